From an optimization exercise on the open Yosys and OpenROAD flow, aimed at small area and a short achievable clock period; shortcuts taken in it are not production practice. At most, simulation tests tie the RTL to the original design; equivalence was not proved. Runs are listed by start time; runs that overlapped did not see each other's results, and the first one shown may already differ from the original design. The series may have gaps, and a smaller design here may also do less where the tests do not look. Only the layout flow was run in runs 2 to 13, 16, 17, 22 to 25, 28, 31, 32, 35 to 39, 43 to 45, 48 and 50; the RTL was not checked for function there. The clock port is modelled as an ideal driver; clocking choices that lean on that would not hold on a real chip.

## flow/config.mk

```make
export PLATFORM = sky130hd
export DESIGN_NAME = fifo
export DESIGN_NICKNAME = fifo
export VERILOG_FILES = /design/flow/design.v
export SDC_FILE = /design/flow/constraint.sdc
export NUM_CORES = 4
export LEC_CHECK = 0
export CAP_MARGIN = 20
export CORE_MARGIN = 2
export CORE_UTILIZATION = 40
export SLEW_MARGIN = 20
```

## flow/run.sh

```bash
#!/bin/bash
# synth_recipe.tcl (not shown) runs the flow's synth.tcl, then flattens the netlist and writes it again
# the make line also repeats each setting of config.mk as NAME=value (left out here)
make -C /OpenROAD-flow-scripts/flow DESIGN_CONFIG=/design/flow/config.mk WORK_HOME=/design/flow/orfs CLKGATE_MAP_FILE= SYNTH_SCRIPT=/design/flow/synth_recipe.tcl finish
```

## flow/design.v

```verilog
`timescale 1ns / 1ps
module fifo
#
(
	parameter		depth = 60,
	parameter		width = 8
)
(
	input				clk,
	input				rst_n,
	input				wr_en,
	input	[width-1:0]	data_in,
	input				rd_en,
	output	[width-1:0]	data_out,
	output				full,
	output				empty
);
localparam		aw = $clog2(depth);
reg	[width-1:0]	mem	[depth-1:0];
reg	[aw:0]		waddr;			 
reg	[aw:0]		raddr;			 
reg	[width-1:0]	temp_rdata;
function [aw:0] next_addr;
	input [aw:0] a;
	begin
		if(a[aw-1:0] == depth-1)
			next_addr = { ~a[aw], { aw{ 1'b0}}};
		else
			next_addr = a + 1'b1;
	end
endfunction
always@(posedge clk or negedge rst_n)
begin
	if(!rst_n)
		waddr <= 0;
	else if(wr_en == 1'b1 && !full)
		waddr <= next_addr(waddr);
	else
		waddr <= waddr;
end
always@(posedge clk or negedge rst_n)
begin
	if(!rst_n)
		raddr <= 0;
	else if(rd_en == 1'b1 && !empty)
		raddr <= next_addr(raddr);
	else
		raddr <= raddr;
end
always@(posedge clk)
begin
	if(!full )
		mem[waddr[aw-1:0]] <= data_in;
	else
		mem[waddr[aw-1:0]] <= mem[waddr[aw-1:0]];
end
assign	data_out = temp_rdata;
always@(posedge clk or negedge rst_n)
begin
	if(!rst_n)
		temp_rdata <= { width{ 1'b0}};
	else if(!empty)
		temp_rdata <= mem[raddr[aw-1:0]];
	else
		temp_rdata <= temp_rdata ;
end
assign	empty = (waddr == raddr)?1'b1:1'b0;
assign	full = ({ ~waddr[aw],waddr[aw-1:0]} == raddr)?1'b1:1'b0;
endmodule
```

## flow/constraint.sdc

```tcl
create_clock -name core_clock -period 3.2 [get_ports {clk}]
set_input_delay 0.6400 -clock core_clock [delete_from_list [all_inputs] [get_ports {clk}]]
set_output_delay 0.6400 -clock core_clock [all_outputs]
set_load 0.01 [all_outputs]
```

==> flow_summary.json, run 1 <==
{
  "outcome": "no timing/DRC/antenna violations",
  "drive_gt1_frac": 0.267,
  "setup_viol": 0,
  "end_kind": "output pin",
  "place_area_mm2": 0.0213,
  "ys.flop_type": "edfxtp_1",
  "syn_inst": 1004,
  "placed_cells": 1714,
  "cts_tree": "built",
  "async_reset_ff_frac": 0.0438,
  "drtIter0Drc": 1000,
  "ant_nets": 0,
  "rsz0062_at_grt": "false",
  "layout_min_cycle_time_ns": 3.08,
  "yosysWarningCount": 1,
  "min_path_type": "primary input to flip-flop",
  "die_w_um": 227,
  "io_buffers": 21,
  "grt_max_degree": 71,
  "start_util": 0.406,
  "ioPinCount": 22,
  "first_pass_iters": 7,
  "routed_via_density": 5.52,
  "synth_edf_count": 480,
  "crit_type": "flip-flop to output pin",
  "vias": 9972,
  "place_congestion": 0.785,
  "holdBufCountCts": 0,
  "clk_path_buf_depth": 3,
  "slew_violations": 0,
  "fin_area_mm2": 0.0229,
  "wirelength_mm": 45.6,
  "max_freq_mhz": 324,
  "diodes": 0,
  "synth_area_mm2": 0.0199,
  "fin_cells": 1807,
  "slew_headroom": 0.391,
  "cp.required_ns": 2.56,
  "fin_skew_ns": 0.0226,
  "yosys_register_bits": 502,
  "syn_area_per_cell_um2": 19.8,
  "fin_crit_sh": 0.963,
  "dp_hpwl_mm": 27.9,
  "area_delta_synth_final_pct": 15.2,
  "max_cap_viol_count": 0,
  "arrival_ns": 2.44,
  "hold_violations": 0,
  "wire_per_inst_um": 25.3,
  "num_rows": 81,
  "cts_buffers": 51,
  "grt_pass1_wl_mm": 67.8,
  "fin_tns_setup_ns": 0,
  "cp_max_fo": 11,
  "yosysSeqAreaShare": 0.752,
  "core-area_mm2": 0.0491,
  "ys_types": 52,
  "dieHeight_um": 227,
  "gr-usage-all-layers": 0.183,
  "worst_pin_slew_ns": 0.911,
  "gr-total-overflow": 0,
  "grt_pass1_vias": 10100,
  "antenna_found_initial": 0,
  "clock_latency_ns": 0.59,
  "die_area_mm2": 0.0515,
  "numClockSinks": 502,
  "clk_pin_slew_ns": 0.06,
  "syn_nets": 1018,
  "final_nets": 1119,
  "cts_root_buf": "clkbuf_16",
  "htreeDepth": 2,
  "drc": 0,
  "start_kind": "flip-flop"
}
[worst max-delay path: stages (launching register included)]
cell and delay, ns:
dfrtp_1 0.49, xnor2_1 0.24, nand4_1 0.26, nor3_4 0.24, clkdlybuf4s50_1 0.62
[layer usage]
| metal | global-route usage | vias up | wire [um] |
|---|---|---|---|
| li1 | - | 4318 | - |
| met1 | 0.260 | 5293 | 20000 |
| met2 | 0.289 | 293 | 21900 |
| met3 | 0.0312 | 68 | 2630 |
| met4 | 0.0597 | 0 | 1150 |
| met5 | 0 | - | 0 |
[flip-flops by register name (all words and copies together), names as in the netlist]
register	flops
waddr	7
raddr	7
temp_rdata	8
mem	480
[cell usage in the layout, fill, tap and decap left out, drive strengths merged, types with 3 or more instances in the layout]
cell and n:
a22oi 9, and2 3, a31oi 5, clkdlybuf4s50 13, nor2 81, nand2b 6, xnor2 8, a211oi 14
o41ai 3, mux2i 32, and3 4, buf 91, o31ai 6, inv 4, nand3b 4, nand3 13
mux4 108, nor3 4, a41oi 4, o21ai 11, clkinv 19, nor2b 12, nor4 10, nand4 5
o22ai 11, edfxtp 480, dfrtp 22, mux2 27, nand2 30, clkbuf 72, a21oi 5
[cells in the mapped netlist, drive strengths merged, types with 3 or more instances]
cell type / number / area, um2
and2: 3 / 18.8
nand3b: 4 / 30.0
mux2i: 32 / 320
a31oi: 5 / 31.3
and3: 4 / 25.0
o41ai: 3 / 26.3
a21oi: 5 / 25.0
o22ai: 11 / 68.8
nand2b: 6 / 37.5
dfrtp: 22 / 551
o31ai: 6 / 50.1
nand4: 5 / 31.3
a211oi: 14 / 105
nor3: 4 / 25.0
nand2: 30 / 113
clkbuf: 19 / 71.3
o21ai: 11 / 55.1
a22oi: 9 / 67.6
mux4: 108 / 2430
nand3: 13 / 65.1
edfxtp: 480 / 14400
inv: 4 / 15.0
a41oi: 4 / 35.0
nor4: 10 / 62.6
buf: 37 / 234
mux2: 27 / 304
nor2: 81 / 304
xnor2: 8 / 70.1
nor2b: 12 / 75.1
[area by class of cell]
class | count | area [um2]
timing repair buffer | 104 | 906
fill | 4187 | 26100
clock inverter | 19 | 135
clock buffer | 72 | 1430
multi-input combinational | 440 | 4630
tap | 664 | 831
sequential | 502 | 15000
inverter | 6 | 22.5
[stage by stage]
stage / util / hold slack (ns) / worst slack, ns
final: 0.467 / 0.308 / 0.118
after global routing: 0.467 / 0.290 / 0.0219
after CTS: 0.467 / 0.275 / 0.0226
after detailed placement: 0.435 / 0.516 / 0.364
after global placement: 0.435 / 0.498 / 0.353
after floorplan: - / 0.344 / 0.873
[worst paths after layout]
| path | start | to | slack, ns | cells past startpoint |
|---|---|---|---|---|
| max reg2reg | raddr[0] | temp_rdata[0] | 0.54 | 6 |
| max | waddr[3] | full | 0.12 | 4 |
| min in group asynchronous | rst_n | temp_rdata[7] | 0.57 | 1 |
| min | data_in[5] | mem[6][5] | 0.31 | 1 |
| max in group asynchronous | rst_n | raddr[0] | 1.96 | 1 |
| min reg2reg | temp_rdata[2] | temp_rdata[2] | 0.53 | 2 |
[kinds of logic (layout without fill, tap and decap cells)]
logic type	count (synthesis)	in the layout	share of synthesized area
AOI/OAI and AO/OA	80	80	0.0291
xor gates and xnor gates	10	10	0.00440
adders and majority gates	2	2	0.00126
buffers and inverters	62	201	0.0165
DFF	502	502	0.752
muxes	167	167	0.154
and+or+nand+nor	181	181	0.0432
[timing repair]
action | in CTS | in global routing
hold endpoints to repair | 0 | 0
buffers inserted | 1 | 1
setup endpoints to repair | 2 | 2
pin swaps | 1 | 1
resized for setup | 2 | 2
Power of run 1 is not shown: the default activity estimate is doubtful for this run.
==> run 2, diff against run 1 <==
==> flow/design.v (replaced) <==
`timescale 1ns / 1ps
module fifo
#
(
	parameter		depth = 60,
	parameter		width = 8
)
(
	input				clk,
	input				rst_n,
	input				wr_en,
	input	[width-1:0]	data_in,
	input				rd_en,
	output	[width-1:0]	data_out,
	output				full,
	output				empty
);
localparam		aw = $clog2(depth);
reg	[width-1:0]	mem	[depth-1:0];
reg	[aw-1:0]	waddr;
reg	[aw-1:0]	raddr;
reg	[width-1:0]	rdata;
reg				full_r;
reg				empty_r;
wire	push = wr_en & ~full_r;
wire	pop  = rd_en & ~empty_r;
wire	[aw-1:0]	waddr_n = (waddr == depth-1) ? { aw{ 1'b0}} : waddr + 1'b1;
wire	[aw-1:0]	raddr_n = (raddr == depth-1) ? { aw{ 1'b0}} : raddr + 1'b1;
always@(posedge clk or negedge rst_n)
begin
	if(!rst_n) begin
		waddr   <= { aw{ 1'b0}};
		raddr   <= { aw{ 1'b0}};
		full_r  <= 1'b0;
		empty_r <= 1'b1;
	end else begin
		if(push)
			waddr <= waddr_n;
		if(pop)
			raddr <= raddr_n;
		empty_r <= push ? 1'b0 : (pop ? (raddr_n == waddr) : empty_r);
		full_r  <= pop  ? 1'b0 : (push ? (waddr_n == raddr) : full_r);
	end
end
always@(posedge clk)
begin
	if(!full_r)
		mem[waddr] <= data_in;
end
always@(posedge clk)
	rdata <= mem[raddr];
assign	data_out = rdata;
assign	empty    = empty_r;
assign	full     = full_r;
endmodule
==> flow_summary.json, run 2 <==
{
  "syn_inst": 1018,
  "startpoint": "raddr[1]",
  "cpPeakStageDelay_ns": 0.82,
  "setup_viol": 0,
  "synth.area.top_cells": "edfxtp_1 72%, mux4_2 10%, dfrtp_1 1.6%",
  "ys_types": 64,
  "drtIter0Drc": 1060,
  "ant_nets": 0,
  "largest_reg_flops": 480,
  "dieHeight_um": 228,
  "setup.worst_path.end": "rdata[6]",
  "timing.rr.start": "raddr[1]",
  "end_kind": "flip-flop",
  "clk_pin_slew_ns": 0.06,
  "core-area_mm2": 0.0492,
  "grt_pass1_vias": 10000,
  "r2r_cells": 5,
  "start_util": 0.407,
  "die_w_um": 228,
  "post-route-util": 0.467,
  "vias": 9935,
  "layout_common_cells": "480 x edfxtp_1, 93 x mux4_2, 79 x buf_4",
  "max_freq_mhz": 362,
  "fin_tns_setup_ns": 0,
  "arrival_ns": 3.21,
  "gr-usage-all-layers": 0.180,
  "crit_type": "flip-flop to flip-flop",
  "drc": 0,
  "first_pass_iters": 5,
  "antenna_found_initial": 0,
  "yosysSeqAreaShare": 0.746,
  "syn_nets": 1032,
  "wire_per_inst_um": 24.8,
  "regToRegEndpoint": "rdata[6]",
  "crit_chain": "mux4_2, o22ai_1, o21ai_1, a221oi_1, a211oi_1",
  "grt_max_degree": 61,
  "rsz0062_at_grt": "false",
  "crit_slowest_cell": "dfrtp_4",
  "post-cts-setup-buffers": 0,
  "reg2reg_slack_ns": 0.44,
  "async_reset_ff_frac": 0.0279,
  "yosysWarningCount": 1,
  "slew_headroom": 0.451,
  "fin_cells": 1821,
  "cts_root_buf": "clkbuf_16",
  "die_area_mm2": 0.0518,
  "io_buffers": 21,
  "gr-total-overflow": 0,
  "clk_path_buf_depth": 3,
  "slew_violations": 0,
  "yosys_register_bits": 502,
  "cts_buffers": 50,
  "min_path_type": "primary input to flip-flop",
  "synth_edf_count": 480,
  "max_cap_viol_count": 0,
  "synth_area_mm2": 0.0200,
  "synth.most_common_cell": "edfxtp_1",
  "worst_pin_slew_ns": 0.821,
  "cp_max_fo": 36,
  "syn_area_per_cell_um2": 19.7,
  "start_kind": "flip-flop",
  "yosys-top-cells-count": "480 x edfxtp_1, 93 x mux4_2, 66 x nor2_1",
  "diodes": 0,
  "routed_via_density": 5.46,
  "area_delta_synth_final_pct": 14.7,
  "yosysTopAreaCellShare": 0.720,
  "cts_resized": 0,
  "dp_hpwl_mm": 28.3,
  "yosysTopAreaCell": "edfxtp_1",
  "fin_skew_ns": 0.0209,
  "grt_pass1_wl_mm": 66.6,
  "ioPinCount": 22,
  "cp.required_ns": 3.64,
  "placed_cells": 1730,
  "ys.flop_type": "edfxtp_1",
  "numClockSinks": 502,
  "outcome": "no timing/DRC/antenna violations",
  "wirelength_mm": 45.2,
  "fin_crit_sh": 0.863,
  "holdBufCountCts": 0,
  "hold_violations": 0,
  "cts_tree": "built",
  "drive_gt1_frac": 0.255,
  "layout_min_cycle_time_ns": 2.76,
  "final_common_cell": "edfxtp_1",
  "clock_latency_ns": 0.59,
  "place_congestion": 0.782,
  "num_rows": 81,
  "htreeDepth": 2,
  "final_nets": 1132
}
-- run 2: cell types whose count changed after synthesis, moves of 8 or more --
cell,previous run,this run
dfrtp_1,22,13
buf_6,3,19
buf_4,14,4
dfxtp_1,0,8
a22o_1,0,16
mux2_2,27,14
nor4_1,10,1
o21ai_0,11,23
mux4_2,108,93
nor2_1,81,66
-- run 2: how the worst min path moves through the flow --
stage	from	end	slack (ns)	cells past startpoint
finish	data_in[0]	mem[28][0]	0.45	1
CTS	data_in[0]	mem[28][0]	0.42	1
global route	data_in[0]	mem[53][0]	0.42	1
global placement	empty_r	empty_r	0.57	1
floorplan	rst_n	full_r	0.34	0
detailed placement	empty_r	empty_r	0.57	1
-- run 2: final cells by class --
type	count	area [um2]
clock buffers	61	1310
clock inverters	30	334
fillers	4092	26200
inverters	2	7.51
multi-input cells	456	4620
flip-flops and latches	502	14900
well taps	664	831
repair buffers	106	913
-- run 2: cells by family (layout without fill, tap and decap cells) --
kind of cell | after synthesis | in the layout | synth area share
xor+xnor | 10 | 10 | 0.00438
buf+inv | 60 | 199 | 0.0231
mux | 145 | 145 | 0.134
fa+ha+maj | 2 | 2 | 0.00125
flops | 502 | 502 | 0.746
simple gates | 167 | 167 | 0.0437
compound gates | 132 | 132 | 0.0474
-- run 2: worst max-delay path, delay by kind of cell (launching register included) --
family	cells	cell delay, ns
AO/OA/AOI/OAI	4	1.17
flip-flops	1	0.82
multiplexers	1	0.60
-- run 2: per-stage QoR --
stage	instance area, um2	hold WS (ns)	setup WS [ns]
2_1_floorplan	20000	0.344	1.08
3_3_place_gp	21300	0.569	0.398
3_5_place_dp	21300	0.570	0.428
4_1_cts	22900	0.418	0.413
5_1_grt	23000	0.424	0.324
6_report	23000	0.451	0.439
-- run 2: metal layers --
metal | up-vias | track usage | wire length [um]
met4 | 0 | 0.0510 | 1100
met1 | 5202 | 0.247 | 19500
li1 | 4391 | - | -
met2 | 277 | 0.289 | 21600
met3 | 65 | 0.0413 | 3020
met5 | - | 0 | 0
Power of run 2 is not shown: the default activity estimate is doubtful for this run.
==> run 3, diff against run 2 <==
--- a/flow/config.mk
+++ b/flow/config.mk
@@ -9,3 +9,4 @@
 export CORE_MARGIN = 2
 export CORE_UTILIZATION = 40
+export SETUP_SLACK_MARGIN = 1.4
 export SLEW_MARGIN = 20
==> flow_summary.json, run 3 <==
{
  "die_w_um": 228,
  "yosysTopAreaCellShare": 0.720,
  "hold_violations": 0,
  "die_area_mm2": 0.0518,
  "clk_path_buf_depth": 3,
  "yosys-top-cells-count": "480 x edfxtp_1, 93 x mux4_2, 66 x nor2_1",
  "yosys_register_bits": 502,
  "worst_pin_slew_ns": 0.715,
  "drtIter0Drc": 985,
  "fin_crit_sh": 0.674,
  "io_buffers": 21,
  "final_common_cell": "edfxtp_1",
  "drc": 0,
  "synth_area_mm2": 0.0200,
  "fin_tns_setup_ns": 0,
  "place_congestion": 0.785,
  "post-route-util": 0.497,
  "holdBufCountCts": 0,
  "wirelength_mm": 48.2,
  "diodes": 0,
  "yosysSeqAreaShare": 0.746,
  "cp_max_fo": 7,
  "start_kind": "flip-flop",
  "syn_area_per_cell_um2": 19.7,
  "cts_buffers": 51,
  "ant_nets": 0,
  "start_util": 0.407,
  "end_kind": "flip-flop",
  "gr-total-overflow": 0,
  "dp_hpwl_mm": 28.5,
  "core-area_mm2": 0.0492,
  "max_cap_viol_count": 0,
  "grt_max_degree": 61,
  "slew_headroom": 0.522,
  "first_pass_iters": 5,
  "rsz0062_at_grt": "true",
  "routed_via_density": 5.55,
  "ys.flop_type": "edfxtp_1",
  "num_rows": 81,
  "ys_types": 64,
  "outcome": "no timing/DRC/antenna violations",
  "layout_common_cells": "480 x edfxtp_1, 95 x mux4_2, 87 x buf_4",
  "drive_gt1_frac": 0.392,
  "dieHeight_um": 228,
  "max_freq_mhz": 464,
  "antenna_found_initial": 0,
  "syn_inst": 1018,
  "slew_violations": 0,
  "cp.required_ns": 3.66,
  "ioPinCount": 22,
  "wire_per_inst_um": 25.8,
  "grt_pass1_vias": 10600,
  "yosysTopAreaCell": "edfxtp_1",
  "numClockSinks": 502,
  "gr-usage-all-layers": 0.191,
  "clock_latency_ns": 0.59,
  "setup_viol": 0,
  "fin_skew_ns": 0.0164,
  "synth_edf_count": 480,
  "vias": 10400,
  "worst_hold_slack_ns": 0.311,
  "synth.area.top_cells": "edfxtp_1 72%, mux4_2 10%, dfrtp_1 1.6%",
  "clk_pin_slew_ns": 0.06,
  "crit_type": "flip-flop to flip-flop",
  "async_reset_ff_frac": 0.0279,
  "cts_root_buf": "clkbuf_16",
  "grt_pass1_wl_mm": 70.9,
  "final_nets": 1188,
  "cts_tree": "built",
  "largest_reg_flops": 480,
  "syn_nets": 1032,
  "min_path_type": "primary input to flip-flop",
  "layout_min_cycle_time_ns": 2.16,
  "arrival_ns": 2.62,
  "synth.most_common_cell": "edfxtp_1",
  "yosysWarningCount": 1,
  "area_delta_synth_final_pct": 22.0,
  "htreeDepth": 2
}
## run 3: cell counts after synthesis
No cell type changed its count.
## run 3: kinds of logic (layout without fill, tap and decap cells)
group                      Yosys count  in the layout  share of synthesized area
AOI/OAI and AO/OA                  132            132                     0.0474
DFF                                502            502                      0.746
adders and majority gates            2              2                    0.00125
muxes                              145            145                      0.134
buffers and inverters               60            251                     0.0231
xor gates and xnor gates            10             10                    0.00438
and+or+nand+nor                    167            167                     0.0437
## run 3: through the flow
step	area [um2]	cells	worst slack [ns]
2_1_floorplan	20100	1018	1.31
3_3_place_gp	21200	1713	0.601
3_5_place_dp	21200	1713	0.604
4_1_cts	24000	1858	1.05
5_1_grt	24400	1873	1.00
6_report	24400	1873	1.04
## run 3: path summary, 6_finish.rpt
kind	from	end	slack, ns	depth (start not counted)
max	raddr[0]	rdata[6]	1.04	8
min	data_in[3]	mem[54][3]	0.31	1
max reg2reg	raddr[0]	rdata[6]	1.04	8
min reg2reg	waddr[0]	waddr[0]	0.67	2
max in group asynchronous	rst_n	raddr[1]	2.25	1
min in group asynchronous	rst_n	waddr[2]	0.45	1
## run 3: cell type report
| cell class | count | area [um2] |
|---|---|---|
| fillers | 3943 | 24700 |
| flip-flops and latches | 502 | 15000 |
| multi-input cells | 456 | 5400 |
| repair buffers | 161 | 1710 |
| clock buffers | 65 | 1360 |
| well taps | 664 | 831 |
| clock inverters | 23 | 148 |
| inverters | 2 | 7.51 |
## run 3: critical path: stages, from the launching register on
cell and delay, ns:
dfrtp_4 0.52, buf_12 0.16, buf_12 0.12, buf_16 0.14, mux4_2 0.45, a21oi_2 0.15
o21ai_2 0.11, a221oi_4 0.26, a211oi_2 0.11
## run 3: what timing repair did
action                                  in CTS  in global routing
setup buffers                               55                 14
gates resized for setup                    188                 43
pin swaps                                   32                 18
gates cloned                                 2                  1
endpoints found under the setup margin     507                298
## run 3: metal layers
layer / track usage / wire [um]
met2: 0.310 / 23600
met1: 0.262 / 20500
met4: 0.0519 / 1180
met3: 0.0404 / 2950
met5: 0 / 0
Power of run 3 is not shown: the default activity estimate is doubtful for this run.
==> run 4, diff against run 3 <==
==> flow/design.v (replaced) <==
`timescale 1ns / 1ps
module fifo
#
(
	parameter		depth = 60,
	parameter		width = 8
)
(
	input				clk,
	input				rst_n,
	input				wr_en,
	input	[width-1:0]	data_in,
	input				rd_en,
	output	[width-1:0]	data_out,
	output				full,
	output				empty
);
localparam		rows = depth / 4;		 
reg	[width-1:0]	bank0	[rows-1:0];
reg	[width-1:0]	bank1	[rows-1:0];
reg	[width-1:0]	bank2	[rows-1:0];
reg	[width-1:0]	bank3	[rows-1:0];
reg	[3:0]		wrow;			 
reg	[1:0]		wbank;			 
reg	[3:0]		rrow0, rrow1, rrow2, rrow3;	 
reg	[1:0]		rbank;			 
reg	[5:0]		count;
reg				full_r;
reg				empty_r;
reg	[width-1:0]	bq0, bq1, bq2, bq3;	 
reg	[width-1:0]	last_in;		 
reg				fresh;			 
reg	[width-1:0]	rdata;
wire	push = wr_en & ~full_r;
wire	pop  = rd_en & ~empty_r;
function [3:0] next_row;
	input [3:0] r;
	begin
		next_row = (r == rows-1) ? 4'd0 : r + 4'd1;
	end
endfunction
always@(posedge clk or negedge rst_n)
begin
	if(!rst_n) begin
		wrow    <= 4'd0;
		wbank   <= 2'd0;
		rrow0   <= 4'd0;
		rrow1   <= 4'd0;
		rrow2   <= 4'd0;
		rrow3   <= 4'd0;
		rbank   <= 2'd0;
		count   <= 6'd0;
		full_r  <= 1'b0;
		empty_r <= 1'b1;
	end else begin
		if(push) begin
			wbank <= wbank + 2'd1;
			if(wbank == 2'd3)
				wrow <= next_row(wrow);
		end
		if(pop) begin
			rbank <= rbank + 2'd1;
			case(rbank)
			2'd0: rrow0 <= next_row(rrow0);
			2'd1: rrow1 <= next_row(rrow1);
			2'd2: rrow2 <= next_row(rrow2);
			2'd3: rrow3 <= next_row(rrow3);
			endcase
		end
		if(push & ~pop)
			count <= count + 6'd1;
		else if(pop & ~push)
			count <= count - 6'd1;
		empty_r <= push ? 1'b0 : (pop ? (count == 6'd1) : empty_r);
		full_r  <= pop ? 1'b0 : (push ? (count == depth-1) : full_r);
	end
end
always@(posedge clk)
begin
	if(!full_r) begin
		case(wbank)
		2'd0: bank0[wrow] <= data_in;
		2'd1: bank1[wrow] <= data_in;
		2'd2: bank2[wrow] <= data_in;
		2'd3: bank3[wrow] <= data_in;
		endcase
	end
end
always@(posedge clk)
begin
	bq0     <= bank0[rrow0];
	bq1     <= bank1[rrow1];
	bq2     <= bank2[rrow2];
	bq3     <= bank3[rrow3];
	last_in <= data_in;
	fresh   <= push & (empty_r | (pop & (count == 6'd1)));
end
always@(posedge clk)
begin
	if(fresh)
		rdata <= last_in;
	else
		case(rbank)
		2'd0: rdata <= bq0;
		2'd1: rdata <= bq1;
		2'd2: rdata <= bq2;
		2'd3: rdata <= bq3;
		endcase
end
assign	data_out = rdata;
assign	empty    = empty_r;
assign	full     = full_r;
endmodule
--- a/flow/config.mk
+++ b/flow/config.mk
@@ -9,4 +9,4 @@
 export CORE_MARGIN = 2
 export CORE_UTILIZATION = 40
-export SETUP_SLACK_MARGIN = 1.4
+export SETUP_SLACK_MARGIN = 1.6
 export SLEW_MARGIN = 20
==> flow_summary.json, run 4 <==
{
  "outcome": "no timing/DRC/antenna violations",
  "htreeDepth": 2,
  "crit_slowest_cell": "dfstp_2",
  "reg2reg_slack_ns": 1.30,
  "max_freq_mhz": 514,
  "gr-total-overflow": 0,
  "async_reset_ff_frac": 0.0570,
  "slew_headroom": 0.429,
  "layout_common_cells": "480 x edfxtp_1, 96 x mux4_2, 74 x buf_4",
  "cp_max_fo": 2,
  "grt_pass1_vias": 11400,
  "synth.area.top_cells": "edfxtp_1 67%, mux4_2 10%, dfxtp_1 4.6%",
  "clk_path_buf_depth": 3,
  "worst_pin_slew_ns": 0.857,
  "hold_violations": 0,
  "rsz0062_at_grt": "true",
  "end_kind": "output pin",
  "wirelength_mm": 51.6,
  "arrival_ns": 1.31,
  "regToRegEndpoint": "bq1[3]",
  "yosysSeqAreaShare": 0.754,
  "crit_type": "flip-flop to output pin",
  "fin_cells": 2096,
  "layout_min_cycle_time_ns": 1.95,
  "dp_hpwl_mm": 29.2,
  "die_area_mm2": 0.0556,
  "yosys-top-cells-count": "480 x edfxtp_1, 96 x mux4_2, 68 x nor2_1",
  "grt_pass1_wl_mm": 75.1,
  "antenna_found_initial": 1,
  "start_util": 0.407,
  "yosysTopAreaCellShare": 0.671,
  "holdBufCountCts": 0,
  "diodes": 0,
  "routed_via_density": 5.49,
  "cp.required_ns": 2.56,
  "io_buffers": 21,
  "fin_tns_setup_ns": 0,
  "slew_violations": 0,
  "num_rows": 84,
  "cts_buffers": 56,
  "grt_max_degree": 62,
  "yosysTopAreaCell": "edfxtp_1",
  "clock_latency_ns": 0.60,
  "yosysWarningCount": 1,
  "wire_per_inst_um": 24.6,
  "ys_types": 46,
  "syn_inst": 1147,
  "max_cap_viol_count": 0,
  "min_path_type": "primary input to async pin",
  "numClockSinks": 561,
  "ys.flop_type": "edfxtp_1",
  "place_congestion": 0.813,
  "timing.rr.start": "rrow1[0]",
  "vias": 11500,
  "synth_edf_count": 480,
  "synth.most_common_cell": "edfxtp_1",
  "die_w_um": 236,
  "yosys_register_bits": 561,
  "final_nets": 1389,
  "area_delta_synth_final_pct": 27.4,
  "setup_viol": 0,
  "first_pass_iters": 6,
  "syn_area_per_cell_um2": 18.7,
  "clk_pin_slew_ns": 0.07,
  "cts_tree": "built",
  "crit_chain": "buf_6",
  "syn_nets": 1173,
  "cts_root_buf": "clkbuf_16",
  "synth_area_mm2": 0.0215,
  "placed_cells": 1849,
  "r2r_cells": 5,
  "final.fill_count": 4115,
  "final-seq-area_mm2": 0.0162,
  "fin_crit_sh": 0.608,
  "drc": 0,
  "final_common_cell": "edfxtp_1",
  "dieHeight_um": 236,
  "fin_skew_ns": 0.0172,
  "multiInputGateArea_mm2": 0.00578,
  "cp.buffers_inverters": 1,
  "gr-usage-all-layers": 0.182,
  "drive_gt1_frac": 0.386,
  "start_kind": "flip-flop",
  "core-area_mm2": 0.0529,
  "ant_nets": 0,
  "ioPinCount": 22,
  "cp_top_family": "flip-flops",
  "cpPeakStageDelay_ns": 0.58,
  "drtIter0Drc": 1122
}
## run 4: changes by cell type in the layout (fill, tap and decap cells not counted), sizes merged, moves of 20 or more
cell / previous run / this run
dfxtp: 8 / 49
o21ai: 30 / 60
buf: 156 / 218
nand2: 35 / 56
a221o: 0 / 32
a22o: 16 / 36
## run 4: how the worst max path moves through the flow
stage,start,to,cells after the start
after floorplan,rd_en,count[5],8
after CTS,empty_r,empty,1
after global routing,empty_r,empty,1
after detailed placement,rd_en,count[5],6
final,empty_r,empty,1
after global placement,rd_en,count[5],6
## run 4: timing repair
item                       4_1_cts  5_1_grt
resized for setup              257      105
cloned                           7        1
setup endpoints to repair      553      483
buffers inserted               103       33
pin swaps                       45       37
## run 4: layer usage
layer | part of all wire | routed length [um] | vias to the layer above | GRT usage
li1 | - | - | 5044 | -
met1 | 0.43 | 22300 | 5996 | 0.254
met2 | 0.48 | 25000 | 381 | 0.295
met3 | 0.057 | 2920 | 90 | 0.0316
met4 | 0.026 | 1360 | 2 | 0.0542
met5 | 0.00016 | 8 | - | 0
## run 4: per-stage QoR
stage | util | hold WS, ns | instance area [um2] | worst slack, ns
after floorplan | - | 0.344 | 21700 | 1.41
after global placement | 0.431 | 0.418 | 22800 | 0.775
after detailed placement | 0.431 | 0.421 | 22800 | 0.780
after CTS | 0.504 | 0.135 | 26700 | 1.22
after global routing | 0.518 | 0.175 | 27400 | 1.21
final | 0.518 | 0.140 | 27400 | 1.25
## run 4: cells by family (layout without fill, tap and decap cells)
group                      after synthesis  count (layout)  share of synthesized area
muxes                                  139             139                      0.121
AOI/OAI and AO/OA                      162             162                     0.0555
and+or+nand+nor                        181             182                     0.0388
buffers and inverters                   82             342                     0.0195
DFF                                    561             561                      0.754
xor gates and xnor gates                 8               8                    0.00326
adders and majority gates               14              14                    0.00815
## run 4: area by class of cell
| type | instances | area share |
|---|---|---|
| clock inverters | 31 | 0.00617 |
| clock buffers | 72 | 0.0545 |
| multi-input cells | 505 | 0.211 |
| repair buffers | 221 | 0.102 |
| inverters | 18 | 0.00256 |
| well taps | 688 | 0.0314 |
| flip-flops and latches | 561 | 0.593 |
## run 4: worst register-to-register path, cell delays in order (launching register included)
cell and delay, ns:
dfrtp_4 0.49, buf_12 0.14, buf_12 0.13, mux4_2 0.54, a22o_1 0.23, a221o_1 0.26
Power of run 4 is not shown: the default activity estimate is doubtful for this run.
==> run 5, diff against run 4 <==
--- a/flow/config.mk
+++ b/flow/config.mk
@@ -9,4 +9,4 @@
 export CORE_MARGIN = 2
 export CORE_UTILIZATION = 40
-export SETUP_SLACK_MARGIN = 1.6
+export SETUP_SLACK_MARGIN = 1.4
 export SLEW_MARGIN = 20
==> flow_summary.json, run 5 <==
{
  "cp_max_fo": 8,
  "cts_root_buf": "clkbuf_16",
  "fin_tns_setup_ns": 0,
  "ys.flop_type": "edfxtp_1",
  "end_kind": "flip-flop",
  "ant_nets": 0,
  "rsz0062_at_grt": "true",
  "synth.area.top_cells": "edfxtp_1 67%, mux4_2 10%, dfxtp_1 4.6%",
  "cp.required_ns": 3.68,
  "yosys_register_bits": 561,
  "wire_per_inst_um": 24.1,
  "grt_max_degree": 62,
  "cts_buffers": 56,
  "cpPeakStageDelay_ns": 0.52,
  "routed_via_density": 5.46,
  "core-area_mm2": 0.0529,
  "yosys-top-cells-count": "480 x edfxtp_1, 96 x mux4_2, 68 x nor2_1",
  "grt_pass1_wl_mm": 72.1,
  "drtIter0Drc": 1076,
  "yosysTopAreaCellShare": 0.671,
  "drive_gt1_frac": 0.305,
  "max_freq_mhz": 519,
  "worst_slack_ns": 1.27,
  "diodes": 0,
  "numClockSinks": 561,
  "grt_pass1_vias": 11100,
  "clock_latency_ns": 0.60,
  "post-route-util": 0.483,
  "clk_path_buf_depth": 3,
  "die_area_mm2": 0.0556,
  "yosysSeqAreaShare": 0.754,
  "dieHeight_um": 236,
  "yosysTopAreaCell": "edfxtp_1",
  "synth.most_common_cell": "edfxtp_1",
  "min_path_type": "primary input to async pin",
  "syn_area_per_cell_um2": 18.7,
  "place_worst_setup_slack_ns": 0.830,
  "startpoint": "rrow0[0]",
  "slew_headroom": 0.399,
  "wirelength_mm": 48.5,
  "final_nets": 1306,
  "fin_crit_sh": 0.603,
  "final_common_cell": "edfxtp_1",
  "antenna_found_initial": 0,
  "num_rows": 84,
  "vias": 11000,
  "clk_pin_slew_ns": 0.06,
  "syn_inst": 1147,
  "timing.rr.start": "rrow0[0]",
  "ys_types": 46,
  "worst_pin_slew_ns": 0.901,
  "async_reset_ff_frac": 0.0570,
  "layout_common_cells": "480 x edfxtp_1, 96 x mux4_2, 90 x buf_4",
  "first_pass_iters": 7,
  "dp_hpwl_mm": 28.3,
  "worst_hold_slack_ns": 0.157,
  "layout_min_cycle_time_ns": 1.93,
  "drc": 0,
  "cts_tree": "built",
  "htreeDepth": 2,
  "syn_nets": 1173,
  "slew_violations": 0,
  "fin_skew_ns": 0.0210,
  "crit_slowest_cell": "dfrtp_4",
  "gr-total-overflow": 0,
  "crit_chain": "buf_12, mux4_2, a22o_1, a221o_1",
  "start_kind": "flip-flop",
  "start_util": 0.407,
  "arrival_ns": 2.40,
  "crit_type": "flip-flop to flip-flop",
  "setup_viol": 0,
  "io_buffers": 21,
  "die_w_um": 236,
  "ioPinCount": 22,
  "max_cap_viol_count": 0,
  "holdBufCountCts": 0,
  "yosysWarningCount": 1,
  "place_congestion": 0.793,
  "hold_violations": 0,
  "outcome": "no timing/DRC/antenna violations",
  "gr-usage-all-layers": 0.175,
  "area_delta_synth_final_pct": 18.9,
  "cp_top_family": "compound AO/OA/AOI/OAI gates",
  "synth_area_mm2": 0.0215,
  "cp.buffers_inverters": 1,
  "synth_edf_count": 480
}
## run 5: cell type report
type	instances	area, um2
fillers	4320	27300
repair buffers	139	1340
clock inverters	23	210
flip-flops and latches	561	16200
multi-input cells	504	5290
well taps	688	861
clock buffers	82	1550
inverters	18	70.1
## run 5: worst paths after layout
path                                to  slack [ns]  cells past startpoint
max in group asynchronous     rrow2[0]        2.37                      1
hold / removal                rrow0[3]        0.16                      1
hold reg to reg               rdata[3]        0.44                      2
setup reg to reg                bq0[5]        1.27                      4
setup / recovery                bq0[5]        1.27                      4
min in group core_clock    bank2[2][2]        0.42                      1
## run 5: cell families after synthesis
logic type      synth area share
flops                      0.754
simple gates              0.0388
compound gates            0.0555
mux                        0.121
buf+inv                   0.0195
fa+ha+maj                0.00815
xor+xnor                 0.00326
## run 5: per-layer routing
layer  vias up  part of all wire  wire (um)  global-route usage
met1      5759              0.45      21900               0.248
met4         0             0.023       1130              0.0490
met2       304              0.47      23000               0.276
met5         -                 0          0                   0
li1       4863                 -          -                   -
met3        78             0.050       2420              0.0355
## run 5: worst reg2reg max path, delay by kind of cell (launching register included)
family / cells / cell delay (ns)
AO/OA/AOI/OAI: 2 / 0.59
flip-flops: 1 / 0.52
multiplexers: 1 / 0.51
buffers and inverters: 1 / 0.18
## run 5: through the flow
| stage | instances | instance area, um2 |
|---|---|---|
| global route | 2015 | 25500 |
| finish | 2015 | 25500 |
| global placement | 1851 | 22700 |
| floorplan | 1147 | 21600 |
| CTS | 1988 | 25200 |
| detailed placement | 1851 | 22700 |
## run 5: what timing repair did
action / CTS / global route
setup buffers: 29 / 26
gates resized for setup: 138 / 26
setup endpoints to repair: 510 / 412
pin swaps: 13 / 2
cloned: 3 / 1
Power of run 5 is not shown: the default activity estimate is doubtful for this run.
==> run 6, diff against run 5 <==
==> flow/design.v (replaced) <==
`timescale 1ns / 1ps
module fifo
#
(
	parameter		depth = 60,
	parameter		width = 8
)
(
	input				clk,
	input				rst_n,
	input				wr_en,
	input	[width-1:0]	data_in,
	input				rd_en,
	output	[width-1:0]	data_out,
	output				full,
	output				empty
);
localparam		rows = depth / 4;		 
reg	[width-1:0]	bank0	[rows-1:0];
reg	[width-1:0]	bank1	[rows-1:0];
reg	[width-1:0]	bank2	[rows-1:0];
reg	[width-1:0]	bank3	[rows-1:0];
reg	[3:0]		wrow;			 
reg	[1:0]		wbank;			 
reg	[3:0]		rrow0, rrow1, rrow2, rrow3;	 
reg	[1:0]		rbank;			 
reg	[5:0]		count;
reg				full_r;			 
reg				empty_r;		 
reg				nfull;			 
reg				nempty;			 
reg	[3:0]		wen;			 
reg	[3:0]		rsel0, rsel1, rsel2, rsel3;	 
reg	[width-1:0]	bq0, bq1, bq2, bq3;	 
reg	[width-1:0]	last_in;		 
reg				fresh;			 
reg	[width-1:0]	rdata;
function [3:0] next_row;
	input [3:0] r;
	begin
		next_row = (r == rows-1) ? 4'd0 : r + 4'd1;
	end
endfunction
wire	push = wr_en & nfull;
wire	pop  = rd_en & nempty;
wire	[1:0]	wbank_n = push ? wbank + 2'd1 : wbank;
wire	[3:0]	rrow0_n = (pop && rbank == 2'd0) ? next_row(rrow0) : rrow0;
wire	[3:0]	rrow1_n = (pop && rbank == 2'd1) ? next_row(rrow1) : rrow1;
wire	[3:0]	rrow2_n = (pop && rbank == 2'd2) ? next_row(rrow2) : rrow2;
wire	[3:0]	rrow3_n = (pop && rbank == 2'd3) ? next_row(rrow3) : rrow3;
wire			empty_n = push ? 1'b0 : (pop ? (count == 6'd1) : ~nempty);
wire			full_n  = pop  ? 1'b0 : (push ? (count == depth-1) : ~nfull);
always@(posedge clk or negedge rst_n)
begin
	if(!rst_n) begin
		wrow    <= 4'd0;
		wbank   <= 2'd0;
		wen     <= 4'b0001;
		rrow0   <= 4'd0;
		rrow1   <= 4'd0;
		rrow2   <= 4'd0;
		rrow3   <= 4'd0;
		rbank   <= 2'd0;
		count   <= 6'd0;
		full_r  <= 1'b0;
		empty_r <= 1'b1;
		nfull   <= 1'b1;
		nempty  <= 1'b0;
	end else begin
		wbank <= wbank_n;
		if(push && wbank == 2'd3)
			wrow <= next_row(wrow);
		wen   <= full_n ? 4'b0000 : (4'b0001 << wbank_n);
		if(pop)
			rbank <= rbank + 2'd1;
		rrow0 <= rrow0_n;
		rrow1 <= rrow1_n;
		rrow2 <= rrow2_n;
		rrow3 <= rrow3_n;
		if(push & ~pop)
			count <= count + 6'd1;
		else if(pop & ~push)
			count <= count - 6'd1;
		empty_r <= empty_n;
		nempty  <= ~empty_n;
		full_r  <= full_n;
		nfull   <= ~full_n;
	end
end
always@(posedge clk)
begin
	rsel0 <= rrow0_n;
	rsel1 <= rrow1_n;
	rsel2 <= rrow2_n;
	rsel3 <= rrow3_n;
end
always@(posedge clk)
begin
	if(wen[0]) bank0[wrow] <= data_in;
	if(wen[1]) bank1[wrow] <= data_in;
	if(wen[2]) bank2[wrow] <= data_in;
	if(wen[3]) bank3[wrow] <= data_in;
end
always@(posedge clk)
begin
	bq0     <= bank0[rsel0];
	bq1     <= bank1[rsel1];
	bq2     <= bank2[rsel2];
	bq3     <= bank3[rsel3];
	last_in <= data_in;
	fresh   <= push & (~nempty | (pop & (count == 6'd1)));
end
always@(posedge clk)
begin
	if(fresh)
		rdata <= last_in;
	else
		case(rbank)
		2'd0: rdata <= bq0;
		2'd1: rdata <= bq1;
		2'd2: rdata <= bq2;
		2'd3: rdata <= bq3;
		endcase
end
assign	data_out = rdata;
assign	empty    = empty_r;
assign	full     = full_r;
endmodule
--- a/flow/config.mk
+++ b/flow/config.mk
@@ -9,4 +9,6 @@
 export CORE_MARGIN = 2
 export CORE_UTILIZATION = 40
-export SETUP_SLACK_MARGIN = 1.4
+export CTS_CLUSTER_DIAMETER = 80
+export CTS_CLUSTER_SIZE = 24
+export SETUP_SLACK_MARGIN = 1.45
 export SLEW_MARGIN = 20
==> flow_summary.json, run 6 <==
{
  "dp_hpwl_mm": 29.4,
  "syn_inst": 1202,
  "worst_pin_slew_ns": 0.941,
  "rsz0062_at_grt": "true",
  "gr-total-overflow": 0,
  "first_pass_iters": 5,
  "holdBufCountCts": 0,
  "drc": 0,
  "routed_via_density": 5.42,
  "synth_edf_count": 480,
  "setup_viol": 0,
  "grt_pass1_wl_mm": 71.0,
  "outcome": "no timing/DRC/antenna violations",
  "min_path_type": "primary input to async pin",
  "fin_crit_sh": 0.594,
  "antenna_found_initial": 1,
  "placed_cells": 1940,
  "yosysWarningCount": 1,
  "wire_per_inst_um": 23.9,
  "vias": 11000,
  "syn_nets": 1223,
  "yosysTopAreaCellShare": 0.647,
  "slew_headroom": 0.373,
  "gr-usage-all-layers": 0.167,
  "synth_area_mm2": 0.0223,
  "grt_max_degree": 62,
  "cp.required_ns": 3.70,
  "drtIter0Drc": 1023,
  "htreeDepth": 1,
  "clock_latency_ns": 0.61,
  "cts_root_buf": "clkbuf_16",
  "max_cap_viol_count": 0,
  "max_freq_mhz": 526,
  "final_nets": 1274,
  "num_rows": 86,
  "drive_gt1_frac": 0.229,
  "clk_path_buf_depth": 3,
  "ant_nets": 0,
  "fin_cells": 2024,
  "hold_violations": 0,
  "clk_pin_slew_ns": 0.09,
  "synth.area.top_cells": "edfxtp_1 65%, mux4_2 6.1%, dfxtp_1 5.8%",
  "final_common_cell": "edfxtp_1",
  "place_congestion": 0.842,
  "arrival_ns": 2.40,
  "numClockSinks": 583,
  "start_kind": "flip-flop",
  "layout_min_cycle_time_ns": 1.90,
  "die_w_um": 240,
  "cts_tree": "built",
  "ys_types": 44,
  "yosys_register_bits": 583,
  "crit_type": "flip-flop to flip-flop",
  "dieHeight_um": 240,
  "layout_common_cells": "480 x edfxtp_1, 63 x nand2_1, 63 x mux4_2",
  "wirelength_mm": 48.3,
  "start_util": 0.405,
  "diodes": 0,
  "multiInputGateArea_mm2": 0.00545,
  "cp_max_fo": 9,
  "yosysSeqAreaShare": 0.748,
  "yosysTopAreaCell": "edfxtp_1",
  "synth.most_common_cell": "edfxtp_1",
  "die_area_mm2": 0.0576,
  "fin_skew_ns": 0.0224,
  "ys.flop_type": "edfxtp_1",
  "area_delta_synth_final_pct": 11.0,
  "io_buffers": 21,
  "syn_area_per_cell_um2": 18.5,
  "ioPinCount": 22,
  "end_kind": "flip-flop",
  "grt_pass1_vias": 10700,
  "final.fill_count": 4738,
  "slew_violations": 0,
  "final-seq-area_mm2": 0.0167,
  "core-area_mm2": 0.0551,
  "yosys-top-cells-count": "480 x edfxtp_1, 65 x dfxtp_1, 64 x nand2_1",
  "worst_hold_slack_ns": 0.170,
  "fin_tns_setup_ns": 0,
  "cts_buffers": 29,
  "async_reset_ff_frac": 0.0652
}
==> run 6: per-stage QoR <==
step	instance area (um2)	worst slack, ns	utilization
2_1_floorplan	22300	1.26	-
3_3_place_gp	23200	0.585	0.421
3_5_place_dp	23200	0.550	0.421
4_1_cts	24600	1.28	0.446
5_1_grt	24800	1.26	0.449
6_report	24800	1.30	0.449
==> run 6: cell type report <==
| cell class | instances | area share |
|---|---|---|
| repair buffers | 78 | 0.0291 |
| flip-flops and latches | 583 | 0.674 |
| well taps | 748 | 0.0378 |
| multi-input cells | 551 | 0.220 |
| inverters | 10 | 0.00177 |
| clock inverters | 7 | 0.00445 |
| clock buffers | 47 | 0.0325 |
==> run 6: cells by family (layout without fill, tap and decap cells) <==
logic type      Yosys count  count (layout)  synth area share
flops                   583             583             0.748
simple gates            234             234            0.0515
compound gates          168             168            0.0508
mux                     132             132             0.119
buf+inv                  68             142            0.0225
fa+ha+maj                 9               9           0.00505
xor+xnor                  8               8           0.00314
==> run 6: timing repair <==
action                     4_1_cts  5_1_grt
resized for setup              179       26
gates cloned                     1        1
setup buffers                   17       11
pin swaps                       10        3
setup endpoints to repair      528      385
==> run 6: worst paths after layout <==
check	slack (ns)	endpoint	cells past startpoint	start
hold reg to reg	0.44	rdata[6]	1	last_in[6]
hold / removal	0.17	rrow2[1]	1	rst_n
max in group asynchronous	2.37	wrow[3]	1	rst_n
setup / recovery	1.30	rdata[3]	5	rbank[0]
min in group core_clock	0.39	bank3[1][6]	1	data_in[6]
setup reg to reg	1.30	rdata[3]	5	rbank[0]
==> run 6: critical path: stages, from the launching register on <==
cell and delay (ns):
dfrtp_2 0.46, inv_4 0.07, ha_4 0.19, a222oi_1 0.65, a211oi_1 0.23, a21o_1 0.21
==> run 6: layer usage <==
metal | wire, um | track usage
met2 | 22700 | 0.266
met3 | 2390 | 0.0203
met4 | 1070 | 0.0359
met1 | 22100 | 0.248
met5 | 0 | 0
Power of run 6 is not shown: the default activity estimate is doubtful for this run.
==> run 7, diff against run 6 <==
--- a/flow/config.mk
+++ b/flow/config.mk
@@ -9,6 +9,4 @@
 export CORE_MARGIN = 2
 export CORE_UTILIZATION = 40
-export CTS_CLUSTER_DIAMETER = 80
-export CTS_CLUSTER_SIZE = 24
 export SETUP_SLACK_MARGIN = 1.45
 export SLEW_MARGIN = 20
==> flow_summary.json, run 7 <==
{
  "area_delta_synth_final_pct": 15.6,
  "drc": 0,
  "cpPeakStageDelay_ns": 0.70,
  "cp_max_fo": 9,
  "slew_headroom": 0.380,
  "antenna_found_initial": 1,
  "cts_root_buf": "clkbuf_16",
  "synthMuxAreaShare": 0.119,
  "synth_edf_count": 480,
  "yosysTopAreaCell": "edfxtp_1",
  "outcome": "no timing/DRC/antenna violations",
  "wirelength_mm": 49.4,
  "path_depth": 5,
  "clk_pin_slew_ns": 0.06,
  "synth-compound-area-share": 0.0508,
  "cp_top_family": "compound AO/OA/AOI/OAI gates",
  "fin_tns_setup_ns": 0,
  "yosys_register_bits": 583,
  "final_common_cell": "edfxtp_1",
  "num_rows": 86,
  "rsz0062_at_grt": "true",
  "ys_types": 44,
  "synth_xor_area_frac": 0.00314,
  "met1_length_mm": 22.1,
  "arrival_ns": 2.44,
  "ioPinCount": 22,
  "clock_latency_ns": 0.63,
  "ant_nets": 0,
  "fin_skew_ns": 0.0315,
  "holdBufCountCts": 0,
  "synthAdderAreaFrac": 0.00505,
  "hold_violations": 0,
  "yosysSeqAreaShare": 0.748,
  "yosys-top-cells-count": "480 x edfxtp_1, 65 x dfxtp_1, 64 x nand2_1",
  "cts_tree": "built",
  "reg2reg_slack_ns": 1.28,
  "syn_inst": 1202,
  "crit_slowest_cell": "a222oi_1",
  "layout_min_cycle_time_ns": 1.92,
  "synth_area_mm2": 0.0223,
  "gr-total-overflow": 0,
  "gr-usage-all-layers": 0.174,
  "diodes": 0,
  "cts_buffers": 57,
  "max_freq_mhz": 522,
  "drtIter0Drc": 1087,
  "met2WireLength_mm": 23.1,
  "cp.required_ns": 3.72,
  "top_layer": "met4",
  "htreeDepth": 2,
  "routed_via_density": 5.40,
  "start_kind": "flip-flop",
  "start_util": 0.405,
  "fin_crit_sh": 0.599,
  "syn_nets": 1223,
  "max_cap_viol_count": 0,
  "first_pass_iters": 6,
  "synthSimpleGateAreaFrac": 0.0515,
  "wire_per_inst_um": 23.8,
  "ys.flop_type": "edfxtp_1",
  "worst_pin_slew_ns": 0.930,
  "place_congestion": 0.842,
  "vias": 11200,
  "dieHeight_um": 240,
  "layout_common_cells": "480 x edfxtp_1, 63 x nand2_1, 62 x mux4_2",
  "yosysTopAreaCellShare": 0.647,
  "cp.buffers_inverters": 1,
  "synth.most_common_cell": "edfxtp_1",
  "grt_pass1_vias": 11100,
  "grt_max_degree": 62,
  "async_reset_ff_frac": 0.0652,
  "final_nets": 1299,
  "dp_hpwl_mm": 29.4,
  "synth_top_family_by_area": "multiplexers",
  "setup_viol": 0,
  "die_w_um": 240,
  "yosysWarningCount": 1,
  "slew_violations": 0,
  "syn_area_per_cell_um2": 18.5,
  "end_kind": "flip-flop",
  "core-area_mm2": 0.0551,
  "grt_pass1_wl_mm": 73.0,
  "die_area_mm2": 0.0576,
  "io_buffers": 21,
  "wl_met3_mm": 3.11,
  "clk_path_buf_depth": 3,
  "min_path_type": "primary input to async pin",
  "r2r_cells": 5,
  "drive_gt1_frac": 0.254,
  "numClockSinks": 583,
  "synth.area.top_cells": "edfxtp_1 65%, mux4_2 6.1%, dfxtp_1 5.8%",
  "final.fill_count": 4636,
  "crit_chain": "inv_4, ha_4, a222oi_1, a211oi_1, a21o_1",
  "crit_type": "flip-flop to flip-flop"
}
[run 7: cell counts after synthesis]
Identical to the previous run, type by type.
[run 7: through the flow]
step	hold WS, ns	cells	instance area, um2	utilization	worst slack [ns]
final	0.149	2075	25800	0.468	1.28
after global routing	0.190	2075	25800	0.468	1.24
after CTS	0.149	2066	25600	0.465	1.28
after detailed placement	0.415	1940	23200	0.421	0.550
after global placement	0.423	1940	23200	0.421	0.585
after floorplan	0.344	1202	22300	-	1.26
[run 7: path summary, 6_finish.rpt]
| check | from | endpoint |
|---|---|---|
| setup / recovery | rbank[0] | rdata[6] |
| hold / removal | rst_n | rrow2[1] |
| setup reg to reg | rbank[0] | rdata[6] |
| hold reg to reg | last_in[6] | rdata[6] |
| max in group asynchronous | rst_n | wrow[1] |
| min in group core_clock | data_in[6] | bank3[1][6] |
[run 7: final cells by class]
class	count	area (um2)	share of cell area
inverters	10	43.8	0.00170
multi-input cells	551	5450	0.211
flip-flops and latches	583	16700	0.648
clock inverters	27	277	0.0107
well taps	748	936	0.0363
repair buffers	75	692	0.0268
clock buffers	81	1680	0.0652
[run 7: kinds of logic after synthesis]
logic type | count (synthesis)
flip-flops | 583
AND/OR/NAND/NOR | 234
AO/OA/AOI/OAI | 168
multiplexers | 132
buffers and inverters | 68
adder cells (fa/ha/maj) | 9
XOR/XNOR | 8
[run 7: timing repair]
action | in CTS | in global routing
endpoints found under the setup margin | 525 | 410
gates cloned | 2 | 0
setup buffers | 16 | 9
gates resized for setup | 177 | 27
pin swaps | 10 | 10
[run 7: metal layers]
metal,up-vias,GRT usage
met3,74,0.0330
li1,4952,-
met5,-,0
met2,342,0.269
met1,5839,0.252
met4,0,0.0480
[run 7: worst reg2reg max path: stages (launching register included)]
cell and delay (ns):
dfrtp_2 0.45, inv_4 0.07, ha_4 0.19, a222oi_1 0.70, a211oi_1 0.21, a21o_1 0.19
Power of run 7 is not shown: the default activity estimate is doubtful for this run.
==> run 8, diff against run 7 <==
--- a/flow/design.v
+++ b/flow/design.v
@@ -26,7 +26,7 @@
 reg	[1:0]		rbank;			 
 reg	[5:0]		count;
-reg				full_r;			 
-reg				empty_r;		 
-reg				nfull;			 
+reg				full_o;			 
+reg				nempty_o;		 
+reg				full_i;			 
 reg				nempty;			 
 reg	[3:0]		wen;			 
@@ -35,4 +35,5 @@
 reg	[width-1:0]	last_in;		 
 reg				fresh;			 
+reg	[3:0]		osel;			 
 reg	[width-1:0]	rdata;
 function [3:0] next_row;
@@ -42,5 +43,5 @@
 	end
 endfunction
-wire	push = wr_en & nfull;
+wire	push = wr_en & ~full_i;
 wire	pop  = rd_en & nempty;
 wire	[1:0]	wbank_n = push ? wbank + 2'd1 : wbank;
@@ -50,5 +51,9 @@
 wire	[3:0]	rrow3_n = (pop && rbank == 2'd3) ? next_row(rrow3) : rrow3;
 wire			empty_n = push ? 1'b0 : (pop ? (count == 6'd1) : ~nempty);
-wire			full_n  = pop  ? 1'b0 : (push ? (count == depth-1) : ~nfull);
+wire			full_n  = pop  ? 1'b0 : (push ? (count == depth-1) : full_i);
+wire			fresh_n = push & (~nempty | (pop & (count == 6'd1)));
+wire	[1:0]	rbank_n = pop ? rbank + 2'd1 : rbank;
+wire	[5:0]	count_n = (push & ~pop) ? count + 6'd1 :
+			  (pop & ~push) ? count - 6'd1 : count;
 always@(posedge clk or negedge rst_n)
 begin
@@ -63,7 +68,7 @@
 		rbank   <= 2'd0;
 		count   <= 6'd0;
-		full_r  <= 1'b0;
-		empty_r <= 1'b1;
-		nfull   <= 1'b1;
+		full_o  <= 1'b0;
+		nempty_o <= 1'b0;
+		full_i  <= 1'b0;
 		nempty  <= 1'b0;
 	end else begin
@@ -72,18 +77,14 @@
 			wrow <= next_row(wrow);
 		wen   <= full_n ? 4'b0000 : (4'b0001 << wbank_n);
-		if(pop)
-			rbank <= rbank + 2'd1;
+		rbank <= rbank_n;
 		rrow0 <= rrow0_n;
 		rrow1 <= rrow1_n;
 		rrow2 <= rrow2_n;
 		rrow3 <= rrow3_n;
-		if(push & ~pop)
-			count <= count + 6'd1;
-		else if(pop & ~push)
-			count <= count - 6'd1;
-		empty_r <= empty_n;
+		count <= count_n;
+		nempty_o <= (count_n != 6'd0);
 		nempty  <= ~empty_n;
-		full_r  <= full_n;
-		nfull   <= ~full_n;
+		full_o  <= (count_n == depth);
+		full_i  <= full_n;
 	end
 end
@@ -109,20 +110,15 @@
 	bq3     <= bank3[rsel3];
 	last_in <= data_in;
-	fresh   <= push & (~nempty | (pop & (count == 6'd1)));
+	fresh   <= fresh_n;
+	osel    <= fresh_n ? 4'b0000 : (4'b0001 << rbank_n);
 end
 always@(posedge clk)
 begin
-	if(fresh)
-		rdata <= last_in;
-	else
-		case(rbank)
-		2'd0: rdata <= bq0;
-		2'd1: rdata <= bq1;
-		2'd2: rdata <= bq2;
-		2'd3: rdata <= bq3;
-		endcase
+	rdata <= ({ width{ fresh}} & last_in)
+	       | ({ width{ osel[0]}} & bq0) | ({ width{ osel[1]}} & bq1)
+	       | ({ width{ osel[2]}} & bq2) | ({ width{ osel[3]}} & bq3);
 end
 assign	data_out = rdata;
-assign	empty    = empty_r;
-assign	full     = full_r;
+assign	empty    = ~nempty_o;
+assign	full     = full_o;
 endmodule
--- a/flow/config.mk
+++ b/flow/config.mk
@@ -8,5 +8,7 @@
 export CAP_MARGIN = 20
 export CORE_MARGIN = 2
-export CORE_UTILIZATION = 40
+export CORE_UTILIZATION = 65
+export CTS_CLUSTER_DIAMETER = 80
+export CTS_CLUSTER_SIZE = 24
 export SETUP_SLACK_MARGIN = 1.45
 export SLEW_MARGIN = 20
==> flow_summary.json, run 8 <==
{
  "outcome": "no timing/DRC/antenna violations",
  "crit_type": "flip-flop to flip-flop",
  "place_congestion": 0.845,
  "ys_types": 48,
  "wirelength_mm": 46.2,
  "ioPinCount": 22,
  "synth_area_mm2": 0.0225,
  "place_area_mm2": 0.0232,
  "clock_latency_ns": 0.58,
  "cts_tree": "built",
  "htreeDepth": 1,
  "drive_gt1_frac": 0.281,
  "die_area_mm2": 0.0361,
  "synth_edf_count": 480,
  "area_delta_synth_final_pct": 9.67,
  "cp_max_fo": 5,
  "yosysWarningCount": 1,
  "synth.most_common_cell": "edfxtp_1",
  "slew_violations": 0,
  "yosysSeqAreaShare": 0.744,
  "max_freq_mhz": 546,
  "antenna_found_initial": 2,
  "fin_skew_ns": 0.0162,
  "min_path_type": "primary input to async pin",
  "fin_tns_setup_ns": 0,
  "setup_viol": 0,
  "worst_pin_slew_ns": 0.942,
  "fin_crit_sh": 0.572,
  "gr-total-overflow": 0,
  "start_kind": "flip-flop",
  "syn_nets": 1150,
  "final_common_cell": "edfxtp_1",
  "ys.flop_type": "edfxtp_1",
  "slew_headroom": 0.372,
  "final_nets": 1214,
  "diodes": 0,
  "layout_min_cycle_time_ns": 1.83,
  "vias": 10800,
  "dieHeight_um": 190,
  "rsz0062_at_grt": "true",
  "first_pass_iters": 5,
  "dp_hpwl_mm": 27.7,
  "cts_root_buf": "clkbuf_16",
  "end_kind": "flip-flop",
  "fin_area_mm2": 0.0247,
  "grt_pass1_vias": 10300,
  "holdBufCountCts": 0,
  "hold_violations": 0,
  "yosys-top-cells-count": "480 x edfxtp_1, 92 x mux4_1, 69 x dfxtp_1",
  "num_rows": 68,
  "io_buffers": 21,
  "yosysTopAreaCellShare": 0.640,
  "drtIter0Drc": 1251,
  "yosys_register_bits": 587,
  "layout_common_cells": "480 x edfxtp_1, 104 x mux4_2, 67 x nand2_1",
  "arrival_ns": 2.27,
  "syn_inst": 1130,
  "start_util": 0.656,
  "yosysTopAreaCell": "edfxtp_1",
  "synth.area.top_cells": "edfxtp_1 64%, mux4_1 11%, dfxtp_1 6.1%",
  "ant_nets": 0,
  "grt_max_degree": 62,
  "gr-usage-all-layers": 0.257,
  "drc": 0,
  "cp.required_ns": 3.64,
  "clk_pin_slew_ns": 0.09,
  "numClockSinks": 587,
  "grt_pass1_wl_mm": 67.1,
  "syn_area_per_cell_um2": 19.9,
  "core-area_mm2": 0.0343,
  "routed_via_density": 6.44,
  "clk_path_buf_depth": 3,
  "async_reset_ff_frac": 0.0647,
  "die_w_um": 190,
  "max_cap_viol_count": 0,
  "wire_per_inst_um": 27.6,
  "cts_buffers": 28,
  "final.fill_count": 2079
}
[run 8: changes by cell type after synthesis, sizes merged, moves of 6 or more]
cell    change
mux4       +32
a21oi      -35
o211ai     -33
a211oi      -7
o21ai      +30
clkbuf      +6
a22oi      -24
nor2       -41
a21o        -7
[run 8: worst paths after layout]
check / slack, ns / endpoint / cells past startpoint / start
max: 1.37 / bq3[7] / 3 / rsel3[0]
min: 0.19 / count[1] / 1 / rst_n
max reg2reg: 1.37 / bq3[7] / 3 / rsel3[0]
min reg2reg: 0.50 / rdata[7] / 2 / bq1[7]
max in group asynchronous: 2.34 / wrow[1] / 1 / rst_n
min in group core_clock: 0.35 / bank0[9][5] / 1 / data_in[5]
[run 8: cell families (layout without fill, tap and decap cells)]
kind of cell / after synthesis / count (layout) / share of synthesized area
xor gates and xnor gates: 7 / 7 / 0.00272
buffers and inverters: 69 / 155 / 0.0177
and+or+nand+nor: 198 / 198 / 0.0448
muxes: 162 / 162 / 0.159
adders and majority gates: 8 / 8 / 0.00445
DFF: 587 / 587 / 0.744
AOI/OAI and AO/OA: 99 / 99 / 0.0277
[run 8: repair_timing]
action | in CTS | in global routing
endpoints found under the hold margin | 0 | 0
cloned | 3 | 5
setup endpoints to repair | 526 | 342
buffers inserted | 14 | 24
pin swaps | 2 | 7
resized for setup | 241 | 58
[run 8: critical path, stage by stage (launching register included)]
cell and delay, ns:
dfxtp_4 0.47, clkbuf_16 0.19, mux4_2 0.51, mux4_2 0.51
[run 8: through the flow]
stage | std cells | hold slack [ns] | setup slack [ns] | utilization
2_1_floorplan | 1130 | 0.344 | 1.39 | -
3_3_place_gp | 1573 | 0.441 | 0.783 | 0.675
3_5_place_dp | 1573 | 0.448 | 0.744 | 0.675
4_1_cts | 1642 | 0.208 | 1.36 | 0.709
5_1_grt | 1671 | 0.251 | 1.36 | 0.720
6_report | 1671 | 0.193 | 1.37 | 0.720
[run 8: area by class of cell]
| type | count | area (um2) | share of cell area |
|---|---|---|---|
| inverters | 12 | 45.0 | 0.00182 |
| clock buffers | 51 | 851 | 0.0345 |
| well taps | 455 | 569 | 0.0231 |
| multi-input cells | 474 | 5490 | 0.222 |
| clock inverters | 1 | 6.26 | 0.000253 |
| repair buffers | 91 | 948 | 0.0384 |
| flip-flops and latches | 587 | 16800 | 0.680 |
[run 8: layer usage]
metal,wire [um],track usage,part of all wire
met1,20200,0.399,0.44
met2,22200,0.403,0.48
met3,2750,0.0356,0.060
met4,979,0.0543,0.021
met5,9,0,0.00019
Power of run 8 is not shown: the default activity estimate is doubtful for this run.
==> run 9, diff against run 8 <==
--- a/flow/config.mk
+++ b/flow/config.mk
@@ -8,5 +8,5 @@
 export CAP_MARGIN = 20
 export CORE_MARGIN = 2
-export CORE_UTILIZATION = 65
+export CORE_UTILIZATION = 40
 export CTS_CLUSTER_DIAMETER = 80
 export CTS_CLUSTER_SIZE = 24
==> flow_summary.json, run 9 <==
{
  "max_cap_viol_count": 0,
  "syn_nets": 1150,
  "clock_latency_ns": 0.59,
  "final_common_cell": "edfxtp_1",
  "async_reset_ff_frac": 0.0647,
  "yosysTopAreaCellShare": 0.640,
  "numClockSinks": 587,
  "end_kind": "flip-flop",
  "fin_skew_ns": 0.0153,
  "min_path_type": "primary input to async pin",
  "cts_buffers": 29,
  "cp.required_ns": 3.67,
  "setup_viol": 0,
  "crit_slowest_cell": "mux4_1",
  "ys.flop_type": "edfxtp_1",
  "worst_hold_slack_ns": 0.173,
  "drtIter0Drc": 1302,
  "rsz0062_at_grt": "true",
  "dp_hpwl_mm": 28.9,
  "synthAdderAreaFrac": 0.00445,
  "synth_area_mm2": 0.0225,
  "yosys_register_bits": 587,
  "startpoint": "rsel2[0]",
  "timing.rr.start": "rsel2[0]",
  "grt_max_degree": 62,
  "fin_crit_sh": 0.573,
  "diodes": 0,
  "grt_pass1_wl_mm": 71.6,
  "ioPinCount": 22,
  "num_rows": 86,
  "setup.worst_path.end": "bq2[2]",
  "io_buffers": 21,
  "slew_violations": 0,
  "drc": 0,
  "die_w_um": 241,
  "gr-total-overflow": 0,
  "cts_root_buf": "clkbuf_16",
  "synth_xor_area_frac": 0.00272,
  "syn_inst": 1130,
  "synth_edf_count": 480,
  "fin_tns_setup_ns": 0,
  "core-area_mm2": 0.0554,
  "grt_pass1_vias": 10600,
  "wire_per_inst_um": 24.9,
  "synth-compound-area-share": 0.0277,
  "yosysWarningCount": 1,
  "ant_nets": 0,
  "layout_common_cells": "480 x edfxtp_1, 109 x mux4_2, 67 x nand2_1",
  "layout_min_cycle_time_ns": 1.83,
  "drive_gt1_frac": 0.281,
  "clk_pin_slew_ns": 0.09,
  "holdBufCountCts": 0,
  "synth.area.top_cells": "edfxtp_1 64%, mux4_1 11%, dfxtp_1 6.1%",
  "worst_pin_slew_ns": 0.913,
  "synthMuxAreaShare": 0.159,
  "antenna_found_initial": 1,
  "arrival_ns": 2.31,
  "ys_types": 48,
  "final_nets": 1209,
  "crit_type": "flip-flop to flip-flop",
  "routed_via_density": 5.38,
  "vias": 10500,
  "start_kind": "flip-flop",
  "place_congestion": 0.825,
  "yosysTopAreaCell": "edfxtp_1",
  "start_util": 0.406,
  "slew_headroom": 0.391,
  "area_delta_synth_final_pct": 11.1,
  "outcome": "no timing/DRC/antenna violations",
  "cpPeakStageDelay_ns": 0.57,
  "cp_max_fo": 6,
  "htreeDepth": 1,
  "final.fill_count": 4692,
  "hold_violations": 0,
  "die_area_mm2": 0.0582,
  "reg2reg_slack_ns": 1.37,
  "gr-usage-all-layers": 0.169,
  "wirelength_mm": 48.8,
  "yosysSeqAreaShare": 0.744,
  "cts_tree": "built",
  "yosys-top-cells-count": "480 x edfxtp_1, 92 x mux4_1, 69 x dfxtp_1",
  "clk_path_buf_depth": 3,
  "first_pass_iters": 6,
  "dieHeight_um": 241,
  "syn_area_per_cell_um2": 19.9,
  "synth_top_family_by_area": "multiplexers",
  "r2r_cells": 4,
  "synthSimpleGateAreaFrac": 0.0448,
  "crit_chain": "buf_6, buf_16, mux4_1, mux4_2",
  "max_freq_mhz": 545,
  "regToRegEndpoint": "bq2[2]",
  "synth.most_common_cell": "edfxtp_1"
}
==> run 9: cell count changes in the layout (fill, tap and decap cells not counted), sizes merged <==
cell	before	now
buf	85	81
bufinv	0	2
clkbuf	55	50
clkinv	0	1
inv	13	14
==> run 9: logic make-up after synthesis <==
kind of cell,after synthesis
mux,162
xor+xnor,7
compound gates,99
buf+inv,69
simple gates,198
flops,587
fa+ha+maj,8
==> run 9: how the worst min path moves through the flow <==
stage | start | endpoint | slack [ns]
finish | rst_n | rrow3[1] | 0.17
global route | rst_n | rrow3[1] | 0.22
CTS | rst_n | rrow3[1] | 0.17
detailed placement | bq1[4] | rdata[4] | 0.45
global placement | bq1[6] | rdata[6] | 0.45
floorplan | rst_n | count[0] | 0.34
==> run 9: cell type report <==
cell class,count,area (um2),area share
clock buffers,48,827,0.0331
clock inverters,5,67.6,0.00270
inverters,12,45.0,0.00180
multi-input cells,474,5420,0.217
flip-flops and latches,587,16800,0.671
well taps,748,936,0.0374
repair buffers,85,946,0.0378
==> run 9: worst max-delay path, delay by kind of cell, from the launching register on <==
family / cells / cell delay [ns]
buffers and inverters: 2 / 0.27
flip-flops: 1 / 0.41
multiplexers: 2 / 1.03
==> run 9: repair_timing <==
| item | in CTS | in global routing |
|---|---|---|
| pin swaps | 2 | 3 |
| buffers inserted | 26 | 6 |
| cloned | 7 | 2 |
| endpoints found under the setup margin | 526 | 215 |
| gates resized for setup | 247 | 38 |
==> run 9: routing by layer <==
layer  GRT usage  routed length [um]  vias up
met4      0.0453                1110        2
met2       0.259               22600      280
met3      0.0313                2680       56
li1            -                   -     4614
met5           0                   8        -
met1       0.249               22300     5586
==> run 9: stage by stage <==
stage	std cells	worst slack (ns)	area [um2]	util
2_1_floorplan	1130	1.39	22500	-
3_3_place_gp	1865	0.729	23500	0.424
3_5_place_dp	1865	0.753	23500	0.424
4_1_cts	1951	1.36	24900	0.448
5_1_grt	1959	1.33	25000	0.451
6_report	1959	1.37	25000	0.451
Power of run 9 is not shown: the default activity estimate is doubtful for this run.
==> run 10, diff against run 9 <==
==> flow/design.v (replaced) <==
`timescale 1ns / 1ps
module fifo
#
(
	parameter		depth = 60,
	parameter		width = 8
)
(
	input				clk,
	input				rst_n,
	input				wr_en,
	input	[width-1:0]	data_in,
	input				rd_en,
	output	[width-1:0]	data_out,
	output				full,
	output				empty
);
localparam		rows = depth / 4;		 
reg	[width-1:0]	bank0	[rows-1:0];
reg	[width-1:0]	bank1	[rows-1:0];
reg	[width-1:0]	bank2	[rows-1:0];
reg	[width-1:0]	bank3	[rows-1:0];
reg	[3:0]		wrow;			 
reg	[1:0]		wbank;			 
reg	[3:0]		wen;			 
reg	[3:0]		rrow;			 
reg	[1:0]		rbank;			 
reg	[5:0]		count;
reg				full_o;			 
reg				nempty_o;		 
reg				full_i;			 
reg				nempty;			 
reg	[3:0]		rsel0, rsel1, rsel2, rsel3;	 
reg	[1:0]		rseln0, rseln1, rseln2, rseln3;	 
reg	[width-1:0]	bq0, bq1, bq2, bq3;	 
reg	[width-1:0]	last_in;		 
reg				fresh;			 
reg	[3:0]		osel;			 
reg	[width-1:0]	rdata;
function [3:0] next_row;
	input [3:0] r;
	begin
		next_row = (r == rows-1) ? 4'd0 : r + 4'd1;
	end
endfunction
wire			push = wr_en & ~full_i;
wire			pop  = rd_en & nempty;
wire	[1:0]	wbank_n = push ? wbank + 2'd1 : wbank;
wire	[1:0]	rbank_n = pop ? rbank + 2'd1 : rbank;
wire	[3:0]	rrow_n  = (pop && rbank == 2'd3) ? next_row(rrow) : rrow;
wire	[3:0]	rrow_n1 = next_row(rrow_n);
wire	[5:0]	count_n = (push & ~pop) ? count + 6'd1 :
			  (pop & ~push) ? count - 6'd1 : count;
wire			empty_n = push ? 1'b0 : (pop ? (count == 6'd1) : ~nempty);
wire			full_n  = pop  ? 1'b0 : (push ? (count == depth-1) : full_i);
wire			fresh_n = push & (~nempty | (pop & (count == 6'd1)));
wire	[3:0]	rsel0_n = (rbank_n == 2'd0) ? rrow_n : rrow_n1;
wire	[3:0]	rsel1_n = (rbank_n <= 2'd1) ? rrow_n : rrow_n1;
wire	[3:0]	rsel2_n = (rbank_n <= 2'd2) ? rrow_n : rrow_n1;
wire	[3:0]	rsel3_n = rrow_n;
always@(posedge clk or negedge rst_n)
begin
	if(!rst_n) begin
		wrow     <= 4'd0;
		wbank    <= 2'd0;
		wen      <= 4'b0001;
		rrow     <= 4'd0;
		rbank    <= 2'd0;
		count    <= 6'd0;
		full_o   <= 1'b0;
		nempty_o <= 1'b0;
		full_i   <= 1'b0;
		nempty   <= 1'b0;
	end else begin
		wbank    <= wbank_n;
		if(push && wbank == 2'd3)
			wrow <= next_row(wrow);
		wen      <= full_n ? 4'b0000 : (4'b0001 << wbank_n);
		rbank    <= rbank_n;
		rrow     <= rrow_n;
		count    <= count_n;
		full_o   <= (count_n == depth);
		nempty_o <= (count_n != 6'd0);
		full_i   <= full_n;
		nempty   <= ~empty_n;
	end
end
always@(posedge clk)
begin
	if(wen[0]) bank0[wrow] <= data_in;
	if(wen[1]) bank1[wrow] <= data_in;
	if(wen[2]) bank2[wrow] <= data_in;
	if(wen[3]) bank3[wrow] <= data_in;
end
always@(posedge clk)
begin
	rsel0   <= rsel0_n;
	rsel1   <= rsel1_n;
	rsel2   <= rsel2_n;
	rsel3   <= rsel3_n;
	rseln0  <= ~rsel0_n[1:0];
	rseln1  <= ~rsel1_n[1:0];
	rseln2  <= ~rsel2_n[1:0];
	rseln3  <= ~rsel3_n[1:0];
	bq0     <= { bank0[{ rsel0[3:2], ~rseln0}][7:4], bank0[rsel0][3:0]};
	bq1     <= { bank1[{ rsel1[3:2], ~rseln1}][7:4], bank1[rsel1][3:0]};
	bq2     <= { bank2[{ rsel2[3:2], ~rseln2}][7:4], bank2[rsel2][3:0]};
	bq3     <= { bank3[{ rsel3[3:2], ~rseln3}][7:4], bank3[rsel3][3:0]};
	last_in <= data_in;
	fresh   <= fresh_n;
	osel    <= fresh_n ? 4'b0000 : (4'b0001 << rbank_n);
end
always@(posedge clk)
begin
	rdata <= ({ width{ fresh}} & last_in)
	       | ({ width{ osel[0]}} & bq0) | ({ width{ osel[1]}} & bq1)
	       | ({ width{ osel[2]}} & bq2) | ({ width{ osel[3]}} & bq3);
end
assign	data_out = rdata;
assign	empty    = ~nempty_o;
assign	full     = full_o;
endmodule
--- a/flow/config.mk
+++ b/flow/config.mk
@@ -8,5 +8,5 @@
 export CAP_MARGIN = 20
 export CORE_MARGIN = 2
-export CORE_UTILIZATION = 40
+export CORE_UTILIZATION = 65
 export CTS_CLUSTER_DIAMETER = 80
 export CTS_CLUSTER_SIZE = 24
==> flow_summary.json, run 10 <==
{
  "outcome": "no timing/DRC/antenna violations",
  "synth.most_common_cell": "edfxtp_1",
  "clk_pin_slew_ns": 0.09,
  "start_util": 0.660,
  "clk_path_buf_depth": 3,
  "clock_latency_ns": 0.58,
  "place_congestion": 0.902,
  "synth_area_mm2": 0.0221,
  "layout_common_cells": "480 x edfxtp_1, 128 x mux4_2, 67 x buf_4",
  "ys_types": 55,
  "rsz0062_at_grt": "true",
  "arrival_ns": 2.61,
  "drive_gt1_frac": 0.341,
  "cts_buffers": 28,
  "r2r_cells": 11,
  "routed_via_density": 6.45,
  "htreeDepth": 1,
  "synth_edf_count": 480,
  "syn_inst": 1153,
  "wirelength_mm": 46.6,
  "crit_slowest_cell": "dfrtp_2",
  "ys.flop_type": "edfxtp_1",
  "final_nets": 1239,
  "die_area_mm2": 0.0356,
  "regToRegEndpoint": "rsel0[2]",
  "grt_max_degree": 62,
  "cpPeakStageDelay_ns": 0.40,
  "die_w_um": 189,
  "ant_nets": 0,
  "cts_root_buf": "clkbuf_16",
  "cp_max_fo": 6,
  "end_kind": "flip-flop",
  "grt_pass1_wl_mm": 69.1,
  "final.fill_count": 1948,
  "drtIter0Drc": 1234,
  "diodes": 0,
  "vias": 10900,
  "yosysSeqAreaShare": 0.750,
  "yosys-top-cells-count": "480 x edfxtp_1, 128 x mux4_2, 77 x dfxtp_1",
  "async_reset_ff_frac": 0.0446,
  "reg2reg_slack_ns": 1.06,
  "yosysTopAreaCell": "edfxtp_1",
  "num_rows": 67,
  "wire_per_inst_um": 27.6,
  "max_freq_mhz": 467,
  "holdBufCountCts": 0,
  "drc": 0,
  "yosysTopAreaCellShare": 0.651,
  "fin_crit_sh": 0.669,
  "antenna_found_initial": 0,
  "crit_type": "flip-flop to flip-flop",
  "core-area_mm2": 0.0335,
  "dp_hpwl_mm": 28.2,
  "crit_chain": "ha_4, and3_4, nand2_2, o21a_4, inv_4, ha_4, xor2_1, a21oi_1, nor2_1, nor3_2, mux2_4",
  "synth.area.top_cells": "edfxtp_1 65%, mux4_2 13%, dfxtp_1 7.0%",
  "hold_violations": 0,
  "start_kind": "flip-flop",
  "yosys_register_bits": 583,
  "cp.required_ns": 3.67,
  "slew_violations": 0,
  "timing.rr.start": "rbank[0]",
  "first_pass_iters": 6,
  "syn_area_per_cell_um2": 19.2,
  "gr-total-overflow": 0,
  "ioPinCount": 22,
  "slew_headroom": 0.480,
  "final_common_cell": "edfxtp_1",
  "cp_common_cell": "ha_4",
  "fin_tns_setup_ns": 0,
  "gr-usage-all-layers": 0.267,
  "area_delta_synth_final_pct": 12.1,
  "path_depth": 11,
  "worst_pin_slew_ns": 0.780,
  "setup_viol": 0,
  "worst_hold_slack_ns": 0.426,
  "numClockSinks": 583,
  "syn_nets": 1172,
  "io_buffers": 21,
  "cp_top_family": "simple AND/OR/NAND/NOR gates",
  "min_path_type": "primary input to async pin",
  "dieHeight_um": 189,
  "cp.buffers_inverters": 1,
  "grt_pass1_vias": 10700,
  "yosysWarningCount": 1,
  "max_cap_viol_count": 0,
  "cts_tree": "built",
  "fin_skew_ns": 0.00981,
  "layout_min_cycle_time_ns": 2.14
}
run 10: cell types whose count changed in the layout (fill, tap and decap cells not counted), moves of 19 or more:
cell	change
nor2_1	+23
buf_4	+30
mux4_2	+19
nand2_1	-21
o21ai_0	-25
mux4_1	-19
dfrtp_1	-22
run 10: through the flow:
stage / cell area [um2] / std cells / worst slack, ns / util
final: 24800 / 1690 / 1.06 / 0.740
after global routing: 24800 / 1690 / 0.993 / 0.740
after CTS: 24600 / 1671 / 1.14 / 0.732
after detailed placement: 22900 / 1580 / 0.146 / 0.682
after global placement: 22900 / 1580 / 0.233 / 0.682
after floorplan: 22300 / 1153 / 0.897 / -
run 10: per-layer routing:
| layer | part of all wire | GRT usage |
|---|---|---|
| met1 | 0.43 | 0.418 |
| met2 | 0.48 | 0.418 |
| met3 | 0.061 | 0.0251 |
| met4 | 0.026 | 0.0673 |
| met5 | 0 | 0 |
run 10: cells by family after synthesis:
family | Yosys count | synth area share
AO/OA/AOI/OAI | 99 | 0.0285
buffers and inverters | 75 | 0.0144
XOR/XNOR | 11 | 0.00435
flip-flops | 583 | 0.750
AND/OR/NAND/NOR | 205 | 0.0478
multiplexers | 173 | 0.151
adder cells (fa/ha/maj) | 7 | 0.00396
run 10: repair_timing:
item,4_1_cts,5_1_grt
pin swaps,12,8
setup buffers,32,18
gates resized for setup,230,47
endpoints found under the hold margin,0,0
endpoints found under the setup margin,559,451
cloned,7,1
run 10: area by class of cell:
| cell class | count | area (um2) | area share |
|---|---|---|---|
| inverters | 9 | 37.5 | 0.00151 |
| flip-flops and latches | 583 | 16700 | 0.672 |
| clock inverters | 3 | 46.3 | 0.00186 |
| repair buffers | 103 | 1010 | 0.0406 |
| well taps | 448 | 561 | 0.0226 |
| clock buffers | 49 | 811 | 0.0327 |
| multi-input cells | 495 | 5690 | 0.229 |
run 10: worst max-delay path by stage:
stage,startpoint,end
after floorplan,rd_en,rsel0[2]
after global routing,rbank[0],rsel1[2]
after global placement,rd_en,rsel0[2]
final,rbank[0],rsel0[2]
after CTS,rbank[0],rsel0[2]
after detailed placement,rd_en,rsel0[2]
Power of run 10 is not shown: the default activity estimate is doubtful for this run.
==> run 11, diff against run 10 <==
--- a/flow/config.mk
+++ b/flow/config.mk
@@ -11,4 +11,4 @@
 export CTS_CLUSTER_DIAMETER = 80
 export CTS_CLUSTER_SIZE = 24
-export SETUP_SLACK_MARGIN = 1.45
+export SETUP_SLACK_MARGIN = 1.55
 export SLEW_MARGIN = 20
==> flow_summary.json, run 11 <==
{
  "outcome": "no timing/DRC/antenna violations",
  "end_kind": "flip-flop",
  "syn_inst": 1153,
  "clk_pin_slew_ns": 0.09,
  "grt_max_degree": 62,
  "slew_headroom": 0.390,
  "syn_area_per_cell_um2": 19.2,
  "multiInputGateArea_mm2": 0.00584,
  "yosys-top-cells-count": "480 x edfxtp_1, 128 x mux4_2, 77 x dfxtp_1",
  "dieHeight_um": 189,
  "syn_nets": 1172,
  "diodes": 0,
  "regToRegEndpoint": "nempty_o",
  "clock_latency_ns": 0.58,
  "worst_pin_slew_ns": 0.914,
  "slew_violations": 0,
  "setup_viol": 0,
  "crit_slowest_cell": "or4_1",
  "rsz0062_at_grt": "true",
  "ys_types": 55,
  "routed_via_density": 6.38,
  "fin_tns_setup_ns": 0,
  "numClockSinks": 583,
  "final-seq-area_mm2": 0.0167,
  "layout_common_cells": "480 x edfxtp_1, 128 x mux4_2, 75 x buf_4",
  "ioPinCount": 22,
  "gr-total-overflow": 0,
  "cp_max_fo": 7,
  "area_delta_synth_final_pct": 13.9,
  "fin_skew_ns": 0.0213,
  "async_reset_ff_frac": 0.0446,
  "final_nets": 1267,
  "cts_buffers": 28,
  "start_util": 0.660,
  "layout_min_cycle_time_ns": 2.13,
  "yosysTopAreaCellShare": 0.651,
  "synth.most_common_cell": "edfxtp_1",
  "synth_area_mm2": 0.0221,
  "cts_root_buf": "clkbuf_16",
  "clk_path_buf_depth": 3,
  "antenna_found_initial": 1,
  "yosysWarningCount": 1,
  "first_pass_iters": 5,
  "crit_chain": "nand2b_2, or4_4, o211ai_2, a21bo_1, or4_1",
  "timing.rr.start": "full_i",
  "cts_tree": "built",
  "max_cap_viol_count": 0,
  "gr-usage-all-layers": 0.270,
  "synth.area.top_cells": "edfxtp_1 65%, mux4_2 13%, dfxtp_1 7.0%",
  "crit_type": "flip-flop to flip-flop",
  "wire_per_inst_um": 27.4,
  "ant_nets": 0,
  "arrival_ns": 2.59,
  "max_freq_mhz": 470,
  "reg2reg_slack_ns": 1.07,
  "drtIter0Drc": 1273,
  "synth_edf_count": 480,
  "place_congestion": 0.841,
  "holdBufCountCts": 0,
  "cpPeakStageDelay_ns": 0.49,
  "drive_gt1_frac": 0.369,
  "grt_pass1_wl_mm": 70.0,
  "ys.flop_type": "edfxtp_1",
  "yosys_register_bits": 583,
  "r2r_cells": 5,
  "post-route-util": 0.752,
  "cp.required_ns": 3.66,
  "wirelength_mm": 47.1,
  "die_w_um": 189,
  "final.fill_count": 1902,
  "die_area_mm2": 0.0356,
  "yosysTopAreaCell": "edfxtp_1",
  "io_buffers": 21,
  "vias": 11000,
  "dp_hpwl_mm": 29.2,
  "final_common_cell": "edfxtp_1",
  "htreeDepth": 1,
  "yosysSeqAreaShare": 0.750,
  "drc": 0,
  "core-area_mm2": 0.0335,
  "grt_pass1_vias": 10900,
  "min_path_type": "primary input to async pin",
  "fin_crit_sh": 0.665,
  "start_kind": "flip-flop",
  "hold_violations": 0,
  "num_rows": 67
}
-- run 11: cells by family (layout without fill, tap and decap cells) --
| family | after synthesis | after routing | share of synthesized area |
|---|---|---|---|
| flops | 583 | 583 | 0.750 |
| mux | 173 | 173 | 0.151 |
| fa+ha+maj | 7 | 7 | 0.00396 |
| compound gates | 99 | 99 | 0.0285 |
| xor+xnor | 11 | 11 | 0.00435 |
| buf+inv | 75 | 192 | 0.0144 |
| simple gates | 205 | 205 | 0.0478 |
-- run 11: final cells by class --
class,instances,share of cell area
clock buffers,50,0.0319
clock inverters,2,0.000844
inverters,9,0.00159
multi-input cells,495,0.232
flip-flops and latches,583,0.662
well taps,448,0.0222
repair buffers,131,0.0501
-- run 11: critical path, delay by kind of cell, from the launching register on --
family             cells  cell delay [ns]
DFF                    1             0.47
and+or+nand+nor        3             1.22
AOI/OAI and AO/OA      2             0.30
-- run 11: what timing repair did --
action,CTS,global route
gates resized for setup,255,65
buffers inserted,57,29
setup endpoints to repair,563,463
pin swaps,18,19
gates cloned,2,0
-- run 11: stage by stage --
stage          instances  setup WS [ns]  hold slack (ns)  cell area (um2)
2_1_floorplan       1153          0.897            0.344            22400
3_3_place_gp        1578          0.265            0.458            22900
3_5_place_dp        1578          0.191            0.479            22900
4_1_cts             1689           1.10            0.419            24800
5_1_grt             1718           1.01            0.458            25200
6_report            1718           1.07            0.439            25200
-- run 11: worst max-delay path by stage --
| stage | from | to | slack, ns | cells past startpoint |
|---|---|---|---|---|
| 2_1_floorplan | rd_en | rsel0[2] | 0.90 | 12 |
| 3_3_place_gp | rd_en | rsel2[2] | 0.26 | 9 |
| 3_5_place_dp | rd_en | rsel2[2] | 0.19 | 9 |
| 4_1_cts | rbank[1] | rsel2[2] | 1.10 | 11 |
| 5_1_grt | rbank[1] | rsel2[2] | 1.01 | 11 |
| 6_report | full_i | nempty_o | 1.07 | 5 |
-- run 11: layer usage --
layer	up-vias	part of all wire	GRT usage
met4	2	0.026	0.0628
li1	4762	-	-
met5	-	0.00028	0
met2	403	0.48	0.431
met1	5742	0.43	0.412
met3	60	0.066	0.0320
Power of run 11 is not shown: the default activity estimate is doubtful for this run.
==> run 12, diff against run 11 <==
--- a/flow/design.v
+++ b/flow/design.v
@@ -26,5 +26,4 @@
 reg	[3:0]		rrow;			 
 reg	[1:0]		rbank;			 
-reg	[5:0]		count;
 reg				full_o;			 
 reg				nempty_o;		 
@@ -48,15 +47,18 @@
 wire	[1:0]	wbank_n = push ? wbank + 2'd1 : wbank;
 wire	[1:0]	rbank_n = pop ? rbank + 2'd1 : rbank;
-wire	[3:0]	rrow_n  = (pop && rbank == 2'd3) ? next_row(rrow) : rrow;
-wire	[3:0]	rrow_n1 = next_row(rrow_n);
-wire	[5:0]	count_n = (push & ~pop) ? count + 6'd1 :
-			  (pop & ~push) ? count - 6'd1 : count;
-wire			empty_n = push ? 1'b0 : (pop ? (count == 6'd1) : ~nempty);
-wire			full_n  = pop  ? 1'b0 : (push ? (count == depth-1) : full_i);
-wire			fresh_n = push & (~nempty | (pop & (count == 6'd1)));
-wire	[3:0]	rsel0_n = (rbank_n == 2'd0) ? rrow_n : rrow_n1;
-wire	[3:0]	rsel1_n = (rbank_n <= 2'd1) ? rrow_n : rrow_n1;
-wire	[3:0]	rsel2_n = (rbank_n <= 2'd2) ? rrow_n : rrow_n1;
-wire	[3:0]	rsel3_n = rrow_n;
+wire	[3:0]	rrow_1  = next_row(rrow);
+wire	[3:0]	rrow_n  = (pop && rbank == 2'd3) ? rrow_1 : rrow;
+wire	[3:0]	wrow_1  = next_row(wrow);
+wire			one     = (rbank == 2'd3) ? (wbank == 2'd0 && wrow == rrow_1)
+				                  : (wbank == rbank + 2'd1 && wrow == rrow);
+wire			most    = (wbank == 2'd3) ? (rbank == 2'd0 && rrow == wrow_1)
+				                  : (rbank == wbank + 2'd1 && rrow == wrow);
+wire			empty_n = push ? 1'b0 : (pop ? one : ~nempty);
+wire			full_n  = pop  ? 1'b0 : (push ? most : full_i);
+wire			fresh_n = push & (~nempty | (pop & one));
+wire	[3:0]	rsel0_n = (rbank != 2'd0 || pop) ? rrow_1 : rrow;
+wire	[3:0]	rsel1_n = (rbank >= 2'd2 || (pop && rbank == 2'd1)) ? rrow_1 : rrow;
+wire	[3:0]	rsel2_n = (rbank == 2'd3 || (pop && rbank == 2'd2)) ? rrow_1 : rrow;
+wire	[3:0]	rsel3_n = (pop && rbank == 2'd3) ? rrow_1 : rrow;
 always@(posedge clk or negedge rst_n)
 begin
@@ -67,5 +69,4 @@
 		rrow     <= 4'd0;
 		rbank    <= 2'd0;
-		count    <= 6'd0;
 		full_o   <= 1'b0;
 		nempty_o <= 1'b0;
@@ -79,7 +80,6 @@
 		rbank    <= rbank_n;
 		rrow     <= rrow_n;
-		count    <= count_n;
-		full_o   <= (count_n == depth);
-		nempty_o <= (count_n != 6'd0);
+		full_o   <= ~pop & (push ? most : full_o);
+		nempty_o <= push | (pop ? ~one : nempty_o);
 		full_i   <= full_n;
 		nempty   <= ~empty_n;
--- a/flow/config.mk
+++ b/flow/config.mk
@@ -11,4 +11,4 @@
 export CTS_CLUSTER_DIAMETER = 80
 export CTS_CLUSTER_SIZE = 24
-export SETUP_SLACK_MARGIN = 1.55
+export SETUP_SLACK_MARGIN = 1.5
 export SLEW_MARGIN = 20
==> flow_summary.json, run 12 <==
{
  "yosys_register_bits": 577,
  "worst_pin_slew_ns": 0.971,
  "cp_max_fo": 7,
  "gr-total-overflow": 0,
  "r2r_cells": 7,
  "synth.area.top_cells": "edfxtp_1 66%, mux4_2 13%, dfxtp_1 7.1%",
  "start_util": 0.656,
  "max_freq_mhz": 503,
  "wire_per_inst_um": 27.1,
  "async_reset_ff_frac": 0.0347,
  "end_kind": "flip-flop",
  "slew_headroom": 0.350,
  "clock_latency_ns": 0.59,
  "gr-usage-all-layers": 0.261,
  "crit_type": "flip-flop to flip-flop",
  "final_nets": 1216,
  "fin_skew_ns": 0.0270,
  "holdPathStages": 2,
  "arrival_ns": 2.44,
  "yosysTopAreaCellShare": 0.660,
  "grt_pass1_vias": 10500,
  "start_kind": "flip-flop",
  "fin_tns_setup_ns": 0,
  "timing.rr.start": "rrow[1]",
  "clk_path_buf_depth": 3,
  "cp.required_ns": 3.65,
  "num_rows": 67,
  "vias": 10600,
  "syn_nets": 1145,
  "synth_area_mm2": 0.0218,
  "clk_pin_slew_ns": 0.09,
  "drive_gt1_frac": 0.333,
  "first_pass_iters": 6,
  "cts_tree": "built",
  "drc": 0,
  "reg2reg_slack_ns": 1.21,
  "area_delta_synth_final_pct": 12.7,
  "ys.flop_type": "edfxtp_1",
  "syn_area_per_cell_um2": 19.4,
  "ioPinCount": 22,
  "numClockSinks": 577,
  "setup_viol": 0,
  "htreeDepth": 1,
  "synth_edf_count": 480,
  "yosysWarningCount": 1,
  "layout_min_cycle_time_ns": 1.99,
  "dieHeight_um": 187,
  "final_common_cell": "edfxtp_1",
  "ant_nets": 0,
  "die_area_mm2": 0.0351,
  "die_w_um": 187,
  "place_congestion": 0.968,
  "yosysSeqAreaShare": 0.754,
  "wirelength_mm": 45.1,
  "grt_pass1_wl_mm": 67.2,
  "diodes": 0,
  "slew_violations": 0,
  "startpoint": "rrow[1]",
  "outcome": "no timing/DRC/antenna violations",
  "yosys-top-cells-count": "480 x edfxtp_1, 128 x mux4_2, 77 x dfxtp_1",
  "io_buffers": 21,
  "routed_via_density": 6.36,
  "rsz0062_at_grt": "true",
  "ys_types": 52,
  "min_path_type": "flip-flop to flip-flop",
  "max_cap_viol_count": 0,
  "dp_hpwl_mm": 27.5,
  "worst_hold_slack_ns": 0.462,
  "hold_violations": 0,
  "fin_crit_sh": 0.621,
  "cts_root_buf": "clkbuf_16",
  "grt_max_degree": 62,
  "layout_common_cells": "480 x edfxtp_1, 128 x mux4_2, 60 x buf_4",
  "cts_buffers": 28,
  "yosysTopAreaCell": "edfxtp_1",
  "antenna_found_initial": 0,
  "drtIter0Drc": 1215,
  "worstHoldStart": "bq3[4]",
  "synth.most_common_cell": "edfxtp_1",
  "core-area_mm2": 0.0333,
  "syn_inst": 1127
}
[run 12: cell types whose count changed after synthesis, sizes merged, moves of 9 or more]
cell / change
and2: -21
and3: +24
clkbuf: +9
inv: +11
nor2: -10
o21ai: +11
[run 12: layer usage]
metal | global-route usage | share of wire | up-vias
li1 | - | - | 4623
met1 | 0.399 | 0.44 | 5527
met2 | 0.402 | 0.47 | 385
met3 | 0.0432 | 0.068 | 74
met4 | 0.0742 | 0.029 | 0
met5 | 0 | 0 | -
[run 12: final timing paths]
check | end
hold / removal | rdata[4]
max in group asynchronous | wrow[0]
hold reg to reg | rdata[4]
setup / recovery | nempty_o
min in group asynchronous | rrow[0]
setup reg to reg | nempty_o
[run 12: cell type report]
class / count / area, um2
clock inverters: 5 / 45.0
clock buffers: 47 / 776
repair buffers: 108 / 1160
well taps: 448 / 561
multi-input cells: 464 / 5450
inverters: 19 / 71.3
flip-flops and latches: 577 / 16500
fillers: 2006 / 8690
[run 12: timing repair]
item	4_1_cts	5_1_grt
pin swaps	8	9
endpoints found under the hold margin	0	0
setup endpoints to repair	543	515
resized for setup	210	75
cloned	6	1
hold buffers	0	0
setup buffers	36	21
[run 12: cells by family (layout without fill, tap and decap cells)]
logic type | after synthesis | count (layout) | share of synthesized area
flops | 577 | 577 | 0.754
simple gates | 165 | 165 | 0.0392
mux | 163 | 163 | 0.148
compound gates | 117 | 117 | 0.0342
buf+inv | 86 | 179 | 0.0158
xor+xnor | 13 | 13 | 0.00522
fa+ha+maj | 6 | 6 | 0.00344
[run 12: metrics by stage]
step,setup WS [ns],cell area (um2),utilization,cells
floorplan,1.30,22000,-,1127
global placement,0.788,22500,0.676,1552
detailed placement,0.709,22500,0.676,1552
CTS,1.14,24100,0.725,1646
global route,1.16,24600,0.739,1668
finish,1.21,24600,0.739,1668
[run 12: worst max-delay path, cell delays in order, from the launching register on]
cell and delay [ns]:
dfrtp_2 0.39, buf_6 0.13, or3b_4 0.38, a311oi_2 0.31
o22ai_2 0.16, o41ai_4 0.21, buf_4 0.19, o221ai_2 0.09
Power of run 12 is not shown: the default activity estimate is doubtful for this run.
==> run 13, diff against run 12 <==
--- a/flow/config.mk
+++ b/flow/config.mk
@@ -9,6 +9,6 @@
 export CORE_MARGIN = 2
 export CORE_UTILIZATION = 65
-export CTS_CLUSTER_DIAMETER = 80
-export CTS_CLUSTER_SIZE = 24
+export CTS_CLUSTER_DIAMETER = 100
+export CTS_CLUSTER_SIZE = 32
 export SETUP_SLACK_MARGIN = 1.5
 export SLEW_MARGIN = 20
==> flow_summary.json, run 13 <==
{
  "outcome": "no timing/DRC/antenna violations",
  "yosysTopAreaCellShare": 0.660,
  "r2r_cells": 7,
  "grt_pass1_vias": 10400,
  "numClockSinks": 577,
  "place_congestion": 0.968,
  "arrival_ns": 2.43,
  "num_rows": 67,
  "first_pass_iters": 5,
  "layout_min_cycle_time_ns": 1.98,
  "start_kind": "flip-flop",
  "syn_nets": 1145,
  "holdBufCountCts": 0,
  "gr-usage-all-layers": 0.262,
  "grt_max_degree": 62,
  "fin_tns_setup_ns": 0,
  "end_kind": "flip-flop",
  "ys.flop_type": "edfxtp_1",
  "fin_crit_sh": 0.618,
  "cts_buffers": 22,
  "yosysTopAreaCell": "edfxtp_1",
  "ant_nets": 0,
  "yosys_register_bits": 577,
  "synth_edf_count": 480,
  "synth.area.top_cells": "edfxtp_1 66%, mux4_2 13%, dfxtp_1 7.1%",
  "crit_type": "flip-flop to flip-flop",
  "diodes": 0,
  "regToRegEndpoint": "nempty_o",
  "dieHeight_um": 187,
  "ys_types": 52,
  "dp_hpwl_mm": 27.5,
  "max_cap_viol_count": 0,
  "syn_area_per_cell_um2": 19.4,
  "htreeDepth": 1,
  "wirelength_mm": 45.1,
  "drc": 0,
  "routed_via_density": 6.41,
  "holdPathStages": 2,
  "drive_gt1_frac": 0.325,
  "clock_latency_ns": 0.57,
  "grt_pass1_wl_mm": 67.5,
  "yosysWarningCount": 1,
  "final_common_cell": "edfxtp_1",
  "clk_pin_slew_ns": 0.12,
  "layout_common_cells": "480 x edfxtp_1, 128 x mux4_2, 57 x buf_4",
  "gr-total-overflow": 0,
  "max_freq_mhz": 506,
  "worst_pin_slew_ns": 0.958,
  "cts_tree": "built",
  "ioPinCount": 22,
  "final.fill_count": 2028,
  "die_w_um": 187,
  "drtIter0Drc": 1244,
  "setup_viol": 0,
  "syn_inst": 1127,
  "synth_area_mm2": 0.0218,
  "min_path_type": "flip-flop to flip-flop",
  "vias": 10600,
  "wire_per_inst_um": 27.3,
  "fin_skew_ns": 0.0492,
  "io_buffers": 21,
  "core-area_mm2": 0.0333,
  "yosysSeqAreaShare": 0.754,
  "async_reset_ff_frac": 0.0347,
  "whs_endpoint": "rdata[2]",
  "hold_violations": 0,
  "start_util": 0.656,
  "slew_headroom": 0.359,
  "slew_violations": 0,
  "cts_root_buf": "clkbuf_16",
  "reg2reg_slack_ns": 1.22,
  "timing.rr.start": "rrow[1]",
  "cp_max_fo": 7,
  "synth.most_common_cell": "edfxtp_1",
  "worstHoldStart": "bq3[2]",
  "die_area_mm2": 0.0351,
  "yosys-top-cells-count": "480 x edfxtp_1, 128 x mux4_2, 77 x dfxtp_1",
  "rsz0062_at_grt": "true",
  "final_nets": 1205,
  "clk_path_buf_depth": 3,
  "area_delta_synth_final_pct": 11.9,
  "cp.required_ns": 3.65,
  "antenna_found_initial": 0
}
[run 13: cell counts after synthesis]
Identical to the previous run, type by type.
[run 13: cell families (layout without fill, tap and decap cells)]
| group | after synthesis | after routing | share of synthesized area |
|---|---|---|---|
| multiplexers | 163 | 163 | 0.148 |
| AND/OR/NAND/NOR | 165 | 165 | 0.0392 |
| flip-flops | 577 | 577 | 0.754 |
| AO/OA/AOI/OAI | 117 | 117 | 0.0342 |
| XOR/XNOR | 13 | 13 | 0.00522 |
| buffers and inverters | 86 | 162 | 0.0158 |
| adder cells (fa/ha/maj) | 6 | 6 | 0.00344 |
[run 13: how the worst max path moves through the flow]
stage	startpoint	to
5_1_grt	rrow[1]	nempty_o
6_report	rrow[1]	nempty_o
3_3_place_gp	wrow[1]	bank0[8][0]
4_1_cts	rrow[1]	nempty_o
3_5_place_dp	wr_en	wen[0]
2_1_floorplan	rrow[0]	nempty_o
[run 13: cell type report]
cell class              count  area (um2)  share of cell area
repair buffers            103        1130              0.0463
multi-input cells         464        5450               0.223
well taps                 448         561              0.0230
inverters                  19        73.8             0.00302
clock buffers              38         632              0.0259
flip-flops and latches    577       16500               0.677
clock inverters             2        47.5             0.00195
[run 13: per-layer routing]
| layer | global-route usage | vias to the layer above | share of wire |
|---|---|---|---|
| met5 | 0 | - | 0 |
| met4 | 0.0516 | 0 | 0.017 |
| met3 | 0.0300 | 53 | 0.066 |
| met2 | 0.412 | 371 | 0.48 |
| met1 | 0.409 | 5567 | 0.44 |
| li1 | - | 4594 | - |
[run 13: critical path, cell delays in order (launching register included)]
cell      delay, ns
dfrtp_2        0.40
buf_6          0.13
or3b_1         0.36
a311oi_2       0.31
o22ai_2        0.17
o41ai_4        0.21
buf_4          0.19
o221ai_2       0.09
[run 13: repair_timing]
| action | 4_1_cts | 5_1_grt |
|---|---|---|
| endpoints found under the setup margin | 547 | 506 |
| resized for setup | 201 | 80 |
| pin swaps | 5 | 12 |
| setup buffers | 38 | 14 |
| gates cloned | 6 | 1 |
[run 13: metrics by stage]
step                utilization  cells  setup slack, ns  hold slack (ns)  cell area, um2
floorplan                     -   1127             1.30            0.344           22000
global placement          0.676   1552            0.788            0.446           22500
detailed placement        0.676   1552            0.709            0.443           22500
CTS                       0.721   1636             1.15            0.472           24000
global route              0.734   1651             1.18            0.503           24400
finish                    0.734   1651             1.22            0.468           24400
Power of run 13 is not shown: the default activity estimate is doubtful for this run.
==> run 14, diff against run 13 <==
--- a/flow/design.v
+++ b/flow/design.v
@@ -26,4 +26,8 @@
 reg	[3:0]		rrow;			 
 reg	[1:0]		rbank;			 
+reg	[3:0]		p1row;			 
+reg	[1:0]		p1bank;
+reg	[3:0]		w1row;			 
+reg	[1:0]		w1bank;
 reg				full_o;			 
 reg				nempty_o;		 
@@ -49,9 +53,6 @@
 wire	[3:0]	rrow_1  = next_row(rrow);
 wire	[3:0]	rrow_n  = (pop && rbank == 2'd3) ? rrow_1 : rrow;
-wire	[3:0]	wrow_1  = next_row(wrow);
-wire			one     = (rbank == 2'd3) ? (wbank == 2'd0 && wrow == rrow_1)
-				                  : (wbank == rbank + 2'd1 && wrow == rrow);
-wire			most    = (wbank == 2'd3) ? (rbank == 2'd0 && rrow == wrow_1)
-				                  : (rbank == wbank + 2'd1 && rrow == wrow);
+wire			one     = (wrow == p1row) && (wbank == p1bank);
+wire			most    = (w1row == rrow) && (w1bank == rbank);
 wire			empty_n = push ? 1'b0 : (pop ? one : ~nempty);
 wire			full_n  = pop  ? 1'b0 : (push ? most : full_i);
@@ -69,4 +70,8 @@
 		rrow     <= 4'd0;
 		rbank    <= 2'd0;
+		p1row    <= 4'd0;
+		p1bank   <= 2'd1;
+		w1row    <= 4'd0;
+		w1bank   <= 2'd1;
 		full_o   <= 1'b0;
 		nempty_o <= 1'b0;
@@ -79,4 +84,14 @@
 		wen      <= full_n ? 4'b0000 : (4'b0001 << wbank_n);
 		rbank    <= rbank_n;
+		if(pop) begin
+			p1bank <= p1bank + 2'd1;
+			if(p1bank == 2'd3)
+				p1row <= next_row(p1row);
+		end
+		if(push) begin
+			w1bank <= w1bank + 2'd1;
+			if(w1bank == 2'd3)
+				w1row <= next_row(w1row);
+		end
 		rrow     <= rrow_n;
 		full_o   <= ~pop & (push ? most : full_o);
--- a/flow/config.mk
+++ b/flow/config.mk
@@ -9,6 +9,6 @@
 export CORE_MARGIN = 2
 export CORE_UTILIZATION = 65
-export CTS_CLUSTER_DIAMETER = 100
-export CTS_CLUSTER_SIZE = 32
-export SETUP_SLACK_MARGIN = 1.5
+export CTS_CLUSTER_DIAMETER = 80
+export CTS_CLUSTER_SIZE = 24
+export SETUP_SLACK_MARGIN = 1.6
 export SLEW_MARGIN = 20
==> flow_summary.json, run 14 <==
{
  "grt_pass1_wl_mm": 73.0,
  "yosysTopAreaCell": "edfxtp_1",
  "async_reset_ff_frac": 0.0543,
  "synth_area_mm2": 0.0224,
  "crit_chain": "buf_2",
  "rsz0062_at_grt": "true",
  "place_congestion": 0.882,
  "cts_root_buf": "clkbuf_16",
  "ioPinCount": 22,
  "max_freq_mhz": 570,
  "drive_gt1_frac": 0.310,
  "fin_crit_sh": 0.548,
  "ys.flop_type": "edfxtp_1",
  "num_rows": 67,
  "synth.area.top_cells": "edfxtp_1 64%, mux4_2 9.0%, dfxtp_1 6.9%",
  "grt_max_degree": 62,
  "worstHoldStart": "data_in[0]",
  "ant_nets": 0,
  "syn_inst": 1234,
  "final_nets": 1343,
  "synth_edf_count": 480,
  "setup_viol": 0,
  "die_area_mm2": 0.0359,
  "start_kind": "flip-flop",
  "hold_violations": 0,
  "yosysWarningCount": 1,
  "wirelength_mm": 49.2,
  "cts_buffers": 28,
  "slew_headroom": 0.519,
  "cp.buffers_inverters": 1,
  "slew_violations": 0,
  "dieHeight_um": 190,
  "core-area_mm2": 0.0337,
  "gr-usage-all-layers": 0.281,
  "numClockSinks": 589,
  "ys_types": 53,
  "layout_common_cells": "480 x edfxtp_1, 92 x mux4_2, 67 x nand2_1",
  "io_buffers": 21,
  "htreeDepth": 1,
  "syn_nets": 1253,
  "final_common_cell": "edfxtp_1",
  "fin_skew_ns": 0.0246,
  "cpPeakStageDelay_ns": 0.39,
  "grt_pass1_vias": 11200,
  "area_delta_synth_final_pct": 12.7,
  "fin_tns_setup_ns": 0,
  "clk_pin_slew_ns": 0.10,
  "regToRegEndpoint": "bank1[11][3]",
  "setup.worst_path.end": "full",
  "max_cap_viol_count": 0,
  "reg2reg_slack_ns": 1.56,
  "drtIter0Drc": 1349,
  "routed_via_density": 6.45,
  "diodes": 0,
  "syn_area_per_cell_um2": 18.1,
  "cp_top_family": "flip-flops",
  "start_util": 0.664,
  "path_depth": 1,
  "synth.most_common_cell": "edfxtp_1",
  "first_pass_iters": 6,
  "antenna_found_initial": 0,
  "drc": 0,
  "r2r_cells": 5,
  "post-route-util": 0.749,
  "yosys_register_bits": 589,
  "holdBufCountCts": 0,
  "wire_per_inst_um": 27.4,
  "fin_cells": 1794,
  "crit_type": "flip-flop to output pin",
  "clk_path_buf_depth": 3,
  "placed_cells": 1673,
  "min_path_type": "primary input to flip-flop",
  "startpoint": "full_o",
  "yosys-top-cells-count": "480 x edfxtp_1, 89 x mux4_2, 77 x dfxtp_1",
  "clock_latency_ns": 0.60,
  "cts_tree": "built",
  "timing.rr.start": "wrow[0]",
  "layout_min_cycle_time_ns": 1.75,
  "end_kind": "output pin",
  "gr-total-overflow": 0,
  "cp.required_ns": 2.56,
  "outcome": "no timing/DRC/antenna violations",
  "worst_pin_slew_ns": 0.722,
  "dp_hpwl_mm": 30.1,
  "arrival_ns": 1.11,
  "final.fill_count": 1931,
  "cp_max_fo": 2,
  "yosysSeqAreaShare": 0.749,
  "yosysTopAreaCellShare": 0.644,
  "crit_slowest_cell": "dfrtp_1",
  "die_w_um": 190,
  "vias": 11600
}
## run 14: cell type report
type,count,area [um2],share of cell area
flip-flops and latches,589,16800,0.666
clock inverters,2,10.0,0.000397
well taps,448,561,0.0222
inverters,7,26.3,0.00104
multi-input cells,573,5740,0.227
clock buffers,50,826,0.0327
repair buffers,125,1260,0.0499
## run 14: how the worst min path moves through the flow
| stage | endpoint | slack [ns] | depth (start not counted) |
|---|---|---|---|
| after global placement | rdata[5] | 0.48 | 2 |
| final | bank3[0][0] | 0.42 | 1 |
| after global routing | bank3[0][0] | 0.41 | 1 |
| after detailed placement | rdata[5] | 0.49 | 2 |
| after CTS | bank3[0][0] | 0.42 | 1 |
| after floorplan | full_i | 0.34 | 0 |
## run 14: metal layers
metal  wire length [um]  share of wire  global-route usage
met3               3500          0.071              0.0422
met1              20900           0.42               0.429
met2              23800           0.48               0.444
met4                988          0.020              0.0549
met5                  0              0                   0
## run 14: timing repair
item	CTS	global route
endpoints found under the setup margin	560	361
resized for setup	226	92
pin swaps	12	31
hold endpoints to repair	0	0
setup buffers	49	20
## run 14: cell families (layout without fill, tap and decap cells)
kind of cell	Yosys count	after routing	share of synthesized area
buf+inv	72	184	0.0203
fa+ha+maj	7	7	0.00391
flops	589	589	0.749
mux	133	133	0.114
simple gates	233	233	0.0519
xor+xnor	16	16	0.00626
compound gates	184	184	0.0548
## run 14: metrics by stage
stage / setup WS, ns / hold WS [ns] / area (um2)
2_1_floorplan: 1.60 / 0.344 / 22400
3_3_place_gp: 0.813 / 0.482 / 23000
3_5_place_dp: 0.782 / 0.494 / 23000
4_1_cts: 1.40 / 0.419 / 24800
5_1_grt: 1.40 / 0.408 / 25200
6_report: 1.45 / 0.425 / 25200
Power of run 14 is not shown: the default activity estimate is doubtful for this run.
==> run 15, diff against run 14 <==
--- a/flow/config.mk
+++ b/flow/config.mk
@@ -11,4 +11,4 @@
 export CTS_CLUSTER_DIAMETER = 80
 export CTS_CLUSTER_SIZE = 24
-export SETUP_SLACK_MARGIN = 1.6
+export SETUP_SLACK_MARGIN = 1.5
 export SLEW_MARGIN = 20
==> flow_summary.json, run 15 <==
{
  "start_kind": "flip-flop",
  "die_w_um": 190,
  "timing.rr.start": "rseln1[0]",
  "min_path_type": "primary input to async pin",
  "place_worst_setup_slack_ns": 0.773,
  "gr-usage-all-layers": 0.266,
  "place_area_mm2": 0.0231,
  "cts_buffers": 28,
  "end_kind": "output pin",
  "setup_viol": 0,
  "vias": 11300,
  "clk_pin_slew_ns": 0.10,
  "path_depth": 2,
  "crit_chain": "inv_1, buf_2",
  "core-area_mm2": 0.0337,
  "clock_latency_ns": 0.58,
  "cp_max_fo": 2,
  "layout_common_cells": "480 x edfxtp_1, 89 x mux4_2, 71 x nand2_1",
  "fin_area_mm2": 0.0245,
  "ant_nets": 0,
  "diodes": 0,
  "final_nets": 1314,
  "dieHeight_um": 190,
  "arrival_ns": 1.14,
  "async_reset_ff_frac": 0.0543,
  "dp_hpwl_mm": 30.2,
  "rsz0062_at_grt": "true",
  "cp.buffers_inverters": 2,
  "crit_type": "flip-flop to output pin",
  "die_area_mm2": 0.0359,
  "place_congestion": 0.858,
  "layout_min_cycle_time_ns": 1.78,
  "cts_root_buf": "clkbuf_16",
  "wire_per_inst_um": 26.8,
  "worst_slack_ns": 1.42,
  "htreeDepth": 1,
  "synth.area.top_cells": "edfxtp_1 64%, mux4_2 9.0%, dfxtp_1 6.9%",
  "max_freq_mhz": 562,
  "grt_pass1_vias": 10900,
  "slew_headroom": 0.544,
  "yosysTopAreaCellShare": 0.644,
  "cts_tree": "built",
  "grt_max_degree": 62,
  "crit_slowest_cell": "dfrtp_1",
  "numClockSinks": 589,
  "io_buffers": 21,
  "yosysWarningCount": 1,
  "outcome": "no timing/DRC/antenna violations",
  "post-route-util": 0.727,
  "ys.flop_type": "edfxtp_1",
  "routed_via_density": 6.41,
  "clk_path_buf_depth": 3,
  "regToRegEndpoint": "bq1[5]",
  "yosysTopAreaCell": "edfxtp_1",
  "ioPinCount": 22,
  "drive_gt1_frac": 0.253,
  "worst_pin_slew_ns": 0.684,
  "yosys_register_bits": 589,
  "synth_area_mm2": 0.0224,
  "drtIter0Drc": 1134,
  "fin_tns_setup_ns": 0,
  "yosysSeqAreaShare": 0.749,
  "gr-total-overflow": 0,
  "drc": 0,
  "yosys-top-cells-count": "480 x edfxtp_1, 89 x mux4_2, 77 x dfxtp_1",
  "num_rows": 67,
  "syn_inst": 1234,
  "fin_skew_ns": 0.0122,
  "cp.required_ns": 2.56,
  "final_common_cell": "edfxtp_1",
  "fin_crit_sh": 0.556,
  "holdBufCountCts": 0,
  "cpPeakStageDelay_ns": 0.37,
  "cp_top_family": "flip-flops",
  "first_pass_iters": 7,
  "ys_types": 53,
  "slew_violations": 0,
  "synth_edf_count": 480,
  "antenna_found_initial": 0,
  "syn_area_per_cell_um2": 18.1,
  "grt_pass1_wl_mm": 69.4,
  "final.fill_count": 2071,
  "start_util": 0.664,
  "syn_nets": 1253,
  "hold_violations": 0,
  "reg2reg_slack_ns": 1.44,
  "area_delta_synth_final_pct": 9.46,
  "r2r_cells": 5,
  "synth.most_common_cell": "edfxtp_1",
  "max_cap_viol_count": 0,
  "wirelength_mm": 47.3
}
==> run 15: cell counts after synthesis <==
No cell type changed its count.
==> run 15: through the flow <==
step	hold WS, ns	instances
after floorplan	0.344	1234
after global placement	0.501	1679
after detailed placement	0.501	1679
after CTS	0.451	1735
after global routing	0.471	1765
final	0.462	1765
==> run 15: cell type report <==
cell class / instances / area [um2] / area share
tap: 448 / 561 / 0.0229
clock buffer: 51 / 808 / 0.0330
sequential: 589 / 16800 / 0.686
inverter: 7 / 26.3 / 0.00107
timing repair buffer: 96 / 823 / 0.0336
multi-input combinational: 573 / 5460 / 0.223
clock inverter: 1 / 16.3 / 0.000664
==> run 15: timing repair <==
action                                  4_1_cts  5_1_grt
resized for setup                           182       44
hold endpoints to repair                      0        0
buffers inserted                              4       30
endpoints found under the setup margin      540      445
pin swaps                                     0        5
==> run 15: worst max-delay path by stage <==
stage          startpoint           to  slack (ns)
2_1_floorplan     wrow[1]  bank1[1][0]        1.56
3_3_place_gp        rd_en    rseln3[0]        0.82
3_5_place_dp        rd_en      rrow[0]        0.77
4_1_cts           wrow[1]  bank2[9][5]        1.39
5_1_grt          nempty_o        empty        1.37
6_report         nempty_o        empty        1.42
==> run 15: per-layer routing <==
| layer | GRT usage | up-vias | share of wire |
|---|---|---|---|
| li1 | - | 4970 | - |
| met2 | 0.415 | 406 | 0.48 |
| met1 | 0.413 | 5879 | 0.43 |
| met5 | 0 | - | 0 |
| met4 | 0.0558 | 0 | 0.016 |
| met3 | 0.0408 | 50 | 0.072 |
==> run 15: logic make-up (layout without fill, tap and decap cells) <==
| logic type | after synthesis | count (layout) | share of synthesized area |
|---|---|---|---|
| fa+ha+maj | 7 | 7 | 0.00391 |
| buf+inv | 72 | 155 | 0.0203 |
| mux | 133 | 133 | 0.114 |
| xor+xnor | 16 | 16 | 0.00626 |
| compound gates | 184 | 184 | 0.0548 |
| flops | 589 | 589 | 0.749 |
| simple gates | 233 | 233 | 0.0519 |
Power of run 15 is not shown: the default activity estimate is doubtful for this run.
==> run 16, diff against run 15 <==
==> flow/design.v (replaced) <==
`timescale 1ns / 1ps
module fifo
#
(
	parameter		depth = 60,
	parameter		width = 8
)
(
	input				clk,
	input				rst_n,
	input				wr_en,
	input	[width-1:0]	data_in,
	input				rd_en,
	output	[width-1:0]	data_out,
	output				full,
	output				empty
);
localparam		rows = depth / 4;		 
reg	[width-1:0]	bank0	[rows-1:0];
reg	[width-1:0]	bank1	[rows-1:0];
reg	[width-1:0]	bank2	[rows-1:0];
reg	[width-1:0]	bank3	[rows-1:0];
reg	[1:0]		wbank;			 
reg	[1:0]		rbank;			 
reg	[3:0]		n0, n1, n2, n3;	 
reg				full_o;			 
reg				nempty_o;		 
reg				full_i;			 
reg				nempty;			 
reg	[width-1:0]	bq0, bq1, bq2, bq3;	 
reg	[width-1:0]	last_in;		 
reg				fresh;			 
reg	[3:0]		osel;			 
reg	[width-1:0]	rdata;
wire			push = wr_en & ~full_i;
wire			pop  = rd_en & nempty;
wire	[3:0]	wr_k = { 4{ push}} & (4'b0001 << wbank);	 
wire	[3:0]	rd_k = { 4{ pop}}  & (4'b0001 << rbank);	 
wire	[1:0]	wbank_n = push ? wbank + 2'd1 : wbank;
wire	[1:0]	rbank_n = pop  ? rbank + 2'd1 : rbank;
wire	[3:0]	n_r = (rbank == 2'd0) ? n0 : (rbank == 2'd1) ? n1 : (rbank == 2'd2) ? n2 : n3;
wire	[3:0]	n_w = (wbank == 2'd0) ? n0 : (wbank == 2'd1) ? n1 : (wbank == 2'd2) ? n2 : n3;
wire			one  = (wbank == rbank + 2'd1) && (n_r == 4'd1);
wire			most = (rbank == wbank + 2'd1) && (n_w == rows-1);
wire			empty_n = push ? 1'b0 : (pop ? one : ~nempty);
wire			full_n  = pop  ? 1'b0 : (push ? most : full_i);
wire			fresh_n = push & (~nempty | (pop & one));
function [3:0] count_k;
	input [3:0] n;
	input       up;
	input       dn;
	begin
		count_k = (up & ~dn) ? n + 4'd1 : (dn & ~up) ? n - 4'd1 : n;
	end
endfunction
always@(posedge clk or negedge rst_n)
begin
	if(!rst_n) begin
		wbank    <= 2'd0;
		rbank    <= 2'd0;
		n0       <= 4'd0;
		n1       <= 4'd0;
		n2       <= 4'd0;
		n3       <= 4'd0;
		full_o   <= 1'b0;
		nempty_o <= 1'b0;
		full_i   <= 1'b0;
		nempty   <= 1'b0;
	end else begin
		wbank    <= wbank_n;
		rbank    <= rbank_n;
		n0       <= count_k(n0, wr_k[0], rd_k[0]);
		n1       <= count_k(n1, wr_k[1], rd_k[1]);
		n2       <= count_k(n2, wr_k[2], rd_k[2]);
		n3       <= count_k(n3, wr_k[3], rd_k[3]);
		full_o   <= ~pop & (push ? most : full_o);
		nempty_o <= push | (pop ? ~one : nempty_o);
		full_i   <= full_n;
		nempty   <= ~empty_n;
	end
end
integer i;
always@(posedge clk)
begin
	if(wr_k[0]) begin
		for(i = rows-1; i > 0; i = i - 1)
			bank0[i] <= bank0[i-1];
		bank0[0] <= data_in;
	end
	if(wr_k[1]) begin
		for(i = rows-1; i > 0; i = i - 1)
			bank1[i] <= bank1[i-1];
		bank1[0] <= data_in;
	end
	if(wr_k[2]) begin
		for(i = rows-1; i > 0; i = i - 1)
			bank2[i] <= bank2[i-1];
		bank2[0] <= data_in;
	end
	if(wr_k[3]) begin
		for(i = rows-1; i > 0; i = i - 1)
			bank3[i] <= bank3[i-1];
		bank3[0] <= data_in;
	end
end
wire	[16*width-1:0]	flat0, flat1, flat2, flat3;
genvar g;
generate
	for(g = 0; g < 16; g = g + 1) begin : flat
		assign flat0[g*width +: width] = bank0[(g == 0) ? 0 : g-1];
		assign flat1[g*width +: width] = bank1[(g == 0) ? 0 : g-1];
		assign flat2[g*width +: width] = bank2[(g == 0) ? 0 : g-1];
		assign flat3[g*width +: width] = bank3[(g == 0) ? 0 : g-1];
	end
endgenerate
wire	[width-1:0]	rd0 = flat0[n0*width +: width];
wire	[width-1:0]	rd1 = flat1[n1*width +: width];
wire	[width-1:0]	rd2 = flat2[n2*width +: width];
wire	[width-1:0]	rd3 = flat3[n3*width +: width];
always@(posedge clk)
begin
	bq0     <= rd0;
	bq1     <= rd1;
	bq2     <= rd2;
	bq3     <= rd3;
	last_in <= data_in;
	fresh   <= fresh_n;
	osel    <= fresh_n ? 4'b0000 : (4'b0001 << rbank_n);
end
always@(posedge clk)
begin
	rdata <= ({ width{ fresh}} & last_in)
	       | ({ width{ osel[0]}} & bq0) | ({ width{ osel[1]}} & bq1)
	       | ({ width{ osel[2]}} & bq2) | ({ width{ osel[3]}} & bq3);
end
assign	data_out = rdata;
assign	empty    = ~nempty_o;
assign	full     = full_o;
endmodule
==> flow_summary.json, run 16 <==
{
  "outcome": "no timing/DRC/antenna violations",
  "syn_inst": 992,
  "r2r_cells": 10,
  "die_w_um": 185,
  "yosysWarningCount": 5,
  "cts_buffers": 27,
  "arrival_ns": 2.55,
  "cts_tree": "built",
  "async_reset_ff_frac": 0.0431,
  "fin_crit_sh": 0.665,
  "diodes": 0,
  "fin_tns_setup_ns": 0,
  "worst_hold_slack_ns": 0.441,
  "syn_nets": 1028,
  "numClockSinks": 557,
  "end_kind": "flip-flop",
  "grt_pass1_wl_mm": 61.3,
  "yosys_register_bits": 557,
  "yosysTopAreaCell": "edfxtp_1",
  "ioPinCount": 22,
  "io_buffers": 21,
  "max_freq_mhz": 470,
  "ys_types": 45,
  "cts_root_buf": "clkbuf_16",
  "yosys-top-cells-count": "480 x edfxtp_1, 112 x mux4_2, 53 x dfxtp_1",
  "dieHeight_um": 185,
  "area_delta_synth_final_pct": 15.4,
  "crit_type": "flip-flop to flip-flop",
  "antenna_found_initial": 0,
  "fin_skew_ns": 0.0131,
  "ant_nets": 0,
  "clock_latency_ns": 0.56,
  "wire_per_inst_um": 26.2,
  "drive_gt1_frac": 0.326,
  "synth.area.top_cells": "edfxtp_1 68%, mux4_2 12%, dfxtp_1 5.0%",
  "first_pass_iters": 8,
  "ys.flop_type": "edfxtp_1",
  "drc": 0,
  "layout_common_cells": "480 x edfxtp_1, 126 x mux4_2, 61 x buf_4",
  "rsz0062_at_grt": "true",
  "final.fill_count": 1743,
  "place_congestion": 0.770,
  "cp.required_ns": 3.62,
  "routed_via_density": 6.29,
  "clk_pin_slew_ns": 0.10,
  "synth_area_mm2": 0.0212,
  "min_path_type": "flip-flop to flip-flop",
  "holdPathStages": 0,
  "worst_slack_ns": 1.07,
  "hold_violations": 0,
  "start_util": 0.656,
  "wirelength_mm": 41.4,
  "slew_violations": 0,
  "synth_edf_count": 480,
  "clk_path_buf_depth": 3,
  "setup_viol": 0,
  "yosysTopAreaCellShare": 0.680,
  "yosysSeqAreaShare": 0.759,
  "layout_min_cycle_time_ns": 2.13,
  "multiInputGateArea_mm2": 0.00500,
  "grt_pass1_vias": 10200,
  "core-area_mm2": 0.0323,
  "final-seq-area_mm2": 0.0161,
  "place_worst_setup_slack_ns": 0.176,
  "worst_pin_slew_ns": 0.931,
  "synth.most_common_cell": "edfxtp_1",
  "drtIter0Drc": 1130,
  "gr-total-overflow": 0,
  "vias": 9951,
  "slew_headroom": 0.379,
  "dp_hpwl_mm": 22.1,
  "final_common_cell": "edfxtp_1",
  "gr-usage-all-layers": 0.242,
  "start_kind": "flip-flop",
  "cp_max_fo": 3,
  "final_nets": 1156,
  "grt_max_degree": 121,
  "die_area_mm2": 0.0341,
  "htreeDepth": 1,
  "num_rows": 66,
  "holdBufCountCts": 0,
  "syn_area_per_cell_um2": 21.4,
  "max_cap_viol_count": 0
}
-- run 16: cell count changes after synthesis, sizes merged, moves of 12 or more --
cell,delta
a211oi,-16
a22oi,-27
and2,-56
buf,-14
dfxtp,-24
ha,+13
mux4,+32
nand2,-48
nor2b,-12
nor3,-17
o211ai,-18
o21ai,-36
-- run 16: logic make-up after synthesis --
| group | synth area share |
|---|---|
| flops | 0.759 |
| mux | 0.159 |
| simple gates | 0.0188 |
| compound gates | 0.0236 |
| buf+inv | 0.0176 |
| fa+ha+maj | 0.0156 |
| xor+xnor | 0.00703 |
-- run 16: layout make-up --
cell class	instances	share of cell area
Clock buffer	47	0.0311
Tap cell	442	0.0226
Clock inverter	2	0.000870
Timing Repair Buffer	149	0.0792
Sequential cell	557	0.659
Inverter	12	0.00235
Multi-Input combinational cell	373	0.205
-- run 16: path summary, 6_finish.rpt --
kind | slack (ns) | to | startpoint
min in group asynchronous | 0.47 | n0[0] | rst_n
worst max register to register | 1.07 | n1[3] | wbank[0]
worst min register to register | 0.44 | bank3[8][6] | bank3[7][6]
worst max-delay path | 1.07 | n1[3] | wbank[0]
worst min-delay path | 0.44 | bank3[8][6] | bank3[7][6]
max in group asynchronous | 2.44 | n3[1] | rst_n
-- run 16: worst max-delay path: stages (launching register included) --
cell,delay [ns]
dfrtp_1,0.42
buf_6,0.15
ha_4,0.15
and2_4,0.16
ha_4,0.16
inv_4,0.07
ha_4,0.19
a21o_1,0.19
a21oi_2,0.16
mux2i_1,0.24
xnor2_1,0.09
-- run 16: repair_timing --
| item | in CTS | in global routing |
|---|---|---|
| pin swaps | 19 | 21 |
| buffers inserted | 70 | 16 |
| gates cloned | 13 | 10 |
| setup endpoints to repair | 543 | 536 |
| hold endpoints to repair | 0 | 0 |
| resized for setup | 134 | 31 |
-- run 16: metrics by stage --
stage	instance area, um2	std cells	util
2_1_floorplan	21400	992	-
3_3_place_gp	22000	1424	0.682
3_5_place_dp	22000	1424	0.682
4_1_cts	24000	1556	0.742
5_1_grt	24400	1582	0.757
6_report	24400	1582	0.757
-- run 16: metal layers --
metal / track usage / vias up / wire length, um
met1: 0.365 / 5272 / 17300
met3: 0.0316 / 59 / 2460
met5: 0 / - / 0
met2: 0.386 / 325 / 20700
li1: - / 4295 / -
met4: 0.0634 / 0 / 982
Power of run 16 is not shown: the default activity estimate is doubtful for this run.
==> run 17, diff against run 16 <==
--- a/flow/design.v
+++ b/flow/design.v
@@ -28,4 +28,6 @@
 reg				full_i;			 
 reg				nempty;			 
+reg	[3:0]		s0, s1, s2, s3;	 
+reg	[1:0]		sn0, sn1, sn2, sn3;	 
 reg	[width-1:0]	bq0, bq1, bq2, bq3;	 
 reg	[width-1:0]	last_in;		 
@@ -39,8 +41,10 @@
 wire	[1:0]	wbank_n = push ? wbank + 2'd1 : wbank;
 wire	[1:0]	rbank_n = pop  ? rbank + 2'd1 : rbank;
-wire	[3:0]	n_r = (rbank == 2'd0) ? n0 : (rbank == 2'd1) ? n1 : (rbank == 2'd2) ? n2 : n3;
-wire	[3:0]	n_w = (wbank == 2'd0) ? n0 : (wbank == 2'd1) ? n1 : (wbank == 2'd2) ? n2 : n3;
-wire			one  = (wbank == rbank + 2'd1) && (n_r == 4'd1);
-wire			most = (rbank == wbank + 2'd1) && (n_w == rows-1);
+wire	[3:0]	one_k  = { (n3 == 4'd1) && (n0 == 4'd0), (n2 == 4'd1) && (n3 == 4'd0),
+			   (n1 == 4'd1) && (n2 == 4'd0), (n0 == 4'd1) && (n1 == 4'd0)};
+wire	[3:0]	most_k = { (n3 == rows-1) && (n0 == rows), (n2 == rows-1) && (n3 == rows),
+			   (n1 == rows-1) && (n2 == rows), (n0 == rows-1) && (n1 == rows)};
+wire			one  = one_k[rbank];
+wire			most = most_k[wbank];
 wire			empty_n = push ? 1'b0 : (pop ? one : ~nempty);
 wire			full_n  = pop  ? 1'b0 : (push ? most : full_i);
@@ -54,4 +58,8 @@
 	end
 endfunction
+wire	[3:0]	n0_n = count_k(n0, wr_k[0], rd_k[0]);
+wire	[3:0]	n1_n = count_k(n1, wr_k[1], rd_k[1]);
+wire	[3:0]	n2_n = count_k(n2, wr_k[2], rd_k[2]);
+wire	[3:0]	n3_n = count_k(n3, wr_k[3], rd_k[3]);
 always@(posedge clk or negedge rst_n)
 begin
@@ -70,8 +78,8 @@
 		wbank    <= wbank_n;
 		rbank    <= rbank_n;
-		n0       <= count_k(n0, wr_k[0], rd_k[0]);
-		n1       <= count_k(n1, wr_k[1], rd_k[1]);
-		n2       <= count_k(n2, wr_k[2], rd_k[2]);
-		n3       <= count_k(n3, wr_k[3], rd_k[3]);
+		n0       <= n0_n;
+		n1       <= n1_n;
+		n2       <= n2_n;
+		n3       <= n3_n;
 		full_o   <= ~pop & (push ? most : full_o);
 		nempty_o <= push | (pop ? ~one : nempty_o);
@@ -114,10 +122,22 @@
 	end
 endgenerate
-wire	[width-1:0]	rd0 = flat0[n0*width +: width];
-wire	[width-1:0]	rd1 = flat1[n1*width +: width];
-wire	[width-1:0]	rd2 = flat2[n2*width +: width];
-wire	[width-1:0]	rd3 = flat3[n3*width +: width];
+wire	[3:0]	t0 = { s0[3:2], ~sn0};
+wire	[3:0]	t1 = { s1[3:2], ~sn1};
+wire	[3:0]	t2 = { s2[3:2], ~sn2};
+wire	[3:0]	t3 = { s3[3:2], ~sn3};
+wire	[width-1:0]	rd0 = { flat0[t0*width+4 +: 4], flat0[s0*width +: 4]};
+wire	[width-1:0]	rd1 = { flat1[t1*width+4 +: 4], flat1[s1*width +: 4]};
+wire	[width-1:0]	rd2 = { flat2[t2*width+4 +: 4], flat2[s2*width +: 4]};
+wire	[width-1:0]	rd3 = { flat3[t3*width+4 +: 4], flat3[s3*width +: 4]};
 always@(posedge clk)
 begin
+	s0      <= n0_n;
+	s1      <= n1_n;
+	s2      <= n2_n;
+	s3      <= n3_n;
+	sn0     <= ~n0_n[1:0];
+	sn1     <= ~n1_n[1:0];
+	sn2     <= ~n2_n[1:0];
+	sn3     <= ~n3_n[1:0];
 	bq0     <= rd0;
 	bq1     <= rd1;
==> flow_summary.json, run 17 <==
{
  "cts_tree": "built",
  "clk_path_buf_depth": 3,
  "yosysWarningCount": 5,
  "clock_latency_ns": 0.58,
  "routed_via_density": 6.27,
  "layout_common_cells": "480 x edfxtp_1, 99 x mux4_2, 66 x dfxtp_1",
  "layout_min_cycle_time_ns": 1.79,
  "syn_area_per_cell_um2": 19.0,
  "yosys-top-cells-count": "480 x edfxtp_1, 97 x mux4_2, 77 x dfxtp_1",
  "outcome": "no timing/DRC/antenna violations",
  "io_buffers": 21,
  "place_congestion": 0.887,
  "synth_area_mm2": 0.0217,
  "rsz0062_at_grt": "true",
  "cp.required_ns": 2.56,
  "fin_skew_ns": 0.0152,
  "ant_nets": 0,
  "yosysSeqAreaShare": 0.762,
  "dieHeight_um": 187,
  "grt_pass1_vias": 10400,
  "cpPeakStageDelay_ns": 0.42,
  "max_freq_mhz": 557,
  "fin_crit_sh": 0.561,
  "syn_nets": 1181,
  "crit_type": "flip-flop to output pin",
  "holdBufCountCts": 0,
  "synth.area.top_cells": "edfxtp_1 66%, mux4_2 10%, dfxtp_1 7.1%",
  "cp_top_family": "flip-flops",
  "ys.flop_type": "edfxtp_1",
  "slew_headroom": 0.355,
  "htreeDepth": 1,
  "die_area_mm2": 0.0349,
  "die_w_um": 187,
  "clk_pin_slew_ns": 0.09,
  "fin_area_mm2": 0.0242,
  "wirelength_mm": 38.9,
  "synth_edf_count": 480,
  "cts_buffers": 28,
  "antenna_found_initial": 2,
  "gr-usage-all-layers": 0.224,
  "end_kind": "output pin",
  "start_kind": "flip-flop",
  "grt_pass1_wl_mm": 60.6,
  "grt_max_degree": 41,
  "vias": 10500,
  "gr-total-overflow": 0,
  "syn_inst": 1141,
  "crit_chain": "inv_2, buf_6",
  "wire_per_inst_um": 23.1,
  "slew_violations": 0,
  "final_nets": 1255,
  "core-area_mm2": 0.0327,
  "synth.most_common_cell": "edfxtp_1",
  "drtIter0Drc": 1102,
  "dp_hpwl_mm": 23.7,
  "place_area_mm2": 0.0226,
  "drive_gt1_frac": 0.226,
  "area_delta_synth_final_pct": 11.4,
  "ioPinCount": 22,
  "fin_tns_setup_ns": 0,
  "cts_root_buf": "clkbuf_16",
  "yosysTopAreaCellShare": 0.663,
  "max_cap_viol_count": 0,
  "cp_max_fo": 2,
  "start_util": 0.665,
  "setup_viol": 0,
  "ys_types": 46,
  "numClockSinks": 581,
  "async_reset_ff_frac": 0.0413,
  "worst_pin_slew_ns": 0.967,
  "diodes": 0,
  "yosysTopAreaCell": "edfxtp_1",
  "cp.buffers_inverters": 2,
  "crit_slowest_cell": "dfrtp_1",
  "drc": 0,
  "yosys_register_bits": 581,
  "final_common_cell": "edfxtp_1",
  "arrival_ns": 1.15,
  "hold_violations": 0,
  "num_rows": 66,
  "min_path_type": "flip-flop to flip-flop",
  "first_pass_iters": 6
}
==> run 17: kinds of logic (layout without fill, tap and decap cells) <==
family,after synthesis,after routing,share of synthesized area
XOR/XNOR,18,18,0.00725
flip-flops,581,581,0.762
AO/OA/AOI/OAI,170,170,0.0518
multiplexers,135,135,0.120
adder cells (fa/ha/maj),28,28,0.0161
AND/OR/NAND/NOR,139,141,0.0290
buffers and inverters,70,164,0.0145
==> run 17: what timing repair did <==
action	4_1_cts	5_1_grt
pin swaps	13	14
setup endpoints to repair	527	286
gates cloned	7	1
resized for setup	101	42
buffers inserted	24	13
==> run 17: routing by layer <==
metal / GRT usage / up-vias / routed length, um
met3: 0.0214 / 64 / 1820
met4: 0.0513 / 0 / 938
met2: 0.347 / 315 / 18500
met5: 0 / - / 0
met1: 0.357 / 5422 / 17600
li1: - / 4726 / -
==> run 17: worst paths after layout <==
path / start / to / slack (ns) / cells past startpoint
min: bank1[5][2] / bank1[6][2] / 0.44 / 0
min reg2reg: bank1[5][2] / bank1[6][2] / 0.44 / 0
min in group asynchronous: rst_n / n0[0] / 0.47 / 2
max: nempty_o / empty / 1.41 / 2
max reg2reg: n0[0] / nempty / 1.44 / 6
max in group asynchronous: rst_n / wbank[0] / 2.43 / 2
==> run 17: area by class of cell <==
cell class / instances / area, um2
Clock inverter: 3 / 18.8
Multi-Input combinational cell: 492 / 5070
Fill cell: 1919 / 8500
Inverter: 19 / 71.3
Sequential cell: 581 / 16600
Timing Repair Buffer: 93 / 1060
Tap cell: 442 / 553
Clock buffer: 49 / 832
==> run 17: metrics by stage <==
stage | hold WS [ns] | worst slack (ns) | cells | util
global route | 0.456 | 1.36 | 1679 | 0.740
detailed placement | 0.427 | 0.476 | 1582 | 0.690
floorplan | 0.344 | 0.830 | 1141 | -
global placement | 0.423 | 0.472 | 1582 | 0.690
finish | 0.444 | 1.41 | 1679 | 0.740
CTS | 0.449 | 1.38 | 1665 | 0.731
Power of run 17 is not shown: the default activity estimate is doubtful for this run.
==> run 18, diff against run 17 <==
--- a/flow/design.v
+++ b/flow/design.v
@@ -50,4 +50,50 @@
 wire			full_n  = pop  ? 1'b0 : (push ? most : full_i);
 wire			fresh_n = push & (~nempty | (pop & one));
+function [3:0] inc4;
+	input [3:0] n;
+	begin
+		case(n)
+		4'd0: inc4 = 4'd1;
+		4'd1: inc4 = 4'd2;
+		4'd2: inc4 = 4'd3;
+		4'd3: inc4 = 4'd4;
+		4'd4: inc4 = 4'd5;
+		4'd5: inc4 = 4'd6;
+		4'd6: inc4 = 4'd7;
+		4'd7: inc4 = 4'd8;
+		4'd8: inc4 = 4'd9;
+		4'd9: inc4 = 4'd10;
+		4'd10: inc4 = 4'd11;
+		4'd11: inc4 = 4'd12;
+		4'd12: inc4 = 4'd13;
+		4'd13: inc4 = 4'd14;
+		4'd14: inc4 = 4'd15;
+		4'd15: inc4 = 4'd0;
+		endcase
+	end
+endfunction
+function [3:0] dec4;
+	input [3:0] n;
+	begin
+		case(n)
+		4'd0: dec4 = 4'd15;
+		4'd1: dec4 = 4'd0;
+		4'd2: dec4 = 4'd1;
+		4'd3: dec4 = 4'd2;
+		4'd4: dec4 = 4'd3;
+		4'd5: dec4 = 4'd4;
+		4'd6: dec4 = 4'd5;
+		4'd7: dec4 = 4'd6;
+		4'd8: dec4 = 4'd7;
+		4'd9: dec4 = 4'd8;
+		4'd10: dec4 = 4'd9;
+		4'd11: dec4 = 4'd10;
+		4'd12: dec4 = 4'd11;
+		4'd13: dec4 = 4'd12;
+		4'd14: dec4 = 4'd13;
+		4'd15: dec4 = 4'd14;
+		endcase
+	end
+endfunction
 function [3:0] count_k;
 	input [3:0] n;
@@ -55,5 +101,5 @@
 	input       dn;
 	begin
-		count_k = (up & ~dn) ? n + 4'd1 : (dn & ~up) ? n - 4'd1 : n;
+		count_k = (up & ~dn) ? inc4(n) : (dn & ~up) ? dec4(n) : n;
 	end
 endfunction
==> flow_summary.json, run 18 <==
{
  "outcome": "no timing/DRC/antenna violations",
  "vias": 10300,
  "dp_hpwl_mm": 23.1,
  "yosysSeqAreaShare": 0.762,
  "crit_type": "flip-flop to output pin",
  "yosysTopAreaCellShare": 0.663,
  "hold_violations": 0,
  "grt_pass1_wl_mm": 61.2,
  "fin_skew_ns": 0.0147,
  "num_rows": 66,
  "synth.area.top_cells": "edfxtp_1 66%, mux4_2 11%, dfxtp_1 7.1%",
  "grt_max_degree": 44,
  "layout_min_cycle_time_ns": 1.80,
  "synth_edf_count": 480,
  "core-area_mm2": 0.0327,
  "final.fill_count": 1935,
  "min_path_type": "flip-flop to flip-flop",
  "yosysTopAreaCell": "edfxtp_1",
  "yosysWarningCount": 5,
  "first_pass_iters": 6,
  "diodes": 0,
  "final_common_cell": "edfxtp_1",
  "worst_pin_slew_ns": 0.908,
  "die_area_mm2": 0.0349,
  "worst_hold_slack_ns": 0.436,
  "synth.most_common_cell": "edfxtp_1",
  "gr-total-overflow": 0,
  "ant_nets": 0,
  "place_congestion": 0.808,
  "slew_headroom": 0.395,
  "die_w_um": 187,
  "routed_via_density": 6.16,
  "start_util": 0.664,
  "layout_common_cells": "480 x edfxtp_1, 107 x mux4_2, 61 x dfxtp_1",
  "setup_viol": 0,
  "cts_tree": "built",
  "cp.required_ns": 2.56,
  "numClockSinks": 581,
  "drive_gt1_frac": 0.255,
  "ioPinCount": 22,
  "post-route-util": 0.744,
  "ys.flop_type": "edfxtp_1",
  "rsz0062_at_grt": "true",
  "dieHeight_um": 187,
  "antenna_found_initial": 3,
  "clk_pin_slew_ns": 0.09,
  "syn_area_per_cell_um2": 19.5,
  "final_nets": 1237,
  "max_freq_mhz": 555,
  "syn_inst": 1115,
  "slew_violations": 0,
  "fin_crit_sh": 0.563,
  "arrival_ns": 1.16,
  "gr-usage-all-layers": 0.228,
  "final-seq-area_mm2": 0.0166,
  "max_cap_viol_count": 0,
  "drtIter0Drc": 1008,
  "wirelength_mm": 39.2,
  "clk_path_buf_depth": 3,
  "io_buffers": 21,
  "end_kind": "output pin",
  "syn_nets": 1151,
  "cts_root_buf": "clkbuf_16",
  "synth_area_mm2": 0.0217,
  "drc": 0,
  "wire_per_inst_um": 23.5,
  "htreeDepth": 1,
  "area_delta_synth_final_pct": 12.0,
  "cp_max_fo": 2,
  "multiInputGateArea_mm2": 0.00501,
  "ys_types": 42,
  "start_kind": "flip-flop",
  "async_reset_ff_frac": 0.0413,
  "yosys_register_bits": 581,
  "cts_buffers": 28,
  "yosys-top-cells-count": "480 x edfxtp_1, 107 x mux4_2, 77 x dfxtp_1",
  "clock_latency_ns": 0.58,
  "grt_pass1_vias": 10300
}
==> run 18: kinds of logic after synthesis <==
family | count (synthesis) | synth area share
buf+inv | 78 | 0.0176
xor+xnor | 18 | 0.00726
fa+ha+maj | 24 | 0.0138
flops | 581 | 0.762
compound gates | 148 | 0.0445
mux | 147 | 0.129
simple gates | 119 | 0.0254
==> run 18: worst max-delay path, stage by stage, from the launching register on <==
cell     delay (ns)
dfrtp_1        0.40
inv_2          0.08
buf_6          0.10
==> run 18: final timing paths <==
path                             start           to  slack [ns]  cells past startpoint
max                           nempty_o        empty        1.40                      2
min                        bank2[8][6]  bank2[9][6]        0.44                      0
max reg2reg                      s0[0]       bq0[1]        1.46                      3
min reg2reg                bank2[8][6]  bank2[9][6]        0.44                      0
max in group asynchronous        rst_n     wbank[0]        2.43                      2
min in group asynchronous        rst_n        n1[2]        0.45                      2
==> run 18: metal layers <==
metal / vias to the layer above / wire (um) / part of all wire / GRT usage
met3: 50 / 1740 / 0.044 / 0.0240
met5: - / 0 / 0 / 0
li1: 4647 / - / - / -
met1: 5324 / 17800 / 0.45 / 0.354
met2: 242 / 18800 / 0.48 / 0.357
met4: 0 / 877 / 0.022 / 0.0534
==> run 18: stage by stage <==
stage                     area [um2]  std cells  setup TNS [ns]  worst slack, ns
after floorplan                21800       1115          -0.192          -0.0758
after CTS                      23900       1639               0             1.36
after detailed placement       22600       1555               0            0.467
final                          24300       1665               0             1.40
after global routing           24300       1665               0             1.36
after global placement         22600       1555               0            0.489
==> run 18: repair_timing <==
action / CTS / global route
buffers inserted: 23 / 23
hold buffers: 0 / 0
resized for setup: 113 / 39
gates cloned: 9 / 3
endpoints found under the setup margin: 543 / 387
pin swaps: 6 / 12
==> run 18: final cells by class <==
| class | instances | area share |
|---|---|---|
| timing repair inverter | 1 | 0.000309 |
| clock inverter | 3 | 0.00103 |
| inverter | 22 | 0.00365 |
| timing repair buffer | 108 | 0.0506 |
| clock buffer | 49 | 0.0330 |
| sequential | 581 | 0.683 |
| tap | 442 | 0.0227 |
| multi-input combinational | 459 | 0.206 |
Power of run 18 is not shown: the default activity estimate is doubtful for this run.
==> run 19, diff against run 18 <==
--- a/flow/config.mk
+++ b/flow/config.mk
@@ -11,4 +11,4 @@
 export CTS_CLUSTER_DIAMETER = 80
 export CTS_CLUSTER_SIZE = 24
-export SETUP_SLACK_MARGIN = 1.5
+export SETUP_SLACK_MARGIN = 1.4
 export SLEW_MARGIN = 20
==> flow_summary.json, run 19 <==
{
  "outcome": "no timing/DRC/antenna violations",
  "wirelength_mm": 37.2,
  "first_pass_iters": 5,
  "synth_edf_count": 480,
  "worst_slack_ns": 1.36,
  "rsz0062_at_grt": "true",
  "grt_pass1_wl_mm": 58.2,
  "gr-usage-all-layers": 0.217,
  "layout_common_cells": "480 x edfxtp_1, 107 x mux4_2, 66 x dfxtp_1",
  "setup_viol": 0,
  "place_area_mm2": 0.0225,
  "worst_pin_slew_ns": 0.853,
  "final_common_cell": "edfxtp_1",
  "syn_nets": 1151,
  "clk_pin_slew_ns": 0.10,
  "synth_area_mm2": 0.0217,
  "yosysSeqAreaShare": 0.762,
  "max_freq_mhz": 543,
  "numClockSinks": 581,
  "fin_area_mm2": 0.0237,
  "drc": 0,
  "final_nets": 1197,
  "ys_types": 42,
  "io_buffers": 21,
  "yosys_register_bits": 581,
  "async_reset_ff_frac": 0.0413,
  "syn_area_per_cell_um2": 19.5,
  "end_kind": "output pin",
  "fin_crit_sh": 0.575,
  "crit_type": "flip-flop to output pin",
  "wire_per_inst_um": 22.9,
  "syn_inst": 1115,
  "fin_skew_ns": 0.0258,
  "start_kind": "flip-flop",
  "grt_max_degree": 81,
  "area_delta_synth_final_pct": 9.24,
  "yosysTopAreaCell": "edfxtp_1",
  "worst_hold_slack_ns": 0.424,
  "synth.area.top_cells": "edfxtp_1 66%, mux4_2 11%, dfxtp_1 7.1%",
  "clock_latency_ns": 0.60,
  "min_path_type": "primary input to async pin",
  "cts_root_buf": "clkbuf_16",
  "cp_max_fo": 2,
  "die_area_mm2": 0.0349,
  "slew_headroom": 0.431,
  "slew_violations": 0,
  "synth.most_common_cell": "edfxtp_1",
  "antenna_found_initial": 1,
  "gr-total-overflow": 0,
  "dieHeight_um": 187,
  "place_congestion": 0.821,
  "dp_hpwl_mm": 22.9,
  "clk_path_buf_depth": 3,
  "num_rows": 66,
  "ioPinCount": 22,
  "ant_nets": 0,
  "grt_pass1_vias": 9907,
  "post-route-util": 0.726,
  "hold_violations": 0,
  "yosysTopAreaCellShare": 0.663,
  "htreeDepth": 1,
  "drtIter0Drc": 996,
  "cp.required_ns": 2.56,
  "yosys-top-cells-count": "480 x edfxtp_1, 107 x mux4_2, 77 x dfxtp_1",
  "ys.flop_type": "edfxtp_1",
  "cts_buffers": 28,
  "vias": 9997,
  "routed_via_density": 6.15,
  "yosysWarningCount": 5,
  "die_w_um": 187,
  "cts_tree": "built",
  "arrival_ns": 1.20,
  "start_util": 0.664,
  "layout_min_cycle_time_ns": 1.84,
  "core-area_mm2": 0.0327,
  "place_worst_setup_slack_ns": 0.533,
  "drive_gt1_frac": 0.204,
  "max_cap_viol_count": 0
}
[run 19: cell counts after synthesis]
Identical to the previous run, type by type.
[run 19: worst paths after layout]
kind                               from  slack (ns)            to  cells after the start
max                            nempty_o        1.36         empty                      2
min                               rst_n        0.42        full_o                      2
max reg2reg                    wbank[0]        1.42   bank0[3][0]                      4
min reg2reg                bank2[13][1]        0.44  bank2[14][1]                      0
max in group asynchronous         rst_n        2.48      wbank[1]                      2
min in group core_clock    bank2[13][1]        0.44  bank2[14][1]                      0
[run 19: area by class of cell]
| cell class | count | area (um2) |
|---|---|---|
| Fill cell | 1989 | 8970 |
| Multi-Input combinational cell | 457 | 4900 |
| Tap cell | 442 | 553 |
| Timing Repair Buffer | 71 | 786 |
| Clock inverter | 2 | 36.3 |
| Clock buffer | 50 | 783 |
| Inverter | 22 | 86.3 |
| Sequential cell | 581 | 16600 |
| Antenna cell | 1 | 2.50 |
[run 19: critical path, cell delays in order, from the launching register on]
cell and delay (ns):
dfrtp_1 0.41, inv_2 0.07, clkbuf_2 0.13
[run 19: metrics by stage]
step                instances  TNS (ns)
finish                   1626         0
global route             1625         0
CTS                      1608         0
detailed placement       1548         0
global placement         1548         0
floorplan                1115    -0.192
[run 19: cell families after synthesis]
logic type,after synthesis,share of synthesized area
flip-flops,581,0.762
multiplexers,147,0.129
AO/OA/AOI/OAI,148,0.0445
XOR/XNOR,18,0.00726
adder cells (fa/ha/maj),24,0.0138
buffers and inverters,78,0.0176
AND/OR/NAND/NOR,119,0.0254
[run 19: timing repair]
item / 4_1_cts / 5_1_grt
setup buffers: 3 / 16
pin swaps: 2 / 5
gates resized for setup: 62 / 37
gates cloned: 5 / 1
endpoints found under the setup margin: 485 / 424
hold buffers: 0 / 0
[run 19: routing by layer]
| metal | track usage | wire, um | vias to the layer above |
|---|---|---|---|
| li1 | - | - | 4567 |
| met1 | 0.346 | 17200 | 5176 |
| met2 | 0.330 | 17500 | 205 |
| met3 | 0.0317 | 1720 | 49 |
| met4 | 0.0418 | 740 | 0 |
| met5 | 0 | 0 | - |
Power of run 19 is not shown: the default activity estimate is doubtful for this run.
==> run 20, diff against run 19 <==
==> flow/flow/run.sh (new file) <==
#!/bin/bash
# The standard layout, with power recovery after global routing: cells on
# paths with positive slack are downsized, which also gives back area.
set -euo pipefail
export RECOVER_POWER=100
bash standard.sh > standard.log 2>&1
==> flow/standard.sh (new file) <==
#!/bin/bash
# synth_recipe.tcl (not shown) runs the flow's synth.tcl, then flattens the netlist and writes it again
# the make line also repeats each setting of config.mk as NAME=value (left out here)
make -C /OpenROAD-flow-scripts/flow DESIGN_CONFIG=/design/flow/config.mk WORK_HOME=/design/flow/orfs CLKGATE_MAP_FILE= SYNTH_SCRIPT=/design/flow/synth_recipe.tcl "${@:-finish}"
--- a/flow/config.mk
+++ b/flow/config.mk
@@ -9,6 +9,6 @@
 export CORE_MARGIN = 2
 export CORE_UTILIZATION = 65
-export CTS_CLUSTER_DIAMETER = 80
-export CTS_CLUSTER_SIZE = 24
-export SETUP_SLACK_MARGIN = 1.4
+export CTS_CLUSTER_DIAMETER = 60
+export CTS_CLUSTER_SIZE = 30
+export SETUP_SLACK_MARGIN = 1.45
 export SLEW_MARGIN = 20
removed: flow/run.sh
==> flow_summary.json, run 20 <==
{
  "wire_per_inst_um": 23.2,
  "cts_buffers": 37,
  "max_cap_viol_count": 1,
  "place_area_mm2": 0.0226,
  "numClockSinks": 581,
  "gr-total-overflow": 0,
  "final_nets": 1231,
  "gr-usage-all-layers": 0.223,
  "syn_area_per_cell_um2": 19.5,
  "grt_max_degree": 86,
  "crit_type": "primary input to flip-flop",
  "synth_area_mm2": 0.0217,
  "max_freq_mhz": 416,
  "holdBufCountCts": 0,
  "post-route-util": 0.738,
  "grt_pass1_vias": 10300,
  "start_util": 0.664,
  "ys.flop_type": "edfxtp_1",
  "final_common_cell": "edfxtp_1",
  "ioPinCount": 22,
  "layout_min_cycle_time_ns": 2.41,
  "area_delta_synth_final_pct": 11.2,
  "arrival_ns": 2.66,
  "syn_nets": 1151,
  "layout_common_cells": "480 x edfxtp_1, 107 x mux4_2, 71 x dfxtp_1",
  "worst_slack_ns": 0.794,
  "crit_chain": "dlygate4sd2_1, nor2b_1, buf_6, and2_0, clkbuf_16",
  "async_reset_ff_frac": 0.0413,
  "yosysTopAreaCellShare": 0.663,
  "start_kind": "primary input",
  "synth_edf_count": 480,
  "ant_nets": 0,
  "num_rows": 66,
  "vias": 10300,
  "clk_pin_slew_ns": 0.09,
  "violations": "max-capacitance violations, max-slew violations",
  "die_w_um": 187,
  "grt_pass1_wl_mm": 60.1,
  "htreeDepth": 2,
  "slew_violations": 25,
  "yosysSeqAreaShare": 0.762,
  "cpPeakStageDelay_ns": 0.88,
  "cts_root_buf": "clkbuf_16",
  "synth.area.top_cells": "edfxtp_1 66%, mux4_2 11%, dfxtp_1 7.1%",
  "drtIter0Drc": 974,
  "wirelength_mm": 38.5,
  "worst_pin_slew_ns": 1.61,
  "setup_viol": 0,
  "dp_hpwl_mm": 23.1,
  "final.fill_count": 1964,
  "slew_headroom": -0.0743,
  "drive_gt1_frac": 0.208,
  "cp_max_fo": 18,
  "yosys-top-cells-count": "480 x edfxtp_1, 107 x mux4_2, 77 x dfxtp_1",
  "routed_via_density": 6.22,
  "end_kind": "flip-flop",
  "crit_slowest_cell": "and2_0",
  "fin_skew_ns": 0.0296,
  "place_worst_setup_slack_ns": 0.467,
  "yosys_register_bits": 581,
  "clock_latency_ns": 0.54,
  "min_path_type": "flip-flop to flip-flop",
  "drc": 0,
  "syn_inst": 1115,
  "outcome": "finished with violations",
  "cp.required_ns": 3.46,
  "antenna_found_initial": 3,
  "io_buffers": 21,
  "synth.most_common_cell": "edfxtp_1",
  "place_congestion": 0.808,
  "die_area_mm2": 0.0349,
  "rsz0062_at_grt": "true",
  "diodes": 0,
  "fin_crit_sh": 0.752,
  "worst_hold_slack_ns": 0.437,
  "cts_tree": "built",
  "yosysWarningCount": 5,
  "core-area_mm2": 0.0327,
  "dieHeight_um": 187,
  "hold_violations": 0,
  "yosysTopAreaCell": "edfxtp_1",
  "clk_path_buf_depth": 3,
  "ys_types": 42,
  "first_pass_iters": 5,
  "fin_area_mm2": 0.0241
}
-- run 20: cell counts after synthesis --
No cell type changed its count.
-- run 20: critical path, delay by kind of cell --
family	cells	cell delay (ns)
and+or+nand+nor	2	1.15
buffers and inverters	3	0.85
-- run 20: metal layers --
| layer | up-vias | routed length [um] | GRT usage |
|---|---|---|---|
| met3 | 57 | 1510 | 0.0257 |
| met4 | 0 | 808 | 0.0534 |
| li1 | 4643 | - | - |
| met5 | - | 0 | 0 |
| met1 | 5404 | 17800 | 0.349 |
| met2 | 241 | 18400 | 0.345 |
-- run 20: worst paths after layout --
| kind | start | to | slack, ns | cells past startpoint |
|---|---|---|---|---|
| worst min register to register | bank2[4][5] | bank2[5][5] | 0.44 | 0 |
| max in group asynchronous | rst_n | wbank[0] | 1.07 | 2 |
| worst max register to register | full_i | bank2[0][5] | 0.82 | 4 |
| worst min-delay path | bank2[4][5] | bank2[5][5] | 0.44 | 0 |
| min in group asynchronous | rst_n | n2[2] | 1.04 | 2 |
| worst max-delay path | wr_en | bank2[0][5] | 0.79 | 5 |
-- run 20: cell type report --
| cell class | instances | area [um2] | area share |
|---|---|---|---|
| clock buffers | 41 | 951 | 0.0394 |
| repair buffers | 94 | 870 | 0.0360 |
| multi-input cells | 458 | 4870 | 0.202 |
| inverters | 22 | 83.8 | 0.00347 |
| repair inverters | 1 | 5.00 | 0.000207 |
| flip-flops and latches | 581 | 16600 | 0.686 |
| well taps | 442 | 553 | 0.0229 |
| clock inverters | 24 | 238 | 0.00985 |
-- run 20: through the flow --
step | TNS (ns) | instances
4_1_cts | 0 | 1640
6_report | 0 | 1663
5_1_grt | 0 | 1663
2_1_floorplan | -0.192 | 1115
3_3_place_gp | 0 | 1555
3_5_place_dp | 0 | 1555
-- run 20: kinds of logic after synthesis --
| logic type | share of synthesized area |
|---|---|
| buffers and inverters | 0.0176 |
| AOI/OAI and AO/OA | 0.0445 |
| DFF | 0.762 |
| muxes | 0.129 |
| and+or+nand+nor | 0.0254 |
| xor gates and xnor gates | 0.00726 |
| adders and majority gates | 0.0138 |
-- run 20: timing repair --
item                                    4_1_cts  5_1_grt
endpoints found under the setup margin      542      415
buffers inserted                             16       19
pin swaps                                     5        5
cloned                                        4        4
resized for setup                            75       33
Power of run 20 is not shown: the default activity estimate is doubtful for this run.
==> run 21, diff against run 20 <==
==> flow/run.sh (new file) <==
#!/bin/bash
# synth_recipe.tcl (not shown) runs the flow's synth.tcl, then flattens the netlist and writes it again
# the make line also repeats each setting of config.mk as NAME=value (left out here)
make -C /OpenROAD-flow-scripts/flow DESIGN_CONFIG=/design/flow/config.mk WORK_HOME=/design/flow/orfs CLKGATE_MAP_FILE= SYNTH_SCRIPT=/design/flow/synth_recipe.tcl finish
removed: flow/flow/run.sh
removed: flow/standard.sh
==> flow_summary.json, run 21 <==
{
  "fin_crit_sh": 0.542,
  "slew_headroom": 0.363,
  "setup_viol": 0,
  "io_buffers": 21,
  "max_freq_mhz": 577,
  "final_nets": 1231,
  "timing.rr.start": "wbank[1]",
  "worstHoldStart": "bank2[4][5]",
  "numClockSinks": 581,
  "cp_max_fo": 2,
  "num_rows": 66,
  "syn_nets": 1151,
  "wirelength_mm": 38.4,
  "top_usage_layer": "met1",
  "arrival_ns": 1.09,
  "cts_root_buf": "clkbuf_16",
  "dp_hpwl_mm": 23.1,
  "htreeDepth": 2,
  "hold_violations": 0,
  "cp.required_ns": 2.56,
  "place_congestion": 0.808,
  "outcome": "no timing/DRC/antenna violations",
  "first_pass_iters": 6,
  "clk_pin_slew_ns": 0.09,
  "final_common_cell": "edfxtp_1",
  "yosys_register_bits": 581,
  "diodes": 0,
  "reg2reg_slack_ns": 1.48,
  "fin_skew_ns": 0.0326,
  "yosysTopAreaCellShare": 0.663,
  "r2r_cells": 4,
  "routed_via_density": 6.21,
  "ys.flop_type": "edfxtp_1",
  "start_kind": "flip-flop",
  "startpoint": "nempty_o",
  "clock_latency_ns": 0.54,
  "clk_path_buf_depth": 3,
  "core-area_mm2": 0.0327,
  "crit_chain": "inv_2, buf_6",
  "synth.area.top_cells": "edfxtp_1 66%, mux4_2 11%, dfxtp_1 7.1%",
  "cpPeakStageDelay_ns": 0.40,
  "post-route-util": 0.745,
  "fin_tns_setup_ns": 0,
  "die_w_um": 187,
  "start_util": 0.664,
  "ys_types": 42,
  "slew_violations": 0,
  "worst_hold_slack_ns": 0.437,
  "whs_endpoint": "bank2[5][5]",
  "crit_type": "flip-flop to output pin",
  "grt_max_degree": 86,
  "area_delta_synth_final_pct": 12.1,
  "vias": 10300,
  "use_met3": 0.0257,
  "regToRegEndpoint": "bank1[3][1]",
  "grt_pass1_vias": 10300,
  "yosys-top-cells-count": "480 x edfxtp_1, 107 x mux4_2, 77 x dfxtp_1",
  "holdPathStages": 0,
  "final.fill_count": 1921,
  "wire_per_inst_um": 23.1,
  "grtUsageMet1": 0.349,
  "cts_tree": "built",
  "drive_gt1_frac": 0.245,
  "crit_slowest_cell": "dfrtp_1",
  "use_met2": 0.345,
  "rsz0062_at_grt": "true",
  "synth.most_common_cell": "edfxtp_1",
  "syn_inst": 1115,
  "yosysTopAreaCell": "edfxtp_1",
  "synth_area_mm2": 0.0217,
  "ioPinCount": 22,
  "async_reset_ff_frac": 0.0413,
  "worst_slack_ns": 1.47,
  "ant_nets": 0,
  "layout_min_cycle_time_ns": 1.73,
  "gr-total-overflow": 0,
  "layout_common_cells": "480 x edfxtp_1, 107 x mux4_2, 64 x dfxtp_1",
  "end_kind": "output pin",
  "max_cap_viol_count": 0,
  "place_worst_setup_slack_ns": 0.467,
  "dieHeight_um": 187,
  "syn_area_per_cell_um2": 19.5,
  "drc": 0,
  "yosysWarningCount": 5,
  "grt_pass1_wl_mm": 60.1,
  "antenna_found_initial": 3,
  "yosysSeqAreaShare": 0.762,
  "cts_buffers": 37,
  "worst_pin_slew_ns": 0.956,
  "drtIter0Drc": 926,
  "min_path_type": "flip-flop to flip-flop",
  "gr-usage-all-layers": 0.223,
  "die_area_mm2": 0.0349,
  "synth_edf_count": 480
}
[run 21: cell counts after synthesis]
No cell type changed its count.
[run 21: routing by layer]
| layer | share of wire | routed length (um) |
|---|---|---|
| met4 | 0.021 | 790 |
| met2 | 0.48 | 18400 |
| met1 | 0.46 | 17500 |
| met5 | 0 | 0 |
| met3 | 0.046 | 1750 |
[run 21: final cells by class]
type / count / area, um2 / area share
tap: 442 / 553 / 0.0227
timing repair inverter: 1 / 7.51 / 0.000308
inverter: 22 / 86.3 / 0.00355
timing repair buffer: 94 / 996 / 0.0409
multi-input combinational: 458 / 4920 / 0.202
clock buffer: 41 / 951 / 0.0391
clock inverter: 24 / 238 / 0.00976
sequential: 581 / 16600 / 0.682
[run 21: how the worst max path moves through the flow]
stage	to	slack [ns]	depth (start not counted)
finish	empty	1.47	2
global route	bank0[1][2]	1.40	4
CTS	n3[1]	1.43	6
detailed placement	n3[1]	0.47	6
global placement	n3[1]	0.49	6
floorplan	n3[1]	-0.08	5
[run 21: critical path, delay by kind of cell, from the launching register on]
kind / cells / cell delay, ns
buffers and inverters: 2 / 0.18
flip-flops: 1 / 0.40
[run 21: what timing repair did]
item | 4_1_cts | 5_1_grt
endpoints found under the setup margin | 542 | 415
setup buffers | 16 | 19
resized for setup | 75 | 33
hold endpoints to repair | 0 | 0
hold buffers | 0 | 0
gates cloned | 4 | 4
pin swaps | 5 | 5
[run 21: cell families after synthesis]
logic type               after synthesis  share of synthesized area
buffers and inverters                 78                     0.0176
XOR/XNOR                              18                    0.00726
adder cells (fa/ha/maj)               24                     0.0138
flip-flops                           581                      0.762
multiplexers                         147                      0.129
AND/OR/NAND/NOR                      119                     0.0254
AO/OA/AOI/OAI                        148                     0.0445
[run 21: metrics by stage]
stage                     std cells  area, um2
after floorplan                1115      21800
after global placement         1555      22600
after detailed placement       1555      22600
after CTS                      1640      24100
after global routing           1663      24400
final                          1663      24400
Power of run 21 is not shown: the default activity estimate is doubtful for this run.
==> run 22, diff against run 21 <==
--- a/flow/design.v
+++ b/flow/design.v
@@ -23,4 +23,5 @@
 reg	[1:0]		wbank;			 
 reg	[1:0]		rbank;			 
+reg	[3:0]		wen;			 
 reg	[3:0]		n0, n1, n2, n3;	 
 reg				full_o;			 
@@ -35,10 +36,32 @@
 reg	[3:0]		osel;			 
 reg	[width-1:0]	rdata;
+function [1:0] inc2;
+	input [1:0] b;
+	begin
+		case(b)
+		2'd0: inc2 = 2'd1;
+		2'd1: inc2 = 2'd2;
+		2'd2: inc2 = 2'd3;
+		2'd3: inc2 = 2'd0;
+		endcase
+	end
+endfunction
+function [3:0] onehot;
+	input [1:0] b;
+	begin
+		case(b)
+		2'd0: onehot = 4'b0001;
+		2'd1: onehot = 4'b0010;
+		2'd2: onehot = 4'b0100;
+		2'd3: onehot = 4'b1000;
+		endcase
+	end
+endfunction
 wire			push = wr_en & ~full_i;
 wire			pop  = rd_en & nempty;
-wire	[3:0]	wr_k = { 4{ push}} & (4'b0001 << wbank);	 
-wire	[3:0]	rd_k = { 4{ pop}}  & (4'b0001 << rbank);	 
-wire	[1:0]	wbank_n = push ? wbank + 2'd1 : wbank;
-wire	[1:0]	rbank_n = pop  ? rbank + 2'd1 : rbank;
+wire	[3:0]	wr_k = { 4{ wr_en}} & wen;			 
+wire	[3:0]	rd_k = { 4{ pop}}  & onehot(rbank);	 
+wire	[1:0]	wbank_n = push ? inc2(wbank) : wbank;
+wire	[1:0]	rbank_n = pop  ? inc2(rbank) : rbank;
 wire	[3:0]	one_k  = { (n3 == 4'd1) && (n0 == 4'd0), (n2 == 4'd1) && (n3 == 4'd0),
 			   (n1 == 4'd1) && (n2 == 4'd0), (n0 == 4'd1) && (n1 == 4'd0)};
@@ -113,4 +136,5 @@
 		wbank    <= 2'd0;
 		rbank    <= 2'd0;
+		wen      <= 4'b0001;
 		n0       <= 4'd0;
 		n1       <= 4'd0;
@@ -124,4 +148,5 @@
 		wbank    <= wbank_n;
 		rbank    <= rbank_n;
+		wen      <= full_n ? 4'b0000 : onehot(wbank_n);
 		n0       <= n0_n;
 		n1       <= n1_n;
@@ -192,5 +217,5 @@
 	last_in <= data_in;
 	fresh   <= fresh_n;
-	osel    <= fresh_n ? 4'b0000 : (4'b0001 << rbank_n);
+	osel    <= fresh_n ? 4'b0000 : onehot(rbank_n);
 end
 always@(posedge clk)
==> flow_summary.json, run 22 <==
{
  "yosysSeqAreaShare": 0.747,
  "antenna_found_initial": 3,
  "start_kind": "flip-flop",
  "dp_hpwl_mm": 25.2,
  "max_freq_mhz": 557,
  "drive_gt1_frac": 0.247,
  "clock_latency_ns": 0.55,
  "yosys-top-cells-count": "480 x edfxtp_1, 104 x mux4_2, 77 x dfxtp_1",
  "syn_area_per_cell_um2": 18.4,
  "multiInputGateArea_mm2": 0.00558,
  "hold_violations": 0,
  "clk_pin_slew_ns": 0.08,
  "area_delta_synth_final_pct": 11.8,
  "arrival_ns": 2.22,
  "min_path_type": "flip-flop to flip-flop",
  "vias": 11100,
  "drc": 0,
  "wirelength_mm": 40.6,
  "ys.flop_type": "edfxtp_1",
  "whs_endpoint": "bank0[6][6]",
  "slew_violations": 0,
  "grt_pass1_wl_mm": 62.8,
  "setup_viol": 0,
  "layout_min_cycle_time_ns": 1.79,
  "cp_max_fo": 4,
  "grt_max_degree": 77,
  "end_kind": "flip-flop",
  "die_w_um": 189,
  "routed_via_density": 6.34,
  "first_pass_iters": 6,
  "drtIter0Drc": 1038,
  "final_common_cell": "edfxtp_1",
  "synth_area_mm2": 0.0223,
  "numClockSinks": 585,
  "final-seq-area_mm2": 0.0167,
  "fin_crit_sh": 0.561,
  "gr-total-overflow": 0,
  "synth.area.top_cells": "edfxtp_1 65%, mux4_2 11%, dfxtp_1 6.9%",
  "cts_tree": "built",
  "timing.rr.start": "n2[0]",
  "final_nets": 1313,
  "worst_pin_slew_ns": 0.812,
  "ioPinCount": 22,
  "crit_type": "flip-flop to flip-flop",
  "core-area_mm2": 0.0337,
  "synth_edf_count": 480,
  "cts_root_buf": "clkbuf_16",
  "holdBufCountCts": 0,
  "wire_per_inst_um": 23.3,
  "gr-usage-all-layers": 0.231,
  "layout_common_cells": "480 x edfxtp_1, 104 x mux4_2, 68 x dfxtp_1",
  "fin_skew_ns": 0.0229,
  "ys_types": 59,
  "htreeDepth": 2,
  "ant_nets": 0,
  "rsz0062_at_grt": "true",
  "yosysTopAreaCellShare": 0.646,
  "worstHoldStart": "bank0[5][6]",
  "final.fill_count": 2011,
  "syn_inst": 1215,
  "io_buffers": 21,
  "place_congestion": 0.872,
  "cts_buffers": 37,
  "max_cap_viol_count": 0,
  "clk_path_buf_depth": 3,
  "die_area_mm2": 0.0358,
  "regToRegEndpoint": "full_o",
  "cp.required_ns": 3.62,
  "start_util": 0.662,
  "yosysWarningCount": 5,
  "synth.most_common_cell": "edfxtp_1",
  "r2r_cells": 6,
  "holdPathStages": 0,
  "yosys_register_bits": 585,
  "reg2reg_slack_ns": 1.41,
  "outcome": "no timing/DRC/antenna violations",
  "num_rows": 67,
  "slew_headroom": 0.458,
  "syn_nets": 1257,
  "fin_tns_setup_ns": 0,
  "async_reset_ff_frac": 0.0479,
  "grt_pass1_vias": 10900,
  "dieHeight_um": 189,
  "yosysTopAreaCell": "edfxtp_1"
}
-- run 22: cell count changes in the layout (fill, tap and decap cells not counted), moves of 5 or more --
cell     before  now
nor2_1       37   48
dfxtp_4       8    3
a21oi_1      45   53
ha_4          0    6
dfrtp_1      20   13
nand2_1      38   57
nor4_1        0    8
xnor2_1      14    0
buf_4        50   41
o21ai_0      10   18
dfrtp_2       4   14
a31oi_1       0    8
-- run 22: worst max-delay path: stages (launching register included) --
cell and delay (ns):
dfrtp_2 0.44, buf_6 0.14, ha_4 0.16, nand4_1 0.11
nor3_2 0.06, or4_4 0.56, o21ba_4 0.21
-- run 22: worst max-delay path by stage --
stage                    to  cells past startpoint      from  slack, ns
2_1_floorplan         n0[0]                      6     wr_en      -0.32
3_3_place_gp   bank3[11][0]                      4     wr_en       0.53
3_5_place_dp          n1[0]                      6     wr_en       0.45
4_1_cts               empty                      2  nempty_o       1.25
5_1_grt              sn1[0]                      6  rbank[1]       1.36
6_report             full_o                      6     n2[0]       1.41
-- run 22: per-layer routing --
layer,up-vias,track usage,part of all wire,routed length [um]
li1,5002,-,-,-
met1,5715,0.358,0.44,18100
met2,301,0.355,0.48,19500
met3,54,0.0304,0.055,2220
met4,0,0.0635,0.022,888
met5,-,0,0,0
-- run 22: logic make-up after synthesis --
kind of cell             share of synthesized area
AO/OA/AOI/OAI                               0.0566
adder cells (fa/ha/maj)                     0.0168
buffers and inverters                       0.0180
flip-flops                                   0.747
multiplexers                                 0.123
AND/OR/NAND/NOR                             0.0382
-- run 22: per-stage QoR --
stage	cell area [um2]	cells	hold slack, ns	utilization	setup WS [ns]
2_1_floorplan	22400	1215	0.344	-	-0.319
3_3_place_gp	23100	1651	0.422	0.686	0.528
3_5_place_dp	23100	1651	0.427	0.686	0.452
4_1_cts	24600	1727	0.437	0.730	1.25
5_1_grt	24900	1745	0.442	0.740	1.36
6_report	24900	1746	0.434	0.740	1.41
-- run 22: layout make-up --
class / instances / share of cell area
multi-input combinational: 543 / 0.224
clock inverter: 24 / 0.0109
inverter: 27 / 0.00477
antenna: 1 / 0.000100
tap: 448 / 0.0225
timing repair buffer: 77 / 0.0294
sequential: 585 / 0.670
clock buffer: 41 / 0.0390
-- run 22: repair_timing --
action                     in CTS  in global routing
gates resized for setup        85                 66
buffers inserted               11                 16
cloned                          0                  2
setup endpoints to repair     563                 61
pin swaps                       4                 10
Power of run 22 is not shown: the default activity estimate is doubtful for this run.
==> run 23, diff against run 22 <==
--- a/flow/config.mk
+++ b/flow/config.mk
@@ -11,4 +11,4 @@
 export CTS_CLUSTER_DIAMETER = 60
 export CTS_CLUSTER_SIZE = 30
-export SETUP_SLACK_MARGIN = 1.45
+export SETUP_SLACK_MARGIN = 1.52
 export SLEW_MARGIN = 20
==> flow_summary.json, run 23 <==
{
  "outcome": "no timing/DRC/antenna violations",
  "numClockSinks": 585,
  "area_delta_synth_final_pct": 13.4,
  "start_util": 0.662,
  "place_congestion": 0.872,
  "setup_viol": 0,
  "htreeDepth": 2,
  "dieHeight_um": 189,
  "crit_chain": "inv_1, buf_2",
  "drive_gt1_frac": 0.273,
  "routed_via_density": 6.34,
  "yosysSeqAreaShare": 0.747,
  "clk_path_buf_depth": 3,
  "startpoint": "nempty_o",
  "arrival_ns": 1.15,
  "clock_latency_ns": 0.55,
  "vias": 11200,
  "grt_max_degree": 77,
  "clk_pin_slew_ns": 0.10,
  "cp_max_fo": 2,
  "yosysWarningCount": 5,
  "cp.required_ns": 2.56,
  "async_reset_ff_frac": 0.0479,
  "layout_common_cells": "480 x edfxtp_1, 104 x mux4_2, 66 x dfxtp_1",
  "rsz0062_at_grt": "true",
  "r2r_cells": 5,
  "synthAdderAreaFrac": 0.0168,
  "slew_headroom": 0.456,
  "min_path_type": "flip-flop to flip-flop",
  "yosysTopAreaCell": "edfxtp_1",
  "cpPeakStageDelay_ns": 0.43,
  "cts_root_buf": "clkbuf_16",
  "placed_cells": 1651,
  "yosysTopAreaCellShare": 0.646,
  "worst_pin_slew_ns": 0.815,
  "path_depth": 2,
  "cp.buffers_inverters": 2,
  "cp_top_family": "flip-flops",
  "crit_slowest_cell": "dfrtp_1",
  "yosys-top-cells-count": "480 x edfxtp_1, 104 x mux4_2, 77 x dfxtp_1",
  "final_common_cell": "edfxtp_1",
  "synth.most_common_cell": "edfxtp_1",
  "holdBufCountCts": 0,
  "grt_pass1_wl_mm": 63.8,
  "die_w_um": 189,
  "end_kind": "output pin",
  "dp_hpwl_mm": 25.2,
  "worst_hold_slack_ns": 0.436,
  "synth_xor_area_frac": 0,
  "cts_buffers": 37,
  "synthMuxAreaShare": 0.123,
  "gr-usage-all-layers": 0.235,
  "max_cap_viol_count": 0,
  "regToRegEndpoint": "full_o",
  "grt_pass1_vias": 11000,
  "synth-compound-area-share": 0.0566,
  "holdPathStages": 0,
  "die_area_mm2": 0.0358,
  "num_rows": 67,
  "yosys_register_bits": 585,
  "io_buffers": 21,
  "hold_violations": 0,
  "fin_cells": 1762,
  "synthSimpleGateAreaFrac": 0.0382,
  "wirelength_mm": 41.2,
  "ioPinCount": 22,
  "reg2reg_slack_ns": 1.43,
  "synth_edf_count": 480,
  "start_kind": "flip-flop",
  "fin_crit_sh": 0.558,
  "fin_skew_ns": 0.0234,
  "worstHoldStart": "bank1[9][0]",
  "max_freq_mhz": 560,
  "cts_tree": "built",
  "syn_nets": 1257,
  "synth_area_mm2": 0.0223,
  "core-area_mm2": 0.0337,
  "final_nets": 1329,
  "first_pass_iters": 7,
  "ant_nets": 0,
  "synth.area.top_cells": "edfxtp_1 65%, mux4_2 11%, dfxtp_1 6.9%",
  "syn_area_per_cell_um2": 18.4,
  "layout_min_cycle_time_ns": 1.79,
  "drc": 0,
  "setup.worst_path.end": "empty",
  "syn_inst": 1215,
  "ys_types": 59,
  "drtIter0Drc": 1119,
  "ys.flop_type": "edfxtp_1",
  "synth_top_family_by_area": "multiplexers",
  "antenna_found_initial": 3,
  "crit_type": "flip-flop to output pin",
  "wire_per_inst_um": 23.4,
  "gr-total-overflow": 0,
  "slew_violations": 0,
  "timing.rr.start": "n2[1]"
}
-- run 23: cell counts after synthesis --
No cell type changed its count.
-- run 23: area by class of cell --
class	instances	area [um2]
Clock inverter	24	273
Antenna cell	1	2.50
Multi-Input combinational cell	543	5720
Clock buffer	41	972
Fill cell	1959	8420
Inverter	27	121
Tap cell	448	561
Timing Repair Buffer	93	932
Sequential cell	585	16700
-- run 23: cell families (layout without fill, tap and decap cells) --
group                      count (synthesis)  in the layout
DFF                                      585            585
adders and majority gates                 30             30
buffers and inverters                     87            185
muxes                                    145            145
other                                      0              1
AOI/OAI and AO/OA                        188            188
and+or+nand+nor                          180            180
-- run 23: repair_timing --
item                                    in CTS  in global routing
hold endpoints to repair                     0                  0
buffers inserted                            21                 21
resized for setup                          137                 68
pin swaps                                    7                 15
endpoints found under the setup margin     570                146
cloned                                       3                  0
-- run 23: worst min-delay path by stage --
| stage | endpoint | slack [ns] |
|---|---|---|
| floorplan | full_i | 0.34 |
| global placement | bank3[14][0] | 0.42 |
| detailed placement | bank2[6][0] | 0.43 |
| CTS | bank0[6][6] | 0.44 |
| global route | bank1[10][0] | 0.44 |
| finish | bank1[10][0] | 0.44 |
-- run 23: metrics by stage --
step | TNS [ns] | setup WS (ns) | area, um2 | util
floorplan | -4.14 | -0.319 | 22400 | -
finish | 0 | 1.41 | 25300 | 0.750
detailed placement | 0 | 0.452 | 23100 | 0.686
global placement | 0 | 0.528 | 23100 | 0.686
CTS | 0 | 1.39 | 24800 | 0.737
global route | 0 | 1.37 | 25300 | 0.750
-- run 23: layer usage --
layer / up-vias / global-route usage / share of wire / routed length (um)
li1: 5053 / - / - / -
met4: 0 / 0.0704 / 0.027 / 1110
met3: 68 / 0.0313 / 0.050 / 2050
met5: - / 0 / 0 / 0
met2: 281 / 0.360 / 0.47 / 19500
met1: 5772 / 0.364 / 0.45 / 18500
Power of run 23 is not shown: the default activity estimate is doubtful for this run.
==> run 24, diff against run 23 <==
--- a/flow/design.v
+++ b/flow/design.v
@@ -21,7 +21,6 @@
 reg	[width-1:0]	bank2	[rows-1:0];
 reg	[width-1:0]	bank3	[rows-1:0];
-reg	[1:0]		wbank;			 
-reg	[1:0]		rbank;			 
-reg	[3:0]		wen;			 
+reg	[3:0]		wb;				 
+reg	[3:0]		rb;				 
 reg	[3:0]		n0, n1, n2, n3;	 
 reg				full_o;			 
@@ -36,38 +35,16 @@
 reg	[3:0]		osel;			 
 reg	[width-1:0]	rdata;
-function [1:0] inc2;
-	input [1:0] b;
-	begin
-		case(b)
-		2'd0: inc2 = 2'd1;
-		2'd1: inc2 = 2'd2;
-		2'd2: inc2 = 2'd3;
-		2'd3: inc2 = 2'd0;
-		endcase
-	end
-endfunction
-function [3:0] onehot;
-	input [1:0] b;
-	begin
-		case(b)
-		2'd0: onehot = 4'b0001;
-		2'd1: onehot = 4'b0010;
-		2'd2: onehot = 4'b0100;
-		2'd3: onehot = 4'b1000;
-		endcase
-	end
-endfunction
 wire			push = wr_en & ~full_i;
 wire			pop  = rd_en & nempty;
-wire	[3:0]	wr_k = { 4{ wr_en}} & wen;			 
-wire	[3:0]	rd_k = { 4{ pop}}  & onehot(rbank);	 
-wire	[1:0]	wbank_n = push ? inc2(wbank) : wbank;
-wire	[1:0]	rbank_n = pop  ? inc2(rbank) : rbank;
+wire	[3:0]	wr_k = { 4{ push}} & wb;		 
+wire	[3:0]	rd_k = { 4{ pop}}  & rb;		 
+wire	[3:0]	wb_n = push ? { wb[2:0], wb[3]} : wb;
+wire	[3:0]	rb_n = pop  ? { rb[2:0], rb[3]} : rb;
 wire	[3:0]	one_k  = { (n3 == 4'd1) && (n0 == 4'd0), (n2 == 4'd1) && (n3 == 4'd0),
 			   (n1 == 4'd1) && (n2 == 4'd0), (n0 == 4'd1) && (n1 == 4'd0)};
 wire	[3:0]	most_k = { (n3 == rows-1) && (n0 == rows), (n2 == rows-1) && (n3 == rows),
 			   (n1 == rows-1) && (n2 == rows), (n0 == rows-1) && (n1 == rows)};
-wire			one  = one_k[rbank];
-wire			most = most_k[wbank];
+wire			one  = |(one_k & rb);
+wire			most = |(most_k & wb);
 wire			empty_n = push ? 1'b0 : (pop ? one : ~nempty);
 wire			full_n  = pop  ? 1'b0 : (push ? most : full_i);
@@ -134,7 +111,6 @@
 begin
 	if(!rst_n) begin
-		wbank    <= 2'd0;
-		rbank    <= 2'd0;
-		wen      <= 4'b0001;
+		wb       <= 4'b0001;
+		rb       <= 4'b0001;
 		n0       <= 4'd0;
 		n1       <= 4'd0;
@@ -146,7 +122,6 @@
 		nempty   <= 1'b0;
 	end else begin
-		wbank    <= wbank_n;
-		rbank    <= rbank_n;
-		wen      <= full_n ? 4'b0000 : onehot(wbank_n);
+		wb       <= wb_n;
+		rb       <= rb_n;
 		n0       <= n0_n;
 		n1       <= n1_n;
@@ -217,5 +192,5 @@
 	last_in <= data_in;
 	fresh   <= fresh_n;
-	osel    <= fresh_n ? 4'b0000 : onehot(rbank_n);
+	osel    <= fresh_n ? 4'b0000 : rb_n;
 end
 always@(posedge clk)
--- a/flow/config.mk
+++ b/flow/config.mk
@@ -11,4 +11,4 @@
 export CTS_CLUSTER_DIAMETER = 60
 export CTS_CLUSTER_SIZE = 30
-export SETUP_SLACK_MARGIN = 1.52
+export SETUP_SLACK_MARGIN = 1.45
 export SLEW_MARGIN = 20
==> flow_summary.json, run 24 <==
{
  "outcome": "no timing/DRC/antenna violations",
  "r2r_cells": 4,
  "layout_min_cycle_time_ns": 1.76,
  "yosysTopAreaCellShare": 0.648,
  "crit_type": "flip-flop to output pin",
  "setup_viol": 0,
  "hold_violations": 0,
  "clock_latency_ns": 0.53,
  "final_common_cell": "edfxtp_1",
  "start_kind": "flip-flop",
  "num_rows": 67,
  "core-area_mm2": 0.0336,
  "synth.area.top_cells": "edfxtp_1 65%, mux4_2 11%, dfxtp_1 6.9%",
  "clk_path_buf_depth": 3,
  "grt_pass1_vias": 10600,
  "timing.rr.start": "nempty",
  "wirelength_mm": 39.9,
  "yosysTopAreaCell": "edfxtp_1",
  "yosys_register_bits": 585,
  "syn_nets": 1237,
  "final_nets": 1291,
  "arrival_ns": 1.12,
  "ys_types": 62,
  "wire_per_inst_um": 23.1,
  "slew_headroom": 0.425,
  "start_util": 0.661,
  "grt_max_degree": 121,
  "whs_endpoint": "bank3[12][6]",
  "slew_violations": 0,
  "holdBufCountCts": 0,
  "die_w_um": 189,
  "holdPathStages": 0,
  "cts_root_buf": "clkbuf_16",
  "cp.required_ns": 2.56,
  "die_area_mm2": 0.0357,
  "drtIter0Drc": 1067,
  "drive_gt1_frac": 0.227,
  "htreeDepth": 2,
  "cts_tree": "built",
  "yosysWarningCount": 5,
  "fin_skew_ns": 0.0183,
  "grt_pass1_wl_mm": 61.8,
  "synth.most_common_cell": "edfxtp_1",
  "regToRegEndpoint": "sn1[0]",
  "yosysSeqAreaShare": 0.749,
  "gr-usage-all-layers": 0.227,
  "rsz0062_at_grt": "true",
  "place_congestion": 0.862,
  "worstHoldStart": "bank3[11][6]",
  "clk_pin_slew_ns": 0.09,
  "numClockSinks": 585,
  "syn_area_per_cell_um2": 18.5,
  "dp_hpwl_mm": 24.5,
  "layout_common_cells": "480 x edfxtp_1, 104 x mux4_2, 64 x nand2_1, 64 x dfxtp_1, 54 x a21oi_1",
  "routed_via_density": 6.33,
  "antenna_found_initial": 2,
  "final.fill_count": 1958,
  "end_kind": "output pin",
  "synth_edf_count": 480,
  "ant_nets": 0,
  "async_reset_ff_frac": 0.0479,
  "min_path_type": "flip-flop to flip-flop",
  "ioPinCount": 22,
  "cp_max_fo": 2,
  "ys.flop_type": "edfxtp_1",
  "cts_buffers": 37,
  "area_delta_synth_final_pct": 11.4,
  "first_pass_iters": 7,
  "worst_pin_slew_ns": 0.862,
  "fin_tns_setup_ns": 0,
  "gr-total-overflow": 0,
  "vias": 10900,
  "max_freq_mhz": 568,
  "max_cap_viol_count": 0,
  "diodes": 0,
  "io_buffers": 21,
  "reg2reg_slack_ns": 1.44,
  "yosys-top-cells-count": "480 x edfxtp_1, 104 x mux4_2, 77 x dfxtp_1",
  "synth_area_mm2": 0.0222,
  "drc": 0,
  "fin_crit_sh": 0.551,
  "syn_inst": 1201,
  "dieHeight_um": 189
}
==> run 24: changes by cell type after synthesis, moves of 4 or more <==
cell and change:
and4_1 +4, ha_1 -6, nor4bb_1 -6, nor2_1 -7, nor4_1 -11, and2_1 -4
inv_1 -10, o21ai_0 +11, mux2i_1 -4
==> run 24: cell type report <==
cell class	count	area (um2)	area share
clock buffer	41	1000	0.0406
clock inverter	23	262	0.0106
inverter	18	97.6	0.00394
multi-input combinational	535	5340	0.215
sequential	585	16700	0.674
tap	448	561	0.0226
timing repair buffer	76	801	0.0323
timing repair inverter	2	13.8	0.000556
==> run 24: cell families (layout without fill, tap and decap cells) <==
group / Yosys count / after routing / share of synthesized area
adder cells (fa/ha/maj): 24 / 24 / 0.0135
flip-flops: 585 / 585 / 0.749
multiplexers: 143 / 143 / 0.123
XOR/XNOR: 1 / 1 / 0.000394
AO/OA/AOI/OAI: 195 / 195 / 0.0584
buffers and inverters: 81 / 160 / 0.0171
AND/OR/NAND/NOR: 172 / 172 / 0.0381
==> run 24: repair_timing <==
| action | CTS | global route |
|---|---|---|
| resized for setup | 76 | 35 |
| setup buffers | 8 | 17 |
| cloned | 2 | 2 |
| setup endpoints to repair | 534 | 300 |
==> run 24: worst max-delay path by stage <==
stage	from	endpoint	depth (start not counted)
after detailed placement	wr_en	bank2[10][2]	4
after global routing	nempty	sn1[0]	4
after CTS	nempty_o	empty	2
final	nempty_o	empty	2
after global placement	wr_en	sn2[0]	6
after floorplan	wr_en	sn1[0]	6
==> run 24: worst max-delay path, stage by stage (launching register included) <==
cell and delay (ns):
dfrtp_1 0.40, inv_2 0.09, buf_6 0.10
==> run 24: through the flow <==
stage                     std cells  area, um2  hold slack (ns)  setup WS [ns]   util
final                          1728      24800            0.438           1.44  0.737
after global routing           1728      24800            0.442           1.40  0.737
after CTS                      1709      24500            0.435           1.41  0.728
after detailed placement       1635      23000            0.427          0.355  0.684
after global placement         1635      23000            0.423          0.363  0.684
after floorplan                1201      22300            0.344         -0.367      -
==> run 24: metal layers <==
layer,part of all wire,global-route usage
met5,0.00025,0
met3,0.057,0.0300
met2,0.46,0.335
met4,0.022,0.0541
met1,0.46,0.368
Power of run 24 is not shown: the default activity estimate is doubtful for this run.
==> run 25, diff against run 24 <==
--- a/flow/config.mk
+++ b/flow/config.mk
@@ -11,4 +11,4 @@
 export CTS_CLUSTER_DIAMETER = 60
 export CTS_CLUSTER_SIZE = 30
-export SETUP_SLACK_MARGIN = 1.45
+export SETUP_SLACK_MARGIN = 1.5
 export SLEW_MARGIN = 20
==> flow_summary.json, run 25 <==
{
  "outcome": "no timing/DRC/antenna violations",
  "end_kind": "output pin",
  "crit_slowest_cell": "dfrtp_1",
  "fin_crit_sh": 0.551,
  "numClockSinks": 585,
  "yosysTopAreaCell": "edfxtp_1",
  "place_area_mm2": 0.0230,
  "setup_viol": 0,
  "place_congestion": 0.862,
  "cts_tree": "built",
  "cpPeakStageDelay_ns": 0.40,
  "grt_max_degree": 121,
  "fin_skew_ns": 0.0167,
  "layout_min_cycle_time_ns": 1.76,
  "arrival_ns": 1.12,
  "dieHeight_um": 189,
  "syn_nets": 1237,
  "grt_pass1_wl_mm": 62.7,
  "slew_violations": 0,
  "max_cap_viol_count": 0,
  "syn_area_per_cell_um2": 18.5,
  "ioPinCount": 22,
  "num_rows": 67,
  "clock_latency_ns": 0.53,
  "ant_nets": 0,
  "antenna_found_initial": 2,
  "synth_area_mm2": 0.0222,
  "dp_hpwl_mm": 24.5,
  "rsz0062_at_grt": "true",
  "vias": 11100,
  "async_reset_ff_frac": 0.0479,
  "gr-usage-all-layers": 0.230,
  "core-area_mm2": 0.0336,
  "placed_cells": 1635,
  "synth.most_common_cell": "edfxtp_1",
  "first_pass_iters": 7,
  "yosysSeqAreaShare": 0.749,
  "holdBufCountCts": 0,
  "cp.required_ns": 2.56,
  "yosysWarningCount": 5,
  "fin_cells": 1760,
  "ys_types": 62,
  "syn_inst": 1201,
  "hold_violations": 0,
  "layout_common_cells": "480 x edfxtp_1, 104 x mux4_2, 66 x buf_4",
  "start_util": 0.661,
  "max_freq_mhz": 567,
  "drtIter0Drc": 1037,
  "drc": 0,
  "clk_path_buf_depth": 3,
  "final_common_cell": "edfxtp_1",
  "grt_pass1_vias": 10700,
  "slew_headroom": 0.447,
  "wirelength_mm": 40.8,
  "synth.area.top_cells": "edfxtp_1 65%, mux4_2 11%, dfxtp_1 6.9%",
  "routed_via_density": 6.31,
  "die_w_um": 189,
  "worst_pin_slew_ns": 0.830,
  "wire_per_inst_um": 23.2,
  "yosys_register_bits": 585,
  "clk_pin_slew_ns": 0.09,
  "cts_root_buf": "clkbuf_16",
  "yosys-top-cells-count": "480 x edfxtp_1, 104 x mux4_2, 77 x dfxtp_1",
  "drive_gt1_frac": 0.259,
  "ys.flop_type": "edfxtp_1",
  "multiInputGateArea_mm2": 0.00538,
  "diodes": 0,
  "final_nets": 1323,
  "crit_type": "flip-flop to output pin",
  "worst_hold_slack_ns": 0.438,
  "synth_edf_count": 480,
  "io_buffers": 21,
  "fin_tns_setup_ns": 0,
  "cts_buffers": 37,
  "gr-total-overflow": 0,
  "htreeDepth": 2,
  "crit_chain": "inv_2, buf_6",
  "start_kind": "flip-flop",
  "fin_area_mm2": 0.0251,
  "final.fill_count": 1927,
  "yosysTopAreaCellShare": 0.648,
  "final-seq-area_mm2": 0.0167,
  "cp_max_fo": 2,
  "min_path_type": "flip-flop to flip-flop",
  "area_delta_synth_final_pct": 12.9,
  "die_area_mm2": 0.0357
}
## run 25: what timing repair did
action,4_1_cts,5_1_grt
setup buffers,13,42
setup endpoints to repair,544,211
pin swaps,0,5
resized for setup,104,47
gates cloned,5,1
## run 25: metal layers
layer | part of all wire | global-route usage | wire [um] | vias up
met4 | 0.024 | 0.0577 | 968 | 2
met3 | 0.052 | 0.0300 | 2130 | 61
met2 | 0.46 | 0.342 | 18700 | 321
met5 | 0.00025 | 0 | 10 | -
li1 | - | - | - | 5000
met1 | 0.46 | 0.370 | 19000 | 5713
## run 25: kinds of logic after synthesis
logic type                 count (synthesis)  share of synthesized area
AOI/OAI and AO/OA                        195                     0.0584
xor gates and xnor gates                   1                   0.000394
adders and majority gates                 24                     0.0135
buffers and inverters                     81                     0.0171
DFF                                      585                      0.749
muxes                                    143                      0.123
and+or+nand+nor                          172                     0.0381
## run 25: area by class of cell
cell class	count	area share
sequential	585	0.666
multi-input combinational	535	0.214
timing repair buffer	108	0.0426
clock buffer	41	0.0400
tap	448	0.0223
clock inverter	23	0.0104
inverter	18	0.00389
timing repair inverter	2	0.000548
## run 25: worst max-delay path, delay by kind of cell (launching register included)
family | cells | cell delay, ns
buffers and inverters | 2 | 0.19
DFF | 1 | 0.40
## run 25: worst paths after layout
path                               from           end  slack, ns  cells past startpoint
min                        bank3[11][6]  bank3[12][6]       0.44                      0
max                            nempty_o         empty       1.44                      2
max reg2reg                       s1[0]        bq1[1]       1.49                      3
min in group asynchronous         rst_n        full_i       0.53                      2
max in group asynchronous         rst_n         wb[0]       2.33                      2
min reg2reg                bank3[11][6]  bank3[12][6]       0.44                      0
## run 25: per-stage QoR
stage	setup slack, ns	utilization
3_5_place_dp	0.355	0.684
5_1_grt	1.41	0.747
6_report	1.44	0.747
2_1_floorplan	-0.367	-
4_1_cts	1.41	0.731
3_3_place_gp	0.363	0.684
Power of run 25 is not shown: the default activity estimate is doubtful for this run.
==> run 26, diff against run 25 <==
--- a/flow/design.v
+++ b/flow/design.v
@@ -21,6 +21,6 @@
 reg	[width-1:0]	bank2	[rows-1:0];
 reg	[width-1:0]	bank3	[rows-1:0];
-reg	[3:0]		wb;				 
-reg	[3:0]		rb;				 
+reg	[1:0]		wbank;			 
+reg	[1:0]		rbank;			 
 reg	[3:0]		n0, n1, n2, n3;	 
 reg				full_o;			 
@@ -37,14 +37,14 @@
 wire			push = wr_en & ~full_i;
 wire			pop  = rd_en & nempty;
-wire	[3:0]	wr_k = { 4{ push}} & wb;		 
-wire	[3:0]	rd_k = { 4{ pop}}  & rb;		 
-wire	[3:0]	wb_n = push ? { wb[2:0], wb[3]} : wb;
-wire	[3:0]	rb_n = pop  ? { rb[2:0], rb[3]} : rb;
+wire	[3:0]	wr_k = { 4{ push}} & (4'b0001 << wbank);	 
+wire	[3:0]	rd_k = { 4{ pop}}  & (4'b0001 << rbank);	 
+wire	[1:0]	wbank_n = push ? wbank + 2'd1 : wbank;
+wire	[1:0]	rbank_n = pop  ? rbank + 2'd1 : rbank;
 wire	[3:0]	one_k  = { (n3 == 4'd1) && (n0 == 4'd0), (n2 == 4'd1) && (n3 == 4'd0),
 			   (n1 == 4'd1) && (n2 == 4'd0), (n0 == 4'd1) && (n1 == 4'd0)};
 wire	[3:0]	most_k = { (n3 == rows-1) && (n0 == rows), (n2 == rows-1) && (n3 == rows),
 			   (n1 == rows-1) && (n2 == rows), (n0 == rows-1) && (n1 == rows)};
-wire			one  = |(one_k & rb);
-wire			most = |(most_k & wb);
+wire			one  = one_k[rbank];
+wire			most = most_k[wbank];
 wire			empty_n = push ? 1'b0 : (pop ? one : ~nempty);
 wire			full_n  = pop  ? 1'b0 : (push ? most : full_i);
@@ -111,6 +111,6 @@
 begin
 	if(!rst_n) begin
-		wb       <= 4'b0001;
-		rb       <= 4'b0001;
+		wbank    <= 2'd0;
+		rbank    <= 2'd0;
 		n0       <= 4'd0;
 		n1       <= 4'd0;
@@ -122,6 +122,6 @@
 		nempty   <= 1'b0;
 	end else begin
-		wb       <= wb_n;
-		rb       <= rb_n;
+		wbank    <= wbank_n;
+		rbank    <= rbank_n;
 		n0       <= n0_n;
 		n1       <= n1_n;
@@ -192,5 +192,5 @@
 	last_in <= data_in;
 	fresh   <= fresh_n;
-	osel    <= fresh_n ? 4'b0000 : rb_n;
+	osel    <= fresh_n ? 4'b0000 : (4'b0001 << rbank_n);
 end
 always@(posedge clk)
--- a/flow/config.mk
+++ b/flow/config.mk
@@ -11,4 +11,5 @@
 export CTS_CLUSTER_DIAMETER = 60
 export CTS_CLUSTER_SIZE = 30
-export SETUP_SLACK_MARGIN = 1.5
+export PLACE_DENSITY = 0.78
+export SETUP_SLACK_MARGIN = 1.45
 export SLEW_MARGIN = 20
==> flow_summary.json, run 26 <==
{
  "use_met2": 0.358,
  "final_nets": 1218,
  "synth_edf_count": 480,
  "crit_type": "flip-flop to output pin",
  "min_path_type": "flip-flop to flip-flop",
  "hold_violations": 0,
  "ioPinCount": 22,
  "yosysTopAreaCell": "edfxtp_1",
  "ant_nets": 0,
  "layout_common_cells": "480 x edfxtp_1, 107 x mux4_2, 70 x dfxtp_1",
  "setup_viol": 0,
  "dp_hpwl_mm": 23.8,
  "num_rows": 66,
  "final_common_cell": "edfxtp_1",
  "synth_area_mm2": 0.0217,
  "gr-total-overflow": 0,
  "async_reset_ff_frac": 0.0413,
  "die_w_um": 187,
  "htreeDepth": 2,
  "arrival_ns": 1.12,
  "outcome": "no timing/DRC/antenna violations",
  "wirelength_mm": 39.1,
  "clk_path_buf_depth": 3,
  "start_kind": "flip-flop",
  "drtIter0Drc": 1101,
  "antenna_found_initial": 1,
  "slew_headroom": 0.427,
  "gr-usage-all-layers": 0.227,
  "ys_types": 42,
  "routed_via_density": 6.30,
  "place_congestion": 0.853,
  "slew_violations": 0,
  "fin_cells": 1652,
  "dieHeight_um": 187,
  "io_buffers": 21,
  "layout_min_cycle_time_ns": 1.76,
  "cts_root_buf": "clkbuf_16",
  "clk_pin_slew_ns": 0.09,
  "vias": 10400,
  "grt_max_degree": 39,
  "max_cap_viol_count": 0,
  "syn_inst": 1115,
  "syn_nets": 1151,
  "yosysTopAreaCellShare": 0.663,
  "placed_cells": 1554,
  "top_usage_layer": "met2",
  "yosys-top-cells-count": "480 x edfxtp_1, 107 x mux4_2, 77 x dfxtp_1",
  "wire_per_inst_um": 23.6,
  "syn_area_per_cell_um2": 19.5,
  "yosys_register_bits": 581,
  "worst_pin_slew_ns": 0.859,
  "drc": 0,
  "cp_max_fo": 2,
  "core-area_mm2": 0.0327,
  "grt_pass1_vias": 10600,
  "timing.rr.start": "s0[0]",
  "cts_tree": "built",
  "synth.area.top_cells": "edfxtp_1 66%, mux4_2 11%, dfxtp_1 7.1%",
  "first_pass_iters": 7,
  "yosysSeqAreaShare": 0.762,
  "fin_skew_ns": 0.0162,
  "worstHoldStart": "bank3[7][3]",
  "use_met3": 0.0370,
  "numClockSinks": 581,
  "start_util": 0.664,
  "cts_buffers": 35,
  "synth.most_common_cell": "edfxtp_1",
  "clock_latency_ns": 0.54,
  "rsz0062_at_grt": "true",
  "startpoint": "nempty_o",
  "ys.flop_type": "edfxtp_1",
  "area_delta_synth_final_pct": 12.1,
  "die_area_mm2": 0.0349,
  "grt_pass1_wl_mm": 61.1,
  "cp.required_ns": 2.56,
  "end_kind": "output pin",
  "max_freq_mhz": 568,
  "yosysWarningCount": 5,
  "fin_crit_sh": 0.550,
  "grtUsageMet1": 0.341,
  "drive_gt1_frac": 0.238,
  "final.fill_count": 1874
}
==> run 26: changes by cell type in the layout (fill, tap and decap cells not counted), sizes merged, moves of 8 or more <==
cell	before	now
buf	95	64
nand2	64	38
o21ai	30	15
xnor2	1	16
nor2	47	37
a21oi	55	47
==> run 26: area by class of cell <==
type	count	area, um2	share of cell area
Sequential cell	581	16600	0.681
Multi-Input combinational cell	457	4920	0.202
Timing Repair Buffer	84	976	0.0401
Clock buffer	39	933	0.0383
Tap cell	442	553	0.0227
Clock inverter	24	288	0.0118
Inverter	22	86.3	0.00355
Timing Repair inverter	1	7.51	0.000308
Antenna cell	2	5.00	0.000206
==> run 26: path summary, 6_finish.rpt <==
check	endpoint	slack (ns)	cells after the start
worst max-delay path	empty	1.44	2
worst min-delay path	bank3[8][3]	0.44	0
worst max register to register	bq0[0]	1.45	3
worst min register to register	bank3[8][3]	0.44	0
max in group asynchronous	rbank[1]	2.41	2
min in group asynchronous	n0[3]	0.49	2
==> run 26: cells by family (layout without fill, tap and decap cells) <==
family | Yosys count | count (layout) | synth area share
adder cells (fa/ha/maj) | 24 | 24 | 0.0138
other | 0 | 2 | 0
flip-flops | 581 | 581 | 0.762
multiplexers | 147 | 147 | 0.129
buffers and inverters | 78 | 170 | 0.0176
XOR/XNOR | 18 | 18 | 0.00726
AO/OA/AOI/OAI | 148 | 148 | 0.0445
AND/OR/NAND/NOR | 119 | 120 | 0.0254
==> run 26: metrics by stage <==
step	hold WS (ns)	utilization	area [um2]	setup slack [ns]	setup TNS [ns]
after floorplan	0.344	-	21800	-0.0758	-0.192
after global placement	0.423	0.690	22600	0.521	0
after detailed placement	0.428	0.690	22600	0.473	0
after CTS	0.439	0.740	24200	1.39	0
after global routing	0.452	0.744	24300	1.39	0
final	0.436	0.744	24300	1.44	0
==> run 26: repair_timing <==
item	CTS	global route
gates cloned	7	0
hold buffers	0	0
resized for setup	64	40
setup endpoints to repair	522	375
buffers inserted	17	9
pin swaps	3	6
==> run 26: per-layer routing <==
layer / vias to the layer above / routed length (um)
met5: - / 0
met4: 0 / 842
met3: 55 / 2350
met2: 353 / 19200
met1: 5373 / 16600
li1: 4620 / -
==> run 26: critical path, stage by stage, from the launching register on <==
cell     delay [ns]
dfrtp_1        0.42
inv_2          0.08
buf_6          0.10
Power of run 26 is not shown: the default activity estimate is doubtful for this run.
==> run 27, diff against run 26 <==
--- a/flow/config.mk
+++ b/flow/config.mk
@@ -8,8 +8,7 @@
 export CAP_MARGIN = 20
 export CORE_MARGIN = 2
-export CORE_UTILIZATION = 65
+export CORE_UTILIZATION = 72
 export CTS_CLUSTER_DIAMETER = 60
 export CTS_CLUSTER_SIZE = 30
-export PLACE_DENSITY = 0.78
 export SETUP_SLACK_MARGIN = 1.45
 export SLEW_MARGIN = 20
==> flow_summary.json, run 27 <==
{
  "setup_viol": 0,
  "place_worst_setup_slack_ns": 0.526,
  "gr-total-overflow": 0,
  "synth_area_mm2": 0.0217,
  "die_area_mm2": 0.0316,
  "fin_area_mm2": 0.0243,
  "slew_violations": 0,
  "syn_nets": 1151,
  "antenna_found_initial": 2,
  "top_layer": "met4",
  "wirelength_mm": 39.8,
  "max_cap_viol_count": 0,
  "dieHeight_um": 178,
  "final_common_cell": "edfxtp_1",
  "cts_root_buf": "clkbuf_16",
  "clk_pin_slew_ns": 0.09,
  "cp.required_ns": 2.56,
  "grt_pass1_vias": 10500,
  "dp_hpwl_mm": 23.4,
  "crit_slowest_cell": "dfrtp_1",
  "start_util": 0.733,
  "routed_via_density": 6.56,
  "place_area_mm2": 0.0224,
  "yosysWarningCount": 5,
  "synth.most_common_cell": "edfxtp_1",
  "outcome": "no timing/DRC/antenna violations",
  "final.fill_count": 1435,
  "async_reset_ff_frac": 0.0413,
  "arrival_ns": 1.13,
  "max_freq_mhz": 565,
  "yosysTopAreaCellShare": 0.663,
  "fin_skew_ns": 0.0195,
  "worst_pin_slew_ns": 0.839,
  "crit_type": "flip-flop to output pin",
  "clk_path_buf_depth": 3,
  "ys_types": 42,
  "yosysTopAreaCell": "edfxtp_1",
  "layout_min_cycle_time_ns": 1.77,
  "clock_latency_ns": 0.55,
  "area_delta_synth_final_pct": 11.7,
  "met1_length_mm": 16.7,
  "synth_edf_count": 480,
  "drtIter0Drc": 1183,
  "numClockSinks": 581,
  "htreeDepth": 2,
  "cp.buffers_inverters": 2,
  "syn_area_per_cell_um2": 19.5,
  "hold_violations": 0,
  "syn_inst": 1115,
  "die_w_um": 178,
  "ant_nets": 0,
  "cts_tree": "built",
  "slew_headroom": 0.440,
  "drive_gt1_frac": 0.248,
  "gr-usage-all-layers": 0.263,
  "cp_top_family": "flip-flops",
  "yosys_register_bits": 581,
  "met2WireLength_mm": 19.8,
  "layout_common_cells": "480 x edfxtp_1, 107 x mux4_2, 65 x dfxtp_1",
  "synth.area.top_cells": "edfxtp_1 66%, mux4_2 11%, dfxtp_1 7.1%",
  "rsz0062_at_grt": "true",
  "drc": 0,
  "diodes": 0,
  "start_kind": "flip-flop",
  "fin_tns_setup_ns": 0,
  "min_path_type": "flip-flop to flip-flop",
  "grt_max_degree": 61,
  "grt_pass1_wl_mm": 61.5,
  "yosysSeqAreaShare": 0.762,
  "wire_per_inst_um": 25.0,
  "num_rows": 63,
  "yosys-top-cells-count": "480 x edfxtp_1, 107 x mux4_2, 77 x dfxtp_1",
  "place_congestion": 0.894,
  "cpPeakStageDelay_ns": 0.40,
  "worst_hold_slack_ns": 0.435,
  "ys.flop_type": "edfxtp_1",
  "final_nets": 1217,
  "end_kind": "output pin",
  "io_buffers": 21,
  "cp_max_fo": 2,
  "first_pass_iters": 8,
  "wl_met3_mm": 2.52,
  "fin_crit_sh": 0.553,
  "worst_slack_ns": 1.43,
  "ioPinCount": 22,
  "cts_buffers": 36,
  "vias": 10500,
  "crit_chain": "inv_2, buf_6",
  "core-area_mm2": 0.0296
}
-- run 27: cell counts after synthesis --
Identical to the previous run, type by type.
-- run 27: through the flow --
stage / util / std cells
after floorplan: - / 1115
after global placement: 0.757 / 1497
after detailed placement: 0.757 / 1497
after CTS: 0.812 / 1586
after global routing: 0.819 / 1597
final: 0.819 / 1597
-- run 27: kinds of logic after synthesis --
kind of cell	count (synthesis)	share of synthesized area
adders and majority gates	24	0.0138
muxes	147	0.129
AOI/OAI and AO/OA	148	0.0445
buffers and inverters	78	0.0176
and+or+nand+nor	119	0.0254
xor gates and xnor gates	18	0.00726
DFF	581	0.762
-- run 27: routing by layer --
layer,vias to the layer above,track usage
met2,362,0.410
met1,5433,0.403
met3,60,0.0409
met5,-,0
li1,4616,-
met4,0,0.0690
-- run 27: worst paths after layout --
| path | start | endpoint | slack [ns] | cells after the start |
|---|---|---|---|---|
| max | nempty_o | empty | 1.43 | 2 |
| min | bank2[8][6] | bank2[9][6] | 0.44 | 0 |
| max reg2reg | s2[0] | bq2[3] | 1.48 | 3 |
| min reg2reg | bank2[8][6] | bank2[9][6] | 0.44 | 0 |
| max in group asynchronous | rst_n | wbank[0] | 2.41 | 2 |
| min in group asynchronous | rst_n | n2[3] | 0.48 | 2 |
-- run 27: area by class of cell --
class | count | area (um2) | area share
Clock buffer | 41 | 951 | 0.0392
Sequential cell | 581 | 16600 | 0.684
Inverter | 22 | 88.8 | 0.00366
Clock inverter | 23 | 285 | 0.0118
Multi-Input combinational cell | 459 | 4960 | 0.204
Tap cell | 390 | 488 | 0.0201
Timing Repair Buffer | 81 | 901 | 0.0371
-- run 27: worst register-to-register path, stage by stage, from the launching register on --
cell,delay (ns)
dfxtp_4,0.41
buf_12,0.16
mux4_2,0.51
mux4_2,0.52
-- run 27: timing repair --
item	4_1_cts	5_1_grt
setup buffers	17	9
pin swaps	4	8
resized for setup	78	46
hold buffers	0	0
cloned	8	2
endpoints found under the setup margin	543	469
Power of run 27 is not shown: the default activity estimate is doubtful for this run.
==> run 28, diff against run 27 <==
--- a/flow/design.v
+++ b/flow/design.v
@@ -23,4 +23,5 @@
 reg	[1:0]		wbank;			 
 reg	[1:0]		rbank;			 
+reg	[3:0]		wen;			 
 reg	[3:0]		n0, n1, n2, n3;	 
 reg				full_o;			 
@@ -35,10 +36,32 @@
 reg	[3:0]		osel;			 
 reg	[width-1:0]	rdata;
+function [1:0] inc2;
+	input [1:0] b;
+	begin
+		case(b)
+		2'd0: inc2 = 2'd1;
+		2'd1: inc2 = 2'd2;
+		2'd2: inc2 = 2'd3;
+		2'd3: inc2 = 2'd0;
+		endcase
+	end
+endfunction
+function [3:0] onehot;
+	input [1:0] b;
+	begin
+		case(b)
+		2'd0: onehot = 4'b0001;
+		2'd1: onehot = 4'b0010;
+		2'd2: onehot = 4'b0100;
+		2'd3: onehot = 4'b1000;
+		endcase
+	end
+endfunction
 wire			push = wr_en & ~full_i;
 wire			pop  = rd_en & nempty;
-wire	[3:0]	wr_k = { 4{ push}} & (4'b0001 << wbank);	 
-wire	[3:0]	rd_k = { 4{ pop}}  & (4'b0001 << rbank);	 
-wire	[1:0]	wbank_n = push ? wbank + 2'd1 : wbank;
-wire	[1:0]	rbank_n = pop  ? rbank + 2'd1 : rbank;
+wire	[3:0]	wr_k = { 4{ wr_en}} & wen;			 
+wire	[3:0]	rd_k = { 4{ pop}}  & onehot(rbank);	 
+wire	[1:0]	wbank_n = push ? inc2(wbank) : wbank;
+wire	[1:0]	rbank_n = pop  ? inc2(rbank) : rbank;
 wire	[3:0]	one_k  = { (n3 == 4'd1) && (n0 == 4'd0), (n2 == 4'd1) && (n3 == 4'd0),
 			   (n1 == 4'd1) && (n2 == 4'd0), (n0 == 4'd1) && (n1 == 4'd0)};
@@ -113,4 +136,5 @@
 		wbank    <= 2'd0;
 		rbank    <= 2'd0;
+		wen      <= 4'b0001;
 		n0       <= 4'd0;
 		n1       <= 4'd0;
@@ -124,4 +148,5 @@
 		wbank    <= wbank_n;
 		rbank    <= rbank_n;
+		wen      <= full_n ? 4'b0000 : onehot(wbank_n);
 		n0       <= n0_n;
 		n1       <= n1_n;
@@ -192,5 +217,5 @@
 	last_in <= data_in;
 	fresh   <= fresh_n;
-	osel    <= fresh_n ? 4'b0000 : (4'b0001 << rbank_n);
+	osel    <= fresh_n ? 4'b0000 : onehot(rbank_n);
 end
 always@(posedge clk)
--- a/flow/config.mk
+++ b/flow/config.mk
@@ -8,7 +8,7 @@
 export CAP_MARGIN = 20
 export CORE_MARGIN = 2
-export CORE_UTILIZATION = 72
+export CORE_UTILIZATION = 65
 export CTS_CLUSTER_DIAMETER = 60
 export CTS_CLUSTER_SIZE = 30
-export SETUP_SLACK_MARGIN = 1.45
+export SETUP_SLACK_MARGIN = 1.47
 export SLEW_MARGIN = 20
==> flow_summary.json, run 28 <==
{
  "layout_common_cells": "480 x edfxtp_1, 104 x mux4_2, 68 x dfxtp_1",
  "crit_type": "flip-flop to output pin",
  "end_kind": "output pin",
  "r2r_cells": 5,
  "fin_skew_ns": 0.0245,
  "wirelength_mm": 40.8,
  "slew_violations": 0,
  "numClockSinks": 585,
  "worst_pin_slew_ns": 0.822,
  "cpPeakStageDelay_ns": 0.43,
  "cts_root_buf": "clkbuf_16",
  "cp_top_family": "flip-flops",
  "ys.flop_type": "edfxtp_1",
  "place_congestion": 0.872,
  "placed_cells": 1651,
  "setup_viol": 0,
  "slew_headroom": 0.451,
  "crit_chain": "inv_1, buf_2",
  "crit_slowest_cell": "dfrtp_1",
  "timing.rr.start": "n2[1]",
  "min_path_type": "flip-flop to flip-flop",
  "grt_pass1_vias": 10900,
  "outcome": "no timing/DRC/antenna violations",
  "clk_pin_slew_ns": 0.08,
  "routed_via_density": 6.33,
  "syn_nets": 1257,
  "grt_max_degree": 77,
  "die_area_mm2": 0.0358,
  "max_cap_viol_count": 0,
  "yosysTopAreaCell": "edfxtp_1",
  "start_kind": "flip-flop",
  "cp.required_ns": 2.56,
  "ant_nets": 0,
  "vias": 11100,
  "yosys_register_bits": 585,
  "num_rows": 67,
  "wire_per_inst_um": 23.3,
  "core-area_mm2": 0.0337,
  "yosysTopAreaCellShare": 0.646,
  "start_util": 0.662,
  "io_buffers": 21,
  "final_common_cell": "edfxtp_1",
  "htreeDepth": 2,
  "async_reset_ff_frac": 0.0479,
  "antenna_found_initial": 3,
  "synth_area_mm2": 0.0223,
  "grt_pass1_wl_mm": 63.0,
  "startpoint": "nempty_o",
  "synth_edf_count": 480,
  "holdBufCountCts": 0,
  "clock_latency_ns": 0.55,
  "gr-total-overflow": 0,
  "final_nets": 1317,
  "fin_crit_sh": 0.556,
  "setup.worst_path.end": "empty",
  "gr-usage-all-layers": 0.231,
  "syn_inst": 1215,
  "arrival_ns": 1.14,
  "hold_violations": 0,
  "cts_buffers": 37,
  "dp_hpwl_mm": 25.2,
  "syn_area_per_cell_um2": 18.4,
  "layout_min_cycle_time_ns": 1.78,
  "final.fill_count": 1983,
  "drive_gt1_frac": 0.258,
  "synth.area.top_cells": "edfxtp_1 65%, mux4_2 11%, dfxtp_1 6.9%",
  "path_depth": 2,
  "drtIter0Drc": 1141,
  "yosysWarningCount": 5,
  "synth.most_common_cell": "edfxtp_1",
  "cp.buffers_inverters": 2,
  "dieHeight_um": 189,
  "regToRegEndpoint": "full_o",
  "max_freq_mhz": 562,
  "multiInputGateArea_mm2": 0.00564,
  "ys_types": 59,
  "die_w_um": 189,
  "cp_max_fo": 2,
  "yosysSeqAreaShare": 0.747,
  "area_delta_synth_final_pct": 12.4,
  "yosys-top-cells-count": "480 x edfxtp_1, 104 x mux4_2, 77 x dfxtp_1",
  "reg2reg_slack_ns": 1.45,
  "cts_tree": "built",
  "drc": 0,
  "clk_path_buf_depth": 3,
  "final-seq-area_mm2": 0.0167,
  "rsz0062_at_grt": "true",
  "fin_cells": 1750,
  "ioPinCount": 22,
  "first_pass_iters": 6
}
-- run 28: cell types whose count changed in the layout (fill, tap and decap cells not counted), sizes merged, moves of 6 or more --
cell,previous run,this run
nor4,0,11
a31oi,0,8
a21oi,47,53
xnor2,16,0
ha,24,30
nor2,37,54
nand2,38,61
-- run 28: logic make-up after synthesis --
| family | share of synthesized area |
|---|---|
| DFF | 0.747 |
| buffers and inverters | 0.0180 |
| adders and majority gates | 0.0168 |
| muxes | 0.123 |
| AOI/OAI and AO/OA | 0.0566 |
| and+or+nand+nor | 0.0382 |
-- run 28: final cells by class --
cell class | instances | share of cell area
antenna | 1 | 0.0000999
clock buffer | 41 | 0.0388
clock inverter | 24 | 0.0109
inverter | 27 | 0.00484
multi-input combinational | 543 | 0.225
sequential | 585 | 0.666
tap | 448 | 0.0224
timing repair buffer | 81 | 0.0315
-- run 28: worst min path at each step --
stage                      start           end  slack [ns]  cells past startpoint
floorplan                  rst_n        full_i        0.34                      0
global placement    bank3[13][0]  bank3[14][0]        0.42                      0
detailed placement   bank2[5][0]   bank2[6][0]        0.43                      0
CTS                  bank0[5][6]   bank0[6][6]        0.44                      0
global route         bank1[9][0]  bank1[10][0]        0.44                      0
finish               bank0[5][6]   bank0[6][6]        0.43                      0
-- run 28: through the flow --
stage | hold slack [ns] | utilization | cell area, um2 | setup TNS [ns] | setup slack (ns)
floorplan | 0.344 | - | 22400 | -4.14 | -0.319
global placement | 0.422 | 0.686 | 23100 | 0 | 0.528
detailed placement | 0.427 | 0.686 | 23100 | 0 | 0.452
CTS | 0.437 | 0.730 | 24600 | 0 | 1.39
global route | 0.443 | 0.743 | 25100 | 0 | 1.37
finish | 0.434 | 0.744 | 25100 | 0 | 1.42
-- run 28: worst reg2reg max path, stage by stage, from the launching register on --
cell and delay (ns):
dfrtp_2 0.48, ha_4 0.19, nand4_1 0.12, nor3_1 0.08, or4_4 0.54, o21ba_2 0.22
-- run 28: timing repair --
item	4_1_cts	5_1_grt
setup endpoints to repair	564	55
pin swaps	4	17
cloned	0	2
setup buffers	13	18
gates resized for setup	106	69
-- run 28: metal layers --
metal,global-route usage,share of wire,vias to the layer above
met2,0.354,0.48,325
met4,0.0662,0.023,0
met5,0,0,-
li1,-,-,5014
met3,0.0311,0.054,54
met1,0.359,0.45,5683
Power of run 28 is not shown: the default activity estimate is doubtful for this run.
==> run 29, diff against run 28 <==
--- a/flow/design.v
+++ b/flow/design.v
@@ -23,5 +23,4 @@
 reg	[1:0]		wbank;			 
 reg	[1:0]		rbank;			 
-reg	[3:0]		wen;			 
 reg	[3:0]		n0, n1, n2, n3;	 
 reg				full_o;			 
@@ -36,32 +35,10 @@
 reg	[3:0]		osel;			 
 reg	[width-1:0]	rdata;
-function [1:0] inc2;
-	input [1:0] b;
-	begin
-		case(b)
-		2'd0: inc2 = 2'd1;
-		2'd1: inc2 = 2'd2;
-		2'd2: inc2 = 2'd3;
-		2'd3: inc2 = 2'd0;
-		endcase
-	end
-endfunction
-function [3:0] onehot;
-	input [1:0] b;
-	begin
-		case(b)
-		2'd0: onehot = 4'b0001;
-		2'd1: onehot = 4'b0010;
-		2'd2: onehot = 4'b0100;
-		2'd3: onehot = 4'b1000;
-		endcase
-	end
-endfunction
 wire			push = wr_en & ~full_i;
 wire			pop  = rd_en & nempty;
-wire	[3:0]	wr_k = { 4{ wr_en}} & wen;			 
-wire	[3:0]	rd_k = { 4{ pop}}  & onehot(rbank);	 
-wire	[1:0]	wbank_n = push ? inc2(wbank) : wbank;
-wire	[1:0]	rbank_n = pop  ? inc2(rbank) : rbank;
+wire	[3:0]	wr_k = { 4{ push}} & (4'b0001 << wbank);	 
+wire	[3:0]	rd_k = { 4{ pop}}  & (4'b0001 << rbank);	 
+wire	[1:0]	wbank_n = push ? wbank + 2'd1 : wbank;
+wire	[1:0]	rbank_n = pop  ? rbank + 2'd1 : rbank;
 wire	[3:0]	one_k  = { (n3 == 4'd1) && (n0 == 4'd0), (n2 == 4'd1) && (n3 == 4'd0),
 			   (n1 == 4'd1) && (n2 == 4'd0), (n0 == 4'd1) && (n1 == 4'd0)};
@@ -136,5 +113,4 @@
 		wbank    <= 2'd0;
 		rbank    <= 2'd0;
-		wen      <= 4'b0001;
 		n0       <= 4'd0;
 		n1       <= 4'd0;
@@ -148,5 +124,4 @@
 		wbank    <= wbank_n;
 		rbank    <= rbank_n;
-		wen      <= full_n ? 4'b0000 : onehot(wbank_n);
 		n0       <= n0_n;
 		n1       <= n1_n;
@@ -217,5 +192,5 @@
 	last_in <= data_in;
 	fresh   <= fresh_n;
-	osel    <= fresh_n ? 4'b0000 : onehot(rbank_n);
+	osel    <= fresh_n ? 4'b0000 : (4'b0001 << rbank_n);
 end
 always@(posedge clk)
--- a/flow/config.mk
+++ b/flow/config.mk
@@ -9,6 +9,6 @@
 export CORE_MARGIN = 2
 export CORE_UTILIZATION = 65
-export CTS_CLUSTER_DIAMETER = 60
-export CTS_CLUSTER_SIZE = 30
+export CTS_CLUSTER_DIAMETER = 55
+export CTS_CLUSTER_SIZE = 28
 export SETUP_SLACK_MARGIN = 1.47
 export SLEW_MARGIN = 20
==> flow_summary.json, run 29 <==
{
  "outcome": "no timing/DRC/antenna violations",
  "holdBufCountCts": 0,
  "synth_edf_count": 480,
  "gr-usage-all-layers": 0.225,
  "synth_area_mm2": 0.0217,
  "async_reset_ff_frac": 0.0413,
  "syn_inst": 1115,
  "cts_buffers": 37,
  "clk_pin_slew_ns": 0.09,
  "ant_nets": 0,
  "max_freq_mhz": 563,
  "fin_area_mm2": 0.0247,
  "drive_gt1_frac": 0.262,
  "dieHeight_um": 187,
  "synth_xor_area_frac": 0.00726,
  "reg2reg_slack_ns": 1.45,
  "core-area_mm2": 0.0327,
  "numClockSinks": 581,
  "crit_chain": "inv_2, buf_6",
  "final_common_cell": "edfxtp_1",
  "clock_latency_ns": 0.54,
  "place_congestion": 0.808,
  "diodes": 0,
  "yosysWarningCount": 5,
  "synthAdderAreaFrac": 0.0138,
  "place_area_mm2": 0.0226,
  "timing.rr.start": "wbank[1]",
  "cp_max_fo": 2,
  "arrival_ns": 1.14,
  "wirelength_mm": 38.9,
  "worstHoldStart": "bank2[13][3]",
  "layout_min_cycle_time_ns": 1.78,
  "antenna_found_initial": 3,
  "holdPathStages": 0,
  "final_nets": 1241,
  "slew_violations": 0,
  "synth_top_family_by_area": "multiplexers",
  "cp.buffers_inverters": 2,
  "synth-compound-area-share": 0.0445,
  "start_kind": "flip-flop",
  "layout_common_cells": "480 x edfxtp_1, 107 x mux4_2, 65 x dfxtp_1",
  "ys.flop_type": "edfxtp_1",
  "grt_max_degree": 44,
  "r2r_cells": 4,
  "synthSimpleGateAreaFrac": 0.0254,
  "post-route-util": 0.754,
  "final.fill_count": 1884,
  "vias": 10400,
  "cts_root_buf": "clkbuf_16",
  "clk_path_buf_depth": 3,
  "yosysTopAreaCell": "edfxtp_1",
  "yosysTopAreaCellShare": 0.663,
  "drtIter0Drc": 960,
  "crit_type": "flip-flop to output pin",
  "first_pass_iters": 8,
  "routed_via_density": 6.22,
  "fin_crit_sh": 0.555,
  "end_kind": "output pin",
  "yosys_register_bits": 581,
  "rsz0062_at_grt": "true",
  "worst_pin_slew_ns": 0.926,
  "whs_endpoint": "bank2[14][3]",
  "wire_per_inst_um": 23.2,
  "min_path_type": "flip-flop to flip-flop",
  "grt_pass1_wl_mm": 60.5,
  "max_cap_viol_count": 0,
  "placed_cells": 1555,
  "start_util": 0.664,
  "io_buffers": 21,
  "hold_violations": 0,
  "syn_area_per_cell_um2": 19.5,
  "num_rows": 66,
  "cpPeakStageDelay_ns": 0.40,
  "fin_skew_ns": 0.0193,
  "crit_slowest_cell": "dfrtp_1",
  "gr-total-overflow": 0,
  "regToRegEndpoint": "bank1[5][7]",
  "slew_headroom": 0.383,
  "setup_viol": 0,
  "cp.required_ns": 2.56,
  "synthMuxAreaShare": 0.129,
  "synth.most_common_cell": "edfxtp_1",
  "cts_tree": "built",
  "drc": 0,
  "grt_pass1_vias": 10400,
  "cp_top_family": "flip-flops",
  "ioPinCount": 22,
  "synth.area.top_cells": "edfxtp_1 66%, mux4_2 11%, dfxtp_1 7.1%",
  "die_w_um": 187,
  "ys_types": 42,
  "syn_nets": 1151,
  "yosysSeqAreaShare": 0.762,
  "area_delta_synth_final_pct": 13.5,
  "die_area_mm2": 0.0349,
  "yosys-top-cells-count": "480 x edfxtp_1, 107 x mux4_2, 77 x dfxtp_1",
  "htreeDepth": 2,
  "dp_hpwl_mm": 23.1,
  "fin_cells": 1676
}
-- run 29: kinds of logic after synthesis --
| kind of cell | after synthesis |
|---|---|
| DFF | 581 |
| AOI/OAI and AO/OA | 148 |
| muxes | 147 |
| and+or+nand+nor | 119 |
| buffers and inverters | 78 |
| adders and majority gates | 24 |
| xor gates and xnor gates | 18 |
-- run 29: layout make-up --
type | instances | area (um2) | area share
timing repair inverter | 1 | 7.51 | 0.000304
clock buffer | 46 | 1060 | 0.0432
tap | 442 | 553 | 0.0224
clock inverter | 22 | 251 | 0.0102
sequential | 581 | 16600 | 0.673
inverter | 22 | 86.3 | 0.00350
multi-input combinational | 458 | 4960 | 0.201
timing repair buffer | 104 | 1130 | 0.0460
-- run 29: worst max path at each step --
stage	slack, ns	cells past startpoint	endpoint	from
floorplan	-0.08	5	n3[1]	wr_en
global placement	0.49	6	n3[1]	wr_en
detailed placement	0.47	6	n3[1]	wr_en
CTS	1.42	2	empty	nempty_o
global route	1.38	6	n1[2]	rbank[1]
finish	1.42	2	empty	nempty_o
-- run 29: repair_timing --
item	CTS	global route
setup endpoints to repair	547	416
setup buffers	24	20
resized for setup	90	30
pin swaps	3	6
cloned	7	2
-- run 29: metrics by stage --
stage / TNS (ns) / worst slack (ns) / hold WS, ns
floorplan: -0.192 / -0.0758 / 0.344
CTS: 0 / 1.42 / 0.439
finish: 0 / 1.42 / 0.433
detailed placement: 0 / 0.467 / 0.428
global route: 0 / 1.38 / 0.448
global placement: 0 / 0.489 / 0.422
-- run 29: routing by layer --
metal,vias up,global-route usage,part of all wire
met5,-,0,0
met4,0,0.0507,0.021
met3,57,0.0295,0.046
met2,273,0.348,0.47
met1,5442,0.351,0.46
li1,4659,-,-
Power of run 29 is not shown: the default activity estimate is doubtful for this run.
==> run 30, diff against run 29 <==
==> flow/flow/run.sh (new file) <==
#!/bin/bash
set -euo pipefail
export POST_CTS_TCL="$PWD/flow/post_cts.tcl"
bash standard.sh > standard.log 2>&1
==> flow/flow/post_cts.tcl (new file) <==
set block [ord::get_db_block]
set removed 0
foreach inst [$block getInsts] {
  if {![string match "clkbuf_0_*" [$inst getName]]} { continue }
  set in_net ""
  set out_net ""
  foreach it [$inst getITerms] {
    if {[$it isInputSignal]} { set in_net [$it getNet] }
    if {[$it isOutputSignal]} { set out_net [$it getNet] }
  }
  if {$in_net eq "" || $out_net eq "" || [$in_net getName] ne "clk"} { continue }
  set loads {}
  foreach it [$out_net getITerms] {
    if {[$it getInst] ne $inst} { lappend loads $it }
  }
  set port_loads 0
  foreach it [$in_net getITerms] { incr port_loads }
  set after [expr {$port_loads - 1 + [llength $loads]}]
  if {$after > 4} {
    puts "post_cts: keeping [$inst getName]: the clock port would drive $after pins"
    continue
  }
  puts "post_cts: removing [$inst getName] ([[$inst getMaster] getName]); the clock port now drives $after pins"
  foreach it $loads {
    $it disconnect
    $it connect $in_net
  }
  foreach it [$inst getITerms] { $it disconnect }
  odb::dbInst_destroy $inst
  odb::dbNet_destroy $out_net
  incr removed
}
if {$removed} {
  estimate_parasitics -placement
  repair_timing_helper
  detailed_placement
  check_placement -verbose
  report_clock_latency
}
==> flow/standard.sh (new file) <==
#!/bin/bash
# synth_recipe.tcl (not shown) runs the flow's synth.tcl, then flattens the netlist and writes it again
# the make line also repeats each setting of config.mk as NAME=value (left out here)
make -C /OpenROAD-flow-scripts/flow DESIGN_CONFIG=/design/flow/config.mk WORK_HOME=/design/flow/orfs CLKGATE_MAP_FILE= SYNTH_SCRIPT=/design/flow/synth_recipe.tcl "${@:-finish}"
--- a/flow/config.mk
+++ b/flow/config.mk
@@ -9,6 +9,6 @@
 export CORE_MARGIN = 2
 export CORE_UTILIZATION = 65
-export CTS_CLUSTER_DIAMETER = 55
-export CTS_CLUSTER_SIZE = 28
-export SETUP_SLACK_MARGIN = 1.47
+export CTS_CLUSTER_DIAMETER = 60
+export CTS_CLUSTER_SIZE = 30
+export SETUP_SLACK_MARGIN = 1.6
 export SLEW_MARGIN = 20
removed: flow/run.sh
==> flow_summary.json, run 30 <==
{
  "grt_max_degree": 35,
  "syn_inst": 1115,
  "clock_latency_ns": 0.38,
  "synth_area_mm2": 0.0217,
  "fin_crit_sh": 0.560,
  "top_layer": "met4",
  "ys_types": 42,
  "die_area_mm2": 0.0349,
  "cpPeakStageDelay_ns": 0.46,
  "fin_skew_ns": 0.0201,
  "max_cap_viol_count": 0,
  "fin_area_mm2": 0.0274,
  "io_buffers": 21,
  "start_kind": "flip-flop",
  "num_rows": 66,
  "area_delta_synth_final_pct": 26.1,
  "async_reset_ff_frac": 0.0413,
  "gr-total-overflow": 0,
  "yosysWarningCount": 5,
  "hold_violations": 0,
  "synth.area.top_cells": "edfxtp_1 66%, mux4_2 11%, dfxtp_1 7.1%",
  "dp_hpwl_mm": 23.2,
  "cp_max_fo": 5,
  "first_pass_iters": 5,
  "final_nets": 1368,
  "met2WireLength_mm": 22.9,
  "ant_nets": 0,
  "start_util": 0.664,
  "place_area_mm2": 0.0225,
  "fin_tns_setup_ns": 0,
  "max_freq_mhz": 558,
  "layout_common_cells": "480 x edfxtp_1, 107 x mux4_2, 69 x clkbuf_16",
  "outcome": "no timing/DRC/antenna violations",
  "worst_hold_slack_ns": 0.443,
  "slew_headroom": 0.436,
  "synth.most_common_cell": "edfxtp_1",
  "drc": 0,
  "yosysSeqAreaShare": 0.762,
  "layout_min_cycle_time_ns": 1.79,
  "syn_nets": 1151,
  "wire_per_inst_um": 26.2,
  "place_congestion": 0.868,
  "rsz0062_at_grt": "true",
  "clk_pin_slew_ns": 0.09,
  "dieHeight_um": 187,
  "cp_top_family": "buffers and inverters",
  "ys.flop_type": "edfxtp_1",
  "antenna_found_initial": 2,
  "place_worst_setup_slack_ns": 0.584,
  "crit_slowest_cell": "dfrtp_2",
  "yosys-top-cells-count": "480 x edfxtp_1, 107 x mux4_2, 77 x dfxtp_1",
  "wirelength_mm": 47.2,
  "slew_violations": 0,
  "cp_common_cell": "buf_12",
  "min_path_type": "flip-flop to flip-flop",
  "core-area_mm2": 0.0327,
  "ioPinCount": 22,
  "die_w_um": 187,
  "met1_length_mm": 20.1,
  "final.fill_count": 1420,
  "grt_pass1_vias": 11100,
  "yosysTopAreaCellShare": 0.663,
  "gr-usage-all-layers": 0.247,
  "worst_slack_ns": 1.41,
  "multiInputGateArea_mm2": 0.00531,
  "worst_pin_slew_ns": 0.845,
  "cp.required_ns": 3.34,
  "grt_pass1_wl_mm": 65.5,
  "yosysTopAreaCell": "edfxtp_1",
  "cp.buffers_inverters": 6,
  "arrival_ns": 1.93,
  "synth_edf_count": 480,
  "crit_type": "flip-flop to flip-flop",
  "cts_tree": "built",
  "yosys_register_bits": 581,
  "numClockSinks": 581,
  "routed_via_density": 6.40,
  "crit_chain": "buf_12, buf_6, ha_4, and2_4, buf_12, buf_12, buf_6, buf_12",
  "syn_area_per_cell_um2": 19.5,
  "diodes": 0,
  "end_kind": "flip-flop",
  "drive_gt1_frac": 0.372,
  "final_common_cell": "edfxtp_1",
  "wl_met3_mm": 2.77,
  "setup_viol": 0,
  "vias": 11500,
  "final-seq-area_mm2": 0.0166,
  "drtIter0Drc": 1186
}
## run 30: cell type report
type	count	share of cell area
clock buffer	40	0.0338
clock inverter	23	0.00813
inverter	22	0.00388
multi-input combinational	457	0.194
sequential	581	0.606
tap	442	0.0202
timing repair buffer	235	0.134
## run 30: logic make-up (layout without fill, tap and decap cells)
family	count (synthesis)	count (layout)	synth area share
xor+xnor	18	18	0.00726
simple gates	119	120	0.0254
mux	147	147	0.129
fa+ha+maj	24	24	0.0138
flops	581	581	0.762
compound gates	148	148	0.0445
buf+inv	78	320	0.0176
## run 30: per-stage QoR
| stage | utilization | cells |
|---|---|---|
| floorplan | - | 1115 |
| global placement | 0.688 | 1547 |
| detailed placement | 0.688 | 1547 |
| global route | 0.838 | 1800 |
| finish | 0.838 | 1800 |
## run 30: final timing paths
check,slack [ns],from,depth (start not counted),end
max reg2reg,1.41,wbank[1],8,bank2[1][1]
min in group asynchronous,0.66,rst_n,2,n2[0]
min reg2reg,0.44,bank0[1][5],0,bank0[2][5]
max,1.41,wbank[1],8,bank2[1][1]
max in group asynchronous,2.23,rst_n,2,n0[1]
min,0.44,bank0[1][5],0,bank0[2][5]
## run 30: per-layer routing
layer  vias up  global-route usage
li1       4945                   -
met1      6041               0.381
met5         -                   0
met2       442               0.385
met4         0              0.0528
met3        88              0.0381
Power of run 30 is not shown: the default activity estimate is doubtful for this run.
==> run 31, diff against run 30 <==
--- a/flow/design.v
+++ b/flow/design.v
@@ -23,4 +23,5 @@
 reg	[1:0]		wbank;			 
 reg	[1:0]		rbank;			 
+reg	[3:0]		wen;			 
 reg	[3:0]		n0, n1, n2, n3;	 
 reg				full_o;			 
@@ -35,10 +36,32 @@
 reg	[3:0]		osel;			 
 reg	[width-1:0]	rdata;
+function [1:0] inc2;
+	input [1:0] b;
+	begin
+		case(b)
+		2'd0: inc2 = 2'd1;
+		2'd1: inc2 = 2'd2;
+		2'd2: inc2 = 2'd3;
+		2'd3: inc2 = 2'd0;
+		endcase
+	end
+endfunction
+function [3:0] onehot;
+	input [1:0] b;
+	begin
+		case(b)
+		2'd0: onehot = 4'b0001;
+		2'd1: onehot = 4'b0010;
+		2'd2: onehot = 4'b0100;
+		2'd3: onehot = 4'b1000;
+		endcase
+	end
+endfunction
 wire			push = wr_en & ~full_i;
 wire			pop  = rd_en & nempty;
-wire	[3:0]	wr_k = { 4{ push}} & (4'b0001 << wbank);	 
-wire	[3:0]	rd_k = { 4{ pop}}  & (4'b0001 << rbank);	 
-wire	[1:0]	wbank_n = push ? wbank + 2'd1 : wbank;
-wire	[1:0]	rbank_n = pop  ? rbank + 2'd1 : rbank;
+wire	[3:0]	wr_k = { 4{ wr_en}} & wen;			 
+wire	[3:0]	rd_k = { 4{ pop}}  & onehot(rbank);	 
+wire	[1:0]	wbank_n = push ? inc2(wbank) : wbank;
+wire	[1:0]	rbank_n = pop  ? inc2(rbank) : rbank;
 wire	[3:0]	one_k  = { (n3 == 4'd1) && (n0 == 4'd0), (n2 == 4'd1) && (n3 == 4'd0),
 			   (n1 == 4'd1) && (n2 == 4'd0), (n0 == 4'd1) && (n1 == 4'd0)};
@@ -113,4 +136,5 @@
 		wbank    <= 2'd0;
 		rbank    <= 2'd0;
+		wen      <= 4'b0001;
 		n0       <= 4'd0;
 		n1       <= 4'd0;
@@ -124,4 +148,5 @@
 		wbank    <= wbank_n;
 		rbank    <= rbank_n;
+		wen      <= full_n ? 4'b0000 : onehot(wbank_n);
 		n0       <= n0_n;
 		n1       <= n1_n;
@@ -192,5 +217,5 @@
 	last_in <= data_in;
 	fresh   <= fresh_n;
-	osel    <= fresh_n ? 4'b0000 : (4'b0001 << rbank_n);
+	osel    <= fresh_n ? 4'b0000 : onehot(rbank_n);
 end
 always@(posedge clk)
--- a/flow/config.mk
+++ b/flow/config.mk
@@ -11,4 +11,4 @@
 export CTS_CLUSTER_DIAMETER = 60
 export CTS_CLUSTER_SIZE = 30
-export SETUP_SLACK_MARGIN = 1.6
+export SETUP_SLACK_MARGIN = 1.55
 export SLEW_MARGIN = 20
==> flow_summary.json, run 31 <==
{
  "grt_pass1_wl_mm": 64.1,
  "grt_pass1_vias": 11100,
  "place_congestion": 0.872,
  "place_worst_setup_slack_ns": 0.452,
  "synth_area_mm2": 0.0223,
  "syn_area_per_cell_um2": 18.4,
  "syn_inst": 1215,
  "drtIter0Drc": 1078,
  "synth.area.top_cells": "edfxtp_1 65%, mux4_2 11%, dfxtp_1 6.9%",
  "vias": 11200,
  "worst_slack_ns": 1.47,
  "max_freq_mhz": 579,
  "final_common_cell": "edfxtp_1",
  "regToRegEndpoint": "full_o",
  "die_area_mm2": 0.0358,
  "slew_violations": 0,
  "io_buffers": 21,
  "setup_viol": 0,
  "clock_latency_ns": 0.38,
  "min_path_type": "flip-flop to flip-flop",
  "max_cap_viol_count": 0,
  "antenna_found_initial": 3,
  "ys.flop_type": "edfxtp_1",
  "dieHeight_um": 189,
  "outcome": "no timing/DRC/antenna violations",
  "arrival_ns": 1.98,
  "grt_max_degree": 77,
  "reg2reg_slack_ns": 1.47,
  "yosys_register_bits": 585,
  "yosysTopAreaCellShare": 0.646,
  "syn_nets": 1257,
  "clk_pin_slew_ns": 0.10,
  "ant_nets": 0,
  "hold_violations": 0,
  "first_pass_iters": 5,
  "layout_min_cycle_time_ns": 1.73,
  "wirelength_mm": 41.2,
  "start_kind": "flip-flop",
  "yosysTopAreaCell": "edfxtp_1",
  "synth_edf_count": 480,
  "ioPinCount": 22,
  "worst_pin_slew_ns": 0.808,
  "slew_headroom": 0.461,
  "fin_area_mm2": 0.0254,
  "numClockSinks": 585,
  "timing.rr.start": "n1[1]",
  "drc": 0,
  "routed_via_density": 6.33,
  "area_delta_synth_final_pct": 13.9,
  "cp.required_ns": 3.45,
  "fin_crit_sh": 0.540,
  "cp_max_fo": 6,
  "gr-usage-all-layers": 0.236,
  "drive_gt1_frac": 0.284,
  "ys_types": 59,
  "placed_cells": 1651,
  "final_nets": 1337,
  "start_util": 0.662,
  "dp_hpwl_mm": 25.2,
  "fin_cells": 1770,
  "synth.most_common_cell": "edfxtp_1",
  "core-area_mm2": 0.0337,
  "layout_common_cells": "480 x edfxtp_1, 104 x mux4_2, 66 x dfxtp_1",
  "crit_type": "flip-flop to flip-flop",
  "yosys-top-cells-count": "480 x edfxtp_1, 104 x mux4_2, 77 x dfxtp_1",
  "rsz0062_at_grt": "true",
  "yosysWarningCount": 5,
  "end_kind": "flip-flop",
  "async_reset_ff_frac": 0.0479,
  "fin_tns_setup_ns": 0,
  "die_w_um": 189,
  "wire_per_inst_um": 23.3,
  "cts_tree": "built",
  "fin_skew_ns": 0.0257,
  "place_area_mm2": 0.0231,
  "yosysSeqAreaShare": 0.747,
  "setup.worst_path.end": "full_o",
  "startpoint": "n1[1]",
  "gr-total-overflow": 0,
  "r2r_cells": 5,
  "num_rows": 67
}
-- run 31: cell count changes after synthesis, moves of 5 or more --
cell | previous run | this run
nor2_1 | 37 | 54
a21oi_1 | 47 | 53
xnor2_1 | 16 | 0
a221oi_1 | 0 | 5
inv_1 | 22 | 27
nand2_1 | 38 | 61
a31oi_1 | 0 | 8
nor4_1 | 0 | 11
clkbuf_1 | 26 | 31
ha_1 | 24 | 30
nor3_1 | 0 | 5
-- run 31: metrics by stage --
step | utilization | hold WS [ns]
after floorplan | - | 0.344
after global placement | 0.686 | 0.422
after detailed placement | 0.686 | 0.427
after global routing | 0.754 | 0.442
final | 0.754 | 0.434
-- run 31: worst min path at each step --
stage | slack (ns) | end | cells after the start | start
final | 0.43 | bank1[10][0] | 0 | bank1[9][0]
after global routing | 0.44 | bank1[10][0] | 0 | bank1[9][0]
after global placement | 0.42 | bank3[14][0] | 0 | bank3[13][0]
after floorplan | 0.34 | full_i | 0 | rst_n
after detailed placement | 0.43 | bank2[6][0] | 0 | bank2[5][0]
-- run 31: cell type report --
| class | instances | area, um2 |
|---|---|---|
| antenna | 1 | 2.50 |
| clock buffer | 40 | 947 |
| clock inverter | 24 | 273 |
| fill | 1935 | 8300 |
| inverter | 27 | 126 |
| multi-input combinational | 543 | 5750 |
| sequential | 585 | 16700 |
| tap | 448 | 561 |
| timing repair buffer | 102 | 1030 |
-- run 31: kinds of logic (layout without fill, tap and decap cells) --
kind of cell	count (synthesis)	after routing	share of synthesized area
multiplexers	145	145	0.123
other	0	1	0
buffers and inverters	87	193	0.0180
AO/OA/AOI/OAI	188	188	0.0566
AND/OR/NAND/NOR	180	180	0.0382
flip-flops	585	585	0.747
adder cells (fa/ha/maj)	30	30	0.0168
-- run 31: routing by layer --
layer	part of all wire	vias up	wire length (um)	GRT usage
met4	0.026	0	1070	0.0692
met1	0.45	5781	18400	0.364
li1	-	5059	-	-
met3	0.053	67	2200	0.0291
met5	0	-	0	0
met2	0.48	305	19600	0.363
-- run 31: critical path, stage by stage, from the launching register on --
cell     delay [ns]
dfrtp_2        0.48
ha_4           0.20
nand4_1        0.10
nor3_2         0.05
or4_4          0.55
o21ba_4        0.21
Power of run 31 is not shown: the default activity estimate is doubtful for this run.
==> run 32, diff against run 31 <==
--- a/flow/config.mk
+++ b/flow/config.mk
@@ -11,4 +11,4 @@
 export CTS_CLUSTER_DIAMETER = 60
 export CTS_CLUSTER_SIZE = 30
-export SETUP_SLACK_MARGIN = 1.55
+export SETUP_SLACK_MARGIN = 1.5
 export SLEW_MARGIN = 20
==> flow_summary.json, run 32 <==
{
  "outcome": "no timing/DRC/antenna violations",
  "placed_cells": 1651,
  "synth_edf_count": 480,
  "worst_hold_slack_ns": 0.435,
  "cts_tree": "built",
  "ant_nets": 0,
  "yosysSeqAreaShare": 0.747,
  "clock_latency_ns": 0.38,
  "yosysTopAreaCellShare": 0.646,
  "synth.area.top_cells": "edfxtp_1 65%, mux4_2 11%, dfxtp_1 6.9%",
  "drc": 0,
  "slew_violations": 0,
  "final_nets": 1317,
  "max_freq_mhz": 575,
  "drtIter0Drc": 1079,
  "ys.flop_type": "edfxtp_1",
  "vias": 11000,
  "die_area_mm2": 0.0358,
  "slew_headroom": 0.462,
  "crit_slowest_cell": "or4_4",
  "hold_violations": 0,
  "async_reset_ff_frac": 0.0479,
  "reg2reg_slack_ns": 1.46,
  "cp_max_fo": 4,
  "fin_skew_ns": 0.0254,
  "min_path_type": "flip-flop to flip-flop",
  "timing.rr.start": "n3[0]",
  "startpoint": "n3[0]",
  "gr-usage-all-layers": 0.233,
  "fin_cells": 1750,
  "layout_common_cells": "480 x edfxtp_1, 104 x mux4_2, 66 x dfxtp_1",
  "dieHeight_um": 189,
  "end_kind": "flip-flop",
  "wirelength_mm": 40.8,
  "antenna_found_initial": 3,
  "worst_slack_ns": 1.46,
  "fin_crit_sh": 0.544,
  "area_delta_synth_final_pct": 12.4,
  "wire_per_inst_um": 23.3,
  "crit_chain": "ha_4, nand4_1, nor3_1, or4_4, o21ba_4",
  "start_util": 0.662,
  "grt_pass1_wl_mm": 63.5,
  "routed_via_density": 6.31,
  "clk_pin_slew_ns": 0.10,
  "synth_area_mm2": 0.0223,
  "synth.most_common_cell": "edfxtp_1",
  "ys_types": 59,
  "final.fill_count": 1979,
  "syn_nets": 1257,
  "crit_type": "flip-flop to flip-flop",
  "numClockSinks": 585,
  "yosysTopAreaCell": "edfxtp_1",
  "ioPinCount": 22,
  "setup_viol": 0,
  "arrival_ns": 1.99,
  "place_worst_setup_slack_ns": 0.452,
  "core-area_mm2": 0.0337,
  "fin_tns_setup_ns": 0,
  "syn_area_per_cell_um2": 18.4,
  "rsz0062_at_grt": "true",
  "cpPeakStageDelay_ns": 0.55,
  "r2r_cells": 5,
  "final_common_cell": "edfxtp_1",
  "max_cap_viol_count": 0,
  "grt_pass1_vias": 11000,
  "yosys-top-cells-count": "480 x edfxtp_1, 104 x mux4_2, 77 x dfxtp_1",
  "drive_gt1_frac": 0.260,
  "first_pass_iters": 7,
  "yosysWarningCount": 5,
  "num_rows": 67,
  "cp.required_ns": 3.45,
  "dp_hpwl_mm": 25.2,
  "grt_max_degree": 77,
  "setup.worst_path.end": "full_o",
  "start_kind": "flip-flop",
  "layout_min_cycle_time_ns": 1.74,
  "yosys_register_bits": 585,
  "worst_pin_slew_ns": 0.805,
  "io_buffers": 21,
  "syn_inst": 1215,
  "regToRegEndpoint": "full_o",
  "gr-total-overflow": 0,
  "place_congestion": 0.872,
  "die_w_um": 189
}
## run 32: metal layers
| layer | part of all wire | vias to the layer above | global-route usage |
|---|---|---|---|
| met4 | 0.024 | 0 | 0.0647 |
| met5 | 0 | - | 0 |
| met1 | 0.45 | 5660 | 0.361 |
| met3 | 0.052 | 54 | 0.0284 |
| li1 | - | 5020 | - |
| met2 | 0.48 | 305 | 0.360 |
## run 32: worst min path at each step
stage | startpoint | slack [ns] | endpoint | cells past startpoint
5_1_grt | bank1[9][0] | 0.44 | bank1[10][0] | 0
6_report | bank1[9][0] | 0.44 | bank1[10][0] | 0
2_1_floorplan | rst_n | 0.34 | full_i | 0
3_5_place_dp | bank2[5][0] | 0.43 | bank2[6][0] | 0
3_3_place_gp | bank3[13][0] | 0.42 | bank3[14][0] | 0
## run 32: final cells by class
class	count	area, um2	share of cell area
flip-flops and latches	585	16700	0.667
multi-input cells	543	5610	0.224
clock buffers	40	947	0.0378
repair buffers	82	842	0.0336
well taps	448	561	0.0224
clock inverters	24	273	0.0109
inverters	27	121	0.00484
diodes	1	2.50	0.0000999
## run 32: critical path, delay by kind of cell (launching register included)
kind,cells,cell delay [ns]
DFF,1,0.48
and+or+nand+nor,3,0.74
adders and majority gates,1,0.19
AOI/OAI and AO/OA,1,0.21
## run 32: through the flow
step / utilization / instance area [um2]
final: 0.744 / 25100
after global routing: 0.743 / 25100
after detailed placement: 0.686 / 23100
after global placement: 0.686 / 23100
after floorplan: - / 22400
## run 32: kinds of logic (layout without fill, tap and decap cells)
logic type | count (synthesis) | after routing | share of synthesized area
fa+ha+maj | 30 | 30 | 0.0168
compound gates | 188 | 188 | 0.0566
buf+inv | 87 | 173 | 0.0180
simple gates | 180 | 180 | 0.0382
flops | 585 | 585 | 0.747
other cells | 0 | 1 | 0
mux | 145 | 145 | 0.123
Power of run 32 is not shown: the default activity estimate is doubtful for this run.
--- run 33: outline of the changes from run 32 ---
flow/design.v: 230 -> 235 lines; modules unchanged: 0
  fifo: edited, 229 -> 234 lines, shown in part
==> module fifo, changes in run 33, first 66 of 213 lines <==
@@ -20,8 +20,10 @@
 reg	[width-1:0]	bank2	[rows-1:0];
 reg	[width-1:0]	bank3	[rows-1:0];
-reg	[1:0]		wbank;			 
-reg	[1:0]		rbank;			 
-reg	[3:0]		wen;			 
+reg	[3:0]		wb;				 
+reg	[3:0]		rb;				 
 reg	[3:0]		n0, n1, n2, n3;	 
+reg	[5:0]		count;			 
+reg				one;			 
+reg				most;			 
 reg				full_o;			 
 reg				nempty_o;		 
@@ -35,61 +37,12 @@
 reg	[3:0]		osel;			 
 reg	[width-1:0]	rdata;
-function [1:0] inc2;
-	input [1:0] b;
-	begin
-		case(b)
-		2'd0: inc2 = 2'd1;
-		2'd1: inc2 = 2'd2;
-		2'd2: inc2 = 2'd3;
-		2'd3: inc2 = 2'd0;
-		endcase
-	end
-endfunction
-function [3:0] onehot;
-	input [1:0] b;
-	begin
-		case(b)
-		2'd0: onehot = 4'b0001;
-		2'd1: onehot = 4'b0010;
-		2'd2: onehot = 4'b0100;
-		2'd3: onehot = 4'b1000;
-		endcase
-	end
-endfunction
-wire			push = wr_en & ~full_i;
-wire			pop  = rd_en & nempty;
-wire	[3:0]	wr_k = { 4{ wr_en}} & wen;			 
-wire	[3:0]	rd_k = { 4{ pop}}  & onehot(rbank);	 
-wire	[1:0]	wbank_n = push ? inc2(wbank) : wbank;
-wire	[1:0]	rbank_n = pop  ? inc2(rbank) : rbank;
-wire	[3:0]	one_k  = { (n3 == 4'd1) && (n0 == 4'd0), (n2 == 4'd1) && (n3 == 4'd0),
-			   (n1 == 4'd1) && (n2 == 4'd0), (n0 == 4'd1) && (n1 == 4'd0)};
-wire	[3:0]	most_k = { (n3 == rows-1) && (n0 == rows), (n2 == rows-1) && (n3 == rows),
-			   (n1 == rows-1) && (n2 == rows), (n0 == rows-1) && (n1 == rows)};
-wire			one  = one_k[rbank];
-wire			most = most_k[wbank];
-wire			empty_n = push ? 1'b0 : (pop ? one : ~nempty);
-wire			full_n  = pop  ? 1'b0 : (push ? most : full_i);
-wire			fresh_n = push & (~nempty | (pop & one));
 function [3:0] inc4;
 	input [3:0] n;
 	begin
 		case(n)
-		4'd0: inc4 = 4'd1;
-		4'd1: inc4 = 4'd2;
-		4'd2: inc4 = 4'd3;
-		4'd3: inc4 = 4'd4;
-		4'd4: inc4 = 4'd5;
-		4'd5: inc4 = 4'd6;
-		4'd6: inc4 = 4'd7;
-		4'd7: inc4 = 4'd8;
--- a/flow/config.mk
+++ b/flow/config.mk
@@ -11,4 +11,4 @@
 export CTS_CLUSTER_DIAMETER = 60
 export CTS_CLUSTER_SIZE = 30
-export SETUP_SLACK_MARGIN = 1.5
+export SETUP_SLACK_MARGIN = 1.55
 export SLEW_MARGIN = 20
==> flow_summary.json, run 33 <==
{
  "yosys_register_bits": 593,
  "yosysWarningCount": 5,
  "die_w_um": 190,
  "routed_via_density": 6.29,
  "start_kind": "flip-flop",
  "dp_hpwl_mm": 24.5,
  "worst_pin_slew_ns": 0.935,
  "area_delta_synth_final_pct": 13.2,
  "dieHeight_um": 190,
  "cp_max_fo": 104,
  "layout_common_cells": "480 x edfxtp_1, 96 x mux4_2, 73 x nand2_1",
  "wirelength_mm": 41.5,
  "arrival_ns": 1.67,
  "end_kind": "flip-flop",
  "antenna_found_initial": 4,
  "setup_viol": 0,
  "fin_crit_sh": 0.517,
  "synth_edf_count": 480,
  "start_util": 0.655,
  "num_rows": 68,
  "numClockSinks": 593,
  "final_nets": 1351,
  "yosysTopAreaCellShare": 0.642,
  "clock_latency_ns": 0.38,
  "min_path_type": "primary input to async pin",
  "synth_area_mm2": 0.0225,
  "ant_nets": 0,
  "slew_violations": 0,
  "vias": 11300,
  "ys_types": 62,
  "clk_pin_slew_ns": 0.09,
  "max_cap_viol_count": 0,
  "slew_headroom": 0.377,
  "drtIter0Drc": 1198,
  "async_reset_ff_frac": 0.0607,
  "die_area_mm2": 0.0361,
  "timing.rr.start": "full_i",
  "diodes": 0,
  "max_freq_mhz": 605,
  "grt_max_degree": 105,
  "rsz0062_at_grt": "true",
  "drc": 0,
  "cp.required_ns": 3.22,
  "outcome": "no timing/DRC/antenna violations",
  "reg2reg_slack_ns": 1.55,
  "grt_pass1_wl_mm": 64.0,
  "yosysSeqAreaShare": 0.750,
  "gr-usage-all-layers": 0.233,
  "synth.most_common_cell": "edfxtp_1",
  "drive_gt1_frac": 0.258,
  "io_buffers": 21,
  "first_pass_iters": 8,
  "ys.flop_type": "edfxtp_1",
  "crit_type": "flip-flop to flip-flop",
  "ioPinCount": 22,
  "gr-total-overflow": 0,
  "grt_pass1_vias": 11100,
  "syn_nets": 1277,
  "syn_inst": 1241,
  "yosys-top-cells-count": "480 x edfxtp_1, 96 x mux4_2, 77 x dfxtp_1",
  "final_common_cell": "edfxtp_1",
  "synth.area.top_cells": "edfxtp_1 64%, mux4_2 9.6%, dfxtp_1 6.9%",
  "core-area_mm2": 0.0343,
  "r2r_cells": 3,
  "yosysTopAreaCell": "edfxtp_1",
  "syn_area_per_cell_um2": 18.1,
  "wire_per_inst_um": 23.1,
  "place_congestion": 0.775,
  "fin_skew_ns": 0.0263,
  "regToRegEndpoint": "bank3[7][4]",
  "fin_tns_setup_ns": 0,
  "hold_violations": 0,
  "layout_min_cycle_time_ns": 1.65,
  "cts_tree": "built"
}
run 33: final cells by class:
| cell class | instances | area, um2 |
|---|---|---|
| Inverter | 20 | 153 |
| Multi-Input combinational cell | 569 | 5640 |
| Sequential cell | 593 | 16900 |
| Tap cell | 455 | 569 |
| Timing Repair inverter | 6 | 70.1 |
| Clock buffer | 39 | 943 |
| Clock inverter | 24 | 320 |
| Fill cell | 1979 | 8860 |
| Timing Repair Buffer | 90 | 832 |
run 33: worst max-delay path, stage by stage, from the launching register on:
cell and delay (ns):
dfrtp_2 0.45, nand3b_4 0.20, clkinvlp_4 0.16, buf_16 0.37
run 33: logic make-up (layout without fill, tap and decap cells):
family / count (synthesis) / in the layout / share of synthesized area
fa+ha+maj: 24 / 24 / 0.0134
mux: 138 / 138 / 0.115
flops: 593 / 593 / 0.750
simple gates: 211 / 211 / 0.0451
xor+xnor: 1 / 1 / 0.000390
compound gates: 195 / 195 / 0.0603
buf+inv: 79 / 179 / 0.0152
run 33: how the worst max path moves through the flow:
stage | from | cells past startpoint | slack, ns | end
3_5_place_dp | wr_en | 4 | 0.32 | bank0[7][6]
5_1_grt | full_i | 8 | 1.48 | count[3]
6_report | full_i | 3 | 1.55 | bank3[7][4]
2_1_floorplan | wr_en | 5 | -0.19 | sn3[0]
3_3_place_gp | wr_en | 4 | 0.38 | bank1[0][0]
run 33: layer usage:
metal,wire [um],track usage,share of wire
met3,2440,0.0380,0.059
met2,19200,0.344,0.46
met4,1060,0.0659,0.025
met5,8,0,0.00019
met1,18800,0.368,0.45
run 33: metrics by stage:
stage | instance area [um2] | instances | utilization | setup WS [ns] | hold slack (ns)
global route | 25400 | 1796 | 0.741 | 1.48 | 0.457
detailed placement | 23500 | 1682 | 0.685 | 0.325 | 0.427
floorplan | 22800 | 1241 | - | -0.189 | 0.344
finish | 25400 | 1796 | 0.741 | 1.55 | 0.391
global placement | 23500 | 1682 | 0.685 | 0.381 | 0.422
Power of run 33 is not shown: the default activity estimate is doubtful for this run.
==> run 34, diff against run 33 <==
==> flow/run.sh (new file) <==
#!/bin/bash
# synth_recipe.tcl (not shown) runs the flow's synth.tcl, then flattens the netlist and writes it again
# the make line also repeats each setting of config.mk as NAME=value (left out here)
make -C /OpenROAD-flow-scripts/flow DESIGN_CONFIG=/design/flow/config.mk WORK_HOME=/design/flow/orfs CLKGATE_MAP_FILE= SYNTH_SCRIPT=/design/flow/synth_recipe.tcl finish
--- a/flow/config.mk
+++ b/flow/config.mk
@@ -11,4 +11,4 @@
 export CTS_CLUSTER_DIAMETER = 60
 export CTS_CLUSTER_SIZE = 30
-export SETUP_SLACK_MARGIN = 1.55
+export SETUP_SLACK_MARGIN = 1.45
 export SLEW_MARGIN = 20
removed: flow/flow/run.sh
removed: flow/flow/post_cts.tcl
removed: flow/standard.sh
==> flow_summary.json, run 34 <==
{
  "htreeDepth": 2,
  "layout_common_cells": "480 x edfxtp_1, 96 x mux4_2, 74 x nand2_1",
  "drive_gt1_frac": 0.221,
  "r2r_cells": 4,
  "cts_buffers": 36,
  "placed_cells": 1686,
  "fin_skew_ns": 0.0271,
  "outcome": "no timing/DRC/antenna violations",
  "reg2reg_slack_ns": 1.47,
  "clk_path_buf_depth": 3,
  "num_rows": 68,
  "synth.most_common_cell": "edfxtp_1",
  "wire_per_inst_um": 22.7,
  "crit_chain": "inv_1, buf_2",
  "crit_slowest_cell": "dfrtp_1",
  "io_buffers": 21,
  "syn_inst": 1241,
  "ys_types": 62,
  "area_delta_synth_final_pct": 11.2,
  "drtIter0Drc": 1076,
  "start_kind": "flip-flop",
  "syn_area_per_cell_um2": 18.1,
  "yosysTopAreaCell": "edfxtp_1",
  "vias": 11000,
  "max_cap_viol_count": 0,
  "fin_crit_sh": 0.567,
  "async_reset_ff_frac": 0.0607,
  "ant_nets": 0,
  "clk_pin_slew_ns": 0.11,
  "dp_hpwl_mm": 24.9,
  "wirelength_mm": 40.1,
  "routed_via_density": 6.24,
  "arrival_ns": 1.18,
  "grt_pass1_wl_mm": 63.0,
  "yosys_register_bits": 593,
  "gr-total-overflow": 0,
  "place_congestion": 0.829,
  "cts_tree": "built",
  "regToRegEndpoint": "sn2[0]",
  "layout_min_cycle_time_ns": 1.82,
  "slew_violations": 0,
  "setup_viol": 0,
  "yosysSeqAreaShare": 0.750,
  "syn_nets": 1277,
  "grt_pass1_vias": 10800,
  "fin_tns_setup_ns": 0,
  "hold_violations": 0,
  "final.fill_count": 2033,
  "cp_max_fo": 2,
  "first_pass_iters": 5,
  "post-route-util": 0.729,
  "die_w_um": 190,
  "die_area_mm2": 0.0361,
  "synth_area_mm2": 0.0225,
  "drc": 0,
  "min_path_type": "primary input to async pin",
  "max_freq_mhz": 551,
  "cpPeakStageDelay_ns": 0.42,
  "start_util": 0.655,
  "final_nets": 1322,
  "numClockSinks": 593,
  "holdBufCountCts": 0,
  "antenna_found_initial": 2,
  "cp.required_ns": 2.56,
  "dieHeight_um": 190,
  "cts_root_buf": "clkbuf_16",
  "slew_headroom": 0.419,
  "yosysWarningCount": 5,
  "ys.flop_type": "edfxtp_1",
  "yosysTopAreaCellShare": 0.642,
  "gr-usage-all-layers": 0.229,
  "worst_pin_slew_ns": 0.871,
  "synth_edf_count": 480,
  "rsz0062_at_grt": "true",
  "ioPinCount": 22,
  "final_common_cell": "edfxtp_1",
  "core-area_mm2": 0.0343,
  "crit_type": "flip-flop to output pin",
  "yosys-top-cells-count": "480 x edfxtp_1, 96 x mux4_2, 77 x dfxtp_1",
  "end_kind": "output pin",
  "synth.area.top_cells": "edfxtp_1 64%, mux4_2 9.6%, dfxtp_1 6.9%",
  "fin_cells": 1768,
  "timing.rr.start": "nempty",
  "grt_max_degree": 80,
  "clock_latency_ns": 0.57
}
## run 34: cell families after synthesis
group	Yosys count	synth area share
mux	138	0.115
buf+inv	79	0.0152
compound gates	195	0.0603
flops	593	0.750
xor+xnor	1	0.000390
simple gates	211	0.0451
fa+ha+maj	24	0.0134
## run 34: worst max path at each step
stage	endpoint	start	cells past startpoint
floorplan	sn3[0]	wr_en	5
global placement	bank0[9][7]	wr_en	4
detailed placement	bank0[14][5]	wr_en	4
CTS	empty	nempty_o	2
global route	empty	nempty_o	2
finish	empty	nempty_o	2
## run 34: routing by layer
layer | vias up | wire [um] | track usage
met3 | 52 | 2060 | 0.0345
met5 | - | 0 | 0
met4 | 0 | 884 | 0.0584
met2 | 258 | 18600 | 0.340
li1 | 5071 | - | -
met1 | 5655 | 18600 | 0.366
## run 34: layout make-up
class	instances	area [um2]	area share
clock buffers	40	947	0.0379
flip-flops and latches	593	16900	0.676
diodes	1	2.50	0.000100
inverters	20	160	0.00641
repair buffers	62	524	0.0210
multi-input cells	569	5520	0.221
well taps	455	569	0.0228
repair inverters	4	42.5	0.00170
clock inverters	24	327	0.0131
## run 34: critical path: cells and delay by family, from the launching register on
kind,cells,cell delay [ns]
DFF,1,0.42
buffers and inverters,2,0.19
## run 34: metrics by stage
stage               setup slack (ns)  hold WS [ns]  area, um2
floorplan                     -0.189         0.344      22800
global placement               0.445         0.422      23500
detailed placement             0.354         0.428      23500
CTS                             1.37         0.199      24900
global route                    1.35         0.255      25000
finish                          1.38         0.187      25000
## run 34: timing repair
action | 4_1_cts | 5_1_grt
pin swaps | 2 | 3
setup buffers | 4 | 9
cloned | 3 | 1
endpoints found under the setup margin | 508 | 80
resized for setup | 59 | 27
Power of run 34 is not shown: the default activity estimate is doubtful for this run.
==> run 35, diff against run 34 <==
--- a/flow/design.v
+++ b/flow/design.v
@@ -31,6 +31,6 @@
 reg				full_i;			 
 reg				nempty;			 
-reg	[3:0]		s0, s1, s2, s3;	 
-reg	[1:0]		sn0, sn1, sn2, sn3;	 
+reg	[3:2]		s0, s1, s2, s3;	 
+reg	[3:0]		l0, l1, l2, l3;	 
 reg	[width-1:0]	bq0, bq1, bq2, bq3;	 
 reg	[width-1:0]	last_in;		 
@@ -198,22 +198,51 @@
 	end
 endgenerate
-wire	[3:0]	t0 = { s0[3:2], ~sn0};
-wire	[3:0]	t1 = { s1[3:2], ~sn1};
-wire	[3:0]	t2 = { s2[3:2], ~sn2};
-wire	[3:0]	t3 = { s3[3:2], ~sn3};
-wire	[width-1:0]	rd0 = { flat0[t0*width+4 +: 4], flat0[s0*width +: 4]};
-wire	[width-1:0]	rd1 = { flat1[t1*width+4 +: 4], flat1[s1*width +: 4]};
-wire	[width-1:0]	rd2 = { flat2[t2*width+4 +: 4], flat2[s2*width +: 4]};
-wire	[width-1:0]	rd3 = { flat3[t3*width+4 +: 4], flat3[s3*width +: 4]};
+function [width-1:0] pick;
+	input [16*width-1:0] f;
+	input [3:0]          l;
+	input [3:2]          h;
+	reg   [width-1:0]    q0, q1, q2, q3;
+	begin
+		q0 = ({ width{ l[0]}} & f[ 0*width +: width]) | ({ width{ l[1]}} & f[ 1*width +: width])
+		   | ({ width{ l[2]}} & f[ 2*width +: width]) | ({ width{ l[3]}} & f[ 3*width +: width]);
+		q1 = ({ width{ l[0]}} & f[ 4*width +: width]) | ({ width{ l[1]}} & f[ 5*width +: width])
+		   | ({ width{ l[2]}} & f[ 6*width +: width]) | ({ width{ l[3]}} & f[ 7*width +: width]);
+		q2 = ({ width{ l[0]}} & f[ 8*width +: width]) | ({ width{ l[1]}} & f[ 9*width +: width])
+		   | ({ width{ l[2]}} & f[10*width +: width]) | ({ width{ l[3]}} & f[11*width +: width]);
+		q3 = ({ width{ l[0]}} & f[12*width +: width]) | ({ width{ l[1]}} & f[13*width +: width])
+		   | ({ width{ l[2]}} & f[14*width +: width]) | ({ width{ l[3]}} & f[15*width +: width]);
+		case(h)
+		2'd0: pick = q0;
+		2'd1: pick = q1;
+		2'd2: pick = q2;
+		2'd3: pick = q3;
+		endcase
+	end
+endfunction
+function [3:0] dec2;
+	input [1:0] b;
+	begin
+		case(b)
+		2'd0: dec2 = 4'b0001;
+		2'd1: dec2 = 4'b0010;
+		2'd2: dec2 = 4'b0100;
+		2'd3: dec2 = 4'b1000;
+		endcase
+	end
+endfunction
+wire	[width-1:0]	rd0 = pick(flat0, l0, s0);
+wire	[width-1:0]	rd1 = pick(flat1, l1, s1);
+wire	[width-1:0]	rd2 = pick(flat2, l2, s2);
+wire	[width-1:0]	rd3 = pick(flat3, l3, s3);
 always@(posedge clk)
 begin
-	s0      <= n0_n;
-	s1      <= n1_n;
-	s2      <= n2_n;
-	s3      <= n3_n;
-	sn0     <= ~n0_n[1:0];
-	sn1     <= ~n1_n[1:0];
-	sn2     <= ~n2_n[1:0];
-	sn3     <= ~n3_n[1:0];
+	s0      <= n0_n[3:2];
+	s1      <= n1_n[3:2];
+	s2      <= n2_n[3:2];
+	s3      <= n3_n[3:2];
+	l0      <= dec2(n0_n[1:0]);
+	l1      <= dec2(n1_n[1:0]);
+	l2      <= dec2(n2_n[1:0]);
+	l3      <= dec2(n3_n[1:0]);
 	bq0     <= rd0;
 	bq1     <= rd1;
==> flow_summary.json, run 35 <==
{
  "ioPinCount": 22,
  "yosysTopAreaCell": "edfxtp_1",
  "worst_hold_slack_ns": 0.208,
  "num_rows": 67,
  "use_met2": 0.357,
  "synth_area_mm2": 0.0220,
  "yosys_register_bits": 593,
  "wirelength_mm": 43.8,
  "fin_area_mm2": 0.0246,
  "io_buffers": 21,
  "yosys-top-cells-count": "480 x edfxtp_1, 132 x a22oi_1, 132 x nand2_1",
  "antenna_found_initial": 1,
  "multiInputGateArea_mm2": 0.00498,
  "max_cap_viol_count": 0,
  "clk_pin_slew_ns": 0.09,
  "setup.worst_path.end": "empty",
  "top_usage_layer": "met1",
  "gr-total-overflow": 0,
  "use_met3": 0.0408,
  "layout_common_cells": "480 x edfxtp_1, 132 x a22oi_1, 128 x nand2_1",
  "routed_via_density": 6.56,
  "path_depth": 2,
  "grtUsageMet1": 0.396,
  "cp_top_family": "flip-flops",
  "synth.most_common_cell": "edfxtp_1",
  "first_pass_iters": 8,
  "regToRegEndpoint": "l3[1]",
  "cp.buffers_inverters": 2,
  "clk_path_buf_depth": 3,
  "yosysTopAreaCellShare": 0.656,
  "start_kind": "flip-flop",
  "final_nets": 1487,
  "ys.flop_type": "edfxtp_1",
  "syn_nets": 1453,
  "final-seq-area_mm2": 0.0169,
  "drc": 0,
  "startpoint": "nempty_o",
  "timing.rr.start": "full_i",
  "synth_edf_count": 480,
  "vias": 12600,
  "place_area_mm2": 0.0229,
  "async_reset_ff_frac": 0.0607,
  "outcome": "no timing/DRC/antenna violations",
  "crit_slowest_cell": "dfrtp_1",
  "worst_pin_slew_ns": 0.909,
  "crit_type": "flip-flop to output pin",
  "cts_buffers": 36,
  "final_common_cell": "edfxtp_1",
  "ant_nets": 0,
  "drive_gt1_frac": 0.165,
  "cpPeakStageDelay_ns": 0.40,
  "reg2reg_slack_ns": 1.46,
  "die_w_um": 188,
  "hold_violations": 0,
  "syn_inst": 1416,
  "start_util": 0.657,
  "grt_pass1_wl_mm": 68.2,
  "place_congestion": 0.850,
  "slew_violations": 0,
  "fin_skew_ns": 0.0175,
  "final.fill_count": 2075,
  "setup_viol": 0,
  "dp_hpwl_mm": 25.4,
  "dieHeight_um": 188,
  "core-area_mm2": 0.0334,
  "wire_per_inst_um": 22.8,
  "min_path_type": "primary input to async pin",
  "slew_headroom": 0.394,
  "numClockSinks": 593,
  "ys_types": 63,
  "layout_min_cycle_time_ns": 1.77,
  "synth.area.top_cells": "edfxtp_1 66%, dfxtp_1 7.0%, a22oi_1 4.5%",
  "die_area_mm2": 0.0353,
  "drtIter0Drc": 1557,
  "rsz0062_at_grt": "true",
  "cp_max_fo": 2,
  "fin_tns_setup_ns": 0,
  "cp.required_ns": 2.56,
  "clock_latency_ns": 0.55,
  "yosysWarningCount": 5,
  "arrival_ns": 1.13,
  "end_kind": "output pin",
  "htreeDepth": 2,
  "yosysSeqAreaShare": 0.767,
  "area_delta_synth_final_pct": 11.8,
  "syn_area_per_cell_um2": 15.5,
  "crit_chain": "inv_1, buf_2",
  "gr-usage-all-layers": 0.248,
  "grt_max_degree": 60,
  "r2r_cells": 6,
  "max_freq_mhz": 566,
  "cts_tree": "built",
  "cts_root_buf": "clkbuf_16",
  "grt_pass1_vias": 12000,
  "fin_crit_sh": 0.552
}
## run 35: cell types whose count changed in the layout (fill, tap and decap cells not counted), sizes merged, moves of 35 or more
cell	previous run	this run
a22oi	25	132
mux2i	39	4
a21oi	46	88
nand2	75	132
mux4	96	1
a31oi	2	37
## run 35: routing by layer
| layer | share of wire | routed length [um] |
|---|---|---|
| met1 | 0.45 | 19900 |
| met3 | 0.074 | 3230 |
| met2 | 0.45 | 19600 |
| met4 | 0.024 | 1070 |
| met5 | 0 | 0 |
## run 35: logic make-up (layout without fill, tap and decap cells)
| family | after synthesis | in the layout | synth area share |
|---|---|---|---|
| buf+inv | 108 | 168 | 0.0189 |
| flops | 593 | 593 | 0.767 |
| compound gates | 395 | 395 | 0.131 |
| fa+ha+maj | 33 | 33 | 0.0181 |
| simple gates | 278 | 278 | 0.0579 |
| mux | 8 | 8 | 0.00587 |
| other cells | 0 | 1 | 0 |
| xor+xnor | 1 | 1 | 0.000399 |
## run 35: final cells by class
| type | count | area share |
|---|---|---|
| Antenna cell | 1 | 0.000102 |
| Clock buffer | 42 | 0.0401 |
| Clock inverter | 22 | 0.0131 |
| Inverter | 22 | 0.00642 |
| Multi-Input combinational cell | 715 | 0.203 |
| Sequential cell | 593 | 0.688 |
| Tap cell | 448 | 0.0228 |
| Timing Repair Buffer | 78 | 0.0253 |
| Timing Repair inverter | 4 | 0.00153 |
## run 35: worst min path at each step
stage / start / endpoint / slack, ns / cells after the start
floorplan: rst_n / count[0] / 0.34 / 0
global placement: bank0[1][2] / bank0[2][2] / 0.43 / 0
detailed placement: bank2[0][3] / bank2[1][3] / 0.43 / 0
CTS: rst_n / n2[1] / 0.23 / 1
global route: rst_n / n2[1] / 0.26 / 1
finish: rst_n / n3[3] / 0.21 / 1
## run 35: per-stage QoR
stage          setup WS (ns)   util  cells
2_1_floorplan           1.36      -   1416
3_3_place_gp           0.441  0.683   1830
3_5_place_dp           0.373  0.683   1830
4_1_cts                 1.41  0.725   1901
5_1_grt                 1.38  0.734   1924
6_report                1.43  0.734   1925
## run 35: timing repair
item,4_1_cts,5_1_grt
buffers inserted,4,22
hold endpoints to repair,0,0
pin swaps,1,5
endpoints found under the setup margin,528,60
cloned,3,1
resized for setup,68,40
hold buffers,0,0
Power of run 35 is not shown: the default activity estimate is doubtful for this run.
==> run 36, diff against run 35 <==
==> flow/flow/run.sh (new file) <==
#!/bin/bash
set -euo pipefail
export POST_CTS_TCL="$PWD/flow/post_cts.tcl"
bash standard.sh > standard.log 2>&1
==> flow/flow/post_cts.tcl (new file) <==
set block [ord::get_db_block]
set removed 0
foreach inst [$block getInsts] {
  if {![string match "clkbuf_0_*" [$inst getName]]} { continue }
  set in_net ""
  set out_net ""
  foreach it [$inst getITerms] {
    if {[$it isInputSignal]} { set in_net [$it getNet] }
    if {[$it isOutputSignal]} { set out_net [$it getNet] }
  }
  if {$in_net eq "" || $out_net eq "" || [$in_net getName] ne "clk"} { continue }
  set loads {}
  foreach it [$out_net getITerms] {
    if {[$it getInst] ne $inst} { lappend loads $it }
  }
  set port_loads 0
  foreach it [$in_net getITerms] { incr port_loads }
  set after [expr {$port_loads - 1 + [llength $loads]}]
  if {$after > 4} {
    puts "post_cts: keeping [$inst getName]: the clock port would drive $after pins"
    continue
  }
  puts "post_cts: removing [$inst getName] ([[$inst getMaster] getName]); the clock port now drives $after pins"
  foreach it $loads {
    $it disconnect
    $it connect $in_net
  }
  foreach it [$inst getITerms] { $it disconnect }
  odb::dbInst_destroy $inst
  odb::dbNet_destroy $out_net
  incr removed
}
if {$removed} {
  estimate_parasitics -placement
  repair_timing_helper
  detailed_placement
  check_placement -verbose
  report_clock_latency
}
==> flow/standard.sh (new file) <==
#!/bin/bash
# synth_recipe.tcl (not shown) runs the flow's synth.tcl, then flattens the netlist and writes it again
# the make line also repeats each setting of config.mk as NAME=value (left out here)
make -C /OpenROAD-flow-scripts/flow DESIGN_CONFIG=/design/flow/config.mk WORK_HOME=/design/flow/orfs CLKGATE_MAP_FILE= SYNTH_SCRIPT=/design/flow/synth_recipe.tcl "${@:-finish}"
--- a/flow/config.mk
+++ b/flow/config.mk
@@ -11,4 +11,4 @@
 export CTS_CLUSTER_DIAMETER = 60
 export CTS_CLUSTER_SIZE = 30
-export SETUP_SLACK_MARGIN = 1.45
+export SETUP_SLACK_MARGIN = 1.6
 export SLEW_MARGIN = 20
removed: flow/run.sh
==> flow_summary.json, run 36 <==
{
  "outcome": "no timing/DRC/antenna violations",
  "gr-total-overflow": 0,
  "place_congestion": 0.848,
  "wirelength_mm": 45.7,
  "syn_area_per_cell_um2": 15.5,
  "yosysTopAreaCellShare": 0.656,
  "drive_gt1_frac": 0.223,
  "fin_crit_sh": 0.525,
  "synth_edf_count": 480,
  "clock_latency_ns": 0.38,
  "fin_skew_ns": 0.0297,
  "wire_per_inst_um": 23.2,
  "cp.required_ns": 3.46,
  "grt_pass1_vias": 12400,
  "synth_area_mm2": 0.0220,
  "start_kind": "flip-flop",
  "first_pass_iters": 5,
  "min_path_type": "primary input to async pin",
  "yosysTopAreaCell": "edfxtp_1",
  "async_reset_ff_frac": 0.0607,
  "area_delta_synth_final_pct": 15.7,
  "yosysSeqAreaShare": 0.767,
  "routed_via_density": 6.47,
  "cp_max_fo": 6,
  "ys_types": 63,
  "num_rows": 67,
  "synth.area.top_cells": "edfxtp_1 66%, dfxtp_1 7.0%, a22oi_1 4.5%",
  "crit_type": "flip-flop to flip-flop",
  "antenna_found_initial": 1,
  "final_common_cell": "edfxtp_1",
  "gr-usage-all-layers": 0.256,
  "arrival_ns": 1.94,
  "grt_max_degree": 55,
  "grtUsageMet1": 0.408,
  "max_freq_mhz": 595,
  "yosysWarningCount": 5,
  "vias": 12800,
  "slew_violations": 0,
  "ant_nets": 0,
  "die_area_mm2": 0.0353,
  "final.fill_count": 1998,
  "fin_tns_setup_ns": 0,
  "multiInputGateArea_mm2": 0.00530,
  "layout_common_cells": "480 x edfxtp_1, 132 x a22oi_1, 128 x nand2_1",
  "core-area_mm2": 0.0334,
  "yosys_register_bits": 593,
  "drtIter0Drc": 1403,
  "end_kind": "flip-flop",
  "slew_headroom": 0.400,
  "hold_violations": 0,
  "io_buffers": 21,
  "ioPinCount": 22,
  "final_nets": 1537,
  "numClockSinks": 593,
  "yosys-top-cells-count": "480 x edfxtp_1, 132 x a22oi_1, 132 x nand2_1",
  "ys.flop_type": "edfxtp_1",
  "worst_pin_slew_ns": 0.900,
  "drc": 0,
  "clk_pin_slew_ns": 0.09,
  "syn_inst": 1416,
  "layout_min_cycle_time_ns": 1.68,
  "start_util": 0.657,
  "grt_pass1_wl_mm": 70.8,
  "die_w_um": 188,
  "rsz0062_at_grt": "true",
  "cts_tree": "built",
  "setup_viol": 0,
  "synth.most_common_cell": "edfxtp_1",
  "use_met2": 0.388,
  "use_met3": 0.0324,
  "dieHeight_um": 188,
  "top_usage_layer": "met1",
  "max_cap_viol_count": 0,
  "final-seq-area_mm2": 0.0169,
  "syn_nets": 1453,
  "dp_hpwl_mm": 25.6
}
## run 36: cell counts after synthesis
Identical to the previous run, type by type.
## run 36: kinds of logic after synthesis
logic type | Yosys count | share of synthesized area
DFF | 593 | 0.767
AOI/OAI and AO/OA | 395 | 0.131
and+or+nand+nor | 278 | 0.0579
buffers and inverters | 108 | 0.0189
adders and majority gates | 33 | 0.0181
muxes | 8 | 0.00587
xor gates and xnor gates | 1 | 0.000399
## run 36: cell type report
class,count,share of cell area
Clock inverter,26,0.0130
Timing Repair inverter,9,0.00413
Inverter,22,0.00630
Sequential cell,593,0.665
Timing Repair Buffer,123,0.0450
Clock buffer,38,0.0357
Multi-Input combinational cell,715,0.208
Antenna cell,1,0.0000984
Tap cell,448,0.0220
## run 36: stage by stage
stage | utilization | instances | area [um2] | worst slack [ns] | hold slack, ns
after detailed placement | 0.686 | 1828 | 22900 | 0.389 | 0.433
after floorplan | - | 1416 | 22300 | 1.36 | 0.344
after global placement | 0.686 | 1828 | 22900 | 0.423 | 0.428
final | 0.760 | 1975 | 25400 | 1.52 | 0.381
after global routing | 0.760 | 1974 | 25400 | 1.48 | 0.428
## run 36: path summary, 6_finish.rpt
| check | startpoint | to | slack (ns) | cells after the start |
|---|---|---|---|---|
| min in group core_clock | bank1[3][2] | bank1[4][2] | 0.44 | 0 |
| max | full_i | l1[3] | 1.52 | 4 |
| min | rst_n | n3[2] | 0.38 | 1 |
| max reg2reg | full_i | l1[3] | 1.52 | 4 |
| min reg2reg | bank1[3][2] | bank1[4][2] | 0.44 | 0 |
| max in group asynchronous | rst_n | n0[0] | 2.18 | 1 |
## run 36: worst max-delay path: stages, from the launching register on
cell and delay (ns):
dfrtp_2 0.47, nand3b_4 0.28, maj3_2 0.37, mux2_4 0.31, and3_1 0.15
## run 36: metal layers
metal / vias up / wire length [um] / share of wire
li1: 5830 / - / -
met3: 53 / 3160 / 0.069
met4: 4 / 746 / 0.016
met5: - / 28 / 0.00061
met2: 510 / 21400 / 0.47
met1: 6380 / 20400 / 0.45
Power of run 36 is not shown: the default activity estimate is doubtful for this run.
==> run 37, diff against run 36 <==
--- a/flow/design.v
+++ b/flow/design.v
@@ -22,4 +22,5 @@
 reg	[width-1:0]	bank3	[rows-1:0];
 reg	[3:0]		wb;				 
+reg	[3:0]		wen;			 
 reg	[3:0]		rb;				 
 reg	[3:0]		n0, n1, n2, n3;	 
@@ -118,5 +119,5 @@
 wire			up   = push & ~pop;		 
 wire			dn   = pop & ~push;		 
-wire	[3:0]	wr_k = { 4{ push}} & wb;		 
+wire	[3:0]	wr_k = { 4{ wr_en}} & wen;		 
 wire	[3:0]	rd_k = { 4{ pop}}  & rb;		 
 wire	[3:0]	wb_n = push ? { wb[2:0], wb[3]} : wb;
@@ -133,4 +134,5 @@
 	if(!rst_n) begin
 		wb       <= 4'b0001;
+		wen      <= 4'b0001;
 		rb       <= 4'b0001;
 		n0       <= 4'd0;
@@ -147,4 +149,5 @@
 	end else begin
 		wb       <= wb_n;
+		wen      <= full_n ? 4'b0000 : wb_n;
 		rb       <= rb_n;
 		n0       <= n0_n;
@@ -231,4 +234,14 @@
 	end
 endfunction
+function [3:0] lo_k;
+	input [1:0] b;
+	input       up;
+	input       dn;
+	reg   [3:0] d;
+	begin
+		d = dec2(b);
+		lo_k = (up & ~dn) ? { d[2:0], d[3]} : (dn & ~up) ? { d[0], d[3:1]} : d;
+	end
+endfunction
 wire	[width-1:0]	rd0 = pick(flat0, l0, s0);
 wire	[width-1:0]	rd1 = pick(flat1, l1, s1);
@@ -241,8 +254,8 @@
 	s2      <= n2_n[3:2];
 	s3      <= n3_n[3:2];
-	l0      <= dec2(n0_n[1:0]);
-	l1      <= dec2(n1_n[1:0]);
-	l2      <= dec2(n2_n[1:0]);
-	l3      <= dec2(n3_n[1:0]);
+	l0      <= lo_k(n0[1:0], wr_k[0], rd_k[0]);
+	l1      <= lo_k(n1[1:0], wr_k[1], rd_k[1]);
+	l2      <= lo_k(n2[1:0], wr_k[2], rd_k[2]);
+	l3      <= lo_k(n3[1:0], wr_k[3], rd_k[3]);
 	bq0     <= rd0;
 	bq1     <= rd1;
--- a/flow/config.mk
+++ b/flow/config.mk
@@ -11,4 +11,4 @@
 export CTS_CLUSTER_DIAMETER = 60
 export CTS_CLUSTER_SIZE = 30
-export SETUP_SLACK_MARGIN = 1.6
+export SETUP_SLACK_MARGIN = 1.55
 export SLEW_MARGIN = 20
==> flow_summary.json, run 37 <==
{
  "yosysSeqAreaShare": 0.762,
  "yosysWarningCount": 5,
  "final_nets": 1561,
  "slew_violations": 0,
  "crit_slowest_cell": "dfrtp_1",
  "grt_pass1_vias": 12400,
  "wire_per_inst_um": 22.2,
  "crit_type": "flip-flop to flip-flop",
  "first_pass_iters": 6,
  "startpoint": "nempty",
  "outcome": "no timing/DRC/antenna violations",
  "drive_gt1_frac": 0.167,
  "yosys-top-cells-count": "480 x edfxtp_1, 176 x nand2_1, 139 x a22oi_1",
  "fin_area_mm2": 0.0250,
  "hold_violations": 0,
  "area_delta_synth_final_pct": 12.5,
  "setup_viol": 0,
  "synth_edf_count": 480,
  "post-route-util": 0.745,
  "place_congestion": 0.847,
  "cp.required_ns": 3.47,
  "place_area_mm2": 0.0230,
  "synth_area_mm2": 0.0223,
  "async_reset_ff_frac": 0.0670,
  "num_rows": 67,
  "fin_skew_ns": 0.0283,
  "gr-usage-all-layers": 0.245,
  "fin_tns_setup_ns": 0,
  "syn_inst": 1478,
  "placed_cells": 1882,
  "crit_chain": "and2_4, inv_6, ha_4, and3_4, a31oi_1, or3_1, o22a_1",
  "drtIter0Drc": 1432,
  "start_kind": "flip-flop",
  "yosysTopAreaCellShare": 0.648,
  "io_buffers": 21,
  "reg2reg_slack_ns": 1.48,
  "ys.flop_type": "edfxtp_1",
  "grt_max_degree": 121,
  "vias": 12800,
  "start_util": 0.662,
  "numClockSinks": 597,
  "yosysTopAreaCell": "edfxtp_1",
  "setup.worst_path.end": "count[5]",
  "layout_min_cycle_time_ns": 1.72,
  "clk_pin_slew_ns": 0.09,
  "fin_cells": 1985,
  "max_freq_mhz": 582,
  "wirelength_mm": 44.0,
  "core-area_mm2": 0.0336,
  "syn_area_per_cell_um2": 15.1,
  "regToRegEndpoint": "count[5]",
  "cpPeakStageDelay_ns": 0.40,
  "dieHeight_um": 189,
  "die_area_mm2": 0.0357,
  "arrival_ns": 1.99,
  "final.fill_count": 2036,
  "worst_pin_slew_ns": 0.767,
  "synth.area.top_cells": "edfxtp_1 65%, dfxtp_1 6.9%, a22oi_1 4.7%",
  "clock_latency_ns": 0.39,
  "synth.most_common_cell": "edfxtp_1",
  "drc": 0,
  "r2r_cells": 7,
  "timing.rr.start": "nempty",
  "fin_crit_sh": 0.537,
  "slew_headroom": 0.489,
  "min_path_type": "primary input to async pin",
  "diodes": 0,
  "antenna_found_initial": 1,
  "end_kind": "flip-flop",
  "max_cap_viol_count": 0,
  "rsz0062_at_grt": "true",
  "gr-total-overflow": 0,
  "grt_pass1_wl_mm": 69.2,
  "dp_hpwl_mm": 24.9,
  "layout_common_cells": "480 x edfxtp_1, 161 x nand2_1, 139 x a22oi_1",
  "ys_types": 49,
  "ant_nets": 0,
  "ioPinCount": 22,
  "final_common_cell": "edfxtp_1",
  "syn_nets": 1528,
  "cp_max_fo": 4,
  "routed_via_density": 6.43,
  "cts_tree": "built",
  "die_w_um": 189,
  "yosys_register_bits": 597
}
[run 37: cell count changes after synthesis, sizes merged, moves of 10 or more]
cell / change
ha: +13
nand2: +44
inv: +12
o21ai: +24
nand3: -16
mux2i: +10
buf: +33
clkbuf: -30
[run 37: worst min path at each step]
stage	start	endpoint	slack, ns
floorplan	rst_n	count[0]	0.34
detailed placement	bank1[7][6]	bank1[8][6]	0.43
finish	rst_n	n2[2]	0.25
global placement	bank0[4][5]	bank0[5][5]	0.43
global route	rst_n	n0[2]	0.30
[run 37: logic make-up (layout without fill, tap and decap cells)]
kind of cell,after synthesis,count (layout),synth area share
flops,597,597,0.762
compound gates,405,405,0.128
simple gates,298,298,0.0559
buf+inv,123,182,0.0253
fa+ha+maj,38,38,0.0214
mux,15,15,0.00680
xor+xnor,2,2,0.000787
[run 37: critical path, delay by kind of cell, from the launching register on]
kind,cells,cell delay (ns)
fa+ha+maj,1,0.16
flops,1,0.40
compound gates,2,0.24
simple gates,3,0.75
buf+inv,1,0.07
[run 37: metal layers]
layer  GRT usage  routed length (um)
met5           0                   9
met4      0.0559                 808
met3      0.0298                2550
met2       0.377               20700
met1       0.382               19900
[run 37: stage by stage]
stage | hold slack (ns) | setup slack [ns]
finish | 0.255 | 1.48
global route | 0.304 | 1.42
detailed placement | 0.432 | 0.409
global placement | 0.429 | 0.459
floorplan | 0.344 | -0.304
[run 37: layout make-up]
cell class                      instances  area, um2  area share
Timing Repair Buffer                   84        866      0.0346
Inverter                               34        168     0.00669
Tap cell                              448        561      0.0224
Clock buffer                           41        951      0.0380
Multi-Input combinational cell        758       5230       0.209
Clock inverter                         23        269      0.0107
Sequential cell                       597      17000       0.679
Power of run 37 is not shown: the default activity estimate is doubtful for this run.
==> run 38, diff against run 37 <==
--- a/flow/config.mk
+++ b/flow/config.mk
@@ -11,4 +11,4 @@
 export CTS_CLUSTER_DIAMETER = 60
 export CTS_CLUSTER_SIZE = 30
-export SETUP_SLACK_MARGIN = 1.55
+export SETUP_SLACK_MARGIN = 1.62
 export SLEW_MARGIN = 20
==> flow_summary.json, run 38 <==
{
  "yosysTopAreaCellShare": 0.648,
  "start_kind": "primary input",
  "setup_viol": 0,
  "layout_min_cycle_time_ns": 1.81,
  "fin_area_mm2": 0.0266,
  "io_buffers": 21,
  "drtIter0Drc": 1606,
  "wire_per_inst_um": 23.3,
  "ioPinCount": 22,
  "max_cap_viol_count": 0,
  "synth.area.top_cells": "edfxtp_1 65%, dfxtp_1 6.9%, a22oi_1 4.7%",
  "met1_length_mm": 20.6,
  "fin_skew_ns": 0.0285,
  "die_area_mm2": 0.0357,
  "synth_edf_count": 480,
  "fin_crit_sh": 0.566,
  "dp_hpwl_mm": 24.9,
  "grt_pass1_vias": 12900,
  "clk_pin_slew_ns": 0.11,
  "cp_max_fo": 5,
  "routed_via_density": 6.49,
  "area_delta_synth_final_pct": 19.4,
  "grt_pass1_wl_mm": 72.7,
  "core-area_mm2": 0.0336,
  "rsz0062_at_grt": "true",
  "worst_pin_slew_ns": 0.771,
  "ant_nets": 0,
  "ys.flop_type": "edfxtp_1",
  "worst_hold_slack_ns": 0.271,
  "end_kind": "flip-flop",
  "synth_area_mm2": 0.0223,
  "async_reset_ff_frac": 0.0670,
  "place_area_mm2": 0.0231,
  "final_common_cell": "edfxtp_1",
  "slew_headroom": 0.486,
  "yosysSeqAreaShare": 0.762,
  "top_layer": "met5",
  "vias": 13400,
  "num_rows": 67,
  "cts_tree": "built",
  "cp.required_ns": 3.49,
  "start_util": 0.662,
  "slew_violations": 0,
  "first_pass_iters": 6,
  "die_w_um": 189,
  "wl_met3_mm": 3.35,
  "max_freq_mhz": 552,
  "wirelength_mm": 48.0,
  "syn_inst": 1478,
  "drc": 0,
  "min_path_type": "primary input to async pin",
  "yosysWarningCount": 5,
  "yosys_register_bits": 597,
  "syn_area_per_cell_um2": 15.1,
  "gr-usage-all-layers": 0.261,
  "diodes": 0,
  "crit_type": "primary input to flip-flop",
  "outcome": "no timing/DRC/antenna violations",
  "yosysTopAreaCell": "edfxtp_1",
  "met2WireLength_mm": 22.6,
  "syn_nets": 1528,
  "clock_latency_ns": 0.38,
  "gr-total-overflow": 0,
  "ys_types": 49,
  "synth.most_common_cell": "edfxtp_1",
  "dieHeight_um": 189,
  "antenna_found_initial": 1,
  "numClockSinks": 597,
  "hold_violations": 0,
  "yosys-top-cells-count": "480 x edfxtp_1, 176 x nand2_1, 139 x a22oi_1",
  "drive_gt1_frac": 0.227,
  "layout_common_cells": "480 x edfxtp_1, 153 x nand2_1, 139 x a22oi_1",
  "final_nets": 1637,
  "place_congestion": 0.834,
  "grt_max_degree": 121,
  "arrival_ns": 2.10
}
run 38: cell counts after synthesis:
No cell type changed its count.
run 38: cell families after synthesis:
group | share of synthesized area
compound gates | 0.128
flops | 0.762
simple gates | 0.0559
fa+ha+maj | 0.0214
mux | 0.00680
xor+xnor | 0.000787
buf+inv | 0.0253
run 38: critical path, cell delays in order:
cell and delay [ns]:
buf_2 0.11, and2_4 0.20, buf_6 0.13, buf_6 0.10, nand2_4 0.06, ha_4 0.17, buf_6 0.13, o41ai_4 0.34
a22oi_1 0.12, o21ai_1 0.10
run 38: final cells by class:
class                      count  area (um2)
clock inverter                23         299
clock buffer                  41         983
sequential                   597       17000
fill                        1825        7030
inverter                      34         173
timing repair buffer         160        2110
multi-input combinational    758        5450
tap                          448         561
run 38: worst paths after layout:
path / slack, ns / from / cells after the start / to
max: 1.39 / rd_en / 10 / n0[0]
min: 0.27 / rst_n / 1 / most
max reg2reg: 1.39 / nempty / 9 / n0[0]
min reg2reg: 0.43 / bank3[0][7] / 0 / bank3[1][7]
max in group asynchronous: 2.49 / rst_n / 1 / n2[0]
min in group core_clock: 0.43 / bank3[0][7] / 0 / bank3[1][7]
run 38: metal layers:
metal | vias up | GRT usage
met1 | 6709 | 0.392
met5 | - | 0
met4 | 2 | 0.0889
li1 | 5981 | -
met2 | 576 | 0.402
met3 | 102 | 0.0373
run 38: stage by stage:
stage | TNS, ns | setup WS [ns] | utilization | std cells
after floorplan | -7.45 | -0.304 | - | 1478
after global placement | 0 | 0.449 | 0.686 | 1887
after detailed placement | 0 | 0.421 | 0.686 | 1887
after global routing | 0 | 1.34 | 0.791 | 2061
final | 0 | 1.39 | 0.791 | 2061
Power of run 38 is not shown: the default activity estimate is doubtful for this run.
==> run 39, diff against run 38 <==
==> flow/design.v (replaced) <==
`timescale 1ns / 1ps
module fifo
#
(
	parameter		depth = 60,
	parameter		width = 8
)
(
	input				clk,
	input				rst_n,
	input				wr_en,
	input	[width-1:0]	data_in,
	input				rd_en,
	output	[width-1:0]	data_out,
	output				full,
	output				empty
);
localparam		rows = depth / 4;		 
reg	[width-1:0]	bank0	[rows-1:0];
reg	[width-1:0]	bank1	[rows-1:0];
reg	[width-1:0]	bank2	[rows-1:0];
reg	[width-1:0]	bank3	[rows-1:0];
reg	[1:0]		wbank;			 
reg	[1:0]		rbank;			 
reg	[3:0]		n0, n1, n2, n3;	 
reg				full_o;			 
reg				nempty_o;		 
reg				full_i;			 
reg				nempty;			 
reg	[3:0]		s0, s1, s2, s3;	 
reg	[width-1:0]	bq0, bq1, bq2, bq3;	 
reg	[width-1:0]	last_in;		 
reg				fresh;			 
reg	[3:0]		osel;			 
reg	[width-1:0]	rdata;
wire			push = wr_en & ~full_i;
wire			pop  = rd_en & nempty;
wire	[3:0]	wr_k = { 4{ push}} & (4'b0001 << wbank);	 
wire	[3:0]	rd_k = { 4{ pop}}  & (4'b0001 << rbank);	 
wire	[1:0]	wbank_n = push ? wbank + 2'd1 : wbank;
wire	[1:0]	rbank_n = pop  ? rbank + 2'd1 : rbank;
wire	[3:0]	one_k  = { (n3 == 4'd1) && (n0 == 4'd0), (n2 == 4'd1) && (n3 == 4'd0),
			   (n1 == 4'd1) && (n2 == 4'd0), (n0 == 4'd1) && (n1 == 4'd0)};
wire	[3:0]	most_k = { (n3 == rows-1) && (n0 == rows), (n2 == rows-1) && (n3 == rows),
			   (n1 == rows-1) && (n2 == rows), (n0 == rows-1) && (n1 == rows)};
wire			one  = one_k[rbank];
wire			most = most_k[wbank];
wire			empty_n = push ? 1'b0 : (pop ? one : ~nempty);
wire			full_n  = pop  ? 1'b0 : (push ? most : full_i);
wire			fresh_n = push & (~nempty | (pop & one));
function [3:0] inc4;
	input [3:0] n;
	begin
		case(n)
		4'd0: inc4 = 4'd1;
		4'd1: inc4 = 4'd2;
		4'd2: inc4 = 4'd3;
		4'd3: inc4 = 4'd4;
		4'd4: inc4 = 4'd5;
		4'd5: inc4 = 4'd6;
		4'd6: inc4 = 4'd7;
		4'd7: inc4 = 4'd8;
		4'd8: inc4 = 4'd9;
		4'd9: inc4 = 4'd10;
		4'd10: inc4 = 4'd11;
		4'd11: inc4 = 4'd12;
		4'd12: inc4 = 4'd13;
		4'd13: inc4 = 4'd14;
		4'd14: inc4 = 4'd15;
		4'd15: inc4 = 4'd0;
		endcase
	end
endfunction
function [3:0] dec4;
	input [3:0] n;
	begin
		case(n)
		4'd0: dec4 = 4'd15;
		4'd1: dec4 = 4'd0;
		4'd2: dec4 = 4'd1;
		4'd3: dec4 = 4'd2;
		4'd4: dec4 = 4'd3;
		4'd5: dec4 = 4'd4;
		4'd6: dec4 = 4'd5;
		4'd7: dec4 = 4'd6;
		4'd8: dec4 = 4'd7;
		4'd9: dec4 = 4'd8;
		4'd10: dec4 = 4'd9;
		4'd11: dec4 = 4'd10;
		4'd12: dec4 = 4'd11;
		4'd13: dec4 = 4'd12;
		4'd14: dec4 = 4'd13;
		4'd15: dec4 = 4'd14;
		endcase
	end
endfunction
function [3:0] count_k;
	input [3:0] n;
	input       up;
	input       dn;
	begin
		count_k = (up & ~dn) ? inc4(n) : (dn & ~up) ? dec4(n) : n;
	end
endfunction
wire	[3:0]	n0_n = count_k(n0, wr_k[0], rd_k[0]);
wire	[3:0]	n1_n = count_k(n1, wr_k[1], rd_k[1]);
wire	[3:0]	n2_n = count_k(n2, wr_k[2], rd_k[2]);
wire	[3:0]	n3_n = count_k(n3, wr_k[3], rd_k[3]);
always@(posedge clk or negedge rst_n)
begin
	if(!rst_n) begin
		wbank    <= 2'd0;
		rbank    <= 2'd0;
		n0       <= 4'd0;
		n1       <= 4'd0;
		n2       <= 4'd0;
		n3       <= 4'd0;
		full_o   <= 1'b0;
		nempty_o <= 1'b0;
		full_i   <= 1'b0;
		nempty   <= 1'b0;
	end else begin
		wbank    <= wbank_n;
		rbank    <= rbank_n;
		n0       <= n0_n;
		n1       <= n1_n;
		n2       <= n2_n;
		n3       <= n3_n;
		full_o   <= ~pop & (push ? most : full_o);
		nempty_o <= push | (pop ? ~one : nempty_o);
		full_i   <= full_n;
		nempty   <= ~empty_n;
	end
end
integer i;
always@(posedge clk)
begin
	if(wr_k[0]) begin
		for(i = rows-1; i > 0; i = i - 1)
			bank0[i] <= bank0[i-1];
		bank0[0] <= data_in;
	end
	if(wr_k[1]) begin
		for(i = rows-1; i > 0; i = i - 1)
			bank1[i] <= bank1[i-1];
		bank1[0] <= data_in;
	end
	if(wr_k[2]) begin
		for(i = rows-1; i > 0; i = i - 1)
			bank2[i] <= bank2[i-1];
		bank2[0] <= data_in;
	end
	if(wr_k[3]) begin
		for(i = rows-1; i > 0; i = i - 1)
			bank3[i] <= bank3[i-1];
		bank3[0] <= data_in;
	end
end
wire	[16*width-1:0]	flat0, flat1, flat2, flat3;
genvar g;
generate
	for(g = 0; g < 16; g = g + 1) begin : flat
		assign flat0[g*width +: width] = bank0[(g == 0) ? 0 : g-1];
		assign flat1[g*width +: width] = bank1[(g == 0) ? 0 : g-1];
		assign flat2[g*width +: width] = bank2[(g == 0) ? 0 : g-1];
		assign flat3[g*width +: width] = bank3[(g == 0) ? 0 : g-1];
	end
endgenerate
wire	[width-1:0]	rd0 = flat0[s0*width +: width];
wire	[width-1:0]	rd1 = flat1[s1*width +: width];
wire	[width-1:0]	rd2 = flat2[s2*width +: width];
wire	[width-1:0]	rd3 = flat3[s3*width +: width];
always@(posedge clk)
begin
	s0      <= n0_n;
	s1      <= n1_n;
	s2      <= n2_n;
	s3      <= n3_n;
	bq0     <= rd0;
	bq1     <= rd1;
	bq2     <= rd2;
	bq3     <= rd3;
	last_in <= data_in;
	fresh   <= fresh_n;
	osel    <= fresh_n ? 4'b0000 : (4'b0001 << rbank_n);
end
always@(posedge clk)
begin
	rdata <= ({ width{ fresh}} & last_in)
	       | ({ width{ osel[0]}} & bq0) | ({ width{ osel[1]}} & bq1)
	       | ({ width{ osel[2]}} & bq2) | ({ width{ osel[3]}} & bq3);
end
assign	data_out = rdata;
assign	empty    = ~nempty_o;
assign	full     = full_o;
endmodule
==> flow/run.sh (new file) <==
#!/bin/bash
# synth_recipe.tcl (not shown) runs the flow's synth.tcl, then flattens the netlist and writes it again
# the make line also repeats each setting of config.mk as NAME=value (left out here)
make -C /OpenROAD-flow-scripts/flow DESIGN_CONFIG=/design/flow/config.mk WORK_HOME=/design/flow/orfs CLKGATE_MAP_FILE= SYNTH_SCRIPT=/design/flow/synth_recipe.tcl finish
--- a/flow/config.mk
+++ b/flow/config.mk
@@ -11,4 +11,4 @@
 export CTS_CLUSTER_DIAMETER = 60
 export CTS_CLUSTER_SIZE = 30
-export SETUP_SLACK_MARGIN = 1.62
+export SETUP_SLACK_MARGIN = 1.45
 export SLEW_MARGIN = 20
removed: flow/flow/run.sh
removed: flow/flow/post_cts.tcl
removed: flow/standard.sh
==> flow_summary.json, run 39 <==
{
  "ys.flop_type": "edfxtp_1",
  "holdBufCountCts": 0,
  "grt_max_degree": 45,
  "final_nets": 1202,
  "place_congestion": 0.815,
  "first_pass_iters": 6,
  "layout_common_cells": "480 x edfxtp_1, 98 x mux4_2, 67 x nor2_1",
  "syn_area_per_cell_um2": 19.6,
  "max_cap_viol_count": 0,
  "vias": 10200,
  "drive_gt1_frac": 0.241,
  "dp_hpwl_mm": 22.8,
  "worst_hold_slack_ns": 0.436,
  "yosysWarningCount": 5,
  "yosysSeqAreaShare": 0.769,
  "routed_via_density": 6.26,
  "wirelength_mm": 38.8,
  "min_path_type": "flip-flop to flip-flop",
  "crit_type": "flip-flop to output pin",
  "start_kind": "flip-flop",
  "syn_nets": 1124,
  "htreeDepth": 2,
  "synth.area.top_cells": "edfxtp_1 68%, mux4_2 10%, dfxtp_1 6.5%",
  "area_delta_synth_final_pct": 13.5,
  "synth.most_common_cell": "edfxtp_1",
  "rsz0062_at_grt": "true",
  "die_area_mm2": 0.0343,
  "grt_pass1_vias": 9966,
  "yosys_register_bits": 573,
  "core-area_mm2": 0.0325,
  "end_kind": "output pin",
  "num_rows": 66,
  "startpoint": "nempty_o",
  "gr-usage-all-layers": 0.229,
  "cp_max_fo": 2,
  "dieHeight_um": 185,
  "r2r_cells": 6,
  "ioPinCount": 22,
  "hold_violations": 0,
  "grt_pass1_wl_mm": 58.5,
  "crit_slowest_cell": "dfrtp_1",
  "io_buffers": 21,
  "ant_nets": 0,
  "drc": 0,
  "gr-total-overflow": 0,
  "cts_root_buf": "clkbuf_16",
  "regToRegEndpoint": "bank1[3][4]",
  "ys_types": 46,
  "fin_tns_setup_ns": 0,
  "path_depth": 2,
  "die_w_um": 185,
  "slew_violations": 0,
  "layout_min_cycle_time_ns": 1.78,
  "worst_pin_slew_ns": 0.659,
  "setup_viol": 0,
  "yosys-top-cells-count": "480 x edfxtp_1, 98 x mux4_2, 69 x dfxtp_1",
  "antenna_found_initial": 3,
  "final_common_cell": "edfxtp_1",
  "async_reset_ff_frac": 0.0419,
  "cp.required_ns": 2.56,
  "cp.buffers_inverters": 2,
  "start_util": 0.657,
  "cts_buffers": 37,
  "setup.worst_path.end": "empty",
  "outcome": "no timing/DRC/antenna violations",
  "synth_area_mm2": 0.0213,
  "reg2reg_slack_ns": 1.46,
  "wire_per_inst_um": 23.7,
  "yosysTopAreaCell": "edfxtp_1",
  "cp_top_family": "flip-flops",
  "fin_crit_sh": 0.558,
  "synth_edf_count": 480,
  "drtIter0Drc": 862,
  "arrival_ns": 1.14,
  "yosysTopAreaCellShare": 0.676,
  "cpPeakStageDelay_ns": 0.40,
  "crit_chain": "inv_2, buf_2",
  "final.fill_count": 1876,
  "clk_pin_slew_ns": 0.10,
  "numClockSinks": 573,
  "cts_tree": "built",
  "fin_skew_ns": 0.0256,
  "syn_inst": 1088,
  "clk_path_buf_depth": 3,
  "max_freq_mhz": 561,
  "slew_headroom": 0.560,
  "timing.rr.start": "wbank[1]",
  "clock_latency_ns": 0.55
}
## run 39: cell types whose count changed in the layout (fill, tap and decap cells not counted), sizes merged, moves of 22 or more
cell and change:
a221oi -32, a211oi +52, a21oi -85, buf -72, nand2 -155, mux4 +98, nor3 -39, a22oi -128
a31oi -33, mux2i +22, o21ai -27, o22ai +30, a222oi -32
## run 39: metal layers
metal	global-route usage	part of all wire	up-vias
li1	-	-	4577
met1	0.351	0.44	5281
met2	0.347	0.47	336
met3	0.0452	0.062	49
met4	0.0581	0.020	0
met5	0	0	-
## run 39: cell families after synthesis
family	count (synthesis)	synth area share
fa+ha+maj	25	0.0145
simple gates	132	0.0290
compound gates	139	0.0468
mux	135	0.121
flops	573	0.769
xor+xnor	14	0.00575
buf+inv	70	0.0144
## run 39: final cells by class
class,instances,area [um2],area share
flip-flops and latches,573,16400,0.678
well taps,442,553,0.0228
clock inverters,27,354,0.0146
diodes,2,5.00,0.000207
clock buffers,38,940,0.0388
multi-input cells,447,4810,0.199
repair buffers,90,1060,0.0439
inverters,17,67.6,0.00279
## run 39: worst min-delay path by stage
stage	from	end	slack [ns]	cells after the start
6_report	bank3[5][7]	bank3[6][7]	0.44	0
5_1_grt	bank3[13][7]	bank3[14][7]	0.45	0
4_1_cts	bank3[13][7]	bank3[14][7]	0.44	0
3_5_place_dp	bank1[5][5]	bank1[6][5]	0.43	0
3_3_place_gp	bank1[5][5]	bank1[6][5]	0.42	0
2_1_floorplan	rst_n	full_i	0.34	0
## run 39: what timing repair did
action	CTS	global route
cloned	2	7
setup endpoints to repair	471	269
buffers inserted	22	10
resized for setup	48	41
pin swaps	4	1
## run 39: stage by stage
step / setup slack [ns] / area [um2] / util / std cells
2_1_floorplan: 0.257 / 21400 / - / 1088
3_3_place_gp: 0.715 / 22300 / 0.687 / 1528
3_5_place_dp: 0.712 / 22300 / 0.687 / 1528
4_1_cts: 1.29 / 23800 / 0.734 / 1617
5_1_grt: 1.38 / 24200 / 0.746 / 1635
6_report: 1.42 / 24200 / 0.746 / 1636
## run 39: worst reg2reg max path, delay by kind of cell (launching register included)
kind                       cells  cell delay, ns
DFF                            1            0.43
buffers and inverters          4            0.65
adders and majority gates      1            0.22
and+or+nand+nor                1            0.15
Power of run 39 is not shown: the default activity estimate is doubtful for this run.
==> run 40, diff against run 39 <==
--- a/flow/design.v
+++ b/flow/design.v
@@ -29,4 +29,5 @@
 reg				nempty;			 
 reg	[3:0]		s0, s1, s2, s3;	 
+reg	[1:0]		sn0, sn1, sn2, sn3;	 
 reg	[width-1:0]	bq0, bq1, bq2, bq3;	 
 reg	[width-1:0]	last_in;		 
@@ -167,8 +168,12 @@
 	end
 endgenerate
-wire	[width-1:0]	rd0 = flat0[s0*width +: width];
-wire	[width-1:0]	rd1 = flat1[s1*width +: width];
-wire	[width-1:0]	rd2 = flat2[s2*width +: width];
-wire	[width-1:0]	rd3 = flat3[s3*width +: width];
+wire	[3:0]	t0 = { s0[3:2], ~sn0};
+wire	[3:0]	t1 = { s1[3:2], ~sn1};
+wire	[3:0]	t2 = { s2[3:2], ~sn2};
+wire	[3:0]	t3 = { s3[3:2], ~sn3};
+wire	[width-1:0]	rd0 = { flat0[t0*width+4 +: 4], flat0[s0*width +: 4]};
+wire	[width-1:0]	rd1 = { flat1[t1*width+4 +: 4], flat1[s1*width +: 4]};
+wire	[width-1:0]	rd2 = { flat2[t2*width+4 +: 4], flat2[s2*width +: 4]};
+wire	[width-1:0]	rd3 = { flat3[t3*width+4 +: 4], flat3[s3*width +: 4]};
 always@(posedge clk)
 begin
@@ -177,4 +182,8 @@
 	s2      <= n2_n;
 	s3      <= n3_n;
+	sn0     <= ~n0_n[1:0];
+	sn1     <= ~n1_n[1:0];
+	sn2     <= ~n2_n[1:0];
+	sn3     <= ~n3_n[1:0];
 	bq0     <= rd0;
 	bq1     <= rd1;
==> flow/flow/run.sh (new file) <==
#!/bin/bash
set -euo pipefail
export POST_CTS_TCL="$PWD/flow/post_cts.tcl"
bash standard.sh > standard.log 2>&1
==> flow/flow/post_cts.tcl (new file) <==
set block [ord::get_db_block]
set removed 0
foreach inst [$block getInsts] {
  if {![string match "clkbuf_0_*" [$inst getName]]} { continue }
  set in_net ""
  set out_net ""
  foreach it [$inst getITerms] {
    if {[$it isInputSignal]} { set in_net [$it getNet] }
    if {[$it isOutputSignal]} { set out_net [$it getNet] }
  }
  if {$in_net eq "" || $out_net eq "" || [$in_net getName] ne "clk"} { continue }
  set loads {}
  foreach it [$out_net getITerms] {
    if {[$it getInst] ne $inst} { lappend loads $it }
  }
  set port_loads 0
  foreach it [$in_net getITerms] { incr port_loads }
  set after [expr {$port_loads - 1 + [llength $loads]}]
  if {$after > 4} {
    puts "post_cts: keeping [$inst getName]: the clock port would drive $after pins"
    continue
  }
  puts "post_cts: removing [$inst getName] ([[$inst getMaster] getName]); the clock port now drives $after pins"
  foreach it $loads {
    $it disconnect
    $it connect $in_net
  }
  foreach it [$inst getITerms] { $it disconnect }
  odb::dbInst_destroy $inst
  odb::dbNet_destroy $out_net
  incr removed
}
if {$removed} {
  estimate_parasitics -placement
  repair_timing_helper
  detailed_placement
  check_placement -verbose
  report_clock_latency
}
==> flow/standard.sh (new file) <==
#!/bin/bash
# synth_recipe.tcl (not shown) runs the flow's synth.tcl, then flattens the netlist and writes it again
# the make line also repeats each setting of config.mk as NAME=value (left out here)
make -C /OpenROAD-flow-scripts/flow DESIGN_CONFIG=/design/flow/config.mk WORK_HOME=/design/flow/orfs CLKGATE_MAP_FILE= SYNTH_SCRIPT=/design/flow/synth_recipe.tcl "${@:-finish}"
--- a/flow/config.mk
+++ b/flow/config.mk
@@ -11,4 +11,4 @@
 export CTS_CLUSTER_DIAMETER = 60
 export CTS_CLUSTER_SIZE = 30
-export SETUP_SLACK_MARGIN = 1.45
+export SETUP_SLACK_MARGIN = 1.52
 export SLEW_MARGIN = 20
removed: flow/run.sh
==> flow_summary.json, run 40 <==
{
  "layout_min_cycle_time_ns": 1.72,
  "ys_types": 42,
  "syn_nets": 1151,
  "antenna_found_initial": 1,
  "slew_violations": 0,
  "vias": 10400,
  "grt_pass1_vias": 10500,
  "core-area_mm2": 0.0327,
  "final.fill_count": 1826,
  "dp_hpwl_mm": 23.2,
  "start_kind": "flip-flop",
  "arrival_ns": 1.96,
  "hold_violations": 0,
  "clk_pin_slew_ns": 0.10,
  "yosysSeqAreaShare": 0.762,
  "worst_slack_ns": 1.48,
  "gr-total-overflow": 0,
  "wl_met3_mm": 2.17,
  "place_area_mm2": 0.0225,
  "min_path_type": "flip-flop to flip-flop",
  "fin_crit_sh": 0.539,
  "rsz0062_at_grt": "true",
  "die_w_um": 187,
  "synth-compound-area-share": 0.0445,
  "cp_max_fo": 4,
  "place_congestion": 0.852,
  "synth_xor_area_frac": 0.00726,
  "met1_length_mm": 17.8,
  "fin_area_mm2": 0.0250,
  "first_pass_iters": 6,
  "synthSimpleGateAreaFrac": 0.0254,
  "io_buffers": 21,
  "drc": 0,
  "crit_type": "flip-flop to flip-flop",
  "ioPinCount": 22,
  "drive_gt1_frac": 0.283,
  "num_rows": 66,
  "final_common_cell": "edfxtp_1",
  "drtIter0Drc": 1094,
  "synth.area.top_cells": "edfxtp_1 66%, mux4_2 11%, dfxtp_1 7.1%",
  "setup_viol": 0,
  "top_layer": "met4",
  "yosysWarningCount": 5,
  "met2WireLength_mm": 18.9,
  "layout_common_cells": "480 x edfxtp_1, 107 x mux4_2, 64 x dfxtp_1",
  "synth_area_mm2": 0.0217,
  "synthMuxAreaShare": 0.129,
  "start_util": 0.664,
  "place_worst_setup_slack_ns": 0.571,
  "area_delta_synth_final_pct": 15.1,
  "outcome": "no timing/DRC/antenna violations",
  "gr-usage-all-layers": 0.230,
  "cts_tree": "built",
  "max_freq_mhz": 580,
  "wire_per_inst_um": 23.4,
  "yosys_register_bits": 581,
  "cp.required_ns": 3.44,
  "die_area_mm2": 0.0349,
  "wirelength_mm": 39.5,
  "fin_skew_ns": 0.0202,
  "slew_headroom": 0.381,
  "syn_inst": 1115,
  "synth_top_family_by_area": "multiplexers",
  "ys.flop_type": "edfxtp_1",
  "yosysTopAreaCellShare": 0.663,
  "max_cap_viol_count": 0,
  "final-seq-area_mm2": 0.0166,
  "synthAdderAreaFrac": 0.0138,
  "synth_edf_count": 480,
  "end_kind": "flip-flop",
  "worst_pin_slew_ns": 0.929,
  "synth.most_common_cell": "edfxtp_1",
  "final_nets": 1257,
  "clock_latency_ns": 0.37,
  "numClockSinks": 581,
  "grt_max_degree": 77,
  "fin_tns_setup_ns": 0,
  "routed_via_density": 6.15,
  "grt_pass1_wl_mm": 61.5,
  "syn_area_per_cell_um2": 19.5,
  "yosysTopAreaCell": "edfxtp_1",
  "dieHeight_um": 187,
  "multiInputGateArea_mm2": 0.00502,
  "worst_hold_slack_ns": 0.442,
  "async_reset_ff_frac": 0.0413,
  "yosys-top-cells-count": "480 x edfxtp_1, 107 x mux4_2, 77 x dfxtp_1",
  "ant_nets": 0
}
run 40: cell count changes in the layout (fill, tap and decap cells not counted), sizes merged, moves of 5 or more:
cell	before	now
o211ai	0	6
o21ai	7	15
or2	0	5
buf	69	110
nand2	21	38
a211oi	60	18
a21oi	9	47
o22ai	30	20
mux4	98	107
dfxtp	69	77
o31ai	2	7
clkinv	13	8
nor2	67	37
run 40: path summary, 6_finish.rpt:
check / start / end / slack [ns] / depth (start not counted)
worst max register to register: wbank[1] / n3[1] / 1.48 / 6
worst min register to register: bank2[6][0] / bank2[7][0] / 0.44 / 0
worst max-delay path: wbank[1] / n3[1] / 1.48 / 6
max in group asynchronous: rst_n / rbank[0] / 2.25 / 2
worst min-delay path: bank2[6][0] / bank2[7][0] / 0.44 / 0
min in group asynchronous: rst_n / wbank[0] / 0.65 / 2
run 40: routing by layer:
| layer | vias up | global-route usage |
|---|---|---|
| met5 | - | 0 |
| met4 | 0 | 0.0507 |
| met3 | 51 | 0.0375 |
| met2 | 273 | 0.350 |
| met1 | 5366 | 0.361 |
| li1 | 4692 | - |
run 40: kinds of logic after synthesis:
logic type	after synthesis
adder cells (fa/ha/maj)	24
multiplexers	147
flip-flops	581
AO/OA/AOI/OAI	148
AND/OR/NAND/NOR	119
XOR/XNOR	18
buffers and inverters	78
run 40: final cells by class:
type | instances | share of cell area
clock inverter | 20 | 0.0104
tap | 442 | 0.0221
sequential | 581 | 0.664
multi-input combinational | 457 | 0.201
antenna | 1 | 0.000100
clock buffer | 43 | 0.0397
inverter | 22 | 0.00365
timing repair buffer | 123 | 0.0595
run 40: critical path, cell delays in order (launching register included):
cell	delay (ns)
dfrtp_2	0.49
ha_4	0.18
nand3b_1	0.16
clkinvlp_4	0.18
and2_4	0.20
o211ai_1	0.26
o31ai_2	0.13
run 40: through the flow:
stage,instances,util
after detailed placement,1552,0.688
after floorplan,1115,-
after global routing,1688,0.765
final,1689,0.765
after global placement,1552,0.688
Power of run 40 is not shown: the default activity estimate is doubtful for this run.
==> run 41, diff against run 40 <==
==> flow/run.sh (new file) <==
#!/bin/bash
# synth_recipe.tcl (not shown) runs the flow's synth.tcl, then flattens the netlist and writes it again
# the make line also repeats each setting of config.mk as NAME=value (left out here)
make -C /OpenROAD-flow-scripts/flow DESIGN_CONFIG=/design/flow/config.mk WORK_HOME=/design/flow/orfs CLKGATE_MAP_FILE= SYNTH_SCRIPT=/design/flow/synth_recipe.tcl finish
--- a/flow/config.mk
+++ b/flow/config.mk
@@ -11,4 +11,5 @@
 export CTS_CLUSTER_DIAMETER = 60
 export CTS_CLUSTER_SIZE = 30
-export SETUP_SLACK_MARGIN = 1.52
+export GPL_ROUTABILITY_DRIVEN = 0
+export SETUP_SLACK_MARGIN = 1.45
 export SLEW_MARGIN = 20
removed: flow/flow/run.sh
removed: flow/flow/post_cts.tcl
removed: flow/standard.sh
==> flow_summary.json, run 41 <==
{
  "final_common_cell": "edfxtp_1",
  "cp.required_ns": 2.56,
  "max_cap_viol_count": 0,
  "num_rows": 66,
  "yosys-top-cells-count": "480 x edfxtp_1, 107 x mux4_2, 77 x dfxtp_1",
  "vias": 10300,
  "diodes": 0,
  "crit_type": "flip-flop to output pin",
  "cp_max_fo": 2,
  "fin_area_mm2": 0.0244,
  "antenna_found_initial": 3,
  "layout_min_cycle_time_ns": 1.73,
  "wire_per_inst_um": 23.1,
  "cpPeakStageDelay_ns": 0.40,
  "synth_edf_count": 480,
  "layout_common_cells": "480 x edfxtp_1, 107 x mux4_2, 64 x dfxtp_1",
  "dp_hpwl_mm": 23.1,
  "setup_viol": 0,
  "yosysTopAreaCell": "edfxtp_1",
  "ioPinCount": 22,
  "place_area_mm2": 0.0226,
  "holdBufCountCts": 0,
  "grt_pass1_wl_mm": 60.1,
  "dieHeight_um": 187,
  "grt_pass1_vias": 10300,
  "numClockSinks": 581,
  "gr-total-overflow": 0,
  "start_util": 0.664,
  "yosys_register_bits": 581,
  "yosysTopAreaCellShare": 0.663,
  "ant_nets": 0,
  "cts_buffers": 37,
  "worst_pin_slew_ns": 0.956,
  "max_freq_mhz": 577,
  "cp.buffers_inverters": 2,
  "cp_top_family": "flip-flops",
  "final.fill_count": 1921,
  "synth.area.top_cells": "edfxtp_1 66%, mux4_2 11%, dfxtp_1 7.1%",
  "clk_pin_slew_ns": 0.09,
  "final_nets": 1231,
  "yosysWarningCount": 5,
  "first_pass_iters": 6,
  "syn_inst": 1115,
  "end_kind": "output pin",
  "arrival_ns": 1.09,
  "min_path_type": "flip-flop to flip-flop",
  "async_reset_ff_frac": 0.0413,
  "crit_chain": "inv_2, buf_6",
  "gr-usage-all-layers": 0.223,
  "routed_via_density": 6.21,
  "die_area_mm2": 0.0349,
  "post-route-util": 0.745,
  "io_buffers": 21,
  "clock_latency_ns": 0.54,
  "cts_root_buf": "clkbuf_16",
  "slew_violations": 0,
  "area_delta_synth_final_pct": 12.1,
  "outcome": "no timing/DRC/antenna violations",
  "htreeDepth": 2,
  "syn_nets": 1151,
  "core-area_mm2": 0.0327,
  "start_kind": "flip-flop",
  "syn_area_per_cell_um2": 19.5,
  "fin_crit_sh": 0.542,
  "worst_slack_ns": 1.47,
  "yosysSeqAreaShare": 0.762,
  "drive_gt1_frac": 0.245,
  "fin_tns_setup_ns": 0,
  "wirelength_mm": 38.4,
  "die_w_um": 187,
  "crit_slowest_cell": "dfrtp_1",
  "rsz0062_at_grt": "true",
  "place_worst_setup_slack_ns": 0.467,
  "cts_tree": "built",
  "drtIter0Drc": 926,
  "clk_path_buf_depth": 3,
  "drc": 0,
  "synth.most_common_cell": "edfxtp_1",
  "hold_violations": 0,
  "ys.flop_type": "edfxtp_1",
  "ys_types": 42,
  "synth_area_mm2": 0.0217,
  "fin_skew_ns": 0.0326,
  "slew_headroom": 0.363,
  "grt_max_degree": 86
}
## run 41: worst reg2reg max path: stages (launching register included)
cell and delay (ns):
dfrtp_2 0.44, inv_1 0.13, ha_1 0.27, and2_4 0.24
buf_6 0.32
## run 41: layout make-up
| type | instances | area (um2) | area share |
|---|---|---|---|
| multi-input cells | 458 | 4920 | 0.202 |
| repair inverters | 1 | 7.51 | 0.000308 |
| repair buffers | 94 | 996 | 0.0409 |
| clock inverters | 24 | 238 | 0.00976 |
| clock buffers | 41 | 951 | 0.0391 |
| well taps | 442 | 553 | 0.0227 |
| flip-flops and latches | 581 | 16600 | 0.682 |
| inverters | 22 | 86.3 | 0.00355 |
## run 41: kinds of logic after synthesis
group	after synthesis	synth area share
xor gates and xnor gates	18	0.00726
adders and majority gates	24	0.0138
and+or+nand+nor	119	0.0254
buffers and inverters	78	0.0176
AOI/OAI and AO/OA	148	0.0445
DFF	581	0.762
muxes	147	0.129
## run 41: metrics by stage
step                      hold slack (ns)  cells
after global placement              0.422   1555
after floorplan                     0.344   1115
after global routing                0.447   1663
after detailed placement            0.428   1555
final                               0.437   1663
after CTS                           0.441   1640
## run 41: metal layers
layer  wire, um  share of wire  GRT usage  vias to the layer above
met5          0              0          0                        -
met4        790          0.021     0.0534                        0
met3       1750          0.046     0.0257                       54
met2      18400           0.48      0.345                      235
met1      17500           0.46      0.349                     5399
li1           -              -          -                     4643
## run 41: timing repair
action                                 in CTS  in global routing
resized for setup                          75                 33
cloned                                      4                  4
pin swaps                                   5                  5
setup endpoints to repair                 542                415
endpoints found under the hold margin       0                  0
setup buffers                              16                 19
## run 41: path summary, 6_finish.rpt
check | cells after the start | start | slack [ns] | endpoint
setup / recovery | 2 | nempty_o | 1.47 | empty
hold / removal | 0 | bank2[4][5] | 0.44 | bank2[5][5]
setup reg to reg | 4 | wbank[1] | 1.48 | bank1[3][1]
hold reg to reg | 0 | bank2[4][5] | 0.44 | bank2[5][5]
max in group asynchronous | 2 | rst_n | 2.37 | wbank[0]
min in group asynchronous | 2 | rst_n | 0.49 | n2[2]
Power of run 41 is not shown: the default activity estimate is doubtful for this run.
==> run 42, diff against run 41 <==
--- a/flow/config.mk
+++ b/flow/config.mk
@@ -11,5 +11,5 @@
 export CTS_CLUSTER_DIAMETER = 60
 export CTS_CLUSTER_SIZE = 30
-export GPL_ROUTABILITY_DRIVEN = 0
 export SETUP_SLACK_MARGIN = 1.45
 export SLEW_MARGIN = 20
+export TNS_END_PERCENT = 10
==> flow_summary.json, run 42 <==
{
  "rsz0062_at_grt": "true",
  "wire_per_inst_um": 23.4,
  "cts_buffers": 35,
  "die_area_mm2": 0.0349,
  "cts_tree": "built",
  "place_congestion": 0.859,
  "start_kind": "flip-flop",
  "synth.most_common_cell": "edfxtp_1",
  "ioPinCount": 22,
  "grt_pass1_vias": 10100,
  "timing.rr.start": "s0[0]",
  "clk_pin_slew_ns": 0.09,
  "worstHoldStart": "bank2[13][4]",
  "synth.area.top_cells": "edfxtp_1 66%, mux4_2 11%, dfxtp_1 7.1%",
  "r2r_cells": 3,
  "vias": 10200,
  "yosysWarningCount": 5,
  "gr-total-overflow": 0,
  "syn_nets": 1151,
  "worst_pin_slew_ns": 0.857,
  "numClockSinks": 581,
  "antenna_found_initial": 3,
  "min_path_type": "flip-flop to flip-flop",
  "setup_viol": 0,
  "syn_inst": 1115,
  "yosysTopAreaCellShare": 0.663,
  "yosysTopAreaCell": "edfxtp_1",
  "end_kind": "flip-flop",
  "placed_cells": 1546,
  "io_buffers": 21,
  "crit_type": "flip-flop to flip-flop",
  "syn_area_per_cell_um2": 19.5,
  "async_reset_ff_frac": 0.0413,
  "drc": 0,
  "fin_skew_ns": 0.0267,
  "final_common_cell": "edfxtp_1",
  "layout_min_cycle_time_ns": 1.76,
  "holdBufCountCts": 0,
  "ys.flop_type": "edfxtp_1",
  "area_delta_synth_final_pct": 11.6,
  "clock_latency_ns": 0.55,
  "holdPathStages": 0,
  "outcome": "no timing/DRC/antenna violations",
  "routed_via_density": 6.22,
  "ant_nets": 0,
  "drive_gt1_frac": 0.220,
  "dp_hpwl_mm": 22.4,
  "drtIter0Drc": 1076,
  "slew_headroom": 0.428,
  "grt_max_degree": 61,
  "max_cap_viol_count": 0,
  "cts_root_buf": "clkbuf_16",
  "num_rows": 66,
  "start_util": 0.664,
  "dieHeight_um": 187,
  "regToRegEndpoint": "bq0[2]",
  "htreeDepth": 2,
  "cp_max_fo": 16,
  "first_pass_iters": 5,
  "slew_violations": 0,
  "diodes": 0,
  "fin_cells": 1638,
  "fin_crit_sh": 0.550,
  "arrival_ns": 2.16,
  "gr-usage-all-layers": 0.224,
  "synth_edf_count": 480,
  "yosys-top-cells-count": "480 x edfxtp_1, 107 x mux4_2, 77 x dfxtp_1",
  "cp.required_ns": 3.60,
  "max_freq_mhz": 569,
  "hold_violations": 0,
  "grt_pass1_wl_mm": 59.7,
  "final_nets": 1206,
  "whs_endpoint": "bank2[14][4]",
  "ys_types": 42,
  "wirelength_mm": 38.4,
  "clk_path_buf_depth": 3,
  "yosys_register_bits": 581,
  "synth_area_mm2": 0.0217,
  "layout_common_cells": "480 x edfxtp_1, 107 x mux4_2, 70 x dfxtp_1",
  "yosysSeqAreaShare": 0.762,
  "die_w_um": 187,
  "core-area_mm2": 0.0327,
  "reg2reg_slack_ns": 1.44
}
[run 42: cell counts after synthesis]
No cell type changed its count.
[run 42: what timing repair did]
| action | CTS | global route |
|---|---|---|
| endpoints found under the setup margin | 518 | 404 |
| endpoints found under the hold margin | 0 | 0 |
| buffers inserted | 4 | 15 |
| gates cloned | 6 | 4 |
| resized for setup | 59 | 29 |
| pin swaps | 4 | 2 |
[run 42: worst max-delay path by stage]
stage,from,endpoint,slack (ns)
6_report,s0[0],bq0[2],1.44
5_1_grt,wbank[0],n3[1],1.36
4_1_cts,nempty_o,empty,1.28
3_5_place_dp,wr_en,bank0[12][5],0.58
3_3_place_gp,wr_en,bank2[0][2],0.61
2_1_floorplan,wr_en,n3[1],-0.08
[run 42: stage by stage]
step           TNS [ns]   util  instance area, um2  setup slack, ns  hold WS, ns
4_1_cts               0  0.733               24000             1.28        0.443
5_1_grt               0  0.741               24200             1.36        0.446
6_report              0  0.741               24200             1.44        0.444
2_1_floorplan    -0.193      -               21700          -0.0762        0.344
3_3_place_gp          0  0.687               22500            0.613        0.422
3_5_place_dp          0  0.687               22500            0.579        0.429
[run 42: kinds of logic after synthesis]
group / count (synthesis) / share of synthesized area
XOR/XNOR: 18 / 0.00726
adder cells (fa/ha/maj): 24 / 0.0138
buffers and inverters: 78 / 0.0176
AND/OR/NAND/NOR: 119 / 0.0254
flip-flops: 581 / 0.762
AO/OA/AOI/OAI: 148 / 0.0445
multiplexers: 147 / 0.129
[run 42: area by class of cell]
type	count	area [um2]
multi-input combinational	457	4900
fill	1982	8460
sequential	581	16600
clock buffer	39	965
clock inverter	24	265
inverter	22	86.3
tap	442	553
timing repair buffer	73	897
[run 42: critical path: stages (launching register included)]
cell and delay (ns):
dfxtp_1 0.33, buf_6 0.23, mux4_2 0.54, mux4_2 0.53
[run 42: metal layers]
metal	vias to the layer above	part of all wire	wire length, um	GRT usage
li1	4588	-	-	-
met3	42	0.056	2140	0.0308
met5	-	0	0	0
met2	288	0.47	17900	0.331
met4	0	0.020	753	0.0537
met1	5274	0.46	17600	0.361
Power of run 42 is not shown: the default activity estimate is doubtful for this run.
==> run 43: too many edits to list; what changed since run 42 <==
flow/design.v: 205 -> 267 lines; modules unchanged: 0
  fifo: edited, 204 -> 266 lines, shown in part
==> module fifo, changes in run 43, first 57 of 267 lines <==
@@ -20,13 +20,17 @@
 reg	[width-1:0]	bank2	[rows-1:0];
 reg	[width-1:0]	bank3	[rows-1:0];
-reg	[1:0]		wbank;			 
-reg	[1:0]		rbank;			 
+reg	[3:0]		wb;				 
+reg	[3:0]		wen;			 
+reg	[3:0]		rb;				 
 reg	[3:0]		n0, n1, n2, n3;	 
+reg	[5:0]		count;			 
+reg				one;			 
+reg				most;			 
 reg				full_o;			 
 reg				nempty_o;		 
 reg				full_i;			 
 reg				nempty;			 
-reg	[3:0]		s0, s1, s2, s3;	 
-reg	[1:0]		sn0, sn1, sn2, sn3;	 
+reg	[3:2]		s0, s1, s2, s3;	 
+reg	[3:0]		l0, l1, l2, l3;	 
 reg	[width-1:0]	bq0, bq1, bq2, bq3;	 
 reg	[width-1:0]	last_in;		 
@@ -34,39 +38,12 @@
 reg	[3:0]		osel;			 
 reg	[width-1:0]	rdata;
-wire			push = wr_en & ~full_i;
-wire			pop  = rd_en & nempty;
-wire	[3:0]	wr_k = { 4{ push}} & (4'b0001 << wbank);	 
-wire	[3:0]	rd_k = { 4{ pop}}  & (4'b0001 << rbank);	 
-wire	[1:0]	wbank_n = push ? wbank + 2'd1 : wbank;
-wire	[1:0]	rbank_n = pop  ? rbank + 2'd1 : rbank;
-wire	[3:0]	one_k  = { (n3 == 4'd1) && (n0 == 4'd0), (n2 == 4'd1) && (n3 == 4'd0),
-			   (n1 == 4'd1) && (n2 == 4'd0), (n0 == 4'd1) && (n1 == 4'd0)};
-wire	[3:0]	most_k = { (n3 == rows-1) && (n0 == rows), (n2 == rows-1) && (n3 == rows),
-			   (n1 == rows-1) && (n2 == rows), (n0 == rows-1) && (n1 == rows)};
-wire			one  = one_k[rbank];
-wire			most = most_k[wbank];
-wire			empty_n = push ? 1'b0 : (pop ? one : ~nempty);
-wire			full_n  = pop  ? 1'b0 : (push ? most : full_i);
-wire			fresh_n = push & (~nempty | (pop & one));
 function [3:0] inc4;
 	input [3:0] n;
 	begin
 		case(n)
-		4'd0: inc4 = 4'd1;
-		4'd1: inc4 = 4'd2;
-		4'd2: inc4 = 4'd3;
-		4'd3: inc4 = 4'd4;
-		4'd4: inc4 = 4'd5;
-		4'd5: inc4 = 4'd6;
-		4'd6: inc4 = 4'd7;
-		4'd7: inc4 = 4'd8;
-		4'd8: inc4 = 4'd9;
-		4'd9: inc4 = 4'd10;
-		4'd10: inc4 = 4'd11;
-		4'd11: inc4 = 4'd12;
-		4'd12: inc4 = 4'd13;
removed: flow/run.sh
==> flow/flow/run.sh (new file) <==
#!/bin/bash
set -euo pipefail
export POST_CTS_TCL="$PWD/flow/post_cts.tcl"
bash standard.sh > standard.log 2>&1
==> flow/flow/post_cts.tcl (new file) <==
set block [ord::get_db_block]
set removed 0
foreach inst [$block getInsts] {
  if {![string match "clkbuf_0_*" [$inst getName]]} { continue }
  set in_net ""
  set out_net ""
  foreach it [$inst getITerms] {
    if {[$it isInputSignal]} { set in_net [$it getNet] }
    if {[$it isOutputSignal]} { set out_net [$it getNet] }
  }
  if {$in_net eq "" || $out_net eq "" || [$in_net getName] ne "clk"} { continue }
  set loads {}
  foreach it [$out_net getITerms] {
    if {[$it getInst] ne $inst} { lappend loads $it }
  }
  set port_loads 0
  foreach it [$in_net getITerms] { incr port_loads }
  set after [expr {$port_loads - 1 + [llength $loads]}]
  if {$after > 4} {
    puts "post_cts: keeping [$inst getName]: the clock port would drive $after pins"
    continue
  }
  puts "post_cts: removing [$inst getName] ([[$inst getMaster] getName]); the clock port now drives $after pins"
  foreach it $loads {
    $it disconnect
    $it connect $in_net
  }
  foreach it [$inst getITerms] { $it disconnect }
  odb::dbInst_destroy $inst
  odb::dbNet_destroy $out_net
  incr removed
}
if {$removed} {
  estimate_parasitics -placement
  repair_timing_helper
  detailed_placement
  check_placement -verbose
  report_clock_latency
}
==> flow/standard.sh (new file) <==
#!/bin/bash
# synth_recipe.tcl (not shown) runs the flow's synth.tcl, then flattens the netlist and writes it again
# the make line also repeats each setting of config.mk as NAME=value (left out here)
make -C /OpenROAD-flow-scripts/flow DESIGN_CONFIG=/design/flow/config.mk WORK_HOME=/design/flow/orfs CLKGATE_MAP_FILE= SYNTH_SCRIPT=/design/flow/synth_recipe.tcl "${@:-finish}"
--- a/flow/config.mk
+++ b/flow/config.mk
@@ -11,5 +11,4 @@
 export CTS_CLUSTER_DIAMETER = 60
 export CTS_CLUSTER_SIZE = 30
-export SETUP_SLACK_MARGIN = 1.45
+export SETUP_SLACK_MARGIN = 1.5
 export SLEW_MARGIN = 20
-export TNS_END_PERCENT = 10
==> flow_summary.json, run 43 <==
{
  "synth.most_common_cell": "edfxtp_1",
  "num_rows": 67,
  "reg2reg_slack_ns": 1.48,
  "die_area_mm2": 0.0355,
  "cpPeakStageDelay_ns": 0.44,
  "clock_latency_ns": 0.39,
  "core-area_mm2": 0.0335,
  "final_common_cell": "edfxtp_1",
  "end_kind": "flip-flop",
  "cts_tree": "built",
  "fin_skew_ns": 0.0342,
  "die_w_um": 189,
  "max_freq_mhz": 580,
  "first_pass_iters": 7,
  "diodes": 0,
  "cp.required_ns": 3.45,
  "synth.area.top_cells": "edfxtp_1 65%, dfxtp_1 7.0%, a22oi_1 4.6%",
  "crit_slowest_cell": "dfrtp_1",
  "grt_pass1_wl_mm": 68.9,
  "grt_max_degree": 121,
  "yosysWarningCount": 5,
  "fin_tns_setup_ns": 0,
  "ioPinCount": 22,
  "grt_pass1_vias": 12100,
  "final_nets": 1497,
  "yosys_register_bits": 597,
  "gr-usage-all-layers": 0.247,
  "antenna_found_initial": 1,
  "worst_hold_slack_ns": 0.418,
  "fin_crit_sh": 0.539,
  "wirelength_mm": 44.0,
  "yosysTopAreaCell": "edfxtp_1",
  "place_worst_setup_slack_ns": 0.491,
  "synth_area_mm2": 0.0221,
  "vias": 12600,
  "yosys-top-cells-count": "480 x edfxtp_1, 140 x nand2_1, 136 x a22oi_1",
  "crit_chain": "inv_1, ha_1, nor3_2, a32oi_1, mux2_2, and3_1",
  "drc": 0,
  "yosysTopAreaCellShare": 0.651,
  "arrival_ns": 1.97,
  "yosysSeqAreaShare": 0.766,
  "post-route-util": 0.737,
  "gr-total-overflow": 0,
  "io_buffers": 21,
  "hold_violations": 0,
  "drtIter0Drc": 1415,
  "place_congestion": 0.850,
  "slew_headroom": 0.340,
  "numClockSinks": 597,
  "worst_slack_ns": 1.48,
  "clk_pin_slew_ns": 0.09,
  "start_util": 0.660,
  "syn_area_per_cell_um2": 15.5,
  "dieHeight_um": 189,
  "ant_nets": 0,
  "min_path_type": "primary input to async pin",
  "wire_per_inst_um": 22.7,
  "layout_min_cycle_time_ns": 1.72,
  "max_cap_viol_count": 0,
  "rsz0062_at_grt": "true",
  "start_kind": "flip-flop",
  "syn_nets": 1462,
  "syn_inst": 1426,
  "outcome": "no timing/DRC/antenna violations",
  "worst_pin_slew_ns": 0.990,
  "routed_via_density": 6.50,
  "dp_hpwl_mm": 25.6,
  "ys.flop_type": "edfxtp_1",
  "synth_edf_count": 480,
  "slew_violations": 0,
  "layout_common_cells": "480 x edfxtp_1, 136 x a22oi_1, 135 x nand2_1",
  "crit_type": "flip-flop to flip-flop",
  "drive_gt1_frac": 0.167,
  "ys_types": 74,
  "area_delta_synth_final_pct": 11.6,
  "cp_max_fo": 4,
  "setup_viol": 0,
  "async_reset_ff_frac": 0.0670
}
run 43: final timing paths:
| kind | start | to | cells past startpoint |
|---|---|---|---|
| setup / recovery | n0[1] | l0[3] | 6 |
| hold / removal | rst_n | n1[0] | 1 |
| setup reg to reg | n0[1] | l0[3] | 6 |
| hold reg to reg | bank1[13][7] | bank1[14][7] | 0 |
| max in group asynchronous | rst_n | n0[0] | 1 |
| min in group core_clock | bank1[13][7] | bank1[14][7] | 0 |
run 43: metal layers:
layer / vias to the layer above / GRT usage / share of wire
met5: - / 0 / 0
met4: 0 / 0.0628 / 0.022
met3: 70 / 0.0324 / 0.064
met2: 460 / 0.378 / 0.47
met1: 6307 / 0.382 / 0.45
li1: 5731 / - / -
run 43: kinds of logic after synthesis:
logic type / count (synthesis) / share of synthesized area
AOI/OAI and AO/OA: 398 / 0.130
xor gates and xnor gates: 1 / 0.000396
adders and majority gates: 32 / 0.0176
buffers and inverters: 106 / 0.0192
DFF: 597 / 0.766
muxes: 11 / 0.00729
and+or+nand+nor: 281 / 0.0590
run 43: layout make-up:
type,count,area (um2)
inverter,19,124
timing repair inverter,3,31.3
clock buffer,38,928
timing repair buffer,82,718
tap,448,561
multi-input combinational,723,5040
clock inverter,25,308
fill,2104,8820
sequential,597,17000
run 43: worst max-delay path: cells and delay by family (launching register included):
family                     cells  cell delay (ns)
AOI/OAI and AO/OA              1             0.11
adders and majority gates      1             0.25
muxes                          1             0.32
buffers and inverters          1             0.12
DFF                            1             0.44
and+or+nand+nor                2             0.36
run 43: metrics by stage:
stage,std cells,cell area [um2]
after global routing,1935,24700
after floorplan,1426,22400
final,1935,24700
after detailed placement,1836,23000
after global placement,1836,23000
Power of run 43 is not shown: the default activity estimate is doubtful for this run.
==> run 44, diff against run 43 <==
--- a/flow/design.v
+++ b/flow/design.v
@@ -24,4 +24,5 @@
 reg	[3:0]		wen;			 
 reg	[3:0]		rb;				 
+reg	[3:0]		pk;				 
 reg	[3:0]		n0, n1, n2, n3;	 
 reg	[5:0]		count;			 
@@ -120,5 +121,5 @@
 wire			dn   = pop & ~push;		 
 wire	[3:0]	wr_k = { 4{ wr_en}} & wen;		 
-wire	[3:0]	rd_k = { 4{ pop}}  & rb;		 
+wire	[3:0]	rd_k = { 4{ rd_en}} & pk;		 
 wire	[3:0]	wb_n = push ? { wb[2:0], wb[3]} : wb;
 wire	[3:0]	rb_n = pop  ? { rb[2:0], rb[3]} : rb;
@@ -136,4 +137,5 @@
 		wen      <= 4'b0001;
 		rb       <= 4'b0001;
+		pk       <= 4'b0000;
 		n0       <= 4'd0;
 		n1       <= 4'd0;
@@ -151,4 +153,5 @@
 		wen      <= full_n ? 4'b0000 : wb_n;
 		rb       <= rb_n;
+		pk       <= empty_n ? 4'b0000 : rb_n;
 		n0       <= n0_n;
 		n1       <= n1_n;
@@ -234,4 +237,14 @@
 	end
 endfunction
+function [3:0] lo_k;
+	input [1:0] b;
+	input       up;
+	input       dn;
+	reg   [3:0] d;
+	begin
+		d = dec2(b);
+		lo_k = (up & ~dn) ? { d[2:0], d[3]} : (dn & ~up) ? { d[0], d[3:1]} : d;
+	end
+endfunction
 wire	[width-1:0]	rd0 = pick(flat0, l0, s0);
 wire	[width-1:0]	rd1 = pick(flat1, l1, s1);
@@ -244,8 +257,8 @@
 	s2      <= n2_n[3:2];
 	s3      <= n3_n[3:2];
-	l0      <= dec2(n0_n[1:0]);
-	l1      <= dec2(n1_n[1:0]);
-	l2      <= dec2(n2_n[1:0]);
-	l3      <= dec2(n3_n[1:0]);
+	l0      <= lo_k(n0[1:0], wr_k[0], rd_k[0]);
+	l1      <= lo_k(n1[1:0], wr_k[1], rd_k[1]);
+	l2      <= lo_k(n2[1:0], wr_k[2], rd_k[2]);
+	l3      <= lo_k(n3[1:0], wr_k[3], rd_k[3]);
 	bq0     <= rd0;
 	bq1     <= rd1;
--- a/flow/config.mk
+++ b/flow/config.mk
@@ -11,4 +11,4 @@
 export CTS_CLUSTER_DIAMETER = 60
 export CTS_CLUSTER_SIZE = 30
-export SETUP_SLACK_MARGIN = 1.5
+export SETUP_SLACK_MARGIN = 1.56
 export SLEW_MARGIN = 20
==> flow_summary.json, run 44 <==
{
  "yosysSeqAreaShare": 0.763,
  "syn_nets": 1524,
  "yosys_register_bits": 601,
  "clock_latency_ns": 0.38,
  "slew_violations": 0,
  "core-area_mm2": 0.0337,
  "grt_pass1_wl_mm": 68.6,
  "drtIter0Drc": 1627,
  "rsz0062_at_grt": "true",
  "start_kind": "primary input",
  "final_common_cell": "edfxtp_1",
  "multiInputGateArea_mm2": 0.00521,
  "final-seq-area_mm2": 0.0171,
  "async_reset_ff_frac": 0.0732,
  "cts_tree": "built",
  "drc": 0,
  "max_cap_viol_count": 0,
  "dp_hpwl_mm": 25.8,
  "wirelength_mm": 43.9,
  "cp.required_ns": 3.20,
  "yosys-top-cells-count": "480 x edfxtp_1, 157 x nand2_1, 139 x a22oi_1",
  "diodes": 0,
  "grt_max_degree": 121,
  "fin_crit_sh": 0.526,
  "first_pass_iters": 7,
  "ant_nets": 0,
  "worst_slack_ns": 1.52,
  "min_path_type": "primary input to async pin",
  "start_util": 0.664,
  "slew_headroom": 0.491,
  "hold_violations": 0,
  "antenna_found_initial": 2,
  "fin_skew_ns": 0.0222,
  "wire_per_inst_um": 22.3,
  "dieHeight_um": 190,
  "gr-usage-all-layers": 0.244,
  "yosysTopAreaCellShare": 0.644,
  "max_freq_mhz": 594,
  "grt_pass1_vias": 12200,
  "placed_cells": 1883,
  "layout_common_cells": "480 x edfxtp_1, 148 x nand2_1, 139 x a22oi_1",
  "place_congestion": 0.832,
  "die_w_um": 190,
  "yosysTopAreaCell": "edfxtp_1",
  "synth.most_common_cell": "edfxtp_1",
  "place_worst_setup_slack_ns": 0.429,
  "ys_types": 50,
  "yosysWarningCount": 5,
  "vias": 12700,
  "area_delta_synth_final_pct": 11.9,
  "syn_inst": 1474,
  "final.fill_count": 2100,
  "fin_area_mm2": 0.0250,
  "outcome": "no timing/DRC/antenna violations",
  "final_nets": 1544,
  "routed_via_density": 6.47,
  "worst_pin_slew_ns": 0.764,
  "reg2reg_slack_ns": 1.52,
  "num_rows": 67,
  "synth.area.top_cells": "edfxtp_1 64%, dfxtp_1 6.9%, a22oi_1 4.7%",
  "layout_min_cycle_time_ns": 1.68,
  "place_area_mm2": 0.0232,
  "gr-total-overflow": 0,
  "die_area_mm2": 0.0359,
  "fin_cells": 1968,
  "ys.flop_type": "edfxtp_1",
  "arrival_ns": 1.69,
  "drive_gt1_frac": 0.158,
  "numClockSinks": 601,
  "clk_pin_slew_ns": 0.08,
  "io_buffers": 21,
  "synth_edf_count": 480,
  "crit_type": "primary input to flip-flop",
  "syn_area_per_cell_um2": 15.2,
  "setup_viol": 0,
  "end_kind": "flip-flop",
  "cp_max_fo": 120,
  "synth_area_mm2": 0.0224,
  "ioPinCount": 22
}
-- run 44: final cells by class --
cell class | instances | share of cell area
Clock buffer | 39 | 0.0377
Clock inverter | 25 | 0.0121
Inverter | 33 | 0.00575
Multi-Input combinational cell | 748 | 0.208
Sequential cell | 601 | 0.684
Tap cell | 448 | 0.0224
Timing Repair Buffer | 74 | 0.0296
-- run 44: routing by layer --
metal	track usage	share of wire
met1	0.376	0.45
met3	0.0298	0.058
met4	0.0733	0.031
met5	0	0
met2	0.371	0.46
-- run 44: cells by family (layout without fill, tap and decap cells) --
logic type      after synthesis  in the layout  share of synthesized area
simple gates                271            271                     0.0524
mux                          22             22                    0.00984
buf+inv                     125            171                     0.0244
xor+xnor                      2              2                   0.000783
compound gates              415            415                      0.129
fa+ha+maj                    38             38                     0.0213
flops                       601            601                      0.763
-- run 44: path summary, 6_finish.rpt --
check	end	start	cells past startpoint
max in group asynchronous	n0[0]	rst_n	2
setup / recovery	bank2[6][3]	wr_en	6
min in group core_clock	bank3[14][0]	bank3[13][0]	0
hold reg to reg	bank3[14][0]	bank3[13][0]	0
setup reg to reg	bank0[10][3]	wen[0]	3
hold / removal	n2[1]	rst_n	1
-- run 44: worst max-delay path, cell delays in order --
cell        delay [ns]
buf_6             0.07
buf_12            0.14
buf_12            0.11
nand2_8           0.05
clkinvlp_4        0.12
buf_16            0.40
-- run 44: per-stage QoR --
step	hold slack, ns	setup TNS, ns	utilization
after floorplan	0.344	-7.40	-
after global placement	0.428	0	0.690
after detailed placement	0.433	0	0.690
after global routing	0.382	0	0.743
final	0.330	0	0.743
Power of run 44 is not shown: the default activity estimate is doubtful for this run.
==> run 45, diff against run 44 <==
--- a/flow/config.mk
+++ b/flow/config.mk
@@ -11,4 +11,4 @@
 export CTS_CLUSTER_DIAMETER = 60
 export CTS_CLUSTER_SIZE = 30
-export SETUP_SLACK_MARGIN = 1.56
+export SETUP_SLACK_MARGIN = 1.5
 export SLEW_MARGIN = 20
==> flow_summary.json, run 45 <==
{
  "rsz0062_at_grt": "true",
  "cts_tree": "built",
  "numClockSinks": 601,
  "max_cap_viol_count": 0,
  "synth-compound-area-share": 0.129,
  "vias": 12600,
  "core-area_mm2": 0.0337,
  "yosysWarningCount": 5,
  "ys.flop_type": "edfxtp_1",
  "synth_edf_count": 480,
  "area_delta_synth_final_pct": 10.6,
  "ioPinCount": 22,
  "synth_top_family_by_area": "compound AO/OA/AOI/OAI gates",
  "min_path_type": "primary input to async pin",
  "crit_type": "primary input to flip-flop",
  "end_kind": "flip-flop",
  "dp_hpwl_mm": 25.4,
  "fin_tns_setup_ns": 0,
  "async_reset_ff_frac": 0.0732,
  "drive_gt1_frac": 0.135,
  "ys_types": 50,
  "final_nets": 1531,
  "yosysSeqAreaShare": 0.763,
  "crit_slowest_cell": "or4b_4",
  "syn_area_per_cell_um2": 15.2,
  "outcome": "no timing/DRC/antenna violations",
  "synth.most_common_cell": "edfxtp_1",
  "synth_xor_area_frac": 0.000783,
  "synth_area_mm2": 0.0224,
  "final-seq-area_mm2": 0.0171,
  "syn_inst": 1474,
  "grt_pass1_wl_mm": 68.2,
  "synthMuxAreaShare": 0.00984,
  "arrival_ns": 1.97,
  "grt_max_degree": 121,
  "r2r_cells": 5,
  "clock_latency_ns": 0.38,
  "synthAdderAreaFrac": 0.0213,
  "setup_viol": 0,
  "synthSimpleGateAreaFrac": 0.0524,
  "final.fill_count": 2123,
  "multiInputGateArea_mm2": 0.00509,
  "clk_pin_slew_ns": 0.09,
  "antenna_found_initial": 0,
  "syn_nets": 1524,
  "diodes": 0,
  "yosys_register_bits": 601,
  "yosysTopAreaCellShare": 0.644,
  "drc": 0,
  "yosys-top-cells-count": "480 x edfxtp_1, 157 x nand2_1, 139 x a22oi_1",
  "yosysTopAreaCell": "edfxtp_1",
  "wirelength_mm": 43.0,
  "fin_cells": 1955,
  "fin_skew_ns": 0.0194,
  "dieHeight_um": 190,
  "io_buffers": 21,
  "gr-usage-all-layers": 0.242,
  "synth.area.top_cells": "edfxtp_1 64%, dfxtp_1 6.9%, a22oi_1 4.7%",
  "final_common_cell": "edfxtp_1",
  "place_worst_setup_slack_ns": 0.497,
  "cpPeakStageDelay_ns": 0.48,
  "cp.required_ns": 3.50,
  "max_freq_mhz": 597,
  "die_w_um": 190,
  "cp_max_fo": 6,
  "start_kind": "primary input",
  "drtIter0Drc": 1390,
  "layout_common_cells": "480 x edfxtp_1, 150 x nand2_1, 139 x a22oi_1",
  "slew_headroom": 0.500,
  "die_area_mm2": 0.0359,
  "routed_via_density": 6.45,
  "layout_min_cycle_time_ns": 1.67,
  "num_rows": 67,
  "ant_nets": 0,
  "worst_slack_ns": 1.53,
  "place_congestion": 0.803,
  "wire_per_inst_um": 22.0,
  "start_util": 0.664,
  "first_pass_iters": 8,
  "crit_chain": "buf_6, buf_12, nand2b_4, inv_6, ha_4, or4b_4, a21oi_2, nor2_1, a31oi_1",
  "worst_pin_slew_ns": 0.750,
  "placed_cells": 1881,
  "fin_crit_sh": 0.523,
  "grt_pass1_vias": 12200,
  "hold_violations": 0,
  "slew_violations": 0,
  "gr-total-overflow": 0
}
## run 45: cell counts after synthesis
No cell type changed its count.
## run 45: per-layer routing
| layer | up-vias | track usage | wire [um] |
|---|---|---|---|
| li1 | 5773 | - | - |
| met1 | 6348 | 0.370 | 19300 |
| met2 | 405 | 0.378 | 20300 |
| met3 | 74 | 0.0248 | 2320 |
| met4 | 0 | 0.0656 | 1040 |
| met5 | - | 0 | 0 |
## run 45: cell families (layout without fill, tap and decap cells)
kind of cell / count (synthesis) / after routing
AOI/OAI and AO/OA: 415 / 415
xor gates and xnor gates: 2 / 2
adders and majority gates: 38 / 38
buffers and inverters: 125 / 158
DFF: 601 / 601
muxes: 22 / 22
and+or+nand+nor: 271 / 271
## run 45: worst paths after layout
| kind | start | end | slack, ns |
|---|---|---|---|
| hold reg to reg | bank2[3][2] | bank2[4][2] | 0.44 |
| setup / recovery | wr_en | count[4] | 1.53 |
| setup reg to reg | l1[2] | bq1[6] | 1.53 |
| min in group core_clock | bank2[3][2] | bank2[4][2] | 0.44 |
| max in group asynchronous | rst_n | nempty | 2.44 |
| hold / removal | rst_n | n2[3] | 0.27 |
## run 45: through the flow
stage / area, um2 / hold slack, ns / utilization
2_1_floorplan: 22700 / 0.344 / -
3_3_place_gp: 23200 / 0.428 / 0.689
3_5_place_dp: 23200 / 0.432 / 0.689
5_1_grt: 24700 / 0.308 / 0.734
6_report: 24700 / 0.268 / 0.734
## run 45: critical path, delay by kind of cell
| kind | cells | cell delay, ns |
|---|---|---|
| and+or+nand+nor | 3 | 0.62 |
| buffers and inverters | 3 | 0.28 |
| AOI/OAI and AO/OA | 2 | 0.27 |
| adders and majority gates | 1 | 0.16 |
## run 45: area by class of cell
class | instances | area share
Timing Repair Buffer | 61 | 0.0224
Sequential cell | 601 | 0.692
Multi-Input combinational cell | 748 | 0.206
Clock inverter | 26 | 0.0141
Tap cell | 448 | 0.0227
Inverter | 33 | 0.00582
Clock buffer | 38 | 0.0376
Power of run 45 is not shown: the default activity estimate is doubtful for this run.
==> run 46, diff against run 45 <==
==> flow/design.v: back to that of run 33 <==
==> flow_summary.json, run 46 <==
{
  "placed_cells": 1688,
  "final.fill_count": 2005,
  "wire_per_inst_um": 22.6,
  "grt_pass1_wl_mm": 63.3,
  "use_met2": 0.346,
  "cp.required_ns": 3.46,
  "drc": 0,
  "yosysWarningCount": 5,
  "numClockSinks": 593,
  "layout_common_cells": "480 x edfxtp_1, 96 x mux4_2, 73 x nand2_1",
  "cp_max_fo": 5,
  "syn_nets": 1277,
  "max_freq_mhz": 609,
  "top_usage_layer": "met1",
  "max_cap_viol_count": 0,
  "arrival_ns": 1.91,
  "yosys-top-cells-count": "480 x edfxtp_1, 96 x mux4_2, 77 x dfxtp_1",
  "yosysTopAreaCellShare": 0.642,
  "start_kind": "flip-flop",
  "ioPinCount": 22,
  "routed_via_density": 6.25,
  "grt_pass1_vias": 11000,
  "start_util": 0.655,
  "yosys_register_bits": 593,
  "yosysSeqAreaShare": 0.750,
  "clock_latency_ns": 0.38,
  "clk_pin_slew_ns": 0.09,
  "antenna_found_initial": 1,
  "drtIter0Drc": 1006,
  "syn_area_per_cell_um2": 18.1,
  "reg2reg_slack_ns": 1.56,
  "vias": 11200,
  "grtUsageMet1": 0.373,
  "cts_tree": "built",
  "fin_crit_sh": 0.514,
  "slew_violations": 0,
  "synth_edf_count": 480,
  "syn_inst": 1241,
  "drive_gt1_frac": 0.247,
  "ys_types": 62,
  "fin_skew_ns": 0.0179,
  "synth.most_common_cell": "edfxtp_1",
  "worst_pin_slew_ns": 0.878,
  "timing.rr.start": "n0[0]",
  "r2r_cells": 6,
  "rsz0062_at_grt": "true",
  "diodes": 0,
  "wirelength_mm": 40.6,
  "multiInputGateArea_mm2": 0.00555,
  "dp_hpwl_mm": 24.5,
  "slew_headroom": 0.415,
  "gr-usage-all-layers": 0.230,
  "end_kind": "flip-flop",
  "final_nets": 1350,
  "setup_viol": 0,
  "crit_type": "flip-flop to flip-flop",
  "use_met3": 0.0277,
  "area_delta_synth_final_pct": 12.4,
  "fin_cells": 1795,
  "ant_nets": 0,
  "place_congestion": 0.807,
  "layout_min_cycle_time_ns": 1.64,
  "yosysTopAreaCell": "edfxtp_1",
  "async_reset_ff_frac": 0.0607,
  "ys.flop_type": "edfxtp_1",
  "grt_max_degree": 121,
  "min_path_type": "primary input to async pin",
  "gr-total-overflow": 0,
  "synth.area.top_cells": "edfxtp_1 64%, mux4_2 9.6%, dfxtp_1 6.9%",
  "final-seq-area_mm2": 0.0169,
  "die_area_mm2": 0.0361,
  "core-area_mm2": 0.0343,
  "die_w_um": 190,
  "first_pass_iters": 6,
  "num_rows": 68,
  "final_common_cell": "edfxtp_1",
  "io_buffers": 21,
  "dieHeight_um": 190,
  "synth_area_mm2": 0.0225,
  "outcome": "no timing/DRC/antenna violations",
  "hold_violations": 0,
  "regToRegEndpoint": "sn0[0]"
}
==> run 46: cell type report <==
type	count	area share
Tap cell	455	0.0225
Multi-Input combinational cell	569	0.220
Timing Repair inverter	6	0.00267
Sequential cell	593	0.669
Timing Repair Buffer	88	0.0306
Clock buffer	37	0.0358
Clock inverter	27	0.0128
Inverter	20	0.00634
==> run 46: logic make-up (layout without fill, tap and decap cells) <==
| family | count (synthesis) | in the layout | share of synthesized area |
|---|---|---|---|
| compound gates | 195 | 195 | 0.0603 |
| xor+xnor | 1 | 1 | 0.000390 |
| mux | 138 | 138 | 0.115 |
| buf+inv | 79 | 178 | 0.0152 |
| flops | 593 | 593 | 0.750 |
| fa+ha+maj | 24 | 24 | 0.0134 |
| simple gates | 211 | 211 | 0.0451 |
==> run 46: how the worst max path moves through the flow <==
| stage | start | endpoint | cells after the start |
|---|---|---|---|
| after global routing | n0[0] | sn0[0] | 6 |
| after floorplan | wr_en | sn3[0] | 5 |
| after detailed placement | wr_en | bank1[13][0] | 4 |
| after global placement | wr_en | bank1[14][0] | 4 |
| final | n0[0] | sn0[0] | 6 |
==> run 46: stage by stage <==
stage | hold slack (ns) | cell area (um2) | utilization | worst slack, ns | setup TNS (ns)
floorplan | 0.344 | 22800 | - | -0.189 | -1.53
global placement | 0.423 | 23500 | 0.686 | 0.361 | 0
detailed placement | 0.427 | 23500 | 0.686 | 0.334 | 0
global route | 0.445 | 25300 | 0.737 | 1.48 | 0
finish | 0.369 | 25300 | 0.737 | 1.56 | 0
==> run 46: worst max-delay path: stages, from the launching register on <==
cell and delay [ns]:
dfrtp_2 0.46, inv_2 0.12, ha_1 0.20, nor2_1 0.05, o211ai_1 0.19, nand3_1 0.15, a221o_1 0.37
==> run 46: per-layer routing <==
metal / part of all wire / vias up
li1: - / 5137
met1: 0.47 / 5781
met2: 0.47 / 254
met3: 0.046 / 43
met4: 0.017 / 0
met5: 0 / -
Power of run 46 is not shown: the default activity estimate is doubtful for this run.
==> run 47, diff against run 46 <==
--- a/flow/config.mk
+++ b/flow/config.mk
@@ -9,6 +9,6 @@
 export CORE_MARGIN = 2
 export CORE_UTILIZATION = 65
-export CTS_CLUSTER_DIAMETER = 60
-export CTS_CLUSTER_SIZE = 30
-export SETUP_SLACK_MARGIN = 1.5
+export CTS_CLUSTER_DIAMETER = 80
+export CTS_CLUSTER_SIZE = 24
+export SETUP_SLACK_MARGIN = 1.48
 export SLEW_MARGIN = 20
==> flow_summary.json, run 47 <==
{
  "slew_violations": 0,
  "synth.area.top_cells": "edfxtp_1 64%, mux4_2 9.6%, dfxtp_1 6.9%",
  "grt_pass1_wl_mm": 64.2,
  "dp_hpwl_mm": 25.0,
  "cts_tree": "built",
  "syn_area_per_cell_um2": 18.1,
  "wire_per_inst_um": 23.3,
  "drive_gt1_frac": 0.218,
  "final_common_cell": "edfxtp_1",
  "die_w_um": 190,
  "max_freq_mhz": 584,
  "fin_tns_setup_ns": 0,
  "hold_violations": 0,
  "drc": 0,
  "ys.flop_type": "edfxtp_1",
  "ioPinCount": 22,
  "area_delta_synth_final_pct": 10.4,
  "place_congestion": 0.785,
  "worst_pin_slew_ns": 0.908,
  "place_area_mm2": 0.0235,
  "fin_skew_ns": 0.0116,
  "antenna_found_initial": 2,
  "cp_max_fo": 4,
  "post-route-util": 0.723,
  "yosysTopAreaCellShare": 0.642,
  "min_path_type": "primary input to async pin",
  "r2r_cells": 6,
  "num_rows": 68,
  "grt_max_degree": 121,
  "reg2reg_slack_ns": 1.49,
  "grt_pass1_vias": 10900,
  "start_util": 0.655,
  "layout_min_cycle_time_ns": 1.71,
  "synth_area_mm2": 0.0225,
  "diodes": 0,
  "fin_crit_sh": 0.535,
  "yosysWarningCount": 5,
  "yosysTopAreaCell": "edfxtp_1",
  "io_buffers": 21,
  "syn_nets": 1277,
  "die_area_mm2": 0.0361,
  "yosys_register_bits": 593,
  "clock_latency_ns": 0.44,
  "final_nets": 1335,
  "drtIter0Drc": 869,
  "vias": 11200,
  "setup_viol": 0,
  "max_cap_viol_count": 0,
  "arrival_ns": 2.04,
  "layout_common_cells": "480 x edfxtp_1, 96 x mux4_2, 73 x nand2_1",
  "final.fill_count": 2090,
  "end_kind": "flip-flop",
  "yosysSeqAreaShare": 0.750,
  "regToRegEndpoint": "sn2[0]",
  "clk_pin_slew_ns": 0.09,
  "syn_inst": 1241,
  "first_pass_iters": 7,
  "synth.most_common_cell": "edfxtp_1",
  "dieHeight_um": 190,
  "timing.rr.start": "nempty",
  "core-area_mm2": 0.0343,
  "rsz0062_at_grt": "true",
  "numClockSinks": 593,
  "wirelength_mm": 41.5,
  "fin_area_mm2": 0.0248,
  "crit_type": "flip-flop to flip-flop",
  "gr-usage-all-layers": 0.233,
  "worst_hold_slack_ns": 0.321,
  "async_reset_ff_frac": 0.0607,
  "ys_types": 62,
  "slew_headroom": 0.395,
  "outcome": "no timing/DRC/antenna violations",
  "yosys-top-cells-count": "480 x edfxtp_1, 96 x mux4_2, 77 x dfxtp_1",
  "ant_nets": 0,
  "start_kind": "flip-flop",
  "cp.required_ns": 3.53,
  "gr-total-overflow": 0,
  "synth_edf_count": 480,
  "routed_via_density": 6.31
}
-- run 47: worst max-delay path by stage --
stage	start	end	slack, ns	cells after the start
2_1_floorplan	wr_en	sn3[0]	-0.19	5
3_3_place_gp	rd_en	sn2[0]	0.50	5
3_5_place_dp	rd_en	sn2[0]	0.42	5
5_1_grt	nempty	sn3[0]	1.42	5
6_report	nempty	sn2[0]	1.49	6
-- run 47: kinds of logic after synthesis --
family          synth area share
flops                      0.750
simple gates              0.0451
compound gates            0.0603
mux                        0.115
buf+inv                   0.0152
fa+ha+maj                 0.0134
xor+xnor                0.000390
-- run 47: per-stage QoR --
step,std cells,worst slack [ns]
finish,1776,1.49
detailed placement,1682,0.423
global placement,1682,0.501
global route,1776,1.42
floorplan,1241,-0.189
-- run 47: metal layers --
metal	GRT usage	wire length, um	part of all wire	vias to the layer above
met5	0	0	0	-
met4	0.0400	560	0.014	0
met3	0.0330	2310	0.056	33
met2	0.354	19600	0.47	280
met1	0.374	19000	0.46	5798
li1	-	-	-	5090
-- run 47: cell type report --
type	instances	area, um2	share of cell area
clock buffer	49	801	0.0323
clock inverter	2	7.51	0.000303
inverter	20	160	0.00646
multi-input combinational	569	5570	0.225
sequential	593	16900	0.681
tap	455	569	0.0230
timing repair buffer	82	726	0.0293
timing repair inverter	6	70.1	0.00283
-- run 47: worst max-delay path, stage by stage, from the launching register on --
cell      delay [ns]
dfrtp_2         0.42
buf_4           0.13
buf_4           0.10
and3_2          0.24
nor2_4          0.05
mux2_4          0.29
a2111o_1        0.37
Power of run 47 is not shown: the default activity estimate is doubtful for this run.
==> run 48, diff against run 47 <==
==> flow/design.v: back to that of run 24 <==
--- a/flow/config.mk
+++ b/flow/config.mk
@@ -9,6 +9,6 @@
 export CORE_MARGIN = 2
 export CORE_UTILIZATION = 65
-export CTS_CLUSTER_DIAMETER = 80
-export CTS_CLUSTER_SIZE = 24
-export SETUP_SLACK_MARGIN = 1.48
+export CTS_CLUSTER_DIAMETER = 60
+export CTS_CLUSTER_SIZE = 30
+export SETUP_SLACK_MARGIN = 1.5
 export SLEW_MARGIN = 20
==> flow_summary.json, run 48 <==
{
  "outcome": "no timing/DRC/antenna violations",
  "yosysSeqAreaShare": 0.749,
  "final_common_cell": "edfxtp_1",
  "synth.area.top_cells": "edfxtp_1 65%, mux4_2 11%, dfxtp_1 6.9%",
  "fin_skew_ns": 0.0189,
  "first_pass_iters": 7,
  "fin_area_mm2": 0.0249,
  "reg2reg_slack_ns": 1.48,
  "worst_slack_ns": 1.48,
  "place_worst_setup_slack_ns": 0.355,
  "synth_edf_count": 480,
  "yosys-top-cells-count": "480 x edfxtp_1, 104 x mux4_2, 77 x dfxtp_1",
  "synth_area_mm2": 0.0222,
  "area_delta_synth_final_pct": 12.1,
  "use_met2": 0.344,
  "num_rows": 67,
  "io_buffers": 21,
  "final.fill_count": 1942,
  "ys.flop_type": "edfxtp_1",
  "gr-total-overflow": 0,
  "start_kind": "flip-flop",
  "diodes": 0,
  "die_area_mm2": 0.0357,
  "drc": 0,
  "vias": 11100,
  "grtUsageMet1": 0.370,
  "wirelength_mm": 40.6,
  "async_reset_ff_frac": 0.0479,
  "r2r_cells": 3,
  "yosysWarningCount": 5,
  "rsz0062_at_grt": "true",
  "slew_headroom": 0.436,
  "layout_min_cycle_time_ns": 1.72,
  "die_w_um": 189,
  "numClockSinks": 585,
  "slew_violations": 0,
  "cp.required_ns": 3.43,
  "use_met3": 0.0272,
  "antenna_found_initial": 2,
  "top_usage_layer": "met1",
  "syn_nets": 1237,
  "syn_inst": 1201,
  "ant_nets": 0,
  "routed_via_density": 6.34,
  "clock_latency_ns": 0.37,
  "core-area_mm2": 0.0336,
  "syn_area_per_cell_um2": 18.5,
  "yosys_register_bits": 585,
  "fin_crit_sh": 0.536,
  "hold_violations": 0,
  "layout_common_cells": "480 x edfxtp_1, 104 x mux4_2, 64 x nand2_1",
  "ioPinCount": 22,
  "drive_gt1_frac": 0.247,
  "place_congestion": 0.862,
  "grt_pass1_wl_mm": 62.7,
  "end_kind": "flip-flop",
  "worst_pin_slew_ns": 0.845,
  "post-route-util": 0.741,
  "cp_max_fo": 8,
  "place_area_mm2": 0.0230,
  "timing.rr.start": "s1[0]",
  "synth.most_common_cell": "edfxtp_1",
  "grt_pass1_vias": 10800,
  "yosysTopAreaCell": "edfxtp_1",
  "max_freq_mhz": 583,
  "min_path_type": "flip-flop to flip-flop",
  "cts_tree": "built",
  "setup.worst_path.end": "bq1[2]",
  "setup_viol": 0,
  "final_nets": 1308,
  "gr-usage-all-layers": 0.230,
  "start_util": 0.661,
  "regToRegEndpoint": "bq1[2]",
  "yosysTopAreaCellShare": 0.648,
  "crit_type": "flip-flop to flip-flop",
  "max_cap_viol_count": 0,
  "grt_max_degree": 121,
  "arrival_ns": 1.95,
  "wire_per_inst_um": 23.3,
  "startpoint": "s1[0]",
  "ys_types": 62,
  "dieHeight_um": 189,
  "dp_hpwl_mm": 24.5,
  "clk_pin_slew_ns": 0.09,
  "drtIter0Drc": 1056
}
run 48: cell types whose count changed in the layout (fill, tap and decap cells not counted), moves of 9 or more:
cell | before | now
dfrtp_1 | 28 | 18
nand2_1 | 73 | 64
clkbuf_1 | 20 | 1
a21oi_1 | 41 | 53
o211ai_1 | 16 | 6
a22oi_1 | 25 | 10
nor2b_1 | 11 | 2
o22ai_1 | 12 | 21
clkbuf_16 | 29 | 40
nand3_1 | 41 | 16
run 48: routing by layer:
metal,vias to the layer above,share of wire
met4,2,0.024
li1,4977,-
met1,5718,0.46
met5,-,0.00025
met3,59,0.056
met2,316,0.46
run 48: kinds of logic after synthesis:
family                     synth area share
and+or+nand+nor                      0.0381
DFF                                   0.749
adders and majority gates            0.0135
buffers and inverters                0.0171
muxes                                 0.123
xor gates and xnor gates           0.000394
AOI/OAI and AO/OA                    0.0584
run 48: final cells by class:
class                           instances  area [um2]  share of cell area
Sequential cell                       585       16700               0.670
Inverter                               18        97.6             0.00392
Clock inverter                         23         262              0.0105
Timing Repair Buffer                   94         940              0.0377
Tap cell                              448         561              0.0225
Timing Repair inverter                  2        13.8            0.000552
Multi-Input combinational cell        535        5360               0.215
Clock buffer                           40         980              0.0393
run 48: metrics by stage:
step,cells,setup TNS [ns],hold slack (ns)
floorplan,1201,-4.58,0.344
global placement,1635,0,0.423
detailed placement,1635,0,0.427
global route,1745,0,0.440
finish,1745,0,0.435
run 48: worst min path at each step:
stage | from | to | slack, ns | cells after the start
after floorplan | rst_n | full_i | 0.34 | 0
after detailed placement | bank0[4][4] | bank0[5][4] | 0.43 | 0
after global routing | bank3[11][6] | bank3[12][6] | 0.44 | 0
final | bank3[11][6] | bank3[12][6] | 0.43 | 0
after global placement | bank2[13][1] | bank2[14][1] | 0.42 | 0
run 48: critical path, cell delays in order, from the launching register on:
cell and delay [ns]:
dfxtp_4 0.39, buf_12 0.15, mux4_2 0.51, mux4_2 0.53
Power of run 48 is not shown: the default activity estimate is doubtful for this run.
==> run 49, diff against run 48 <==
==> flow/design.v: back to that of run 33 <==
--- a/flow/config.mk
+++ b/flow/config.mk
@@ -8,5 +8,5 @@
 export CAP_MARGIN = 20
 export CORE_MARGIN = 2
-export CORE_UTILIZATION = 65
+export CORE_UTILIZATION = 72
 export CTS_CLUSTER_DIAMETER = 60
 export CTS_CLUSTER_SIZE = 30
==> flow_summary.json, run 49 <==
{
  "outcome": "no timing/DRC/antenna violations",
  "hold_violations": 0,
  "clock_latency_ns": 0.38,
  "syn_area_per_cell_um2": 18.1,
  "drtIter0Drc": 1170,
  "grt_pass1_wl_mm": 65.9,
  "yosys-top-cells-count": "480 x edfxtp_1, 96 x mux4_2, 77 x dfxtp_1",
  "rsz0062_at_grt": "true",
  "start_util": 0.732,
  "reg2reg_slack_ns": 1.52,
  "yosys_register_bits": 593,
  "fin_tns_setup_ns": 0,
  "min_path_type": "primary input to async pin",
  "drc": 0,
  "r2r_cells": 5,
  "wirelength_mm": 42.6,
  "max_cap_viol_count": 0,
  "ys_types": 62,
  "slew_violations": 0,
  "gr-total-overflow": 0,
  "drive_gt1_frac": 0.240,
  "cp.required_ns": 3.46,
  "final.fill_count": 1471,
  "yosysSeqAreaShare": 0.750,
  "first_pass_iters": 6,
  "timing.rr.start": "full_i",
  "max_freq_mhz": 594,
  "crit_type": "flip-flop to flip-flop",
  "clk_pin_slew_ns": 0.09,
  "cts_tree": "built",
  "final_common_cell": "edfxtp_1",
  "yosysWarningCount": 5,
  "multiInputGateArea_mm2": 0.00556,
  "synth-compound-area-share": 0.0603,
  "synthSimpleGateAreaFrac": 0.0451,
  "synth_xor_area_frac": 0.000390,
  "arrival_ns": 1.94,
  "end_kind": "flip-flop",
  "gr-usage-all-layers": 0.262,
  "grt_pass1_vias": 11500,
  "synth.area.top_cells": "edfxtp_1 64%, mux4_2 9.6%, dfxtp_1 6.9%",
  "fin_crit_sh": 0.526,
  "num_rows": 64,
  "worst_hold_slack_ns": 0.364,
  "synthMuxAreaShare": 0.115,
  "synth_area_mm2": 0.0225,
  "yosysTopAreaCellShare": 0.642,
  "worst_slack_ns": 1.52,
  "setup_viol": 0,
  "grt_max_degree": 80,
  "ys.flop_type": "edfxtp_1",
  "core-area_mm2": 0.0307,
  "numClockSinks": 593,
  "post-route-util": 0.821,
  "antenna_found_initial": 3,
  "layout_common_cells": "480 x edfxtp_1, 96 x mux4_2, 72 x nand2_1",
  "slew_headroom": 0.437,
  "ant_nets": 0,
  "async_reset_ff_frac": 0.0607,
  "place_congestion": 0.855,
  "fin_skew_ns": 0.0169,
  "syn_nets": 1277,
  "io_buffers": 21,
  "wire_per_inst_um": 24.6,
  "start_kind": "flip-flop",
  "routed_via_density": 6.64,
  "final-seq-area_mm2": 0.0169,
  "synth.most_common_cell": "edfxtp_1",
  "area_delta_synth_final_pct": 12.1,
  "syn_inst": 1241,
  "synth_edf_count": 480,
  "place_worst_setup_slack_ns": 0.385,
  "die_w_um": 181,
  "worst_pin_slew_ns": 0.845,
  "synthAdderAreaFrac": 0.0134,
  "regToRegEndpoint": "sn1[0]",
  "ioPinCount": 22,
  "dp_hpwl_mm": 24.9,
  "yosysTopAreaCell": "edfxtp_1",
  "cp_max_fo": 7,
  "vias": 11500,
  "final_nets": 1345,
  "layout_min_cycle_time_ns": 1.68,
  "synth_top_family_by_area": "multiplexers",
  "dieHeight_um": 181,
  "die_area_mm2": 0.0326
}
==> run 49: cell families after synthesis <==
| kind of cell | after synthesis |
|---|---|
| flip-flops | 593 |
| multiplexers | 138 |
| XOR/XNOR | 1 |
| adder cells (fa/ha/maj) | 24 |
| buffers and inverters | 79 |
| AO/OA/AOI/OAI | 195 |
| AND/OR/NAND/NOR | 211 |
==> run 49: critical path: stages (launching register included) <==
cell and delay [ns]:
dfrtp_2 0.45, nand3b_1 0.30, buf_4 0.22, nor2_4 0.19
o21ai_2 0.11, a221o_1 0.31
==> run 49: layout make-up <==
cell class / count / area share
antenna: 1 / 0.0000994
clock buffer: 40 / 0.0372
clock inverter: 23 / 0.0110
inverter: 20 / 0.00646
multi-input combinational: 569 / 0.221
sequential: 593 / 0.671
tap: 396 / 0.0197
timing repair buffer: 83 / 0.0307
timing repair inverter: 7 / 0.00313
==> run 49: through the flow <==
step           instance area [um2]  cells
6_report                     25200   1732
3_3_place_gp                 23400   1620
3_5_place_dp                 23400   1620
5_1_grt                      25200   1731
2_1_floorplan                22800   1241
==> run 49: layer usage <==
metal,part of all wire,GRT usage
met5,0.00016,0
met4,0.029,0.0723
met3,0.078,0.0408
met2,0.48,0.405
met1,0.41,0.403
==> run 49: how the worst max path moves through the flow <==
stage,from,endpoint,cells past startpoint
global placement,wr_en,bank1[14][5],4
finish,full_i,sn1[0],5
floorplan,wr_en,sn3[0],5
global route,full_i,n1[0],5
detailed placement,wr_en,bank1[14][4],4
Power of run 49 is not shown: the default activity estimate is doubtful for this run.
==> run 50, diff against run 49 <==
--- a/flow/design.v
+++ b/flow/design.v
@@ -23,4 +23,6 @@
 reg	[3:0]		wb;				 
 reg	[3:0]		rb;				 
+reg	[3:0]		wen;			 
+reg	[3:0]		pk;				 
 reg	[3:0]		n0, n1, n2, n3;	 
 reg	[5:0]		count;			 
@@ -118,6 +120,6 @@
 wire			up   = push & ~pop;		 
 wire			dn   = pop & ~push;		 
-wire	[3:0]	wr_k = { 4{ push}} & wb;		 
-wire	[3:0]	rd_k = { 4{ pop}}  & rb;		 
+wire	[3:0]	wr_k = { 4{ wr_en}} & wen;		 
+wire	[3:0]	rd_k = { 4{ rd_en}} & pk;		 
 wire	[3:0]	wb_n = push ? { wb[2:0], wb[3]} : wb;
 wire	[3:0]	rb_n = pop  ? { rb[2:0], rb[3]} : rb;
@@ -134,4 +136,6 @@
 		wb       <= 4'b0001;
 		rb       <= 4'b0001;
+		wen      <= 4'b0001;
+		pk       <= 4'b0000;
 		n0       <= 4'd0;
 		n1       <= 4'd0;
@@ -148,4 +152,6 @@
 		wb       <= wb_n;
 		rb       <= rb_n;
+		wen      <= full_n ? 4'b0000 : wb_n;
+		pk       <= empty_n ? 4'b0000 : rb_n;
 		n0       <= n0_n;
 		n1       <= n1_n;
--- a/flow/config.mk
+++ b/flow/config.mk
@@ -8,5 +8,5 @@
 export CAP_MARGIN = 20
 export CORE_MARGIN = 2
-export CORE_UTILIZATION = 72
+export CORE_UTILIZATION = 65
 export CTS_CLUSTER_DIAMETER = 60
 export CTS_CLUSTER_SIZE = 30
==> flow_summary.json, run 50 <==
{
  "io_buffers": 21,
  "final_common_cell": "edfxtp_1",
  "cp.required_ns": 3.45,
  "syn_nets": 1270,
  "yosysWarningCount": 5,
  "cts_tree": "built",
  "arrival_ns": 1.98,
  "ys_types": 60,
  "fin_crit_sh": 0.540,
  "worst_pin_slew_ns": 0.768,
  "setup_viol": 0,
  "gr-total-overflow": 0,
  "final-seq-area_mm2": 0.0171,
  "grt_pass1_vias": 11000,
  "syn_inst": 1235,
  "async_reset_ff_frac": 0.0732,
  "clock_latency_ns": 0.38,
  "antenna_found_initial": 2,
  "max_freq_mhz": 579,
  "multiInputGateArea_mm2": 0.00551,
  "core-area_mm2": 0.0345,
  "area_delta_synth_final_pct": 11.9,
  "outcome": "no timing/DRC/antenna violations",
  "die_w_um": 191,
  "syn_area_per_cell_um2": 18.5,
  "cp_common_cell": "mux4_2",
  "reg2reg_slack_ns": 1.47,
  "num_rows": 68,
  "max_cap_viol_count": 0,
  "cp_max_fo": 7,
  "diodes": 0,
  "drc": 0,
  "synth.most_common_cell": "edfxtp_1",
  "final.fill_count": 2048,
  "fin_tns_setup_ns": 0,
  "crit_slowest_cell": "mux4_2",
  "synth_area_mm2": 0.0228,
  "cp_top_family": "multiplexers",
  "grt_pass1_wl_mm": 63.0,
  "min_path_type": "primary input to async pin",
  "timing.rr.start": "s0[0]",
  "synth_edf_count": 480,
  "layout_min_cycle_time_ns": 1.73,
  "cp.buffers_inverters": 2,
  "end_kind": "flip-flop",
  "yosys-top-cells-count": "480 x edfxtp_1, 111 x mux4_2, 77 x dfxtp_1",
  "first_pass_iters": 5,
  "yosys_register_bits": 601,
  "place_congestion": 0.795,
  "ant_nets": 0,
  "ys.flop_type": "edfxtp_1",
  "layout_common_cells": "480 x edfxtp_1, 111 x mux4_2, 69 x a21oi_1",
  "post-route-util": 0.739,
  "drtIter0Drc": 1010,
  "clk_pin_slew_ns": 0.09,
  "crit_chain": "buf_12, buf_16, mux4_2, mux4_2",
  "slew_headroom": 0.488,
  "yosysTopAreaCell": "edfxtp_1",
  "dieHeight_um": 191,
  "wire_per_inst_um": 22.8,
  "dp_hpwl_mm": 24.5,
  "start_kind": "flip-flop",
  "crit_type": "flip-flop to flip-flop",
  "yosysSeqAreaShare": 0.748,
  "fin_skew_ns": 0.0252,
  "start_util": 0.660,
  "r2r_cells": 4,
  "regToRegEndpoint": "bq0[0]",
  "wirelength_mm": 40.7,
  "vias": 11100,
  "gr-usage-all-layers": 0.226,
  "final_nets": 1340,
  "routed_via_density": 6.24,
  "rsz0062_at_grt": "true",
  "hold_violations": 0,
  "cpPeakStageDelay_ns": 0.52,
  "grt_max_degree": 63,
  "yosysTopAreaCellShare": 0.632,
  "path_depth": 4,
  "numClockSinks": 601,
  "slew_violations": 0,
  "drive_gt1_frac": 0.251,
  "synth.area.top_cells": "edfxtp_1 63%, mux4_2 11%, dfxtp_1 6.8%",
  "ioPinCount": 22,
  "die_area_mm2": 0.0366
}
==> run 50: cell count changes after synthesis, sizes merged, moves of 6 or more <==
cell,previous run,this run
dfrtp,34,41
a22oi,25,10
mux4,96,111
clkbuf,30,24
nand3,48,8
nor2b,11,4
buf,29,37
o211ai,16,5
nand3b,6,0
a21oi,46,74
o22ai,12,28
a211oi,23,14
==> run 50: cells by family after synthesis <==
logic type,count (synthesis),synth area share
AO/OA/AOI/OAI,207,0.0591
XOR/XNOR,1,0.000384
adder cells (fa/ha/maj),23,0.0126
buffers and inverters,85,0.0192
flip-flops,601,0.748
multiplexers,154,0.129
AND/OR/NAND/NOR,164,0.0320
==> run 50: worst max path at each step <==
stage	start	endpoint	slack (ns)
finish	s0[0]	bq0[0]	1.47
global route	s0[0]	bq0[3]	1.44
detailed placement	rd_en	most	0.46
global placement	rd_en	most	0.51
floorplan	wr_en	n0[0]	-0.37
==> run 50: area by class of cell <==
| cell class | instances | area share |
|---|---|---|
| tap | 455 | 0.0223 |
| timing repair inverter | 1 | 0.000294 |
| clock buffer | 41 | 0.0369 |
| sequential | 601 | 0.670 |
| inverter | 24 | 0.00412 |
| clock inverter | 23 | 0.00848 |
| multi-input combinational | 549 | 0.216 |
| timing repair buffer | 92 | 0.0414 |
==> run 50: worst reg2reg max path, stage by stage, from the launching register on <==
cell     delay [ns]
dfxtp_4        0.38
buf_12         0.11
buf_16         0.12
mux4_2         0.52
mux4_2         0.49
==> run 50: stage by stage <==
stage | instances | area, um2 | hold WS (ns) | worst slack, ns
3_3_place_gp | 1677 | 23600 | 0.424 | 0.506
5_1_grt | 1786 | 25500 | 0.279 | 1.44
3_5_place_dp | 1677 | 23600 | 0.427 | 0.460
6_report | 1786 | 25500 | 0.249 | 1.47
2_1_floorplan | 1235 | 22900 | 0.344 | -0.368
==> run 50: layer usage <==
metal	share of wire	vias up	GRT usage
met5	0.00032	-	0
met4	0.020	2	0.0470
met3	0.053	55	0.0296
met2	0.47	277	0.348
met1	0.45	5705	0.357
li1	-	5108	-
Power of run 50 is not shown: the default activity estimate is doubtful for this run.

## separate check: timing with driven ports
The flow's constraints put no driver on any port. The routed layouts listed below were extracted and timed again, unchanged, in two steps.
Step 1, drivers: a clkbuf_16 drives clk and a buf_2 each remaining input, both assumed.
Step 2 also shifts input and output timing later by t, the mid clock arrival at the registers, as if the neighbouring blocks saw the same clock.
Slacks: ideal ports / drivers / drivers and shift; pairs: ideal ports / drivers.
run | t, ns | slack for setup (ns) | worst setup path at the end | worst register clock-pin slew, ns | worst slew at a driven data input, ns
run 1 | 0.632 | 0.118 / 0.061 / 0.538 | register to register | 0.06 / 0.06 | 0.04
run 2 | 0.633 | 0.439 / 0.439 / 0.439 | register to register | 0.06 / 0.06 | 0.04
run 3 | 0.639 | 1.045 / 1.045 / 1.045 | register to register | 0.06 / 0.06 | 0.04
run 4 | 0.649 | 1.253 / 1.200 / 0.884 | input to register | 0.07 / 0.07 | 0.08
run 5 | 0.655 | 1.272 / 1.245 / 0.884 | input to register | 0.07 / 0.07 | 0.03
run 6 | 0.651 | 1.299 / 1.275 / 0.920 | input to register | 0.10 / 0.10 | 0.04
run 7 | 0.669 | 1.283 / 1.252 / 0.880 | input to register | 0.07 / 0.07 | 0.04
run 8 | 0.631 | 1.370 / 1.370 / 0.988 | input to register | 0.10 / 0.10 | 0.05
run 9 | 0.643 | 1.367 / 1.367 / 0.998 | input to register | 0.10 / 0.10 | 0.04
run 10 | 0.629 | 1.059 / 1.059 / 0.712 | input to register | 0.10 / 0.10 | 0.04
run 11 | 0.629 | 1.071 / 1.071 / 0.625 | input to register | 0.10 / 0.10 | 0.03
run 12 | 0.633 | 1.214 / 1.214 / 0.778 | input to register | 0.10 / 0.10 | 0.05
run 13 | 0.598 | 1.224 / 1.224 / 0.802 | input to register | 0.12 / 0.12 | 0.05
run 14 | 0.637 | 1.445 / 1.392 / 1.052 | input to register | 0.10 / 0.10 | 0.04
run 15 | 0.627 | 1.421 / 1.367 / 0.968 | input to register | 0.10 / 0.10 | 0.03
run 16 | 0.606 | 1.070 / 1.070 / 0.572 | input to register | 0.10 / 0.10 | 0.09
run 17 | 0.621 | 1.405 / 1.354 / 0.937 | input to register | 0.10 / 0.10 | 0.05
run 18 | 0.630 | 1.398 / 1.343 / 0.991 | input to register | 0.10 / 0.10 | 0.08
run 19 | 0.638 | 1.358 / 1.304 / 0.790 | input to register | 0.10 / 0.10 | 0.06
run 20 | 0.576 | 0.794 / 0.817 / 0.246 | input to register | 0.10 / 0.10 | 0.09
run 21 | 0.577 | 1.466 / 1.414 / 0.990 | input to register | 0.10 / 0.10 | 0.09
run 22 | 0.591 | 1.405 / 1.374 / 1.049 | input to register | 0.10 / 0.10 | 0.07
run 23 | 0.589 | 1.415 / 1.360 / 1.074 | input to register | 0.10 / 0.10 | 0.07
run 24 | 0.579 | 1.438 / 1.383 / 0.892 | input to register | 0.10 / 0.10 | 0.05
run 25 | 0.583 | 1.436 / 1.379 / 0.950 | input to register | 0.10 / 0.10 | 0.05
run 26 | 0.580 | 1.439 / 1.389 / 0.949 | input to register | 0.10 / 0.10 | 0.03
run 27 | 0.592 | 1.430 / 1.376 / 0.954 | input to register | 0.10 / 0.10 | 0.05
run 28 | 0.589 | 1.420 / 1.365 / 0.953 | input to register | 0.10 / 0.10 | 0.07
run 29 | 0.585 | 1.424 / 1.372 / 0.908 | input to register | 0.09 / 0.09 | 0.08
run 30 | 0.464 | 1.409 / 1.409 / 1.051 | input to register | 0.11 / 0.11 | 0.09
run 31 | 0.470 | 1.472 / 1.472 / 1.189 | input to register | 0.10 / 0.10 | 0.07
run 32 | 0.471 | 1.460 / 1.460 / 1.075 | input to register | 0.10 / 0.10 | 0.07
run 33 | 0.472 | 1.547 / 1.526 / 1.172 | input to register | 0.10 / 0.10 | 0.05
run 34 | 0.607 | 1.384 / 1.330 / 0.939 | input to register | 0.11 / 0.11 | 0.07
run 35 | 0.597 | 1.434 / 1.380 / 0.934 | input to register | 0.10 / 0.10 | 0.04
run 36 | 0.468 | 1.521 / 1.510 / 1.176 | input to register | 0.11 / 0.11 | 0.03
run 37 | 0.474 | 1.483 / 1.483 / 1.112 | input to register | 0.10 / 0.10 | 0.05
run 38 | 0.477 | 1.388 / 1.393 / 1.000 | input to register | 0.11 / 0.11 | 0.05
run 39 | 0.591 | 1.416 / 1.362 / 0.877 | input to register | 0.10 / 0.10 | 0.07
run 40 | 0.462 | 1.476 / 1.476 / 1.095 | input to register | 0.10 / 0.10 | 0.11
run 41 | 0.577 | 1.466 / 1.414 / 0.990 | input to register | 0.10 / 0.10 | 0.09
run 42 | 0.589 | 1.441 / 1.393 / 1.011 | input to register | 0.11 / 0.11 | 0.05
run 43 | 0.470 | 1.477 / 1.477 / 1.087 | input to register | 0.11 / 0.11 | 0.03
run 44 | 0.470 | 1.516 / 1.490 / 1.108 | input to register | 0.10 / 0.10 | 0.04
run 45 | 0.468 | 1.525 / 1.475 / 1.121 | input to register | 0.10 / 0.10 | 0.04
run 46 | 0.470 | 1.557 / 1.512 / 1.170 | input to register | 0.10 / 0.10 | 0.03
run 47 | 0.506 | 1.488 / 1.451 / 1.043 | input to register | 0.10 / 0.10 | 0.05
run 48 | 0.460 | 1.484 / 1.484 / 1.071 | input to register | 0.10 / 0.10 | 0.05
run 49 | 0.466 | 1.516 / 1.489 / 1.117 | input to register | 0.10 / 0.10 | 0.06
run 50 | 0.462 | 1.472 / 1.471 / 1.105 | input to register | 0.10 / 0.10 | 0.07
The setup slack of run 19, which loses most, moves by -0.054 ns with the drivers and by -0.568 ns with both steps.
